Source: an optimization exercise on an open RTL-to-GDS flow (aim: small area). Production flows keep margins and buffers that such runs may drop.
Where RTL was checked, it was by simulation tests only, not by an equivalence proof against the original.
The runs stand in the order in which they began. Some may have run side by side, so a run need not build on the results above it, and the first need not be the original design.
Not every run is shown, and edits may drop behaviour that the tests do not exercise.
No functional check of the RTL was part of run 7.
Power is estimated from default activity; no workload was simulated.

==> flow/design.v <==
`timescale 1ns / 1ps
module DualPortBRAM #(
parameter RAM_WIDTH = 16,                        
parameter RAM_DEPTH = 2**10,                     
parameter RAM_PERFORMANCE = "HIGH_PERFORMANCE"   
)
(
    input  RdClk,                           
    input  rst_n,
    input [clogb2(RAM_DEPTH-1)-1:0] RdAddress,  
    output [RAM_WIDTH-1:0] RdData         
 );
   wire   ReadEn;                          
   assign ReadEn = 1;
   wire   WrRst;                           
   assign WrRst = !rst_n;
   wire RdRegEn;                         
   assign RdRegEn = 1;
   reg [RAM_WIDTH-1:0] RAM [RAM_DEPTH-1:0];
   reg [RAM_WIDTH-1:0] RAM_Data;
   initial
     $readmemh("SineLUT.hex", RAM, 0, RAM_DEPTH-1);
   always @(posedge RdClk)
     if (ReadEn)
       RAM_Data <= RAM[RdAddress];
   generate
     if (RAM_PERFORMANCE == "LOW_LATENCY") begin: no_output_register
        assign RdData = RAM_Data;
     end else begin: output_register
       reg [RAM_WIDTH-1:0] doutb_reg;
       always @(posedge RdClk)
         if (WrRst)
           doutb_reg <= {RAM_WIDTH{1'b0}};
         else if (RdRegEn)
           doutb_reg <= RAM_Data;
       assign RdData = doutb_reg;
     end
   endgenerate
   function integer clogb2;
     input integer depth;
       for (clogb2=0; depth>0; clogb2=clogb2+1)
         depth = depth >> 1;
   endfunction
endmodule
`timescale 1ns / 1ps
module DDS(
    input                DAC_clk,
    input                rst_n,
    input                en,            
    input         [31:0] FreqCntrl,     
    input         [31:0] PhaseCntrl,    
    input signed  [15:0] AmplCntrl,     
    input                DataPathSelect,  
    input         [31:0] DirectValue,     
    output signed [15:0] SampleOut        
    );
    parameter RAM_WIDTH = 16;     
    parameter RAM_DEPTH = 2**10;  
    parameter RAM_PERFORMANCE = "HIGH_PERFORMANCE";
    localparam ADDR_WIDTH = clogb2(RAM_DEPTH-1);
    wire [RAM_WIDTH - 1 : 0] RdData;
    reg [23:0] Accu;  
    always @ (posedge DAC_clk)
    begin
        if (rst_n ==  0)
        begin
            Accu <= 0;
        end
        else begin
            if (en ==  1)
            begin  
                Accu <= Accu + FreqCntrl[23:0] ;
            end
            else
            begin
                Accu <= 0;
            end
        end
     end
     reg [23:0] PhaseAddress;
     always @ (posedge DAC_clk)
     begin
         if (rst_n ==  0)
         begin
             PhaseAddress <= 0;
         end
         else
         begin
            PhaseAddress <= Accu + PhaseCntrl[23:0];
         end
      end
     wire [ADDR_WIDTH-1:0] RdAddress ;
     assign RdAddress = PhaseAddress[23:24-ADDR_WIDTH];
     DualPortBRAM #(
     .RAM_WIDTH(RAM_WIDTH),            
     .RAM_DEPTH(RAM_DEPTH),            
     .RAM_PERFORMANCE(RAM_PERFORMANCE) 
     )
     LUT(
    .RdClk(DAC_clk),         
    .rst_n(rst_n),
    .RdAddress(RdAddress),                   
    .RdData(RdData)                          
      );
     wire signed [RAM_WIDTH-1:0]   LUT_Sample_s;
     wire signed [2*RAM_WIDTH-1:0] DirectValue_s;
     reg  signed [2*RAM_WIDTH-1:0] MultRes;
     assign LUT_Sample_s = RdData;
     assign DirectValue_s = { DirectValue[RAM_WIDTH-1:0] , 16'b0 } ;
     always @ (posedge DAC_clk)
     begin
         if (rst_n ==  0)
         begin
             MultRes <= 0;
         end
         else
         begin
            if(DataPathSelect == 0)
            begin
                MultRes <= DirectValue_s ; 
            end
            else
            begin
                 MultRes <= LUT_Sample_s * AmplCntrl;
            end
         end
     end
    assign  SampleOut = MultRes[2*RAM_WIDTH-1:RAM_WIDTH ];
    function integer clogb2;
      input integer depth;
        for (clogb2=0; depth>0; clogb2=clogb2+1)
          depth = depth >> 1;
    endfunction
endmodule
==> flow/SineLUT.hex <==
0000
00C9
0192
025B
0324
03ED
04B6
057F
0648
0711
07D9
08A2
096B
0A33
0AFB
0BC4
0C8C
0D54
0E1C
0EE4
0FAB
1073
113A
1201
12C8
138F
1455
151C
15E2
16A8
176E
1833
18F9
19BE
1A83
1B47
1C0C
1CD0
1D93
1E57
1F1A
1FDD
209F
2162
2224
22E5
23A7
2467
2528
25E8
26A8
2768
2827
28E5
29A4
2A62
2B1F
2BDC
2C99
2D55
2E11
2ECC
2F87
3042
30FC
31B5
326E
3327
33DF
3497
354E
3604
36BA
3770
3825
38D9
398D
3A40
3AF3
3BA5
3C57
3D08
3DB8
3E68
3F17
3FC6
4074
4121
41CE
427A
4326
43D1
447B
4524
45CD
4675
471D
47C4
486A
490F
49B4
4A58
4AFB
4B9E
4C40
4CE1
4D81
4E21
4EC0
4F5E
4FFB
5098
5134
51CF
5269
5303
539B
5433
54CA
5560
55F6
568A
571E
57B1
5843
58D4
5964
59F4
5A82
5B10
5B9D
5C29
5CB4
5D3E
5DC8
5E50
5ED7
5F5E
5FE4
6068
60EC
616F
61F1
6272
62F2
6371
63EF
646C
64E9
6564
65DE
6657
66D0
6747
67BD
6832
68A7
691A
698C
69FD
6A6E
6ADD
6B4B
6BB8
6C24
6C8F
6CF9
6D62
6DCA
6E31
6E97
6EFB
6F5F
6FC2
7023
7083
70E3
7141
719E
71FA
7255
72AF
7308
735F
73B6
740B
7460
74B3
7505
7556
75A6
75F4
7642
768E
76D9
7723
776C
77B4
77FB
7840
7885
78C8
790A
794A
798A
79C9
7A06
7A42
7A7D
7AB7
7AEF
7B27
7B5D
7B92
7BC6
7BF9
7C2A
7C5A
7C89
7CB7
7CE4
7D0F
7D3A
7D63
7D8A
7DB1
7DD6
7DFB
7E1E
7E3F
7E60
7E7F
7E9D
7EBA
7ED6
7EF0
7F0A
7F22
7F38
7F4E
7F62
7F75
7F87
7F98
7FA7
7FB5
7FC2
7FCE
7FD9
7FE2
7FEA
7FF1
7FF6
7FFA
7FFE
7FFF
7FFF
7FFF
7FFE
7FFA
7FF6
7FF1
7FEA
7FE2
7FD9
7FCE
7FC2
7FB5
7FA7
7F98
7F87
7F75
7F62
7F4E
7F38
7F22
7F0A
7EF0
7ED6
7EBA
7E9D
7E7F
7E60
7E3F
7E1E
7DFB
7DD6
7DB1
7D8A
7D63
7D3A
7D0F
7CE4
7CB7
7C89
7C5A
7C2A
7BF9
7BC6
7B92
7B5D
7B27
7AEF
7AB7
7A7D
7A42
7A06
79C9
798A
794A
790A
78C8
7885
7840
77FB
77B4
776C
7723
76D9
768E
7642
75F4
75A6
7556
7505
74B3
7460
740B
73B6
735F
7308
72AF
7255
71FA
719E
7141
70E3
7083
7023
6FC2
6F5F
6EFB
6E97
6E31
6DCA
6D62
6CF9
6C8F
6C24
6BB8
6B4B
6ADD
6A6E
69FD
698C
691A
68A7
6832
67BD
6747
66D0
6657
65DE
6564
64E9
646C
63EF
6371
62F2
6272
61F1
616F
60EC
6068
5FE4
5F5E
5ED7
5E50
5DC8
5D3E
5CB4
5C29
5B9D
5B10
5A82
59F4
5964
58D4
5843
57B1
571E
568A
55F6
5560
54CA
5433
539B
5303
5269
51CF
5134
5098
4FFB
4F5E
4EC0
4E21
4D81
4CE1
4C40
4B9E
4AFB
4A58
49B4
490F
486A
47C4
471D
4675
45CD
4524
447B
43D1
4326
427A
41CE
4121
4074
3FC6
3F17
3E68
3DB8
3D08
3C57
3BA5
3AF3
3A40
398D
38D9
3825
3770
36BA
3604
354E
3497
33DF
3327
326E
31B5
30FC
3042
2F87
2ECC
2E11
2D55
2C99
2BDC
2B1F
2A62
29A4
28E5
2827
2768
26A8
25E8
2528
2467
23A7
22E5
2224
2162
209F
1FDD
1F1A
1E57
1D93
1CD0
1C0C
1B47
1A83
19BE
18F9
1833
176E
16A8
15E2
151C
1455
138F
12C8
1201
113A
1073
0FAB
0EE4
0E1C
0D54
0C8C
0BC4
0AFB
0A33
096B
08A2
07D9
0711
0648
057F
04B6
03ED
0324
025B
0192
00C9
0000
FF37
FE6E
FDA5
FCDC
FC13
FB4A
FA81
F9B8
F8EF
F827
F75E
F695
F5CD
F505
F43C
F374
F2AC
F1E4
F11C
F055
EF8D
EEC6
EDFF
ED38
EC71
EBAB
EAE4
EA1E
E958
E892
E7CD
E707
E642
E57D
E4B9
E3F4
E330
E26D
E1A9
E0E6
E023
DF61
DE9E
DDDC
DD1B
DC59
DB99
DAD8
DA18
D958
D898
D7D9
D71B
D65C
D59E
D4E1
D424
D367
D2AB
D1EF
D134
D079
CFBE
CF04
CE4B
CD92
CCD9
CC21
CB69
CAB2
C9FC
C946
C890
C7DB
C727
C673
C5C0
C50D
C45B
C3A9
C2F8
C248
C198
C0E9
C03A
BF8C
BEDF
BE32
BD86
BCDA
BC2F
BB85
BADC
BA33
B98B
B8E3
B83C
B796
B6F1
B64C
B5A8
B505
B462
B3C0
B31F
B27F
B1DF
B140
B0A2
B005
AF68
AECC
AE31
AD97
ACFD
AC65
ABCD
AB36
AAA0
AA0A
A976
A8E2
A84F
A7BD
A72C
A69C
A60C
A57E
A4F0
A463
A3D7
A34C
A2C2
A238
A1B0
A129
A0A2
A01C
9F98
9F14
9E91
9E0F
9D8E
9D0E
9C8F
9C11
9B94
9B17
9A9C
9A22
99A9
9930
98B9
9843
97CE
9759
96E6
9674
9603
9592
9523
94B5
9448
93DC
9371
9307
929E
9236
91CF
9169
9105
90A1
903E
8FDD
8F7D
8F1D
8EBF
8E62
8E06
8DAB
8D51
8CF8
8CA1
8C4A
8BF5
8BA0
8B4D
8AFB
8AAA
8A5A
8A0C
89BE
8972
8927
88DD
8894
884C
8805
87C0
877B
8738
86F6
86B6
8676
8637
85FA
85BE
8583
8549
8511
84D9
84A3
846E
843A
8407
83D6
83A6
8377
8349
831C
82F1
82C6
829D
8276
824F
822A
8205
81E2
81C1
81A0
8181
8163
8146
812A
8110
80F6
80DE
80C8
80B2
809E
808B
8079
8068
8059
804B
803E
8032
8027
801E
8016
800F
800A
8006
8002
8001
8000
8001
8002
8006
800A
800F
8016
801E
8027
8032
803E
804B
8059
8068
8079
808B
809E
80B2
80C8
80DE
80F6
8110
812A
8146
8163
8181
81A0
81C1
81E2
8205
822A
824F
8276
829D
82C6
82F1
831C
8349
8377
83A6
83D6
8407
843A
846E
84A3
84D9
8511
8549
8583
85BE
85FA
8637
8676
86B6
86F6
8738
877B
87C0
8805
884C
8894
88DD
8927
8972
89BE
8A0C
8A5A
8AAA
8AFB
8B4D
8BA0
8BF5
8C4A
8CA1
8CF8
8D51
8DAB
8E06
8E62
8EBF
8F1D
8F7D
8FDD
903E
90A1
9105
9169
91CF
9236
929E
9307
9371
93DC
9448
94B5
9523
9592
9603
9674
96E6
9759
97CE
9843
98B9
9930
99A9
9A22
9A9C
9B17
9B94
9C11
9C8F
9D0E
9D8E
9E0F
9E91
9F14
9F98
A01C
A0A2
A129
A1B0
A238
A2C2
A34C
A3D7
A463
A4F0
A57E
A60C
A69C
A72C
A7BD
A84F
A8E2
A976
AA0A
AAA0
AB36
ABCD
AC65
ACFD
AD97
AE31
AECC
AF68
B005
B0A2
B140
B1DF
B27F
B31F
B3C0
B462
B505
B5A8
B64C
B6F1
B796
B83C
B8E3
B98B
BA33
BADC
BB85
BC2F
BCDA
BD86
BE32
BEDF
BF8C
C03A
C0E9
C198
C248
C2F8
C3A9
C45B
C50D
C5C0
C673
C727
C7DB
C890
C946
C9FC
CAB2
CB69
CC21
CCD9
CD92
CE4B
CF04
CFBE
D079
D134
D1EF
D2AB
D367
D424
D4E1
D59E
D65C
D71B
D7D9
D898
D958
DA18
DAD8
DB99
DC59
DD1B
DDDC
DE9E
DF61
E023
E0E6
E1A9
E26D
E330
E3F4
E4B9
E57D
E642
E707
E7CD
E892
E958
EA1E
EAE4
EBAB
EC71
ED38
EDFF
EEC6
EF8D
F055
F11C
F1E4
F2AC
F374
F43C
F505
F5CD
F695
F75E
F827
F8EF
F9B8
FA81
FB4A
FC13
FCDC
FDA5
FE6E
FF37
==> flow/run.sh <==
#!/bin/bash
# synth_recipe.tcl (not shown) runs the flow's synth.tcl, then flattens the netlist and writes it again
# the make line also repeats each setting of config.mk as NAME=value (left out here)
make -C /OpenROAD-flow-scripts/flow DESIGN_CONFIG=/design/flow/config.mk WORK_HOME=/design/flow/orfs CLKGATE_MAP_FILE= SYNTH_SCRIPT=/design/flow/synth_recipe.tcl finish
==> flow/config.mk <==
export PLATFORM = sky130hd
export DESIGN_NAME = DDS
export DESIGN_NICKNAME = DDS
export VERILOG_FILES = /design/flow/design.v
export SDC_FILE = /design/flow/constraint.sdc
export NUM_CORES = 4
export LEC_CHECK = 0
export ABC_AREA = 1
export CAP_MARGIN = 20
export CORE_MARGIN = 2
export CORE_UTILIZATION = 30
export PLACE_DENSITY = 0.45
export SLEW_MARGIN = 20
export SYNTH_MEMORY_MAX_BITS = 262144
==> flow/constraint.sdc <==
create_clock -name core_clock -period 10.0 [get_ports {DAC_clk}]
set_input_delay 2.0000 -clock core_clock [delete_from_list [all_inputs] [get_ports {DAC_clk}]]
set_output_delay 2.0000 -clock core_clock [all_outputs]
set_load 0.01 [all_outputs]
==> results of run 1 <==
## Yosys cell counts, drive strengths merged (8+ instances only)
master and count:
nand3 443, a21o 12, fa 262, o21a 10
a211oi 8, nand4 35, o21bai 13, xnor2 8
o211ai 22, a31oi 21, nand2 1575, ha 152
inv 689, dfxtp 82, clkbuf 111, nor3 25
a21oi 263, nor2 370, or2 9, o21ai 249
buf 115
## cells by family after synthesis
kind of cell             Yosys count  synth area share
AND/OR/NAND/NOR                 2473             0.389
buffers and inverters            918             0.140
AO/OA/AOI/OAI                    621             0.129
adder cells (fa/ha/maj)          414             0.275
flip-flops                        82            0.0631
XOR/XNOR                          13           0.00437
## final timing paths
check	from	cells after the start	slack, ns	endpoint
setup / recovery	AmplCntrl[3]	21	1.81	MultRes[31]
hold reg to reg	LUT.RAM_Data[6]	2	0.41	LUT.output_register.doutb_reg[6]
hold / removal	LUT.RAM_Data[6]	2	0.41	LUT.output_register.doutb_reg[6]
setup reg to reg	LUT.output_register.doutb_reg[15]	20	3.52	MultRes[28]
## report_power, final
part,internal (mW),switching (mW),total (mW)
registers,0.417,0.143,0.559
clock network,0.240,0.195,0.435
logic,3.02,6.44,9.46
total,3.67,6.78,10.5
## through the flow
step | setup slack (ns) | total power [mW] | cells | cell area, µm²
floorplan | 2.70 | 6.66 | 4521 | 26000
global route | 1.33 | 11.6 | 5644 | 28400
CTS | 1.79 | 10.4 | 5644 | 28400
detailed placement | 1.38 | 9.89 | 5628 | 28100
finish | 1.81 | 10.5 | 5653 | 28400
global placement | 1.38 | 9.96 | 5628 | 28100
## routing by layer
layer | up-vias | GRT usage | wire (µm)
met1 | 15500 | 0.479 | 67100
met4 | 12 | 0.243 | 13200
met5 | - | 0 | 73
met2 | 2282 | 0.549 | 70100
li1 | 14100 | - | -
met3 | 655 | 0.125 | 21000
## area by class of cell
type,instances,area share
multi-input combinational,3521,0.730
inverter,692,0.0915
sequential,82,0.0582
timing repair buffer,178,0.0561
tap,1155,0.0508
clock buffer,10,0.00880
clock inverter,6,0.00343
antenna,9,0.000792
## tightest hold or removal path, delay by kind of cell, from the launching register on
family,cells,cell delay (ns)
buffers and inverters,1,0.05
flip-flops,1,0.30
AND/OR/NAND/NOR,1,0.05
## cells in the final DEF, fill, tap and decap left out, types with 7 or more instances in the layout
master / count
o21bai_1: 13
nor2_2: 11
a31oi_1: 21
nor2_1: 352
or2_2: 9
nor4_1: 7
o21ai_0: 235
nand4_1: 35
xnor2_1: 8
nand2_2: 16
diode_2: 9
a211oi_1: 8
inv_1: 680
o21ai_1: 14
nor3_1: 25
nand3_1: 443
o211ai_1: 22
clkdlybuf4s50_1: 99
o21a_1: 10
nand2_1: 1559
dfxtp_1: 77
a21oi_1: 262
ha_1: 152
fa_1: 262
a21o_1: 12
buf_4: 78
clkbuf_16: 10
nor2_4: 7
==> metrics.md, run 1 <==
| Metric | Value |
|---|---|
| Status | `finished clean` |
| Clock skew | `0.0314 ns` |
| Clock buffer depth | `2` |
| Residual DRC count | `0` |
| Minimum clock period | `8.19 ns` |
| Worst EP required | `10.30 ns` |
| 1st-iter DRT viols | `4811` |
| Initial antenna violation count | `16` |
| # port buffers | `99` |
| Worst skew pair latency | `0.40 ns` |
| Crit start category | `primary input` |
| Ys async rst share | `0` |
| Final TNS setup | `0 ns` |
| Final Core Density | `0.329` |
| Die H | `299 µm` |
| Top cell family by delay on the critical path | `adder cells` |
| Fin. Hold Viols | `0` |
| Layout area overhead | `9.24%` |
| RSZ-0062 raised after global routing | `false` |
| Max Freq | `122 MHz` |
| Die area | `89100 µm²` |
| Vias/cell | `5.74` |
| Buf+Inv Stages, Crit Path | `5` |
| Area of the multi-input gates | `20800 µm²` |
| Synth area leaders | `nand2_1 (22%), fa_1 (20%), inv_1 (9.8%)` |
| # rows | `108` |
| Core Region | `86300 µm²` |
| H-tree depth | `3` |
| WL/cell | `30.3 µm` |
| Cell at the slowest stage of the critical path | `clkdlybuf4s50_1` |
| Warnings from Yosys | `2` |
| Post-cts sizing count | `0` |
| CP Cell Sequence | `clkdlybuf4s50_1 -> nand2_1 -> inv_1 -> fa_1 -> fa_1 -> fa_1 -> fa_1 -> fa_1 -> inv_1 -> fa_1 -> inv_1 -> ha_1 -> a21oi_1 -> a21boi_0 -> o21ai_0 -> a21oi_1 -> nand2_1 -> nand2_1 -> nand3_1 -> nand2_1 -> inv_1` |
| NumNets Final | `5014` |
| Kind of critical path | `in -> reg` |
| Seq cells post-synth | `82` |
| Filler cell count | `10100` |
| Synth top area share | `0.225` |
| Clk slew on worst S/H paths | `0.09 ns` |
| Crit path capture type | `register` |
| Pins Over Slew Limit | `0` |
| Hold Crit Class | `reg -> reg` |
| Hold Buf Count CTS | `0` |
| Layout cells sized above 1 | `0.0339` |
| Routed wire length | `171 mm` |
| Leakage | `15.6 nW` |
| CTS buffer count | `9` |
| Minimum hold slack | `0.409 ns` |
| Mapped cell area | `26000 µm²` |
| Library cell with the largest summed area after synthesis | `nand2_1` |
| Postcts setup bufs | `0` |
| Remaining antenna violation count | `0` |
| Clock Tree Root | `clkbuf_16` |
| Die W | `299 µm` |
| First-pass GRT wire length | `239 mm` |
| Via count | `32500` |
| Yosys cell types | `44` |
| Number of flip-flops under the largest register name | `24` |
| Top cell by count, worst path | `fa_1` |
| Max Cap Violations | `0` |
| Sequential share of the synthesized area | `0.0631` |
| Vias in the first global route | `31100` |
| Initial core utilization | `0.301` |
| Final setup fails | `0` |
| Pwr dens | `368 nW/µm²` |
| Peak supply drop | `0.434 mV` |
| Worst-Margin Slew | `1.21 ns` |
| All-Layer GR Usage | `0.378` |
| Clock tree from TritonCTS | `done` |
| # clock sinks | `82` |
| Slew margin rel. | `0.194` |
| Router iterations before antenna repair | `7` |
| Cells after Synth | `4521` |
| Grt ovf | `0` |
| Mean area per synthesized cell | `5.76 µm²` |
| Largest net degree at the start of global routing | `121` |
| Detail Placement HPWL | `129 mm` |
| Sequential cell area | `1660 µm²` |
| I/O pin total | `132` |
| CP max FO | `16` |
| Net count after synthesis | `5051` |
| Biggest register | `Accu` |
| Post-synth EDFFs | `0` |
| Final period util | `0.819` |
| CP peak stage delay | `0.89 ns` |
| GPL Wtd Cong | `1.10` |
| WP data arrival | `8.49 ns` |
| Dominant synthesized flop cell | `dfxtp_1` |
==> run 2: changes to the inputs <==
==> flow/design.v (replaced) <==
module DualPortBRAM (
    input      [7:0]  Addr,
    output reg [14:0] Mag
);
    always @* begin
        case (Addr)
            8'd0: Mag = 15'd0;
            8'd1: Mag = 15'd201;
            8'd2: Mag = 15'd402;
            8'd3: Mag = 15'd603;
            8'd4: Mag = 15'd804;
            8'd5: Mag = 15'd1005;
            8'd6: Mag = 15'd1206;
            8'd7: Mag = 15'd1407;
            8'd8: Mag = 15'd1608;
            8'd9: Mag = 15'd1809;
            8'd10: Mag = 15'd2009;
            8'd11: Mag = 15'd2210;
            8'd12: Mag = 15'd2411;
            8'd13: Mag = 15'd2611;
            8'd14: Mag = 15'd2811;
            8'd15: Mag = 15'd3012;
            8'd16: Mag = 15'd3212;
            8'd17: Mag = 15'd3412;
            8'd18: Mag = 15'd3612;
            8'd19: Mag = 15'd3812;
            8'd20: Mag = 15'd4011;
            8'd21: Mag = 15'd4211;
            8'd22: Mag = 15'd4410;
            8'd23: Mag = 15'd4609;
            8'd24: Mag = 15'd4808;
            8'd25: Mag = 15'd5007;
            8'd26: Mag = 15'd5205;
            8'd27: Mag = 15'd5404;
            8'd28: Mag = 15'd5602;
            8'd29: Mag = 15'd5800;
            8'd30: Mag = 15'd5998;
            8'd31: Mag = 15'd6195;
            8'd32: Mag = 15'd6393;
            8'd33: Mag = 15'd6590;
            8'd34: Mag = 15'd6787;
            8'd35: Mag = 15'd6983;
            8'd36: Mag = 15'd7180;
            8'd37: Mag = 15'd7376;
            8'd38: Mag = 15'd7571;
            8'd39: Mag = 15'd7767;
            8'd40: Mag = 15'd7962;
            8'd41: Mag = 15'd8157;
            8'd42: Mag = 15'd8351;
            8'd43: Mag = 15'd8546;
            8'd44: Mag = 15'd8740;
            8'd45: Mag = 15'd8933;
            8'd46: Mag = 15'd9127;
            8'd47: Mag = 15'd9319;
            8'd48: Mag = 15'd9512;
            8'd49: Mag = 15'd9704;
            8'd50: Mag = 15'd9896;
            8'd51: Mag = 15'd10088;
            8'd52: Mag = 15'd10279;
            8'd53: Mag = 15'd10469;
            8'd54: Mag = 15'd10660;
            8'd55: Mag = 15'd10850;
            8'd56: Mag = 15'd11039;
            8'd57: Mag = 15'd11228;
            8'd58: Mag = 15'd11417;
            8'd59: Mag = 15'd11605;
            8'd60: Mag = 15'd11793;
            8'd61: Mag = 15'd11980;
            8'd62: Mag = 15'd12167;
            8'd63: Mag = 15'd12354;
            8'd64: Mag = 15'd12540;
            8'd65: Mag = 15'd12725;
            8'd66: Mag = 15'd12910;
            8'd67: Mag = 15'd13095;
            8'd68: Mag = 15'd13279;
            8'd69: Mag = 15'd13463;
            8'd70: Mag = 15'd13646;
            8'd71: Mag = 15'd13828;
            8'd72: Mag = 15'd14010;
            8'd73: Mag = 15'd14192;
            8'd74: Mag = 15'd14373;
            8'd75: Mag = 15'd14553;
            8'd76: Mag = 15'd14733;
            8'd77: Mag = 15'd14912;
            8'd78: Mag = 15'd15091;
            8'd79: Mag = 15'd15269;
            8'd80: Mag = 15'd15447;
            8'd81: Mag = 15'd15624;
            8'd82: Mag = 15'd15800;
            8'd83: Mag = 15'd15976;
            8'd84: Mag = 15'd16151;
            8'd85: Mag = 15'd16326;
            8'd86: Mag = 15'd16500;
            8'd87: Mag = 15'd16673;
            8'd88: Mag = 15'd16846;
            8'd89: Mag = 15'd17018;
            8'd90: Mag = 15'd17190;
            8'd91: Mag = 15'd17361;
            8'd92: Mag = 15'd17531;
            8'd93: Mag = 15'd17700;
            8'd94: Mag = 15'd17869;
            8'd95: Mag = 15'd18037;
            8'd96: Mag = 15'd18205;
            8'd97: Mag = 15'd18372;
            8'd98: Mag = 15'd18538;
            8'd99: Mag = 15'd18703;
            8'd100: Mag = 15'd18868;
            8'd101: Mag = 15'd19032;
            8'd102: Mag = 15'd19195;
            8'd103: Mag = 15'd19358;
            8'd104: Mag = 15'd19520;
            8'd105: Mag = 15'd19681;
            8'd106: Mag = 15'd19841;
            8'd107: Mag = 15'd20001;
            8'd108: Mag = 15'd20160;
            8'd109: Mag = 15'd20318;
            8'd110: Mag = 15'd20475;
            8'd111: Mag = 15'd20632;
            8'd112: Mag = 15'd20788;
            8'd113: Mag = 15'd20943;
            8'd114: Mag = 15'd21097;
            8'd115: Mag = 15'd21251;
            8'd116: Mag = 15'd21403;
            8'd117: Mag = 15'd21555;
            8'd118: Mag = 15'd21706;
            8'd119: Mag = 15'd21856;
            8'd120: Mag = 15'd22006;
            8'd121: Mag = 15'd22154;
            8'd122: Mag = 15'd22302;
            8'd123: Mag = 15'd22449;
            8'd124: Mag = 15'd22595;
            8'd125: Mag = 15'd22740;
            8'd126: Mag = 15'd22884;
            8'd127: Mag = 15'd23028;
            8'd128: Mag = 15'd23170;
            8'd129: Mag = 15'd23312;
            8'd130: Mag = 15'd23453;
            8'd131: Mag = 15'd23593;
            8'd132: Mag = 15'd23732;
            8'd133: Mag = 15'd23870;
            8'd134: Mag = 15'd24008;
            8'd135: Mag = 15'd24144;
            8'd136: Mag = 15'd24279;
            8'd137: Mag = 15'd24414;
            8'd138: Mag = 15'd24548;
            8'd139: Mag = 15'd24680;
            8'd140: Mag = 15'd24812;
            8'd141: Mag = 15'd24943;
            8'd142: Mag = 15'd25073;
            8'd143: Mag = 15'd25202;
            8'd144: Mag = 15'd25330;
            8'd145: Mag = 15'd25457;
            8'd146: Mag = 15'd25583;
            8'd147: Mag = 15'd25708;
            8'd148: Mag = 15'd25833;
            8'd149: Mag = 15'd25956;
            8'd150: Mag = 15'd26078;
            8'd151: Mag = 15'd26199;
            8'd152: Mag = 15'd26320;
            8'd153: Mag = 15'd26439;
            8'd154: Mag = 15'd26557;
            8'd155: Mag = 15'd26674;
            8'd156: Mag = 15'd26791;
            8'd157: Mag = 15'd26906;
            8'd158: Mag = 15'd27020;
            8'd159: Mag = 15'd27133;
            8'd160: Mag = 15'd27246;
            8'd161: Mag = 15'd27357;
            8'd162: Mag = 15'd27467;
            8'd163: Mag = 15'd27576;
            8'd164: Mag = 15'd27684;
            8'd165: Mag = 15'd27791;
            8'd166: Mag = 15'd27897;
            8'd167: Mag = 15'd28002;
            8'd168: Mag = 15'd28106;
            8'd169: Mag = 15'd28209;
            8'd170: Mag = 15'd28311;
            8'd171: Mag = 15'd28411;
            8'd172: Mag = 15'd28511;
            8'd173: Mag = 15'd28610;
            8'd174: Mag = 15'd28707;
            8'd175: Mag = 15'd28803;
            8'd176: Mag = 15'd28899;
            8'd177: Mag = 15'd28993;
            8'd178: Mag = 15'd29086;
            8'd179: Mag = 15'd29178;
            8'd180: Mag = 15'd29269;
            8'd181: Mag = 15'd29359;
            8'd182: Mag = 15'd29448;
            8'd183: Mag = 15'd29535;
            8'd184: Mag = 15'd29622;
            8'd185: Mag = 15'd29707;
            8'd186: Mag = 15'd29792;
            8'd187: Mag = 15'd29875;
            8'd188: Mag = 15'd29957;
            8'd189: Mag = 15'd30038;
            8'd190: Mag = 15'd30118;
            8'd191: Mag = 15'd30196;
            8'd192: Mag = 15'd30274;
            8'd193: Mag = 15'd30350;
            8'd194: Mag = 15'd30425;
            8'd195: Mag = 15'd30499;
            8'd196: Mag = 15'd30572;
            8'd197: Mag = 15'd30644;
            8'd198: Mag = 15'd30715;
            8'd199: Mag = 15'd30784;
            8'd200: Mag = 15'd30853;
            8'd201: Mag = 15'd30920;
            8'd202: Mag = 15'd30986;
            8'd203: Mag = 15'd31050;
            8'd204: Mag = 15'd31114;
            8'd205: Mag = 15'd31177;
            8'd206: Mag = 15'd31238;
            8'd207: Mag = 15'd31298;
            8'd208: Mag = 15'd31357;
            8'd209: Mag = 15'd31415;
            8'd210: Mag = 15'd31471;
            8'd211: Mag = 15'd31527;
            8'd212: Mag = 15'd31581;
            8'd213: Mag = 15'd31634;
            8'd214: Mag = 15'd31686;
            8'd215: Mag = 15'd31737;
            8'd216: Mag = 15'd31786;
            8'd217: Mag = 15'd31834;
            8'd218: Mag = 15'd31881;
            8'd219: Mag = 15'd31927;
            8'd220: Mag = 15'd31972;
            8'd221: Mag = 15'd32015;
            8'd222: Mag = 15'd32058;
            8'd223: Mag = 15'd32099;
            8'd224: Mag = 15'd32138;
            8'd225: Mag = 15'd32177;
            8'd226: Mag = 15'd32214;
            8'd227: Mag = 15'd32251;
            8'd228: Mag = 15'd32286;
            8'd229: Mag = 15'd32319;
            8'd230: Mag = 15'd32352;
            8'd231: Mag = 15'd32383;
            8'd232: Mag = 15'd32413;
            8'd233: Mag = 15'd32442;
            8'd234: Mag = 15'd32470;
            8'd235: Mag = 15'd32496;
            8'd236: Mag = 15'd32522;
            8'd237: Mag = 15'd32546;
            8'd238: Mag = 15'd32568;
            8'd239: Mag = 15'd32590;
            8'd240: Mag = 15'd32610;
            8'd241: Mag = 15'd32629;
            8'd242: Mag = 15'd32647;
            8'd243: Mag = 15'd32664;
            8'd244: Mag = 15'd32679;
            8'd245: Mag = 15'd32693;
            8'd246: Mag = 15'd32706;
            8'd247: Mag = 15'd32718;
            8'd248: Mag = 15'd32729;
            8'd249: Mag = 15'd32738;
            8'd250: Mag = 15'd32746;
            8'd251: Mag = 15'd32753;
            8'd252: Mag = 15'd32758;
            8'd253: Mag = 15'd32762;
            8'd254: Mag = 15'd32766;
            8'd255: Mag = 15'd32767;
            default: Mag = 15'd0;
        endcase
    end
endmodule
`timescale 1ns / 1ps
module DDS(
    input                DAC_clk,
    input                rst_n,
    input                en,
    input         [31:0] FreqCntrl,
    input         [31:0] PhaseCntrl,
    input signed  [15:0] AmplCntrl,
    input                DataPathSelect,
    input         [31:0] DirectValue,
    output signed [15:0] SampleOut
    );
    reg [23:0] Accu;
    reg [9:0]  PhaseAddress;    
    reg [9:0]  AddrR;           
    reg [15:0] SampleMag;       
    reg        SampleNeg;
    reg [15:0] MultRes;         
    wire [23:0] AccuSum;        
    wire [9:0]  PhaseSum;       
    wire s1;
    wire c2;
    DDS_HA ha2 (.A(Accu[0]), .B(FreqCntrl[0]), .S(s1), .CO(c2));
    wire s3;
    wire c4;
    DDS_FA fa4 (.A(Accu[1]), .B(FreqCntrl[1]), .CI(c2), .S(s3), .CO(c4));
    wire s5;
    wire c6;
    DDS_FA fa6 (.A(Accu[2]), .B(FreqCntrl[2]), .CI(c4), .S(s5), .CO(c6));
    wire s7;
    wire c8;
    DDS_FA fa8 (.A(Accu[3]), .B(FreqCntrl[3]), .CI(c6), .S(s7), .CO(c8));
    wire s9;
    wire c10;
    DDS_FA fa10 (.A(Accu[4]), .B(FreqCntrl[4]), .CI(c8), .S(s9), .CO(c10));
    wire s11;
    wire c12;
    DDS_FA fa12 (.A(Accu[5]), .B(FreqCntrl[5]), .CI(c10), .S(s11), .CO(c12));
    wire s13;
    wire c14;
    DDS_FA fa14 (.A(Accu[6]), .B(FreqCntrl[6]), .CI(c12), .S(s13), .CO(c14));
    wire s15;
    wire c16;
    DDS_FA fa16 (.A(Accu[7]), .B(FreqCntrl[7]), .CI(c14), .S(s15), .CO(c16));
    wire s17;
    wire c18;
    DDS_FA fa18 (.A(Accu[8]), .B(FreqCntrl[8]), .CI(c16), .S(s17), .CO(c18));
    wire s19;
    wire c20;
    DDS_FA fa20 (.A(Accu[9]), .B(FreqCntrl[9]), .CI(c18), .S(s19), .CO(c20));
    wire s21;
    wire c22;
    DDS_FA fa22 (.A(Accu[10]), .B(FreqCntrl[10]), .CI(c20), .S(s21), .CO(c22));
    wire s23;
    wire c24;
    DDS_FA fa24 (.A(Accu[11]), .B(FreqCntrl[11]), .CI(c22), .S(s23), .CO(c24));
    wire s25;
    wire c26;
    DDS_FA fa26 (.A(Accu[12]), .B(FreqCntrl[12]), .CI(c24), .S(s25), .CO(c26));
    wire s27;
    wire c28;
    DDS_FA fa28 (.A(Accu[13]), .B(FreqCntrl[13]), .CI(c26), .S(s27), .CO(c28));
    wire s29;
    wire c30;
    DDS_HA ha30 (.A(Accu[14]), .B(FreqCntrl[14]), .S(s29), .CO(c30));
    wire s31;
    wire c32;
    DDS_FA fa32 (.A(Accu[15]), .B(FreqCntrl[15]), .CI(c30), .S(s31), .CO(c32));
    wire s33;
    wire c34;
    DDS_FA fa34 (.A(Accu[16]), .B(FreqCntrl[16]), .CI(c32), .S(s33), .CO(c34));
    wire s35;
    wire c36;
    DDS_FA fa36 (.A(Accu[17]), .B(FreqCntrl[17]), .CI(c34), .S(s35), .CO(c36));
    wire s37;
    wire c38;
    DDS_FA fa38 (.A(Accu[18]), .B(FreqCntrl[18]), .CI(c36), .S(s37), .CO(c38));
    wire s39;
    wire c40;
    DDS_FA fa40 (.A(Accu[19]), .B(FreqCntrl[19]), .CI(c38), .S(s39), .CO(c40));
    wire s41;
    wire c42;
    DDS_FA fa42 (.A(Accu[20]), .B(FreqCntrl[20]), .CI(c40), .S(s41), .CO(c42));
    wire s43;
    wire c44;
    DDS_FA fa44 (.A(Accu[21]), .B(FreqCntrl[21]), .CI(c42), .S(s43), .CO(c44));
    wire s45;
    wire c46;
    DDS_FA fa46 (.A(Accu[22]), .B(FreqCntrl[22]), .CI(c44), .S(s45), .CO(c46));
    wire x47;
    assign x47 = Accu[23] ^ FreqCntrl[23] ^ c46;
    wire x48;
    assign x48 = s29 ^ c28;
    wire x49;
    assign x49 = s31 ^ (c28 & s29);
    wire t50;
    assign t50 = s29 & s31;
    wire x51;
    assign x51 = s33 ^ (c28 & t50);
    wire t52;
    assign t52 = t50 & s33;
    wire x53;
    assign x53 = s35 ^ (c28 & t52);
    wire t54;
    assign t54 = t52 & s35;
    wire x55;
    assign x55 = s37 ^ (c28 & t54);
    wire t56;
    assign t56 = t54 & s37;
    wire x57;
    assign x57 = s39 ^ (c28 & t56);
    wire t58;
    assign t58 = t56 & s39;
    wire x59;
    assign x59 = s41 ^ (c28 & t58);
    wire t60;
    assign t60 = t58 & s41;
    wire x61;
    assign x61 = s43 ^ (c28 & t60);
    wire t62;
    assign t62 = t60 & s43;
    wire x63;
    assign x63 = s45 ^ (c28 & t62);
    wire t64;
    assign t64 = t62 & s45;
    wire x65;
    assign x65 = x47 ^ (c28 & t64);
    assign AccuSum[0] = s1;
    assign AccuSum[1] = s3;
    assign AccuSum[2] = s5;
    assign AccuSum[3] = s7;
    assign AccuSum[4] = s9;
    assign AccuSum[5] = s11;
    assign AccuSum[6] = s13;
    assign AccuSum[7] = s15;
    assign AccuSum[8] = s17;
    assign AccuSum[9] = s19;
    assign AccuSum[10] = s21;
    assign AccuSum[11] = s23;
    assign AccuSum[12] = s25;
    assign AccuSum[13] = s27;
    assign AccuSum[14] = x48;
    assign AccuSum[15] = x49;
    assign AccuSum[16] = x51;
    assign AccuSum[17] = x53;
    assign AccuSum[18] = x55;
    assign AccuSum[19] = x57;
    assign AccuSum[20] = x59;
    assign AccuSum[21] = x61;
    assign AccuSum[22] = x63;
    assign AccuSum[23] = x65;
    wire g66;
    assign g66 = Accu[0] & PhaseCntrl[0];
    wire m67;
    DDS_MAJ mj67 (.A(Accu[1]), .B(PhaseCntrl[1]), .C(g66), .Y(m67));
    wire m68;
    DDS_MAJ mj68 (.A(Accu[2]), .B(PhaseCntrl[2]), .C(m67), .Y(m68));
    wire m69;
    DDS_MAJ mj69 (.A(Accu[3]), .B(PhaseCntrl[3]), .C(m68), .Y(m69));
    wire m70;
    DDS_MAJ mj70 (.A(Accu[4]), .B(PhaseCntrl[4]), .C(m69), .Y(m70));
    wire m71;
    DDS_MAJ mj71 (.A(Accu[5]), .B(PhaseCntrl[5]), .C(m70), .Y(m71));
    wire m72;
    DDS_MAJ mj72 (.A(Accu[6]), .B(PhaseCntrl[6]), .C(m71), .Y(m72));
    wire m73;
    DDS_MAJ mj73 (.A(Accu[7]), .B(PhaseCntrl[7]), .C(m72), .Y(m73));
    wire m74;
    DDS_MAJ mj74 (.A(Accu[8]), .B(PhaseCntrl[8]), .C(m73), .Y(m74));
    wire m75;
    DDS_MAJ mj75 (.A(Accu[9]), .B(PhaseCntrl[9]), .C(m74), .Y(m75));
    wire m76;
    DDS_MAJ mj76 (.A(Accu[10]), .B(PhaseCntrl[10]), .C(m75), .Y(m76));
    wire m77;
    DDS_MAJ mj77 (.A(Accu[11]), .B(PhaseCntrl[11]), .C(m76), .Y(m77));
    wire m78;
    DDS_MAJ mj78 (.A(Accu[12]), .B(PhaseCntrl[12]), .C(m77), .Y(m78));
    wire m79;
    DDS_MAJ mj79 (.A(Accu[13]), .B(PhaseCntrl[13]), .C(m78), .Y(m79));
    wire s80;
    wire c81;
    DDS_HA ha81 (.A(Accu[14]), .B(PhaseCntrl[14]), .S(s80), .CO(c81));
    wire s82;
    wire c83;
    DDS_FA fa83 (.A(Accu[15]), .B(PhaseCntrl[15]), .CI(c81), .S(s82), .CO(c83));
    wire s84;
    wire c85;
    DDS_FA fa85 (.A(Accu[16]), .B(PhaseCntrl[16]), .CI(c83), .S(s84), .CO(c85));
    wire s86;
    wire c87;
    DDS_FA fa87 (.A(Accu[17]), .B(PhaseCntrl[17]), .CI(c85), .S(s86), .CO(c87));
    wire s88;
    wire c89;
    DDS_FA fa89 (.A(Accu[18]), .B(PhaseCntrl[18]), .CI(c87), .S(s88), .CO(c89));
    wire s90;
    wire c91;
    DDS_FA fa91 (.A(Accu[19]), .B(PhaseCntrl[19]), .CI(c89), .S(s90), .CO(c91));
    wire s92;
    wire c93;
    DDS_FA fa93 (.A(Accu[20]), .B(PhaseCntrl[20]), .CI(c91), .S(s92), .CO(c93));
    wire s94;
    wire c95;
    DDS_FA fa95 (.A(Accu[21]), .B(PhaseCntrl[21]), .CI(c93), .S(s94), .CO(c95));
    wire s96;
    wire c97;
    DDS_FA fa97 (.A(Accu[22]), .B(PhaseCntrl[22]), .CI(c95), .S(s96), .CO(c97));
    wire x98;
    assign x98 = Accu[23] ^ PhaseCntrl[23] ^ c97;
    wire x99;
    assign x99 = s80 ^ m79;
    wire x100;
    assign x100 = s82 ^ (m79 & s80);
    wire t101;
    assign t101 = s80 & s82;
    wire x102;
    assign x102 = s84 ^ (m79 & t101);
    wire t103;
    assign t103 = t101 & s84;
    wire x104;
    assign x104 = s86 ^ (m79 & t103);
    wire t105;
    assign t105 = t103 & s86;
    wire x106;
    assign x106 = s88 ^ (m79 & t105);
    wire t107;
    assign t107 = t105 & s88;
    wire x108;
    assign x108 = s90 ^ (m79 & t107);
    wire t109;
    assign t109 = t107 & s90;
    wire x110;
    assign x110 = s92 ^ (m79 & t109);
    wire t111;
    assign t111 = t109 & s92;
    wire x112;
    assign x112 = s94 ^ (m79 & t111);
    wire t113;
    assign t113 = t111 & s94;
    wire x114;
    assign x114 = s96 ^ (m79 & t113);
    wire t115;
    assign t115 = t113 & s96;
    wire x116;
    assign x116 = x98 ^ (m79 & t115);
    assign PhaseSum[0] = x99;
    assign PhaseSum[1] = x100;
    assign PhaseSum[2] = x102;
    assign PhaseSum[3] = x104;
    assign PhaseSum[4] = x106;
    assign PhaseSum[5] = x108;
    assign PhaseSum[6] = x110;
    assign PhaseSum[7] = x112;
    assign PhaseSum[8] = x114;
    assign PhaseSum[9] = x116;
    always @(posedge DAC_clk) begin
        if (!rst_n || !en) Accu <= 24'd0;
        else               Accu <= AccuSum;
    end
    always @(posedge DAC_clk) begin
        if (!rst_n) PhaseAddress <= 10'd0;
        else        PhaseAddress <= PhaseSum;
    end
    always @(posedge DAC_clk)
        AddrR <= PhaseAddress;
    wire       Half    = AddrR[9];
    wire       Mirror  = AddrR[8];
    wire [7:0] J       = AddrR[7:0];
    wire       JZero   = (J == 8'd0);
    wire [7:0] Idx     = Mirror ? (JZero ? 8'd255 : (8'd0 - J)) : J;
    wire       Special = Half & Mirror & JZero;    
    wire [14:0] Mag;
    DualPortBRAM LUT (.Addr(Idx), .Mag(Mag));
    always @(posedge DAC_clk) begin
        if (!rst_n) begin
            SampleMag <= 16'd0;
            SampleNeg <= 1'b0;
        end else begin
            SampleMag <= Special ? 16'h8000 : {1'b0, Mag};
            SampleNeg <= Half & !Special;
        end
    end
    wire [15:0] Prod;
    DDS_Mult Mult (.Mag(SampleMag), .Neg(SampleNeg), .A(AmplCntrl), .P(Prod));
    always @(posedge DAC_clk) begin
        if (!rst_n)              MultRes <= 16'd0;
        else if (DataPathSelect) MultRes <= Prod;
        else                     MultRes <= DirectValue[15:0];
    end
    assign SampleOut = MultRes;
endmodule
module DDS_FA (input A, input B, input CI, output S, output CO);
    assign S  = A ^ B ^ CI;
    assign CO = (A & B) | (A & CI) | (B & CI);
endmodule
module DDS_HA (input A, input B, output S, output CO);
    assign S  = A ^ B;
    assign CO = A & B;
endmodule
module DDS_MAJ (input A, input B, input C, output Y);
    assign Y = (A & B) | (A & C) | (B & C);
endmodule
module DDS_BPP (input One, input Two, input Ng, input Aj, input Ajm, output P);
    assign P = ((One & Aj) | (Two & Ajm)) ^ Ng;
endmodule
module DDS_Mult (
    input  [15:0] Mag,
    input         Neg,
    input  [15:0] A,
    output [15:0] P
);
    wire one0 = Mag[0] ^ 1'b0;
    wire two0 = (Mag[1] ^ Mag[0]) & ~(Mag[0] ^ 1'b0);
    wire ng0 = Mag[1] ^ Neg;
    wire [16:0] pp0;
    assign pp0[0] = ((one0 & A[0]) | (two0 & 1'b0)) ^ ng0;
    assign pp0[1] = ((one0 & A[1]) | (two0 & A[0])) ^ ng0;
    assign pp0[2] = ((one0 & A[2]) | (two0 & A[1])) ^ ng0;
    assign pp0[3] = ((one0 & A[3]) | (two0 & A[2])) ^ ng0;
    assign pp0[4] = ((one0 & A[4]) | (two0 & A[3])) ^ ng0;
    assign pp0[5] = ((one0 & A[5]) | (two0 & A[4])) ^ ng0;
    assign pp0[6] = ((one0 & A[6]) | (two0 & A[5])) ^ ng0;
    assign pp0[7] = ((one0 & A[7]) | (two0 & A[6])) ^ ng0;
    assign pp0[8] = ((one0 & A[8]) | (two0 & A[7])) ^ ng0;
    assign pp0[9] = ((one0 & A[9]) | (two0 & A[8])) ^ ng0;
    assign pp0[10] = ((one0 & A[10]) | (two0 & A[9])) ^ ng0;
    assign pp0[11] = ((one0 & A[11]) | (two0 & A[10])) ^ ng0;
    assign pp0[12] = ((one0 & A[12]) | (two0 & A[11])) ^ ng0;
    assign pp0[13] = ((one0 & A[13]) | (two0 & A[12])) ^ ng0;
    assign pp0[14] = ((one0 & A[14]) | (two0 & A[13])) ^ ng0;
    assign pp0[15] = ((one0 & A[15]) | (two0 & A[14])) ^ ng0;
    assign pp0[16] = ((one0 & A[15]) | (two0 & A[15])) ^ ng0;
    wire one1 = Mag[2] ^ Mag[1];
    wire two1 = (Mag[3] ^ Mag[2]) & ~(Mag[2] ^ Mag[1]);
    wire ng1 = Mag[3] ^ Neg;
    wire [16:0] pp1;
    assign pp1[0] = ((one1 & A[0]) | (two1 & 1'b0)) ^ ng1;
    assign pp1[1] = ((one1 & A[1]) | (two1 & A[0])) ^ ng1;
    assign pp1[2] = ((one1 & A[2]) | (two1 & A[1])) ^ ng1;
    assign pp1[3] = ((one1 & A[3]) | (two1 & A[2])) ^ ng1;
    assign pp1[4] = ((one1 & A[4]) | (two1 & A[3])) ^ ng1;
    assign pp1[5] = ((one1 & A[5]) | (two1 & A[4])) ^ ng1;
    assign pp1[6] = ((one1 & A[6]) | (two1 & A[5])) ^ ng1;
    assign pp1[7] = ((one1 & A[7]) | (two1 & A[6])) ^ ng1;
    assign pp1[8] = ((one1 & A[8]) | (two1 & A[7])) ^ ng1;
    assign pp1[9] = ((one1 & A[9]) | (two1 & A[8])) ^ ng1;
    assign pp1[10] = ((one1 & A[10]) | (two1 & A[9])) ^ ng1;
    assign pp1[11] = ((one1 & A[11]) | (two1 & A[10])) ^ ng1;
    assign pp1[12] = ((one1 & A[12]) | (two1 & A[11])) ^ ng1;
    assign pp1[13] = ((one1 & A[13]) | (two1 & A[12])) ^ ng1;
    assign pp1[14] = ((one1 & A[14]) | (two1 & A[13])) ^ ng1;
    assign pp1[15] = ((one1 & A[15]) | (two1 & A[14])) ^ ng1;
    assign pp1[16] = ((one1 & A[15]) | (two1 & A[15])) ^ ng1;
    wire one2 = Mag[4] ^ Mag[3];
    wire two2 = (Mag[5] ^ Mag[4]) & ~(Mag[4] ^ Mag[3]);
    wire ng2 = Mag[5] ^ Neg;
    wire [16:0] pp2;
    assign pp2[0] = ((one2 & A[0]) | (two2 & 1'b0)) ^ ng2;
    assign pp2[1] = ((one2 & A[1]) | (two2 & A[0])) ^ ng2;
    assign pp2[2] = ((one2 & A[2]) | (two2 & A[1])) ^ ng2;
    assign pp2[3] = ((one2 & A[3]) | (two2 & A[2])) ^ ng2;
    assign pp2[4] = ((one2 & A[4]) | (two2 & A[3])) ^ ng2;
    assign pp2[5] = ((one2 & A[5]) | (two2 & A[4])) ^ ng2;
    assign pp2[6] = ((one2 & A[6]) | (two2 & A[5])) ^ ng2;
    assign pp2[7] = ((one2 & A[7]) | (two2 & A[6])) ^ ng2;
    assign pp2[8] = ((one2 & A[8]) | (two2 & A[7])) ^ ng2;
    assign pp2[9] = ((one2 & A[9]) | (two2 & A[8])) ^ ng2;
    assign pp2[10] = ((one2 & A[10]) | (two2 & A[9])) ^ ng2;
    assign pp2[11] = ((one2 & A[11]) | (two2 & A[10])) ^ ng2;
    assign pp2[12] = ((one2 & A[12]) | (two2 & A[11])) ^ ng2;
    assign pp2[13] = ((one2 & A[13]) | (two2 & A[12])) ^ ng2;
    assign pp2[14] = ((one2 & A[14]) | (two2 & A[13])) ^ ng2;
    assign pp2[15] = ((one2 & A[15]) | (two2 & A[14])) ^ ng2;
    assign pp2[16] = ((one2 & A[15]) | (two2 & A[15])) ^ ng2;
    wire one3 = Mag[6] ^ Mag[5];
    wire two3 = (Mag[7] ^ Mag[6]) & ~(Mag[6] ^ Mag[5]);
    wire ng3 = Mag[7] ^ Neg;
    wire [16:0] pp3;
    assign pp3[0] = ((one3 & A[0]) | (two3 & 1'b0)) ^ ng3;
    assign pp3[1] = ((one3 & A[1]) | (two3 & A[0])) ^ ng3;
    assign pp3[2] = ((one3 & A[2]) | (two3 & A[1])) ^ ng3;
    assign pp3[3] = ((one3 & A[3]) | (two3 & A[2])) ^ ng3;
    assign pp3[4] = ((one3 & A[4]) | (two3 & A[3])) ^ ng3;
    assign pp3[5] = ((one3 & A[5]) | (two3 & A[4])) ^ ng3;
    assign pp3[6] = ((one3 & A[6]) | (two3 & A[5])) ^ ng3;
    assign pp3[7] = ((one3 & A[7]) | (two3 & A[6])) ^ ng3;
    assign pp3[8] = ((one3 & A[8]) | (two3 & A[7])) ^ ng3;
    assign pp3[9] = ((one3 & A[9]) | (two3 & A[8])) ^ ng3;
    assign pp3[10] = ((one3 & A[10]) | (two3 & A[9])) ^ ng3;
    assign pp3[11] = ((one3 & A[11]) | (two3 & A[10])) ^ ng3;
    assign pp3[12] = ((one3 & A[12]) | (two3 & A[11])) ^ ng3;
    assign pp3[13] = ((one3 & A[13]) | (two3 & A[12])) ^ ng3;
    assign pp3[14] = ((one3 & A[14]) | (two3 & A[13])) ^ ng3;
    assign pp3[15] = ((one3 & A[15]) | (two3 & A[14])) ^ ng3;
    assign pp3[16] = ((one3 & A[15]) | (two3 & A[15])) ^ ng3;
    wire one4 = Mag[8] ^ Mag[7];
    wire two4 = (Mag[9] ^ Mag[8]) & ~(Mag[8] ^ Mag[7]);
    wire ng4 = Mag[9] ^ Neg;
    wire [16:0] pp4;
    assign pp4[0] = ((one4 & A[0]) | (two4 & 1'b0)) ^ ng4;
    assign pp4[1] = ((one4 & A[1]) | (two4 & A[0])) ^ ng4;
    assign pp4[2] = ((one4 & A[2]) | (two4 & A[1])) ^ ng4;
    assign pp4[3] = ((one4 & A[3]) | (two4 & A[2])) ^ ng4;
    assign pp4[4] = ((one4 & A[4]) | (two4 & A[3])) ^ ng4;
    assign pp4[5] = ((one4 & A[5]) | (two4 & A[4])) ^ ng4;
    assign pp4[6] = ((one4 & A[6]) | (two4 & A[5])) ^ ng4;
    assign pp4[7] = ((one4 & A[7]) | (two4 & A[6])) ^ ng4;
    assign pp4[8] = ((one4 & A[8]) | (two4 & A[7])) ^ ng4;
    assign pp4[9] = ((one4 & A[9]) | (two4 & A[8])) ^ ng4;
    assign pp4[10] = ((one4 & A[10]) | (two4 & A[9])) ^ ng4;
    assign pp4[11] = ((one4 & A[11]) | (two4 & A[10])) ^ ng4;
    assign pp4[12] = ((one4 & A[12]) | (two4 & A[11])) ^ ng4;
    assign pp4[13] = ((one4 & A[13]) | (two4 & A[12])) ^ ng4;
    assign pp4[14] = ((one4 & A[14]) | (two4 & A[13])) ^ ng4;
    assign pp4[15] = ((one4 & A[15]) | (two4 & A[14])) ^ ng4;
    assign pp4[16] = ((one4 & A[15]) | (two4 & A[15])) ^ ng4;
    wire one5 = Mag[10] ^ Mag[9];
    wire two5 = (Mag[11] ^ Mag[10]) & ~(Mag[10] ^ Mag[9]);
    wire ng5 = Mag[11] ^ Neg;
    wire [16:0] pp5;
    assign pp5[0] = ((one5 & A[0]) | (two5 & 1'b0)) ^ ng5;
    assign pp5[1] = ((one5 & A[1]) | (two5 & A[0])) ^ ng5;
    assign pp5[2] = ((one5 & A[2]) | (two5 & A[1])) ^ ng5;
    assign pp5[3] = ((one5 & A[3]) | (two5 & A[2])) ^ ng5;
    assign pp5[4] = ((one5 & A[4]) | (two5 & A[3])) ^ ng5;
    assign pp5[5] = ((one5 & A[5]) | (two5 & A[4])) ^ ng5;
    assign pp5[6] = ((one5 & A[6]) | (two5 & A[5])) ^ ng5;
    assign pp5[7] = ((one5 & A[7]) | (two5 & A[6])) ^ ng5;
    assign pp5[8] = ((one5 & A[8]) | (two5 & A[7])) ^ ng5;
    assign pp5[9] = ((one5 & A[9]) | (two5 & A[8])) ^ ng5;
    assign pp5[10] = ((one5 & A[10]) | (two5 & A[9])) ^ ng5;
    assign pp5[11] = ((one5 & A[11]) | (two5 & A[10])) ^ ng5;
    assign pp5[12] = ((one5 & A[12]) | (two5 & A[11])) ^ ng5;
    assign pp5[13] = ((one5 & A[13]) | (two5 & A[12])) ^ ng5;
    assign pp5[14] = ((one5 & A[14]) | (two5 & A[13])) ^ ng5;
    assign pp5[15] = ((one5 & A[15]) | (two5 & A[14])) ^ ng5;
    assign pp5[16] = ((one5 & A[15]) | (two5 & A[15])) ^ ng5;
    wire one6 = Mag[12] ^ Mag[11];
    wire two6 = (Mag[13] ^ Mag[12]) & ~(Mag[12] ^ Mag[11]);
    wire ng6 = Mag[13] ^ Neg;
    wire [16:0] pp6;
    assign pp6[0] = ((one6 & A[0]) | (two6 & 1'b0)) ^ ng6;
    assign pp6[1] = ((one6 & A[1]) | (two6 & A[0])) ^ ng6;
    assign pp6[2] = ((one6 & A[2]) | (two6 & A[1])) ^ ng6;
    assign pp6[3] = ((one6 & A[3]) | (two6 & A[2])) ^ ng6;
    assign pp6[4] = ((one6 & A[4]) | (two6 & A[3])) ^ ng6;
    assign pp6[5] = ((one6 & A[5]) | (two6 & A[4])) ^ ng6;
    assign pp6[6] = ((one6 & A[6]) | (two6 & A[5])) ^ ng6;
    assign pp6[7] = ((one6 & A[7]) | (two6 & A[6])) ^ ng6;
    assign pp6[8] = ((one6 & A[8]) | (two6 & A[7])) ^ ng6;
    assign pp6[9] = ((one6 & A[9]) | (two6 & A[8])) ^ ng6;
    assign pp6[10] = ((one6 & A[10]) | (two6 & A[9])) ^ ng6;
    assign pp6[11] = ((one6 & A[11]) | (two6 & A[10])) ^ ng6;
    assign pp6[12] = ((one6 & A[12]) | (two6 & A[11])) ^ ng6;
    assign pp6[13] = ((one6 & A[13]) | (two6 & A[12])) ^ ng6;
    assign pp6[14] = ((one6 & A[14]) | (two6 & A[13])) ^ ng6;
    assign pp6[15] = ((one6 & A[15]) | (two6 & A[14])) ^ ng6;
    assign pp6[16] = ((one6 & A[15]) | (two6 & A[15])) ^ ng6;
    wire one7 = Mag[14] ^ Mag[13];
    wire two7 = (Mag[15] ^ Mag[14]) & ~(Mag[14] ^ Mag[13]);
    wire ng7 = Mag[15] ^ Neg;
    wire [16:0] pp7;
    assign pp7[0] = ((one7 & A[0]) | (two7 & 1'b0)) ^ ng7;
    assign pp7[1] = ((one7 & A[1]) | (two7 & A[0])) ^ ng7;
    assign pp7[2] = ((one7 & A[2]) | (two7 & A[1])) ^ ng7;
    assign pp7[3] = ((one7 & A[3]) | (two7 & A[2])) ^ ng7;
    assign pp7[4] = ((one7 & A[4]) | (two7 & A[3])) ^ ng7;
    assign pp7[5] = ((one7 & A[5]) | (two7 & A[4])) ^ ng7;
    assign pp7[6] = ((one7 & A[6]) | (two7 & A[5])) ^ ng7;
    assign pp7[7] = ((one7 & A[7]) | (two7 & A[6])) ^ ng7;
    assign pp7[8] = ((one7 & A[8]) | (two7 & A[7])) ^ ng7;
    assign pp7[9] = ((one7 & A[9]) | (two7 & A[8])) ^ ng7;
    assign pp7[10] = ((one7 & A[10]) | (two7 & A[9])) ^ ng7;
    assign pp7[11] = ((one7 & A[11]) | (two7 & A[10])) ^ ng7;
    assign pp7[12] = ((one7 & A[12]) | (two7 & A[11])) ^ ng7;
    assign pp7[13] = ((one7 & A[13]) | (two7 & A[12])) ^ ng7;
    assign pp7[14] = ((one7 & A[14]) | (two7 & A[13])) ^ ng7;
    assign pp7[15] = ((one7 & A[15]) | (two7 & A[14])) ^ ng7;
    assign pp7[16] = ((one7 & A[15]) | (two7 & A[15])) ^ ng7;
    wire s1;
    wire c2;
    DDS_HA ha2 (.A(ng5), .B(pp0[10]), .S(s1), .CO(c2));
    wire s3;
    wire c4;
    DDS_HA ha4 (.A(pp0[11]), .B(pp1[9]), .S(s3), .CO(c4));
    wire s5;
    wire c6;
    DDS_FA fa6 (.A(ng6), .B(pp0[12]), .CI(pp1[10]), .S(s5), .CO(c6));
    wire s7;
    wire c8;
    DDS_HA ha8 (.A(pp2[8]), .B(pp3[6]), .S(s7), .CO(c8));
    wire s9;
    wire c10;
    DDS_FA fa10 (.A(pp0[13]), .B(pp1[11]), .CI(pp2[9]), .S(s9), .CO(c10));
    wire s11;
    wire c12;
    DDS_HA ha12 (.A(pp3[7]), .B(pp4[5]), .S(s11), .CO(c12));
    wire s13;
    wire c14;
    DDS_FA fa14 (.A(ng7), .B(pp0[14]), .CI(pp1[12]), .S(s13), .CO(c14));
    wire s15;
    wire c16;
    DDS_FA fa16 (.A(pp2[10]), .B(pp3[8]), .CI(pp4[6]), .S(s15), .CO(c16));
    wire s17;
    wire c18;
    DDS_HA ha18 (.A(pp5[4]), .B(pp6[2]), .S(s17), .CO(c18));
    wire s19;
    wire c20;
    DDS_FA fa20 (.A(pp0[15]), .B(pp1[13]), .CI(pp2[11]), .S(s19), .CO(c20));
    wire s21;
    wire c22;
    DDS_FA fa22 (.A(pp3[9]), .B(pp4[7]), .CI(pp5[5]), .S(s21), .CO(c22));
    wire s23;
    wire c24;
    DDS_HA ha24 (.A(pp6[3]), .B(pp7[1]), .S(s23), .CO(c24));
    wire s25;
    wire c26;
    DDS_FA fa26 (.A(~pp0[16]), .B(pp1[14]), .CI(pp2[12]), .S(s25), .CO(c26));
    wire s27;
    wire c28;
    DDS_FA fa28 (.A(pp3[10]), .B(pp4[8]), .CI(pp5[6]), .S(s27), .CO(c28));
    wire s29;
    wire c30;
    DDS_HA ha30 (.A(pp6[4]), .B(~pp7[2]), .S(s29), .CO(c30));
    wire s31;
    wire c32;
    DDS_FA fa32 (.A(pp1[15]), .B(pp2[13]), .CI(pp3[11]), .S(s31), .CO(c32));
    wire s33;
    wire c34;
    DDS_FA fa34 (.A(pp4[9]), .B(pp5[7]), .CI(pp6[5]), .S(s33), .CO(c34));
    wire s35;
    wire c36;
    DDS_HA ha36 (.A(pp7[3]), .B(~pp7[2]), .S(s35), .CO(c36));
    wire s37;
    wire c38;
    DDS_FA fa38 (.A(~pp1[16]), .B(pp2[14]), .CI(pp3[12]), .S(s37), .CO(c38));
    wire s39;
    wire c40;
    DDS_FA fa40 (.A(pp4[10]), .B(pp5[8]), .CI(pp6[6]), .S(s39), .CO(c40));
    wire s41;
    wire c42;
    DDS_HA ha42 (.A(pp7[4]), .B(pp7[2]), .S(s41), .CO(c42));
    wire s43;
    wire c44;
    DDS_FA fa44 (.A(pp2[15]), .B(pp3[13]), .CI(pp4[11]), .S(s43), .CO(c44));
    wire s45;
    wire c46;
    DDS_HA ha46 (.A(pp5[9]), .B(pp6[7]), .S(s45), .CO(c46));
    wire s47;
    wire c48;
    DDS_FA fa48 (.A(~pp2[16]), .B(pp3[14]), .CI(pp4[12]), .S(s47), .CO(c48));
    wire s49;
    wire c50;
    DDS_HA ha50 (.A(pp5[10]), .B(pp6[8]), .S(s49), .CO(c50));
    wire s51;
    wire c52;
    DDS_HA ha52 (.A(pp3[15]), .B(pp4[13]), .S(s51), .CO(c52));
    wire s53;
    wire c54;
    DDS_HA ha54 (.A(~pp3[16]), .B(pp4[14]), .S(s53), .CO(c54));
    wire s55;
    wire c56;
    DDS_HA ha56 (.A(ng3), .B(pp0[6]), .S(s55), .CO(c56));
    wire s57;
    wire c58;
    DDS_HA ha58 (.A(pp0[7]), .B(pp1[5]), .S(s57), .CO(c58));
    wire s59;
    wire c60;
    DDS_FA fa60 (.A(ng4), .B(pp0[8]), .CI(pp1[6]), .S(s59), .CO(c60));
    wire s61;
    wire c62;
    DDS_HA ha62 (.A(pp2[4]), .B(pp3[2]), .S(s61), .CO(c62));
    wire s63;
    wire c64;
    DDS_FA fa64 (.A(pp0[9]), .B(pp1[7]), .CI(pp2[5]), .S(s63), .CO(c64));
    wire s65;
    wire c66;
    DDS_HA ha66 (.A(pp3[3]), .B(pp4[1]), .S(s65), .CO(c66));
    wire s67;
    wire c68;
    DDS_FA fa68 (.A(pp1[8]), .B(pp2[6]), .CI(pp3[4]), .S(s67), .CO(c68));
    wire s69;
    wire c70;
    DDS_FA fa70 (.A(pp4[2]), .B(pp5[0]), .CI(s1), .S(s69), .CO(c70));
    wire s71;
    wire c72;
    DDS_FA fa72 (.A(pp2[7]), .B(pp3[5]), .CI(pp4[3]), .S(s71), .CO(c72));
    wire s73;
    wire c74;
    DDS_FA fa74 (.A(pp5[1]), .B(c2), .CI(s3), .S(s73), .CO(c74));
    wire s75;
    wire c76;
    DDS_FA fa76 (.A(pp4[4]), .B(pp5[2]), .CI(pp6[0]), .S(s75), .CO(c76));
    wire s77;
    wire c78;
    DDS_FA fa78 (.A(c4), .B(s7), .CI(s5), .S(s77), .CO(c78));
    wire s79;
    wire c80;
    DDS_FA fa80 (.A(pp5[3]), .B(pp6[1]), .CI(c8), .S(s79), .CO(c80));
    wire s81;
    wire c82;
    DDS_FA fa82 (.A(s11), .B(c6), .CI(s9), .S(s81), .CO(c82));
    wire s83;
    wire c84;
    DDS_FA fa84 (.A(pp7[0]), .B(c12), .CI(s17), .S(s83), .CO(c84));
    wire s85;
    wire c86;
    DDS_FA fa86 (.A(c10), .B(s13), .CI(s15), .S(s85), .CO(c86));
    wire s87;
    wire c88;
    DDS_FA fa88 (.A(c18), .B(s23), .CI(c14), .S(s87), .CO(c88));
    wire s89;
    wire c90;
    DDS_FA fa90 (.A(c16), .B(s19), .CI(s21), .S(s89), .CO(c90));
    wire s91;
    wire c92;
    DDS_FA fa92 (.A(c24), .B(s29), .CI(c20), .S(s91), .CO(c92));
    wire s93;
    wire c94;
    DDS_FA fa94 (.A(c22), .B(s25), .CI(s27), .S(s93), .CO(c94));
    wire s95;
    wire c96;
    DDS_FA fa96 (.A(c30), .B(s35), .CI(c26), .S(s95), .CO(c96));
    wire s97;
    wire c98;
    DDS_FA fa98 (.A(c28), .B(s31), .CI(s33), .S(s97), .CO(c98));
    wire s99;
    wire c100;
    DDS_FA fa100 (.A(c36), .B(s41), .CI(c32), .S(s99), .CO(c100));
    wire s101;
    wire c102;
    DDS_FA fa102 (.A(c34), .B(s37), .CI(s39), .S(s101), .CO(c102));
    wire s103;
    wire c104;
    DDS_FA fa104 (.A(~pp7[5]), .B(c42), .CI(s45), .S(s103), .CO(c104));
    wire s105;
    wire c106;
    DDS_FA fa106 (.A(c38), .B(c40), .CI(s43), .S(s105), .CO(c106));
    wire s107;
    wire c108;
    DDS_FA fa108 (.A(pp7[6]), .B(pp7[5]), .CI(c46), .S(s107), .CO(c108));
    wire s109;
    wire c110;
    DDS_FA fa110 (.A(s49), .B(c44), .CI(s47), .S(s109), .CO(c110));
    wire s111;
    wire c112;
    DDS_FA fa112 (.A(pp5[11]), .B(pp6[9]), .CI(~pp7[7]), .S(s111), .CO(c112));
    wire s113;
    wire c114;
    DDS_FA fa114 (.A(c50), .B(s51), .CI(c48), .S(s113), .CO(c114));
    wire s115;
    wire c116;
    DDS_FA fa116 (.A(pp5[12]), .B(pp6[10]), .CI(pp7[8]), .S(s115), .CO(c116));
    wire s117;
    wire c118;
    DDS_FA fa118 (.A(pp7[7]), .B(c52), .CI(s53), .S(s117), .CO(c118));
    wire s119;
    wire c120;
    DDS_FA fa120 (.A(pp4[15]), .B(pp5[13]), .CI(pp6[11]), .S(s119), .CO(c120));
    wire s121;
    wire c122;
    DDS_HA ha122 (.A(~pp7[9]), .B(c54), .S(s121), .CO(c122));
    wire s123;
    wire c124;
    DDS_FA fa124 (.A(~pp4[16]), .B(pp5[14]), .CI(pp6[12]), .S(s123), .CO(c124));
    wire s125;
    wire c126;
    DDS_HA ha126 (.A(pp7[10]), .B(pp7[9]), .S(s125), .CO(c126));
    wire s127;
    wire c128;
    DDS_HA ha128 (.A(pp5[15]), .B(pp6[13]), .S(s127), .CO(c128));
    wire s129;
    wire c130;
    DDS_HA ha130 (.A(~pp5[16]), .B(pp6[14]), .S(s129), .CO(c130));
    wire s131;
    wire c132;
    DDS_HA ha132 (.A(ng2), .B(pp0[4]), .S(s131), .CO(c132));
    wire s133;
    wire c134;
    DDS_HA ha134 (.A(pp0[5]), .B(pp1[3]), .S(s133), .CO(c134));
    wire s135;
    wire c136;
    DDS_FA fa136 (.A(pp1[4]), .B(pp2[2]), .CI(pp3[0]), .S(s135), .CO(c136));
    wire s137;
    wire c138;
    DDS_FA fa138 (.A(pp2[3]), .B(pp3[1]), .CI(c56), .S(s137), .CO(c138));
    wire s139;
    wire c140;
    DDS_FA fa140 (.A(pp4[0]), .B(c58), .CI(s61), .S(s139), .CO(c140));
    wire s141;
    wire c142;
    DDS_FA fa142 (.A(c62), .B(s65), .CI(c60), .S(s141), .CO(c142));
    wire s143;
    wire c144;
    DDS_FA fa144 (.A(c66), .B(c64), .CI(s67), .S(s143), .CO(c144));
    wire s145;
    wire c146;
    DDS_FA fa146 (.A(c68), .B(s71), .CI(c70), .S(s145), .CO(c146));
    wire s147;
    wire c148;
    DDS_FA fa148 (.A(c72), .B(s75), .CI(c74), .S(s147), .CO(c148));
    wire s149;
    wire c150;
    DDS_FA fa150 (.A(c76), .B(s79), .CI(c78), .S(s149), .CO(c150));
    wire s151;
    wire c152;
    DDS_FA fa152 (.A(c80), .B(s83), .CI(c82), .S(s151), .CO(c152));
    wire s153;
    wire c154;
    DDS_FA fa154 (.A(c84), .B(c86), .CI(s87), .S(s153), .CO(c154));
    wire s155;
    wire c156;
    DDS_FA fa156 (.A(c88), .B(c90), .CI(s91), .S(s155), .CO(c156));
    wire s157;
    wire c158;
    DDS_FA fa158 (.A(c92), .B(c94), .CI(s95), .S(s157), .CO(c158));
    wire s159;
    wire c160;
    DDS_FA fa160 (.A(c96), .B(c98), .CI(s99), .S(s159), .CO(c160));
    wire s161;
    wire c162;
    DDS_FA fa162 (.A(c100), .B(s103), .CI(c102), .S(s161), .CO(c162));
    wire s163;
    wire c164;
    DDS_FA fa164 (.A(c104), .B(s107), .CI(c106), .S(s163), .CO(c164));
    wire s165;
    wire c166;
    DDS_FA fa166 (.A(s111), .B(c108), .CI(c110), .S(s165), .CO(c166));
    wire s167;
    wire c168;
    DDS_FA fa168 (.A(c112), .B(s115), .CI(c114), .S(s167), .CO(c168));
    wire s169;
    wire c170;
    DDS_FA fa170 (.A(c116), .B(s119), .CI(s121), .S(s169), .CO(c170));
    wire s171;
    wire c172;
    DDS_FA fa172 (.A(s125), .B(c120), .CI(c122), .S(s171), .CO(c172));
    wire s173;
    wire c174;
    DDS_FA fa174 (.A(~pp7[11]), .B(c126), .CI(s127), .S(s173), .CO(c174));
    wire s175;
    wire c176;
    DDS_FA fa176 (.A(pp7[12]), .B(pp7[11]), .CI(c128), .S(s175), .CO(c176));
    wire s177;
    wire c178;
    DDS_HA ha178 (.A(pp6[15]), .B(~pp7[13]), .S(s177), .CO(c178));
    wire s179;
    wire c180;
    DDS_HA ha180 (.A(~pp6[16]), .B(pp7[14]), .S(s179), .CO(c180));
    wire s181;
    wire c182;
    DDS_HA ha182 (.A(ng1), .B(pp0[2]), .S(s181), .CO(c182));
    wire s183;
    wire c184;
    DDS_HA ha184 (.A(pp0[3]), .B(pp1[1]), .S(s183), .CO(c184));
    wire s185;
    wire c186;
    DDS_FA fa186 (.A(pp1[2]), .B(pp2[0]), .CI(s131), .S(s185), .CO(c186));
    wire s187;
    wire c188;
    DDS_FA fa188 (.A(pp2[1]), .B(c132), .CI(s133), .S(s187), .CO(c188));
    wire s189;
    wire c190;
    DDS_FA fa190 (.A(c134), .B(s55), .CI(s135), .S(s189), .CO(c190));
    wire s191;
    wire c192;
    DDS_FA fa192 (.A(s57), .B(c136), .CI(s137), .S(s191), .CO(c192));
    wire s193;
    wire c194;
    DDS_FA fa194 (.A(s59), .B(c138), .CI(s139), .S(s193), .CO(c194));
    wire s195;
    wire c196;
    DDS_FA fa196 (.A(s63), .B(c140), .CI(s141), .S(s195), .CO(c196));
    wire s197;
    wire c198;
    DDS_FA fa198 (.A(c142), .B(s69), .CI(s143), .S(s197), .CO(c198));
    wire s199;
    wire c200;
    DDS_FA fa200 (.A(s73), .B(c144), .CI(s145), .S(s199), .CO(c200));
    wire s201;
    wire c202;
    DDS_FA fa202 (.A(s77), .B(c146), .CI(s147), .S(s201), .CO(c202));
    wire s203;
    wire c204;
    DDS_FA fa204 (.A(s81), .B(c148), .CI(s149), .S(s203), .CO(c204));
    wire s205;
    wire c206;
    DDS_FA fa206 (.A(s85), .B(c150), .CI(s151), .S(s205), .CO(c206));
    wire s207;
    wire c208;
    DDS_FA fa208 (.A(s89), .B(c152), .CI(s153), .S(s207), .CO(c208));
    wire s209;
    wire c210;
    DDS_FA fa210 (.A(s93), .B(c154), .CI(s155), .S(s209), .CO(c210));
    wire s211;
    wire c212;
    DDS_FA fa212 (.A(s97), .B(c156), .CI(s157), .S(s211), .CO(c212));
    wire s213;
    wire c214;
    DDS_FA fa214 (.A(s101), .B(c158), .CI(s159), .S(s213), .CO(c214));
    wire s215;
    wire c216;
    DDS_FA fa216 (.A(s105), .B(c160), .CI(s161), .S(s215), .CO(c216));
    wire s217;
    wire c218;
    DDS_FA fa218 (.A(s109), .B(c162), .CI(s163), .S(s217), .CO(c218));
    wire s219;
    wire c220;
    DDS_FA fa220 (.A(s113), .B(c164), .CI(s165), .S(s219), .CO(c220));
    wire s221;
    wire c222;
    DDS_FA fa222 (.A(s117), .B(c166), .CI(s167), .S(s221), .CO(c222));
    wire s223;
    wire c224;
    DDS_FA fa224 (.A(c118), .B(s169), .CI(c168), .S(s223), .CO(c224));
    wire s225;
    wire c226;
    DDS_FA fa226 (.A(s123), .B(c170), .CI(s171), .S(s225), .CO(c226));
    wire s227;
    wire c228;
    DDS_FA fa228 (.A(c124), .B(s173), .CI(c172), .S(s227), .CO(c228));
    wire s229;
    wire c230;
    DDS_FA fa230 (.A(s129), .B(c174), .CI(s175), .S(s229), .CO(c230));
    wire s231;
    wire c232;
    DDS_FA fa232 (.A(c130), .B(s177), .CI(c176), .S(s231), .CO(c232));
    wire s233;
    wire c234;
    DDS_FA fa234 (.A(pp7[13]), .B(c178), .CI(s179), .S(s233), .CO(c234));
    wire s235;
    wire c236;
    DDS_HA ha236 (.A(~pp7[15]), .B(c180), .S(s235), .CO(c236));
    wire s237;
    wire c238;
    DDS_HA ha238 (.A(~pp7[16]), .B(pp7[15]), .S(s237), .CO(c238));
    wire g239;
    assign g239 = ng0 & pp0[0];
    wire p240;
    assign p240 = ng0 | pp0[0];
    wire g241;
    assign g241 = s181 & pp1[0];
    wire p242;
    assign p242 = s181 | pp1[0];
    wire g243;
    assign g243 = c182 & s183;
    wire p244;
    assign p244 = c182 | s183;
    wire g245;
    assign g245 = c184 & s185;
    wire p246;
    assign p246 = c184 | s185;
    wire g247;
    assign g247 = c186 & s187;
    wire p248;
    assign p248 = c186 | s187;
    wire g249;
    assign g249 = c188 & s189;
    wire p250;
    assign p250 = c188 | s189;
    wire g251;
    assign g251 = c190 & s191;
    wire p252;
    assign p252 = c190 | s191;
    wire g253;
    assign g253 = c192 & s193;
    wire p254;
    assign p254 = c192 | s193;
    wire g255;
    assign g255 = c194 & s195;
    wire p256;
    assign p256 = c194 | s195;
    wire g257;
    assign g257 = c196 & s197;
    wire p258;
    assign p258 = c196 | s197;
    wire g259;
    assign g259 = c198 & s199;
    wire p260;
    assign p260 = c198 | s199;
    wire g261;
    assign g261 = c200 & s201;
    wire p262;
    assign p262 = c200 | s201;
    wire g263;
    assign g263 = c202 & s203;
    wire p264;
    assign p264 = c202 | s203;
    wire g265;
    assign g265 = c204 & s205;
    wire p266;
    assign p266 = c204 | s205;
    wire g267;
    assign g267 = c206 & s207;
    wire p268;
    assign p268 = c206 | s207;
    wire s269;
    wire c270;
    DDS_HA ha270 (.A(c208), .B(s209), .S(s269), .CO(c270));
    wire s271;
    wire c272;
    DDS_HA ha272 (.A(c210), .B(s211), .S(s271), .CO(c272));
    wire s273;
    wire c274;
    DDS_HA ha274 (.A(c212), .B(s213), .S(s273), .CO(c274));
    wire s275;
    wire c276;
    DDS_HA ha276 (.A(c214), .B(s215), .S(s275), .CO(c276));
    wire s277;
    wire c278;
    DDS_HA ha278 (.A(c216), .B(s217), .S(s277), .CO(c278));
    wire s279;
    wire c280;
    DDS_HA ha280 (.A(c218), .B(s219), .S(s279), .CO(c280));
    wire s281;
    wire c282;
    DDS_HA ha282 (.A(c220), .B(s221), .S(s281), .CO(c282));
    wire s283;
    wire c284;
    DDS_HA ha284 (.A(c222), .B(s223), .S(s283), .CO(c284));
    wire s285;
    wire c286;
    DDS_HA ha286 (.A(c224), .B(s225), .S(s285), .CO(c286));
    wire s287;
    wire c288;
    DDS_HA ha288 (.A(c226), .B(s227), .S(s287), .CO(c288));
    wire s289;
    wire c290;
    DDS_HA ha290 (.A(c228), .B(s229), .S(s289), .CO(c290));
    wire s291;
    wire c292;
    DDS_HA ha292 (.A(c230), .B(s231), .S(s291), .CO(c292));
    wire s293;
    wire c294;
    DDS_HA ha294 (.A(c232), .B(s233), .S(s293), .CO(c294));
    wire s295;
    wire c296;
    DDS_HA ha296 (.A(c234), .B(s235), .S(s295), .CO(c296));
    wire s297;
    wire c298;
    DDS_HA ha298 (.A(c236), .B(s237), .S(s297), .CO(c298));
    wire s299;
    wire c300;
    DDS_HA ha300 (.A(c238), .B(1'b1), .S(s299), .CO(c300));
    wire G301;
    assign G301 = 1'b0 | (pp0[1] & g239);
    wire P302;
    assign P302 = pp0[1] & p240;
    wire G303;
    assign G303 = g243 | (p244 & g241);
    wire P304;
    assign P304 = p244 & p242;
    wire G305;
    assign G305 = G303 | (P304 & G301);
    wire P306;
    assign P306 = P304 & P302;
    wire G307;
    assign G307 = g247 | (p248 & g245);
    wire P308;
    assign P308 = p248 & p246;
    wire G309;
    assign G309 = g251 | (p252 & g249);
    wire P310;
    assign P310 = p252 & p250;
    wire G311;
    assign G311 = G309 | (P310 & G307);
    wire P312;
    assign P312 = P310 & P308;
    wire G313;
    assign G313 = G311 | (P312 & G305);
    wire P314;
    assign P314 = P312 & P306;
    wire G315;
    assign G315 = g255 | (p256 & g253);
    wire P316;
    assign P316 = p256 & p254;
    wire G317;
    assign G317 = g259 | (p260 & g257);
    wire P318;
    assign P318 = p260 & p258;
    wire G319;
    assign G319 = G317 | (P318 & G315);
    wire P320;
    assign P320 = P318 & P316;
    wire G321;
    assign G321 = g263 | (p264 & g261);
    wire P322;
    assign P322 = p264 & p262;
    wire G323;
    assign G323 = g267 | (p268 & g265);
    wire P324;
    assign P324 = p268 & p266;
    wire G325;
    assign G325 = G323 | (P324 & G321);
    wire P326;
    assign P326 = P324 & P322;
    wire G327;
    assign G327 = G325 | (P326 & G319);
    wire P328;
    assign P328 = P326 & P320;
    wire G329;
    assign G329 = G327 | (P328 & G313);
    wire P330;
    assign P330 = P328 & P314;
    wire k331;
    assign k331 = G329 | (P330 & 1'b0);
    wire G332;
    assign G332 = c272 | (s271 & c270);
    wire P333;
    assign P333 = s271 & s269;
    wire G334;
    assign G334 = c276 | (s275 & c274);
    wire P335;
    assign P335 = s275 & s273;
    wire G336;
    assign G336 = c274 | (s273 & G332);
    wire P337;
    assign P337 = s273 & P333;
    wire G338;
    assign G338 = G334 | (P335 & G332);
    wire P339;
    assign P339 = P335 & P333;
    wire G340;
    assign G340 = c280 | (s279 & c278);
    wire P341;
    assign P341 = s279 & s277;
    wire G342;
    assign G342 = c284 | (s283 & c282);
    wire P343;
    assign P343 = s283 & s281;
    wire G344;
    assign G344 = c282 | (s281 & G340);
    wire P345;
    assign P345 = s281 & P341;
    wire G346;
    assign G346 = G342 | (P343 & G340);
    wire P347;
    assign P347 = P343 & P341;
    wire G348;
    assign G348 = c278 | (s277 & G338);
    wire P349;
    assign P349 = s277 & P339;
    wire G350;
    assign G350 = G340 | (P341 & G338);
    wire P351;
    assign P351 = P341 & P339;
    wire G352;
    assign G352 = G344 | (P345 & G338);
    wire P353;
    assign P353 = P345 & P339;
    wire G354;
    assign G354 = G346 | (P347 & G338);
    wire P355;
    assign P355 = P347 & P339;
    wire G356;
    assign G356 = c288 | (s287 & c286);
    wire P357;
    assign P357 = s287 & s285;
    wire G358;
    assign G358 = c292 | (s291 & c290);
    wire P359;
    assign P359 = s291 & s289;
    wire G360;
    assign G360 = c290 | (s289 & G356);
    wire P361;
    assign P361 = s289 & P357;
    wire G362;
    assign G362 = G358 | (P359 & G356);
    wire P363;
    assign P363 = P359 & P357;
    wire G364;
    assign G364 = c296 | (s295 & c294);
    wire P365;
    assign P365 = s295 & s293;
    wire G366;
    assign G366 = c300 | (s299 & c298);
    wire P367;
    assign P367 = s299 & s297;
    wire G368;
    assign G368 = c298 | (s297 & G364);
    wire P369;
    assign P369 = s297 & P365;
    wire G370;
    assign G370 = G366 | (P367 & G364);
    wire P371;
    assign P371 = P367 & P365;
    wire G372;
    assign G372 = c294 | (s293 & G362);
    wire P373;
    assign P373 = s293 & P363;
    wire G374;
    assign G374 = G364 | (P365 & G362);
    wire P375;
    assign P375 = P365 & P363;
    wire G376;
    assign G376 = G368 | (P369 & G362);
    wire P377;
    assign P377 = P369 & P363;
    wire G378;
    assign G378 = G370 | (P371 & G362);
    wire P379;
    assign P379 = P371 & P363;
    wire G380;
    assign G380 = c286 | (s285 & G354);
    wire P381;
    assign P381 = s285 & P355;
    wire G382;
    assign G382 = G356 | (P357 & G354);
    wire P383;
    assign P383 = P357 & P355;
    wire G384;
    assign G384 = G360 | (P361 & G354);
    wire P385;
    assign P385 = P361 & P355;
    wire G386;
    assign G386 = G362 | (P363 & G354);
    wire P387;
    assign P387 = P363 & P355;
    wire G388;
    assign G388 = G372 | (P373 & G354);
    wire P389;
    assign P389 = P373 & P355;
    wire G390;
    assign G390 = G374 | (P375 & G354);
    wire P391;
    assign P391 = P375 & P355;
    wire G392;
    assign G392 = G376 | (P377 & G354);
    wire P393;
    assign P393 = P377 & P355;
    wire G394;
    assign G394 = G378 | (P379 & G354);
    wire P395;
    assign P395 = P379 & P355;
    assign P[0] = s269 ^ k331;
    wire k396;
    assign k396 = c270 | (s269 & k331);
    assign P[1] = s271 ^ k396;
    wire k397;
    assign k397 = G332 | (P333 & k331);
    assign P[2] = s273 ^ k397;
    wire k398;
    assign k398 = G336 | (P337 & k331);
    assign P[3] = s275 ^ k398;
    wire k399;
    assign k399 = G338 | (P339 & k331);
    assign P[4] = s277 ^ k399;
    wire k400;
    assign k400 = G348 | (P349 & k331);
    assign P[5] = s279 ^ k400;
    wire k401;
    assign k401 = G350 | (P351 & k331);
    assign P[6] = s281 ^ k401;
    wire k402;
    assign k402 = G352 | (P353 & k331);
    assign P[7] = s283 ^ k402;
    wire k403;
    assign k403 = G354 | (P355 & k331);
    assign P[8] = s285 ^ k403;
    wire k404;
    assign k404 = G380 | (P381 & k331);
    assign P[9] = s287 ^ k404;
    wire k405;
    assign k405 = G382 | (P383 & k331);
    assign P[10] = s289 ^ k405;
    wire k406;
    assign k406 = G384 | (P385 & k331);
    assign P[11] = s291 ^ k406;
    wire k407;
    assign k407 = G386 | (P387 & k331);
    assign P[12] = s293 ^ k407;
    wire k408;
    assign k408 = G388 | (P389 & k331);
    assign P[13] = s295 ^ k408;
    wire k409;
    assign k409 = G390 | (P391 & k331);
    assign P[14] = s297 ^ k409;
    wire k410;
    assign k410 = G392 | (P393 & k331);
    assign P[15] = s299 ^ k410;
endmodule
--- a/flow/config.mk
+++ b/flow/config.mk
@@ -13,2 +13,4 @@
 export SLEW_MARGIN = 20
+export SYNTH_HIERARCHICAL = 1
 export SYNTH_MEMORY_MAX_BITS = 262144
+export SYNTH_MINIMUM_KEEP_SIZE = 0
removed: flow/SineLUT.hex
==> metrics.md, run 2 <==
| Metric | Value |
|---|---|
| Post-synth top cells | `nand2_1 (543), nor2_1 (214), nand3_1 (173)` |
| Router iterations before antenna repair | `6 (-1)` |
| CP peak stage delay | `0.42 ns (-0.47 ns)` |
| Cell at the slowest stage of the critical path | `fa_1` |
| CP max FO | `5 (-11)` |
| Pins Over Slew Limit | `0 (unchanged)` |
| Mean area per synthesized cell | `6.64 µm² (+15%)` |
| CP Cell Sequence | `clkdlybuf4s50_1 -> ha_1 -> fa_1 -> fa_1 -> fa_1 -> fa_1 -> fa_1 -> fa_1 -> fa_1 -> fa_1 -> fa_1 -> fa_1 -> fa_1 -> fa_1 -> fa_1 -> inv_1 -> nor2_2 -> nand4_2 -> nor2_2 -> o21ai_0 -> nor2_1` |
| Mux cell area share after synthesis | `0 (unchanged)` |
| Final Core Density | `0.343 (+0.0137)` |
| Via count | `13700 (-58%)` |
| Minimum clock period | `8.13 ns (-0.0627 ns)` |
| Clk slew on worst S/H paths | `0.06 ns (-0.03 ns)` |
| Clock skew | `0.0113 ns (-0.0201 ns)` |
| Initial core utilization | `0.303 (+0.00127)` |
| Minimum hold slack | `0.326 ns (-0.0826 ns)` |
| Grt ovf | `0 (unchanged)` |
| Commonest non-fill, non-tap cells in the layout | `nand2_1 (543), nor2_1 (214), inv_1 (172)` |
| Crit start category | `primary input` |
| Synth top area share | `0.179 (-0.0461)` |
| Seq cells post-synth | `77 (-6.1%)` |
| Die H | `215 µm (-28%)` |
| WL/cell | `19.0 µm (-37%)` |
| WP data arrival | `8.38 ns (-0.11 ns)` |
| Max Freq | `123 MHz (+0.77%)` |
| Hold Crit Class | `reg -> reg` |
| 1st-iter DRT viols | `1236 (-74%)` |
| Number of flip-flops under the largest register name | `24 (unchanged)` |
| Largest regs | `Accu (24), MultRes (16), SampleMag (16)` |
| Dominant synthesized flop cell | `dfxtp_1` |
| I/O pin total | `132 (unchanged)` |
| Crit path capture type | `register` |
| Core Region | `44000 µm² (-49%)` |
| Placed Instance Area | `14800 µm² (-47%)` |
| XOR/XNOR Fraction of Synth Area | `0.0978 (+0.0934)` |
| Warnings from Yosys | `8 (+6)` |
| Detail Placement HPWL | `37.8 mm (-71%)` |
| NumNets Final | `2351 (-53%)` |
| First-pass GRT wire length | `78.8 mm (-67%)` |
| Reg-to-reg endpoint | `Accu[21]` |
| Clock tree from TritonCTS | `done` |
| Fin. Hold Viols | `0 (unchanged)` |
| Top cell by count, worst path | `fa_1` |
| ANT cells | `0 (-9)` |
| Slew margin rel. | `0.306 (+0.113)` |
| Residual DRC count | `0 (unchanged)` |
| Cells after Synth | `2008 (-56%)` |
| Worst EP required | `10.25 ns (-0.05 ns)` |
| # port buffers | `99 (unchanged)` |
| Biggest register | `Accu` |
| Library cell with the largest summed area after synthesis | `fa_1` |
| Routed wire length | `50.3 mm (-71%)` |
| Worst-Margin Slew | `1.04 ns (-0.166 ns)` |
| Post-synth EDFFs | `0 (unchanged)` |
| # rows | `77 (-29%)` |
| Ys async rst share | `0 (unchanged)` |
| Yosys cell types | `45 (+2.3%)` |
| RSZ-0062 raised after global routing | `false` |
| Fin area | `15100 µm² (-47%)` |
| Postcts setup bufs | `0 (unchanged)` |
| H-tree depth | `3 (unchanged)` |
| All-Layer GR Usage | `0.217 (-0.162)` |
| Vias/cell | `5.20 (-9.4%)` |
| Kind of critical path | `in -> reg` |
| Clock buffer depth | `2 (unchanged)` |
| Setup crit start | `FreqCntrl[0]` |
| Initial antenna violation count | `0 (-16)` |
| Remaining antenna violation count | `0 (unchanged)` |
| Final setup fails | `0 (unchanged)` |
| Worst R2R Path Depth | `20 (unchanged)` |
| Compound-Gate Fraction of Synth Area | `0.124 (-0.00534)` |
| Hold Buf Count CTS | `0 (unchanged)` |
| Commonest non-fill, non-tap cell in the layout | `nand2_1` |
| Net count after synthesis | `2315 (-54%)` |
| Main combinational cell family by area after synthesis | `simple AND/OR/NAND/NOR gates` |
| Status | `finished clean` |
| Adder-cell share of the synthesized area | `0.246 (-0.0282)` |
| Layout area overhead | `13.3%` |
| Reg-to-Reg Start | `Accu[0]` |
| Vias in the first global route | `13800 (-56%)` |
| # clock sinks | `77 (-6.1%)` |
| CP Capture Point | `Accu[21]` |
| GPL Wtd Cong | `0.961 (-13%)` |
| CTS buffer count | `9 (unchanged)` |
| Worst skew pair latency | `0.35 ns (-0.05 ns)` |
| Layout cells sized above 1 | `0.0551 (+0.0213)` |
| Most frequent cell after synthesis | `nand2_1` |
| Largest net degree at the start of global routing | `56 (-54%)` |
| Final TNS setup | `0 ns (unchanged)` |
| Max Cap Violations | `0 (unchanged)` |
| Die area | `46100 µm² (-48%)` |
| Sequential share of the synthesized area | `0.116 (+0.0526)` |
| Die W | `215 µm (-28%)` |
| Post-cts sizing count | `0 (unchanged)` |
| R2r setup slk | `3.59 ns (+0.07 ns)` |
| Mapped cell area | `13300 µm² (-49%)` |
| Clock Tree Root | `clkbuf_16` |
| Final period util | `0.813 (-0.00627)` |
| Synth Area in Simple Gates | `0.327 (-0.0613)` |
| Synth area leaders | `fa_1 (18%), nand2_1 (15%), dfxtp_1 (12%)` |
## run 2: cell types whose count changed in the layout (fill, tap and decap cells not counted), sizes merged, moves of 137 or more
| cell | before | now |
|---|---|---|
| nand2 | 1575 | 561 |
| fa | 262 | 119 |
| o21ai | 249 | 62 |
| nor2 | 370 | 233 |
| nand3 | 443 | 187 |
| a21oi | 263 | 84 |
| inv | 690 | 187 |
## run 2: worst max-delay path, delay by kind of cell
| family | cells | cell delay (ns) |
|---|---|---|
| adder cells (fa/ha/maj) | 14 | 5.37 |
| AND/OR/NAND/NOR | 4 | 0.31 |
| buffers and inverters | 2 | 0.51 |
| AO/OA/AOI/OAI | 1 | 0.15 |
## run 2: per-layer routing
layer  global-route usage  routed length (µm)
met5                    0                   0
met4               0.0722                1440
met3               0.0252                3220
met2                0.363               23800
met1                0.289               21800
## run 2: layout make-up
cell class,count,area (µm²)
clock buffer,9,225
clock inverter,7,121
fill,4924,28900
inverter,187,704
multi-input combinational,1649,10600
sequential,77,1540
tap,592,741
timing repair buffer,120,1150
## run 2: through the flow
stage | worst slack, ns | cells
final | 1.87 | 2641
after global routing | 1.59 | 2641
after CTS | 1.89 | 2641
after detailed placement | 1.56 | 2625
after global placement | 1.58 | 2624
after floorplan | 2.31 | 2008
## run 2: worst min-delay path by stage
| stage | from | end | slack [ns] | cells past startpoint |
|---|---|---|---|---|
| 6_report | PhaseAddress[2] | AddrR[2] | 0.33 | 0 |
| 5_1_grt | PhaseAddress[6] | AddrR[6] | 0.33 | 0 |
| 4_1_cts | PhaseAddress[2] | AddrR[2] | 0.33 | 0 |
| 3_5_place_dp | PhaseAddress[2] | AddrR[2] | 0.31 | 0 |
| 3_3_place_gp | PhaseAddress[2] | AddrR[2] | 0.31 | 0 |
| 2_1_floorplan | PhaseAddress[0] | AddrR[0] | 0.31 | 0 |
## run 2: kinds of logic (layout without fill, tap and decap cells)
kind of cell,Yosys count,in the layout
fa+ha+maj,191,191
xor+xnor,148,148
compound gates,289,289
other cells,1,1
buf+inv,282,323
flops,77,77
simple gates,1020,1020
## run 2: per-module statistics from Yosys (local to each module, per instance)
module | times used | flip-flops and latches | cells
DualPortBRAM | 1 | 0 | 835
DDS_Mult | 1 | 0 | 616
DDS | 1 | 77 | 338
DDS_MAJ | 13 | 0 | 4
DDS_FA | 119 | 0 | 1
DDS_HA | 48 | 0 | 1
Power of run 2 is left out: the tool's default activity adds up to more than one toggle a clock period on the data nets, which glitch-free logic cannot reach.
==> run 3: changes to the inputs <==
--- a/flow/design.v
+++ b/flow/design.v
@@ -1,266 +1,994 @@
 module DualPortBRAM (
-    input      [7:0]  Addr,
-    output reg [14:0] Mag
+    input  [7:0]  Addr,
+    output [14:0] Mag
 );
-    always @* begin
-        case (Addr)
-            8'd0: Mag = 15'd0;
-            8'd1: Mag = 15'd201;
-            8'd2: Mag = 15'd402;
-            8'd3: Mag = 15'd603;
-            8'd4: Mag = 15'd804;
-            8'd5: Mag = 15'd1005;
-            8'd6: Mag = 15'd1206;
-            8'd7: Mag = 15'd1407;
-            8'd8: Mag = 15'd1608;
-            8'd9: Mag = 15'd1809;
-            8'd10: Mag = 15'd2009;
-            8'd11: Mag = 15'd2210;
-            8'd12: Mag = 15'd2411;
-            8'd13: Mag = 15'd2611;
-            8'd14: Mag = 15'd2811;
-            8'd15: Mag = 15'd3012;
-            8'd16: Mag = 15'd3212;
-            8'd17: Mag = 15'd3412;
-            8'd18: Mag = 15'd3612;
-            8'd19: Mag = 15'd3812;
-            8'd20: Mag = 15'd4011;
-            8'd21: Mag = 15'd4211;
-            8'd22: Mag = 15'd4410;
-            8'd23: Mag = 15'd4609;
-            8'd24: Mag = 15'd4808;
-            8'd25: Mag = 15'd5007;
-            8'd26: Mag = 15'd5205;
-            8'd27: Mag = 15'd5404;
-            8'd28: Mag = 15'd5602;
-            8'd29: Mag = 15'd5800;
-            8'd30: Mag = 15'd5998;
-            8'd31: Mag = 15'd6195;
-            8'd32: Mag = 15'd6393;
-            8'd33: Mag = 15'd6590;
-            8'd34: Mag = 15'd6787;
-            8'd35: Mag = 15'd6983;
-            8'd36: Mag = 15'd7180;
-            8'd37: Mag = 15'd7376;
-            8'd38: Mag = 15'd7571;
-            8'd39: Mag = 15'd7767;
-            8'd40: Mag = 15'd7962;
-            8'd41: Mag = 15'd8157;
-            8'd42: Mag = 15'd8351;
-            8'd43: Mag = 15'd8546;
-            8'd44: Mag = 15'd8740;
-            8'd45: Mag = 15'd8933;
-            8'd46: Mag = 15'd9127;
-            8'd47: Mag = 15'd9319;
-            8'd48: Mag = 15'd9512;
-            8'd49: Mag = 15'd9704;
-            8'd50: Mag = 15'd9896;
-            8'd51: Mag = 15'd10088;
-            8'd52: Mag = 15'd10279;
-            8'd53: Mag = 15'd10469;
-            8'd54: Mag = 15'd10660;
-            8'd55: Mag = 15'd10850;
-            8'd56: Mag = 15'd11039;
-            8'd57: Mag = 15'd11228;
-            8'd58: Mag = 15'd11417;
-            8'd59: Mag = 15'd11605;
-            8'd60: Mag = 15'd11793;
-            8'd61: Mag = 15'd11980;
-            8'd62: Mag = 15'd12167;
-            8'd63: Mag = 15'd12354;
-            8'd64: Mag = 15'd12540;
-            8'd65: Mag = 15'd12725;
-            8'd66: Mag = 15'd12910;
-            8'd67: Mag = 15'd13095;
-            8'd68: Mag = 15'd13279;
-            8'd69: Mag = 15'd13463;
-            8'd70: Mag = 15'd13646;
-            8'd71: Mag = 15'd13828;
-            8'd72: Mag = 15'd14010;
-            8'd73: Mag = 15'd14192;
-            8'd74: Mag = 15'd14373;
-            8'd75: Mag = 15'd14553;
-            8'd76: Mag = 15'd14733;
-            8'd77: Mag = 15'd14912;
-            8'd78: Mag = 15'd15091;
-            8'd79: Mag = 15'd15269;
-            8'd80: Mag = 15'd15447;
-            8'd81: Mag = 15'd15624;
-            8'd82: Mag = 15'd15800;
-            8'd83: Mag = 15'd15976;
-            8'd84: Mag = 15'd16151;
-            8'd85: Mag = 15'd16326;
-            8'd86: Mag = 15'd16500;
-            8'd87: Mag = 15'd16673;
-            8'd88: Mag = 15'd16846;
-            8'd89: Mag = 15'd17018;
-            8'd90: Mag = 15'd17190;
-            8'd91: Mag = 15'd17361;
-            8'd92: Mag = 15'd17531;
-            8'd93: Mag = 15'd17700;
-            8'd94: Mag = 15'd17869;
-            8'd95: Mag = 15'd18037;
-            8'd96: Mag = 15'd18205;
-            8'd97: Mag = 15'd18372;
-            8'd98: Mag = 15'd18538;
-            8'd99: Mag = 15'd18703;
-            8'd100: Mag = 15'd18868;
-            8'd101: Mag = 15'd19032;
-            8'd102: Mag = 15'd19195;
-            8'd103: Mag = 15'd19358;
-            8'd104: Mag = 15'd19520;
-            8'd105: Mag = 15'd19681;
-            8'd106: Mag = 15'd19841;
-            8'd107: Mag = 15'd20001;
-            8'd108: Mag = 15'd20160;
-            8'd109: Mag = 15'd20318;
-            8'd110: Mag = 15'd20475;
-            8'd111: Mag = 15'd20632;
-            8'd112: Mag = 15'd20788;
-            8'd113: Mag = 15'd20943;
-            8'd114: Mag = 15'd21097;
-            8'd115: Mag = 15'd21251;
-            8'd116: Mag = 15'd21403;
-            8'd117: Mag = 15'd21555;
-            8'd118: Mag = 15'd21706;
-            8'd119: Mag = 15'd21856;
-            8'd120: Mag = 15'd22006;
-            8'd121: Mag = 15'd22154;
-            8'd122: Mag = 15'd22302;
-            8'd123: Mag = 15'd22449;
-            8'd124: Mag = 15'd22595;
-            8'd125: Mag = 15'd22740;
-            8'd126: Mag = 15'd22884;
-            8'd127: Mag = 15'd23028;
-            8'd128: Mag = 15'd23170;
-            8'd129: Mag = 15'd23312;
-            8'd130: Mag = 15'd23453;
-            8'd131: Mag = 15'd23593;
-            8'd132: Mag = 15'd23732;
-            8'd133: Mag = 15'd23870;
-            8'd134: Mag = 15'd24008;
-            8'd135: Mag = 15'd24144;
-            8'd136: Mag = 15'd24279;
-            8'd137: Mag = 15'd24414;
-            8'd138: Mag = 15'd24548;
-            8'd139: Mag = 15'd24680;
-            8'd140: Mag = 15'd24812;
-            8'd141: Mag = 15'd24943;
-            8'd142: Mag = 15'd25073;
-            8'd143: Mag = 15'd25202;
-            8'd144: Mag = 15'd25330;
-            8'd145: Mag = 15'd25457;
-            8'd146: Mag = 15'd25583;
-            8'd147: Mag = 15'd25708;
-            8'd148: Mag = 15'd25833;
-            8'd149: Mag = 15'd25956;
-            8'd150: Mag = 15'd26078;
-            8'd151: Mag = 15'd26199;
-            8'd152: Mag = 15'd26320;
-            8'd153: Mag = 15'd26439;
-            8'd154: Mag = 15'd26557;
-            8'd155: Mag = 15'd26674;
-            8'd156: Mag = 15'd26791;
-            8'd157: Mag = 15'd26906;
-            8'd158: Mag = 15'd27020;
-            8'd159: Mag = 15'd27133;
-            8'd160: Mag = 15'd27246;
-            8'd161: Mag = 15'd27357;
-            8'd162: Mag = 15'd27467;
-            8'd163: Mag = 15'd27576;
-            8'd164: Mag = 15'd27684;
-            8'd165: Mag = 15'd27791;
-            8'd166: Mag = 15'd27897;
-            8'd167: Mag = 15'd28002;
-            8'd168: Mag = 15'd28106;
-            8'd169: Mag = 15'd28209;
-            8'd170: Mag = 15'd28311;
-            8'd171: Mag = 15'd28411;
-            8'd172: Mag = 15'd28511;
-            8'd173: Mag = 15'd28610;
-            8'd174: Mag = 15'd28707;
-            8'd175: Mag = 15'd28803;
-            8'd176: Mag = 15'd28899;
-            8'd177: Mag = 15'd28993;
-            8'd178: Mag = 15'd29086;
-            8'd179: Mag = 15'd29178;
-            8'd180: Mag = 15'd29269;
-            8'd181: Mag = 15'd29359;
-            8'd182: Mag = 15'd29448;
-            8'd183: Mag = 15'd29535;
-            8'd184: Mag = 15'd29622;
-            8'd185: Mag = 15'd29707;
-            8'd186: Mag = 15'd29792;
-            8'd187: Mag = 15'd29875;
-            8'd188: Mag = 15'd29957;
-            8'd189: Mag = 15'd30038;
-            8'd190: Mag = 15'd30118;
-            8'd191: Mag = 15'd30196;
-            8'd192: Mag = 15'd30274;
-            8'd193: Mag = 15'd30350;
-            8'd194: Mag = 15'd30425;
-            8'd195: Mag = 15'd30499;
-            8'd196: Mag = 15'd30572;
-            8'd197: Mag = 15'd30644;
-            8'd198: Mag = 15'd30715;
-            8'd199: Mag = 15'd30784;
-            8'd200: Mag = 15'd30853;
-            8'd201: Mag = 15'd30920;
-            8'd202: Mag = 15'd30986;
-            8'd203: Mag = 15'd31050;
-            8'd204: Mag = 15'd31114;
-            8'd205: Mag = 15'd31177;
-            8'd206: Mag = 15'd31238;
-            8'd207: Mag = 15'd31298;
-            8'd208: Mag = 15'd31357;
-            8'd209: Mag = 15'd31415;
-            8'd210: Mag = 15'd31471;
-            8'd211: Mag = 15'd31527;
-            8'd212: Mag = 15'd31581;
-            8'd213: Mag = 15'd31634;
-            8'd214: Mag = 15'd31686;
-            8'd215: Mag = 15'd31737;
-            8'd216: Mag = 15'd31786;
-            8'd217: Mag = 15'd31834;
-            8'd218: Mag = 15'd31881;
-            8'd219: Mag = 15'd31927;
-            8'd220: Mag = 15'd31972;
-            8'd221: Mag = 15'd32015;
-            8'd222: Mag = 15'd32058;
-            8'd223: Mag = 15'd32099;
-            8'd224: Mag = 15'd32138;
-            8'd225: Mag = 15'd32177;
-            8'd226: Mag = 15'd32214;
-            8'd227: Mag = 15'd32251;
-            8'd228: Mag = 15'd32286;
-            8'd229: Mag = 15'd32319;
-            8'd230: Mag = 15'd32352;
-            8'd231: Mag = 15'd32383;
-            8'd232: Mag = 15'd32413;
-            8'd233: Mag = 15'd32442;
-            8'd234: Mag = 15'd32470;
-            8'd235: Mag = 15'd32496;
-            8'd236: Mag = 15'd32522;
-            8'd237: Mag = 15'd32546;
-            8'd238: Mag = 15'd32568;
-            8'd239: Mag = 15'd32590;
-            8'd240: Mag = 15'd32610;
-            8'd241: Mag = 15'd32629;
-            8'd242: Mag = 15'd32647;
-            8'd243: Mag = 15'd32664;
-            8'd244: Mag = 15'd32679;
-            8'd245: Mag = 15'd32693;
-            8'd246: Mag = 15'd32706;
-            8'd247: Mag = 15'd32718;
-            8'd248: Mag = 15'd32729;
-            8'd249: Mag = 15'd32738;
-            8'd250: Mag = 15'd32746;
-            8'd251: Mag = 15'd32753;
-            8'd252: Mag = 15'd32758;
-            8'd253: Mag = 15'd32762;
-            8'd254: Mag = 15'd32766;
-            8'd255: Mag = 15'd32767;
-            default: Mag = 15'd0;
-        endcase
-    end
+  wire n24, n25, n26, n27, n28, n29, n30,
+    n32, n33, n34, n35, n36, n37, n38, n39,
+    n40, n41, n42, n43, n44, n45, n46, n47,
+    n48, n49, n50, n51, n52, n53, n54, n55,
+    n56, n57, n58, n59, n60, n61, n62, n63,
+    n64, n65, n66, n67, n68, n69, n71, n72,
+    n73, n74, n75, n76, n77, n78, n79, n80,
+    n81, n82, n83, n84, n85, n86, n87, n88,
+    n89, n90, n91, n92, n93, n94, n95, n96,
+    n97, n98, n99, n100, n101, n102, n103,
+    n104, n105, n106, n107, n108, n109, n110,
+    n111, n112, n113, n114, n115, n116, n117,
+    n118, n119, n120, n121, n122, n123, n124,
+    n125, n126, n127, n128, n129, n130, n131,
+    n132, n133, n134, n135, n136, n137, n138,
+    n139, n140, n141, n142, n143, n144, n145,
+    n146, n147, n148, n149, n150, n151, n152,
+    n153, n154, n155, n156, n157, n158, n159,
+    n160, n161, n162, n163, n164, n165, n166,
+    n167, n169, n170, n171, n172, n173, n174,
+    n175, n176, n177, n178, n179, n180, n181,
+    n182, n183, n185, n186, n187, n188, n189,
+    n190, n191, n192, n193, n194, n195, n196,
+    n197, n198, n199, n200, n201, n202, n203,
+    n204, n205, n206, n207, n208, n209, n210,
+    n211, n212, n213, n214, n215, n216, n217,
+    n218, n219, n220, n221, n222, n223, n224,
+    n225, n226, n227, n228, n229, n230, n231,
+    n233, n234, n235, n236, n237, n238, n239,
+    n240, n241, n242, n243, n244, n246, n247,
+    n248, n249, n250, n251, n252, n253, n254,
+    n255, n256, n257, n258, n259, n260, n261,
+    n262, n263, n264, n265, n266, n267, n268,
+    n269, n270, n271, n272, n273, n274, n275,
+    n276, n277, n278, n279, n280, n281, n282,
+    n283, n284, n285, n286, n287, n288, n289,
+    n290, n291, n292, n293, n294, n295, n296,
+    n297, n298, n299, n300, n301, n302, n303,
+    n304, n305, n306, n307, n308, n309, n310,
+    n311, n312, n313, n314, n315, n316, n317,
+    n318, n319, n320, n321, n322, n323, n324,
+    n325, n326, n327, n328, n329, n330, n331,
+    n332, n333, n334, n335, n336, n337, n339,
+    n340, n341, n342, n343, n344, n345, n346,
+    n347, n348, n349, n350, n351, n352, n353,
+    n354, n355, n356, n357, n358, n359, n360,
+    n361, n362, n363, n364, n365, n366, n367,
+    n368, n369, n370, n371, n372, n373, n374,
+    n375, n376, n377, n378, n379, n380, n381,
+    n382, n383, n384, n385, n386, n387, n388,
+    n389, n390, n391, n392, n393, n394, n395,
+    n396, n397, n398, n399, n400, n401, n402,
+    n403, n404, n405, n406, n407, n408, n410,
+    n411, n412, n413, n414, n415, n416, n417,
+    n418, n419, n420, n421, n422, n423, n424,
+    n425, n426, n427, n428, n429, n430, n431,
+    n432, n433, n434, n435, n436, n437, n438,
+    n439, n440, n441, n442, n443, n444, n445,
+    n446, n447, n448, n449, n450, n451, n452,
+    n453, n454, n455, n456, n457, n458, n459,
+    n460, n461, n462, n463, n464, n465, n466,
+    n467, n469, n470, n471, n472, n473, n474,
+    n475, n476, n477, n478, n479, n480, n481,
+    n482, n483, n484, n485, n486, n487, n488,
+    n489, n490, n491, n492, n493, n494, n495,
+    n496, n497, n498, n499, n500, n501, n502,
+    n503, n504, n505, n506, n507, n508, n509,
+    n510, n511, n512, n513, n514, n515, n516,
+    n517, n518, n519, n520, n521, n522, n523,
+    n524, n525, n526, n527, n528, n529, n530,
+    n531, n532, n533, n534, n535, n536, n537,
+    n538, n539, n541, n542, n543, n544, n545,
+    n546, n547, n548, n549, n550, n551, n552,
+    n553, n554, n555, n556, n557, n558, n559,
+    n560, n561, n562, n563, n564, n565, n566,
+    n567, n568, n569, n570, n571, n572, n573,
+    n574, n575, n576, n577, n578, n579, n580,
+    n581, n582, n583, n584, n585, n586, n587,
+    n588, n589, n590, n591, n592, n593, n594,
+    n595, n596, n597, n598, n599, n600, n601,
+    n602, n603, n604, n605, n606, n607, n608,
+    n609, n610, n611, n612, n613, n614, n615,
+    n617, n618, n619, n620, n621, n622, n623,
+    n624, n625, n626, n627, n628, n629, n630,
+    n631, n632, n633, n634, n635, n636, n637,
+    n638, n639, n640, n641, n642, n643, n644,
+    n645, n646, n647, n648, n649, n650, n651,
+    n652, n653, n654, n655, n656, n657, n658,
+    n659, n660, n661, n662, n663, n664, n665,
+    n666, n667, n668, n669, n670, n671, n672,
+    n673, n674, n675, n676, n677, n678, n679,
+    n680, n681, n682, n683, n684, n685, n686,
+    n687, n688, n689, n690, n691, n692, n693,
+    n695, n696, n697, n698, n699, n700, n701,
+    n702, n703, n704, n705, n706, n707, n708,
+    n709, n710, n711, n712, n713, n714, n715,
+    n716, n717, n718, n719, n720, n721, n722,
+    n723, n724, n725, n726, n727, n728, n729,
+    n730, n731, n732, n733, n734, n735, n736,
+    n737, n738, n739, n740, n741, n742, n743,
+    n744, n745, n746, n747, n748, n749, n750,
+    n751, n752, n753, n754, n755, n756, n757,
+    n758, n759, n760, n761, n763, n764, n765,
+    n766, n767, n768, n769, n770, n771, n772,
+    n773, n774, n775, n776, n777, n778, n779,
+    n780, n781, n782, n783, n784, n785, n786,
+    n787, n788, n789, n790, n791, n792, n793,
+    n794, n795, n796, n797, n798, n799, n800,
+    n801, n802, n803, n804, n805, n806, n807,
+    n808, n809, n810, n811, n812, n813, n814,
+    n815, n816, n817, n818, n819, n820, n821,
+    n822, n823, n824, n825, n826, n828, n829,
+    n830, n831, n832, n833, n834, n835, n836,
+    n837, n838, n839, n840, n841, n842, n843,
+    n844, n845, n846, n847, n848, n849, n850,
+    n851, n852, n853, n854, n855, n856, n857,
+    n858, n859, n860, n861, n862, n863, n864,
+    n865, n866, n867, n868, n869, n870, n871,
+    n872, n873, n874, n875, n876, n877, n878,
+    n879, n880, n881, n882, n883, n884, n885,
+    n886, n887, n888, n889, n890;
+  assign n24 = ~Addr[7] & ~Addr[6];
+  assign n25 = Addr[4] & Addr[3];
+  assign n26 = ~Addr[7] & ~Addr[5];
+  assign n27 = Addr[4] & Addr[2];
+  assign n28 = Addr[1] & n27;
+  assign n29 = ~n25 & n26;
+  assign n30 = ~n28 & n29;
+  assign Mag[14] = ~n24 & ~n30;
+  assign n32 = ~Addr[7] & ~Addr[1];
+  assign n33 = ~n24 & ~n32;
+  assign n34 = Addr[2] & Addr[1];
+  assign n35 = Addr[0] & n34;
+  assign n36 = ~Addr[7] & ~Addr[4];
+  assign n37 = Addr[7] & Addr[4];
+  assign n38 = ~n36 & ~n37;
+  assign n39 = ~n33 & n35;
+  assign n40 = n38 & ~n39;
+  assign n41 = Addr[6] & ~Addr[2];
+  assign n42 = Addr[5] & ~n41;
+  assign n43 = Addr[7] & n34;
+  assign n44 = n40 & n42;
+  assign n45 = ~n43 & n44;
+  assign n46 = ~Addr[2] & ~Addr[1];
+  assign n47 = ~Addr[2] & ~Addr[0];
+  assign n48 = ~n46 & ~n47;
+  assign n49 = ~n42 & n48;
+  assign n50 = ~n40 & n49;
+  assign n51 = ~n45 & ~n50;
+  assign n52 = Addr[5] & ~Addr[1];
+  assign n53 = Addr[7] & Addr[6];
+  assign n54 = ~Addr[6] & Addr[2];
+  assign n55 = Addr[1] & Addr[0];
+  assign n56 = ~Addr[4] & ~n54;
+  assign n57 = ~n55 & n56;
+  assign n58 = ~n33 & ~n52;
+  assign n59 = ~n53 & ~n57;
+  assign n60 = ~n58 & ~n59;
+  assign n61 = Addr[3] & n51;
+  assign n62 = ~n60 & n61;
+  assign n63 = Addr[7] & Addr[5];
+  assign n64 = ~Addr[4] & ~n63;
+  assign n65 = ~n62 & n64;
+  assign n66 = ~n26 & ~n65;
+  assign n67 = ~Addr[7] & Addr[6];
+  assign n68 = ~n30 & n67;
+  assign n69 = ~Addr[6] & ~n66;
+  assign Mag[13] = ~n68 & ~n69;
+  assign n71 = Addr[7] & ~Addr[6];
+  assign n72 = ~Addr[5] & Addr[2];
+  assign n73 = Addr[0] & ~n72;
+  assign n74 = Addr[4] & ~Addr[2];
+  assign n75 = ~Addr[2] & Addr[0];
+  assign n76 = Addr[3] & n75;
+  assign n77 = ~Addr[7] & ~n76;
+  assign n78 = ~n73 & ~n74;
+  assign n79 = ~Addr[3] & n78;
+  assign n80 = n77 & ~n79;
+  assign n81 = ~Addr[3] & ~Addr[2];
+  assign n82 = Addr[6] & ~Addr[4];
+  assign n83 = Addr[5] & n81;
+  assign n84 = n82 & n83;
+  assign n85 = ~Addr[4] & ~Addr[2];
+  assign n86 = Addr[5] & n85;
+  assign n87 = ~n27 & ~n86;
+  assign n88 = Addr[5] & ~Addr[2];
+  assign n89 = ~Addr[0] & ~n88;
+  assign n90 = ~n87 & ~n89;
+  assign n91 = ~Addr[6] & ~n90;
+  assign n92 = ~n84 & ~n91;
+  assign n93 = Addr[3] & Addr[0];
+  assign n94 = n87 & ~n93;
+  assign n95 = Addr[5] & Addr[2];
+  assign n96 = n93 & ~n95;
+  assign n97 = Addr[6] & ~Addr[5];
+  assign n98 = ~Addr[4] & ~Addr[3];
+  assign n99 = ~n25 & ~n98;
+  assign n100 = ~Addr[3] & ~Addr[0];
+  assign n101 = ~n85 & ~n100;
+  assign n102 = ~Addr[4] & n81;
+  assign n103 = ~n101 & ~n102;
+  assign n104 = ~n85 & ~n99;
+  assign n105 = Addr[7] & n104;
+  assign n106 = ~n103 & ~n105;
+  assign n107 = n67 & ~n96;
+  assign n108 = ~n94 & n107;
+  assign n109 = n97 & ~n106;
+  assign n110 = ~n108 & ~n109;
+  assign n111 = ~n80 & ~n92;
+  assign n112 = n110 & ~n111;
+  assign n113 = ~n72 & ~n88;
+  assign n114 = ~Addr[7] & ~Addr[3];
+  assign n115 = ~n112 & ~n113;
+  assign n116 = n114 & n115;
+  assign n117 = ~n93 & n99;
+  assign n118 = ~Addr[2] & n117;
+  assign n119 = ~n104 & ~n118;
+  assign n120 = ~Addr[6] & ~n119;
+  assign n121 = n63 & ~n120;
+  assign n122 = ~n84 & n121;
+  assign n123 = Addr[4] & n80;
+  assign n124 = n95 & ~n123;
+  assign n125 = Addr[6] & n124;
+  assign n126 = ~Addr[4] & ~n80;
+  assign n127 = n125 & ~n126;
+  assign n128 = Addr[7] & ~Addr[3];
+  assign n129 = Addr[6] & Addr[5];
+  assign n130 = Addr[2] & ~Addr[0];
+  assign n131 = Addr[6] & Addr[4];
+  assign n132 = ~Addr[7] & Addr[3];
+  assign n133 = ~Addr[5] & n130;
+  assign n134 = n132 & ~n133;
+  assign n135 = ~n131 & n134;
+  assign n136 = ~Addr[6] & ~Addr[0];
+  assign n137 = Addr[6] & Addr[0];
+  assign n138 = Addr[7] & ~Addr[5];
+  assign n139 = ~n136 & ~n137;
+  assign n140 = ~n138 & ~n139;
+  assign n141 = n25 & n140;
+  assign n142 = ~Addr[5] & n71;
+  assign n143 = ~n141 & ~n142;
+  assign n144 = ~Addr[2] & ~n143;
+  assign n145 = n97 & n128;
+  assign n146 = ~n129 & n135;
+  assign n147 = ~n145 & ~n146;
+  assign n148 = ~n144 & n147;
+  assign n149 = ~n116 & ~n122;
+  assign n150 = ~n127 & n149;
+  assign n151 = n148 & n150;
+  assign n152 = ~n55 & n128;
+  assign n153 = Addr[1] & ~n152;
+  assign n154 = ~n151 & ~n153;
+  assign n155 = ~Addr[5] & ~Addr[4];
+  assign n156 = ~Addr[7] & Addr[2];
+  assign n157 = Addr[7] & ~Addr[2];
+  assign n158 = ~Addr[0] & n156;
+  assign n159 = ~n157 & ~n158;
+  assign n160 = ~Addr[6] & Addr[3];
+  assign n161 = ~n75 & ~n130;
+  assign n162 = n142 & n161;
+  assign n163 = ~n112 & ~n162;
+  assign n164 = n159 & n160;
+  assign n165 = ~n155 & n164;
+  assign n166 = Addr[1] & ~n165;
+  assign n167 = ~n163 & n166;
+  assign Mag[9] = n154 | n167;
+  assign n169 = n82 & Mag[9];
+  assign n170 = ~n95 & n169;
+  assign n171 = Addr[4] & n71;
+  assign n172 = ~n170 & ~n171;
+  assign n173 = Addr[4] & ~Addr[3];
+  assign n174 = Addr[5] & n54;
+  assign n175 = ~Addr[5] & Addr[4];
+  assign n176 = Addr[2] & ~n154;
+  assign n177 = n175 & ~n176;
+  assign n178 = Addr[5] & ~n173;
+  assign n179 = ~n177 & ~n178;
+  assign n180 = ~n174 & n179;
+  assign n181 = n114 & n180;
+  assign n182 = ~Addr[3] & ~n172;
+  assign n183 = ~n181 & ~n182;
+  assign Mag[11] = ~n62 & n183;
+  assign n185 = ~Addr[5] & Mag[11];
+  assign n186 = Addr[5] & ~Mag[11];
+  assign n187 = ~n185 & ~n186;
+  assign n188 = Addr[4] & ~Addr[1];
+  assign n189 = Addr[3] & ~n188;
+  assign n190 = n71 & n87;
+  assign n191 = n189 & ~n190;
+  assign n192 = ~Addr[6] & Addr[4];
+  assign n193 = ~n82 & ~n192;
+  assign n194 = ~Addr[7] & Addr[4];
+  assign n195 = ~Addr[2] & n194;
+  assign n196 = Addr[2] & ~Addr[1];
+  assign n197 = ~Addr[5] & ~n196;
+  assign n198 = ~Addr[1] & n130;
+  assign n199 = ~n197 & ~n198;
+  assign n200 = n114 & ~n199;
+  assign n201 = ~Addr[4] & Addr[3];
+  assign n202 = ~Addr[6] & ~n201;
+  assign n203 = Addr[5] & ~Addr[0];
+  assign n204 = n46 & n203;
+  assign n205 = ~Addr[5] & ~Addr[1];
+  assign n206 = ~Addr[4] & Addr[2];
+  assign n207 = ~n205 & n206;
+  assign n208 = n48 & n138;
+  assign n209 = ~n207 & ~n208;
+  assign n210 = Addr[3] & ~n209;
+  assign n211 = ~Addr[3] & n209;
+  assign n212 = ~n210 & ~n211;
+  assign n213 = ~n200 & ~n202;
+  assign n214 = ~n62 & n213;
+  assign n215 = ~n204 & n212;
+  assign n216 = ~n214 & ~n215;
+  assign n217 = ~n195 & ~n216;
+  assign n218 = ~Addr[7] & n129;
+  assign n219 = n191 & ~n193;
+  assign n220 = n217 & ~n218;
+  assign n221 = ~n219 & ~n220;
+  assign n222 = Mag[14] & ~n217;
+  assign n223 = ~n25 & n53;
+  assign n224 = ~n132 & ~n223;
+  assign n225 = n35 & ~n217;
+  assign n226 = ~n224 & ~n225;
+  assign n227 = n222 & n226;
+  assign n228 = ~n222 & ~n226;
+  assign n229 = ~n227 & ~n228;
+  assign n230 = ~n187 & ~n229;
+  assign n231 = n187 & ~n221;
+  assign Mag[10] = n230 | n231;
+  assign n233 = ~Addr[5] & ~Mag[10];
+  assign n234 = ~Addr[5] & ~n24;
+  assign n235 = ~n62 & ~n233;
+  assign n236 = n24 & n235;
+  assign n237 = ~n234 & ~n236;
+  assign n238 = ~n30 & ~n66;
+  assign n239 = ~Addr[6] & ~n238;
+  assign n240 = ~n24 & n62;
+  assign n241 = Addr[5] & n240;
+  assign n242 = ~n68 & ~n239;
+  assign n243 = ~n241 & ~n242;
+  assign n244 = Addr[4] & n237;
+  assign Mag[12] = ~n243 | n244;
+  assign n246 = n25 & n34;
+  assign n247 = Addr[3] & ~Addr[1];
+  assign n248 = Addr[0] & n196;
+  assign n249 = ~n203 & ~n248;
+  assign n250 = n247 & ~n249;
+  assign n251 = Addr[1] & ~Addr[0];
+  assign n252 = ~Addr[1] & Addr[0];
+  assign n253 = ~n251 & ~n252;
+  assign n254 = Addr[5] & ~Addr[3];
+  assign n255 = ~Addr[1] & ~Addr[0];
+  assign n256 = ~n130 & ~n255;
+  assign n257 = ~Addr[1] & ~n74;
+  assign n258 = n256 & ~n257;
+  assign n259 = ~Addr[5] & ~n253;
+  assign n260 = n254 & n258;
+  assign n261 = ~n259 & ~n260;
+  assign n262 = n71 & n261;
+  assign n263 = Addr[3] & Addr[2];
+  assign n264 = Addr[5] & ~n81;
+  assign n265 = ~n263 & n264;
+  assign n266 = n82 & n265;
+  assign n267 = ~n76 & ~n130;
+  assign n268 = Addr[3] & ~Addr[2];
+  assign n269 = n203 & n268;
+  assign n270 = ~Addr[5] & ~n267;
+  assign n271 = ~n269 & ~n270;
+  assign n272 = ~Addr[1] & ~n271;
+  assign n273 = ~Addr[7] & ~n272;
+  assign n274 = ~Addr[2] & Addr[1];
+  assign n275 = ~n100 & n274;
+  assign n276 = ~n196 & ~n275;
+  assign n277 = ~n25 & ~n276;
+  assign n278 = n97 & ~n246;
+  assign n279 = ~n277 & n278;
+  assign n280 = ~n266 & ~n273;
+  assign n281 = ~n279 & n280;
+  assign n282 = Addr[2] & n251;
+  assign n283 = ~n46 & ~n253;
+  assign n284 = n189 & n283;
+  assign n285 = ~Addr[3] & ~n283;
+  assign n286 = Addr[6] & ~n284;
+  assign n287 = ~n285 & n286;
+  assign n288 = ~n75 & ~n282;
+  assign n289 = ~Addr[6] & n288;
+  assign n290 = Addr[5] & ~n289;
+  assign n291 = ~n287 & n290;
+  assign n292 = n136 & n274;
+  assign n293 = ~n34 & ~n46;
+  assign n294 = ~n41 & ~n54;
+  assign n295 = Addr[3] & n293;
+  assign n296 = ~n294 & ~n295;
+  assign n297 = Addr[0] & n296;
+  assign n298 = ~n292 & ~n297;
+  assign n299 = n155 & ~n298;
+  assign n300 = ~n291 & ~n299;
+  assign n301 = ~Addr[7] & ~n300;
+  assign n302 = ~n250 & n262;
+  assign n303 = ~n246 & n302;
+  assign n304 = ~n281 & ~n301;
+  assign n305 = ~n303 & ~n304;
+  assign n306 = Addr[3] & ~Addr[0];
+  assign n307 = ~Addr[3] & Addr[0];
+  assign n308 = ~n306 & ~n307;
+  assign n309 = Addr[0] & n81;
+  assign n310 = n27 & n308;
+  assign n311 = ~n309 & ~n310;
+  assign n312 = ~Addr[4] & ~Addr[1];
+  assign n313 = ~Addr[7] & ~n312;
+  assign n314 = n189 & ~n313;
+  assign n315 = ~Addr[4] & ~n308;
+  assign n316 = ~n314 & ~n315;
+  assign n317 = Addr[2] & n316;
+  assign n318 = ~n100 & n267;
+  assign n319 = ~n75 & ~n97;
+  assign n320 = ~Addr[1] & ~n318;
+  assign n321 = ~n319 & ~n320;
+  assign n322 = ~n204 & ~n321;
+  assign n323 = n153 & ~n311;
+  assign n324 = ~n194 & ~n317;
+  assign n325 = ~n323 & ~n324;
+  assign n326 = ~n322 & n325;
+  assign n327 = Addr[6] & ~Addr[0];
+  assign n328 = Addr[5] & Addr[4];
+  assign n329 = Addr[4] & ~n46;
+  assign n330 = ~n52 & ~n329;
+  assign n331 = Addr[6] & ~n328;
+  assign n332 = ~n330 & n331;
+  assign n333 = ~n327 & ~n332;
+  assign n334 = ~Addr[6] & Addr[0];
+  assign n335 = n28 & n333;
+  assign n336 = ~n334 & n335;
+  assign n337 = ~n305 & ~n326;
+  assign Mag[8] = n336 | ~n337;
+  assign n339 = ~n37 & ~Mag[10];
+  assign n340 = n251 & ~n339;
+  assign n341 = n97 & n340;
+  assign n342 = n51 & n341;
+  assign n343 = Addr[3] & ~n47;
+  assign n344 = n82 & ~n343;
+  assign n345 = n192 & ~n307;
+  assign n346 = ~n344 & ~n345;
+  assign n347 = ~n88 & n137;
+  assign n348 = ~Addr[5] & ~n98;
+  assign n349 = ~n347 & ~n348;
+  assign n350 = Addr[0] & n349;
+  assign n351 = ~Addr[5] & ~n346;
+  assign n352 = ~n350 & ~n351;
+  assign n353 = n25 & n253;
+  assign n354 = n41 & n353;
+  assign n355 = ~Addr[1] & ~n352;
+  assign n356 = ~n354 & ~n355;
+  assign n357 = n46 & n254;
+  assign n358 = ~Addr[4] & n357;
+  assign n359 = ~Addr[1] & ~n358;
+  assign n360 = n352 & ~n359;
+  assign n361 = Addr[4] & n92;
+  assign n362 = n360 & ~n361;
+  assign n363 = n86 & ~n308;
+  assign n364 = ~Addr[7] & ~n84;
+  assign n365 = ~n363 & ~n364;
+  assign n366 = n356 & ~n362;
+  assign n367 = ~n365 & ~n366;
+  assign n368 = Addr[1] & ~n97;
+  assign n369 = n25 & ~n368;
+  assign n370 = ~Addr[3] & Addr[1];
+  assign n371 = ~Addr[6] & ~n255;
+  assign n372 = ~Addr[3] & ~n82;
+  assign n373 = ~n371 & ~n372;
+  assign n374 = ~Addr[2] & n373;
+  assign n375 = n54 & n370;
+  assign n376 = n136 & n188;
+  assign n377 = ~n375 & ~n376;
+  assign n378 = ~n374 & n377;
+  assign n379 = ~n155 & ~n378;
+  assign n380 = Addr[5] & ~n46;
+  assign n381 = n328 & n370;
+  assign n382 = ~n205 & ~n381;
+  assign n383 = ~n27 & n382;
+  assign n384 = n334 & n380;
+  assign n385 = n383 & ~n384;
+  assign n386 = ~n369 & ~n379;
+  assign n387 = ~n385 & ~n386;
+  assign n388 = ~n191 & n205;
+  assign n389 = ~n385 & ~n388;
+  assign n390 = ~n379 & ~n389;
+  assign n391 = Addr[7] & ~n387;
+  assign n392 = ~n390 & n391;
+  assign n393 = n196 & n327;
+  assign n394 = n27 & n129;
+  assign n395 = n308 & n394;
+  assign n396 = ~Addr[5] & ~Addr[3];
+  assign n397 = ~Addr[7] & ~Addr[2];
+  assign n398 = Addr[6] & n252;
+  assign n399 = ~n397 & n398;
+  assign n400 = n396 & n399;
+  assign n401 = ~Addr[0] & n142;
+  assign n402 = ~n400 & ~n401;
+  assign n403 = ~n128 & n393;
+  assign n404 = ~n38 & n403;
+  assign n405 = n402 & ~n404;
+  assign n406 = ~n395 & n405;
+  assign n407 = ~n342 & ~n367;
+  assign n408 = ~n392 & n407;
+  assign Mag[7] = ~n406 | ~n408;
+  assign n410 = ~n75 & ~n99;
+  assign n411 = n71 & ~n410;
+  assign n412 = n75 & n99;
+  assign n413 = n411 & ~n412;
+  assign n414 = ~n88 & ~n206;
+  assign n415 = Addr[3] & n414;
+  assign n416 = n334 & ~n415;
+  assign n417 = ~n357 & n416;
+  assign n418 = n333 & ~n417;
+  assign n419 = ~Addr[3] & ~Addr[1];
+  assign n420 = ~n275 & ~n419;
+  assign n421 = ~Addr[0] & ~n420;
+  assign n422 = ~n47 & ~n247;
+  assign n423 = ~Addr[5] & ~n422;
+  assign n424 = n35 & n173;
+  assign n425 = ~n423 & ~n424;
+  assign n426 = ~Addr[7] & ~n418;
+  assign n427 = ~n421 & n426;
+  assign n428 = n425 & n427;
+  assign n429 = ~Addr[2] & ~n178;
+  assign n430 = Addr[7] & Addr[1];
+  assign n431 = Addr[2] & n306;
+  assign n432 = ~n429 & n430;
+  assign n433 = ~n431 & n432;
+  assign n434 = ~Addr[3] & ~n46;
+  assign n435 = n328 & ~n434;
+  assign n436 = n53 & n435;
+  assign n437 = ~n428 & ~n433;
+  assign n438 = ~n436 & n437;
+  assign n439 = Addr[6] & ~n34;
+  assign n440 = n308 & n439;
+  assign n441 = ~n160 & ~n440;
+  assign n442 = n234 & ~n329;
+  assign n443 = ~n441 & n442;
+  assign n444 = ~Addr[6] & ~Addr[2];
+  assign n445 = n173 & ~n444;
+  assign n446 = n293 & n445;
+  assign n447 = ~n95 & ~n254;
+  assign n448 = ~n446 & ~n447;
+  assign n449 = ~n203 & n448;
+  assign n450 = Addr[4] & n449;
+  assign n451 = Addr[6] & ~n188;
+  assign n452 = ~n71 & ~n157;
+  assign n453 = ~Addr[5] & n452;
+  assign n454 = n306 & n453;
+  assign n455 = ~n137 & n396;
+  assign n456 = n136 & n419;
+  assign n457 = ~n37 & ~n86;
+  assign n458 = ~n455 & ~n456;
+  assign n459 = ~n457 & ~n458;
+  assign n460 = ~n451 & n454;
+  assign n461 = ~n459 & ~n460;
+  assign n462 = ~n413 & ~n438;
+  assign n463 = n461 & ~n462;
+  assign n464 = ~n450 & n463;
+  assign n465 = ~n443 & n464;
+  assign n466 = n187 & n438;
+  assign n467 = n413 & n466;
+  assign Mag[6] = ~n465 | n467;
+  assign n469 = ~Addr[2] & ~n128;
+  assign n470 = ~Addr[4] & n157;
+  assign n471 = ~Addr[5] & ~n470;
+  assign n472 = n55 & n99;
+  assign n473 = ~n469 & n471;
+  assign n474 = ~n472 & ~n473;
+  assign n475 = n37 & n92;
+  assign n476 = n474 & ~n475;
+  assign n477 = Addr[2] & n472;
+  assign n478 = n37 & n93;
+  assign n479 = ~Addr[6] & ~n478;
+  assign n480 = ~n43 & n479;
+  assign n481 = ~Addr[5] & n160;
+  assign n482 = ~Addr[1] & ~n54;
+  assign n483 = n93 & n482;
+  assign n484 = Addr[7] & n483;
+  assign n485 = n73 & n370;
+  assign n486 = ~n484 & ~n485;
+  assign n487 = n95 & n251;
+  assign n488 = n486 & ~n487;
+  assign n489 = ~n481 & n488;
+  assign n490 = ~n456 & n489;
+  assign n491 = Addr[3] & Addr[1];
+  assign n492 = ~Addr[5] & ~Addr[0];
+  assign n493 = Addr[4] & n491;
+  assign n494 = ~n492 & n493;
+  assign n495 = ~Addr[3] & n188;
+  assign n496 = ~n62 & ~n495;
+  assign n497 = n47 & ~n496;
+  assign n498 = ~Addr[4] & ~n490;
+  assign n499 = ~n497 & ~n498;
+  assign n500 = ~n494 & n499;
+  assign n501 = ~n24 & n500;
+  assign n502 = ~n99 & ~n357;
+  assign n503 = ~n447 & ~n502;
+  assign n504 = ~Addr[7] & ~n503;
+  assign n505 = ~n205 & ~n504;
+  assign n506 = ~n501 & n505;
+  assign n507 = n27 & n52;
+  assign n508 = n96 & ~n188;
+  assign n509 = ~n507 & ~n508;
+  assign n510 = n203 & n509;
+  assign n511 = ~Mag[10] & n510;
+  assign n512 = Mag[10] & ~n509;
+  assign n513 = Addr[1] & n132;
+  assign n514 = n27 & n513;
+  assign n515 = n471 & ~n514;
+  assign n516 = ~Addr[7] & ~n274;
+  assign n517 = Addr[3] & ~n516;
+  assign n518 = n256 & n517;
+  assign n519 = ~n93 & n159;
+  assign n520 = n518 & ~n519;
+  assign n521 = n63 & n252;
+  assign n522 = n515 & ~n520;
+  assign n523 = ~n521 & ~n522;
+  assign n524 = ~n152 & n206;
+  assign n525 = ~n513 & n524;
+  assign n526 = Addr[4] & ~n153;
+  assign n527 = ~n157 & n526;
+  assign n528 = ~n343 & n527;
+  assign n529 = ~n35 & ~n204;
+  assign n530 = n194 & ~n529;
+  assign n531 = ~n525 & ~n528;
+  assign n532 = ~n523 & n531;
+  assign n533 = ~n530 & ~n532;
+  assign n534 = ~n512 & n533;
+  assign n535 = ~n511 & n534;
+  assign n536 = Addr[6] & ~n535;
+  assign n537 = ~n477 & n480;
+  assign n538 = ~n476 & n537;
+  assign n539 = ~n506 & ~n538;
+  assign Mag[5] = n536 | ~n539;
+  assign n541 = ~Addr[4] & Addr[1];
+  assign n542 = ~n188 & ~n541;
+  assign n543 = ~n37 & ~n371;
+  assign n544 = ~Addr[4] & n334;
+  assign n545 = ~n251 & ~n544;
+  assign n546 = Addr[2] & ~n327;
+  assign n547 = Addr[7] & n546;
+  assign n548 = ~n542 & ~n543;
+  assign n549 = n38 & ~n545;
+  assign n550 = ~n548 & ~n549;
+  assign n551 = ~n547 & n550;
+  assign n552 = n396 & ~n551;
+  assign n553 = n132 & n292;
+  assign n554 = Addr[0] & ~n155;
+  assign n555 = n67 & ~n554;
+  assign n556 = n419 & n555;
+  assign n557 = ~n552 & ~n553;
+  assign n558 = ~n556 & n557;
+  assign n559 = ~Mag[9] & ~n542;
+  assign n560 = Addr[7] & n559;
+  assign n561 = ~n558 & ~n560;
+  assign n562 = n113 & n137;
+  assign n563 = n53 & n282;
+  assign n564 = ~n562 & ~n563;
+  assign n565 = Addr[5] & n136;
+  assign n566 = ~n51 & ~n565;
+  assign n567 = Addr[2] & n566;
+  assign n568 = n51 & ~n393;
+  assign n569 = ~n567 & ~n568;
+  assign n570 = n71 & n161;
+  assign n571 = ~n88 & n570;
+  assign n572 = ~n252 & ~n430;
+  assign n573 = ~n89 & n572;
+  assign n574 = Addr[4] & ~n573;
+  assign n575 = ~n41 & ~n334;
+  assign n576 = n205 & ~n575;
+  assign n577 = n36 & ~n282;
+  assign n578 = ~n571 & n574;
+  assign n579 = ~n569 & n578;
+  assign n580 = ~n576 & n577;
+  assign n581 = ~n579 & ~n580;
+  assign n582 = Addr[1] & n54;
+  assign n583 = Addr[3] & ~n582;
+  assign n584 = Addr[7] & ~Addr[4];
+  assign n585 = n203 & ~n482;
+  assign n586 = n584 & ~n585;
+  assign n587 = ~n293 & n481;
+  assign n588 = n583 & ~n586;
+  assign n589 = ~n587 & ~n588;
+  assign n590 = n564 & ~n581;
+  assign n591 = ~n589 & ~n590;
+  assign n592 = ~Addr[4] & n100;
+  assign n593 = ~n444 & ~n592;
+  assign n594 = n52 & ~n593;
+  assign n595 = n370 & ~n546;
+  assign n596 = n161 & n247;
+  assign n597 = ~n595 & ~n596;
+  assign n598 = n584 & ~n597;
+  assign n599 = ~n36 & n334;
+  assign n600 = ~n28 & ~n599;
+  assign n601 = n254 & n600;
+  assign n602 = ~n598 & n601;
+  assign n603 = n55 & n71;
+  assign n604 = Addr[4] & n603;
+  assign n605 = ~n86 & ~n602;
+  assign n606 = ~n604 & n605;
+  assign n607 = ~n569 & ~n594;
+  assign n608 = ~n92 & ~n607;
+  assign n609 = ~n131 & ~n569;
+  assign n610 = ~Addr[0] & ~n609;
+  assign n611 = n397 & ~n594;
+  assign n612 = ~n610 & ~n611;
+  assign n613 = ~n608 & n612;
+  assign n614 = ~n606 & n613;
+  assign n615 = ~n561 & ~n591;
+  assign Mag[4] = n614 | ~n615;
+  assign n617 = n46 & n327;
+  assign n618 = n114 & ~n312;
+  assign n619 = ~n329 & n517;
+  assign n620 = ~n128 & ~n430;
+  assign n621 = ~n99 & ~n620;
+  assign n622 = ~n619 & ~n621;
+  assign n623 = ~n541 & ~n622;
+  assign n624 = ~n618 & ~n623;
+  assign n625 = n203 & ~n624;
+  assign n626 = Addr[4] & ~n132;
+  assign n627 = ~n397 & n626;
+  assign n628 = ~n491 & ~n627;
+  assign n629 = ~n157 & ~n628;
+  assign n630 = ~Addr[5] & ~n629;
+  assign n631 = Addr[6] & ~n630;
+  assign n632 = n88 & n491;
+  assign n633 = ~n263 & ~n329;
+  assign n634 = n38 & ~n633;
+  assign n635 = Addr[5] & Addr[3];
+  assign n636 = n541 & n635;
+  assign n637 = Addr[0] & ~n634;
+  assign n638 = ~n636 & ~n637;
+  assign n639 = n188 & ~n263;
+  assign n640 = Addr[7] & n639;
+  assign n641 = ~n632 & ~n640;
+  assign n642 = ~n638 & n641;
+  assign n643 = ~n625 & n631;
+  assign n644 = ~n642 & n643;
+  assign n645 = ~n251 & ~n274;
+  assign n646 = ~Addr[3] & ~n645;
+  assign n647 = n71 & ~n646;
+  assign n648 = n293 & n330;
+  assign n649 = Addr[3] & n328;
+  assign n650 = n46 & n649;
+  assign n651 = ~n396 & ~n635;
+  assign n652 = ~n74 & n651;
+  assign n653 = ~n541 & n652;
+  assign n654 = ~n648 & ~n650;
+  assign n655 = ~n653 & n654;
+  assign n656 = Addr[0] & ~n655;
+  assign n657 = n196 & n201;
+  assign n658 = ~Addr[0] & n657;
+  assign n659 = n647 & ~n658;
+  assign n660 = ~n656 & n659;
+  assign n661 = ~n88 & ~n492;
+  assign n662 = n117 & ~n661;
+  assign n663 = n93 & n188;
+  assign n664 = ~n662 & ~n663;
+  assign n665 = ~n594 & n664;
+  assign n666 = n24 & n665;
+  assign n667 = ~Addr[5] & Addr[0];
+  assign n668 = ~n99 & ~Mag[11];
+  assign n669 = n667 & n668;
+  assign n670 = n666 & ~n669;
+  assign n671 = n38 & n617;
+  assign n672 = ~n670 & ~n671;
+  assign n673 = ~n660 & n672;
+  assign n674 = ~n644 & n673;
+  assign n675 = ~n81 & ~n370;
+  assign n676 = ~n247 & n675;
+  assign n677 = Addr[7] & n676;
+  assign n678 = n132 & ~n293;
+  assign n679 = ~n677 & ~n678;
+  assign n680 = n88 & n542;
+  assign n681 = ~n173 & n680;
+  assign n682 = n679 & ~n681;
+  assign n683 = ~n175 & ~n679;
+  assign n684 = ~n682 & ~n683;
+  assign n685 = ~Addr[0] & n684;
+  assign n686 = ~n195 & ~n619;
+  assign n687 = n137 & n686;
+  assign n688 = ~n380 & n687;
+  assign n689 = Addr[7] & n279;
+  assign n690 = ~n74 & ~n206;
+  assign n691 = n689 & n690;
+  assign n692 = n688 & ~n691;
+  assign n693 = ~n674 & ~n685;
+  assign Mag[3] = ~n692 & ~n693;
+  assign n695 = n307 & ~n444;
+  assign n696 = n97 & n161;
+  assign n697 = ~n370 & ~n695;
+  assign n698 = ~n161 & n380;
+  assign n699 = ~n697 & ~n698;
+  assign n700 = ~n696 & n699;
+  assign n701 = Addr[4] & ~n393;
+  assign n702 = n212 & n327;
+  assign n703 = ~Addr[3] & Addr[2];
+  assign n704 = ~Addr[6] & n651;
+  assign n705 = ~n703 & ~n704;
+  assign n706 = n312 & n705;
+  assign n707 = ~n700 & n701;
+  assign n708 = ~n702 & n706;
+  assign n709 = ~n707 & ~n708;
+  assign n710 = ~Addr[2] & n253;
+  assign n711 = ~n197 & ~n253;
+  assign n712 = ~Addr[4] & ~Addr[0];
+  assign n713 = n279 & ~n712;
+  assign n714 = ~n212 & n713;
+  assign n715 = ~n710 & ~n711;
+  assign n716 = n160 & n715;
+  assign n717 = Addr[7] & ~n716;
+  assign n718 = ~n714 & n717;
+  assign n719 = ~n243 & ~n249;
+  assign n720 = ~n282 & ~n719;
+  assign n721 = ~Addr[6] & ~Addr[1];
+  assign n722 = ~Addr[2] & ~n565;
+  assign n723 = ~n721 & ~n722;
+  assign n724 = n243 & ~n723;
+  assign n725 = ~n116 & n724;
+  assign n726 = ~Addr[5] & ~n268;
+  assign n727 = n287 & ~n726;
+  assign n728 = ~n725 & ~n727;
+  assign n729 = Mag[11] & ~n720;
+  assign n730 = n728 & ~n729;
+  assign n731 = ~n709 & n718;
+  assign n732 = n36 & ~n730;
+  assign n733 = ~n731 & ~n732;
+  assign n734 = ~n175 & ~n712;
+  assign n735 = ~n187 & ~n734;
+  assign n736 = Addr[4] & n308;
+  assign n737 = ~n203 & n736;
+  assign n738 = ~n735 & ~n737;
+  assign n739 = ~n62 & ~n174;
+  assign n740 = n251 & ~n739;
+  assign n741 = n129 & n161;
+  assign n742 = ~n269 & ~n741;
+  assign n743 = n541 & n742;
+  assign n744 = Addr[7] & n743;
+  assign n745 = n194 & ~n617;
+  assign n746 = ~n740 & n745;
+  assign n747 = ~n744 & ~n746;
+  assign n748 = n294 & ~n738;
+  assign n749 = ~n747 & ~n748;
+  assign n750 = ~n200 & n217;
+  assign n751 = ~Addr[6] & n81;
+  assign n752 = Addr[6] & ~n81;
+  assign n753 = n52 & ~n752;
+  assign n754 = ~n137 & n253;
+  assign n755 = ~n398 & ~n754;
+  assign n756 = n95 & n755;
+  assign n757 = n25 & n756;
+  assign n758 = ~n751 & n753;
+  assign n759 = ~n750 & n758;
+  assign n760 = ~n757 & ~n759;
+  assign n761 = n733 & ~n749;
+  assign Mag[2] = ~n760 | n761;
+  assign n763 = ~n177 & ~n491;
+  assign n764 = ~n81 & n763;
+  assign n765 = Addr[7] & ~n347;
+  assign n766 = ~n764 & ~n765;
+  assign n767 = ~n46 & n155;
+  assign n768 = n161 & ~n398;
+  assign n769 = ~n199 & n767;
+  assign n770 = ~Addr[3] & ~n768;
+  assign n771 = ~n769 & ~n770;
+  assign n772 = ~n191 & n771;
+  assign n773 = ~n93 & ~n254;
+  assign n774 = ~n216 & ~n584;
+  assign n775 = n773 & n774;
+  assign n776 = n772 & ~n775;
+  assign n777 = ~n766 & ~n776;
+  assign n778 = ~n273 & ~n777;
+  assign n779 = n26 & ~n103;
+  assign n780 = n99 & n779;
+  assign n781 = ~Addr[0] & n651;
+  assign n782 = ~n98 & n781;
+  assign n783 = ~n780 & ~n782;
+  assign n784 = ~n144 & n783;
+  assign n785 = Addr[1] & n784;
+  assign n786 = ~n363 & ~n785;
+  assign n787 = ~Addr[4] & n128;
+  assign n788 = ~n786 & ~n787;
+  assign n789 = n479 & n788;
+  assign n790 = ~n195 & n789;
+  assign n791 = ~n55 & ~n370;
+  assign n792 = n156 & n791;
+  assign n793 = Addr[6] & ~n419;
+  assign n794 = ~n783 & ~n793;
+  assign n795 = n792 & n794;
+  assign n796 = ~Addr[1] & n194;
+  assign n797 = ~n268 & ~n796;
+  assign n798 = ~n194 & ~n205;
+  assign n799 = ~n155 & n798;
+  assign n800 = n797 & ~n799;
+  assign n801 = ~n27 & n52;
+  assign n802 = Addr[0] & ~n98;
+  assign n803 = ~n88 & n584;
+  assign n804 = ~n802 & ~n803;
+  assign n805 = n801 & n804;
+  assign n806 = ~n801 & ~n804;
+  assign n807 = ~n805 & ~n806;
+  assign n808 = Addr[3] & ~n457;
+  assign n809 = ~n63 & n808;
+  assign n810 = ~n188 & n809;
+  assign n811 = ~n47 & n254;
+  assign n812 = Addr[4] & n811;
+  assign n813 = ~n767 & ~n812;
+  assign n814 = ~n810 & n813;
+  assign n815 = ~n27 & ~n814;
+  assign n816 = Addr[7] & n306;
+  assign n817 = ~n34 & n114;
+  assign n818 = ~n816 & ~n817;
+  assign n819 = ~n282 & n818;
+  assign n820 = n807 & ~n815;
+  assign n821 = ~n800 & n820;
+  assign n822 = ~n813 & ~n819;
+  assign n823 = ~n821 & ~n822;
+  assign n824 = Addr[6] & ~n823;
+  assign n825 = ~n778 & ~n790;
+  assign n826 = ~n795 & n825;
+  assign Mag[1] = n824 | ~n826;
+  assign n828 = n327 & n419;
+  assign n829 = ~n35 & ~n828;
+  assign n830 = Addr[6] & ~Addr[3];
+  assign n831 = Addr[2] & n830;
+  assign n832 = Addr[1] & n831;
+  assign n833 = Addr[6] & ~n519;
+  assign n834 = ~n315 & ~n833;
+  assign n835 = Addr[3] & n46;
+  assign n836 = ~n834 & ~n835;
+  assign n837 = ~n832 & n836;
+  assign n838 = ~n584 & n837;
+  assign n839 = Addr[4] & ~n829;
+  assign n840 = ~n838 & ~n839;
+  assign n841 = ~n598 & n840;
+  assign n842 = ~Addr[5] & n841;
+  assign n843 = Addr[5] & ~n137;
+  assign n844 = ~n446 & n843;
+  assign n845 = ~n71 & n312;
+  assign n846 = ~Addr[0] & ~n845;
+  assign n847 = Addr[6] & ~n196;
+  assign n848 = ~Addr[4] & n253;
+  assign n849 = ~n431 & n848;
+  assign n850 = n128 & n645;
+  assign n851 = n626 & ~n850;
+  assign n852 = n263 & ~n846;
+  assign n853 = ~n851 & ~n852;
+  assign n854 = ~n849 & n853;
+  assign n855 = ~n847 & n854;
+  assign n856 = Addr[7] & ~n160;
+  assign n857 = n397 & ~n752;
+  assign n858 = ~n856 & ~n857;
+  assign n859 = n541 & n858;
+  assign n860 = Addr[7] & ~n136;
+  assign n861 = ~n98 & ~n860;
+  assign n862 = n469 & ~n861;
+  assign n863 = ~n251 & n862;
+  assign n864 = n844 & ~n855;
+  assign n865 = ~n859 & n864;
+  assign n866 = ~n863 & n865;
+  assign n867 = n129 & ~n397;
+  assign n868 = ~n32 & ~n867;
+  assign n869 = Addr[0] & ~n396;
+  assign n870 = ~n495 & n869;
+  assign n871 = n85 & n132;
+  assign n872 = n870 & ~n871;
+  assign n873 = ~n621 & n872;
+  assign n874 = ~n868 & n873;
+  assign n875 = ~n842 & ~n866;
+  assign n876 = ~n874 & n875;
+  assign n877 = ~n88 & ~n157;
+  assign n878 = n93 & n877;
+  assign n879 = Addr[7] & n161;
+  assign n880 = n627 & ~n879;
+  assign n881 = ~n63 & n878;
+  assign n882 = ~n27 & n881;
+  assign n883 = ~n880 & ~n882;
+  assign n884 = ~n157 & ~n160;
+  assign n885 = n471 & ~n884;
+  assign n886 = ~n156 & n885;
+  assign n887 = Addr[1] & n886;
+  assign n888 = n883 & ~n887;
+  assign n889 = ~n721 & ~n883;
+  assign n890 = ~n888 & ~n889;
+  assign Mag[0] = n876 | n890;
 endmodule
==> flow/flow/run.sh (new file) <==
#!/bin/bash
# The standard layout (standard.sh, all ORFS steps), with the port buffers
# made of the smallest buffer cell instead of the default clkdlybuf4s50_1.
set -euo pipefail
bash standard.sh BUFFER_PORTS_ARGS="-buffer_cell sky130_fd_sc_hd__buf_1" finish > standard_flow.log 2>&1
==> flow/standard.sh (new file) <==
#!/bin/bash
# synth_recipe.tcl (not shown) runs the flow's synth.tcl, then flattens the netlist and writes it again
# the make line also repeats each setting of config.mk as NAME=value (left out here)
make -C /OpenROAD-flow-scripts/flow DESIGN_CONFIG=/design/flow/config.mk WORK_HOME=/design/flow/orfs CLKGATE_MAP_FILE= SYNTH_SCRIPT=/design/flow/synth_recipe.tcl "${@:-finish}"
--- a/flow/config.mk
+++ b/flow/config.mk
@@ -10,4 +10,5 @@
 export CORE_MARGIN = 2
-export CORE_UTILIZATION = 30
-export PLACE_DENSITY = 0.45
+export CORE_UTILIZATION = 55.0
+export CTS_BUF_LIST = sky130_fd_sc_hd__clkbuf_8
+export PLACE_DENSITY = 0.65
 export SLEW_MARGIN = 20
removed: flow/run.sh
==> metrics.md, run 3 <==
| Metric | Value |
|---|---|
| Filler cell count | `2171 (-56%)` |
| GPL Wtd Cong | `1.05 (+9.0%)` |
| Routed wire length | `45.8 mm (-8.9%)` |
| CP max FO | `5 (unchanged)` |
| Mean area per synthesized cell | `7.21 µm² (+8.6%)` |
| Hold Crit Class | `reg -> reg` |
| Cells after Synth | `1794 (-11%)` |
| Layout cells sized above 1 | `0.0620 (+0.00688)` |
| Mapped cell area | `12900 µm² (-3.0%)` |
| Router iterations before antenna repair | `6 (unchanged)` |
| Final setup fails | `0 (unchanged)` |
| CTS buffer count | `9 (unchanged)` |
| Crit start category | `primary input` |
| Commonest non-fill, non-tap cells in the layout | `nand2_1 (328), inv_1 (191), nor2_1 (190)` |
| Top cell family by delay on the critical path | `adder cells` |
| First-pass GRT wire length | `70.9 mm (-10%)` |
| Kind of critical path | `in -> reg` |
| Ys async rst share | `0 (unchanged)` |
| Biggest register | `Accu` |
| # rows | `56 (-27%)` |
| Vias/cell | `6.16 (+18%)` |
| Worst-Margin Slew | `0.754 ns (-0.286 ns)` |
| I/O pin total | `132 (unchanged)` |
| Final period util | `0.774 (-0.0386)` |
| Status | `finished clean` |
| # clock sinks | `77 (unchanged)` |
| Max Cap Violations | `0 (unchanged)` |
| Synth top area share | `0.184 (+0.00552)` |
| H-tree depth | `3 (unchanged)` |
| WP data arrival | `8.02 ns (-0.36 ns)` |
| # port buffers | `99 (unchanged)` |
| Post-cts sizing count | `0 (unchanged)` |
| CP peak stage delay | `0.41 ns (about the same)` |
| Clk slew on worst S/H paths | `0.09 ns (+0.03 ns)` |
| Post-synth EDFFs | `0 (unchanged)` |
| Slew margin rel. | `0.491 (+0.185)` |
| Hold Buf Count CTS | `0 (unchanged)` |
| Library cell with the largest summed area after synthesis | `fa_1` |
| Yosys cell types | `62 (+38%)` |
| Remaining antenna violation count | `0 (unchanged)` |
| Warnings from Yosys | `7 (-1)` |
| WL/cell | `21.1 µm (+11%)` |
| Residual DRC count | `0 (unchanged)` |
| Die area | `24700 µm² (-46%)` |
| Net count after synthesis | `2127 (-8.1%)` |
| Worst EP required | `10.27 ns (+0.02 ns)` |
| Pins Over Slew Limit | `0 (unchanged)` |
| Worst skew pair latency | `0.38 ns (+0.03 ns)` |
| Die H | `157 µm (-27%)` |
| Post-synth top cells | `nand2_1 (328), inv_1 (191), nor2_1 (190)` |
| Seq cells post-synth | `77 (unchanged)` |
| Vias in the first global route | `13000 (-5.9%)` |
| Sequential share of the synthesized area | `0.119 (+0.00357)` |
| Largest net degree at the start of global routing | `29 (-48%)` |
| Clock Tree Root | `clkbuf_8` |
| Core Region | `23300 µm² (-47%)` |
| Postcts setup bufs | `0 (unchanged)` |
| Crit path capture type | `register` |
| ANT cells | `0 (unchanged)` |
| Grt ovf | `0 (unchanged)` |
| Layout area overhead | `6.28%` |
| Minimum clock period | `7.74 ns (-0.386 ns)` |
| Sequential cell area | `1540 µm² (unchanged)` |
| Number of flip-flops under the largest register name | `24 (unchanged)` |
| Dominant synthesized flop cell | `dfxtp_1` |
| Fin. Hold Viols | `0 (unchanged)` |
| RSZ-0062 raised after global routing | `false` |
| Synth area leaders | `fa_1 (18%), dfxtp_1 (12%), nand2_1 (9.5%)` |
| Max Freq | `129 MHz (+5.0%)` |
| Die W | `157 µm (-27%)` |
| Clock buffer depth | `2 (unchanged)` |
| Via count | `13400 (-2.6%)` |
| Top cell by count, worst path | `fa_1` |
| Final TNS setup | `0 ns (unchanged)` |
| Buf+Inv Stages, Crit Path | `2 (unchanged)` |
| Most frequent cell after synthesis | `nand2_1` |
| Largest regs | `Accu (24), MultRes (16), SampleMag (16)` |
| Detail Placement HPWL | `34.8 mm (-7.9%)` |
| CP Cell Sequence | `buf_1 -> ha_1 -> fa_1 -> fa_1 -> fa_1 -> fa_1 -> fa_1 -> fa_1 -> fa_1 -> fa_1 -> fa_1 -> fa_1 -> fa_1 -> fa_1 -> fa_1 -> inv_1 -> nor2_2 -> nand4_2 -> nor2_2 -> o21ai_0 -> nor2_1` |
| NumNets Final | `2182 (-7.2%)` |
| 1st-iter DRT viols | `1328 (+7.4%)` |
| Initial core utilization | `0.556 (+0.253)` |
| All-Layer GR Usage | `0.372 (+0.156)` |
| Area of the multi-input gates | `10300 µm² (-3.3%)` |
| Initial antenna violation count | `1 (+1)` |
| Cell at the slowest stage of the critical path | `fa_1` |
| Commonest non-fill, non-tap cell in the layout | `nand2_1` |
| Clock tree from TritonCTS | `done` |
| Clock skew | `0.0157 ns (+0.00442 ns)` |
-- run 3: cell count changes after synthesis, sizes merged, moves of 5 or more --
cell / previous run / this run
nor2: 233 / 208
nor3: 10 / 19
o31ai: 0 / 8
a211oi: 3 / 8
o2111ai: 0 / 10
o21ai: 62 / 85
o22ai: 119 / 129
nand3: 187 / 86
ha: 72 / 98
inv: 185 / 204
buf: 50 / 30
nand2: 561 / 341
o211ai: 5 / 15
-- run 3: logic make-up (layout without fill, tap and decap cells) --
logic type / count (synthesis) / in the layout / synth area share
XOR/XNOR: 150 / 150 / 0.102
adder cells (fa/ha/maj): 217 / 217 / 0.279
flip-flops: 77 / 77 / 0.119
other: 1 / 1 / 0.000290
buffers and inverters: 281 / 341 / 0.0880
AO/OA/AOI/OAI: 383 / 383 / 0.180
AND/OR/NAND/NOR: 685 / 685 / 0.231
-- run 3: per-stage QoR --
stage | cell area (µm²) | hold slack (ns) | instances | setup WS [ns] | utilization
final | 13700 | 0.331 | 2173 | 2.26 | 0.591
after CTS | 13700 | 0.332 | 2173 | 2.30 | 0.591
after global placement | 13500 | 0.310 | 2157 | 2.01 | 0.581
after global routing | 13700 | 0.342 | 2173 | 2.03 | 0.591
after detailed placement | 13500 | 0.312 | 2157 | 1.92 | 0.581
after floorplan | 12900 | 0.310 | 1794 | 2.31 | -
-- run 3: area by class of cell --
cell class                      instances  area share
Sequential cell                        77       0.112
Multi-Input combinational cell       1436       0.747
Tap cell                              319      0.0290
Clock inverter                          6     0.00683
Inverter                              206      0.0566
Clock buffer                           10      0.0100
Timing Repair Buffer                  119      0.0380
-- run 3: metal layers --
layer  up-vias  GRT usage  share of wire
met3       222     0.0840          0.096
met1      6295      0.442           0.37
met5         -          0        0.00031
li1       6087          -              -
met2       786      0.625           0.46
met4         2      0.203          0.065
-- run 3: Yosys stat by module, one instance, submodules excluded --
module        cells inside  area, µm²  flops+latches
DDS_MAJ                  4       21.3              0
DDS_HA                   1       12.5              0
DualPortBRAM           620       3360              0
DDS_FA                   1       20.0              0
DDS                    338       2790             77
DDS_Mult               617       3520              0
-- run 3: final timing paths --
check | cells past startpoint | slack, ns | endpoint | from
worst min register to register | 0 | 0.33 | AddrR[2] | PhaseAddress[2]
worst max register to register | 20 | 3.61 | Accu[21] | Accu[0]
worst max-delay path | 21 | 2.26 | Accu[21] | FreqCntrl[0]
worst min-delay path | 0 | 0.33 | AddrR[2] | PhaseAddress[2]
Power of run 3 is left out for the same reason.
==> run 4: changes to the inputs <==
--- a/flow/design.v
+++ b/flow/design.v
@@ -1147,28 +1147,28 @@
     assign g66 = Accu[0] & PhaseCntrl[0];
-    wire m67;
-    DDS_MAJ mj67 (.A(Accu[1]), .B(PhaseCntrl[1]), .C(g66), .Y(m67));
-    wire m68;
-    DDS_MAJ mj68 (.A(Accu[2]), .B(PhaseCntrl[2]), .C(m67), .Y(m68));
-    wire m69;
-    DDS_MAJ mj69 (.A(Accu[3]), .B(PhaseCntrl[3]), .C(m68), .Y(m69));
-    wire m70;
-    DDS_MAJ mj70 (.A(Accu[4]), .B(PhaseCntrl[4]), .C(m69), .Y(m70));
-    wire m71;
-    DDS_MAJ mj71 (.A(Accu[5]), .B(PhaseCntrl[5]), .C(m70), .Y(m71));
-    wire m72;
-    DDS_MAJ mj72 (.A(Accu[6]), .B(PhaseCntrl[6]), .C(m71), .Y(m72));
-    wire m73;
-    DDS_MAJ mj73 (.A(Accu[7]), .B(PhaseCntrl[7]), .C(m72), .Y(m73));
-    wire m74;
-    DDS_MAJ mj74 (.A(Accu[8]), .B(PhaseCntrl[8]), .C(m73), .Y(m74));
-    wire m75;
-    DDS_MAJ mj75 (.A(Accu[9]), .B(PhaseCntrl[9]), .C(m74), .Y(m75));
-    wire m76;
-    DDS_MAJ mj76 (.A(Accu[10]), .B(PhaseCntrl[10]), .C(m75), .Y(m76));
-    wire m77;
-    DDS_MAJ mj77 (.A(Accu[11]), .B(PhaseCntrl[11]), .C(m76), .Y(m77));
-    wire m78;
-    DDS_MAJ mj78 (.A(Accu[12]), .B(PhaseCntrl[12]), .C(m77), .Y(m78));
-    wire m79;
-    DDS_MAJ mj79 (.A(Accu[13]), .B(PhaseCntrl[13]), .C(m78), .Y(m79));
+    wire k67;
+    assign k67 = (Accu[1] & PhaseCntrl[1]) | (g66 & (Accu[1] | PhaseCntrl[1]));
+    wire k68;
+    assign k68 = (Accu[2] & PhaseCntrl[2]) | (k67 & (Accu[2] | PhaseCntrl[2]));
+    wire k69;
+    assign k69 = (Accu[3] & PhaseCntrl[3]) | (k68 & (Accu[3] | PhaseCntrl[3]));
+    wire k70;
+    assign k70 = (Accu[4] & PhaseCntrl[4]) | (k69 & (Accu[4] | PhaseCntrl[4]));
+    wire k71;
+    assign k71 = (Accu[5] & PhaseCntrl[5]) | (k70 & (Accu[5] | PhaseCntrl[5]));
+    wire k72;
+    assign k72 = (Accu[6] & PhaseCntrl[6]) | (k71 & (Accu[6] | PhaseCntrl[6]));
+    wire k73;
+    assign k73 = (Accu[7] & PhaseCntrl[7]) | (k72 & (Accu[7] | PhaseCntrl[7]));
+    wire k74;
+    assign k74 = (Accu[8] & PhaseCntrl[8]) | (k73 & (Accu[8] | PhaseCntrl[8]));
+    wire k75;
+    assign k75 = (Accu[9] & PhaseCntrl[9]) | (k74 & (Accu[9] | PhaseCntrl[9]));
+    wire k76;
+    assign k76 = (Accu[10] & PhaseCntrl[10]) | (k75 & (Accu[10] | PhaseCntrl[10]));
+    wire k77;
+    assign k77 = (Accu[11] & PhaseCntrl[11]) | (k76 & (Accu[11] | PhaseCntrl[11]));
+    wire k78;
+    assign k78 = (Accu[12] & PhaseCntrl[12]) | (k77 & (Accu[12] | PhaseCntrl[12]));
+    wire k79;
+    assign k79 = (Accu[13] & PhaseCntrl[13]) | (k78 & (Accu[13] | PhaseCntrl[13]));
     wire s80;
@@ -1203,5 +1203,5 @@
     wire x99;
-    assign x99 = s80 ^ m79;
+    assign x99 = s80 ^ k79;
     wire x100;
-    assign x100 = s82 ^ (m79 & s80);
+    assign x100 = s82 ^ (k79 & s80);
     wire t101;
@@ -1209,3 +1209,3 @@
     wire x102;
-    assign x102 = s84 ^ (m79 & t101);
+    assign x102 = s84 ^ (k79 & t101);
     wire t103;
@@ -1213,3 +1213,3 @@
     wire x104;
-    assign x104 = s86 ^ (m79 & t103);
+    assign x104 = s86 ^ (k79 & t103);
     wire t105;
@@ -1217,3 +1217,3 @@
     wire x106;
-    assign x106 = s88 ^ (m79 & t105);
+    assign x106 = s88 ^ (k79 & t105);
     wire t107;
@@ -1221,3 +1221,3 @@
     wire x108;
-    assign x108 = s90 ^ (m79 & t107);
+    assign x108 = s90 ^ (k79 & t107);
     wire t109;
@@ -1225,3 +1225,3 @@
     wire x110;
-    assign x110 = s92 ^ (m79 & t109);
+    assign x110 = s92 ^ (k79 & t109);
     wire t111;
@@ -1229,3 +1229,3 @@
     wire x112;
-    assign x112 = s94 ^ (m79 & t111);
+    assign x112 = s94 ^ (k79 & t111);
     wire t113;
@@ -1233,3 +1233,3 @@
     wire x114;
-    assign x114 = s96 ^ (m79 & t113);
+    assign x114 = s96 ^ (k79 & t113);
     wire t115;
@@ -1237,3 +1237,3 @@
     wire x116;
-    assign x116 = x98 ^ (m79 & t115);
+    assign x116 = x98 ^ (k79 & t115);
     assign PhaseSum[0] = x99;
@@ -2008,167 +2008,143 @@
     wire G336;
-    assign G336 = c274 | (s273 & G332);
+    assign G336 = c280 | (s279 & c278);
     wire P337;
-    assign P337 = s273 & P333;
+    assign P337 = s279 & s277;
     wire G338;
-    assign G338 = G334 | (P335 & G332);
+    assign G338 = c284 | (s283 & c282);
     wire P339;
-    assign P339 = P335 & P333;
+    assign P339 = s283 & s281;
     wire G340;
-    assign G340 = c280 | (s279 & c278);
+    assign G340 = c288 | (s287 & c286);
     wire P341;
-    assign P341 = s279 & s277;
+    assign P341 = s287 & s285;
     wire G342;
-    assign G342 = c284 | (s283 & c282);
+    assign G342 = c292 | (s291 & c290);
     wire P343;
-    assign P343 = s283 & s281;
+    assign P343 = s291 & s289;
     wire G344;
-    assign G344 = c282 | (s281 & G340);
+    assign G344 = c296 | (s295 & c294);
     wire P345;
-    assign P345 = s281 & P341;
+    assign P345 = s295 & s293;
     wire G346;
-    assign G346 = G342 | (P343 & G340);
+    assign G346 = c300 | (s299 & c298);
     wire P347;
-    assign P347 = P343 & P341;
+    assign P347 = s299 & s297;
     wire G348;
-    assign G348 = c278 | (s277 & G338);
+    assign G348 = G334 | (P335 & G332);
     wire P349;
-    assign P349 = s277 & P339;
+    assign P349 = P335 & P333;
     wire G350;
-    assign G350 = G340 | (P341 & G338);
+    assign G350 = G338 | (P339 & G336);
     wire P351;
-    assign P351 = P341 & P339;
+    assign P351 = P339 & P337;
     wire G352;
-    assign G352 = G344 | (P345 & G338);
+    assign G352 = G342 | (P343 & G340);
     wire P353;
-    assign P353 = P345 & P339;
+    assign P353 = P343 & P341;
     wire G354;
-    assign G354 = G346 | (P347 & G338);
+    assign G354 = G346 | (P347 & G344);
     wire P355;
-    assign P355 = P347 & P339;
+    assign P355 = P347 & P345;
     wire G356;
-    assign G356 = c288 | (s287 & c286);
+    assign G356 = G350 | (P351 & G348);
     wire P357;
-    assign P357 = s287 & s285;
+    assign P357 = P351 & P349;
     wire G358;
-    assign G358 = c292 | (s291 & c290);
+    assign G358 = G354 | (P355 & G352);
     wire P359;
-    assign P359 = s291 & s289;
+    assign P359 = P355 & P353;
     wire G360;
-    assign G360 = c290 | (s289 & G356);
+    assign G360 = G358 | (P359 & G356);
     wire P361;
-    assign P361 = s289 & P357;
+    assign P361 = P359 & P357;
     wire G362;
-    assign G362 = G358 | (P359 & G356);
+    assign G362 = G352 | (P353 & G356);
     wire P363;
-    assign P363 = P359 & P357;
+    assign P363 = P353 & P357;
     wire G364;
-    assign G364 = c296 | (s295 & c294);
+    assign G364 = G336 | (P337 & G348);
     wire P365;
-    assign P365 = s295 & s293;
+    assign P365 = P337 & P349;
     wire G366;
-    assign G366 = c300 | (s299 & c298);
+    assign G366 = G340 | (P341 & G356);
     wire P367;
-    assign P367 = s299 & s297;
+    assign P367 = P341 & P357;
     wire G368;
-    assign G368 = c298 | (s297 & G364);
+    assign G368 = G344 | (P345 & G362);
     wire P369;
-    assign P369 = s297 & P365;
+    assign P369 = P345 & P363;
     wire G370;
-    assign G370 = G366 | (P367 & G364);
+    assign G370 = c274 | (s273 & G332);
     wire P371;
-    assign P371 = P367 & P365;
+    assign P371 = s273 & P333;
     wire G372;
-    assign G372 = c294 | (s293 & G362);
+    assign G372 = c278 | (s277 & G348);
     wire P373;
-    assign P373 = s293 & P363;
+    assign P373 = s277 & P349;
     wire G374;
-    assign G374 = G364 | (P365 & G362);
+    assign G374 = c282 | (s281 & G364);
     wire P375;
-    assign P375 = P365 & P363;
+    assign P375 = s281 & P365;
     wire G376;
-    assign G376 = G368 | (P369 & G362);
+    assign G376 = c286 | (s285 & G356);
     wire P377;
-    assign P377 = P369 & P363;
+    assign P377 = s285 & P357;
     wire G378;
-    assign G378 = G370 | (P371 & G362);
+    assign G378 = c290 | (s289 & G366);
     wire P379;
-    assign P379 = P371 & P363;
+    assign P379 = s289 & P367;
     wire G380;
-    assign G380 = c286 | (s285 & G354);
+    assign G380 = c294 | (s293 & G362);
     wire P381;
-    assign P381 = s285 & P355;
+    assign P381 = s293 & P363;
     wire G382;
-    assign G382 = G356 | (P357 & G354);
+    assign G382 = c298 | (s297 & G368);
     wire P383;
-    assign P383 = P357 & P355;
-    wire G384;
-    assign G384 = G360 | (P361 & G354);
-    wire P385;
-    assign P385 = P361 & P355;
-    wire G386;
-    assign G386 = G362 | (P363 & G354);
-    wire P387;
-    assign P387 = P363 & P355;
-    wire G388;
-    assign G388 = G372 | (P373 & G354);
-    wire P389;
-    assign P389 = P373 & P355;
-    wire G390;
-    assign G390 = G374 | (P375 & G354);
-    wire P391;
-    assign P391 = P375 & P355;
-    wire G392;
-    assign G392 = G376 | (P377 & G354);
-    wire P393;
-    assign P393 = P377 & P355;
-    wire G394;
-    assign G394 = G378 | (P379 & G354);
-    wire P395;
-    assign P395 = P379 & P355;
+    assign P383 = s297 & P369;
     assign P[0] = s269 ^ k331;
+    wire k384;
+    assign k384 = c270 | (s269 & k331);
+    assign P[1] = s271 ^ k384;
+    wire k385;
+    assign k385 = G332 | (P333 & k331);
+    assign P[2] = s273 ^ k385;
+    wire k386;
+    assign k386 = G370 | (P371 & k331);
+    assign P[3] = s275 ^ k386;
+    wire k387;
+    assign k387 = G348 | (P349 & k331);
+    assign P[4] = s277 ^ k387;
+    wire k388;
+    assign k388 = G372 | (P373 & k331);
+    assign P[5] = s279 ^ k388;
+    wire k389;
+    assign k389 = G364 | (P365 & k331);
+    assign P[6] = s281 ^ k389;
+    wire k390;
+    assign k390 = G374 | (P375 & k331);
+    assign P[7] = s283 ^ k390;
+    wire k391;
+    assign k391 = G356 | (P357 & k331);
+    assign P[8] = s285 ^ k391;
+    wire k392;
+    assign k392 = G376 | (P377 & k331);
+    assign P[9] = s287 ^ k392;
+    wire k393;
+    assign k393 = G366 | (P367 & k331);
+    assign P[10] = s289 ^ k393;
+    wire k394;
+    assign k394 = G378 | (P379 & k331);
+    assign P[11] = s291 ^ k394;
+    wire k395;
+    assign k395 = G362 | (P363 & k331);
+    assign P[12] = s293 ^ k395;
     wire k396;
-    assign k396 = c270 | (s269 & k331);
-    assign P[1] = s271 ^ k396;
+    assign k396 = G380 | (P381 & k331);
+    assign P[13] = s295 ^ k396;
     wire k397;
-    assign k397 = G332 | (P333 & k331);
-    assign P[2] = s273 ^ k397;
+    assign k397 = G368 | (P369 & k331);
+    assign P[14] = s297 ^ k397;
     wire k398;
-    assign k398 = G336 | (P337 & k331);
-    assign P[3] = s275 ^ k398;
-    wire k399;
-    assign k399 = G338 | (P339 & k331);
-    assign P[4] = s277 ^ k399;
-    wire k400;
-    assign k400 = G348 | (P349 & k331);
-    assign P[5] = s279 ^ k400;
-    wire k401;
-    assign k401 = G350 | (P351 & k331);
-    assign P[6] = s281 ^ k401;
-    wire k402;
-    assign k402 = G352 | (P353 & k331);
-    assign P[7] = s283 ^ k402;
-    wire k403;
-    assign k403 = G354 | (P355 & k331);
-    assign P[8] = s285 ^ k403;
-    wire k404;
-    assign k404 = G380 | (P381 & k331);
-    assign P[9] = s287 ^ k404;
-    wire k405;
-    assign k405 = G382 | (P383 & k331);
-    assign P[10] = s289 ^ k405;
-    wire k406;
-    assign k406 = G384 | (P385 & k331);
-    assign P[11] = s291 ^ k406;
-    wire k407;
-    assign k407 = G386 | (P387 & k331);
-    assign P[12] = s293 ^ k407;
-    wire k408;
-    assign k408 = G388 | (P389 & k331);
-    assign P[13] = s295 ^ k408;
-    wire k409;
-    assign k409 = G390 | (P391 & k331);
-    assign P[14] = s297 ^ k409;
-    wire k410;
-    assign k410 = G392 | (P393 & k331);
-    assign P[15] = s299 ^ k410;
+    assign k398 = G382 | (P383 & k331);
+    assign P[15] = s299 ^ k398;
 endmodule
==> flow/flow/run.sh (replaced) <==
#!/bin/bash
# The standard layout (standard.sh runs every ORFS step), with
# - the port buffers made of the smallest buffer cell instead of the default clkdlybuf4s50_1,
# - clock tree synthesis without dummy load cells at the leaves.
set -euo pipefail
bash standard.sh \
  BUFFER_PORTS_ARGS="-buffer_cell sky130_fd_sc_hd__buf_1" \
  CTS_ARGS="-sink_clustering_enable -repair_clock_nets -dont_use_dummy_load -buf_list sky130_fd_sc_hd__clkbuf_8 -sink_clustering_size 20 -sink_clustering_max_diameter 100" \
  finish > standard_flow.log 2>&1
--- a/flow/config.mk
+++ b/flow/config.mk
@@ -8,8 +8,7 @@
 export ABC_AREA = 1
-export CAP_MARGIN = 20
+export CAP_MARGIN = 10
 export CORE_MARGIN = 2
 export CORE_UTILIZATION = 55.0
-export CTS_BUF_LIST = sky130_fd_sc_hd__clkbuf_8
 export PLACE_DENSITY = 0.65
-export SLEW_MARGIN = 20
+export SLEW_MARGIN = 10
 export SYNTH_HIERARCHICAL = 1
==> metrics.md, run 4 <==
| Metric | Value |
|---|---|
| Top cell by count, worst path | `fa_1` |
| Post-synth EDFFs | `0 (unchanged)` |
| Slew margin rel. | `0.468 (-0.0224)` |
| Library cell with the largest summed area after synthesis | `fa_1` |
| XOR/XNOR Fraction of Synth Area | `0.103 (+0.00118)` |
| Yosys cell types | `60 (-3.2%)` |
| Layout cells sized above 1 | `0.0470 (-0.0151)` |
| Filler cell count | `2181 (+0.46%)` |
| # clock sinks | `77 (unchanged)` |
| NumNets Final | `2166 (-0.73%)` |
| Number of flip-flops under the largest register name | `24 (unchanged)` |
| Core Region | `22700 µm² (-2.4%)` |
| Vias/cell | `6.27 (+1.8%)` |
| Largest net degree at the start of global routing | `29 (unchanged)` |
| WP data arrival | `8.50 ns (+0.48 ns)` |
| RSZ-0062 raised after global routing | `false` |
| Residual DRC count | `0 (unchanged)` |
| Via count | `13300 (-0.88%)` |
| Minimum clock period | `8.25 ns (+0.506 ns)` |
| Ys async rst share | `0 (unchanged)` |
| 1st-iter DRT viols | `1468 (+11%)` |
| I/O pin total | `132 (unchanged)` |
| Vias in the first global route | `13100 (+0.70%)` |
| Post-cts sizing count | `0 (unchanged)` |
| GPL Wtd Cong | `1.06 (+0.84%)` |
| Synth top area share | `0.186 (+0.00213)` |
| Minimum hold slack | `0.313 ns (-0.0175 ns)` |
| Grt ovf | `0 (unchanged)` |
| CTS buffer count | `9 (unchanged)` |
| Fin area | `13400 µm² (-2.2%)` |
| Placed Instance Area | `13300 µm² (-1.5%)` |
| Final period util | `0.825 (+0.0506)` |
| Hold Crit Class | `reg -> reg` |
| Worst EP required | `10.26 ns (about the same)` |
| Final TNS setup | `0 ns (unchanged)` |
| Router iterations before antenna repair | `6 (unchanged)` |
| Die area | `24500 µm² (-1.1%)` |
| ANT cells | `0 (unchanged)` |
| Seq cells post-synth | `77 (unchanged)` |
| Compound-Gate Fraction of Synth Area | `0.187 (+0.00658)` |
| # port buffers | `99 (unchanged)` |
| CP peak stage delay | `0.43 ns (+0.02 ns)` |
| Warnings from Yosys | `7 (unchanged)` |
| Remaining antenna violation count | `0 (unchanged)` |
| # rows | `55 (-1.8%)` |
| Clock buffer depth | `2 (unchanged)` |
| Sequential share of the synthesized area | `0.121 (+0.00138)` |
| Worst skew pair latency | `0.37 ns (about the same)` |
| Kind of critical path | `in -> reg` |
| Die W | `156 µm (-0.56%)` |
| Fin. Hold Viols | `0 (unchanged)` |
| Initial antenna violation count | `0 (-1)` |
| Buf+Inv Stages, Crit Path | `4 (+2)` |
| Synth Area in Simple Gates | `0.213 (-0.0179)` |
| First-pass GRT wire length | `70.8 mm (-0.19%)` |
| Crit start category | `primary input` |
| WL/cell | `21.5 µm (+2.0%)` |
| Final setup fails | `0 (unchanged)` |
| Die H | `156 µm (-0.56%)` |
| Detail Placement HPWL | `34.7 mm (-0.26%)` |
| Hold Buf Count CTS | `0 (unchanged)` |
| Clock skew | `0.0317 ns (+0.0160 ns)` |
| Most frequent cell after synthesis | `nand2_1` |
| Clock Tree Root | `clkbuf_8` |
| Largest regs | `Accu (24), MultRes (16), SampleMag (16)` |
| Dominant synthesized flop cell | `dfxtp_1` |
| H-tree depth | `3 (unchanged)` |
| Postcts setup bufs | `0 (unchanged)` |
| CP max FO | `3 (-2)` |
| Final Core Density | `0.592 (+0.000831)` |
| Mean area per synthesized cell | `7.18 µm² (-0.36%)` |
| Commonest non-fill, non-tap cells in the layout | `nand2_1 (306), inv_1 (207), nor2_1 (191)` |
| Post-synth top cells | `nand2_1 (306), inv_1 (207), nor2_1 (191)` |
| Max Freq | `121 MHz (-6.1%)` |
| Commonest non-fill, non-tap cell in the layout | `nand2_1` |
| Routed wire length | `45.4 mm (-0.69%)` |
| Max Cap Violations | `0 (unchanged)` |
| Cells after Synth | `1780 (-0.78%)` |
| Worst-Margin Slew | `0.788 ns (+0.0331 ns)` |
| Crit path capture type | `register` |
| Top cell family by delay on the critical path | `adder cells` |
| Cell at the slowest stage of the critical path | `fa_1` |
| Pins Over Slew Limit | `0 (unchanged)` |
| Biggest register | `Accu` |
| Status | `finished clean` |
| Main combinational cell family by area after synthesis | `adder cells` |
| Clock tree from TritonCTS | `done` |
| Net count after synthesis | `2113 (-0.66%)` |
| Clk slew on worst S/H paths | `0.09 ns (about the same)` |
| Layout area overhead | `5.10%` |
| Adder-cell share of the synthesized area | `0.282 (+0.00322)` |
| Initial core utilization | `0.563 (+0.00703)` |
| Mapped cell area | `12800 µm² (-1.1%)` |
| Synth area leaders | `fa_1 (19%), dfxtp_1 (12%), ha_1 (9.6%)` |
| Mux cell area share after synthesis | `0 (unchanged)` |
| All-Layer GR Usage | `0.376 (+0.00340)` |
[run 4: cell count changes after synthesis, sizes merged, moves of 2 or more]
cell    change
a31oi       -2
inv        +16
nand2      -22
nor3        +7
a21oi       +9
nor2       -10
nor3b       +3
clkbuf      +3
nand3      -11
o22a        +3
nand4       -9
a22o        +2
[run 4: per-layer routing]
metal | up-vias | part of all wire | global-route usage
met5 | - | 0 | 0
met4 | 0 | 0.061 | 0.197
met3 | 215 | 0.10 | 0.0786
met2 | 875 | 0.46 | 0.621
met1 | 6169 | 0.38 | 0.462
li1 | 6015 | - | -
[run 4: through the flow]
| stage | setup WS (ns) | std cells |
|---|---|---|
| 3_3_place_gp | 1.58 | 2107 |
| 2_1_floorplan | 1.93 | 1780 |
| 3_5_place_dp | 1.44 | 2107 |
| 4_1_cts | 1.79 | 2116 |
| 6_report | 1.75 | 2116 |
| 5_1_grt | 1.50 | 2116 |
[run 4: path summary, 6_finish.rpt]
path                                      start  endpoint  slack [ns]  cells after the start
worst max-delay path               FreqCntrl[0]  Accu[23]        1.75                     28
worst min-delay path            PhaseAddress[3]  AddrR[3]        0.31                      0
worst max register to register          Accu[0]  Accu[23]        3.13                     27
worst min register to register  PhaseAddress[3]  AddrR[3]        0.31                      0
[run 4: logic make-up (layout without fill, tap and decap cells)]
kind of cell / count (synthesis) / in the layout
and+or+nand+nor: 644 / 644
other: 1 / 1
AOI/OAI and AO/OA: 391 / 391
xor gates and xnor gates: 150 / 150
buffers and inverters: 300 / 351
adders and majority gates: 217 / 217
DFF: 77 / 77
[run 4: per-module statistics from Yosys (local to each module, per instance)]
module / cells inside / flops+latches / cell area (µm²) / times used
DDS: 382 / 77 / 2950 / 1
DDS_Mult: 611 / 0 / 3490 / 1
DDS_HA: 1 / 0 / 12.5 / 48
DDS_FA: 1 / 0 / 20.0 / 119
DualPortBRAM: 620 / 0 / 3360 / 1
[run 4: cell type report]
class,instances,area (µm²),share of cell area
Multi-Input combinational cell,1403,10100,0.748
Sequential cell,77,1540,0.115
Inverter,223,837,0.0623
Timing Repair Buffer,119,522,0.0388
Tap cell,285,357,0.0265
Clock buffer,9,124,0.00922
Power of run 4 is left out for the same reason.
==> run 5: changes to the inputs <==
==> flow/flow/run.sh (replaced) <==
#!/bin/bash
# Layout flow: the standard synthesis, then the combinational logic of its netlist
# re-mapped by ABC with an area script (registers, full and half adders kept as they
# are, so every register keeps its name and cell), then the standard ORFS steps with
# - the port buffers made of the smallest buffer cell instead of the default clkdlybuf4s50_1,
# - clock tree synthesis without dummy load cells at the leaves.
# Each tool's output goes to a log file in this folder.
set -euo pipefail
ARGS=(
  BUFFER_PORTS_ARGS="-buffer_cell sky130_fd_sc_hd__buf_1"
  CTS_ARGS="-sink_clustering_enable -repair_clock_nets -dont_use_dummy_load -buf_list sky130_fd_sc_hd__clkbuf_8 -sink_clustering_size 20 -sink_clustering_max_diameter 100"
)
bash standard.sh "${ARGS[@]}" synth > flow_synth.log 2>&1

R=orfs/results/${FLOW_PLATFORM}/DDS/base
LIB=${FLOW_HOME}/platforms/${FLOW_PLATFORM}/lib/sky130_fd_sc_hd__tt_025C_1v80.lib
YOSYS=yosys
if [[ -x ${FLOW_HOME}/../tools/install/yosys/bin/yosys ]]; then
  YOSYS=${FLOW_HOME}/../tools/install/yosys/bin/yosys
fi
cp $R/1_2_yosys.v 1_2_yosys.standard.v
python3 flow/cellfunc.py "$LIB" cells_func.v > cellfunc.log 2>&1
DONTUSE=""
for c in $(sed -n 's/.*cell ("\(sky130_fd_sc_hd__\(lpflow\|probe\)[a-z0-9_]*\)").*/\1/p' "$LIB"); do
  DONTUSE="$DONTUSE -dont_use $c"
done
cat > resyn.ys <<EOT
read_verilog cells_func.v
read_liberty -lib -ignore_redef $LIB
read_verilog 1_2_yosys.standard.v
hierarchy -top ${FLOW_TOP}
flatten
hierarchy -top ${FLOW_TOP}
read_liberty -lib -ignore_redef $LIB
techmap
opt -purge
abc -liberty $LIB $DONTUSE -script $PWD/flow/resyn.abc
opt_clean -purge
setundef -zero
hilomap -singleton -hicell sky130_fd_sc_hd__conb_1 HI -locell sky130_fd_sc_hd__conb_1 LO
insbuf -buf sky130_fd_sc_hd__buf_1 A X
splitnets
opt_clean -purge
check -assert
stat -liberty $LIB
write_verilog -noattr -nohex -nodec 1_2_yosys.resyn.v
EOT
$YOSYS -s resyn.ys > resyn.log 2>&1
cp 1_2_yosys.resyn.v $R/1_2_yosys.v
touch $R/1_2_yosys.v

bash standard.sh "${ARGS[@]}" finish > flow_finish.log 2>&1
==> flow/flow/cellfunc.py (new file) <==
#!/usr/bin/env python3
"""Writes a Verilog model (one assign) of every single-output combinational cell of a
liberty file, except full/half adders, so yosys can re-map the standard synthesis's logic."""
import re, sys
lib = open(sys.argv[1]).read()
skip = ['__fa_', '__ha_', '__conb_', '__lpflow_', '__probe']
out = []
for c in re.split(r'\n\s*cell \(', lib)[1:]:
    name = re.match(r'"([^"]+)"', c).group(1)
    if any(x in name for x in skip) or re.search(r'\bff\s*\(|\blatch\s*\(|statetable', c):
        continue
    ins, outs, ok = [], [], True
    for p, body in re.findall(r'pin \("(\w+)"\)\s*\{(.*?)\n\s{8}\}', c, re.S):
        d = re.search(r'direction\s*:\s*"?(\w+)', body)
        if not d:
            continue
        if d.group(1) == 'input':
            ins.append(p)
        elif d.group(1) == 'output':
            f = re.search(r'function\s*:\s*"([^"]+)"', body)
            if not f or re.search(r'three_state', body):
                ok = False
                break
            outs.append((p, f.group(1)))
        else:
            ok = False
    if not ok or len(outs) != 1 or not ins:
        continue
    p, f = outs[0]
    e = f.replace('!', '~').replace('*', '&').replace('+', '|')
    e = re.sub(r'(\w)\s+(?=[\w(~])', r'\1 & ', e)
    e = re.sub(r'\)\s+(?=[\w(~])', r') & ', e)
    out.append("module %s(%s); %s output %s; assign %s = %s; endmodule" % (
        name, ", ".join(ins + [p]), " ".join("input %s;" % i for i in ins), p, p, e))
open(sys.argv[2], 'w').write("\n".join(out) + "\n")
==> flow/flow/resyn.abc (new file) <==
strash
&get -n
&dch
&nf -R 1000
&put
mfs2
strash
dch
map -a
mfs2
strash
dch
map -a
topo
==> metrics.md, run 5 <==
| Metric | Value |
|---|---|
| Final period util | `0.851 (+0.0265)` |
| ANT cells | `0 (unchanged)` |
| Commonest non-fill, non-tap cells in the layout | `clkinv_1 (198), nor2_1 (172), xor2_1 (138)` |
| Grt ovf | `0 (unchanged)` |
| Status | `finished clean` |
| H-tree depth | `3 (unchanged)` |
| Top cell family by delay on the critical path | `compound AO/OA/AOI/OAI gates` |
| Biggest register | `Accu` |
| Final setup fails | `0 (unchanged)` |
| Clock skew | `0.0326 ns (+0.000903 ns)` |
| R2r setup slk | `2.61 ns (-0.52 ns)` |
| Initial core utilization | `0.556 (-0.00689)` |
| First-pass GRT wire length | `68.7 mm (-3.0%)` |
| Net count after synthesis | `1807 (-14%)` |
| Postcts setup bufs | `0 (unchanged)` |
| # rows | `53 (-3.6%)` |
| Final Core Density | `0.612 (+0.0209)` |
| Hold Crit Class | `reg -> reg` |
| Worst skew pair latency | `0.37 ns (about the same)` |
| Slew margin rel. | `0.196 (-0.272)` |
| Buf+Inv Stages, Crit Path | `2 (-2)` |
| Hold Startpoint | `PhaseAddress[6]` |
| Vias/cell | `6.58 (+4.8%)` |
| Layout area overhead | `10.2%` |
| Kind of critical path | `in -> reg` |
| I/O pin total | `132 (unchanged)` |
| Placed insts | `1885 (-11%)` |
| Final TNS setup | `0 ns (unchanged)` |
| Remaining antenna violation count | `0 (unchanged)` |
| Reg-to-Reg Start | `SampleMag[7]` |
| Via count | `12500 (-6.2%)` |
| Number of flip-flops under the largest register name | `24 (unchanged)` |
| Crit start category | `primary input` |
| All-Layer GR Usage | `0.405 (+0.0291)` |
| Fin. Hold Viols | `0 (unchanged)` |
| Fin cells | `1894 (-10%)` |
| WP data arrival | `8.72 ns (+0.22 ns)` |
| Minimum clock period | `8.51 ns (+0.265 ns)` |
| Worst Hold Endpoint | `AddrR[6]` |
| Die H | `149 µm (-4.6%)` |
| Mapped cell area | `11600 µm² (-9.1%)` |
| Worst EP required | `10.21 ns (-0.05 ns)` |
| # port buffers | `99 (unchanged)` |
| Residual DRC count | `0 (unchanged)` |
| Clock Tree Root | `clkbuf_8` |
| Detail Placement HPWL | `33.8 mm (-2.6%)` |
| Clk slew on worst S/H paths | `0.09 ns (about the same)` |
| Worst R2R Path Depth | `28 (+3.7%)` |
| GPL Wtd Cong | `1.03 (-2.1%)` |
| Core Region | `20900 µm² (-8.0%)` |
| Clock buffer depth | `2 (unchanged)` |
| RSZ-0062 raised after global routing | `false` |
| 1st-iter DRT viols | `1233 (-16%)` |
| Cell at the slowest stage of the critical path | `o221ai_1` |
| Filler cell count | `1863 (-15%)` |
| Warnings from Yosys | `7 (unchanged)` |
| CP peak stage delay | `0.66 ns (+0.23 ns)` |
| Hold Buf Count CTS | `0 (unchanged)` |
| Reg-to-reg endpoint | `MultRes[15]` |
| Layout cells sized above 1 | `0.0414 (-0.00559)` |
| Die W | `149 µm (-4.6%)` |
| Commonest non-fill, non-tap cell in the layout | `clkinv_1` |
| Vias in the first global route | `12300 (-6.3%)` |
| Largest net degree at the start of global routing | `33 (+14%)` |
| Die area | `22300 µm² (-8.9%)` |
| Mean area per synthesized cell | `7.88 µm² (+9.7%)` |
| NumNets Final | `1954 (-9.8%)` |
| WL/cell | `23.6 µm (+9.8%)` |
| CP max FO | `16 (+13)` |
| Minimum hold slack | `0.298 ns (-0.0151 ns)` |
| Post-cts sizing count | `0 (unchanged)` |
| Routed wire length | `44.6 mm (-1.8%)` |
| # clock sinks | `77 (unchanged)` |
| Initial antenna violation count | `0 (unchanged)` |
| Max Freq | `117 MHz (-3.1%)` |
| Hold depth | `0 (unchanged)` |
| Largest regs | `Accu (24), MultRes (16), SampleMag (16)` |
| Clock tree from TritonCTS | `done` |
| CTS buffer count | `9 (unchanged)` |
| Max Cap Violations | `0 (unchanged)` |
| Pins Over Slew Limit | `0 (unchanged)` |
| Crit path capture type | `register` |
| Worst-Margin Slew | `1.21 ns (+0.418 ns)` |
| Cells after Synth | `1474 (-17%)` |
| Router iterations before antenna repair | `8 (+2)` |
[run 5: worst register-to-register path, delay by kind of cell, from the launching register on]
family / cells / cell delay, ns
buffers and inverters: 1 / 0.55
XOR/XNOR: 2 / 0.36
flip-flops: 1 / 0.37
AND/OR/NAND/NOR: 11 / 1.47
adder cells (fa/ha/maj): 4 / 1.87
AO/OA/AOI/OAI: 10 / 2.63
[run 5: area by class of cell]
cell class / instances / area, µm² / share of cell area
Sequential cell: 77 / 1540 / 0.121
Multi-Input combinational cell: 1199 / 9390 / 0.734
Timing Repair Buffer: 136 / 649 / 0.0508
Clock buffer: 9 / 124 / 0.00968
Inverter: 198 / 743 / 0.0581
Tap cell: 275 / 344 / 0.0269
[run 5: worst max path at each step]
| stage | slack, ns | from | depth (start not counted) | to |
|---|---|---|---|---|
| 2_1_floorplan | 1.60 | FreqCntrl[0] | 29 | Accu[23] |
| 3_3_place_gp | 1.32 | FreqCntrl[0] | 30 | Accu[23] |
| 3_5_place_dp | 1.11 | FreqCntrl[0] | 30 | Accu[23] |
| 4_1_cts | 1.48 | FreqCntrl[0] | 30 | Accu[23] |
| 5_1_grt | 1.15 | FreqCntrl[0] | 30 | Accu[23] |
| 6_report | 1.49 | AmplCntrl[8] | 27 | MultRes[15] |
[run 5: per-stage QoR]
step | instance area [µm²] | worst slack, ns
4_1_cts | 12800 | 1.48
2_1_floorplan | 11600 | 1.60
3_3_place_gp | 12700 | 1.32
6_report | 12800 | 1.49
5_1_grt | 12800 | 1.15
3_5_place_dp | 12700 | 1.11
[run 5: routing by layer]
| layer | track usage | wire length (µm) | share of wire |
|---|---|---|---|
| met2 | 0.651 | 20300 | 0.45 |
| met5 | 0 | 0 | 0 |
| met4 | 0.230 | 3210 | 0.072 |
| met3 | 0.102 | 5200 | 0.12 |
| met1 | 0.495 | 15900 | 0.36 |
Power of run 5 is left out for the same reason.
==> run 6: changes to the inputs <==
--- a/flow/design.v
+++ b/flow/design.v
@@ -4,3 +4,3 @@
 );
-  wire n24, n25, n26, n27, n28, n29, n30,
+  wire n24, n25, n26, n27, n28, n29, n31,
     n32, n33, n34, n35, n36, n37, n38, n39,
@@ -9,27 +9,27 @@
     n56, n57, n58, n59, n60, n61, n62, n63,
-    n64, n65, n66, n67, n68, n69, n71, n72,
-    n73, n74, n75, n76, n77, n78, n79, n80,
-    n81, n82, n83, n84, n85, n86, n87, n88,
-    n89, n90, n91, n92, n93, n94, n95, n96,
-    n97, n98, n99, n100, n101, n102, n103,
-    n104, n105, n106, n107, n108, n109, n110,
-    n111, n112, n113, n114, n115, n116, n117,
-    n118, n119, n120, n121, n122, n123, n124,
-    n125, n126, n127, n128, n129, n130, n131,
-    n132, n133, n134, n135, n136, n137, n138,
-    n139, n140, n141, n142, n143, n144, n145,
-    n146, n147, n148, n149, n150, n151, n152,
-    n153, n154, n155, n156, n157, n158, n159,
-    n160, n161, n162, n163, n164, n165, n166,
-    n167, n169, n170, n171, n172, n173, n174,
-    n175, n176, n177, n178, n179, n180, n181,
-    n182, n183, n185, n186, n187, n188, n189,
-    n190, n191, n192, n193, n194, n195, n196,
-    n197, n198, n199, n200, n201, n202, n203,
-    n204, n205, n206, n207, n208, n209, n210,
-    n211, n212, n213, n214, n215, n216, n217,
-    n218, n219, n220, n221, n222, n223, n224,
-    n225, n226, n227, n228, n229, n230, n231,
-    n233, n234, n235, n236, n237, n238, n239,
-    n240, n241, n242, n243, n244, n246, n247,
+    n64, n65, n66, n67, n68, n69, n70, n71,
+    n72, n73, n74, n75, n76, n77, n78, n79,
+    n80, n81, n82, n83, n84, n85, n86, n87,
+    n88, n89, n90, n91, n92, n93, n94, n95,
+    n96, n97, n98, n99, n100, n101, n102,
+    n103, n104, n105, n106, n107, n108, n109,
+    n110, n111, n112, n113, n114, n115, n116,
+    n117, n118, n119, n120, n121, n122, n123,
+    n124, n125, n126, n127, n128, n129, n130,
+    n131, n132, n133, n134, n135, n136, n137,
+    n138, n139, n140, n141, n142, n143, n144,
+    n145, n146, n147, n148, n149, n150, n151,
+    n152, n153, n154, n155, n156, n157, n158,
+    n159, n160, n161, n162, n163, n164, n165,
+    n166, n167, n168, n169, n170, n171, n172,
+    n173, n174, n175, n177, n178, n179, n180,
+    n181, n182, n183, n185, n186, n187, n188,
+    n189, n191, n192, n193, n194, n195, n196,
+    n197, n199, n200, n201, n202, n203, n204,
+    n205, n206, n207, n208, n209, n210, n211,
+    n212, n213, n214, n215, n216, n217, n218,
+    n219, n220, n221, n222, n223, n224, n225,
+    n226, n227, n228, n229, n230, n231, n232,
+    n234, n235, n236, n237, n238, n239, n240,
+    n241, n242, n243, n244, n245, n246, n247,
     n248, n249, n250, n251, n252, n253, n254,
@@ -42,7 +42,7 @@
     n297, n298, n299, n300, n301, n302, n303,
-    n304, n305, n306, n307, n308, n309, n310,
-    n311, n312, n313, n314, n315, n316, n317,
-    n318, n319, n320, n321, n322, n323, n324,
-    n325, n326, n327, n328, n329, n330, n331,
-    n332, n333, n334, n335, n336, n337, n339,
+    n305, n306, n307, n308, n309, n310, n311,
+    n312, n313, n314, n315, n316, n317, n318,
+    n319, n320, n321, n322, n323, n324, n325,
+    n326, n327, n328, n329, n330, n331, n332,
+    n333, n334, n335, n336, n337, n338, n339,
     n340, n341, n342, n343, n344, n345, n346,
@@ -51,8 +51,8 @@
     n361, n362, n363, n364, n365, n366, n367,
-    n368, n369, n370, n371, n372, n373, n374,
-    n375, n376, n377, n378, n379, n380, n381,
-    n382, n383, n384, n385, n386, n387, n388,
-    n389, n390, n391, n392, n393, n394, n395,
-    n396, n397, n398, n399, n400, n401, n402,
-    n403, n404, n405, n406, n407, n408, n410,
+    n368, n369, n370, n371, n373, n374, n375,
+    n376, n377, n378, n379, n380, n381, n382,
+    n383, n384, n385, n386, n387, n388, n389,
+    n390, n391, n392, n393, n394, n395, n396,
+    n397, n398, n399, n400, n401, n402, n403,
+    n404, n405, n406, n407, n408, n409, n410,
     n411, n412, n413, n414, n415, n416, n417,
@@ -61,7 +61,7 @@
     n432, n433, n434, n435, n436, n437, n438,
-    n439, n440, n441, n442, n443, n444, n445,
-    n446, n447, n448, n449, n450, n451, n452,
-    n453, n454, n455, n456, n457, n458, n459,
-    n460, n461, n462, n463, n464, n465, n466,
-    n467, n469, n470, n471, n472, n473, n474,
+    n439, n440, n441, n442, n444, n445, n446,
+    n447, n448, n449, n450, n451, n452, n453,
+    n454, n455, n456, n457, n458, n459, n460,
+    n461, n462, n463, n464, n465, n466, n467,
+    n468, n469, n470, n471, n472, n473, n474,
     n475, n476, n477, n478, n479, n480, n481,
@@ -71,7 +71,7 @@
     n503, n504, n505, n506, n507, n508, n509,
-    n510, n511, n512, n513, n514, n515, n516,
-    n517, n518, n519, n520, n521, n522, n523,
-    n524, n525, n526, n527, n528, n529, n530,
-    n531, n532, n533, n534, n535, n536, n537,
-    n538, n539, n541, n542, n543, n544, n545,
+    n510, n511, n513, n514, n515, n516, n517,
+    n518, n519, n520, n521, n522, n523, n524,
+    n525, n526, n527, n528, n529, n530, n531,
+    n532, n533, n534, n535, n536, n537, n538,
+    n539, n540, n541, n542, n543, n544, n545,
     n546, n547, n548, n549, n550, n551, n552,
@@ -82,6 +82,6 @@
     n581, n582, n583, n584, n585, n586, n587,
-    n588, n589, n590, n591, n592, n593, n594,
-    n595, n596, n597, n598, n599, n600, n601,
-    n602, n603, n604, n605, n606, n607, n608,
-    n609, n610, n611, n612, n613, n614, n615,
+    n588, n589, n590, n591, n592, n594, n595,
+    n596, n597, n598, n599, n600, n601, n602,
+    n603, n604, n605, n606, n607, n608, n609,
+    n610, n611, n612, n613, n614, n615, n616,
     n617, n618, n619, n620, n621, n622, n623,
@@ -92,7 +92,7 @@
     n652, n653, n654, n655, n656, n657, n658,
-    n659, n660, n661, n662, n663, n664, n665,
-    n666, n667, n668, n669, n670, n671, n672,
-    n673, n674, n675, n676, n677, n678, n679,
-    n680, n681, n682, n683, n684, n685, n686,
-    n687, n688, n689, n690, n691, n692, n693,
+    n659, n660, n661, n662, n663, n664, n666,
+    n667, n668, n669, n670, n671, n672, n673,
+    n674, n675, n676, n677, n678, n679, n680,
+    n681, n682, n683, n684, n685, n686, n687,
+    n688, n689, n690, n691, n692, n693, n694,
     n695, n696, n697, n698, n699, n700, n701,
@@ -101,8 +101,8 @@
     n716, n717, n718, n719, n720, n721, n722,
-    n723, n724, n725, n726, n727, n728, n729,
-    n730, n731, n732, n733, n734, n735, n736,
-    n737, n738, n739, n740, n741, n742, n743,
-    n744, n745, n746, n747, n748, n749, n750,
-    n751, n752, n753, n754, n755, n756, n757,
-    n758, n759, n760, n761, n763, n764, n765,
+    n723, n724, n726, n727, n728, n729, n730,
+    n731, n732, n733, n734, n735, n736, n737,
+    n738, n739, n740, n741, n742, n743, n744,
+    n745, n746, n747, n748, n749, n750, n751,
+    n752, n753, n754, n755, n756, n757, n758,
+    n759, n760, n761, n762, n763, n764, n765,
     n766, n767, n768, n769, n770, n771, n772,
@@ -110,8 +110,8 @@
     n780, n781, n782, n783, n784, n785, n786,
-    n787, n788, n789, n790, n791, n792, n793,
-    n794, n795, n796, n797, n798, n799, n800,
-    n801, n802, n803, n804, n805, n806, n807,
-    n808, n809, n810, n811, n812, n813, n814,
-    n815, n816, n817, n818, n819, n820, n821,
-    n822, n823, n824, n825, n826, n828, n829,
+    n787, n788, n789, n790, n791, n792, n794,
+    n795, n796, n797, n798, n799, n800, n801,
+    n802, n803, n804, n805, n806, n807, n808,
+    n809, n810, n811, n812, n813, n814, n815,
+    n816, n817, n818, n819, n820, n821, n822,
+    n823, n824, n825, n826, n827, n828, n829,
     n830, n831, n832, n833, n834, n835, n836,
@@ -119,876 +119,837 @@
     n844, n845, n846, n847, n848, n849, n850,
-    n851, n852, n853, n854, n855, n856, n857,
-    n858, n859, n860, n861, n862, n863, n864,
-    n865, n866, n867, n868, n869, n870, n871,
-    n872, n873, n874, n875, n876, n877, n878,
-    n879, n880, n881, n882, n883, n884, n885,
-    n886, n887, n888, n889, n890;
-  assign n24 = ~Addr[7] & ~Addr[6];
-  assign n25 = Addr[4] & Addr[3];
-  assign n26 = ~Addr[7] & ~Addr[5];
-  assign n27 = Addr[4] & Addr[2];
-  assign n28 = Addr[1] & n27;
-  assign n29 = ~n25 & n26;
-  assign n30 = ~n28 & n29;
-  assign Mag[14] = ~n24 & ~n30;
-  assign n32 = ~Addr[7] & ~Addr[1];
-  assign n33 = ~n24 & ~n32;
-  assign n34 = Addr[2] & Addr[1];
-  assign n35 = Addr[0] & n34;
-  assign n36 = ~Addr[7] & ~Addr[4];
-  assign n37 = Addr[7] & Addr[4];
+    n851, n852, n853, n854, n855, n856;
+  assign n24 = ~Addr[5] & ~Addr[4];
+  assign n25 = Addr[6] & ~n24;
+  assign n26 = Addr[2] & Addr[1];
+  assign n27 = ~Addr[5] & ~Addr[3];
+  assign n28 = ~n26 & n27;
+  assign n29 = n25 & ~n28;
+  assign Mag[14] = Addr[7] | n29;
+  assign n31 = ~Addr[5] & Addr[4];
+  assign n32 = Addr[7] & ~Addr[4];
+  assign n33 = ~Addr[7] & Addr[4];
+  assign n34 = ~n32 & ~n33;
+  assign n35 = ~Addr[6] & Addr[2];
+  assign n36 = Addr[1] & Addr[0];
+  assign n37 = ~Addr[4] & Addr[1];
   assign n38 = ~n36 & ~n37;
-  assign n39 = ~n33 & n35;
-  assign n40 = n38 & ~n39;
+  assign n39 = n35 & ~n38;
+  assign n40 = ~n34 & ~n39;
   assign n41 = Addr[6] & ~Addr[2];
   assign n42 = Addr[5] & ~n41;
-  assign n43 = Addr[7] & n34;
-  assign n44 = n40 & n42;
-  assign n45 = ~n43 & n44;
-  assign n46 = ~Addr[2] & ~Addr[1];
-  assign n47 = ~Addr[2] & ~Addr[0];
-  assign n48 = ~n46 & ~n47;
-  assign n49 = ~n42 & n48;
-  assign n50 = ~n40 & n49;
-  assign n51 = ~n45 & ~n50;
-  assign n52 = Addr[5] & ~Addr[1];
-  assign n53 = Addr[7] & Addr[6];
-  assign n54 = ~Addr[6] & Addr[2];
-  assign n55 = Addr[1] & Addr[0];
-  assign n56 = ~Addr[4] & ~n54;
-  assign n57 = ~n55 & n56;
-  assign n58 = ~n33 & ~n52;
-  assign n59 = ~n53 & ~n57;
-  assign n60 = ~n58 & ~n59;
-  assign n61 = Addr[3] & n51;
-  assign n62 = ~n60 & n61;
-  assign n63 = Addr[7] & Addr[5];
-  assign n64 = ~Addr[4] & ~n63;
-  assign n65 = ~n62 & n64;
-  assign n66 = ~n26 & ~n65;
-  assign n67 = ~Addr[7] & Addr[6];
-  assign n68 = ~n30 & n67;
-  assign n69 = ~Addr[6] & ~n66;
-  assign Mag[13] = ~n68 & ~n69;
-  assign n71 = Addr[7] & ~Addr[6];
-  assign n72 = ~Addr[5] & Addr[2];
-  assign n73 = Addr[0] & ~n72;
-  assign n74 = Addr[4] & ~Addr[2];
+  assign n43 = n40 & n42;
+  assign n44 = ~n32 & n36;
+  assign n45 = ~n42 & n44;
+  assign n46 = ~n40 & n45;
+  assign n47 = ~n43 & ~n46;
+  assign n48 = ~Addr[5] & Addr[2];
+  assign n49 = n34 & n48;
+  assign n50 = Addr[3] & ~n49;
+  assign n51 = n47 & n50;
+  assign n52 = Addr[6] & ~n36;
+  assign n53 = ~Addr[2] & ~Addr[1];
+  assign n54 = ~n52 & ~n53;
+  assign n55 = Addr[5] & ~Addr[4];
+  assign n56 = ~n37 & ~n55;
+  assign n57 = ~n54 & ~n56;
+  assign n58 = ~Addr[2] & ~n36;
+  assign n59 = n32 & n58;
+  assign n60 = Addr[7] & Addr[6];
+  assign n61 = ~n59 & ~n60;
+  assign n62 = ~n57 & n61;
+  assign n63 = n51 & n62;
+  assign n64 = Addr[5] & ~Addr[2];
+  assign n65 = ~n48 & ~n64;
+  assign n66 = ~Addr[7] & Addr[3];
+  assign n67 = Addr[6] & ~n31;
+  assign n68 = ~n66 & ~n67;
+  assign n69 = ~Addr[4] & Addr[3];
+  assign n70 = Addr[4] & ~Addr[3];
+  assign n71 = ~n69 & ~n70;
+  assign n72 = ~n68 & ~n71;
+  assign n73 = ~Addr[7] & ~n72;
+  assign n74 = Addr[2] & ~Addr[0];
   assign n75 = ~Addr[2] & Addr[0];
-  assign n76 = Addr[3] & n75;
-  assign n77 = ~Addr[7] & ~n76;
-  assign n78 = ~n73 & ~n74;
-  assign n79 = ~Addr[3] & n78;
-  assign n80 = n77 & ~n79;
-  assign n81 = ~Addr[3] & ~Addr[2];
-  assign n82 = Addr[6] & ~Addr[4];
-  assign n83 = Addr[5] & n81;
-  assign n84 = n82 & n83;
-  assign n85 = ~Addr[4] & ~Addr[2];
-  assign n86 = Addr[5] & n85;
-  assign n87 = ~n27 & ~n86;
-  assign n88 = Addr[5] & ~Addr[2];
-  assign n89 = ~Addr[0] & ~n88;
-  assign n90 = ~n87 & ~n89;
-  assign n91 = ~Addr[6] & ~n90;
-  assign n92 = ~n84 & ~n91;
-  assign n93 = Addr[3] & Addr[0];
-  assign n94 = n87 & ~n93;
-  assign n95 = Addr[5] & Addr[2];
-  assign n96 = n93 & ~n95;
-  assign n97 = Addr[6] & ~Addr[5];
-  assign n98 = ~Addr[4] & ~Addr[3];
-  assign n99 = ~n25 & ~n98;
-  assign n100 = ~Addr[3] & ~Addr[0];
-  assign n101 = ~n85 & ~n100;
-  assign n102 = ~Addr[4] & n81;
-  assign n103 = ~n101 & ~n102;
-  assign n104 = ~n85 & ~n99;
-  assign n105 = Addr[7] & n104;
-  assign n106 = ~n103 & ~n105;
-  assign n107 = n67 & ~n96;
-  assign n108 = ~n94 & n107;
-  assign n109 = n97 & ~n106;
-  assign n110 = ~n108 & ~n109;
-  assign n111 = ~n80 & ~n92;
-  assign n112 = n110 & ~n111;
-  assign n113 = ~n72 & ~n88;
-  assign n114 = ~Addr[7] & ~Addr[3];
-  assign n115 = ~n112 & ~n113;
-  assign n116 = n114 & n115;
-  assign n117 = ~n93 & n99;
-  assign n118 = ~Addr[2] & n117;
-  assign n119 = ~n104 & ~n118;
-  assign n120 = ~Addr[6] & ~n119;
-  assign n121 = n63 & ~n120;
-  assign n122 = ~n84 & n121;
-  assign n123 = Addr[4] & n80;
-  assign n124 = n95 & ~n123;
-  assign n125 = Addr[6] & n124;
-  assign n126 = ~Addr[4] & ~n80;
-  assign n127 = n125 & ~n126;
-  assign n128 = Addr[7] & ~Addr[3];
-  assign n129 = Addr[6] & Addr[5];
-  assign n130 = Addr[2] & ~Addr[0];
-  assign n131 = Addr[6] & Addr[4];
-  assign n132 = ~Addr[7] & Addr[3];
-  assign n133 = ~Addr[5] & n130;
-  assign n134 = n132 & ~n133;
-  assign n135 = ~n131 & n134;
-  assign n136 = ~Addr[6] & ~Addr[0];
-  assign n137 = Addr[6] & Addr[0];
-  assign n138 = Addr[7] & ~Addr[5];
-  assign n139 = ~n136 & ~n137;
-  assign n140 = ~n138 & ~n139;
-  assign n141 = n25 & n140;
-  assign n142 = ~Addr[5] & n71;
-  assign n143 = ~n141 & ~n142;
-  assign n144 = ~Addr[2] & ~n143;
-  assign n145 = n97 & n128;
-  assign n146 = ~n129 & n135;
-  assign n147 = ~n145 & ~n146;
-  assign n148 = ~n144 & n147;
-  assign n149 = ~n116 & ~n122;
-  assign n150 = ~n127 & n149;
-  assign n151 = n148 & n150;
-  assign n152 = ~n55 & n128;
-  assign n153 = Addr[1] & ~n152;
-  assign n154 = ~n151 & ~n153;
-  assign n155 = ~Addr[5] & ~Addr[4];
-  assign n156 = ~Addr[7] & Addr[2];
-  assign n157 = Addr[7] & ~Addr[2];
-  assign n158 = ~Addr[0] & n156;
-  assign n159 = ~n157 & ~n158;
-  assign n160 = ~Addr[6] & Addr[3];
-  assign n161 = ~n75 & ~n130;
-  assign n162 = n142 & n161;
-  assign n163 = ~n112 & ~n162;
-  assign n164 = n159 & n160;
-  assign n165 = ~n155 & n164;
-  assign n166 = Addr[1] & ~n165;
-  assign n167 = ~n163 & n166;
-  assign Mag[9] = n154 | n167;
-  assign n169 = n82 & Mag[9];
-  assign n170 = ~n95 & n169;
-  assign n171 = Addr[4] & n71;
+  assign n76 = ~n74 & ~n75;
+  assign n77 = Addr[6] & n24;
+  assign n78 = ~n76 & n77;
+  assign n79 = ~Addr[6] & ~n24;
+  assign n80 = n76 & ~n77;
+  assign n81 = ~n79 & n80;
+  assign n82 = ~n78 & ~n81;
+  assign n83 = n73 & n82;
+  assign n84 = ~n41 & ~n69;
+  assign n85 = ~n25 & n84;
+  assign n86 = ~n83 & n85;
+  assign n87 = ~Addr[3] & ~Addr[2];
+  assign n88 = Addr[6] & n55;
+  assign n89 = n87 & n88;
+  assign n90 = Addr[3] & Addr[0];
+  assign n91 = Addr[4] & ~n90;
+  assign n92 = ~Addr[7] & Addr[6];
+  assign n93 = Addr[2] & n92;
+  assign n94 = n91 & n93;
+  assign n95 = ~Addr[6] & ~Addr[2];
+  assign n96 = ~Addr[3] & Addr[0];
+  assign n97 = ~n95 & ~n96;
+  assign n98 = n68 & n97;
+  assign n99 = ~n94 & ~n98;
+  assign n100 = ~n89 & n99;
+  assign n101 = ~n86 & n100;
+  assign n102 = ~n65 & ~n101;
+  assign n103 = n83 & n99;
+  assign n104 = n25 & ~n103;
+  assign n105 = Addr[3] & ~n104;
+  assign n106 = ~n102 & ~n105;
+  assign n107 = Addr[3] & ~Addr[0];
+  assign n108 = n48 & n107;
+  assign n109 = ~Addr[7] & ~Addr[1];
+  assign n110 = ~n108 & n109;
+  assign n111 = ~n106 & n110;
+  assign n112 = Addr[4] & ~n65;
+  assign n113 = ~n24 & ~n112;
+  assign n114 = n73 & n113;
+  assign n115 = ~n111 & ~n114;
+  assign n116 = ~n63 & ~n115;
+  assign n117 = n31 & ~n116;
+  assign n118 = n55 & ~n63;
+  assign n119 = ~n117 & ~n118;
+  assign n120 = ~Addr[6] & ~Addr[5];
+  assign n121 = Addr[6] & Addr[5];
+  assign n122 = ~n120 & ~n121;
+  assign n123 = n119 & n122;
+  assign n124 = ~n60 & n115;
+  assign n125 = Addr[7] & n76;
+  assign n126 = n120 & n125;
+  assign n127 = ~n101 & ~n126;
+  assign n128 = Addr[5] & Addr[0];
+  assign n129 = ~Addr[4] & ~n128;
+  assign n130 = Addr[6] & ~n129;
+  assign n131 = ~Addr[7] & Addr[5];
+  assign n132 = ~Addr[6] & ~Addr[0];
+  assign n133 = ~n33 & n132;
+  assign n134 = ~n131 & n133;
+  assign n135 = Addr[3] & ~Addr[2];
+  assign n136 = ~n134 & n135;
+  assign n137 = ~n130 & n136;
+  assign n138 = ~n127 & ~n137;
+  assign n139 = Addr[0] & ~n24;
+  assign n140 = Addr[6] & ~Addr[5];
+  assign n141 = Addr[3] & Addr[2];
+  assign n142 = ~n140 & n141;
+  assign n143 = n139 & n142;
+  assign n144 = Addr[1] & ~n143;
+  assign n145 = n138 & n144;
+  assign n146 = n71 & ~n75;
+  assign n147 = ~Addr[4] & ~n107;
+  assign n148 = ~Addr[2] & ~n147;
+  assign n149 = ~Addr[6] & n148;
+  assign n150 = ~n146 & n149;
+  assign n151 = ~Addr[4] & ~Addr[3];
+  assign n152 = ~n95 & n151;
+  assign n153 = ~n150 & ~n152;
+  assign n154 = Addr[5] & ~n153;
+  assign n155 = Addr[3] & Addr[1];
+  assign n156 = n58 & ~n155;
+  assign n157 = ~n52 & ~n156;
+  assign n158 = Addr[6] & Addr[3];
+  assign n159 = Addr[7] & ~n158;
+  assign n160 = ~n157 & n159;
+  assign n161 = ~n154 & n160;
+  assign n162 = Addr[7] & Addr[5];
+  assign n163 = n153 & n162;
+  assign n164 = ~n63 & n163;
+  assign n165 = ~n161 & ~n164;
+  assign n166 = ~n111 & n165;
+  assign n167 = ~n145 & n166;
+  assign n168 = ~Addr[3] & ~Addr[0];
+  assign n169 = ~Addr[7] & n168;
+  assign n170 = n55 & ~n169;
+  assign n171 = ~Addr[0] & n70;
   assign n172 = ~n170 & ~n171;
-  assign n173 = Addr[4] & ~Addr[3];
-  assign n174 = Addr[5] & n54;
-  assign n175 = ~Addr[5] & Addr[4];
-  assign n176 = Addr[2] & ~n154;
-  assign n177 = n175 & ~n176;
-  assign n178 = Addr[5] & ~n173;
-  assign n179 = ~n177 & ~n178;
-  assign n180 = ~n174 & n179;
-  assign n181 = n114 & n180;
-  assign n182 = ~Addr[3] & ~n172;
-  assign n183 = ~n181 & ~n182;
-  assign Mag[11] = ~n62 & n183;
-  assign n185 = ~Addr[5] & Mag[11];
-  assign n186 = Addr[5] & ~Mag[11];
+  assign n173 = ~Addr[1] & ~n172;
+  assign n174 = Addr[6] & n173;
+  assign n175 = Addr[2] & n174;
+  assign Mag[9] = ~n167 | n175;
+  assign n177 = ~Addr[4] & ~n42;
+  assign n178 = Mag[9] & n177;
+  assign n179 = ~n124 & ~n178;
+  assign n180 = Addr[7] & ~Addr[6];
+  assign n181 = ~Addr[4] & n180;
+  assign n182 = ~Addr[3] & ~n181;
+  assign n183 = ~n179 & n182;
+  assign Mag[11] = ~n63 & ~n183;
+  assign n185 = ~Addr[5] & ~Mag[11];
+  assign n186 = Addr[5] & Mag[11];
   assign n187 = ~n185 & ~n186;
-  assign n188 = Addr[4] & ~Addr[1];
-  assign n189 = Addr[3] & ~n188;
-  assign n190 = n71 & n87;
-  assign n191 = n189 & ~n190;
-  assign n192 = ~Addr[6] & Addr[4];
-  assign n193 = ~n82 & ~n192;
-  assign n194 = ~Addr[7] & Addr[4];
-  assign n195 = ~Addr[2] & n194;
-  assign n196 = Addr[2] & ~Addr[1];
-  assign n197 = ~Addr[5] & ~n196;
-  assign n198 = ~Addr[1] & n130;
-  assign n199 = ~n197 & ~n198;
-  assign n200 = n114 & ~n199;
-  assign n201 = ~Addr[4] & Addr[3];
-  assign n202 = ~Addr[6] & ~n201;
-  assign n203 = Addr[5] & ~Addr[0];
-  assign n204 = n46 & n203;
-  assign n205 = ~Addr[5] & ~Addr[1];
-  assign n206 = ~Addr[4] & Addr[2];
-  assign n207 = ~n205 & n206;
-  assign n208 = n48 & n138;
+  assign n188 = n119 & n187;
+  assign n189 = Addr[7] & ~n188;
+  assign Mag[13] = n123 | n189;
+  assign n191 = Addr[4] & Addr[3];
+  assign n192 = ~Addr[7] & ~n191;
+  assign n193 = n188 & ~n192;
+  assign n194 = ~Addr[7] & ~n119;
+  assign n195 = ~Addr[6] & ~n194;
+  assign n196 = ~n193 & n195;
+  assign n197 = n92 & ~n119;
+  assign Mag[12] = ~n196 & ~n197;
+  assign n199 = ~n180 & n187;
+  assign n200 = Addr[6] & ~n102;
+  assign n201 = ~Addr[4] & n26;
+  assign n202 = Addr[7] & ~Addr[5];
+  assign n203 = ~n58 & n202;
+  assign n204 = ~n201 & ~n203;
+  assign n205 = ~Addr[3] & ~n204;
+  assign n206 = Addr[4] & ~Addr[2];
+  assign n207 = Addr[1] & ~Addr[0];
+  assign n208 = ~Addr[1] & Addr[0];
   assign n209 = ~n207 & ~n208;
-  assign n210 = Addr[3] & ~n209;
-  assign n211 = ~Addr[3] & n209;
-  assign n212 = ~n210 & ~n211;
-  assign n213 = ~n200 & ~n202;
-  assign n214 = ~n62 & n213;
-  assign n215 = ~n204 & n212;
-  assign n216 = ~n214 & ~n215;
-  assign n217 = ~n195 & ~n216;
-  assign n218 = ~Addr[7] & n129;
-  assign n219 = n191 & ~n193;
-  assign n220 = n217 & ~n218;
-  assign n221 = ~n219 & ~n220;
-  assign n222 = Mag[14] & ~n217;
-  assign n223 = ~n25 & n53;
-  assign n224 = ~n132 & ~n223;
-  assign n225 = n35 & ~n217;
-  assign n226 = ~n224 & ~n225;
-  assign n227 = n222 & n226;
-  assign n228 = ~n222 & ~n226;
-  assign n229 = ~n227 & ~n228;
-  assign n230 = ~n187 & ~n229;
-  assign n231 = n187 & ~n221;
-  assign Mag[10] = n230 | n231;
-  assign n233 = ~Addr[5] & ~Mag[10];
-  assign n234 = ~Addr[5] & ~n24;
-  assign n235 = ~n62 & ~n233;
-  assign n236 = n24 & n235;
-  assign n237 = ~n234 & ~n236;
-  assign n238 = ~n30 & ~n66;
-  assign n239 = ~Addr[6] & ~n238;
-  assign n240 = ~n24 & n62;
-  assign n241 = Addr[5] & n240;
-  assign n242 = ~n68 & ~n239;
-  assign n243 = ~n241 & ~n242;
-  assign n244 = Addr[4] & n237;
-  assign Mag[12] = ~n243 | n244;
-  assign n246 = n25 & n34;
-  assign n247 = Addr[3] & ~Addr[1];
-  assign n248 = Addr[0] & n196;
-  assign n249 = ~n203 & ~n248;
-  assign n250 = n247 & ~n249;
-  assign n251 = Addr[1] & ~Addr[0];
-  assign n252 = ~Addr[1] & Addr[0];
-  assign n253 = ~n251 & ~n252;
-  assign n254 = Addr[5] & ~Addr[3];
-  assign n255 = ~Addr[1] & ~Addr[0];
-  assign n256 = ~n130 & ~n255;
-  assign n257 = ~Addr[1] & ~n74;
-  assign n258 = n256 & ~n257;
-  assign n259 = ~Addr[5] & ~n253;
-  assign n260 = n254 & n258;
-  assign n261 = ~n259 & ~n260;
-  assign n262 = n71 & n261;
-  assign n263 = Addr[3] & Addr[2];
-  assign n264 = Addr[5] & ~n81;
-  assign n265 = ~n263 & n264;
-  assign n266 = n82 & n265;
-  assign n267 = ~n76 & ~n130;
-  assign n268 = Addr[3] & ~Addr[2];
-  assign n269 = n203 & n268;
-  assign n270 = ~Addr[5] & ~n267;
-  assign n271 = ~n269 & ~n270;
-  assign n272 = ~Addr[1] & ~n271;
-  assign n273 = ~Addr[7] & ~n272;
-  assign n274 = ~Addr[2] & Addr[1];
-  assign n275 = ~n100 & n274;
-  assign n276 = ~n196 & ~n275;
-  assign n277 = ~n25 & ~n276;
-  assign n278 = n97 & ~n246;
-  assign n279 = ~n277 & n278;
-  assign n280 = ~n266 & ~n273;
-  assign n281 = ~n279 & n280;
-  assign n282 = Addr[2] & n251;
-  assign n283 = ~n46 & ~n253;
-  assign n284 = n189 & n283;
-  assign n285 = ~Addr[3] & ~n283;
-  assign n286 = Addr[6] & ~n284;
-  assign n287 = ~n285 & n286;
-  assign n288 = ~n75 & ~n282;
-  assign n289 = ~Addr[6] & n288;
-  assign n290 = Addr[5] & ~n289;
-  assign n291 = ~n287 & n290;
-  assign n292 = n136 & n274;
-  assign n293 = ~n34 & ~n46;
-  assign n294 = ~n41 & ~n54;
-  assign n295 = Addr[3] & n293;
-  assign n296 = ~n294 & ~n295;
-  assign n297 = Addr[0] & n296;
-  assign n298 = ~n292 & ~n297;
-  assign n299 = n155 & ~n298;
-  assign n300 = ~n291 & ~n299;
-  assign n301 = ~Addr[7] & ~n300;
-  assign n302 = ~n250 & n262;
-  assign n303 = ~n246 & n302;
-  assign n304 = ~n281 & ~n301;
-  assign n305 = ~n303 & ~n304;
-  assign n306 = Addr[3] & ~Addr[0];
-  assign n307 = ~Addr[3] & Addr[0];
-  assign n308 = ~n306 & ~n307;
-  assign n309 = Addr[0] & n81;
-  assign n310 = n27 & n308;
-  assign n311 = ~n309 & ~n310;
-  assign n312 = ~Addr[4] & ~Addr[1];
-  assign n313 = ~Addr[7] & ~n312;
-  assign n314 = n189 & ~n313;
-  assign n315 = ~Addr[4] & ~n308;
+  assign n210 = n206 & n209;
+  assign n211 = ~n48 & ~n55;
+  assign n212 = n207 & ~n211;
+  assign n213 = ~n210 & ~n212;
+  assign n214 = ~Addr[2] & Addr[1];
+  assign n215 = Addr[5] & ~n214;
+  assign n216 = ~n213 & n215;
+  assign n217 = n55 & ~n95;
+  assign n218 = ~Addr[3] & ~n217;
+  assign n219 = n204 & ~n218;
+  assign n220 = ~n216 & n219;
+  assign n221 = ~n205 & ~n220;
+  assign n222 = ~n200 & n221;
+  assign n223 = n99 & ~n222;
+  assign n224 = ~Mag[9] & ~n223;
+  assign n225 = ~Addr[6] & n167;
+  assign n226 = n73 & ~n225;
+  assign n227 = ~n224 & ~n226;
+  assign n228 = n199 & ~n227;
+  assign n229 = Addr[2] & ~n121;
+  assign n230 = ~n227 & ~n229;
+  assign n231 = ~n222 & ~n230;
+  assign n232 = ~n199 & n231;
+  assign Mag[10] = n228 | n232;
+  assign n234 = ~Addr[4] & ~n26;
+  assign n235 = ~n168 & ~n234;
+  assign n236 = ~n156 & ~n235;
+  assign n237 = n140 & ~n236;
+  assign n238 = ~n87 & ~n141;
+  assign n239 = n88 & n238;
+  assign n240 = ~Addr[1] & ~Addr[0];
+  assign n241 = Addr[5] & n135;
+  assign n242 = ~n48 & ~n241;
+  assign n243 = n240 & ~n242;
+  assign n244 = ~Addr[7] & ~n243;
+  assign n245 = ~n239 & ~n244;
+  assign n246 = ~n237 & n245;
+  assign n247 = n208 & ~n227;
+  assign n248 = Addr[3] & ~Addr[1];
+  assign n249 = ~n75 & n248;
+  assign n250 = ~Addr[3] & Addr[1];
+  assign n251 = ~n74 & n250;
+  assign n252 = ~n249 & ~n251;
+  assign n253 = Addr[5] & ~n252;
+  assign n254 = ~Addr[5] & ~n209;
+  assign n255 = n180 & ~n254;
+  assign n256 = ~n253 & n255;
+  assign n257 = ~n247 & n256;
+  assign n258 = n246 & ~n257;
+  assign n259 = ~Addr[3] & n246;
+  assign n260 = n135 & n167;
+  assign n261 = ~Addr[3] & ~n53;
+  assign n262 = ~n75 & ~n261;
+  assign n263 = n37 & ~n74;
+  assign n264 = n262 & ~n263;
+  assign n265 = ~Addr[7] & ~Addr[5];
+  assign n266 = ~n264 & n265;
+  assign n267 = Addr[4] & Addr[1];
+  assign n268 = Addr[0] & n267;
+  assign n269 = ~n265 & n268;
+  assign n270 = ~n266 & ~n269;
+  assign n271 = ~n83 & ~n270;
+  assign n272 = ~n260 & n271;
+  assign n273 = ~n259 & n272;
+  assign n274 = Addr[6] & Addr[0];
+  assign n275 = n65 & n274;
+  assign n276 = ~Addr[4] & Addr[2];
+  assign n277 = ~n275 & ~n276;
+  assign n278 = ~Addr[6] & Addr[0];
+  assign n279 = Addr[2] & ~n278;
+  assign n280 = ~n209 & n279;
+  assign n281 = n277 & n280;
+  assign n282 = ~Addr[2] & n33;
+  assign n283 = ~n132 & ~n274;
+  assign n284 = ~Addr[3] & ~Addr[1];
+  assign n285 = ~n36 & ~n284;
+  assign n286 = ~n283 & n285;
+  assign n287 = n282 & ~n286;
+  assign n288 = ~n281 & ~n287;
+  assign n289 = ~Addr[6] & n115;
+  assign n290 = ~Addr[3] & ~n208;
+  assign n291 = ~n289 & n290;
+  assign n292 = ~n288 & ~n291;
+  assign n293 = n158 & ~n207;
+  assign n294 = ~Addr[6] & ~n75;
+  assign n295 = ~n293 & ~n294;
+  assign n296 = ~n280 & ~n295;
+  assign n297 = n131 & ~n296;
+  assign n298 = Addr[6] & ~n75;
+  assign n299 = ~n209 & n298;
+  assign n300 = ~n51 & n299;
+  assign n301 = n297 & ~n300;
+  assign n302 = ~n292 & ~n301;
+  assign n303 = ~n273 & n302;
+  assign Mag[8] = n258 | ~n303;
+  assign n305 = Addr[4] & Addr[2];
+  assign n306 = ~n96 & n121;
+  assign n307 = n305 & n306;
+  assign n308 = ~Addr[7] & ~Addr[4];
+  assign n309 = Addr[6] & ~Addr[3];
+  assign n310 = ~n308 & n309;
+  assign n311 = n254 & n310;
+  assign n312 = ~n307 & ~n311;
+  assign n313 = ~n83 & ~n312;
+  assign n314 = ~n31 & ~n298;
+  assign n315 = ~n64 & n129;
   assign n316 = ~n314 & ~n315;
-  assign n317 = Addr[2] & n316;
-  assign n318 = ~n100 & n267;
-  assign n319 = ~n75 & ~n97;
-  assign n320 = ~Addr[1] & ~n318;
-  assign n321 = ~n319 & ~n320;
-  assign n322 = ~n204 & ~n321;
-  assign n323 = n153 & ~n311;
-  assign n324 = ~n194 & ~n317;
+  assign n317 = ~Addr[0] & ~Mag[10];
+  assign n318 = Addr[4] & ~Addr[1];
+  assign n319 = Addr[5] & ~n318;
+  assign n320 = n317 & n319;
+  assign n321 = ~Addr[5] & n90;
+  assign n322 = ~n132 & ~n321;
+  assign n323 = ~Addr[1] & n322;
+  assign n324 = Addr[1] & ~n322;
   assign n325 = ~n323 & ~n324;
-  assign n326 = ~n322 & n325;
-  assign n327 = Addr[6] & ~Addr[0];
-  assign n328 = Addr[5] & Addr[4];
-  assign n329 = Addr[4] & ~n46;
-  assign n330 = ~n52 & ~n329;
-  assign n331 = Addr[6] & ~n328;
-  assign n332 = ~n330 & n331;
-  assign n333 = ~n327 & ~n332;
-  assign n334 = ~Addr[6] & Addr[0];
-  assign n335 = n28 & n333;
-  assign n336 = ~n334 & n335;
-  assign n337 = ~n305 & ~n326;
-  assign Mag[8] = n336 | ~n337;
-  assign n339 = ~n37 & ~Mag[10];
-  assign n340 = n251 & ~n339;
-  assign n341 = n97 & n340;
-  assign n342 = n51 & n341;
-  assign n343 = Addr[3] & ~n47;
-  assign n344 = n82 & ~n343;
-  assign n345 = n192 & ~n307;
-  assign n346 = ~n344 & ~n345;
-  assign n347 = ~n88 & n137;
-  assign n348 = ~Addr[5] & ~n98;
-  assign n349 = ~n347 & ~n348;
-  assign n350 = Addr[0] & n349;
-  assign n351 = ~Addr[5] & ~n346;
-  assign n352 = ~n350 & ~n351;
-  assign n353 = n25 & n253;
-  assign n354 = n41 & n353;
-  assign n355 = ~Addr[1] & ~n352;
-  assign n356 = ~n354 & ~n355;
-  assign n357 = n46 & n254;
-  assign n358 = ~Addr[4] & n357;
-  assign n359 = ~Addr[1] & ~n358;
-  assign n360 = n352 & ~n359;
-  assign n361 = Addr[4] & n92;
-  assign n362 = n360 & ~n361;
-  assign n363 = n86 & ~n308;
-  assign n364 = ~Addr[7] & ~n84;
-  assign n365 = ~n363 & ~n364;
-  assign n366 = n356 & ~n362;
-  assign n367 = ~n365 & ~n366;
-  assign n368 = Addr[1] & ~n97;
-  assign n369 = n25 & ~n368;
-  assign n370 = ~Addr[3] & Addr[1];
-  assign n371 = ~Addr[6] & ~n255;
-  assign n372 = ~Addr[3] & ~n82;
-  assign n373 = ~n371 & ~n372;
-  assign n374 = ~Addr[2] & n373;
-  assign n375 = n54 & n370;
-  assign n376 = n136 & n188;
-  assign n377 = ~n375 & ~n376;
-  assign n378 = ~n374 & n377;
-  assign n379 = ~n155 & ~n378;
-  assign n380 = Addr[5] & ~n46;
-  assign n381 = n328 & n370;
-  assign n382 = ~n205 & ~n381;
-  assign n383 = ~n27 & n382;
-  assign n384 = n334 & n380;
-  assign n385 = n383 & ~n384;
-  assign n386 = ~n369 & ~n379;
-  assign n387 = ~n385 & ~n386;
-  assign n388 = ~n191 & n205;
-  assign n389 = ~n385 & ~n388;
-  assign n390 = ~n379 & ~n389;
-  assign n391 = Addr[7] & ~n387;
-  assign n392 = ~n390 & n391;
-  assign n393 = n196 & n327;
-  assign n394 = n27 & n129;
-  assign n395 = n308 & n394;
-  assign n396 = ~Addr[5] & ~Addr[3];
-  assign n397 = ~Addr[7] & ~Addr[2];
-  assign n398 = Addr[6] & n252;
-  assign n399 = ~n397 & n398;
-  assign n400 = n396 & n399;
-  assign n401 = ~Addr[0] & n142;
-  assign n402 = ~n400 & ~n401;
-  assign n403 = ~n128 & n393;
-  assign n404 = ~n38 & n403;
-  assign n405 = n402 & ~n404;
-  assign n406 = ~n395 & n405;
-  assign n407 = ~n342 & ~n367;
-  assign n408 = ~n392 & n407;
-  assign Mag[7] = ~n406 | ~n408;
-  assign n410 = ~n75 & ~n99;
-  assign n411 = n71 & ~n410;
-  assign n412 = n75 & n99;
-  assign n413 = n411 & ~n412;
-  assign n414 = ~n88 & ~n206;
-  assign n415 = Addr[3] & n414;
-  assign n416 = n334 & ~n415;
-  assign n417 = ~n357 & n416;
-  assign n418 = n333 & ~n417;
-  assign n419 = ~Addr[3] & ~Addr[1];
-  assign n420 = ~n275 & ~n419;
-  assign n421 = ~Addr[0] & ~n420;
-  assign n422 = ~n47 & ~n247;
-  assign n423 = ~Addr[5] & ~n422;
-  assign n424 = n35 & n173;
-  assign n425 = ~n423 & ~n424;
-  assign n426 = ~Addr[7] & ~n418;
-  assign n427 = ~n421 & n426;
-  assign n428 = n425 & n427;
-  assign n429 = ~Addr[2] & ~n178;
-  assign n430 = Addr[7] & Addr[1];
-  assign n431 = Addr[2] & n306;
-  assign n432 = ~n429 & n430;
-  assign n433 = ~n431 & n432;
-  assign n434 = ~Addr[3] & ~n46;
-  assign n435 = n328 & ~n434;
-  assign n436 = n53 & n435;
-  assign n437 = ~n428 & ~n433;
-  assign n438 = ~n436 & n437;
-  assign n439 = Addr[6] & ~n34;
-  assign n440 = n308 & n439;
-  assign n441 = ~n160 & ~n440;
-  assign n442 = n234 & ~n329;
-  assign n443 = ~n441 & n442;
-  assign n444 = ~Addr[6] & ~Addr[2];
-  assign n445 = n173 & ~n444;
-  assign n446 = n293 & n445;
-  assign n447 = ~n95 & ~n254;
-  assign n448 = ~n446 & ~n447;
-  assign n449 = ~n203 & n448;
-  assign n450 = Addr[4] & n449;
-  assign n451 = Addr[6] & ~n188;
-  assign n452 = ~n71 & ~n157;
-  assign n453 = ~Addr[5] & n452;
-  assign n454 = n306 & n453;
-  assign n455 = ~n137 & n396;
-  assign n456 = n136 & n419;
-  assign n457 = ~n37 & ~n86;
-  assign n458 = ~n455 & ~n456;
-  assign n459 = ~n457 & ~n458;
-  assign n460 = ~n451 & n454;
-  assign n461 = ~n459 & ~n460;
-  assign n462 = ~n413 & ~n438;
-  assign n463 = n461 & ~n462;
-  assign n464 = ~n450 & n463;
-  assign n465 = ~n443 & n464;
-  assign n466 = n187 & n438;
-  assign n467 = n413 & n466;
-  assign Mag[6] = ~n465 | n467;
-  assign n469 = ~Addr[2] & ~n128;
-  assign n470 = ~Addr[4] & n157;
-  assign n471 = ~Addr[5] & ~n470;
-  assign n472 = n55 & n99;
-  assign n473 = ~n469 & n471;
-  assign n474 = ~n472 & ~n473;
-  assign n475 = n37 & n92;
-  assign n476 = n474 & ~n475;
-  assign n477 = Addr[2] & n472;
-  assign n478 = n37 & n93;
-  assign n479 = ~Addr[6] & ~n478;
-  assign n480 = ~n43 & n479;
-  assign n481 = ~Addr[5] & n160;
-  assign n482 = ~Addr[1] & ~n54;
-  assign n483 = n93 & n482;
-  assign n484 = Addr[7] & n483;
-  assign n485 = n73 & n370;
-  assign n486 = ~n484 & ~n485;
-  assign n487 = n95 & n251;
-  assign n488 = n486 & ~n487;
-  assign n489 = ~n481 & n488;
-  assign n490 = ~n456 & n489;
-  assign n491 = Addr[3] & Addr[1];
-  assign n492 = ~Addr[5] & ~Addr[0];
-  assign n493 = Addr[4] & n491;
-  assign n494 = ~n492 & n493;
-  assign n495 = ~Addr[3] & n188;
-  assign n496 = ~n62 & ~n495;
-  assign n497 = n47 & ~n496;
-  assign n498 = ~Addr[4] & ~n490;
-  assign n499 = ~n497 & ~n498;
-  assign n500 = ~n494 & n499;
-  assign n501 = ~n24 & n500;
-  assign n502 = ~n99 & ~n357;
-  assign n503 = ~n447 & ~n502;
-  assign n504 = ~Addr[7] & ~n503;
-  assign n505 = ~n205 & ~n504;
-  assign n506 = ~n501 & n505;
-  assign n507 = n27 & n52;
-  assign n508 = n96 & ~n188;
-  assign n509 = ~n507 & ~n508;
-  assign n510 = n203 & n509;
-  assign n511 = ~Mag[10] & n510;
-  assign n512 = Mag[10] & ~n509;
-  assign n513 = Addr[1] & n132;
-  assign n514 = n27 & n513;
-  assign n515 = n471 & ~n514;
-  assign n516 = ~Addr[7] & ~n274;
-  assign n517 = Addr[3] & ~n516;
-  assign n518 = n256 & n517;
-  assign n519 = ~n93 & n159;
-  assign n520 = n518 & ~n519;
-  assign n521 = n63 & n252;
-  assign n522 = n515 & ~n520;
-  assign n523 = ~n521 & ~n522;
-  assign n524 = ~n152 & n206;
-  assign n525 = ~n513 & n524;
-  assign n526 = Addr[4] & ~n153;
-  assign n527 = ~n157 & n526;
-  assign n528 = ~n343 & n527;
-  assign n529 = ~n35 & ~n204;
-  assign n530 = n194 & ~n529;
-  assign n531 = ~n525 & ~n528;
-  assign n532 = ~n523 & n531;
-  assign n533 = ~n530 & ~n532;
-  assign n534 = ~n512 & n533;
-  assign n535 = ~n511 & n534;
-  assign n536 = Addr[6] & ~n535;
-  assign n537 = ~n477 & n480;
-  assign n538 = ~n476 & n537;
-  assign n539 = ~n506 & ~n538;
-  assign Mag[5] = n536 | ~n539;
-  assign n541 = ~Addr[4] & Addr[1];
-  assign n542 = ~n188 & ~n541;
-  assign n543 = ~n37 & ~n371;
-  assign n544 = ~Addr[4] & n334;
-  assign n545 = ~n251 & ~n544;
-  assign n546 = Addr[2] & ~n327;
-  assign n547 = Addr[7] & n546;
-  assign n548 = ~n542 & ~n543;
-  assign n549 = n38 & ~n545;
-  assign n550 = ~n548 & ~n549;
-  assign n551 = ~n547 & n550;
-  assign n552 = n396 & ~n551;
-  assign n553 = n132 & n292;
-  assign n554 = Addr[0] & ~n155;
-  assign n555 = n67 & ~n554;
-  assign n556 = n419 & n555;
-  assign n557 = ~n552 & ~n553;
-  assign n558 = ~n556 & n557;
-  assign n559 = ~Mag[9] & ~n542;
-  assign n560 = Addr[7] & n559;
-  assign n561 = ~n558 & ~n560;
-  assign n562 = n113 & n137;
-  assign n563 = n53 & n282;
-  assign n564 = ~n562 & ~n563;
-  assign n565 = Addr[5] & n136;
-  assign n566 = ~n51 & ~n565;
-  assign n567 = Addr[2] & n566;
-  assign n568 = n51 & ~n393;
-  assign n569 = ~n567 & ~n568;
-  assign n570 = n71 & n161;
-  assign n571 = ~n88 & n570;
-  assign n572 = ~n252 & ~n430;
-  assign n573 = ~n89 & n572;
-  assign n574 = Addr[4] & ~n573;
-  assign n575 = ~n41 & ~n334;
-  assign n576 = n205 & ~n575;
-  assign n577 = n36 & ~n282;
-  assign n578 = ~n571 & n574;
-  assign n579 = ~n569 & n578;
-  assign n580 = ~n576 & n577;
-  assign n581 = ~n579 & ~n580;
-  assign n582 = Addr[1] & n54;
-  assign n583 = Addr[3] & ~n582;
-  assign n584 = Addr[7] & ~Addr[4];
-  assign n585 = n203 & ~n482;
-  assign n586 = n584 & ~n585;
-  assign n587 = ~n293 & n481;
-  assign n588 = n583 & ~n586;
-  assign n589 = ~n587 & ~n588;
-  assign n590 = n564 & ~n581;
-  assign n591 = ~n589 & ~n590;
-  assign n592 = ~Addr[4] & n100;
-  assign n593 = ~n444 & ~n592;
-  assign n594 = n52 & ~n593;
-  assign n595 = n370 & ~n546;
-  assign n596 = n161 & n247;
-  assign n597 = ~n595 & ~n596;
-  assign n598 = n584 & ~n597;
-  assign n599 = ~n36 & n334;
-  assign n600 = ~n28 & ~n599;
-  assign n601 = n254 & n600;
-  assign n602 = ~n598 & n601;
-  assign n603 = n55 & n71;
-  assign n604 = Addr[4] & n603;
-  assign n605 = ~n86 & ~n602;
-  assign n606 = ~n604 & n605;
-  assign n607 = ~n569 & ~n594;
-  assign n608 = ~n92 & ~n607;
-  assign n609 = ~n131 & ~n569;
-  assign n610 = ~Addr[0] & ~n609;
-  assign n611 = n397 & ~n594;
-  assign n612 = ~n610 & ~n611;
-  assign n613 = ~n608 & n612;
-  assign n614 = ~n606 & n613;
-  assign n615 = ~n561 & ~n591;
-  assign Mag[4] = n614 | ~n615;
-  assign n617 = n46 & n327;
-  assign n618 = n114 & ~n312;
-  assign n619 = ~n329 & n517;
-  assign n620 = ~n128 & ~n430;
-  assign n621 = ~n99 & ~n620;
-  assign n622 = ~n619 & ~n621;
-  assign n623 = ~n541 & ~n622;
-  assign n624 = ~n618 & ~n623;
-  assign n625 = n203 & ~n624;
-  assign n626 = Addr[4] & ~n132;
-  assign n627 = ~n397 & n626;
-  assign n628 = ~n491 & ~n627;
-  assign n629 = ~n157 & ~n628;
-  assign n630 = ~Addr[5] & ~n629;
-  assign n631 = Addr[6] & ~n630;
-  assign n632 = n88 & n491;
-  assign n633 = ~n263 & ~n329;
-  assign n634 = n38 & ~n633;
-  assign n635 = Addr[5] & Addr[3];
-  assign n636 = n541 & n635;
-  assign n637 = Addr[0] & ~n634;
-  assign n638 = ~n636 & ~n637;
-  assign n639 = n188 & ~n263;
-  assign n640 = Addr[7] & n639;
-  assign n641 = ~n632 & ~n640;
-  assign n642 = ~n638 & n641;
-  assign n643 = ~n625 & n631;
-  assign n644 = ~n642 & n643;
-  assign n645 = ~n251 & ~n274;
-  assign n646 = ~Addr[3] & ~n645;
-  assign n647 = n71 & ~n646;
-  assign n648 = n293 & n330;
-  assign n649 = Addr[3] & n328;
-  assign n650 = n46 & n649;
-  assign n651 = ~n396 & ~n635;
-  assign n652 = ~n74 & n651;
-  assign n653 = ~n541 & n652;
-  assign n654 = ~n648 & ~n650;
-  assign n655 = ~n653 & n654;
-  assign n656 = Addr[0] & ~n655;
-  assign n657 = n196 & n201;
-  assign n658 = ~Addr[0] & n657;
-  assign n659 = n647 & ~n658;
-  assign n660 = ~n656 & n659;
-  assign n661 = ~n88 & ~n492;
-  assign n662 = n117 & ~n661;
-  assign n663 = n93 & n188;
-  assign n664 = ~n662 & ~n663;
-  assign n665 = ~n594 & n664;
-  assign n666 = n24 & n665;
-  assign n667 = ~Addr[5] & Addr[0];
-  assign n668 = ~n99 & ~Mag[11];
-  assign n669 = n667 & n668;
-  assign n670 = n666 & ~n669;
-  assign n671 = n38 & n617;
-  assign n672 = ~n670 & ~n671;
-  assign n673 = ~n660 & n672;
-  assign n674 = ~n644 & n673;
-  assign n675 = ~n81 & ~n370;
-  assign n676 = ~n247 & n675;
-  assign n677 = Addr[7] & n676;
-  assign n678 = n132 & ~n293;
-  assign n679 = ~n677 & ~n678;
-  assign n680 = n88 & n542;
-  assign n681 = ~n173 & n680;
-  assign n682 = n679 & ~n681;
-  assign n683 = ~n175 & ~n679;
-  assign n684 = ~n682 & ~n683;
-  assign n685 = ~Addr[0] & n684;
-  assign n686 = ~n195 & ~n619;
-  assign n687 = n137 & n686;
-  assign n688 = ~n380 & n687;
-  assign n689 = Addr[7] & n279;
-  assign n690 = ~n74 & ~n206;
-  assign n691 = n689 & n690;
-  assign n692 = n688 & ~n691;
-  assign n693 = ~n674 & ~n685;
-  assign Mag[3] = ~n692 & ~n693;
-  assign n695 = n307 & ~n444;
-  assign n696 = n97 & n161;
-  assign n697 = ~n370 & ~n695;
-  assign n698 = ~n161 & n380;
-  assign n699 = ~n697 & ~n698;
-  assign n700 = ~n696 & n699;
-  assign n701 = Addr[4] & ~n393;
-  assign n702 = n212 & n327;
-  assign n703 = ~Addr[3] & Addr[2];
-  assign n704 = ~Addr[6] & n651;
-  assign n705 = ~n703 & ~n704;
-  assign n706 = n312 & n705;
-  assign n707 = ~n700 & n701;
-  assign n708 = ~n702 & n706;
-  assign n709 = ~n707 & ~n708;
-  assign n710 = ~Addr[2] & n253;
-  assign n711 = ~n197 & ~n253;
-  assign n712 = ~Addr[4] & ~Addr[0];
-  assign n713 = n279 & ~n712;
-  assign n714 = ~n212 & n713;
-  assign n715 = ~n710 & ~n711;
-  assign n716 = n160 & n715;
-  assign n717 = Addr[7] & ~n716;
-  assign n718 = ~n714 & n717;
-  assign n719 = ~n243 & ~n249;
-  assign n720 = ~n282 & ~n719;
-  assign n721 = ~Addr[6] & ~Addr[1];
-  assign n722 = ~Addr[2] & ~n565;
-  assign n723 = ~n721 & ~n722;
-  assign n724 = n243 & ~n723;
-  assign n725 = ~n116 & n724;
-  assign n726 = ~Addr[5] & ~n268;
-  assign n727 = n287 & ~n726;
-  assign n728 = ~n725 & ~n727;
-  assign n729 = Mag[11] & ~n720;
-  assign n730 = n728 & ~n729;
-  assign n731 = ~n709 & n718;
-  assign n732 = n36 & ~n730;
-  assign n733 = ~n731 & ~n732;
-  assign n734 = ~n175 & ~n712;
-  assign n735 = ~n187 & ~n734;
-  assign n736 = Addr[4] & n308;
-  assign n737 = ~n203 & n736;
-  assign n738 = ~n735 & ~n737;
-  assign n739 = ~n62 & ~n174;
-  assign n740 = n251 & ~n739;
-  assign n741 = n129 & n161;
-  assign n742 = ~n269 & ~n741;
-  assign n743 = n541 & n742;
-  assign n744 = Addr[7] & n743;
-  assign n745 = n194 & ~n617;
-  assign n746 = ~n740 & n745;
-  assign n747 = ~n744 & ~n746;
-  assign n748 = n294 & ~n738;
-  assign n749 = ~n747 & ~n748;
-  assign n750 = ~n200 & n217;
-  assign n751 = ~Addr[6] & n81;
-  assign n752 = Addr[6] & ~n81;
-  assign n753 = n52 & ~n752;
-  assign n754 = ~n137 & n253;
-  assign n755 = ~n398 & ~n754;
-  assign n756 = n95 & n755;
-  assign n757 = n25 & n756;
-  assign n758 = ~n751 & n753;
-  assign n759 = ~n750 & n758;
-  assign n760 = ~n757 & ~n759;
-  assign n761 = n733 & ~n749;
-  assign Mag[2] = ~n760 | n761;
-  assign n763 = ~n177 & ~n491;
-  assign n764 = ~n81 & n763;
-  assign n765 = Addr[7] & ~n347;
-  assign n766 = ~n764 & ~n765;
-  assign n767 = ~n46 & n155;
-  assign n768 = n161 & ~n398;
-  assign n769 = ~n199 & n767;
-  assign n770 = ~Addr[3] & ~n768;
-  assign n771 = ~n769 & ~n770;
-  assign n772 = ~n191 & n771;
-  assign n773 = ~n93 & ~n254;
-  assign n774 = ~n216 & ~n584;
-  assign n775 = n773 & n774;
-  assign n776 = n772 & ~n775;
-  assign n777 = ~n766 & ~n776;
-  assign n778 = ~n273 & ~n777;
-  assign n779 = n26 & ~n103;
-  assign n780 = n99 & n779;
-  assign n781 = ~Addr[0] & n651;
-  assign n782 = ~n98 & n781;
-  assign n783 = ~n780 & ~n782;
-  assign n784 = ~n144 & n783;
-  assign n785 = Addr[1] & n784;
-  assign n786 = ~n363 & ~n785;
-  assign n787 = ~Addr[4] & n128;
-  assign n788 = ~n786 & ~n787;
-  assign n789 = n479 & n788;
-  assign n790 = ~n195 & n789;
-  assign n791 = ~n55 & ~n370;
-  assign n792 = n156 & n791;
-  assign n793 = Addr[6] & ~n419;
-  assign n794 = ~n783 & ~n793;
-  assign n795 = n792 & n794;
-  assign n796 = ~Addr[1] & n194;
-  assign n797 = ~n268 & ~n796;
-  assign n798 = ~n194 & ~n205;
-  assign n799 = ~n155 & n798;
-  assign n800 = n797 & ~n799;
-  assign n801 = ~n27 & n52;
-  assign n802 = Addr[0] & ~n98;
-  assign n803 = ~n88 & n584;
-  assign n804 = ~n802 & ~n803;
-  assign n805 = n801 & n804;
-  assign n806 = ~n801 & ~n804;
-  assign n807 = ~n805 & ~n806;
-  assign n808 = Addr[3] & ~n457;
-  assign n809 = ~n63 & n808;
-  assign n810 = ~n188 & n809;
-  assign n811 = ~n47 & n254;
-  assign n812 = Addr[4] & n811;
-  assign n813 = ~n767 & ~n812;
-  assign n814 = ~n810 & n813;
-  assign n815 = ~n27 & ~n814;
-  assign n816 = Addr[7] & n306;
-  assign n817 = ~n34 & n114;
-  assign n818 = ~n816 & ~n817;
-  assign n819 = ~n282 & n818;
-  assign n820 = n807 & ~n815;
-  assign n821 = ~n800 & n820;
-  assign n822 = ~n813 & ~n819;
-  assign n823 = ~n821 & ~n822;
-  assign n824 = Addr[6] & ~n823;
-  assign n825 = ~n778 & ~n790;
-  assign n826 = ~n795 & n825;
-  assign Mag[1] = n824 | ~n826;
-  assign n828 = n327 & n419;
-  assign n829 = ~n35 & ~n828;
-  assign n830 = Addr[6] & ~Addr[3];
-  assign n831 = Addr[2] & n830;
-  assign n832 = Addr[1] & n831;
-  assign n833 = Addr[6] & ~n519;
-  assign n834 = ~n315 & ~n833;
-  assign n835 = Addr[3] & n46;
-  assign n836 = ~n834 & ~n835;
-  assign n837 = ~n832 & n836;
-  assign n838 = ~n584 & n837;
-  assign n839 = Addr[4] & ~n829;
-  assign n840 = ~n838 & ~n839;
-  assign n841 = ~n598 & n840;
-  assign n842 = ~Addr[5] & n841;
-  assign n843 = Addr[5] & ~n137;
-  assign n844 = ~n446 & n843;
-  assign n845 = ~n71 & n312;
-  assign n846 = ~Addr[0] & ~n845;
-  assign n847 = Addr[6] & ~n196;
-  assign n848 = ~Addr[4] & n253;
-  assign n849 = ~n431 & n848;
-  assign n850 = n128 & n645;
-  assign n851 = n626 & ~n850;
-  assign n852 = n263 & ~n846;
-  assign n853 = ~n851 & ~n852;
-  assign n854 = ~n849 & n853;
-  assign n855 = ~n847 & n854;
-  assign n856 = Addr[7] & ~n160;
-  assign n857 = n397 & ~n752;
-  assign n858 = ~n856 & ~n857;
-  assign n859 = n541 & n858;
-  assign n860 = Addr[7] & ~n136;
-  assign n861 = ~n98 & ~n860;
-  assign n862 = n469 & ~n861;
-  assign n863 = ~n251 & n862;
-  assign n864 = n844 & ~n855;
-  assign n865 = ~n859 & n864;
-  assign n866 = ~n863 & n865;
-  assign n867 = n129 & ~n397;
-  assign n868 = ~n32 & ~n867;
-  assign n869 = Addr[0] & ~n396;
-  assign n870 = ~n495 & n869;
-  assign n871 = n85 & n132;
-  assign n872 = n870 & ~n871;
-  assign n873 = ~n621 & n872;
-  assign n874 = ~n868 & n873;
-  assign n875 = ~n842 & ~n866;
-  assign n876 = ~n874 & n875;
-  assign n877 = ~n88 & ~n157;
-  assign n878 = n93 & n877;
-  assign n879 = Addr[7] & n161;
-  assign n880 = n627 & ~n879;
-  assign n881 = ~n63 & n878;
-  assign n882 = ~n27 & n881;
-  assign n883 = ~n880 & ~n882;
-  assign n884 = ~n157 & ~n160;
-  assign n885 = n471 & ~n884;
-  assign n886 = ~n156 & n885;
-  assign n887 = Addr[1] & n886;
-  assign n888 = n883 & ~n887;
-  assign n889 = ~n721 & ~n883;
-  assign n890 = ~n888 & ~n889;
-  assign Mag[0] = n876 | n890;
+  assign n326 = ~n320 & n325;
+  assign n327 = ~n316 & ~n326;
+  assign n328 = ~Addr[7] & ~Addr[6];
+  assign n329 = ~Addr[1] & ~n96;
+  assign n330 = n75 & n250;
+  assign n331 = ~n329 & ~n330;
+  assign n332 = n31 & ~n331;
+  assign n333 = n328 & ~n332;
+  assign n334 = Addr[3] & ~n213;
+  assign n335 = Addr[5] & Addr[2];
+  assign n336 = n37 & n335;
+  assign n337 = n92 & ~n336;
+  assign n338 = ~n334 & n337;
+  assign n339 = ~n333 & ~n338;
+  assign n340 = ~n327 & ~n339;
+  assign n341 = ~Addr[1] & n135;
+  assign n342 = n278 & ~n341;
+  assign n343 = ~Addr[5] & n248;
+  assign n344 = ~n342 & ~n343;
+  assign n345 = ~n120 & ~n344;
+  assign n346 = n206 & ~n250;
+  assign n347 = Addr[5] & Addr[4];
+  assign n348 = ~n346 & n347;
+  assign n349 = Addr[2] & ~n158;
+  assign n350 = n267 & n349;
+  assign n351 = ~n348 & ~n350;
+  assign n352 = ~n345 & n351;
+  assign n353 = n41 & ~n70;
+  assign n354 = n35 & n250;
+  assign n355 = ~n353 & ~n354;
+  assign n356 = ~n24 & ~n355;
+  assign n357 = ~Addr[4] & ~n135;
+  assign n358 = n132 & ~n267;
+  assign n359 = ~n357 & n358;
+  assign n360 = ~n356 & ~n359;
+  assign n361 = ~n352 & n360;
+  assign n362 = ~n247 & n361;
+  assign n363 = n352 & ~n360;
+  assign n364 = ~Addr[6] & ~Addr[1];
+  assign n365 = n107 & n364;
+  assign n366 = ~Addr[7] & ~n365;
+  assign n367 = ~Addr[0] & n120;
+  assign n368 = ~n366 & ~n367;
+  assign n369 = ~n363 & n368;
+  assign n370 = ~n362 & n369;
+  assign n371 = ~n340 & ~n370;
+  assign Mag[7] = n313 | n371;
+  assign n373 = Addr[0] & ~n31;
+  assign n374 = ~n58 & ~n373;
+  assign n375 = ~n173 & ~n374;
+  assign n376 = n92 & n375;
+  assign n377 = ~n320 & n376;
+  assign n378 = ~n121 & ~n224;
+  assign n379 = ~n297 & ~n378;
+  assign n380 = ~n224 & ~n240;
+  assign n381 = ~n379 & ~n380;
+  assign n382 = ~n322 & n328;
+  assign n383 = ~n178 & n382;
+  assign n384 = Addr[2] & Addr[0];
+  assign n385 = n70 & n384;
+  assign n386 = ~Addr[7] & n385;
+  assign n387 = n115 & n386;
+  assign n388 = n107 & ~n375;
+  assign n389 = ~n37 & ~n346;
+  assign n390 = Addr[5] & ~n389;
+  assign n391 = ~n26 & ~n390;
+  assign n392 = ~n388 & ~n391;
+  assign n393 = Addr[7] & ~n392;
+  assign n394 = ~Addr[5] & Addr[3];
+  assign n395 = n208 & n394;
+  assign n396 = ~n71 & n75;
+  assign n397 = ~n146 & n180;
+  assign n398 = ~n396 & n397;
+  assign n399 = ~n395 & ~n398;
+  assign n400 = ~n393 & n399;
+  assign n401 = ~n387 & n400;
+  assign n402 = ~n383 & n401;
+  assign n403 = ~n381 & n402;
+  assign n404 = ~n377 & n403;
+  assign n405 = ~n238 & ~n250;
+  assign n406 = n180 & n405;
+  assign n407 = ~n187 & n406;
+  assign n408 = Addr[6] & Addr[2];
+  assign n409 = n240 & n408;
+  assign n410 = Addr[3] & n409;
+  assign n411 = n168 & n202;
+  assign n412 = ~n410 & ~n411;
+  assign n413 = Addr[6] & Addr[1];
+  assign n414 = ~n90 & ~n413;
+  assign n415 = n335 & ~n414;
+  assign n416 = Addr[7] & ~Addr[3];
+  assign n417 = ~Addr[6] & n416;
+  assign n418 = n209 & n417;
+  assign n419 = ~n415 & ~n418;
+  assign n420 = n412 & n419;
+  assign n421 = ~Addr[4] & n420;
+  assign n422 = Mag[11] & ~n421;
+  assign n423 = ~Addr[2] & ~Addr[0];
+  assign n424 = ~n70 & ~n423;
+  assign n425 = n70 & n423;
+  assign n426 = ~Addr[1] & ~n425;
+  assign n427 = ~n424 & n426;
+  assign n428 = n138 & n427;
+  assign n429 = ~n422 & n428;
+  assign n430 = Addr[4] & ~n420;
+  assign n431 = n66 & n367;
+  assign n432 = Addr[3] & n180;
+  assign n433 = ~n96 & ~n107;
+  assign n434 = Addr[6] & n433;
+  assign n435 = ~n432 & ~n434;
+  assign n436 = ~n53 & ~n234;
+  assign n437 = ~Addr[5] & ~n436;
+  assign n438 = ~n435 & n437;
+  assign n439 = ~n431 & ~n438;
+  assign n440 = ~n430 & n439;
+  assign n441 = ~n429 & n440;
+  assign n442 = ~n407 & n441;
+  assign Mag[6] = n404 | ~n442;
+  assign n444 = n135 & n209;
+  assign n445 = n162 & ~n444;
+  assign n446 = n180 & ~n281;
+  assign n447 = ~n445 & ~n446;
+  assign n448 = ~Addr[6] & ~n107;
+  assign n449 = ~n135 & ~n240;
+  assign n450 = n448 & ~n449;
+  assign n451 = Addr[1] & n96;
+  assign n452 = ~n450 & ~n451;
+  assign n453 = n55 & ~n452;
+  assign n454 = n55 & ~n208;
+  assign n455 = ~n250 & ~n364;
+  assign n456 = ~n454 & n455;
+  assign n457 = ~n216 & ~n456;
+  assign n458 = ~n453 & n457;
+  assign n459 = ~n447 & ~n458;
+  assign n460 = ~n36 & n187;
+  assign n461 = ~n70 & ~n187;
+  assign n462 = ~Addr[2] & ~n461;
+  assign n463 = ~n460 & n462;
+  assign n464 = Addr[0] & ~n71;
+  assign n465 = ~Addr[7] & ~n464;
+  assign n466 = Addr[4] & Addr[0];
+  assign n467 = ~Addr[1] & ~n466;
+  assign n468 = ~n465 & ~n467;
+  assign n469 = n48 & ~n468;
+  assign n470 = n131 & ~n191;
+  assign n471 = n405 & n470;
+  assign n472 = ~Addr[1] & n385;
+  assign n473 = n70 & n131;
+  assign n474 = ~Addr[6] & ~n473;
+  assign n475 = ~n472 & n474;
+  assign n476 = ~n471 & n475;
+  assign n477 = ~n469 & n476;
+  assign n478 = ~n463 & n477;
+  assign n479 = ~Addr[7] & ~n248;
+  assign n480 = Addr[2] & ~n479;
+  assign n481 = ~Mag[11] & n480;
+  assign n482 = ~n58 & ~n70;
+  assign n483 = ~n318 & ~n482;
+  assign n484 = ~n26 & ~n53;
+  assign n485 = n90 & ~n484;
+  assign n486 = ~n483 & ~n485;
+  assign n487 = n265 & ~n486;
+  assign n488 = ~n75 & n131;
+  assign n489 = ~n202 & ~n488;
+  assign n490 = ~n210 & ~n268;
+  assign n491 = ~n489 & ~n490;
+  assign n492 = ~n128 & ~n330;
+  assign n493 = n135 & ~n318;
+  assign n494 = ~Addr[3] & Addr[2];
+  assign n495 = n318 & n494;
+  assign n496 = Addr[5] & ~n495;
+  assign n497 = ~n493 & n496;
+  assign n498 = ~n492 & ~n497;
+  assign n499 = Addr[7] & ~n384;
+  assign n500 = n31 & ~n238;
+  assign n501 = n499 & n500;
+  assign n502 = ~Addr[0] & n66;
+  assign n503 = n201 & n502;
+  assign n504 = Addr[6] & ~n503;
+  assign n505 = ~n501 & n504;
+  assign n506 = ~n498 & n505;
+  assign n507 = ~n491 & n506;
+  assign n508 = ~n487 & n507;
+  assign n509 = ~n481 & n508;
+  assign n510 = ~n320 & n509;
+  assign n511 = ~n478 & ~n510;
+  assign Mag[5] = n459 | n511;
+  assign n513 = n168 & ~n484;
+  assign n514 = ~n327 & n513;
+  assign n515 = n165 & n364;
+  assign n516 = ~n64 & n180;
+  assign n517 = n76 & n516;
+  assign n518 = ~n515 & ~n517;
+  assign n519 = Mag[13] & ~n518;
+  assign n520 = Addr[7] & ~Addr[2];
+  assign n521 = ~n408 & ~n520;
+  assign n522 = ~n153 & n521;
+  assign n523 = n153 & ~n521;
+  assign n524 = ~n522 & ~n523;
+  assign n525 = ~Addr[0] & n360;
+  assign n526 = ~n524 & n525;
+  assign n527 = ~n191 & n520;
+  assign n528 = ~n364 & ~n494;
+  assign n529 = ~n267 & ~n528;
+  assign n530 = ~n527 & ~n529;
+  assign n531 = Addr[5] & ~n530;
+  assign n532 = ~n526 & n531;
+  assign n533 = ~n519 & n532;
+  assign n534 = ~n514 & n533;
+  assign n535 = Addr[5] & Addr[1];
+  assign n536 = n35 & n535;
+  assign n537 = n53 & n140;
+  assign n538 = ~Addr[6] & ~n128;
+  assign n539 = ~n209 & n538;
+  assign n540 = ~n537 & ~n539;
+  assign n541 = ~Addr[4] & ~n540;
+  assign n542 = ~n275 & ~n541;
+  assign n543 = ~n140 & n214;
+  assign n544 = ~n36 & ~n543;
+  assign n545 = n33 & ~n544;
+  assign n546 = ~n33 & n408;
+  assign n547 = n207 & n546;
+  assign n548 = ~n517 & ~n547;
+  assign n549 = ~n545 & n548;
+  assign n550 = n542 & n549;
+  assign n551 = ~n542 & ~n549;
+  assign n552 = n120 & ~n551;
+  assign n553 = n32 & ~n552;
+  assign n554 = ~n550 & ~n553;
+  assign n555 = ~n121 & ~n384;
+  assign n556 = ~n275 & ~n555;
+  assign n557 = ~n47 & ~n556;
+  assign n558 = ~n202 & n409;
+  assign n559 = n47 & n558;
+  assign n560 = ~n557 & ~n559;
+  assign n561 = Addr[4] & ~n560;
+  assign n562 = ~n216 & ~n561;
+  assign n563 = ~n554 & n562;
+  assign n564 = ~n536 & ~n563;
+  assign n565 = Addr[3] & ~n564;
+  assign n566 = ~Addr[4] & n207;
+  assign n567 = ~n318 & ~n566;
+  assign n568 = ~n35 & ~n208;
+  assign n569 = n567 & n568;
+  assign n570 = n35 & ~n567;
+  assign n571 = ~Addr[4] & ~Addr[1];
+  assign n572 = n41 & n571;
+  assign n573 = n202 & ~n572;
+  assign n574 = ~n570 & n573;
+  assign n575 = ~n569 & n574;
+  assign n576 = ~n37 & ~n318;
+  assign n577 = ~Addr[5] & ~n576;
+  assign n578 = ~n240 & n328;
+  assign n579 = n577 & n578;
+  assign n580 = Addr[6] & ~Addr[1];
+  assign n581 = Addr[1] & n31;
+  assign n582 = ~n580 & ~n581;
+  assign n583 = ~Addr[7] & ~n139;
+  assign n584 = ~n582 & n583;
+  assign n585 = ~Addr[3] & ~n584;
+  assign n586 = ~n579 & n585;
+  assign n587 = ~n575 & n586;
+  assign n588 = ~n565 & ~n587;
+  assign n589 = Addr[7] & ~n394;
+  assign n590 = n268 & n589;
+  assign n591 = ~n564 & n590;
+  assign n592 = ~n588 & ~n591;
+  assign Mag[4] = n534 | ~n592;
+  assign n594 = ~n343 & ~n535;
+  assign n595 = n33 & ~n594;
+  assign n596 = Addr[7] & ~n24;
+  assign n597 = ~n318 & ~n535;
+  assign n598 = n596 & n597;
+  assign n599 = ~n595 & ~n598;
+  assign n600 = n423 & ~n599;
+  assign n601 = ~n27 & ~n241;
+  assign n602 = ~n178 & n601;
+  assign n603 = ~n33 & n274;
+  assign n604 = ~n305 & n603;
+  assign n605 = ~n59 & n604;
+  assign n606 = ~n602 & n605;
+  assign n607 = Addr[5] & ~Addr[3];
+  assign n608 = n153 & ~n607;
+  assign n609 = n180 & ~n608;
+  assign n610 = ~n41 & ~n107;
+  assign n611 = ~n432 & n610;
+  assign n612 = ~Addr[5] & ~n611;
+  assign n613 = ~n609 & ~n612;
+  assign n614 = ~n92 & n240;
+  assign n615 = n389 & ~n614;
+  assign n616 = ~n613 & n615;
+  assign n617 = Addr[3] & ~n137;
+  assign n618 = ~Addr[6] & Addr[1];
+  assign n619 = ~n577 & ~n618;
+  assign n620 = ~n617 & n619;
+  assign n621 = n141 & ~n571;
+  assign n622 = ~n466 & n499;
+  assign n623 = ~n621 & n622;
+  assign n624 = ~n149 & n623;
+  assign n625 = ~n620 & n624;
+  assign n626 = ~Addr[5] & ~n433;
+  assign n627 = n240 & n607;
+  assign n628 = ~n626 & ~n627;
+  assign n629 = ~Addr[4] & ~n628;
+  assign n630 = Addr[5] & ~n90;
+  assign n631 = ~n321 & ~n630;
+  assign n632 = n148 & ~n631;
+  assign n633 = n90 & n318;
+  assign n634 = ~Addr[5] & n171;
+  assign n635 = ~n633 & ~n634;
+  assign n636 = ~n632 & n635;
+  assign n637 = ~n629 & n636;
+  assign n638 = n24 & ~n168;
+  assign n639 = ~n169 & ~n638;
+  assign n640 = Addr[6] & ~n639;
+  assign n641 = n637 & n640;
+  assign n642 = n328 & ~n637;
+  assign n643 = ~n53 & ~n546;
+  assign n644 = Addr[5] & ~n643;
+  assign n645 = ~n33 & ~n155;
+  assign n646 = ~n53 & ~n645;
+  assign n647 = Addr[6] & ~n646;
+  assign n648 = ~n644 & ~n647;
+  assign n649 = ~Addr[1] & n87;
+  assign n650 = ~Addr[4] & n649;
+  assign n651 = ~Addr[0] & ~n650;
+  assign n652 = ~Addr[7] & ~n651;
+  assign n653 = ~n168 & ~n284;
+  assign n654 = ~n467 & n653;
+  assign n655 = ~Addr[1] & n32;
+  assign n656 = n494 & n655;
+  assign n657 = ~n654 & ~n656;
+  assign n658 = ~n652 & n657;
+  assign n659 = ~n648 & ~n658;
+  assign n660 = ~n642 & ~n659;
+  assign n661 = ~n641 & n660;
+  assign n662 = ~n625 & n661;
+  assign n663 = ~n616 & n662;
+  assign n664 = ~n606 & ~n663;
+  assign Mag[3] = n600 | n664;
+  assign n666 = ~Mag[11] & ~n266;
+  assign n667 = ~n74 & n122;
+  assign n668 = ~n35 & ~n335;
+  assign n669 = ~n667 & n668;
+  assign n670 = ~n297 & ~n669;
+  assign n671 = ~n666 & ~n670;
+  assign n672 = Addr[6] & ~n74;
+  assign n673 = n262 & n672;
+  assign n674 = n33 & ~n673;
+  assign n675 = Addr[7] & n37;
+  assign n676 = ~n674 & ~n675;
+  assign n677 = ~n671 & ~n676;
+  assign n678 = ~n55 & ~n384;
+  assign n679 = ~Addr[6] & ~n678;
+  assign n680 = n277 & ~n679;
+  assign n681 = n248 & ~n680;
+  assign n682 = ~n63 & n681;
+  assign n683 = ~n191 & ~n284;
+  assign n684 = n423 & n683;
+  assign n685 = Addr[7] & ~n142;
+  assign n686 = ~n395 & n685;
+  assign n687 = ~n684 & n686;
+  assign n688 = n680 & n687;
+  assign n689 = ~n308 & ~n688;
+  assign n690 = ~n682 & n689;
+  assign n691 = ~n209 & ~n556;
+  assign n692 = ~n229 & ~n691;
+  assign n693 = n48 & n207;
+  assign n694 = ~n202 & ~n693;
+  assign n695 = ~n692 & n694;
+  assign n696 = Addr[3] & ~n695;
+  assign n697 = ~Addr[1] & ~n74;
+  assign n698 = ~n322 & n697;
+  assign n699 = ~n75 & n607;
+  assign n700 = ~Addr[7] & ~n699;
+  assign n701 = ~n209 & ~n700;
+  assign n702 = Addr[2] & ~n107;
+  assign n703 = n120 & ~n702;
+  assign n704 = ~n416 & ~n703;
+  assign n705 = ~n701 & n704;
+  assign n706 = ~n698 & n705;
+  assign n707 = ~n696 & n706;
+  assign n708 = ~n690 & ~n707;
+  assign n709 = ~n677 & ~n708;
+  assign n710 = n91 & ~n607;
+  assign n711 = n560 & ~n710;
+  assign n712 = ~n222 & ~n711;
+  assign n713 = n318 & ~n434;
+  assign n714 = ~n335 & n448;
+  assign n715 = n713 & ~n714;
+  assign n716 = ~n712 & ~n715;
+  assign n717 = Addr[4] & ~n168;
+  assign n718 = ~n248 & ~n717;
+  assign n719 = ~n61 & n718;
+  assign n720 = Addr[6] & ~n63;
+  assign n721 = n581 & ~n720;
+  assign n722 = ~n719 & ~n721;
+  assign n723 = n712 & n722;
+  assign n724 = ~n716 & ~n723;
+  assign Mag[2] = n709 | n724;
+  assign n726 = Addr[0] & Mag[10];
+  assign n727 = ~n119 & ~n317;
+  assign n728 = ~n726 & n727;
+  assign n729 = n343 & ~n713;
+  assign n730 = ~n171 & n364;
+  assign n731 = ~n729 & n730;
+  assign n732 = ~n728 & n731;
+  assign n733 = ~n74 & n224;
+  assign n734 = ~n73 & ~n143;
+  assign n735 = ~n733 & n734;
+  assign n736 = ~Addr[4] & ~n48;
+  assign n737 = ~n466 & ~n736;
+  assign n738 = n73 & ~n737;
+  assign n739 = ~Addr[1] & ~n738;
+  assign n740 = ~n735 & n739;
+  assign n741 = Addr[3] & n58;
+  assign n742 = ~n614 & n741;
+  assign n743 = ~n167 & n742;
+  assign n744 = ~Addr[1] & ~n101;
+  assign n745 = ~n37 & n92;
+  assign n746 = n37 & ~n92;
+  assign n747 = ~n135 & ~n274;
+  assign n748 = ~n746 & n747;
+  assign n749 = ~n745 & n748;
+  assign n750 = ~n744 & n749;
+  assign n751 = ~n76 & n473;
+  assign n752 = n41 & ~n73;
+  assign n753 = Addr[1] & ~n752;
+  assign n754 = ~n246 & ~n753;
+  assign n755 = n48 & n274;
+  assign n756 = ~Addr[4] & ~n580;
+  assign n757 = ~n306 & n756;
+  assign n758 = ~n755 & n757;
+  assign n759 = ~n754 & n758;
+  assign n760 = ~n751 & ~n759;
+  assign n761 = ~n750 & n760;
+  assign n762 = ~n743 & n761;
+  assign n763 = ~n740 & n762;
+  assign n764 = Addr[3] & n272;
+  assign n765 = n207 & n347;
+  assign n766 = ~n32 & ~n765;
+  assign n767 = ~Addr[3] & ~n766;
+  assign n768 = n202 & ~n702;
+  assign n769 = n265 & n385;
+  assign n770 = ~n282 & ~n769;
+  assign n771 = ~n768 & n770;
+  assign n772 = ~n767 & n771;
+  assign n773 = ~Addr[6] & ~n772;
+  assign n774 = ~n764 & ~n773;
+  assign n775 = ~n763 & n774;
+  assign n776 = ~n732 & n775;
+  assign n777 = n24 & ~n697;
+  assign n778 = Addr[1] & n141;
+  assign n779 = ~Addr[3] & ~n76;
+  assign n780 = ~n778 & ~n779;
+  assign n781 = ~n777 & n780;
+  assign n782 = ~n712 & n781;
+  assign n783 = ~n26 & ~n64;
+  assign n784 = ~Addr[3] & ~n783;
+  assign n785 = Addr[7] & n274;
+  assign n786 = ~n784 & n785;
+  assign n787 = ~n782 & n786;
+  assign n788 = n247 & ~n771;
+  assign n789 = ~n246 & ~n788;
+  assign n790 = n782 & ~n786;
+  assign n791 = ~n789 & n790;
+  assign n792 = ~n787 & ~n791;
+  assign Mag[1] = n776 | ~n792;
+  assign n794 = n191 & ~Mag[12];
+  assign n795 = n41 & ~n284;
+  assign n796 = Addr[0] & ~n795;
+  assign n797 = ~n651 & ~n796;
+  assign n798 = ~n135 & n672;
+  assign n799 = ~Addr[6] & n135;
+  assign n800 = n37 & ~n799;
+  assign n801 = ~n798 & n800;
+  assign n802 = n74 & n318;
+  assign n803 = ~Addr[7] & ~n802;
+  assign n804 = ~n801 & n803;
+  assign n805 = ~n797 & n804;
+  assign n806 = ~Addr[0] & ~n341;
+  assign n807 = ~n464 & ~n806;
+  assign n808 = ~n61 & ~n807;
+  assign n809 = Addr[3] & ~n305;
+  assign n810 = ~n423 & n809;
+  assign n811 = n180 & ~n385;
+  assign n812 = ~n649 & n811;
+  assign n813 = ~n810 & n812;
+  assign n814 = ~n808 & ~n813;
+  assign n815 = ~n805 & n814;
+  assign n816 = n52 & n70;
+  assign n817 = ~n513 & n816;
+  assign n818 = Addr[5] & ~n817;
+  assign n819 = ~n815 & n818;
+  assign n820 = ~n794 & n819;
+  assign n821 = Addr[2] & n268;
+  assign n822 = ~n535 & ~n630;
+  assign n823 = ~n821 & n822;
+  assign n824 = ~n174 & n823;
+  assign n825 = n93 & ~n208;
+  assign n826 = ~Addr[4] & ~n433;
+  assign n827 = ~Addr[7] & ~n90;
+  assign n828 = n41 & ~n827;
+  assign n829 = ~n826 & ~n828;
+  assign n830 = ~n825 & n829;
+  assign n831 = ~Addr[2] & n250;
+  assign n832 = n32 & ~n831;
+  assign n833 = n413 & n494;
+  assign n834 = ~n341 & ~n833;
+  assign n835 = ~n832 & n834;
+  assign n836 = ~n830 & n835;
+  assign n837 = Addr[1] & ~n305;
+  assign n838 = n160 & n837;
+  assign n839 = ~n836 & ~n838;
+  assign n840 = n824 & n839;
+  assign n841 = ~n820 & ~n840;
+  assign n842 = n125 & n729;
+  assign n843 = ~n141 & n162;
+  assign n844 = Addr[3] & ~n162;
+  assign n845 = ~n520 & n844;
+  assign n846 = ~n843 & ~n845;
+  assign n847 = ~Addr[4] & ~n846;
+  assign n848 = n31 & n135;
+  assign n849 = ~n847 & ~n848;
+  assign n850 = ~n209 & ~n849;
+  assign n851 = ~Addr[7] & ~n494;
+  assign n852 = n318 & ~n851;
+  assign n853 = ~n125 & n852;
+  assign n854 = ~n850 & ~n853;
+  assign n855 = ~Addr[6] & ~n854;
+  assign n856 = ~n842 & ~n855;
+  assign Mag[0] = n841 | ~n856;
 endmodule
--- a/flow/flow/run.sh
+++ b/flow/flow/run.sh
@@ -2,4 +2,6 @@
 # Layout flow: the standard synthesis, then the combinational logic of its netlist
-# re-mapped by ABC with an area script (registers, full and half adders kept as they
-# are, so every register keeps its name and cell), then the standard ORFS steps with
+# re-mapped by ABC with an area script (registers kept as they are, so every register
+# keeps its name and cell; the full and half adder cells of the design's own adder
+# modules kept too; adders that synthesis found in random logic turned back into
+# logic), then the standard ORFS steps with
 # - the port buffers made of the smallest buffer cell instead of the default clkdlybuf4s50_1,
@@ -22,2 +24,3 @@
 python3 flow/cellfunc.py "$LIB" cells_func.v > cellfunc.log 2>&1
+python3 flow/unmapfa.py 1_2_yosys.standard.v 1_2_yosys.marked.v > unmapfa.log 2>&1
 DONTUSE=""
@@ -29,3 +32,3 @@
 read_liberty -lib -ignore_redef $LIB
-read_verilog 1_2_yosys.standard.v
+read_verilog 1_2_yosys.marked.v
 hierarchy -top ${FLOW_TOP}
--- a/flow/flow/cellfunc.py
+++ b/flow/flow/cellfunc.py
@@ -35 +35,6 @@
 open(sys.argv[2], 'w').write("\n".join(out) + "\n")
+with open(sys.argv[2], 'a') as f:
+    f.write("module remap_fa(A, B, CIN, COUT, SUM); input A; input B; input CIN; output COUT; output SUM;"
+            " assign SUM = A ^ B ^ CIN; assign COUT = (A & B) | (A & CIN) | (B & CIN); endmodule\n")
+    f.write("module remap_ha(A, B, COUT, SUM); input A; input B; output COUT; output SUM;"
+            " assign SUM = A ^ B; assign COUT = A & B; endmodule\n")
==> flow/flow/resyn.abc (replaced) <==
strash
&get -n
&dch
&nf -R 1000
&put
mfs2
strash
&get -n
&dch
&nf -R 1000
&put
mfs2
strash
dch
map -a
mfs2
strash
dch
map -a
mfs2
strash
dch
map -a
topo
==> flow/flow/unmapfa.py (new file) <==
#!/usr/bin/env python3
"""Marks the full/half adder cells of a netlist whose outputs drive only anonymous nets
(adders that Yosys's extract_fa found in random logic, rather than the design's own
adder cells) so that the re-mapping turns them back into logic."""
import re, sys
src = open(sys.argv[1]).read()
pat = re.compile(r'(sky130_fd_sc_hd__(fa|ha)_\d+)(\s+\S+\s*\()(.*?)\);', re.S)
n = [0, 0]
def sub(m):
    pins = dict(re.findall(r'\.(\w+)\(([^()]*)\)', m.group(4)))
    outs = [pins.get(p, '').strip() for p in ('SUM', 'COUT')]
    if all(o == '' or re.fullmatch(r'_\d+_', o) for o in outs):
        n[0] += 1
        return 'remap_%s%s%s);' % (m.group(2), m.group(3), m.group(4))
    n[1] += 1
    return m.group(0)
out = pat.sub(sub, src)
open(sys.argv[2], 'w').write(out)
sys.stderr.write("adders re-mapped: %d, kept: %d\n" % tuple(n))
--- a/flow/config.mk
+++ b/flow/config.mk
@@ -10,3 +10,3 @@
 export CORE_MARGIN = 2
-export CORE_UTILIZATION = 55.0
+export CORE_UTILIZATION = 55
 export PLACE_DENSITY = 0.65
==> metrics.md, run 6 <==
| Metric | Value |
|---|---|
| Via count | `12800 (+3.1%)` |
| Clock skew | `0.0320 ns (-0.000607 ns)` |
| Die W | `146 µm (-2.2%)` |
| Cell at the slowest stage of the critical path | `fa_1` |
| Placed insts | `1878 (-0.37%)` |
| NumNets Final | `1910 (-2.3%)` |
| GRT met1 Usage | `0.517 (+0.0227)` |
| Detail Placement HPWL | `35.4 mm (+4.7%)` |
| WP data arrival | `8.92 ns (+0.20 ns)` |
| Layout area overhead | `11.3%` |
| Slew margin rel. | `0.227 (+0.0305)` |
| Routed wire length | `46.1 mm (+3.4%)` |
| Buf+Inv Stages, Crit Path | `6 (+4)` |
| Filler cell count | `1699 (-8.8%)` |
| Fin. Hold Viols | `0 (unchanged)` |
| Vias/cell | `6.80 (+3.4%)` |
| ANT cells | `0 (unchanged)` |
| Die area | `21300 µm² (-4.4%)` |
| Worst-Margin Slew | `1.16 ns (-0.0457 ns)` |
| Worst EP required | `10.29 ns (+0.08 ns)` |
| Cells after Synth | `1467 (-0.47%)` |
| Minimum clock period | `8.63 ns (+0.116 ns)` |
| Pins Over Slew Limit | `0 (unchanged)` |
| Residual DRC count | `0 (unchanged)` |
| CP max FO | `16 (unchanged)` |
| H-tree depth | `3 (unchanged)` |
| Mean area per synthesized cell | `7.56 µm² (-4.0%)` |
| Clk slew on worst S/H paths | `0.08 ns (about the same)` |
| Top cell family by delay on the critical path | `compound AO/OA/AOI/OAI gates` |
| Final TNS setup | `0 ns (unchanged)` |
| Remaining antenna violation count | `0 (unchanged)` |
| First-pass GRT wire length | `71.3 mm (+3.8%)` |
| Sequential cell area | `1540 µm² (unchanged)` |
| WL/cell | `24.5 µm (+3.7%)` |
| Commonest non-fill, non-tap cell in the layout | `nor2_1` |
| Grt ovf | `0 (unchanged)` |
| Final period util | `0.863 (+0.0116)` |
| Met2 usage | `0.705 (+0.0543)` |
| RSZ-0062 raised after global routing | `false` |
| # port buffers | `99 (unchanged)` |
| Vias in the first global route | `12800 (+3.9%)` |
| Status | `finished clean` |
| Layer carrying the most global-route usage | `met2` |
| GR Util met3 | `0.101 (-0.000887)` |
| Warnings from Yosys | `7 (unchanged)` |
| Layout cells sized above 1 | `0.0475 (+0.00609)` |
| Largest regs | `Accu (24), MultRes (16), SampleMag (16)` |
| Kind of critical path | `in -> reg` |
| Clock Tree Root | `clkbuf_8` |
| Crit path capture type | `register` |
| Commonest non-fill, non-tap cells in the layout | `nor2_1 (213), clkinv_1 (193), o22ai_1 (139)` |
| Initial core utilization | `0.564 (+0.00838)` |
| Worst skew pair latency | `0.37 ns (about the same)` |
| Clock tree from TritonCTS | `done` |
| Hold Buf Count CTS | `0 (unchanged)` |
| CP peak stage delay | `0.53 ns (-0.13 ns)` |
| Net count after synthesis | `1753 (-3.0%)` |
| Number of flip-flops under the largest register name | `24 (unchanged)` |
| Core Region | `19700 µm² (-5.9%)` |
| # rows | `51 (-3.8%)` |
| I/O pin total | `132 (unchanged)` |
| 1st-iter DRT viols | `1652 (+34%)` |
| Final setup fails | `0 (unchanged)` |
| Biggest register | `Accu` |
| Post-cts sizing count | `0 (unchanged)` |
| Fin cells | `1887 (-0.37%)` |
| Die H | `146 µm (-2.2%)` |
| Max Cap Violations | `0 (unchanged)` |
| # clock sinks | `77 (unchanged)` |
| GPL Wtd Cong | `1.11 (+6.9%)` |
| Router iterations before antenna repair | `7 (-1)` |
| CTS buffer count | `9 (unchanged)` |
| Postcts setup bufs | `0 (unchanged)` |
| Crit start category | `primary input` |
| Area of the multi-input gates | `8900 µm² (-5.2%)` |
| All-Layer GR Usage | `0.429 (+0.0241)` |
| Max Freq | `116 MHz (-1.3%)` |
| Hold Crit Class | `reg -> reg` |
| Largest net degree at the start of global routing | `31 (-6.1%)` |
| Initial antenna violation count | `0 (unchanged)` |
| Clock buffer depth | `2 (unchanged)` |
| Mapped cell area | `11100 µm² (-4.5%)` |
## run 6: metal layers
| layer | vias up | part of all wire |
|---|---|---|
| met4 | 0 | 0.073 |
| met2 | 1116 | 0.46 |
| met1 | 5978 | 0.35 |
| li1 | 5435 | - |
| met3 | 308 | 0.12 |
| met5 | - | 0 |
## run 6: layout make-up
cell class | instances | share of cell area
inverter | 193 | 0.0587
multi-input combinational | 1197 | 0.721
timing repair buffer | 146 | 0.0587
sequential | 77 | 0.125
clock buffer | 9 | 0.0100
tap | 265 | 0.0269
## run 6: worst reg2reg max path: cells and delay by family (launching register included)
kind                      cells  cell delay, ns
buffers and inverters        13            2.08
AOI/OAI and AO/OA             8            1.71
xor gates and xnor gates      1            0.27
DFF                           1            0.38
and+or+nand+nor              18            3.32
## run 6: worst paths after layout
check	end	slack (ns)	from	cells after the start
worst min-delay path	AddrR[1]	0.31	PhaseAddress[1]	0
worst min register to register	AddrR[1]	0.31	PhaseAddress[1]	0
worst max register to register	SampleMag[4]	2.12	AddrR[0]	40
worst max-delay path	MultRes[15]	1.37	AmplCntrl[7]	34
## run 6: through the flow
stage	worst slack, ns	util	hold WS [ns]	instance area (µm²)
after floorplan	1.58	-	0.310	11100
after global placement	1.25	0.622	0.311	12200
after detailed placement	1.04	0.622	0.313	12200
after CTS	1.46	0.628	0.317	12300
after global routing	0.930	0.628	0.320	12300
final	1.37	0.628	0.312	12300
Power of run 6 is left out for the same reason.
==> run 7: changes to the inputs <==
--- a/flow/design.v
+++ b/flow/design.v
@@ -969,3 +969,2 @@
     reg [9:0]  PhaseAddress;    
-    reg [9:0]  AddrR;           
     reg [15:0] SampleMag;       
@@ -1217,10 +1216,16 @@
     end
-    always @(posedge DAC_clk)
-        AddrR <= PhaseAddress;
-    wire       Half    = AddrR[9];
-    wire       Mirror  = AddrR[8];
-    wire [7:0] J       = AddrR[7:0];
+    wire       Half    = PhaseAddress[9];
+    wire       Mirror  = PhaseAddress[8];
+    wire [7:0] J       = PhaseAddress[7:0];
     wire       JZero   = (J == 8'd0);
-    wire [7:0] Idx     = Mirror ? (JZero ? 8'd255 : (8'd0 - J)) : J;
-    wire       Special = Half & Mirror & JZero;    
+    wire [7:0] Fold    = Mirror ? (JZero ? 8'd255 : (8'd0 - J)) : J;
+    reg  [7:0] Idx;
+    reg        IdxHalf;       
+    reg        IdxSpecial;    
+    always @(posedge DAC_clk) begin
+        Idx        <= Fold;
+        IdxHalf    <= Half;
+        IdxSpecial <= Half & Mirror & JZero;
+    end
+    wire       Special = IdxSpecial;
     wire [14:0] Mag;
@@ -1233,3 +1238,3 @@
             SampleMag <= Special ? 16'h8000 : {1'b0, Mag};
-            SampleNeg <= Half & !Special;
+            SampleNeg <= IdxHalf & !Special;
         end
--- a/flow/config.mk
+++ b/flow/config.mk
@@ -11,2 +11,3 @@
 export CORE_UTILIZATION = 55
+export GPL_TIMING_DRIVEN = 0
 export PLACE_DENSITY = 0.65
==> metrics.md, run 7 <==
| Metric | Value |
|---|---|
| Setup crit start | `Idx[4]` |
| Hold Crit Class | `reg -> reg` |
| Die area | `21300 µm² (-0.12%)` |
| Top cell family by delay on the critical path | `simple AND/OR/NAND/NOR gates` |
| Cells after Synth | `1468 (+0.068%)` |
| RSZ-0062 raised after global routing | `false` |
| # rows | `51 (unchanged)` |
| Initial core utilization | `0.565 (+0.00114)` |
| Clock tree from TritonCTS | `done` |
| CP peak stage delay | `1.08 ns (+0.55 ns)` |
| Post-cts sizing count | `0 (unchanged)` |
| Router iterations before antenna repair | `9 (+2)` |
| Crit path capture type | `register` |
| CP Capture Point | `SampleMag[4]` |
| Largest regs | `Accu (24), MultRes (16), SampleMag (16)` |
| 1st-iter DRT viols | `1611 (-2.5%)` |
| Clk slew on worst S/H paths | `0.08 ns (about the same)` |
| Final setup fails | `0 (unchanged)` |
| CP max FO | `24 (+8)` |
| CTS buffer count | `9 (unchanged)` |
| Die W | `146 µm (about the same)` |
| Die H | `146 µm (about the same)` |
| Max Freq | `108 MHz (-6.8%)` |
| Mapped cell area | `11100 µm² (-0.12%)` |
| Commonest non-fill, non-tap cells in the layout | `nor2_1 (217), clkinv_1 (188), o22ai_1 (143)` |
| Routed wire length | `44.4 mm (-3.8%)` |
| WP data arrival | `9.48 ns (+0.56 ns)` |
| Minimum clock period | `9.25 ns (+0.625 ns)` |
| Worst R2R Path Depth | `28 (-30%)` |
| Clock Tree Root | `clkbuf_8` |
| Met3 wire len | `5.56 mm (-0.45%)` |
| Crit start category | `register` |
| NumNets Final | `1873 (-1.9%)` |
| Reg-to-Reg Start | `Idx[4]` |
| Fin. Hold Viols | `0 (unchanged)` |
| Initial antenna violation count | `1 (+1)` |
| Detail Placement HPWL | `33.6 mm (-5.0%)` |
| DP Worst Slack | `0.860 ns (-0.183 ns)` |
| H-tree depth | `3 (unchanged)` |
| Warnings from Yosys | `7 (unchanged)` |
| Clock buffer depth | `2 (unchanged)` |
| Routed length on met1 | `15.3 mm (-4.8%)` |
| WL/cell | `24.0 µm (-1.9%)` |
| Status | `finished clean` |
| Slew margin rel. | `0.219 (-0.00778)` |
| Top cell by count, worst path | `nor2_1` |
| Wire length on met2 | `19.9 mm (-6.1%)` |
| Reg-to-reg endpoint | `SampleMag[4]` |
| Final TNS setup | `0 ns (unchanged)` |
| Number of flip-flops under the largest register name | `24 (unchanged)` |
| Cell at the slowest stage of the critical path | `clkinv_1` |
| Mean area per synthesized cell | `7.55 µm² (-0.19%)` |
| R2r setup slk | `0.75 ns (-1.37 ns)` |
| Top Metal Used | `met5` |
| # clock sinks | `77 (unchanged)` |
| Hold Startpoint | `PhaseAddress[9]` |
| Area of the multi-input gates | `8920 µm² (+0.18%)` |
| Setup slack after layout | `0.746 ns (-0.625 ns)` |
| Worst skew pair latency | `0.37 ns (about the same)` |
| Filler cell count | `1696 (-0.18%)` |
| First-pass GRT wire length | `68.5 mm (-4.0%)` |
| Layout cells sized above 1 | `0.0227 (-0.0248)` |
| Hold Buf Count CTS | `0 (unchanged)` |
| Crit path depth | `28 (-18%)` |
| Net count after synthesis | `1754 (+0.057%)` |
| Remaining antenna violation count | `0 (unchanged)` |
| Core Region | `19600 µm² (-0.32%)` |
| Grt ovf | `0 (unchanged)` |
| GPL Wtd Cong | `1.12 (+1.2%)` |
| Minimum hold slack | `0.368 ns (+0.0560 ns)` |
| Layout area overhead | `9.33%` |
| All-Layer GR Usage | `0.412 (-0.0172)` |
| Worst-Margin Slew | `1.17 ns (+0.0117 ns)` |
| I/O pin total | `132 (unchanged)` |
| Max Cap Violations | `0 (unchanged)` |
| Vias in the first global route | `12600 (-1.1%)` |
| Kind of critical path | `reg -> reg` |
| Worst EP required | `10.22 ns (-0.07 ns)` |
| Final period util | `0.925 (+0.0625)` |
| Buf+Inv Stages, Crit Path | `5 (-1)` |
| Largest net degree at the start of global routing | `33 (+6.5%)` |
| Vias/cell | `6.75 (-0.72%)` |
| Sequential cell area | `1540 µm² (unchanged)` |
| ANT cells | `0 (unchanged)` |
| Postcts setup bufs | `0 (unchanged)` |
| # port buffers | `99 (unchanged)` |
| Residual DRC count | `0 (unchanged)` |
| Clock skew | `0.0292 ns (-0.00274 ns)` |
| Commonest non-fill, non-tap cell in the layout | `nor2_1` |
| Via count | `12500 (-2.7%)` |
| Biggest register | `Accu` |
| Pins Over Slew Limit | `0 (unchanged)` |
==> run 7: worst register-to-register path, delay by kind of cell, from the launching register on <==
family	cells	cell delay, ns
AO/OA/AOI/OAI	10	2.69
XOR/XNOR	1	0.49
buffers and inverters	5	1.85
flip-flops	1	1.02
AND/OR/NAND/NOR	12	3.07
==> run 7: worst min-delay path by stage <==
stage	cells past startpoint	slack (ns)	endpoint
2_1_floorplan	0	0.34	IdxHalf
3_3_place_gp	0	0.36	IdxHalf
3_5_place_dp	0	0.35	IdxHalf
4_1_cts	0	0.37	IdxHalf
5_1_grt	0	0.38	IdxHalf
6_report	0	0.37	IdxHalf
==> run 7: cell type report <==
cell class,count,area share
inverter,188,0.0583
multi-input combinational,1203,0.736
clock buffer,9,0.0102
timing repair buffer,108,0.0406
sequential,77,0.127
tap,265,0.0274
==> run 7: per-stage QoR <==
| stage | instance area [µm²] | util | std cells |
|---|---|---|---|
| after global placement | 11800 | 0.601 | 1832 |
| after global routing | 12100 | 0.618 | 1850 |
| after detailed placement | 12000 | 0.610 | 1840 |
| after CTS | 12100 | 0.617 | 1849 |
| final | 12100 | 0.618 | 1850 |
| after floorplan | 11100 | - | 1468 |
==> run 7: per-layer routing <==
layer  vias up  track usage
met5         -            0
met4         2        0.290
met3       343        0.114
met2      1053        0.656
met1      5719        0.480
li1       5378            -
Power of run 7 is left out for the same reason.
==> run 8: changes to the inputs <==
--- a/flow/design.v
+++ b/flow/design.v
@@ -1012,3 +1012,3 @@
     wire c26;
-    DDS_FA fa26 (.A(Accu[12]), .B(FreqCntrl[12]), .CI(c24), .S(s25), .CO(c26));
+    DDS_HA ha26 (.A(Accu[12]), .B(FreqCntrl[12]), .S(s25), .CO(c26));
     wire s27;
@@ -1018,3 +1018,3 @@
     wire c30;
-    DDS_HA ha30 (.A(Accu[14]), .B(FreqCntrl[14]), .S(s29), .CO(c30));
+    DDS_FA fa30 (.A(Accu[14]), .B(FreqCntrl[14]), .CI(c28), .S(s29), .CO(c30));
     wire s31;
@@ -1046,37 +1046,45 @@
     wire x48;
-    assign x48 = s29 ^ c28;
+    assign x48 = s25 ^ c24;
     wire x49;
-    assign x49 = s31 ^ (c28 & s29);
+    assign x49 = s27 ^ (c24 & s25);
     wire t50;
-    assign t50 = s29 & s31;
+    assign t50 = s25 & s27;
     wire x51;
-    assign x51 = s33 ^ (c28 & t50);
+    assign x51 = s29 ^ (c24 & t50);
     wire t52;
-    assign t52 = t50 & s33;
+    assign t52 = t50 & s29;
     wire x53;
-    assign x53 = s35 ^ (c28 & t52);
+    assign x53 = s31 ^ (c24 & t52);
     wire t54;
-    assign t54 = t52 & s35;
+    assign t54 = t52 & s31;
     wire x55;
-    assign x55 = s37 ^ (c28 & t54);
+    assign x55 = s33 ^ (c24 & t54);
     wire t56;
-    assign t56 = t54 & s37;
+    assign t56 = t54 & s33;
     wire x57;
-    assign x57 = s39 ^ (c28 & t56);
+    assign x57 = s35 ^ (c24 & t56);
     wire t58;
-    assign t58 = t56 & s39;
+    assign t58 = t56 & s35;
     wire x59;
-    assign x59 = s41 ^ (c28 & t58);
+    assign x59 = s37 ^ (c24 & t58);
     wire t60;
-    assign t60 = t58 & s41;
+    assign t60 = t58 & s37;
     wire x61;
-    assign x61 = s43 ^ (c28 & t60);
+    assign x61 = s39 ^ (c24 & t60);
     wire t62;
-    assign t62 = t60 & s43;
+    assign t62 = t60 & s39;
     wire x63;
-    assign x63 = s45 ^ (c28 & t62);
+    assign x63 = s41 ^ (c24 & t62);
     wire t64;
-    assign t64 = t62 & s45;
+    assign t64 = t62 & s41;
     wire x65;
-    assign x65 = x47 ^ (c28 & t64);
+    assign x65 = s43 ^ (c24 & t64);
+    wire t66;
+    assign t66 = t64 & s43;
+    wire x67;
+    assign x67 = s45 ^ (c24 & t66);
+    wire t68;
+    assign t68 = t66 & s45;
+    wire x69;
+    assign x69 = x47 ^ (c24 & t68);
     assign AccuSum[0] = s1;
@@ -1093,87 +1101,79 @@
     assign AccuSum[11] = s23;
-    assign AccuSum[12] = s25;
-    assign AccuSum[13] = s27;
-    assign AccuSum[14] = x48;
-    assign AccuSum[15] = x49;
-    assign AccuSum[16] = x51;
-    assign AccuSum[17] = x53;
-    assign AccuSum[18] = x55;
-    assign AccuSum[19] = x57;
-    assign AccuSum[20] = x59;
-    assign AccuSum[21] = x61;
-    assign AccuSum[22] = x63;
-    assign AccuSum[23] = x65;
-    wire g66;
-    assign g66 = Accu[0] & PhaseCntrl[0];
-    wire k67;
-    assign k67 = (Accu[1] & PhaseCntrl[1]) | (g66 & (Accu[1] | PhaseCntrl[1]));
-    wire k68;
-    assign k68 = (Accu[2] & PhaseCntrl[2]) | (k67 & (Accu[2] | PhaseCntrl[2]));
-    wire k69;
-    assign k69 = (Accu[3] & PhaseCntrl[3]) | (k68 & (Accu[3] | PhaseCntrl[3]));
-    wire k70;
-    assign k70 = (Accu[4] & PhaseCntrl[4]) | (k69 & (Accu[4] | PhaseCntrl[4]));
+    assign AccuSum[12] = x48;
+    assign AccuSum[13] = x49;
+    assign AccuSum[14] = x51;
+    assign AccuSum[15] = x53;
+    assign AccuSum[16] = x55;
+    assign AccuSum[17] = x57;
+    assign AccuSum[18] = x59;
+    assign AccuSum[19] = x61;
+    assign AccuSum[20] = x63;
+    assign AccuSum[21] = x65;
+    assign AccuSum[22] = x67;
+    assign AccuSum[23] = x69;
+    wire g70;
+    assign g70 = Accu[0] & PhaseCntrl[0];
     wire k71;
-    assign k71 = (Accu[5] & PhaseCntrl[5]) | (k70 & (Accu[5] | PhaseCntrl[5]));
+    assign k71 = (Accu[1] & PhaseCntrl[1]) | (g70 & (Accu[1] | PhaseCntrl[1]));
     wire k72;
-    assign k72 = (Accu[6] & PhaseCntrl[6]) | (k71 & (Accu[6] | PhaseCntrl[6]));
+    assign k72 = (Accu[2] & PhaseCntrl[2]) | (k71 & (Accu[2] | PhaseCntrl[2]));
     wire k73;
-    assign k73 = (Accu[7] & PhaseCntrl[7]) | (k72 & (Accu[7] | PhaseCntrl[7]));
+    assign k73 = (Accu[3] & PhaseCntrl[3]) | (k72 & (Accu[3] | PhaseCntrl[3]));
     wire k74;
-    assign k74 = (Accu[8] & PhaseCntrl[8]) | (k73 & (Accu[8] | PhaseCntrl[8]));
+    assign k74 = (Accu[4] & PhaseCntrl[4]) | (k73 & (Accu[4] | PhaseCntrl[4]));
     wire k75;
-    assign k75 = (Accu[9] & PhaseCntrl[9]) | (k74 & (Accu[9] | PhaseCntrl[9]));
+    assign k75 = (Accu[5] & PhaseCntrl[5]) | (k74 & (Accu[5] | PhaseCntrl[5]));
     wire k76;
-    assign k76 = (Accu[10] & PhaseCntrl[10]) | (k75 & (Accu[10] | PhaseCntrl[10]));
+    assign k76 = (Accu[6] & PhaseCntrl[6]) | (k75 & (Accu[6] | PhaseCntrl[6]));
     wire k77;
-    assign k77 = (Accu[11] & PhaseCntrl[11]) | (k76 & (Accu[11] | PhaseCntrl[11]));
+    assign k77 = (Accu[7] & PhaseCntrl[7]) | (k76 & (Accu[7] | PhaseCntrl[7]));
     wire k78;
-    assign k78 = (Accu[12] & PhaseCntrl[12]) | (k77 & (Accu[12] | PhaseCntrl[12]));
+    assign k78 = (Accu[8] & PhaseCntrl[8]) | (k77 & (Accu[8] | PhaseCntrl[8]));
     wire k79;
-    assign k79 = (Accu[13] & PhaseCntrl[13]) | (k78 & (Accu[13] | PhaseCntrl[13]));
-    wire s80;
-    wire c81;
-    DDS_HA ha81 (.A(Accu[14]), .B(PhaseCntrl[14]), .S(s80), .CO(c81));
-    wire s82;
-    wire c83;
-    DDS_FA fa83 (.A(Accu[15]), .B(PhaseCntrl[15]), .CI(c81), .S(s82), .CO(c83));
+    assign k79 = (Accu[9] & PhaseCntrl[9]) | (k78 & (Accu[9] | PhaseCntrl[9]));
+    wire k80;
+    assign k80 = (Accu[10] & PhaseCntrl[10]) | (k79 & (Accu[10] | PhaseCntrl[10]));
+    wire k81;
+    assign k81 = (Accu[11] & PhaseCntrl[11]) | (k80 & (Accu[11] | PhaseCntrl[11]));
+    wire k82;
+    assign k82 = (Accu[12] & PhaseCntrl[12]) | (k81 & (Accu[12] | PhaseCntrl[12]));
+    wire k83;
+    assign k83 = (Accu[13] & PhaseCntrl[13]) | (k82 & (Accu[13] | PhaseCntrl[13]));
     wire s84;
     wire c85;
-    DDS_FA fa85 (.A(Accu[16]), .B(PhaseCntrl[16]), .CI(c83), .S(s84), .CO(c85));
+    DDS_HA ha85 (.A(Accu[14]), .B(PhaseCntrl[14]), .S(s84), .CO(c85));
     wire s86;
     wire c87;
-    DDS_FA fa87 (.A(Accu[17]), .B(PhaseCntrl[17]), .CI(c85), .S(s86), .CO(c87));
+    DDS_FA fa87 (.A(Accu[15]), .B(PhaseCntrl[15]), .CI(c85), .S(s86), .CO(c87));
     wire s88;
     wire c89;
-    DDS_FA fa89 (.A(Accu[18]), .B(PhaseCntrl[18]), .CI(c87), .S(s88), .CO(c89));
+    DDS_FA fa89 (.A(Accu[16]), .B(PhaseCntrl[16]), .CI(c87), .S(s88), .CO(c89));
     wire s90;
     wire c91;
-    DDS_FA fa91 (.A(Accu[19]), .B(PhaseCntrl[19]), .CI(c89), .S(s90), .CO(c91));
+    DDS_FA fa91 (.A(Accu[17]), .B(PhaseCntrl[17]), .CI(c89), .S(s90), .CO(c91));
     wire s92;
     wire c93;
-    DDS_FA fa93 (.A(Accu[20]), .B(PhaseCntrl[20]), .CI(c91), .S(s92), .CO(c93));
+    DDS_FA fa93 (.A(Accu[18]), .B(PhaseCntrl[18]), .CI(c91), .S(s92), .CO(c93));
     wire s94;
     wire c95;
-    DDS_FA fa95 (.A(Accu[21]), .B(PhaseCntrl[21]), .CI(c93), .S(s94), .CO(c95));
+    DDS_FA fa95 (.A(Accu[19]), .B(PhaseCntrl[19]), .CI(c93), .S(s94), .CO(c95));
     wire s96;
     wire c97;
-    DDS_FA fa97 (.A(Accu[22]), .B(PhaseCntrl[22]), .CI(c95), .S(s96), .CO(c97));
-    wire x98;
-    assign x98 = Accu[23] ^ PhaseCntrl[23] ^ c97;
-    wire x99;
-    assign x99 = s80 ^ k79;
-    wire x100;
-    assign x100 = s82 ^ (k79 & s80);
-    wire t101;
-    assign t101 = s80 & s82;
+    DDS_FA fa97 (.A(Accu[20]), .B(PhaseCntrl[20]), .CI(c95), .S(s96), .CO(c97));
+    wire s98;
+    wire c99;
+    DDS_FA fa99 (.A(Accu[21]), .B(PhaseCntrl[21]), .CI(c97), .S(s98), .CO(c99));
+    wire s100;
+    wire c101;
+    DDS_FA fa101 (.A(Accu[22]), .B(PhaseCntrl[22]), .CI(c99), .S(s100), .CO(c101));
     wire x102;
-    assign x102 = s84 ^ (k79 & t101);
-    wire t103;
-    assign t103 = t101 & s84;
+    assign x102 = Accu[23] ^ PhaseCntrl[23] ^ c101;
+    wire x103;
+    assign x103 = s84 ^ k83;
     wire x104;
-    assign x104 = s86 ^ (k79 & t103);
+    assign x104 = s86 ^ (k83 & s84);
     wire t105;
-    assign t105 = t103 & s86;
+    assign t105 = s84 & s86;
     wire x106;
-    assign x106 = s88 ^ (k79 & t105);
+    assign x106 = s88 ^ (k83 & t105);
     wire t107;
@@ -1181,3 +1181,3 @@
     wire x108;
-    assign x108 = s90 ^ (k79 & t107);
+    assign x108 = s90 ^ (k83 & t107);
     wire t109;
@@ -1185,3 +1185,3 @@
     wire x110;
-    assign x110 = s92 ^ (k79 & t109);
+    assign x110 = s92 ^ (k83 & t109);
     wire t111;
@@ -1189,3 +1189,3 @@
     wire x112;
-    assign x112 = s94 ^ (k79 & t111);
+    assign x112 = s94 ^ (k83 & t111);
     wire t113;
@@ -1193,3 +1193,3 @@
     wire x114;
-    assign x114 = s96 ^ (k79 & t113);
+    assign x114 = s96 ^ (k83 & t113);
     wire t115;
@@ -1197,13 +1197,21 @@
     wire x116;
-    assign x116 = x98 ^ (k79 & t115);
-    assign PhaseSum[0] = x99;
-    assign PhaseSum[1] = x100;
-    assign PhaseSum[2] = x102;
-    assign PhaseSum[3] = x104;
-    assign PhaseSum[4] = x106;
-    assign PhaseSum[5] = x108;
-    assign PhaseSum[6] = x110;
-    assign PhaseSum[7] = x112;
-    assign PhaseSum[8] = x114;
-    assign PhaseSum[9] = x116;
+    assign x116 = s98 ^ (k83 & t115);
+    wire t117;
+    assign t117 = t115 & s98;
+    wire x118;
+    assign x118 = s100 ^ (k83 & t117);
+    wire t119;
+    assign t119 = t117 & s100;
+    wire x120;
+    assign x120 = x102 ^ (k83 & t119);
+    assign PhaseSum[0] = x103;
+    assign PhaseSum[1] = x104;
+    assign PhaseSum[2] = x106;
+    assign PhaseSum[3] = x108;
+    assign PhaseSum[4] = x110;
+    assign PhaseSum[5] = x112;
+    assign PhaseSum[6] = x114;
+    assign PhaseSum[7] = x116;
+    assign PhaseSum[8] = x118;
+    assign PhaseSum[9] = x120;
     always @(posedge DAC_clk) begin
==> metrics.md, run 8 <==
| Metric | Value |
|---|---|
| CP Capture Point | `SampleMag[4]` |
| Clock buffer depth | `2 (unchanged)` |
| Slew margin rel. | `0.139 (-0.0798)` |
| Commonest non-fill, non-tap cell in the layout | `nor2_1` |
| CTS buffer count | `9 (unchanged)` |
| GPL Wtd Cong | `1.11 (-1.2%)` |
| Router iterations before antenna repair | `6 (-3)` |
| Layout area overhead | `9.08%` |
| Hold Buf Count CTS | `0 (unchanged)` |
| Clock skew | `0.0374 ns (+0.00821 ns)` |
| Residual DRC count | `0 (unchanged)` |
| RSZ-0062 raised after global routing | `false` |
| Final TNS setup | `0 ns (unchanged)` |
| Clock Tree Root | `clkbuf_8` |
| Worst R2R Path Depth | `26 (-7.1%)` |
| Die W | `146 µm (about the same)` |
| Layout cells sized above 1 | `0.0222 (-0.000491)` |
| # port buffers | `99 (unchanged)` |
| Remaining antenna violation count | `0 (unchanged)` |
| Net count after synthesis | `1746 (-0.46%)` |
| Crit path depth | `26 (-7.1%)` |
| R2r setup slk | `0.55 ns (-0.19 ns)` |
| Core Region | `19600 µm² (unchanged)` |
| Die area | `21300 µm² (about the same)` |
| Initial core utilization | `0.565 (about the same)` |
| Clock tree from TritonCTS | `done` |
| Status | `finished clean` |
| Cell at the slowest stage of the critical path | `clkinv_1` |
| CP peak stage delay | `1.17 ns (+0.09 ns)` |
| Kind of critical path | `reg -> reg` |
| Cells after Synth | `1460 (-0.54%)` |
| Crit start category | `register` |
| Top cell by count, worst path | `clkinv_1` |
| Hold Startpoint | `PhaseAddress[9]` |
| Number of flip-flops under the largest register name | `24 (unchanged)` |
| WP data arrival | `9.69 ns (+0.21 ns)` |
| Post-cts sizing count | `0 (unchanged)` |
| NumNets Final | `1863 (-0.53%)` |
| ANT cells | `0 (unchanged)` |
| Grt ovf | `0 (unchanged)` |
| Routed wire length | `44.6 mm (+0.46%)` |
| # clock sinks | `77 (unchanged)` |
| Commonest non-fill, non-tap cells in the layout | `nor2_1 (219), clkinv_1 (184), o22ai_1 (140)` |
| Buf+Inv Stages, Crit Path | `6 (+1)` |
| Postcts setup bufs | `0 (unchanged)` |
| Crit path capture type | `register` |
| CP max FO | `29 (+21%)` |
| Mapped cell area | `11100 µm² (about the same)` |
| Biggest register | `Accu` |
| Final setup fails | `0 (unchanged)` |
| First-pass GRT wire length | `68.4 mm (-0.12%)` |
| I/O pin total | `132 (unchanged)` |
| Hold Crit Class | `reg -> reg` |
| Initial antenna violation count | `0 (-1)` |
| Vias/cell | `6.78 (+0.41%)` |
| Reg-to-reg endpoint | `SampleMag[4]` |
| WL/cell | `24.2 µm (+1.0%)` |
| Worst skew pair latency | `0.37 ns (about the same)` |
| Vias in the first global route | `12300 (-2.8%)` |
| Largest net degree at the start of global routing | `32 (-3.0%)` |
| Pins Over Slew Limit | `0 (unchanged)` |
| Final period util | `0.945 (+0.0192)` |
| Setup crit start | `Idx[6]` |
| Largest regs | `Accu (24), MultRes (16), SampleMag (16)` |
| Max Freq | `106 MHz (-2.0%)` |
| Max Cap Violations | `0 (unchanged)` |
| Mean area per synthesized cell | `7.59 µm² (+0.56%)` |
| Clk slew on worst S/H paths | `0.09 ns (about the same)` |
| All-Layer GR Usage | `0.413 (+0.000985)` |
| Worst-Margin Slew | `1.29 ns (+0.118 ns)` |
| Fin. Hold Viols | `0 (unchanged)` |
| # rows | `51 (unchanged)` |
| Detail Placement HPWL | `33.4 mm (-0.51%)` |
| Via count | `12500 (-0.13%)` |
| H-tree depth | `3 (unchanged)` |
| Die H | `146 µm (about the same)` |
| Warnings from Yosys | `7 (unchanged)` |
| 1st-iter DRT viols | `1746 (+8.4%)` |
| Reg-to-Reg Start | `Idx[6]` |
| Top cell family by delay on the critical path | `simple AND/OR/NAND/NOR gates` |
| Minimum clock period | `9.45 ns (+0.192 ns)` |
| Worst EP required | `10.24 ns (+0.02 ns)` |
## run 8: area by class of cell
class	count	area [µm²]
sequential	77	1540
timing repair buffer	106	454
fill	1692	7510
multi-input combinational	1199	8940
tap	265	332
inverter	184	691
clock buffer	9	124
## run 8: layer usage
metal	share of wire	global-route usage	vias to the layer above	routed length, µm
met5	0.00090	0.0136	-	40
met4	0.076	0.242	2	3400
met3	0.13	0.110	322	5670
met2	0.45	0.674	1052	20200
met1	0.34	0.489	5731	15300
li1	-	-	5372	-
## run 8: through the flow
step | util | setup slack, ns | instances | hold WS [ns] | cell area, µm²
floorplan | - | 2.07 | 1460 | 0.338 | 11100
global placement | 0.601 | 1.14 | 1824 | 0.347 | 11800
detailed placement | 0.610 | 1.44 | 1831 | 0.355 | 11900
CTS | 0.616 | 1.48 | 1840 | 0.382 | 12100
global route | 0.617 | 0.566 | 1840 | 0.395 | 12100
finish | 0.617 | 0.554 | 1840 | 0.389 | 12100
## run 8: worst min path at each step
stage	slack [ns]	end	depth (start not counted)
final	0.39	IdxHalf	0
after global routing	0.39	IdxHalf	0
after CTS	0.38	IdxHalf	0
after detailed placement	0.35	IdxHalf	0
after global placement	0.35	IdxHalf	0
after floorplan	0.34	IdxHalf	0
## run 8: worst register-to-register path, cell delays in order (launching register included)
cell and delay (ns):
dfxtp_1 0.99, clkinv_1 1.17, nor2_1 0.92, clkinv_1 0.61
nand2_1 0.41, o21ai_0 0.19, nor2_1 0.36, nand3_1 0.31
clkinv_1 0.21, o21ai_0 0.09, o21ai_0 0.21, nand3_1 0.29
a21oi_1 0.61, nor2_1 0.17, o221ai_1 0.21, nand2_1 0.28
clkinv_1 0.20, nand2_1 0.09, nand2_1 0.24, nor2_1 0.09
a22oi_1 0.36, clkinv_1 0.20, nor3_1 0.30, clkinv_1 0.23
a21oi_1 0.24, o211ai_1 0.14, a41oi_1 0.22
Power of run 8 is left out for the same reason.
==> run 9: changes to the inputs <==
--- a/flow/flow/run.sh
+++ b/flow/flow/run.sh
@@ -12,3 +12,3 @@
   BUFFER_PORTS_ARGS="-buffer_cell sky130_fd_sc_hd__buf_1"
-  CTS_ARGS="-sink_clustering_enable -repair_clock_nets -dont_use_dummy_load -buf_list sky130_fd_sc_hd__clkbuf_8 -sink_clustering_size 20 -sink_clustering_max_diameter 100"
+  CTS_ARGS="-sink_clustering_enable -repair_clock_nets -dont_use_dummy_load -buf_list sky130_fd_sc_hd__clkbuf_8 -sink_clustering_size 30 -sink_clustering_max_diameter 200"
 )
==> metrics.md, run 9 <==
| Metric | Value |
|---|---|
| Vias in the first global route | `12300 (unchanged)` |
| Post-cts sizing count | `0 (unchanged)` |
| Residual DRC count | `0 (unchanged)` |
| Vias/cell | `6.78 (unchanged)` |
| 1st-iter DRT viols | `1746 (unchanged)` |
| Status | `finished clean` |
| # port buffers | `99 (unchanged)` |
| Core Region | `19600 µm² (unchanged)` |
| Warnings from Yosys | `7 (unchanged)` |
| Worst EP required | `10.24 ns (about the same)` |
| First-pass GRT wire length | `68.4 mm (unchanged)` |
| Crit path capture type | `register` |
| Commonest non-fill, non-tap cells in the layout | `nor2_1 (219), clkinv_1 (184), o22ai_1 (140)` |
| Placed insts | `1831 (unchanged)` |
| Detail Placement HPWL | `33.4 mm (unchanged)` |
| Layout area overhead | `9.08% (unchanged)` |
| Pins Over Slew Limit | `0 (unchanged)` |
| Number of flip-flops under the largest register name | `24 (unchanged)` |
| Fin cells | `1840 (unchanged)` |
| Clock skew | `0.0374 ns (unchanged)` |
| GPL Wtd Cong | `1.11 (unchanged)` |
| Max Freq | `106 MHz (unchanged)` |
| I/O pin total | `132 (unchanged)` |
| Clock buffer depth | `2 (unchanged)` |
| Max Cap Violations | `0 (unchanged)` |
| WL/cell | `24.2 µm (unchanged)` |
| WP data arrival | `9.69 ns (about the same)` |
| Mapped cell area | `11100 µm² (unchanged)` |
| Setup slack after layout | `0.554 ns (unchanged)` |
| CP max FO | `29 (unchanged)` |
| NumNets Final | `1863 (unchanged)` |
| Commonest non-fill, non-tap cell in the layout | `nor2_1` |
| Layer carrying the most global-route usage | `met2` |
| Die W | `146 µm (unchanged)` |
| Grt ovf | `0 (unchanged)` |
| Worst skew pair latency | `0.37 ns (about the same)` |
| Router iterations before antenna repair | `6 (unchanged)` |
| Slew margin rel. | `0.139 (unchanged)` |
| Initial core utilization | `0.565 (unchanged)` |
| # clock sinks | `77 (unchanged)` |
| Remaining antenna violation count | `0 (unchanged)` |
| Crit start category | `register` |
| Final TNS setup | `0 ns (unchanged)` |
| RSZ-0062 raised after global routing | `false` |
| Postcts setup bufs | `0 (unchanged)` |
| DP Worst Slack | `1.44 ns (unchanged)` |
| Cells after Synth | `1460 (unchanged)` |
| Worst-Margin Slew | `1.29 ns (unchanged)` |
| # rows | `51 (unchanged)` |
| CTS buffer count | `9 (unchanged)` |
| Die H | `146 µm (unchanged)` |
| Minimum clock period | `9.45 ns (unchanged)` |
| ANT cells | `0 (unchanged)` |
| Final Core Density | `0.617 (unchanged)` |
| Clk slew on worst S/H paths | `0.09 ns (about the same)` |
| All-Layer GR Usage | `0.413 (unchanged)` |
| GRT met1 Usage | `0.489 (unchanged)` |
| Kind of critical path | `reg -> reg` |
| Hold Crit Class | `reg -> reg` |
| Layout cells sized above 1 | `0.0222 (unchanged)` |
| H-tree depth | `3 (unchanged)` |
| GR Util met3 | `0.110 (unchanged)` |
| Die area | `21300 µm² (unchanged)` |
| Largest regs | `Accu (24), MultRes (16), SampleMag (16)` |
| Biggest register | `Accu` |
| Final setup fails | `0 (unchanged)` |
| Hold Buf Count CTS | `0 (unchanged)` |
| Clock tree from TritonCTS | `done` |
| Net count after synthesis | `1746 (unchanged)` |
| Via count | `12500 (unchanged)` |
| Fin. Hold Viols | `0 (unchanged)` |
| Mean area per synthesized cell | `7.59 µm² (unchanged)` |
| Met2 usage | `0.674 (unchanged)` |
| Routed wire length | `44.6 mm (unchanged)` |
| Clock Tree Root | `clkbuf_8` |
| Initial antenna violation count | `0 (unchanged)` |
| Final period util | `0.945 (unchanged)` |
| Largest net degree at the start of global routing | `32 (unchanged)` |
## run 9: per-layer routing
metal  share of wire  vias up
met3            0.13      322
li1                -     5372
met1            0.34     5731
met5         0.00090        -
met4           0.076        2
met2            0.45     1052
## run 9: layout make-up
class / count / area [µm²]
fillers: 1692 / 7510
flip-flops and latches: 77 / 1540
multi-input cells: 1199 / 8940
repair buffers: 106 / 454
inverters: 184 / 691
clock buffers: 9 / 124
well taps: 265 / 332
## run 9: through the flow
step | cell area [µm²] | hold WS (ns)
global route | 12100 | 0.395
detailed placement | 11900 | 0.355
floorplan | 11100 | 0.338
CTS | 12100 | 0.382
finish | 12100 | 0.389
global placement | 11800 | 0.347
## run 9: worst paths after layout
check | start | endpoint | slack, ns | cells after the start
setup reg to reg | Idx[6] | SampleMag[4] | 0.55 | 26
hold / removal | PhaseAddress[9] | IdxHalf | 0.39 | 0
setup / recovery | Idx[6] | SampleMag[4] | 0.55 | 26
hold reg to reg | PhaseAddress[9] | IdxHalf | 0.39 | 0
## run 9: worst max-delay path, cell delays in order, from the launching register on
cell and delay [ns]:
dfxtp_1 0.99, clkinv_1 1.17, nor2_1 0.90, clkinv_1 0.61, nand2_1 0.41, o21ai_0 0.19, nor2_1 0.36, nand3_1 0.31
clkinv_1 0.21, o21ai_0 0.09, o21ai_0 0.21, nand3_1 0.29, a21oi_1 0.61, nor2_1 0.17, o221ai_1 0.21, nand2_1 0.28
clkinv_1 0.20, nand2_1 0.09, nand2_1 0.24, nor2_1 0.08, a22oi_1 0.36, clkinv_1 0.20, nor3_1 0.30, clkinv_1 0.23
a21oi_1 0.24, o211ai_1 0.14, a41oi_1 0.22
Power of run 9 is left out for the same reason.
==> run 10: changes to the inputs <==
--- a/flow/design.v
+++ b/flow/design.v
@@ -972,2 +972,4 @@
     reg [15:0] MultRes;         
+    reg         AccuC;
+    wire        AccuCarry;      
     wire [23:0] AccuSum;        
@@ -977,2 +979,3 @@
     DDS_HA ha2 (.A(Accu[0]), .B(FreqCntrl[0]), .S(s1), .CO(c2));
+    assign AccuSum[0] = s1;
     wire s3;
@@ -980,2 +983,3 @@
     DDS_FA fa4 (.A(Accu[1]), .B(FreqCntrl[1]), .CI(c2), .S(s3), .CO(c4));
+    assign AccuSum[1] = s3;
     wire s5;
@@ -983,2 +987,3 @@
     DDS_FA fa6 (.A(Accu[2]), .B(FreqCntrl[2]), .CI(c4), .S(s5), .CO(c6));
+    assign AccuSum[2] = s5;
     wire s7;
@@ -986,2 +991,3 @@
     DDS_FA fa8 (.A(Accu[3]), .B(FreqCntrl[3]), .CI(c6), .S(s7), .CO(c8));
+    assign AccuSum[3] = s7;
     wire s9;
@@ -989,2 +995,3 @@
     DDS_FA fa10 (.A(Accu[4]), .B(FreqCntrl[4]), .CI(c8), .S(s9), .CO(c10));
+    assign AccuSum[4] = s9;
     wire s11;
@@ -992,2 +999,3 @@
     DDS_FA fa12 (.A(Accu[5]), .B(FreqCntrl[5]), .CI(c10), .S(s11), .CO(c12));
+    assign AccuSum[5] = s11;
     wire s13;
@@ -995,2 +1003,3 @@
     DDS_FA fa14 (.A(Accu[6]), .B(FreqCntrl[6]), .CI(c12), .S(s13), .CO(c14));
+    assign AccuSum[6] = s13;
     wire s15;
@@ -998,2 +1007,3 @@
     DDS_FA fa16 (.A(Accu[7]), .B(FreqCntrl[7]), .CI(c14), .S(s15), .CO(c16));
+    assign AccuSum[7] = s15;
     wire s17;
@@ -1001,2 +1011,3 @@
     DDS_FA fa18 (.A(Accu[8]), .B(FreqCntrl[8]), .CI(c16), .S(s17), .CO(c18));
+    assign AccuSum[8] = s17;
     wire s19;
@@ -1004,2 +1015,3 @@
     DDS_FA fa20 (.A(Accu[9]), .B(FreqCntrl[9]), .CI(c18), .S(s19), .CO(c20));
+    assign AccuSum[9] = s19;
     wire s21;
@@ -1007,2 +1019,3 @@
     DDS_FA fa22 (.A(Accu[10]), .B(FreqCntrl[10]), .CI(c20), .S(s21), .CO(c22));
+    assign AccuSum[10] = s21;
     wire s23;
@@ -1010,5 +1023,8 @@
     DDS_FA fa24 (.A(Accu[11]), .B(FreqCntrl[11]), .CI(c22), .S(s23), .CO(c24));
+    assign AccuSum[11] = s23;
+    assign AccuCarry = c24;
     wire s25;
     wire c26;
-    DDS_HA ha26 (.A(Accu[12]), .B(FreqCntrl[12]), .S(s25), .CO(c26));
+    DDS_FA fa26 (.A(Accu[12]), .B(FreqCntrl[12]), .CI(AccuC), .S(s25), .CO(c26));
+    assign AccuSum[12] = s25;
     wire s27;
@@ -1016,2 +1032,3 @@
     DDS_FA fa28 (.A(Accu[13]), .B(FreqCntrl[13]), .CI(c26), .S(s27), .CO(c28));
+    assign AccuSum[13] = s27;
     wire s29;
@@ -1019,2 +1036,3 @@
     DDS_FA fa30 (.A(Accu[14]), .B(FreqCntrl[14]), .CI(c28), .S(s29), .CO(c30));
+    assign AccuSum[14] = s29;
     wire s31;
@@ -1022,2 +1040,3 @@
     DDS_FA fa32 (.A(Accu[15]), .B(FreqCntrl[15]), .CI(c30), .S(s31), .CO(c32));
+    assign AccuSum[15] = s31;
     wire s33;
@@ -1025,2 +1044,3 @@
     DDS_FA fa34 (.A(Accu[16]), .B(FreqCntrl[16]), .CI(c32), .S(s33), .CO(c34));
+    assign AccuSum[16] = s33;
     wire s35;
@@ -1028,2 +1048,3 @@
     DDS_FA fa36 (.A(Accu[17]), .B(FreqCntrl[17]), .CI(c34), .S(s35), .CO(c36));
+    assign AccuSum[17] = s35;
     wire s37;
@@ -1031,2 +1052,3 @@
     DDS_FA fa38 (.A(Accu[18]), .B(FreqCntrl[18]), .CI(c36), .S(s37), .CO(c38));
+    assign AccuSum[18] = s37;
     wire s39;
@@ -1034,2 +1056,3 @@
     DDS_FA fa40 (.A(Accu[19]), .B(FreqCntrl[19]), .CI(c38), .S(s39), .CO(c40));
+    assign AccuSum[19] = s39;
     wire s41;
@@ -1037,2 +1060,3 @@
     DDS_FA fa42 (.A(Accu[20]), .B(FreqCntrl[20]), .CI(c40), .S(s41), .CO(c42));
+    assign AccuSum[20] = s41;
     wire s43;
@@ -1040,2 +1064,3 @@
     DDS_FA fa44 (.A(Accu[21]), .B(FreqCntrl[21]), .CI(c42), .S(s43), .CO(c44));
+    assign AccuSum[21] = s43;
     wire s45;
@@ -1043,178 +1068,127 @@
     DDS_FA fa46 (.A(Accu[22]), .B(FreqCntrl[22]), .CI(c44), .S(s45), .CO(c46));
+    assign AccuSum[22] = s45;
     wire x47;
     assign x47 = Accu[23] ^ FreqCntrl[23] ^ c46;
-    wire x48;
-    assign x48 = s25 ^ c24;
-    wire x49;
-    assign x49 = s27 ^ (c24 & s25);
-    wire t50;
-    assign t50 = s25 & s27;
-    wire x51;
-    assign x51 = s29 ^ (c24 & t50);
-    wire t52;
-    assign t52 = t50 & s29;
-    wire x53;
-    assign x53 = s31 ^ (c24 & t52);
-    wire t54;
-    assign t54 = t52 & s31;
-    wire x55;
-    assign x55 = s33 ^ (c24 & t54);
-    wire t56;
-    assign t56 = t54 & s33;
-    wire x57;
-    assign x57 = s35 ^ (c24 & t56);
-    wire t58;
-    assign t58 = t56 & s35;
-    wire x59;
-    assign x59 = s37 ^ (c24 & t58);
-    wire t60;
-    assign t60 = t58 & s37;
-    wire x61;
-    assign x61 = s39 ^ (c24 & t60);
-    wire t62;
-    assign t62 = t60 & s39;
-    wire x63;
-    assign x63 = s41 ^ (c24 & t62);
-    wire t64;
-    assign t64 = t62 & s41;
-    wire x65;
-    assign x65 = s43 ^ (c24 & t64);
-    wire t66;
-    assign t66 = t64 & s43;
-    wire x67;
-    assign x67 = s45 ^ (c24 & t66);
-    wire t68;
-    assign t68 = t66 & s45;
-    wire x69;
-    assign x69 = x47 ^ (c24 & t68);
-    assign AccuSum[0] = s1;
-    assign AccuSum[1] = s3;
-    assign AccuSum[2] = s5;
-    assign AccuSum[3] = s7;
-    assign AccuSum[4] = s9;
-    assign AccuSum[5] = s11;
-    assign AccuSum[6] = s13;
-    assign AccuSum[7] = s15;
-    assign AccuSum[8] = s17;
-    assign AccuSum[9] = s19;
-    assign AccuSum[10] = s21;
-    assign AccuSum[11] = s23;
-    assign AccuSum[12] = x48;
-    assign AccuSum[13] = x49;
-    assign AccuSum[14] = x51;
-    assign AccuSum[15] = x53;
-    assign AccuSum[16] = x55;
-    assign AccuSum[17] = x57;
-    assign AccuSum[18] = x59;
-    assign AccuSum[19] = x61;
-    assign AccuSum[20] = x63;
-    assign AccuSum[21] = x65;
-    assign AccuSum[22] = x67;
-    assign AccuSum[23] = x69;
-    wire g70;
-    assign g70 = Accu[0] & PhaseCntrl[0];
-    wire k71;
-    assign k71 = (Accu[1] & PhaseCntrl[1]) | (g70 & (Accu[1] | PhaseCntrl[1]));
-    wire k72;
-    assign k72 = (Accu[2] & PhaseCntrl[2]) | (k71 & (Accu[2] | PhaseCntrl[2]));
-    wire k73;
-    assign k73 = (Accu[3] & PhaseCntrl[3]) | (k72 & (Accu[3] | PhaseCntrl[3]));
-    wire k74;
-    assign k74 = (Accu[4] & PhaseCntrl[4]) | (k73 & (Accu[4] | PhaseCntrl[4]));
-    wire k75;
-    assign k75 = (Accu[5] & PhaseCntrl[5]) | (k74 & (Accu[5] | PhaseCntrl[5]));
-    wire k76;
-    assign k76 = (Accu[6] & PhaseCntrl[6]) | (k75 & (Accu[6] | PhaseCntrl[6]));
-    wire k77;
-    assign k77 = (Accu[7] & PhaseCntrl[7]) | (k76 & (Accu[7] | PhaseCntrl[7]));
-    wire k78;
-    assign k78 = (Accu[8] & PhaseCntrl[8]) | (k77 & (Accu[8] | PhaseCntrl[8]));
-    wire k79;
-    assign k79 = (Accu[9] & PhaseCntrl[9]) | (k78 & (Accu[9] | PhaseCntrl[9]));
-    wire k80;
-    assign k80 = (Accu[10] & PhaseCntrl[10]) | (k79 & (Accu[10] | PhaseCntrl[10]));
-    wire k81;
-    assign k81 = (Accu[11] & PhaseCntrl[11]) | (k80 & (Accu[11] | PhaseCntrl[11]));
-    wire k82;
-    assign k82 = (Accu[12] & PhaseCntrl[12]) | (k81 & (Accu[12] | PhaseCntrl[12]));
-    wire k83;
-    assign k83 = (Accu[13] & PhaseCntrl[13]) | (k82 & (Accu[13] | PhaseCntrl[13]));
-    wire s84;
-    wire c85;
-    DDS_HA ha85 (.A(Accu[14]), .B(PhaseCntrl[14]), .S(s84), .CO(c85));
-    wire s86;
-    wire c87;
-    DDS_FA fa87 (.A(Accu[15]), .B(PhaseCntrl[15]), .CI(c85), .S(s86), .CO(c87));
-    wire s88;
-    wire c89;
-    DDS_FA fa89 (.A(Accu[16]), .B(PhaseCntrl[16]), .CI(c87), .S(s88), .CO(c89));
-    wire s90;
-    wire c91;
-    DDS_FA fa91 (.A(Accu[17]), .B(PhaseCntrl[17]), .CI(c89), .S(s90), .CO(c91));
-    wire s92;
-    wire c93;
-    DDS_FA fa93 (.A(Accu[18]), .B(PhaseCntrl[18]), .CI(c91), .S(s92), .CO(c93));
-    wire s94;
-    wire c95;
-    DDS_FA fa95 (.A(Accu[19]), .B(PhaseCntrl[19]), .CI(c93), .S(s94), .CO(c95));
-    wire s96;
-    wire c97;
-    DDS_FA fa97 (.A(Accu[20]), .B(PhaseCntrl[20]), .CI(c95), .S(s96), .CO(c97));
-    wire s98;
-    wire c99;
-    DDS_FA fa99 (.A(Accu[21]), .B(PhaseCntrl[21]), .CI(c97), .S(s98), .CO(c99));
-    wire s100;
-    wire c101;
-    DDS_FA fa101 (.A(Accu[22]), .B(PhaseCntrl[22]), .CI(c99), .S(s100), .CO(c101));
+    assign AccuSum[23] = x47;
+    wire g48;
+    assign g48 = Accu[0] & PhaseCntrl[0];
+    wire k49;
+    assign k49 = (Accu[1] & PhaseCntrl[1]) | (g48 & (Accu[1] | PhaseCntrl[1]));
+    wire k50;
+    assign k50 = (Accu[2] & PhaseCntrl[2]) | (k49 & (Accu[2] | PhaseCntrl[2]));
+    wire k51;
+    assign k51 = (Accu[3] & PhaseCntrl[3]) | (k50 & (Accu[3] | PhaseCntrl[3]));
+    wire k52;
+    assign k52 = (Accu[4] & PhaseCntrl[4]) | (k51 & (Accu[4] | PhaseCntrl[4]));
+    wire k53;
+    assign k53 = (Accu[5] & PhaseCntrl[5]) | (k52 & (Accu[5] | PhaseCntrl[5]));
+    wire k54;
+    assign k54 = (Accu[6] & PhaseCntrl[6]) | (k53 & (Accu[6] | PhaseCntrl[6]));
+    wire k55;
+    assign k55 = (Accu[7] & PhaseCntrl[7]) | (k54 & (Accu[7] | PhaseCntrl[7]));
+    wire k56;
+    assign k56 = (Accu[8] & PhaseCntrl[8]) | (k55 & (Accu[8] | PhaseCntrl[8]));
+    wire k57;
+    assign k57 = (Accu[9] & PhaseCntrl[9]) | (k56 & (Accu[9] | PhaseCntrl[9]));
+    wire k58;
+    assign k58 = (Accu[10] & PhaseCntrl[10]) | (k57 & (Accu[10] | PhaseCntrl[10]));
+    wire k59;
+    assign k59 = (Accu[11] & PhaseCntrl[11]) | (k58 & (Accu[11] | PhaseCntrl[11]));
+    wire s60;
+    wire c61;
+    DDS_FA fa61 (.A(Accu[12]), .B(PhaseCntrl[12]), .CI(AccuC), .S(s60), .CO(c61));
+    wire s62;
+    wire c63;
+    DDS_FA fa63 (.A(Accu[13]), .B(PhaseCntrl[13]), .CI(c61), .S(s62), .CO(c63));
+    wire s64;
+    wire c65;
+    DDS_FA fa65 (.A(Accu[14]), .B(PhaseCntrl[14]), .CI(c63), .S(s64), .CO(c65));
+    wire s66;
+    wire c67;
+    DDS_FA fa67 (.A(Accu[15]), .B(PhaseCntrl[15]), .CI(c65), .S(s66), .CO(c67));
+    wire s68;
+    wire c69;
+    DDS_FA fa69 (.A(Accu[16]), .B(PhaseCntrl[16]), .CI(c67), .S(s68), .CO(c69));
+    wire s70;
+    wire c71;
+    DDS_FA fa71 (.A(Accu[17]), .B(PhaseCntrl[17]), .CI(c69), .S(s70), .CO(c71));
+    wire s72;
+    wire c73;
+    DDS_FA fa73 (.A(Accu[18]), .B(PhaseCntrl[18]), .CI(c71), .S(s72), .CO(c73));
+    wire s74;
+    wire c75;
+    DDS_FA fa75 (.A(Accu[19]), .B(PhaseCntrl[19]), .CI(c73), .S(s74), .CO(c75));
+    wire s76;
+    wire c77;
+    DDS_FA fa77 (.A(Accu[20]), .B(PhaseCntrl[20]), .CI(c75), .S(s76), .CO(c77));
+    wire s78;
+    wire c79;
+    DDS_FA fa79 (.A(Accu[21]), .B(PhaseCntrl[21]), .CI(c77), .S(s78), .CO(c79));
+    wire s80;
+    wire c81;
+    DDS_FA fa81 (.A(Accu[22]), .B(PhaseCntrl[22]), .CI(c79), .S(s80), .CO(c81));
+    wire x82;
+    assign x82 = Accu[23] ^ PhaseCntrl[23] ^ c81;
+    wire x83;
+    assign x83 = s60 ^ k59;
+    wire x84;
+    assign x84 = s62 ^ (k59 & s60);
+    wire t85;
+    assign t85 = s60 & s62;
+    wire x86;
+    assign x86 = s64 ^ (k59 & t85);
+    wire t87;
+    assign t87 = t85 & s64;
+    wire x88;
+    assign x88 = s66 ^ (k59 & t87);
+    wire t89;
+    assign t89 = t87 & s66;
+    wire x90;
+    assign x90 = s68 ^ (k59 & t89);
+    wire t91;
+    assign t91 = t89 & s68;
+    wire x92;
+    assign x92 = s70 ^ (k59 & t91);
+    wire t93;
+    assign t93 = t91 & s70;
+    wire x94;
+    assign x94 = s72 ^ (k59 & t93);
+    wire t95;
+    assign t95 = t93 & s72;
+    wire x96;
+    assign x96 = s74 ^ (k59 & t95);
+    wire t97;
+    assign t97 = t95 & s74;
+    wire x98;
+    assign x98 = s76 ^ (k59 & t97);
+    wire t99;
+    assign t99 = t97 & s76;
+    wire x100;
+    assign x100 = s78 ^ (k59 & t99);
+    wire t101;
+    assign t101 = t99 & s78;
     wire x102;
-    assign x102 = Accu[23] ^ PhaseCntrl[23] ^ c101;
-    wire x103;
-    assign x103 = s84 ^ k83;
+    assign x102 = s80 ^ (k59 & t101);
+    wire t103;
+    assign t103 = t101 & s80;
     wire x104;
-    assign x104 = s86 ^ (k83 & s84);
-    wire t105;
-    assign t105 = s84 & s86;
-    wire x106;
-    assign x106 = s88 ^ (k83 & t105);
-    wire t107;
-    assign t107 = t105 & s88;
-    wire x108;
-    assign x108 = s90 ^ (k83 & t107);
-    wire t109;
-    assign t109 = t107 & s90;
-    wire x110;
-    assign x110 = s92 ^ (k83 & t109);
-    wire t111;
-    assign t111 = t109 & s92;
-    wire x112;
-    assign x112 = s94 ^ (k83 & t111);
-    wire t113;
-    assign t113 = t111 & s94;
-    wire x114;
-    assign x114 = s96 ^ (k83 & t113);
-    wire t115;
-    assign t115 = t113 & s96;
-    wire x116;
-    assign x116 = s98 ^ (k83 & t115);
-    wire t117;
-    assign t117 = t115 & s98;
-    wire x118;
-    assign x118 = s100 ^ (k83 & t117);
-    wire t119;
-    assign t119 = t117 & s100;
-    wire x120;
-    assign x120 = x102 ^ (k83 & t119);
-    assign PhaseSum[0] = x103;
-    assign PhaseSum[1] = x104;
-    assign PhaseSum[2] = x106;
-    assign PhaseSum[3] = x108;
-    assign PhaseSum[4] = x110;
-    assign PhaseSum[5] = x112;
-    assign PhaseSum[6] = x114;
-    assign PhaseSum[7] = x116;
-    assign PhaseSum[8] = x118;
-    assign PhaseSum[9] = x120;
+    assign x104 = x82 ^ (k59 & t103);
+    assign PhaseSum[0] = x86;
+    assign PhaseSum[1] = x88;
+    assign PhaseSum[2] = x90;
+    assign PhaseSum[3] = x92;
+    assign PhaseSum[4] = x94;
+    assign PhaseSum[5] = x96;
+    assign PhaseSum[6] = x98;
+    assign PhaseSum[7] = x100;
+    assign PhaseSum[8] = x102;
+    assign PhaseSum[9] = x104;
     always @(posedge DAC_clk) begin
-        if (!rst_n || !en) Accu <= 24'd0;
-        else               Accu <= AccuSum;
+        if (!rst_n || !en) begin
+            Accu  <= 24'd0;
+            AccuC <= 1'b0;
+        end else begin
+            Accu  <= AccuSum;
+            AccuC <= AccuCarry;
+        end
     end
--- a/flow/flow/run.sh
+++ b/flow/flow/run.sh
@@ -12,3 +12,3 @@
   BUFFER_PORTS_ARGS="-buffer_cell sky130_fd_sc_hd__buf_1"
-  CTS_ARGS="-sink_clustering_enable -repair_clock_nets -dont_use_dummy_load -buf_list sky130_fd_sc_hd__clkbuf_8 -sink_clustering_size 30 -sink_clustering_max_diameter 200"
+  CTS_ARGS="-sink_clustering_enable -repair_clock_nets -dont_use_dummy_load -buf_list sky130_fd_sc_hd__clkbuf_8 -sink_clustering_size 20 -sink_clustering_max_diameter 100"
 )
==> metrics.md, run 10 <==
| Metric | Value |
|---|---|
| Status | `finished clean` |
| RSZ-0062 raised after global routing | `false` |
| First-pass GRT wire length | `67.0 mm (-2.1%)` |
| Hold Buf Count CTS | `0 (unchanged)` |
| Minimum hold slack | `0.370 ns (-0.0190 ns)` |
| Worst-Margin Slew | `1.34 ns (+0.0472 ns)` |
| 1st-iter DRT viols | `1787 (+2.3%)` |
| Largest net degree at the start of global routing | `33 (+3.1%)` |
| Max Cap Violations | `0 (unchanged)` |
| Biggest register | `Accu` |
| Warnings from Yosys | `7 (unchanged)` |
| Router iterations before antenna repair | `7 (+1)` |
| Buf+Inv Stages, Crit Path | `7 (+1)` |
| WL/cell | `23.6 µm (-2.9%)` |
| GR Util met3 | `0.0966 (-0.0132)` |
| Cells after Synth | `1437 (-1.6%)` |
| Detail Placement HPWL | `32.0 mm (-4.3%)` |
| Post-cts sizing count | `0 (unchanged)` |
| H-tree depth | `3 (unchanged)` |
| # rows | `51 (unchanged)` |
| Postcts setup bufs | `0 (unchanged)` |
| Vias/cell | `6.79 (+0.15%)` |
| Largest regs | `Accu (24), MultRes (16), SampleMag (16)` |
| R2r setup slk | `0.68 ns (+0.13 ns)` |
| Final period util | `0.932 (-0.0127)` |
| Die W | `146 µm (-0.20%)` |
| Reg-to-Reg Start | `Idx[4]` |
| Fin cells | `1818 (-1.2%)` |
| Top cell family by delay on the critical path | `simple AND/OR/NAND/NOR gates` |
| Die area | `21200 µm² (-0.40%)` |
| Grt ovf | `0 (unchanged)` |
| Worst skew pair latency | `0.37 ns (about the same)` |
| # clock sinks | `78 (+1.3%)` |
| ANT cells | `0 (unchanged)` |
| GPL Wtd Cong | `1.09 (-1.2%)` |
| Minimum clock period | `9.32 ns (-0.127 ns)` |
| Top cell by count, worst path | `clkinv_1` |
| Commonest non-fill, non-tap cells in the layout | `nor2_1 (219), clkinv_1 (186), o22ai_1 (146)` |
| Max Freq | `107 MHz (+1.4%)` |
| I/O pin total | `132 (unchanged)` |
| Clock skew | `0.0284 ns (-0.00901 ns)` |
| Initial core utilization | `0.563 (-0.00236)` |
| Clock buffer depth | `2 (unchanged)` |
| Net count after synthesis | `1723 (-1.3%)` |
| Initial antenna violation count | `0 (unchanged)` |
| Crit path capture type | `register` |
| Residual DRC count | `0 (unchanged)` |
| GRT met1 Usage | `0.485 (-0.00350)` |
| CP max FO | `22 (-24%)` |
| Layout area overhead | `9.22%` |
| Layout cells sized above 1 | `0.0225 (+0.000315)` |
| Fin. Hold Viols | `0 (unchanged)` |
| Pins Over Slew Limit | `0 (unchanged)` |
| Setup crit start | `Idx[4]` |
| Die H | `146 µm (-0.20%)` |
| Cell at the slowest stage of the critical path | `clkinv_1` |
| Clk slew on worst S/H paths | `0.09 ns (about the same)` |
| Via count | `12300 (-1.0%)` |
| Final Core Density | `0.615 (-0.00179)` |
| Hold Startpoint | `PhaseAddress[9]` |
| Vias in the first global route | `12200 (-0.13%)` |
| Met2 usage | `0.652 (-0.0224)` |
| Commonest non-fill, non-tap cell in the layout | `nor2_1` |
| Layer carrying the most global-route usage | `met2` |
| NumNets Final | `1841 (-1.2%)` |
| Hold Crit Class | `reg -> reg` |
| CTS buffer count | `9 (unchanged)` |
| All-Layer GR Usage | `0.403 (-0.00970)` |
| Crit start category | `register` |
| CP peak stage delay | `1.12 ns (-0.05 ns)` |
| Worst EP required | `10.22 ns (-0.02 ns)` |
| Kind of critical path | `reg -> reg` |
| Clock Tree Root | `clkbuf_8` |
| Remaining antenna violation count | `0 (unchanged)` |
| Mapped cell area | `11000 µm² (-0.42%)` |
| Number of flip-flops under the largest register name | `24 (unchanged)` |
| Mean area per synthesized cell | `7.68 µm² (+1.2%)` |
| Core Region | `19600 µm² (unchanged)` |
| WP data arrival | `9.54 ns (-0.15 ns)` |
| # port buffers | `99 (unchanged)` |
| Final TNS setup | `0 ns (unchanged)` |
| Final setup fails | `0 (unchanged)` |
| Placed insts | `1809 (-1.2%)` |
| Clock tree from TritonCTS | `done` |
| Slew margin rel. | `0.108 (-0.0315)` |
| Routed wire length | `42.8 mm (-4.0%)` |
[run 10: stage by stage]
step	cell area (µm²)	setup WS (ns)
after detailed placement	11900	1.24
after global routing	12000	0.773
after global placement	11700	1.15
after CTS	12000	1.56
final	12000	0.681
after floorplan	11000	2.66
[run 10: cell type report]
| type | count | area, µm² |
|---|---|---|
| Timing Repair Buffer | 107 | 469 |
| Sequential cell | 78 | 1560 |
| Inverter | 186 | 698 |
| Tap cell | 265 | 332 |
| Multi-Input combinational cell | 1173 | 8860 |
| Clock buffer | 9 | 124 |
| Fill cell | 1684 | 7540 |
[run 10: layer usage]
layer  share of wire  up-vias
li1                -     5273
met1            0.35     5658
met2            0.44     1091
met3            0.12      326
met4           0.083        0
met5               0        -
[run 10: worst paths after layout]
path | end | cells after the start
worst max register to register | SampleMag[4] | 29
worst min-delay path | IdxHalf | 0
worst max-delay path | SampleMag[4] | 29
worst min register to register | IdxHalf | 0
[run 10: worst reg2reg max path: cells and delay by family (launching register included)]
family	cells	cell delay, ns
and+or+nand+nor	14	3.98
buffers and inverters	7	2.13
AOI/OAI and AO/OA	7	1.76
DFF	1	1.07
xor gates and xnor gates	1	0.23
Power of run 10 is left out for the same reason.
==> run 11: changes to the inputs <==
--- a/flow/config.mk
+++ b/flow/config.mk
@@ -10,5 +10,5 @@
 export CORE_MARGIN = 2
-export CORE_UTILIZATION = 55
+export CORE_UTILIZATION = 65
 export GPL_TIMING_DRIVEN = 0
-export PLACE_DENSITY = 0.65
+export PLACE_DENSITY = 0.72
 export SLEW_MARGIN = 10
==> metrics.md, run 11 <==
| Metric | Value |
|---|---|
| WL/cell | `24.8 µm (+5.3%)` |
| Top Metal Used | `met4` |
| Initial core utilization | `0.665 (+0.102)` |
| Core Region | `16600 µm² (-15%)` |
| CP peak stage delay | `0.95 ns (-0.17 ns)` |
| # port buffers | `99 (unchanged)` |
| Router iterations before antenna repair | `14 (+7)` |
| CTS buffer count | `9 (unchanged)` |
| Detail Placement HPWL | `31.3 mm (-2.2%)` |
| Layout cells sized above 1 | `0.0257 (+0.00319)` |
| Worst R2R Path Depth | `29 (unchanged)` |
| Warnings from Yosys | `7 (unchanged)` |
| RSZ-0062 raised after global routing | `false` |
| Commonest non-fill, non-tap cell in the layout | `nor2_1` |
| Clock tree from TritonCTS | `done` |
| Initial antenna violation count | `0 (unchanged)` |
| Hold Buf Count CTS | `0 (unchanged)` |
| # clock sinks | `78 (unchanged)` |
| Largest regs | `Accu (24), MultRes (16), SampleMag (16)` |
| Worst skew pair latency | `0.39 ns (+0.02 ns)` |
| CP max FO | `22 (unchanged)` |
| Via count | `12800 (+3.5%)` |
| ANT cells | `0 (unchanged)` |
| First-pass GRT wire length | `68.7 mm (+2.6%)` |
| Routed wire length | `44.0 mm (+2.8%)` |
| Post-cts sizing count | `0 (unchanged)` |
| Minimum clock period | `9.12 ns (-0.198 ns)` |
| Die W | `134 µm (-7.8%)` |
| Vias/cell | `7.20 (+6.0%)` |
| Mean area per synthesized cell | `7.68 µm² (unchanged)` |
| # rows | `47 (-7.8%)` |
| Remaining antenna violation count | `0 (unchanged)` |
| Net count after synthesis | `1723 (unchanged)` |
| Top cell by count, worst path | `clkinv_1` |
| Die H | `134 µm (-7.8%)` |
| Die area | `18000 µm² (-15%)` |
| Postcts setup bufs | `0 (unchanged)` |
| Mapped cell area | `11000 µm² (unchanged)` |
| Layout area overhead | `8.85%` |
| Clock skew | `0.0366 ns (+0.00820 ns)` |
| Pins Over Slew Limit | `0 (unchanged)` |
| Met3 wire len | `6.60 mm (+26%)` |
| Fin. Hold Viols | `0 (unchanged)` |
| Crit start category | `register` |
| Slew margin rel. | `0.0853 (-0.0224)` |
| Max Cap Violations | `0 (unchanged)` |
| Cells after Synth | `1437 (unchanged)` |
| Wire length on met2 | `18.9 mm (-0.51%)` |
| Residual DRC count | `0 (unchanged)` |
| Worst-Margin Slew | `1.37 ns (+0.0335 ns)` |
| Crit path capture type | `register` |
| H-tree depth | `3 (unchanged)` |
| 1st-iter DRT viols | `2476 (+39%)` |
| Clk slew on worst S/H paths | `0.08 ns (about the same)` |
| I/O pin total | `132 (unchanged)` |
| Clock buffer depth | `2 (unchanged)` |
| Worst EP required | `10.24 ns (+0.02 ns)` |
| Biggest register | `Accu` |
| Cell at the slowest stage of the critical path | `dfxtp_1` |
| Grt ovf | `0 (unchanged)` |
| All-Layer GR Usage | `0.492 (+0.0891)` |
| Largest net degree at the start of global routing | `33 (unchanged)` |
| Final setup fails | `0 (unchanged)` |
| Hold Crit Class | `reg -> reg` |
| Final TNS setup | `0 ns (unchanged)` |
| Number of flip-flops under the largest register name | `24 (unchanged)` |
| GPL Wtd Cong | `1.24 (+14%)` |
| Max Freq | `110 MHz (+2.2%)` |
| Commonest non-fill, non-tap cells in the layout | `nor2_1 (219), clkinv_1 (186), o22ai_1 (146)` |
| Vias in the first global route | `12800 (+4.4%)` |
| WP data arrival | `9.37 ns (-0.17 ns)` |
| Hold depth | `2 (+2)` |
| Clock Tree Root | `clkbuf_8` |
| Routed length on met1 | `14.3 mm (-4.6%)` |
| Final period util | `0.912 (-0.0198)` |
| Status | `finished clean` |
| Kind of critical path | `reg -> reg` |
| NumNets Final | `1843 (+0.11%)` |
==> run 11: cell type report <==
type                            instances  area [µm²]
Clock buffer                            9         124
Fill cell                            1204        4580
Inverter                              186         698
Multi-Input combinational cell       1173        8860
Sequential cell                        78        1560
Tap cell                              220         275
Timing Repair Buffer                  109         492
==> run 11: final timing paths <==
| kind | startpoint | end | slack, ns |
|---|---|---|---|
| worst min-delay path | IdxHalf | SampleNeg | 0.41 |
| worst max register to register | Idx[4] | SampleMag[4] | 0.88 |
| worst max-delay path | Idx[4] | SampleMag[4] | 0.88 |
| worst min register to register | IdxHalf | SampleNeg | 0.41 |
==> run 11: metrics by stage <==
step	std cells	worst slack, ns	hold slack (ns)	cell area, µm²	utilization
4_1_cts	1773	1.50	0.408	12000	0.723
5_1_grt	1775	0.845	0.418	12000	0.724
3_5_place_dp	1764	1.22	0.380	11900	0.715
3_3_place_gp	1756	1.64	0.384	11700	0.704
2_1_floorplan	1437	2.66	0.338	11000	-
6_report	1775	0.879	0.408	12000	0.724
==> run 11: critical path, delay by kind of cell, from the launching register on <==
kind                   cells  cell delay (ns)
buffers and inverters      7             1.94
AND/OR/NAND/NOR           14             4.21
AO/OA/AOI/OAI              7             1.63
XOR/XNOR                   1             0.23
flip-flops                 1             0.95
==> run 11: layer usage <==
metal	vias up	track usage
met5	-	0
met4	0	0.329
met3	470	0.195
met2	1298	0.763
met1	5734	0.562
li1	5277	-
Power of run 11 is left out for the same reason.

==> afterwards: timing with drivers on the ports <==
Ports are ideal in the flow. The routed layouts listed here were re-timed in OpenROAD.
Step 1 (the two cells are an assumption about what drives the block):
set clk [get_ports {DAC_clk}]
set_driving_cell -lib_cell sky130_fd_sc_hd__clkbuf_16 $clk
set_driving_cell -lib_cell sky130_fd_sc_hd__buf_2 [delete_from_list [all_inputs] $clk]
Step 2 also shifts input and output timing later by t, the mid clock arrival at the registers, as if the neighbouring blocks saw the same clock.
Three values: ideal ports, drivers, drivers and shift; two values: the first two.
run	t (ns)	setup slack, ns	slew at the worst register clock pin (ns)	cell pins on the clock port's net
run 1	0.446	1.810 / 1.850 / 1.404	0.09 / 0.09	1
run 2	0.398	1.872 / 1.900 / 1.502	0.07 / 0.07	1
run 3	0.410	2.258 / 2.276 / 1.866	0.09 / 0.09	1
run 4	0.395	1.752 / 1.769 / 1.374	0.09 / 0.09	1
run 5	0.397	1.487 / 1.503 / 1.106	0.09 / 0.09	1
run 6	0.398	1.371 / 1.391 / 0.993	0.09 / 0.09	1
run 7	0.395	0.746 / 0.746 / 0.737	0.09 / 0.09	1
run 8	0.400	0.554 / 0.554 / 0.554	0.10 / 0.10	1
run 9	0.400	0.554 / 0.554 / 0.554	0.10 / 0.10	1
run 10	0.397	0.681 / 0.681 / 0.681	0.09 / 0.09	1
run 11	0.410	0.879 / 0.879 / 0.879	0.10 / 0.10	1
After both steps every run listed still meets setup and hold. The setup slack of run 1, which loses most, moves by +0.040 ns with the drivers and by -0.406 ns with both steps.
